This design comes from an exercise in tuning for a short achievable clock period on the open sky130 flow, not from production work.
Where RTL was checked, it was by simulation tests only, not by an equivalence proof against the original.
Order is by start time. A run may have started before the one above it ended, and the first run may already hold edits.
The series may have gaps, and a smaller design here may also do less where the tests do not look.
For runs 1 to 5, 8 to 10, 12 to 14, 27, 29, 33 and 37, only the layout was checked, not whether the RTL still works.
The clock cells of runs 7, 9, 13, 15 to 22 and 24 to 37 come from the design's own scripts or RTL, not from TritonCTS.
No driver is modelled on the clock port, so clock power and skew are understated where the tree is cut down; a real chip needs a root buffer or a tree.
Power is estimated from default activity; no workload was simulated.

==> flow/design.v <==
module alu(OPA, OPB, CIN, INP_VALID, CLK, RST, CMD, CE, MODE, COUT, OFLOW, RES, G, E, L, ERR);
    input [7:0] OPA, OPB;
    input CLK, RST, CE, MODE, CIN;
    input [1:0] INP_VALID;
    input [3:0] CMD;
    output reg [15:0] RES;
    output reg COUT, OFLOW, G, E, L, ERR;
    wire mul_en = CE & MODE & (INP_VALID == 2'b11) & (CMD[3:2] == 2'b10) & (CMD[1] ^ CMD[0]);
    wire inc = CMD[0];
    wire [9:0] y = {1'b0, 1'b0, OPB};
    wire ym1 = inc;
    wire [9:0] x1 = inc ? {2'b00, OPA} : {1'b0, OPA, 1'b0};
    wire [9:0] x2 = inc ? {1'b0, OPA, 1'b1} : {OPA, 2'b00};
    wire b0_y0 = ym1, b0_y1 = y[0], b0_y2 = y[1];
    wire one0 = mul_en & (b0_y1 ^ b0_y0);
    wire two0 = mul_en & ((b0_y2 & ~b0_y1 & ~b0_y0) | (~b0_y2 & b0_y1 & b0_y0));
    wire neg0 = mul_en & b0_y2 & ~(b0_y1 & b0_y0);
    wire pos0 = mul_en & ~b0_y2 & (b0_y1 | b0_y0);
    wire [9:0] row0_d = (({10{one0}} & x1[9:0]) | ({10{two0}} & x2[9:0])) ^ {10{neg0}};
    wire cor0_d = inc ? pos0 : neg0;
    wire b1_y0 = y[1], b1_y1 = y[2], b1_y2 = y[3];
    wire one1 = mul_en & (b1_y1 ^ b1_y0);
    wire two1 = mul_en & ((b1_y2 & ~b1_y1 & ~b1_y0) | (~b1_y2 & b1_y1 & b1_y0));
    wire neg1 = mul_en & b1_y2 & ~(b1_y1 & b1_y0);
    wire pos1 = mul_en & ~b1_y2 & (b1_y1 | b1_y0);
    wire [9:0] row1_d = (({10{one1}} & x1[9:0]) | ({10{two1}} & x2[9:0])) ^ {10{neg1}};
    wire cor1_d = inc ? pos1 : neg1;
    wire b2_y0 = y[3], b2_y1 = y[4], b2_y2 = y[5];
    wire one2 = mul_en & (b2_y1 ^ b2_y0);
    wire two2 = mul_en & ((b2_y2 & ~b2_y1 & ~b2_y0) | (~b2_y2 & b2_y1 & b2_y0));
    wire neg2 = mul_en & b2_y2 & ~(b2_y1 & b2_y0);
    wire pos2 = mul_en & ~b2_y2 & (b2_y1 | b2_y0);
    wire [9:0] row2_d = (({10{one2}} & x1[9:0]) | ({10{two2}} & x2[9:0])) ^ {10{neg2}};
    wire cor2_d = inc ? pos2 : neg2;
    wire b3_y0 = y[5], b3_y1 = y[6], b3_y2 = y[7];
    wire one3 = mul_en & (b3_y1 ^ b3_y0);
    wire two3 = mul_en & ((b3_y2 & ~b3_y1 & ~b3_y0) | (~b3_y2 & b3_y1 & b3_y0));
    wire neg3 = mul_en & b3_y2 & ~(b3_y1 & b3_y0);
    wire pos3 = mul_en & ~b3_y2 & (b3_y1 | b3_y0);
    wire [9:0] row3_d = (({10{one3}} & x1[9:0]) | ({10{two3}} & x2[9:0])) ^ {10{neg3}};
    wire cor3_d = inc ? pos3 : neg3;
    wire b4_y0 = y[7], b4_y1 = y[8], b4_y2 = y[9];
    wire one4 = mul_en & (b4_y1 ^ b4_y0);
    wire two4 = mul_en & ((b4_y2 & ~b4_y1 & ~b4_y0) | (~b4_y2 & b4_y1 & b4_y0));
    wire neg4 = mul_en & b4_y2 & ~(b4_y1 & b4_y0);
    wire pos4 = mul_en & ~b4_y2 & (b4_y1 | b4_y0);
    wire [7:0] row4_d = (({8{one4}} & x1[7:0]) | ({8{two4}} & x2[7:0])) ^ {8{neg4}};
    wire cor4_d = inc ? pos4 : neg4;
    reg [9:0] row0_q;
    reg inv0_q, cor0_q;
    reg [9:0] row1_q;
    reg inv1_q, cor1_q;
    reg [9:0] row2_q;
    reg inv2_q, cor2_q;
    reg [9:0] row3_q;
    reg inv3_q, cor3_q;
    reg [7:0] row4_q;
    reg inv4_q, cor4_q;
    reg [7:0] a_q, b_q;
    reg cin_q, ce_q, mode_q;
    reg [1:0] iv_q;
    reg [3:0] cmd_q;
    always @(posedge CLK) begin
        row0_q <= row0_d;
        inv0_q <= neg0;
        cor0_q <= cor0_d;
        row1_q <= row1_d;
        inv1_q <= neg1;
        cor1_q <= cor1_d;
        row2_q <= row2_d;
        inv2_q <= neg2;
        cor2_q <= cor2_d;
        row3_q <= row3_d;
        inv3_q <= neg3;
        cor3_q <= cor3_d;
        row4_q <= row4_d;
        inv4_q <= neg4;
        cor4_q <= cor4_d;
        a_q <= OPA; b_q <= OPB; cin_q <= CIN; ce_q <= CE; mode_q <= MODE;
        iv_q <= INP_VALID; cmd_q <= CMD;
    end
    wire s0 = row0_q[6] ^ row1_q[4];
    wire k0 = row0_q[6] & row1_q[4];
    wire s1 = row0_q[7] ^ row1_q[5];
    wire k1 = row0_q[7] & row1_q[5];
    wire s2 = row0_q[8] ^ row1_q[6] ^ row2_q[4];
    wire k2 = (row0_q[8] & row1_q[6]) | (row0_q[8] & row2_q[4]) | (row1_q[6] & row2_q[4]);
    wire s3 = row3_q[2] ^ row4_q[0];
    wire k3 = row3_q[2] & row4_q[0];
    wire s4 = row0_q[9] ^ row1_q[7] ^ row2_q[5];
    wire k4 = (row0_q[9] & row1_q[7]) | (row0_q[9] & row2_q[5]) | (row1_q[7] & row2_q[5]);
    wire s5 = row3_q[3] ^ row4_q[1];
    wire k5 = row3_q[3] & row4_q[1];
    wire s6 = inv0_q ^ row1_q[8] ^ row2_q[6];
    wire k6 = (inv0_q & row1_q[8]) | (inv0_q & row2_q[6]) | (row1_q[8] & row2_q[6]);
    wire s7 = row3_q[4] ^ row4_q[2];
    wire k7 = row3_q[4] & row4_q[2];
    wire s8 = inv0_q ^ row1_q[9] ^ row2_q[7];
    wire k8 = (inv0_q & row1_q[9]) | (inv0_q & row2_q[7]) | (row1_q[9] & row2_q[7]);
    wire s9 = row3_q[5] ^ row4_q[3];
    wire k9 = row3_q[5] & row4_q[3];
    wire s10 = inv0_q ^ inv1_q ^ row2_q[8];
    wire k10 = (inv0_q & inv1_q) | (inv0_q & row2_q[8]) | (inv1_q & row2_q[8]);
    wire s11 = row3_q[6] ^ row4_q[4];
    wire k11 = row3_q[6] & row4_q[4];
    wire s12 = inv0_q ^ inv1_q ^ row2_q[9];
    wire k12 = (inv0_q & inv1_q) | (inv0_q & row2_q[9]) | (inv1_q & row2_q[9]);
    wire s13 = row3_q[7] ^ row4_q[5];
    wire k13 = row3_q[7] & row4_q[5];
    wire s14 = inv0_q ^ inv1_q ^ inv2_q;
    wire k14 = (inv0_q & inv1_q) | (inv0_q & inv2_q) | (inv1_q & inv2_q);
    wire s15 = row3_q[8] ^ row4_q[6];
    wire k15 = row3_q[8] & row4_q[6];
    wire s16 = inv0_q ^ inv1_q ^ inv2_q;
    wire k16 = (inv0_q & inv1_q) | (inv0_q & inv2_q) | (inv1_q & inv2_q);
    wire s17 = row3_q[9] ^ row4_q[7];
    wire k17 = row3_q[9] & row4_q[7];
    wire s18 = row0_q[4] ^ row1_q[2];
    wire k18 = row0_q[4] & row1_q[2];
    wire s19 = row0_q[5] ^ row1_q[3];
    wire k19 = row0_q[5] & row1_q[3];
    wire s20 = s0 ^ row2_q[2] ^ row3_q[0];
    wire k20 = (s0 & row2_q[2]) | (s0 & row3_q[0]) | (row2_q[2] & row3_q[0]);
    wire s21 = k0 ^ s1 ^ row2_q[3];
    wire k21 = (k0 & s1) | (k0 & row2_q[3]) | (s1 & row2_q[3]);
    wire s22 = k1 ^ s2 ^ s3;
    wire k22 = (k1 & s2) | (k1 & s3) | (s2 & s3);
    wire s23 = k2 ^ k3 ^ s4;
    wire k23 = (k2 & k3) | (k2 & s4) | (k3 & s4);
    wire s24 = k4 ^ k5 ^ s6;
    wire k24 = (k4 & k5) | (k4 & s6) | (k5 & s6);
    wire s25 = k6 ^ k7 ^ s8;
    wire k25 = (k6 & k7) | (k6 & s8) | (k7 & s8);
    wire s26 = k8 ^ k9 ^ s10;
    wire k26 = (k8 & k9) | (k8 & s10) | (k9 & s10);
    wire s27 = k10 ^ k11 ^ s12;
    wire k27 = (k10 & k11) | (k10 & s12) | (k11 & s12);
    wire s28 = k12 ^ k13 ^ s14;
    wire k28 = (k12 & k13) | (k12 & s14) | (k13 & s14);
    wire s29 = k14 ^ k15 ^ s16;
    wire k29 = (k14 & k15) | (k14 & s16) | (k15 & s16);
    wire s30 = row0_q[2] ^ row1_q[0];
    wire k30 = row0_q[2] & row1_q[0];
    wire s31 = row0_q[3] ^ row1_q[1];
    wire k31 = row0_q[3] & row1_q[1];
    wire s32 = s18 ^ row2_q[0] ^ cor2_q;
    wire k32 = (s18 & row2_q[0]) | (s18 & cor2_q) | (row2_q[0] & cor2_q);
    wire s33 = k18 ^ s19 ^ row2_q[1];
    wire k33 = (k18 & s19) | (k18 & row2_q[1]) | (s19 & row2_q[1]);
    wire s34 = k19 ^ s20 ^ cor3_q;
    wire k34 = (k19 & s20) | (k19 & cor3_q) | (s20 & cor3_q);
    wire s35 = k20 ^ s21 ^ row3_q[1];
    wire k35 = (k20 & s21) | (k20 & row3_q[1]) | (s21 & row3_q[1]);
    wire s36 = k21 ^ s22 ^ cor4_q;
    wire k36 = (k21 & s22) | (k21 & cor4_q) | (s22 & cor4_q);
    wire s37 = k22 ^ s23 ^ s5;
    wire k37 = (k22 & s23) | (k22 & s5) | (s23 & s5);
    wire s38 = k23 ^ s24 ^ s7;
    wire k38 = (k23 & s24) | (k23 & s7) | (s24 & s7);
    wire s39 = k24 ^ s25 ^ s9;
    wire k39 = (k24 & s25) | (k24 & s9) | (s25 & s9);
    wire s40 = k25 ^ s26 ^ s11;
    wire k40 = (k25 & s26) | (k25 & s11) | (s26 & s11);
    wire s41 = k26 ^ s27 ^ s13;
    wire k41 = (k26 & s27) | (k26 & s13) | (s27 & s13);
    wire s42 = k27 ^ s28 ^ s15;
    wire k42 = (k27 & s28) | (k27 & s15) | (s28 & s15);
    wire s43 = k28 ^ s29 ^ s17;
    wire k43 = (k28 & s29) | (k28 & s17) | (s29 & s17);
    wire [15:0] pa = {k42, k41, k40, k39, k38, k37, k36, k35, k34, k33, k32, k31, k30, s30, row0_q[1], row0_q[0]};
    wire [15:0] pb = {s43, s42, s41, s40, s39, s38, s37, s36, s35, s34, s33, s32, s31, cor1_q, 1'b0, cor0_q};
    wire [15:0] prod = pa + pb;
    reg [15:0] res_t;
    reg cout_t, oflow_t, g_t, e_t, l_t, err_t;
    wire ab_ok = (iv_q == 2'b11);
    wire [8:0] sadd = {a_q[7], a_q} + {b_q[7], b_q};
    wire [8:0] ssub = {a_q[7], a_q} - {b_q[7], b_q};
    always @* begin
        res_t = 16'd0;
        cout_t = 1'b0; oflow_t = 1'b0; g_t = 1'b0; e_t = 1'b0; l_t = 1'b0; err_t = 1'b0;
        if (ce_q) begin
            if (mode_q) begin
                case (cmd_q)
                    4'd0: if (ab_ok) begin
                        {cout_t, res_t[7:0]} = {1'b0, a_q} + {1'b0, b_q};
                    end
                    4'd1: if (ab_ok) begin
                        oflow_t = (a_q < b_q);
                        res_t[7:0] = a_q - b_q;
                    end
                    4'd2: if (ab_ok) begin
                        {cout_t, res_t[7:0]} = {1'b0, a_q} + {1'b0, b_q} + {8'd0, cin_q};
                    end
                    4'd3: if (ab_ok) begin
                        oflow_t = (a_q < (b_q + {7'd0, cin_q}));
                        res_t[7:0] = a_q - b_q - {7'd0, cin_q};
                    end
                    4'd4: if (iv_q[0]) res_t[7:0] = a_q + 8'd1;
                    4'd5: if (iv_q[0]) begin
                        res_t[7:0] = a_q - 8'd1;
                        oflow_t = (a_q == 8'd0);
                    end
                    4'd6: if (iv_q[1]) res_t[7:0] = b_q + 8'd1;
                    4'd7: if (iv_q[1]) begin
                        res_t[7:0] = b_q - 8'd1;
                        oflow_t = (b_q == 8'd0);
                    end
                    4'd8: if (ab_ok) begin
                        e_t = (a_q == b_q);
                        g_t = (a_q > b_q);
                        l_t = (a_q < b_q);
                    end
                    4'd11: if (ab_ok) begin
                        res_t = {{7{sadd[8]}}, sadd};
                        oflow_t = (a_q[7] == b_q[7]) && (sadd[7] != a_q[7]);
                        cout_t = sadd[8];
                        l_t = sadd[8];
                        e_t = (sadd == 9'd0);
                        g_t = ~sadd[8] & (sadd != 9'd0);
                    end
                    4'd12: if (ab_ok) begin
                        res_t = {{7{ssub[8]}}, ssub};
                        oflow_t = (a_q[7] != b_q[7]) && (ssub[7] != a_q[7]);
                        cout_t = ssub[8];
                        l_t = ssub[8];
                        e_t = (ssub == 9'd0);
                        g_t = ~ssub[8] & (ssub != 9'd0);
                    end
                    default: ;
                endcase
            end
            else begin
                case (cmd_q)
                    4'd0: if (ab_ok) res_t[7:0] = a_q & b_q;
                    4'd1: if (ab_ok) res_t[7:0] = ~(a_q & b_q);
                    4'd2: if (ab_ok) res_t[7:0] = a_q | b_q;
                    4'd3: if (ab_ok) res_t[7:0] = ~(a_q | b_q);
                    4'd4: if (ab_ok) res_t[7:0] = a_q ^ b_q;
                    4'd5: if (ab_ok) res_t[7:0] = ~(a_q ^ b_q);
                    4'd6: if (iv_q[0]) res_t[7:0] = ~a_q;
                    4'd7: if (iv_q[1]) res_t[7:0] = ~b_q;
                    4'd8: if (iv_q[0]) res_t[7:0] = {1'b0, a_q[7:1]};
                    4'd9: if (iv_q[0]) res_t[7:0] = {a_q[6:0], 1'b0};
                    4'd10: if (iv_q[1]) res_t[7:0] = {1'b0, b_q[7:1]};
                    4'd11: if (iv_q[1]) res_t[7:0] = {b_q[6:0], 1'b0};
                    4'd12: if (ab_ok) begin
                        if (b_q[7:3] == 5'd0) res_t[7:0] = ({a_q, a_q} << b_q[2:0]) >> 8;
                        else err_t = 1'b1;
                    end
                    4'd13: if (ab_ok) begin
                        if (b_q[7:3] == 5'd0) res_t[7:0] = {a_q, a_q} >> b_q[2:0];
                        else err_t = 1'b1;
                    end
                    default: ;
                endcase
            end
        end
    end
    always @(posedge CLK or posedge RST) begin
        if (RST) begin
            RES <= 16'd0;
            COUT <= 1'b0; OFLOW <= 1'b0; G <= 1'b0; E <= 1'b0; L <= 1'b0; ERR <= 1'b0;
        end
        else begin
            RES <= res_t | prod;
            COUT <= cout_t; OFLOW <= oflow_t; G <= g_t; E <= e_t; L <= l_t; ERR <= err_t;
        end
    end
endmodule
==> flow/run.sh <==
#!/bin/bash
# synth_recipe.tcl (not shown) runs the flow's synth.tcl, then flattens the netlist and writes it again
# the make line also repeats each setting of config.mk as NAME=value (left out here)
make -C /OpenROAD-flow-scripts/flow DESIGN_CONFIG=/design/flow/config.mk WORK_HOME=/design/flow/orfs CLKGATE_MAP_FILE= SYNTH_SCRIPT=/design/flow/synth_recipe.tcl finish
==> flow/config.mk <==
export PLATFORM = sky130hd
export DESIGN_NAME = alu
export DESIGN_NICKNAME = alu
export VERILOG_FILES = /design/flow/design.v
export SDC_FILE = /design/flow/constraint.sdc
export NUM_CORES = 4
export LEC_CHECK = 0
export CAP_MARGIN = 20
export CORE_MARGIN = 2
export CORE_UTILIZATION = 40
export SLEW_MARGIN = 20
==> flow/constraint.sdc <==
create_clock -name core_clock -period 8.0 [get_ports {CLK}]
set_input_delay 1.6000 -clock core_clock [delete_from_list [all_inputs] [get_ports {CLK}]]
set_output_delay 1.6000 -clock core_clock [all_outputs]
set_load 0.01 [all_outputs]
==> results of run 1 <==
==> cell families after synthesis <==
kind of cell / Yosys count
flops: 103
xor+xnor: 111
buf+inv: 156
simple gates: 330
compound gates: 293
mux: 37
fa+ha+maj: 111
==> area by class of cell <==
type	instances	area share (%)
Sequential cell	103	20.5
Multi-Input combinational cell	882	63.8
Inverter	88	3.12
Tap cell	319	3.77
Timing Repair Buffer	66	5.82
Clock inverter	6	0.663
Clock buffer	10	2.26
==> how the worst max path moves through the flow <==
stage	from	to	slack, ps
finish	CMD[0]	row2_q[6]	3940
global route	CMD[0]	row2_q[6]	3760
detailed placement	CMD[0]	row2_q[5]	3600
global placement	CMD[0]	row2_q[1]	3690
floorplan	row0_q[8]	RES[15]	4590
CTS	CMD[0]	row2_q[6]	3980
==> critical path, cell delays in order <==
cell and delay [ps]:
clkdlybuf4s50_1 450, buf_4 330, xnor2_1 150, or4_1 650, nor2_1 890, xor2_1 150
==> through the flow <==
stage,power (µW),utilization (%)
after floorplan,813,-
after global placement,929,43.7
after detailed placement,932,43.7
after CTS,1380,45.0
after global routing,1440,45.0
final,1380,45.0
==> power groups by stage <==
stage          logic [µW]  clock network [µW]  registers (µW)
6_report              387                 450             542
5_1_grt               420                 477             543
4_1_cts               380                 458             542
3_5_place_dp          378                   0             553
3_3_place_gp          376                   0             553
2_1_floorplan         261                   0             552
==> routing by layer <==
| layer | routed length (µm) | vias up | share of wire [%] | GRT usage [%] |
|---|---|---|---|---|
| li1 | - | 4092 | - | - |
| met1 | 14200 | 4189 | 47 | 36.6 |
| met2 | 12700 | 400 | 42 | 36.0 |
| met3 | 2870 | 49 | 9.5 | 5.91 |
| met4 | 598 | 0 | 2.0 | 6.22 |
| met5 | 0 | - | 0 | 0 |
==> placed cells by master (no fill, tap or decap), drive strengths merged, types with 7 or more instances in the layout <==
| cell type | n |
|---|---|
| mux2i | 29 |
| buf | 18 |
| and2 | 15 |
| a221oi | 13 |
| inv | 90 |
| dfrtp | 22 |
| and3 | 14 |
| a21oi | 67 |
| nor2 | 87 |
| or3 | 8 |
| xor2 | 55 |
| ha | 82 |
| a22oi | 9 |
| fa | 29 |
| o21a | 8 |
| mux4 | 8 |
| nor4 | 11 |
| nand4 | 8 |
| clkdlybuf4s50 | 48 |
| a31oi | 7 |
| o21ai | 48 |
| dfxtp | 81 |
| o221ai | 9 |
| nand3 | 40 |
| nand2 | 72 |
| a211oi | 8 |
| o22ai | 47 |
| nor3 | 21 |
| nand2b | 18 |
| clkbuf | 10 |
| a211o | 9 |
| nor2b | 12 |
| xnor2 | 56 |
==> sequential cells by signal (all words and copies together), names as in the netlist, 2 cells and up <==
name	flops
b_q	8
row0_q	10
row3_q	10
row2_q	10
RES	16
row4_q	8
row1_q	10
cmd_q	4
iv_q	2
a_q	8
==> impl_results.md, run 1 <==
- Final min period: around 4000 ps
- Drt wl/cell: roughly 21 µm
- Seq pwr share: 39.3%
- Sequential area share after synthesis: between 20% and 30%
- Post-CTS Setup Repair Bufs: 0
- Max Clock Skew: roughly 12 ps
- Starting density of the core: 40.7%
- Antenna cells: 0
- Crit path max fanout: 32
- Compound-cell area share of the yosys netlist: roughly a fifth
- Worst-path clk slew: ~80 ps
- First-pass GRT wire length: 47500 µm
- Async SR Flop Fraction: between 20% and 30%
- Pre-CTS setup slack: around 3600 ps
- Post-Synth XOR/XNOR Area: between 10% and 20%
- Hold Startpoint: row0_q[0]
- Fraction of layout cells with a size suffix above 1: between 5 and 6%
- Hold/Removal Path Class: reg -> reg
- Slew headroom: between 20 and 30%
- Setup TNS: 0 ps
- Worst path required time: approximately 8200 ps
- Clock Sinks: 103
- Final Setup Violations: 0
- R2r startpoint: b_q[4]
- LEAKAGE: around 0.0047 µW
- Slew Limit Fails: 0
- Via Count: roughly 8700
- Yosys cell types: 88
- Mapped cell area: around 0.0095 mm²
- Critical Path Start Type: primary input
- DR pass1 iterations: 7
- Syn. warnings: 1
- DP Wirelength: roughly 23000 µm
- Max frequency: approximately 0.25 GHz
- Largest net degree at the start of global routing: 45
- Vias in the first global route: 8152
- #FFs+latches synth: just over 100
- CP Class: in -> reg
- Dominant cell type by area after synthesis: dfxtp_1
- Final Cell Area: 0.0106 mm²
- Syn Inst Count: 1141
- DR vias/cell: a little under 6
- Remaining DRCs: 0
- Total grt overflow: 0
- Placed Instances: between 1000 and 1500
- P_int: 907 µW
- CTS tree: done
- Worst hold-check slack: around 570 ps
- Worst setup margin: 3940 ps
- Hold Path Sink: RES[0]
- Synth Area in Adders: approximately 17%
- Routed WL: ~30000 µm
- WP data arrival: about 4300 ps
- Synth Net Count: ~1300
- Synthesized area per cell: ~8.4 µm²
- Main combinational cell family by area after synthesis: compound AO/OA/AOI/OAI gates
- Worst Tran Pin Value: approximately 1100 ps
- IR drop worst, VDD: roughly 0.090 mV
- Most frequent cell after synthesis: nor2_1
- Initial DRC count: around 760
- CTS hold repair buffers: 0
- Net Sw Frac: approximately a third
- Port Buffers: 48
- Clock Tree Root: clkbuf_16
- H-tree depth: 3
- Antenna Nets Post-Route: 0
- RSZ-0062 raised after global routing: no
- # Max-Cap Violations: 0
- Reg area: about 0.0022 mm²
- Insertion delay to the later sink of the worst-skew pair: between 300 and 400 ps
- Die Wd: 158 µm
- All-Layer GR Usage: around a quarter
- CTS max path bufs: 2
- # rows: 56
- Mux share of post-synthesis cell area: a little under 5%
- Area contributors post-synth: dfxtp_1 17%, ha_1 11%, fa_1 6.1%
- Post-layout net count: about 1300
- Routability Congestion: between 0.9 and 1
- Initial antenna violation count: 0
- Period utilization: about half
- Cts repair resizes: 0
- Top cell type's share of synthesized area: 17.0%
- Ys flop type: dfxtp_1
- Chip Height: 158 µm
- Hold-critical path depth: 2
- R2R Setup Slk: 4190 ps
- FILL cells: between 2000 and 2500
- Cell Area, Placed: about 0.010 mm²
- Post-synth top cells: 85 x nor2_1, 83 x inv_1, 82 x ha_1
- Layout Cells excl Fill: 1474
- Post-Synth Simple-Gate Area: about 17%
- R2R depth: 10
- Pwr Density: between 100 and 150 mW/mm²
- Endpoints failing hold: 0
- Comb power frac: around 28%
- P&R area growth vs syn: 10.8%
- Post-synth EDFFs: 0
- Num CTS Buffers: 9
- Psw: 471 µW
- Core ar.: about 0.023 mm²
- Area of the multi-input gates: approximately 0.0067 mm²
- Critical Path Sink Type: flip-flop
- I/O pin count: 49
- Status: no timing/DRC/antenna violations
- R2r endpoint: RES[6]
- Clock share of power: about a third
- Die Area: roughly 0.025 mm²
==> run 2: changes to the inputs <==
--- a/flow/config.mk
+++ b/flow/config.mk
@@ -5,7 +5,9 @@
 export SDC_FILE = /design/flow/constraint.sdc
 export NUM_CORES = 4
 export LEC_CHECK = 0
+export ABC_CLOCK_PERIOD_IN_PS = 2500
 export CAP_MARGIN = 20
 export CORE_MARGIN = 2
 export CORE_UTILIZATION = 40
+export SETUP_SLACK_MARGIN = 5
 export SLEW_MARGIN = 20
==> run 2 against run 1 <==
  * Largest cell class unchanged
  * Clock power increased by 2%
  * Utilization increased by 7.0 points
  * Sequential share of layout area decreased by 2.5 points
  * Routed wire length increased by 11%
  * Non-clock buffer count increased by 81
  * Synthesized cell count unchanged
  * Die area unchanged
  * Hold slack improved by 7.5 ps
  * Clock skew decreased by 1.2 ps
  * Register-to-register slack improved by 290 ps
==> impl_results.md, run 2 <==
- Post-layout net count: 1369 (+6.3%)
- Vias in the first global route: 8520 (+4.5%)
- Final Setup Violations: 0 (unchanged)
- Sequential area share after synthesis: 22.8% (unchanged)
- Routability Congestion: 0.971 (-1.0%)
- WP data arrival: 3750 ps (-510 ps)
- Final Util: 52.0% (+7.0 points)
- CP Class: reg -> reg
- Most frequent cells in the layout: 78 x nor2_1, 73 x buf_4, 72 x inv_1
- Initial DRC count: 735 (-2.8%)
- Endpoints failing hold: 0 (unchanged)
- # Max-Cap Violations: 0 (unchanged)
- Biggest register: RES
- # rows: 56 (unchanged)
- DR vias/cell: 5.90 (-0.31%)
- Post-synth top cells: 85 x nor2_1, 83 x inv_1, 82 x ha_1
- Yosys cell types: 88 (unchanged)
- Syn Inst Count: 1141 (unchanged)
- P&R area growth vs syn: 28.0%
- Fraction of layout cells with a size suffix above 1: 22.2% (+16 points)
- Largest net degree at the start of global routing: 40 (-11%)
- Status: no timing/DRC/antenna violations
- Critical Path Start Type: flip-flop
- Via Count: 9181 (+5.2%)
- Period utilization: 44.0% (-6.7 points)
- Max incr delay on CP: 500 ps (-390 ps)
- Max frequency: 0.284 GHz (+15%)
- Die Area: 0.0251 mm² (unchanged)
- Synthesized area per cell: 8.36 µm² (unchanged)
- Clock share of power: 30.7% (-1.9 points)
- Hold/Removal Path Class: reg -> reg
- P_int: 970 µW (+6.9%)
- Starting density of the core: 40.7% (unchanged)
- Buffers & Inverters on Critical Path: 2 (unchanged)
- Pwr Density: 122 mW/mm² (-6.1%)
- First-pass GRT wire length: 49700 µm (+4.8%)
- Most frequent cell after synthesis: nor2_1
- I/O pin count: 49 (unchanged)
- Syn. warnings: 1 (unchanged)
- Area contributors post-synth: dfxtp_1 17%, ha_1 11%, fa_1 6.1%
- Max Clock Skew: 10.7 ps (-1.23 ps)
- Mapped cell area: 0.00954 mm² (unchanged)
- IR drop worst, VDD: 0.0973 mV (+7.8%)
- LEAKAGE: 0.00528 µW (+13%)
- Chip Height: 158 µm (unchanged)
- All-Layer GR Usage: 26.1% (+1.4 points)
- H-tree depth: 3 (unchanged)
- Commonest non-fill, non-tap cell in the layout: nor2_1
- Synth Net Count: 1279 (unchanged)
- Final min period: 3520 ps (-533 ps)
- Remaining DRCs: 0 (unchanged)
- Async SR Flop Fraction: 21.4% (unchanged)
- #FFs+latches synth: 103 (unchanged)
- Worst setup margin: 4480 ps (+533 ps)
- Net Sw Frac: 35.1% (+0.92 points)
- Die Wd: 158 µm (unchanged)
- Slew headroom: 33.0% (+5.1 points)
- Num CTS Buffers: 9 (unchanged)
- Psw: 525 µW (+11%)
- Initial antenna violation count: 0 (unchanged)
- Crit-path leading delay family: adder cells
- Worst path required time: 8230 ps (+30 ps)
- DP Wirelength: 23100 µm (+1.4%)
- Slowest cell on crit path: fa_1
- CTS tree: done
- Layout Cells excl Fill: 1555 (+5.5%)
- Drt wl/cell: 21.7 µm (+5.2%)
- Slew Limit Fails: 0 (unchanged)
- Clock Sinks: 103 (unchanged)
- Port Buffers: 48 (unchanged)
- CTS max path bufs: 2 (unchanged)
- Comb power frac: 32.8% (+4.8 points)
- Pwr Total: 1500 µW (+8.5%)
- Seq pwr share: 36.5% (-2.8 points)
- Clock Tree Root: clkbuf_16
- Worst-path clk slew: 70 ps (about the same)
- CTS hold repair buffers: 0 (unchanged)
- RSZ-0062 raised after global routing: yes
- Worst Tran Pin Value: 1000 ps (-47.7 ps)
- Post-synth EDFFs: 0 (unchanged)
- DR pass1 iterations: 5 (-2)
- Critical Path Sink Type: flip-flop
- Placed Instances: 1457 (-0.069%)
- Setup TNS: 0 ps (unchanged)
- Dominant cell type by area after synthesis: dfxtp_1
- Antenna Nets Post-Route: 0 (unchanged)
- Crit-path cells: ha_1, inv_2, fa_1, fa_1, inv_1, ha_4, a2111o_1, a31oi_4, o31ai_2, o41a_1, nand3_1, nand2_1, xnor2_1, nand2_1
- Core ar.: 0.0235 mm² (unchanged)
- Antenna cells: 0 (unchanged)
- Top cell type's share of synthesized area: 17.0% (unchanged)
- Routed WL: 33700 µm (+11%)
- Pre-CTS setup slack: 3850 ps (+254 ps)
- Insertion delay to the later sink of the worst-skew pair: 360 ps (about the same)
- Total grt overflow: 0 (unchanged)
- Crit path max fanout: 5 (-84%)
- Ys flop type: dfxtp_1
- Largest register FFs: 16 (unchanged)
==> run 2: cell counts after synthesis <==
Identical to the previous run, type by type.
==> run 2: power by group through the flow <==
stage	clock network [µW]	logic, µW	registers (µW)
after floorplan	0	267	552
after global placement	0	375	557
after detailed placement	0	377	557
after CTS	467	435	544
after global routing	492	523	547
final	459	491	546
==> run 2: final cells by class <==
| type | count | area, µm² |
|---|---|---|
| Fill cell | 2145 | 11300 |
| Multi-Input combinational cell | 882 | 7400 |
| Sequential cell | 103 | 2200 |
| Timing Repair Buffer | 147 | 1530 |
| Tap cell | 319 | 399 |
| Inverter | 88 | 362 |
| Clock buffer | 9 | 225 |
| Clock inverter | 7 | 88.8 |
==> run 2: timing repair <==
action / 4_1_cts / 5_1_grt
buffers inserted: 45 / 29
pin swaps: 40 / 45
gates resized for setup: 124 / 78
gates cloned: 5 / 3
endpoints found under the setup margin: 75 / 57
==> run 2: worst paths after layout <==
kind | depth (start not counted) | end | slack [ps] | start
max | 14 | RES[14] | 4480 | row0_q[6]
min | 2 | RES[0] | 580 | cor0_q
max reg2reg | 14 | RES[14] | 4480 | row0_q[6]
min reg2reg | 2 | RES[0] | 580 | cor0_q
max in group asynchronous | 2 | RES[0] | 5600 | RST
min in group asynchronous | 2 | RES[12] | 1780 | RST
==> run 2: worst min-delay path, delay by kind of cell, from the launching register on <==
| family | cells | cell delay, ps |
|---|---|---|
| AOI/OAI and AO/OA | 1 | 100 |
| DFF | 1 | 320 |
| adders and majority gates | 1 | 130 |
==> run 2: logic make-up after synthesis <==
family | after synthesis | share of synthesized area, %
and+or+nand+nor | 330 | 17.4
AOI/OAI and AO/OA | 293 | 21.1
buffers and inverters | 156 | 6.66
xor gates and xnor gates | 111 | 10.4
adders and majority gates | 111 | 16.8
DFF | 103 | 22.8
muxes | 37 | 4.93
==> run 2: stage by stage <==
stage / hold WS [ps] / instance area (µm²)
3_3_place_gp: 541 / 10300
6_report: 576 / 12200
4_1_cts: 578 / 11600
5_1_grt: 611 / 12200
2_1_floorplan: 512 / 9650
3_5_place_dp: 546 / 10300
==> run 2: per-layer routing <==
metal / routed length [µm] / vias to the layer above / track usage [%] / share of wire, %
li1: - / 4254 / - / -
met1: 14900 / 4431 / 36.7 / 44
met2: 14700 / 424 / 39.1 / 44
met3: 3090 / 72 / 6.70 / 9.2
met4: 1040 / 0 / 8.19 / 3.1
met5: 0 / - / 0 / 0
==> run 3: changes to the inputs <==
==> flow/flow/run.sh (new file) <==
#!/bin/bash
# Standard ORFS flow with full-adder extraction off, a tight ABC delay target and
# repair_timing aiming well below the 8 ns constraint.
bash standard.sh ADDER_MAP_FILE= ABC_CLOCK_PERIOD_IN_PS=1000 SETUP_SLACK_MARGIN=5.6 finish > flow_make.log 2>&1
==> flow/standard.sh (new file) <==
#!/bin/bash
# synth_recipe.tcl (not shown) runs the flow's synth.tcl, then flattens the netlist and writes it again
# the make line also repeats each setting of config.mk as NAME=value (left out here)
make -C /OpenROAD-flow-scripts/flow DESIGN_CONFIG=/design/flow/config.mk WORK_HOME=/design/flow/orfs CLKGATE_MAP_FILE= SYNTH_SCRIPT=/design/flow/synth_recipe.tcl "${@:-finish}"
==> flow/config.mk (replaced) <==
export PLATFORM = sky130hd
export DESIGN_NAME = alu
export DESIGN_NICKNAME = alu
export VERILOG_FILES = /design/flow/design.v
export SDC_FILE = /design/flow/constraint.sdc
export NUM_CORES = 4
export LEC_CHECK = 0
export CAP_MARGIN = 20
export CORE_MARGIN = 2
export CORE_UTILIZATION = 40
export SLEW_MARGIN = 20
removed: flow/run.sh
==> run 3 against run 2 <==
  * Synthesized area is 2.0% lower
  * Via count is 16% higher
  * First-iteration DRC count is 82% higher
  * Clock skew is 5.3 ps higher
  * Sequential cell count stayed put
  * Combinational power is 14% higher
  * Non-clock buffer count is 21 higher
  * Register-to-register slack worse by 30 ps
  * Clock power is 4% higher
  * Critical path depth stayed put
  * Die area is 2.0% lower
  * Largest power group is now combinational logic
==> impl_results.md, run 3 <==
- Status: no timing/DRC/antenna violations
- Mapped cell area: 0.00935 mm² (-2.0%)
- Endpoints failing hold: 0 (unchanged)
- Biggest register: RES
- Final Setup Violations: 0 (unchanged)
- Synth Net Count: 1325 (+3.6%)
- Core ar.: 0.0228 mm² (-3.0%)
- # Max-Cap Violations: 0 (unchanged)
- CTS max path bufs: 2 (unchanged)
- Syn Inst Count: 1298 (+14%)
- Area of the multi-input gates: 0.00829 mm² (+12%)
- IR drop worst, VDD: 0.113 mV (+16%)
- DR pass1 iterations: 6 (+1)
- Routed WL: 36500 µm (+8.1%)
- Starting density of the core: 41.1% (+0.40 points)
- Crit path max fanout: 6 (+1)
- Max Clock Skew: 16.0 ps (+5.26 ps)
- Port Buffers: 48 (unchanged)
- Slew headroom: 18.3% (-15 points)
- Worst Tran Pin Value: 1210 ps (+204 ps)
- Setup crit start: a_q[0]
- WP data arrival: 3810 ps (+60 ps)
- Most frequent cell after synthesis: nor2_1
- H-tree depth: 3 (unchanged)
- Post-synth top cells: 178 x nor2_1, 128 x nand2_1, 122 x xnor2_1
- Hold/Removal Path Class: reg -> reg
- Via Count: 10600 (+16%)
- Hold Startpoint: ce_q
- DR vias/cell: 6.24 (+5.7%)
- DP Wirelength: 21200 µm (-8.5%)
- Most frequent cells in the layout: 137 x nor2_1, 122 x nand2_1, 89 x xnor2_1
- # rows: 55 (-1.8%)
- Critical Path Start Type: flip-flop
- CTS tree: done
- Worst-path clk slew: 90 ps (+20 ps)
- Die Wd: 157 µm (-0.98%)
- Top cell type's share of synthesized area: 17.3% (+0.35 points)
- Worst path required time: 8260 ps (+30 ps)
- Period utilization: 44.4% (+0.32 points)
- Die Area: 0.0246 mm² (-2.0%)
- Synthesized area per cell: 7.21 µm² (-14%)
- Largest net degree at the start of global routing: 57 (+43%)
- Clock Sinks: 103 (unchanged)
- Syn. warnings: 1 (unchanged)
- Chip Height: 157 µm (-0.98%)
- Largest register FFs: 16 (unchanged)
- Dominant cell type by area after synthesis: dfxtp_1
- Max frequency: 0.282 GHz (-0.73%)
- Final min period: 3550 ps (+25.7 ps)
- Pwr Density: 121 mW/mm² (-1.1%)
- Async SR Flop Fraction: 21.4% (unchanged)
- Insertion delay to the later sink of the worst-skew pair: 370 ps (about the same)
- Setup TNS: 0 ps (unchanged)
- Routability Congestion: 0.912 (-6.1%)
- Pre-CTS setup slack: 3730 ps (-122 ps)
- Post-synth EDFFs: 0 (unchanged)
- Post-layout net count: 1413 (+3.2%)
- Remaining DRCs: 0 (unchanged)
- Total grt overflow: 0 (unchanged)
- P&R area growth vs syn: 40.3%
- Sequential area share after synthesis: 23.2% (+0.47 points)
- Area contributors post-synth: dfxtp_1 17%, xnor2_1 11%, nor2_1 7.1%
- Worst setup margin: 4450 ps (-25.7 ps)
- R2r startpoint: a_q[0]
- Initial DRC count: 1337 (+82%)
- #FFs+latches synth: 103 (unchanged)
- All-Layer GR Usage: 27.8% (+1.7 points)
- Vias in the first global route: 9508 (+12%)
- LEAKAGE: 0.00492 µW (-6.8%)
- Initial antenna violation count: 2 (+2)
- Num CTS Buffers: 9 (unchanged)
- Slew Limit Fails: 0 (unchanged)
- Antenna cells: 0 (unchanged)
- Ys flop type: dfxtp_1
- Antenna Nets Post-Route: 0 (unchanged)
- Reg area: 0.00220 mm² (-0.28%)
- I/O pin count: 49 (unchanged)
- Clock Tree Root: clkbuf_16
- Drt wl/cell: 21.4 µm (-1.3%)
- Commonest non-fill, non-tap cell in the layout: nor2_1
- Fraction of layout cells with a size suffix above 1: 31.0% (+8.8 points)
- Critical Path Sink Type: flip-flop
- RSZ-0062 raised after global routing: yes
- First-pass GRT wire length: 53500 µm (+7.6%)
- FILL cells: 1966 (-8.3%)
- CP Class: reg -> reg
- Yosys cell types: 71 (-19%)
- Final Util: 57.6% (+5.6 points)
## run 3: kinds of logic (layout without fill, tap and decap cells)
| kind of cell | count (synthesis) | count (layout) | synth area share, % |
|---|---|---|---|
| buffers and inverters | 136 | 220 | 5.53 |
| AO/OA/AOI/OAI | 376 | 376 | 26.0 |
| adder cells (fa/ha/maj) | 38 | 38 | 4.28 |
| multiplexers | 32 | 35 | 3.42 |
| AND/OR/NAND/NOR | 450 | 456 | 21.7 |
| flip-flops | 103 | 103 | 23.2 |
| XOR/XNOR | 163 | 163 | 15.9 |
## run 3: what timing repair did
action	4_1_cts	5_1_grt
gates cloned	13	1
hold buffers	0	0
endpoints found under the setup margin	103	121
pin swaps	77	79
setup buffers	69	34
resized for setup	376	129
## run 3: final cells by class
| class | instances | share of cell area, % |
|---|---|---|
| multi-input cells | 1068 | 63.1 |
| clock inverters | 7 | 0.601 |
| well taps | 313 | 2.98 |
| repair buffers | 168 | 13.6 |
| flip-flops and latches | 103 | 16.8 |
| clock buffers | 9 | 1.72 |
| inverters | 36 | 1.20 |
## run 3: layer usage
metal / part of all wire, % / global-route usage, % / wire (µm) / vias up
met4: 4.0 / 11.2 / 1440 / 2
met5: 0.036 / 0 / 13 / -
met3: 9.3 / 5.15 / 3390 / 127
met1: 42 / 38.5 / 15300 / 5032
li1: - / - / - / 4847
met2: 45 / 42.5 / 16300 / 627
## run 3: worst max-delay path, stage by stage (launching register included)
cell and delay, ps:
dfxtp_4 360, buf_12 130, nand2b_4 140, maj3_2 320, maj3_2 310, maj3_2 330
maj3_2 330, maj3_2 320, buf_4 140, buf_6 120, xor2_4 190, or3_4 420
xnor2_1 130, a21oi_1 140, o21ai_1 70
## run 3: path summary, 6_finish.rpt
path	endpoint	depth (start not counted)	slack, ps
min	RES[0]	2	600
max	RES[7]	14	4450
max in group asynchronous	OFLOW	2	6080
min in group asynchronous	RES[13]	2	1610
min reg2reg	RES[0]	2	600
max reg2reg	RES[7]	14	4450
## run 3: report_power, final
group	switching (µW)	leakage [µW]	internal, µW
registers	24.6	0.000966	525
logic	310	0.00380	253
clock network	249	0.000151	228
## run 3: per-stage QoR
stage          area (µm²)  hold WS [ps]  std cells  total power, µW
2_1_floorplan        9740           472       1298              819
3_5_place_dp        10100           573       1571              905
3_3_place_gp        10100           568       1571              901
4_1_cts             12200           586       1669             1490
5_1_grt             13100           617       1704             1640
6_report            13100           604       1704             1590
==> run 4: changes to the inputs <==
==> flow/design.v (replaced) <==
module alu(OPA, OPB, CIN, INP_VALID, CLK, RST, CMD, CE, MODE, COUT, OFLOW, RES, G, E, L, ERR);
    input [7:0] OPA, OPB;
    input CLK, RST, CE, MODE, CIN;
    input [1:0] INP_VALID;
    input [3:0] CMD;
    output reg [15:0] RES;
    output reg COUT, OFLOW, G, E, L, ERR;
    wire vab = INP_VALID[0] & INP_VALID[1];
    wire va = INP_VALID[0];
    wire vb = INP_VALID[1];
    wire am = CE & MODE;
    wire lm = CE & ~MODE;
    wire d_add = am & vab & (CMD == 4'd0);
    wire d_sub = am & vab & (CMD == 4'd1);
    wire d_addc = am & vab & (CMD == 4'd2);
    wire d_subc = am & vab & (CMD == 4'd3);
    wire d_inca = am & va & (CMD == 4'd4);
    wire d_deca = am & va & (CMD == 4'd5);
    wire d_incb = am & vb & (CMD == 4'd6);
    wire d_decb = am & vb & (CMD == 4'd7);
    wire d_cmp = am & vab & (CMD == 4'd8);
    wire d_sadd = am & vab & (CMD == 4'd11);
    wire d_ssub = am & vab & (CMD == 4'd12);
    wire d_and = lm & vab & (CMD == 4'd0);
    wire d_nand = lm & vab & (CMD == 4'd1);
    wire d_or = lm & vab & (CMD == 4'd2);
    wire d_nor = lm & vab & (CMD == 4'd3);
    wire d_xor = lm & vab & (CMD == 4'd4);
    wire d_xnor = lm & vab & (CMD == 4'd5);
    wire d_nota = lm & va & (CMD == 4'd6);
    wire d_notb = lm & vb & (CMD == 4'd7);
    wire d_shra = lm & va & (CMD == 4'd8);
    wire d_shla = lm & va & (CMD == 4'd9);
    wire d_shrb = lm & vb & (CMD == 4'd10);
    wire d_shlb = lm & vb & (CMD == 4'd11);
    wire d_rol = lm & vab & (CMD == 4'd12);
    wire d_ror = lm & vab & (CMD == 4'd13);
    wire mul_en = am & vab & (CMD[3:2] == 2'b10) & (CMD[1] ^ CMD[0]);
    wire inc = CMD[0];
    wire [9:0] y = {2'b00, OPB};
    wire [9:0] x1 = inc ? {2'b00, OPA} : {1'b0, OPA, 1'b0};
    wire [9:0] x2 = inc ? {1'b0, OPA, 1'b1} : {OPA, 2'b00};
    wire b0_y0 = inc, b0_y1 = y[0], b0_y2 = y[1];
    wire one0 = mul_en & (b0_y1 ^ b0_y0);
    wire two0 = mul_en & ((b0_y2 & ~b0_y1 & ~b0_y0) | (~b0_y2 & b0_y1 & b0_y0));
    wire neg0 = mul_en & b0_y2 & ~(b0_y1 & b0_y0);
    wire pos0 = mul_en & ~b0_y2 & (b0_y1 | b0_y0);
    wire [9:0] row0_d = (({10{one0}} & x1[9:0]) | ({10{two0}} & x2[9:0])) ^ {10{neg0}};
    wire cor0_d = inc ? pos0 : neg0;
    wire b1_y0 = y[1], b1_y1 = y[2], b1_y2 = y[3];
    wire one1 = mul_en & (b1_y1 ^ b1_y0);
    wire two1 = mul_en & ((b1_y2 & ~b1_y1 & ~b1_y0) | (~b1_y2 & b1_y1 & b1_y0));
    wire neg1 = mul_en & b1_y2 & ~(b1_y1 & b1_y0);
    wire pos1 = mul_en & ~b1_y2 & (b1_y1 | b1_y0);
    wire [9:0] row1_d = (({10{one1}} & x1[9:0]) | ({10{two1}} & x2[9:0])) ^ {10{neg1}};
    wire cor1_d = inc ? pos1 : neg1;
    wire b2_y0 = y[3], b2_y1 = y[4], b2_y2 = y[5];
    wire one2 = mul_en & (b2_y1 ^ b2_y0);
    wire two2 = mul_en & ((b2_y2 & ~b2_y1 & ~b2_y0) | (~b2_y2 & b2_y1 & b2_y0));
    wire neg2 = mul_en & b2_y2 & ~(b2_y1 & b2_y0);
    wire pos2 = mul_en & ~b2_y2 & (b2_y1 | b2_y0);
    wire [9:0] row2_d = (({10{one2}} & x1[9:0]) | ({10{two2}} & x2[9:0])) ^ {10{neg2}};
    wire cor2_d = inc ? pos2 : neg2;
    wire b3_y0 = y[5], b3_y1 = y[6], b3_y2 = y[7];
    wire one3 = mul_en & (b3_y1 ^ b3_y0);
    wire two3 = mul_en & ((b3_y2 & ~b3_y1 & ~b3_y0) | (~b3_y2 & b3_y1 & b3_y0));
    wire neg3 = mul_en & b3_y2 & ~(b3_y1 & b3_y0);
    wire pos3 = mul_en & ~b3_y2 & (b3_y1 | b3_y0);
    wire [9:0] row3_d = (({10{one3}} & x1[9:0]) | ({10{two3}} & x2[9:0])) ^ {10{neg3}};
    wire cor3_d = inc ? pos3 : neg3;
    wire b4_y0 = y[7], b4_y1 = y[8], b4_y2 = y[9];
    wire one4 = mul_en & (b4_y1 ^ b4_y0);
    wire two4 = mul_en & ((b4_y2 & ~b4_y1 & ~b4_y0) | (~b4_y2 & b4_y1 & b4_y0));
    wire neg4 = mul_en & b4_y2 & ~(b4_y1 & b4_y0);
    wire pos4 = mul_en & ~b4_y2 & (b4_y1 | b4_y0);
    wire [7:0] row4_d = (({8{one4}} & x1[7:0]) | ({8{two4}} & x2[7:0])) ^ {8{neg4}};
    wire cor4_d = inc ? pos4 : neg4;
    reg [9:0] row0_q;
    reg inv0_q, cor0_q;
    reg [9:0] row1_q;
    reg inv1_q, cor1_q;
    reg [9:0] row2_q;
    reg inv2_q, cor2_q;
    reg [9:0] row3_q;
    reg inv3_q, cor3_q;
    reg [7:0] row4_q;
    reg inv4_q, cor4_q;
    reg [7:0] a_q, b_q;
    reg cu_q, cv_q, bmax_cin_q;
    reg q_add;
    reg q_sub;
    reg q_addc;
    reg q_subc;
    reg q_inca;
    reg q_deca;
    reg q_incb;
    reg q_decb;
    reg q_cmp;
    reg q_sadd;
    reg q_ssub;
    reg q_and;
    reg q_nand;
    reg q_or;
    reg q_nor;
    reg q_xor;
    reg q_xnor;
    reg q_nota;
    reg q_notb;
    reg q_shra;
    reg q_shla;
    reg q_shrb;
    reg q_shlb;
    reg q_rol;
    reg q_ror;
    always @(posedge CLK) begin
        row0_q <= row0_d;
        inv0_q <= neg0;
        cor0_q <= cor0_d;
        row1_q <= row1_d;
        inv1_q <= neg1;
        cor1_q <= cor1_d;
        row2_q <= row2_d;
        inv2_q <= neg2;
        cor2_q <= cor2_d;
        row3_q <= row3_d;
        inv3_q <= neg3;
        cor3_q <= cor3_d;
        row4_q <= row4_d;
        inv4_q <= neg4;
        cor4_q <= cor4_d;
        a_q <= OPA;
        b_q <= OPB;
        cu_q <= CIN & ~CMD[3] & CMD[1] & ~CMD[0];           
        cv_q <= ~(CIN & ~CMD[3] & CMD[1] & CMD[0]);   
        bmax_cin_q <= CIN & (&OPB);
        q_add <= d_add;
        q_sub <= d_sub;
        q_addc <= d_addc;
        q_subc <= d_subc;
        q_inca <= d_inca;
        q_deca <= d_deca;
        q_incb <= d_incb;
        q_decb <= d_decb;
        q_cmp <= d_cmp;
        q_sadd <= d_sadd;
        q_ssub <= d_ssub;
        q_and <= d_and;
        q_nand <= d_nand;
        q_or <= d_or;
        q_nor <= d_nor;
        q_xor <= d_xor;
        q_xnor <= d_xnor;
        q_nota <= d_nota;
        q_notb <= d_notb;
        q_shra <= d_shra;
        q_shla <= d_shla;
        q_shrb <= d_shrb;
        q_shlb <= d_shlb;
        q_rol <= d_rol;
        q_ror <= d_ror;
    end
    wire u_g0 = a_q[0] & b_q[0];
    wire u_p0 = a_q[0] ^ b_q[0];
    wire u_g1 = a_q[1] & b_q[1];
    wire u_p1 = a_q[1] ^ b_q[1];
    wire u_g2 = a_q[2] & b_q[2];
    wire u_p2 = a_q[2] ^ b_q[2];
    wire u_g3 = a_q[3] & b_q[3];
    wire u_p3 = a_q[3] ^ b_q[3];
    wire u_g4 = a_q[4] & b_q[4];
    wire u_p4 = a_q[4] ^ b_q[4];
    wire u_g5 = a_q[5] & b_q[5];
    wire u_p5 = a_q[5] ^ b_q[5];
    wire u_g6 = a_q[6] & b_q[6];
    wire u_p6 = a_q[6] ^ b_q[6];
    wire u_g7 = a_q[7] & b_q[7];
    wire u_p7 = a_q[7] ^ b_q[7];
    wire u_G0c = u_g0 | (u_p0 & cu_q);
    wire u_G0_1 = u_g1 | (u_p1 & u_G0c);
    wire u_G0_2 = u_g2 | (u_p2 & u_g1);
    wire u_P0_2 = u_p2 & u_p1;
    wire u_G0_3 = u_g3 | (u_p3 & u_g2);
    wire u_P0_3 = u_p3 & u_p2;
    wire u_G0_4 = u_g4 | (u_p4 & u_g3);
    wire u_P0_4 = u_p4 & u_p3;
    wire u_G0_5 = u_g5 | (u_p5 & u_g4);
    wire u_P0_5 = u_p5 & u_p4;
    wire u_G0_6 = u_g6 | (u_p6 & u_g5);
    wire u_P0_6 = u_p6 & u_p5;
    wire u_G0_7 = u_g7 | (u_p7 & u_g6);
    wire u_P0_7 = u_p7 & u_p6;
    wire u_G1_2 = u_G0_2 | (u_P0_2 & u_G0c);
    wire u_G1_3 = u_G0_3 | (u_P0_3 & u_G0_1);
    wire u_G1_4 = u_G0_4 | (u_P0_4 & u_G0_2);
    wire u_P1_4 = u_P0_4 & u_P0_2;
    wire u_G1_5 = u_G0_5 | (u_P0_5 & u_G0_3);
    wire u_P1_5 = u_P0_5 & u_P0_3;
    wire u_G1_6 = u_G0_6 | (u_P0_6 & u_G0_4);
    wire u_P1_6 = u_P0_6 & u_P0_4;
    wire u_G1_7 = u_G0_7 | (u_P0_7 & u_G0_5);
    wire u_P1_7 = u_P0_7 & u_P0_5;
    wire u_G2_4 = u_G1_4 | (u_P1_4 & u_G0c);
    wire u_G2_5 = u_G1_5 | (u_P1_5 & u_G0_1);
    wire u_G2_6 = u_G1_6 | (u_P1_6 & u_G1_2);
    wire u_G2_7 = u_G1_7 | (u_P1_7 & u_G1_3);
    wire v_g0 = a_q[0] & ~b_q[0];
    wire v_p0 = a_q[0] ^ ~b_q[0];
    wire v_g1 = a_q[1] & ~b_q[1];
    wire v_p1 = a_q[1] ^ ~b_q[1];
    wire v_g2 = a_q[2] & ~b_q[2];
    wire v_p2 = a_q[2] ^ ~b_q[2];
    wire v_g3 = a_q[3] & ~b_q[3];
    wire v_p3 = a_q[3] ^ ~b_q[3];
    wire v_g4 = a_q[4] & ~b_q[4];
    wire v_p4 = a_q[4] ^ ~b_q[4];
    wire v_g5 = a_q[5] & ~b_q[5];
    wire v_p5 = a_q[5] ^ ~b_q[5];
    wire v_g6 = a_q[6] & ~b_q[6];
    wire v_p6 = a_q[6] ^ ~b_q[6];
    wire v_g7 = a_q[7] & ~b_q[7];
    wire v_p7 = a_q[7] ^ ~b_q[7];
    wire v_G0c = v_g0 | (v_p0 & cv_q);
    wire v_G0_1 = v_g1 | (v_p1 & v_G0c);
    wire v_G0_2 = v_g2 | (v_p2 & v_g1);
    wire v_P0_2 = v_p2 & v_p1;
    wire v_G0_3 = v_g3 | (v_p3 & v_g2);
    wire v_P0_3 = v_p3 & v_p2;
    wire v_G0_4 = v_g4 | (v_p4 & v_g3);
    wire v_P0_4 = v_p4 & v_p3;
    wire v_G0_5 = v_g5 | (v_p5 & v_g4);
    wire v_P0_5 = v_p5 & v_p4;
    wire v_G0_6 = v_g6 | (v_p6 & v_g5);
    wire v_P0_6 = v_p6 & v_p5;
    wire v_G0_7 = v_g7 | (v_p7 & v_g6);
    wire v_P0_7 = v_p7 & v_p6;
    wire v_G1_2 = v_G0_2 | (v_P0_2 & v_G0c);
    wire v_G1_3 = v_G0_3 | (v_P0_3 & v_G0_1);
    wire v_G1_4 = v_G0_4 | (v_P0_4 & v_G0_2);
    wire v_P1_4 = v_P0_4 & v_P0_2;
    wire v_G1_5 = v_G0_5 | (v_P0_5 & v_G0_3);
    wire v_P1_5 = v_P0_5 & v_P0_3;
    wire v_G1_6 = v_G0_6 | (v_P0_6 & v_G0_4);
    wire v_P1_6 = v_P0_6 & v_P0_4;
    wire v_G1_7 = v_G0_7 | (v_P0_7 & v_G0_5);
    wire v_P1_7 = v_P0_7 & v_P0_5;
    wire v_G2_4 = v_G1_4 | (v_P1_4 & v_G0c);
    wire v_G2_5 = v_G1_5 | (v_P1_5 & v_G0_1);
    wire v_G2_6 = v_G1_6 | (v_P1_6 & v_G1_2);
    wire v_G2_7 = v_G1_7 | (v_P1_7 & v_G1_3);
    wire [7:0] su = {(u_p7 ^ u_G2_6), (u_p6 ^ u_G2_5), (u_p5 ^ u_G2_4), (u_p4 ^ u_G1_3), (u_p3 ^ u_G1_2), (u_p2 ^ u_G0_1), (u_p1 ^ u_G0c), (u_p0 ^ cu_q)};
    wire cu8 = u_G2_7;
    wire [7:0] sv = {(v_p7 ^ v_G2_6), (v_p6 ^ v_G2_5), (v_p5 ^ v_G2_4), (v_p4 ^ v_G1_3), (v_p3 ^ v_G1_2), (v_p2 ^ v_G0_1), (v_p1 ^ v_G0c), (v_p0 ^ cv_q)};
    wire cv8 = v_G2_7;
    wire [7:0] ia = a_q + 8'd1;
    wire [7:0] da = a_q - 8'd1;
    wire [7:0] ib = b_q + 8'd1;
    wire [7:0] db = b_q - 8'd1;
    wire s8a = a_q[7] ^ b_q[7] ^ cu8;      
    wire s8s = a_q[7] ^ ~b_q[7] ^ cv8;     
    wire eq = (a_q == b_q);
    wire zsa = ~(|su) & ~s8a;
    wire zss = ~(|sv) & ~s8s;
    wire [15:0] rolv = {a_q, a_q} << b_q[2:0];
    wire [15:0] rorv = {a_q, a_q} >> b_q[2:0];
    wire berr = |b_q[7:3];
    wire [7:0] lo8 =
          ({8{q_add | q_addc | q_sadd}} & su)
        | ({8{q_sub | q_subc | q_ssub}} & sv)
        | ({8{q_inca}} & ia) | ({8{q_deca}} & da) | ({8{q_incb}} & ib) | ({8{q_decb}} & db)
        | ({8{q_and}} & (a_q & b_q)) | ({8{q_nand}} & ~(a_q & b_q))
        | ({8{q_or}} & (a_q | b_q)) | ({8{q_nor}} & ~(a_q | b_q))
        | ({8{q_xor}} & (a_q ^ b_q)) | ({8{q_xnor}} & ~(a_q ^ b_q))
        | ({8{q_nota}} & ~a_q) | ({8{q_notb}} & ~b_q)
        | ({8{q_shra}} & {1'b0, a_q[7:1]}) | ({8{q_shla}} & {a_q[6:0], 1'b0})
        | ({8{q_shrb}} & {1'b0, b_q[7:1]}) | ({8{q_shlb}} & {b_q[6:0], 1'b0})
        | ({8{q_rol & ~berr}} & rolv[15:8]) | ({8{q_ror & ~berr}} & rorv[7:0]);
    wire hi = (q_sadd & s8a) | (q_ssub & s8s);
    wire [15:0] other = {{8{hi}}, lo8};
    wire cout_d = ((q_add | q_addc) & cu8) | (q_sadd & s8a) | (q_ssub & s8s);
    wire oflow_d = (q_sub & ~cv8) | (q_subc & ~cv8 & ~bmax_cin_q)
        | (q_deca & (a_q == 8'd0)) | (q_decb & (b_q == 8'd0))
        | (q_sadd & (a_q[7] == b_q[7]) & (su[7] != a_q[7]))
        | (q_ssub & (a_q[7] != b_q[7]) & (sv[7] != a_q[7]));
    wire g_d = (q_cmp & cv8 & ~eq) | (q_sadd & ~s8a & ~zsa) | (q_ssub & ~s8s & ~zss);
    wire e_d = (q_cmp & eq) | (q_sadd & zsa) | (q_ssub & zss);
    wire l_d = (q_cmp & ~cv8) | (q_sadd & s8a) | (q_ssub & s8s);
    wire err_d = (q_rol | q_ror) & berr;
    wire t0s = row0_q[6] ^ row1_q[4];
    wire t0c = row0_q[6] & row1_q[4];
    wire t1s = row0_q[7] ^ row1_q[5];
    wire t1c = row0_q[7] & row1_q[5];
    wire t2s = row0_q[8] ^ row1_q[6] ^ row2_q[4];
    wire t2c = (row0_q[8] & row1_q[6]) | (row0_q[8] & row2_q[4]) | (row1_q[6] & row2_q[4]);
    wire t3s = row3_q[2] ^ row4_q[0];
    wire t3c = row3_q[2] & row4_q[0];
    wire t4s = row0_q[9] ^ row1_q[7] ^ row2_q[5];
    wire t4c = (row0_q[9] & row1_q[7]) | (row0_q[9] & row2_q[5]) | (row1_q[7] & row2_q[5]);
    wire t5s = row3_q[3] ^ row4_q[1];
    wire t5c = row3_q[3] & row4_q[1];
    wire t6s = inv0_q ^ row1_q[8] ^ row2_q[6];
    wire t6c = (inv0_q & row1_q[8]) | (inv0_q & row2_q[6]) | (row1_q[8] & row2_q[6]);
    wire t7s = row3_q[4] ^ row4_q[2];
    wire t7c = row3_q[4] & row4_q[2];
    wire t8s = inv0_q ^ row1_q[9] ^ row2_q[7];
    wire t8c = (inv0_q & row1_q[9]) | (inv0_q & row2_q[7]) | (row1_q[9] & row2_q[7]);
    wire t9s = row3_q[5] ^ row4_q[3];
    wire t9c = row3_q[5] & row4_q[3];
    wire t10s = inv0_q ^ inv1_q ^ row2_q[8];
    wire t10c = (inv0_q & inv1_q) | (inv0_q & row2_q[8]) | (inv1_q & row2_q[8]);
    wire t11s = row3_q[6] ^ row4_q[4];
    wire t11c = row3_q[6] & row4_q[4];
    wire t12s = inv0_q ^ inv1_q ^ row2_q[9];
    wire t12c = (inv0_q & inv1_q) | (inv0_q & row2_q[9]) | (inv1_q & row2_q[9]);
    wire t13s = row3_q[7] ^ row4_q[5];
    wire t13c = row3_q[7] & row4_q[5];
    wire t14s = inv0_q ^ inv1_q ^ inv2_q;
    wire t14c = (inv0_q & inv1_q) | (inv0_q & inv2_q) | (inv1_q & inv2_q);
    wire t15s = row3_q[8] ^ row4_q[6];
    wire t15c = row3_q[8] & row4_q[6];
    wire t16s = inv0_q ^ inv1_q ^ inv2_q;
    wire t16c = (inv0_q & inv1_q) | (inv0_q & inv2_q) | (inv1_q & inv2_q);
    wire t17s = row3_q[9] ^ row4_q[7];
    wire t17c = row3_q[9] & row4_q[7];
    wire t18s = row0_q[4] ^ row1_q[2];
    wire t18c = row0_q[4] & row1_q[2];
    wire t19s = row0_q[5] ^ row1_q[3];
    wire t19c = row0_q[5] & row1_q[3];
    wire t20s = t0s ^ row2_q[2] ^ row3_q[0];
    wire t20c = (t0s & row2_q[2]) | (t0s & row3_q[0]) | (row2_q[2] & row3_q[0]);
    wire t21s = t0c ^ t1s ^ row2_q[3];
    wire t21c = (t0c & t1s) | (t0c & row2_q[3]) | (t1s & row2_q[3]);
    wire t22s = t1c ^ t2s ^ t3s;
    wire t22c = (t1c & t2s) | (t1c & t3s) | (t2s & t3s);
    wire t23s = t2c ^ t3c ^ t4s;
    wire t23c = (t2c & t3c) | (t2c & t4s) | (t3c & t4s);
    wire t24s = t4c ^ t5c ^ t6s;
    wire t24c = (t4c & t5c) | (t4c & t6s) | (t5c & t6s);
    wire t25s = t6c ^ t7c ^ t8s;
    wire t25c = (t6c & t7c) | (t6c & t8s) | (t7c & t8s);
    wire t26s = t8c ^ t9c ^ t10s;
    wire t26c = (t8c & t9c) | (t8c & t10s) | (t9c & t10s);
    wire t27s = t10c ^ t11c ^ t12s;
    wire t27c = (t10c & t11c) | (t10c & t12s) | (t11c & t12s);
    wire t28s = t12c ^ t13c ^ t14s;
    wire t28c = (t12c & t13c) | (t12c & t14s) | (t13c & t14s);
    wire t29s = t14c ^ t15c ^ t16s;
    wire t29c = (t14c & t15c) | (t14c & t16s) | (t15c & t16s);
    wire t30s = row0_q[2] ^ row1_q[0];
    wire t30c = row0_q[2] & row1_q[0];
    wire t31s = row0_q[3] ^ row1_q[1];
    wire t31c = row0_q[3] & row1_q[1];
    wire t32s = t18s ^ row2_q[0] ^ cor2_q;
    wire t32c = (t18s & row2_q[0]) | (t18s & cor2_q) | (row2_q[0] & cor2_q);
    wire t33s = t18c ^ t19s ^ row2_q[1];
    wire t33c = (t18c & t19s) | (t18c & row2_q[1]) | (t19s & row2_q[1]);
    wire t34s = t19c ^ t20s ^ cor3_q;
    wire t34c = (t19c & t20s) | (t19c & cor3_q) | (t20s & cor3_q);
    wire t35s = t20c ^ t21s ^ row3_q[1];
    wire t35c = (t20c & t21s) | (t20c & row3_q[1]) | (t21s & row3_q[1]);
    wire t36s = t21c ^ t22s ^ cor4_q;
    wire t36c = (t21c & t22s) | (t21c & cor4_q) | (t22s & cor4_q);
    wire t37s = t22c ^ t23s ^ t5s;
    wire t37c = (t22c & t23s) | (t22c & t5s) | (t23s & t5s);
    wire t38s = t23c ^ t24s ^ t7s;
    wire t38c = (t23c & t24s) | (t23c & t7s) | (t24s & t7s);
    wire t39s = t24c ^ t25s ^ t9s;
    wire t39c = (t24c & t25s) | (t24c & t9s) | (t25s & t9s);
    wire t40s = t25c ^ t26s ^ t11s;
    wire t40c = (t25c & t26s) | (t25c & t11s) | (t26s & t11s);
    wire t41s = t26c ^ t27s ^ t13s;
    wire t41c = (t26c & t27s) | (t26c & t13s) | (t27s & t13s);
    wire t42s = t27c ^ t28s ^ t15s;
    wire t42c = (t27c & t28s) | (t27c & t15s) | (t28s & t15s);
    wire t43s = t28c ^ t29s ^ t17s;
    wire t43c = (t28c & t29s) | (t28c & t17s) | (t29s & t17s);
    wire f_g0 = row0_q[0] & cor0_q;
    wire f_p0 = row0_q[0] ^ cor0_q;
    wire f_g1 = row0_q[1] & 1'b0;
    wire f_p1 = row0_q[1] ^ 1'b0;
    wire f_g2 = t30s & cor1_q;
    wire f_p2 = t30s ^ cor1_q;
    wire f_g3 = t30c & t31s;
    wire f_p3 = t30c ^ t31s;
    wire f_g4 = t31c & t32s;
    wire f_p4 = t31c ^ t32s;
    wire f_g5 = t32c & t33s;
    wire f_p5 = t32c ^ t33s;
    wire f_g6 = t33c & t34s;
    wire f_p6 = t33c ^ t34s;
    wire f_g7 = t34c & t35s;
    wire f_p7 = t34c ^ t35s;
    wire f_g8 = t35c & t36s;
    wire f_p8 = t35c ^ t36s;
    wire f_g9 = t36c & t37s;
    wire f_p9 = t36c ^ t37s;
    wire f_g10 = t37c & t38s;
    wire f_p10 = t37c ^ t38s;
    wire f_g11 = t38c & t39s;
    wire f_p11 = t38c ^ t39s;
    wire f_g12 = t39c & t40s;
    wire f_p12 = t39c ^ t40s;
    wire f_g13 = t40c & t41s;
    wire f_p13 = t40c ^ t41s;
    wire f_g14 = t41c & t42s;
    wire f_p14 = t41c ^ t42s;
    wire f_g15 = t42c & t43s;
    wire f_p15 = t42c ^ t43s;
    wire f_G0_1 = f_g1 | (f_p1 & f_g0);
    wire f_G0_2 = f_g2 | (f_p2 & f_g1);
    wire f_P0_2 = f_p2 & f_p1;
    wire f_G0_3 = f_g3 | (f_p3 & f_g2);
    wire f_P0_3 = f_p3 & f_p2;
    wire f_G0_4 = f_g4 | (f_p4 & f_g3);
    wire f_P0_4 = f_p4 & f_p3;
    wire f_G0_5 = f_g5 | (f_p5 & f_g4);
    wire f_P0_5 = f_p5 & f_p4;
    wire f_G0_6 = f_g6 | (f_p6 & f_g5);
    wire f_P0_6 = f_p6 & f_p5;
    wire f_G0_7 = f_g7 | (f_p7 & f_g6);
    wire f_P0_7 = f_p7 & f_p6;
    wire f_G0_8 = f_g8 | (f_p8 & f_g7);
    wire f_P0_8 = f_p8 & f_p7;
    wire f_G0_9 = f_g9 | (f_p9 & f_g8);
    wire f_P0_9 = f_p9 & f_p8;
    wire f_G0_10 = f_g10 | (f_p10 & f_g9);
    wire f_P0_10 = f_p10 & f_p9;
    wire f_G0_11 = f_g11 | (f_p11 & f_g10);
    wire f_P0_11 = f_p11 & f_p10;
    wire f_G0_12 = f_g12 | (f_p12 & f_g11);
    wire f_P0_12 = f_p12 & f_p11;
    wire f_G0_13 = f_g13 | (f_p13 & f_g12);
    wire f_P0_13 = f_p13 & f_p12;
    wire f_G0_14 = f_g14 | (f_p14 & f_g13);
    wire f_P0_14 = f_p14 & f_p13;
    wire f_G0_15 = f_g15 | (f_p15 & f_g14);
    wire f_P0_15 = f_p15 & f_p14;
    wire f_G1_2 = f_G0_2 | (f_P0_2 & f_g0);
    wire f_G1_3 = f_G0_3 | (f_P0_3 & f_G0_1);
    wire f_G1_4 = f_G0_4 | (f_P0_4 & f_G0_2);
    wire f_P1_4 = f_P0_4 & f_P0_2;
    wire f_G1_5 = f_G0_5 | (f_P0_5 & f_G0_3);
    wire f_P1_5 = f_P0_5 & f_P0_3;
    wire f_G1_6 = f_G0_6 | (f_P0_6 & f_G0_4);
    wire f_P1_6 = f_P0_6 & f_P0_4;
    wire f_G1_7 = f_G0_7 | (f_P0_7 & f_G0_5);
    wire f_P1_7 = f_P0_7 & f_P0_5;
    wire f_G1_8 = f_G0_8 | (f_P0_8 & f_G0_6);
    wire f_P1_8 = f_P0_8 & f_P0_6;
    wire f_G1_9 = f_G0_9 | (f_P0_9 & f_G0_7);
    wire f_P1_9 = f_P0_9 & f_P0_7;
    wire f_G1_10 = f_G0_10 | (f_P0_10 & f_G0_8);
    wire f_P1_10 = f_P0_10 & f_P0_8;
    wire f_G1_11 = f_G0_11 | (f_P0_11 & f_G0_9);
    wire f_P1_11 = f_P0_11 & f_P0_9;
    wire f_G1_12 = f_G0_12 | (f_P0_12 & f_G0_10);
    wire f_P1_12 = f_P0_12 & f_P0_10;
    wire f_G1_13 = f_G0_13 | (f_P0_13 & f_G0_11);
    wire f_P1_13 = f_P0_13 & f_P0_11;
    wire f_G1_14 = f_G0_14 | (f_P0_14 & f_G0_12);
    wire f_P1_14 = f_P0_14 & f_P0_12;
    wire f_G1_15 = f_G0_15 | (f_P0_15 & f_G0_13);
    wire f_P1_15 = f_P0_15 & f_P0_13;
    wire f_G2_4 = f_G1_4 | (f_P1_4 & f_g0);
    wire f_G2_5 = f_G1_5 | (f_P1_5 & f_G0_1);
    wire f_G2_6 = f_G1_6 | (f_P1_6 & f_G1_2);
    wire f_G2_7 = f_G1_7 | (f_P1_7 & f_G1_3);
    wire f_G2_8 = f_G1_8 | (f_P1_8 & f_G1_4);
    wire f_P2_8 = f_P1_8 & f_P1_4;
    wire f_G2_9 = f_G1_9 | (f_P1_9 & f_G1_5);
    wire f_P2_9 = f_P1_9 & f_P1_5;
    wire f_G2_10 = f_G1_10 | (f_P1_10 & f_G1_6);
    wire f_P2_10 = f_P1_10 & f_P1_6;
    wire f_G2_11 = f_G1_11 | (f_P1_11 & f_G1_7);
    wire f_P2_11 = f_P1_11 & f_P1_7;
    wire f_G2_12 = f_G1_12 | (f_P1_12 & f_G1_8);
    wire f_P2_12 = f_P1_12 & f_P1_8;
    wire f_G2_13 = f_G1_13 | (f_P1_13 & f_G1_9);
    wire f_P2_13 = f_P1_13 & f_P1_9;
    wire f_G2_14 = f_G1_14 | (f_P1_14 & f_G1_10);
    wire f_P2_14 = f_P1_14 & f_P1_10;
    wire f_G2_15 = f_G1_15 | (f_P1_15 & f_G1_11);
    wire f_P2_15 = f_P1_15 & f_P1_11;
    wire f_G3_8 = f_G2_8 | (f_P2_8 & f_g0);
    wire f_G3_9 = f_G2_9 | (f_P2_9 & f_G0_1);
    wire f_G3_10 = f_G2_10 | (f_P2_10 & f_G1_2);
    wire f_G3_11 = f_G2_11 | (f_P2_11 & f_G1_3);
    wire f_G3_12 = f_G2_12 | (f_P2_12 & f_G2_4);
    wire f_G3_13 = f_G2_13 | (f_P2_13 & f_G2_5);
    wire f_G3_14 = f_G2_14 | (f_P2_14 & f_G2_6);
    wire f_G3_15 = f_G2_15 | (f_P2_15 & f_G2_7);
    wire [15:0] res_d = {((f_p15 | other[15]) ^ f_G3_14), ((f_p14 | other[14]) ^ f_G3_13), ((f_p13 | other[13]) ^ f_G3_12), ((f_p12 | other[12]) ^ f_G3_11), ((f_p11 | other[11]) ^ f_G3_10), ((f_p10 | other[10]) ^ f_G3_9), ((f_p9 | other[9]) ^ f_G3_8), ((f_p8 | other[8]) ^ f_G2_7), ((f_p7 | other[7]) ^ f_G2_6), ((f_p6 | other[6]) ^ f_G2_5), ((f_p5 | other[5]) ^ f_G2_4), ((f_p4 | other[4]) ^ f_G1_3), ((f_p3 | other[3]) ^ f_G1_2), ((f_p2 | other[2]) ^ f_G0_1), ((f_p1 | other[1]) ^ f_g0), ((f_p0 | other[0]) ^ 1'b0)};
    always @(posedge CLK or posedge RST) begin
        if (RST) begin
            RES <= 16'd0;
            COUT <= 1'b0; OFLOW <= 1'b0; G <= 1'b0; E <= 1'b0; L <= 1'b0; ERR <= 1'b0;
        end
        else begin
            RES <= res_d;
            COUT <= cout_d; OFLOW <= oflow_d; G <= g_d; E <= e_d; L <= l_d; ERR <= err_d;
        end
    end
endmodule
==> flow/run.sh (new file) <==
#!/bin/bash
# synth_recipe.tcl (not shown) runs the flow's synth.tcl, then flattens the netlist and writes it again
# the make line also repeats each setting of config.mk as NAME=value (left out here)
make -C /OpenROAD-flow-scripts/flow DESIGN_CONFIG=/design/flow/config.mk WORK_HOME=/design/flow/orfs CLKGATE_MAP_FILE= SYNTH_SCRIPT=/design/flow/synth_recipe.tcl finish
--- a/flow/config.mk
+++ b/flow/config.mk
@@ -5,7 +5,9 @@
 export SDC_FILE = /design/flow/constraint.sdc
 export NUM_CORES = 4
 export LEC_CHECK = 0
+export ABC_CLOCK_PERIOD_IN_PS = 2500
 export CAP_MARGIN = 20
 export CORE_MARGIN = 2
 export CORE_UTILIZATION = 40
+export SETUP_SLACK_MARGIN = 5
 export SLEW_MARGIN = 20
removed: flow/flow/run.sh
removed: flow/standard.sh
==> run 4 against run 3 <==
  * Critical path type unchanged
  * Largest cell class unchanged
  * Still clean on timing, DRC and antenna
  * Maximum frequency is 7.8% higher
  * Total power is 6.6% higher
  * Global-route usage is 3.3 points lower
==> impl_results.md, run 4 <==
- Critical Path Sink Type: flip-flop
- Critical Path Start Type: flip-flop
- H-tree depth: 4 (+1)
- Die Wd: 152 µm (-3.4%)
- Slowest cell on crit path: fa_1
- LEAKAGE: 0.00446 µW (-9.3%)
- Crit-path leading delay family: adder cells
- CTS hold repair buffers: 0 (unchanged)
- Status: no timing/DRC/antenna violations
- Pwr Total: 1690 µW (+6.6%)
- Most frequent cell after synthesis: inv_1
- Routability Congestion: 0.935 (+2.5%)
- Area of the multi-input gates: 0.00600 mm² (-28%)
- Crit-path cells: inv_1, fa_1, fa_1, fa_1, inv_1, ha_1, a21o_1, a41o_4, a31o_4, xnor2_2
- Largest net degree at the start of global routing: 33 (-42%)
- Top cell type's share of synthesized area: 23.0% (+5.6 points)
- FILL cells: 1964 (-0.10%)
- Pwr Density: 157 mW/mm² (+30%)
- Chip Height: 152 µm (-3.4%)
- Fraction of layout cells with a size suffix above 1: 18.6% (-12 points)
- Mapped cell area: 0.00871 mm² (-6.9%)
- R2R depth: 10 (-4)
- P&R area growth vs syn: 23.9%
- Ys flop type: dfxtp_1
- Vias in the first global route: 7339 (-23%)
- DR pass1 iterations: 8 (+2)
- Insertion delay to the later sink of the worst-skew pair: 430 ps (+60 ps)
- Async SR Flop Fraction: 18.0% (-3.3 points)
- Starting density of the core: 41.0% (about the same)
- # Max-Cap Violations: 0 (unchanged)
- CTS max path bufs: 2 (unchanged)
- Syn Inst Count: 978 (-25%)
- Core ar.: 0.0212 mm² (-6.8%)
- Post-synth EDFFs: 0 (unchanged)
- Drt wl/cell: 20.8 µm (-3.0%)
- Pre-CTS setup slack: 3710 ps (-27.2 ps)
- Cell Area, Placed: 0.00952 mm² (-6.1%)
- Routed WL: 27400 µm (-25%)
- Largest register FFs: 16 (unchanged)
- Sequential area share after synthesis: 29.3% (+6.1 points)
- Final min period: 3290 ps (-258 ps)
- Crit path depth: 10 (-4)
- Slew Limit Fails: 0 (unchanged)
- CTS tree: done
- Crit path max fanout: 3 (-3)
- Post-synth top cells: 110 x inv_1, 100 x dfxtp_1, 67 x nor2_1
- Setup crit end: RES[15]
- Biggest register: RES
- Post-layout net count: 1156 (-18%)
- Final Cell Area: 0.0108 mm² (-18%)
- Max frequency: 0.304 GHz (+7.8%)
- Worst path required time: 8310 ps (+50 ps)
- Hold/Removal Path Class: reg -> reg
- I/O pin count: 49 (unchanged)
- Final Util: 50.8% (-6.8 points)
- IR drop worst, VDD: 0.134 mV (+19%)
- Total grt overflow: 0 (unchanged)
- R2r endpoint: RES[15]
- Antenna Nets Post-Route: 0 (unchanged)
- All-Layer GR Usage: 24.5% (-3.3 points)
- Via Count: 7618 (-28%)
- Commonest non-fill, non-tap cell in the layout: inv_1
- RSZ-0062 raised after global routing: yes
- Initial antenna violation count: 0 (-2)
- Clock Tree Root: clkbuf_16
- First-pass GRT wire length: 42300 µm (-21%)
- Worst-path clk slew: 60 ps (-30 ps)
- Synth Net Count: 1102 (-17%)
- Area contributors post-synth: dfxtp_1 23%, ha_1 9.5%, fa_1 7.1%
- Yosys cell types: 73 (+2.8%)
- Port Buffers: 48 (unchanged)
- Most frequent cells in the layout: 97 x inv_1, 86 x dfxtp_1, 65 x nor2_1
- R2R Setup Slk: 4710 ps (+260 ps)
- #FFs+latches synth: 122 (+18%)
- DP Wirelength: 19500 µm (-7.7%)
- Worst setup margin: 4710 ps (+258 ps)
- Syn. warnings: 1 (unchanged)
- R2r startpoint: inv1_q
- Setup TNS: 0 ps (unchanged)
- Worst Tran Pin Value: 899 ps (-310 ps)
- Final Setup Violations: 0 (unchanged)
- WP data arrival: 3600 ps (-210 ps)
- Synthesized area per cell: 8.91 µm² (+24%)
- Setup crit start: inv1_q
- # rows: 53 (-3.6%)
- Dominant cell type by area after synthesis: dfxtp_1
- Max incr delay on CP: 520 ps (+100 ps)
- DR vias/cell: 5.77 (-7.5%)
- Clock Sinks: 122 (+18%)
- Remaining DRCs: 0 (unchanged)
- Die Area: 0.0230 mm² (-6.7%)
- Initial DRC count: 867 (-35%)
- Reg area: 0.00258 mm² (+17%)
- Num CTS Buffers: 17 (+8)
- Antenna cells: 0 (unchanged)
- Endpoints failing hold: 0 (unchanged)
- Top cell by count, worst path: fa_1
- Buffers & Inverters on Critical Path: 2 (-1)
- Max Clock Skew: 13.9 ps (-2.04 ps)
- CP Class: reg -> reg
- Slew headroom: 39.6% (+21 points)
- Period utilization: 41.1% (-3.2 points)
==> run 4: cell types whose count changed in the layout (fill, tap and decap cells not counted), sizes merged, moves of 53 or more <==
| cell | change |
|---|---|
| inv | +72 |
| ha | +66 |
| nor2 | -110 |
| xnor2 | -59 |
| buf | -117 |
| nand2 | -88 |
| o21ai | -64 |
| a21oi | -53 |
==> run 4: layout make-up <==
type | instances | share of cell area [%]
multi-input cells | 700 | 55.6
flip-flops and latches | 122 | 23.9
repair buffers | 80 | 7.65
clock buffers | 18 | 4.07
inverters | 111 | 4.05
well taps | 275 | 3.19
clock inverters | 14 | 1.47
==> run 4: where the power goes <==
group / switching [µW] / internal [µW]
logic: 163 / 110
clock network: 310 / 473
registers: 15.6 / 620
==> run 4: cell families (layout without fill, tap and decap cells) <==
logic type,after synthesis,count (layout),synth area share [%]
adder cells (fa/ha/maj),97,97,16.6
XOR/XNOR,84,84,8.45
buffers and inverters,159,223,7.45
flip-flops,122,122,29.3
multiplexers,48,48,6.85
AO/OA/AOI/OAI,202,204,15.9
AND/OR/NAND/NOR,266,267,15.4
==> run 4: worst min path at each step <==
stage / cells after the start / start / to
finish: 1 / q_rol / ERR
global route: 1 / q_rol / ERR
detailed placement: 1 / q_rol / ERR
global placement: 1 / q_rol / ERR
floorplan: 1 / q_rol / ERR
CTS: 1 / q_rol / ERR
==> run 4: what timing repair did <==
| action | CTS | global route |
|---|---|---|
| gates cloned | 5 | 1 |
| buffers inserted | 17 | 2 |
| resized for setup | 89 | 45 |
| endpoints found under the setup margin | 69 | 53 |
| pin swaps | 13 | 16 |
==> run 4: through the flow <==
stage                     hold WS, ps  std cells
after floorplan                   434        978
after global placement            452       1262
after detailed placement          464       1263
after CTS                         478       1317
after global routing              506       1320
final                             476       1320
==> run 4: worst register-to-register path, delay by kind of cell (launching register included) <==
kind                     cells  cell delay [ps]
AO/OA/AOI/OAI                3              670
XOR/XNOR                     1              120
adder cells (fa/ha/maj)      4             1770
buffers and inverters        2              150
flip-flops                   1              460
==> run 4: routing by layer <==
| metal | global-route usage (%) | routed length (µm) |
|---|---|---|
| met4 | 9.44 | 875 |
| met2 | 36.0 | 11900 |
| met1 | 34.1 | 12300 |
| met5 | 0 | 0 |
| met3 | 6.86 | 2300 |
==> run 5: changes to the inputs <==
==> flow/flow/run.sh (new file) <==
#!/bin/bash
# Standard ORFS flow with full-adder extraction off, a tight ABC delay target and
# repair_timing aiming well below the 8 ns constraint.
bash standard.sh ADDER_MAP_FILE= ABC_CLOCK_PERIOD_IN_PS=1000 SETUP_SLACK_MARGIN=5.6 finish > flow_make.log 2>&1
==> flow/standard.sh (new file) <==
#!/bin/bash
# synth_recipe.tcl (not shown) runs the flow's synth.tcl, then flattens the netlist and writes it again
# the make line also repeats each setting of config.mk as NAME=value (left out here)
make -C /OpenROAD-flow-scripts/flow DESIGN_CONFIG=/design/flow/config.mk WORK_HOME=/design/flow/orfs CLKGATE_MAP_FILE= SYNTH_SCRIPT=/design/flow/synth_recipe.tcl "${@:-finish}"
==> flow/config.mk (replaced) <==
export PLATFORM = sky130hd
export DESIGN_NAME = alu
export DESIGN_NICKNAME = alu
export VERILOG_FILES = /design/flow/design.v
export SDC_FILE = /design/flow/constraint.sdc
export NUM_CORES = 4
export LEC_CHECK = 0
export CAP_MARGIN = 20
export CORE_MARGIN = 2
export CORE_UTILIZATION = 40
export SLEW_MARGIN = 20
removed: flow/run.sh
==> run 5 against run 4 <==
  * First-iteration DRC count increased by 47%
  * Count of clock-buffer cells in the layout stayed put
  * Worst setup slack better by 280 ps
  * Clock power barely moved
  * Routed wire length grew 36%
  * Die area up 4.2%
  * Cell count rose by 23%
  * Synthesized cell count is 21% higher
  * Hold slack improved by 78 ps
  * Total power up 13%
  * Sequential share of layout area down 4.7 points
  * Utilization is 8.8 points higher
  * Largest cell class unchanged
==> impl_results.md, run 5 <==
- Worst-path clk slew: 70 ps (about the same)
- DR pass1 iterations: 7 (-1)
- Endpoints failing hold: 0 (unchanged)
- Pwr Density: 142 mW/mm² (-9.4%)
- Via Count: 10100 (+33%)
- Mapped cell area: 0.00909 mm² (+4.4%)
- Starting density of the core: 40.4% (-0.65 points)
- Setup TNS: 0 ps (unchanged)
- Routability Congestion: 0.930 (-0.50%)
- Initial DRC count: 1275 (+47%)
- Total grt overflow: 0 (unchanged)
- Biggest register: RES
- Vias in the first global route: 9210 (+25%)
- Antenna Nets Post-Route: 0 (unchanged)
- Hold/Removal Path Class: reg -> reg
- Critical Path Sink Type: flip-flop
- Pwr Total: 1910 µW (+13%)
- FILL cells: 1832 (-6.7%)
- Status: no timing/DRC/antenna violations
- Ys flop type: dfxtp_1
- Slew headroom: 46.8% (+7.2 points)
- Fraction of layout cells with a size suffix above 1: 36.0% (+17 points)
- CTS tree: done
- Syn Inst Count: 1184 (+21%)
- Cell Area, Placed: 0.00993 mm² (+4.3%)
- Top cell type's share of synthesized area: 22.0% (-0.96 points)
- Area contributors post-synth: dfxtp_1 22%, xnor2_1 8.7%, nor2_1 7.0%
- Dominant cell type by area after synthesis: dfxtp_1
- WP data arrival: 3310 ps (-290 ps)
- Hold-critical path depth: 2 (+1)
- Antenna cells: 0 (unchanged)
- Max Clock Skew: 11.3 ps (-2.63 ps)
- Post-synth top cells: 170 x nor2_1, 101 x nand2_1, 100 x dfxtp_1
- Async SR Flop Fraction: 18.0% (unchanged)
- Yosys cell types: 83 (+14%)
- R2R depth: 13 (+3)
- Initial antenna violation count: 0 (unchanged)
- First-pass GRT wire length: 53600 µm (+26%)
- Critical Path Start Type: flip-flop
- Syn. warnings: 1 (unchanged)
- H-tree depth: 4 (unchanged)
- CTS hold repair buffers: 0 (unchanged)
- Area of the multi-input gates: 0.00759 mm² (+26%)
- P&R area growth vs syn: 47.7%
- Drt wl/cell: 23.1 µm (+11%)
- Commonest non-fill, non-tap cell in the layout: nor2_1
- Insertion delay to the later sink of the worst-skew pair: 430 ps (about the same)
- I/O pin count: 49 (unchanged)
- RSZ-0062 raised after global routing: yes
- Routed WL: 37400 µm (+36%)
- Largest net degree at the start of global routing: 51 (+55%)
- Slew Limit Fails: 0 (unchanged)
- Clock Sinks: 122 (unchanged)
- Most frequent cells in the layout: 138 x nor2_1, 93 x nand2_1, 93 x buf_4
- Post-synth EDFFs: 0 (unchanged)
- Clock Tree Root: clkbuf_16
- CTS max path bufs: 2 (unchanged)
- # Max-Cap Violations: 0 (unchanged)
- Die Wd: 155 µm (+2.1%)
- IR drop worst, VDD: 0.124 mV (-7.4%)
- Final Setup Violations: 0 (unchanged)
- Reg area: 0.00259 mm² (+0.15%)
- All-Layer GR Usage: 28.9% (+4.4 points)
- Final min period: 3010 ps (-284 ps)
- #FFs+latches synth: 122 (unchanged)
- Remaining DRCs: 0 (unchanged)
- Chip Height: 155 µm (+2.1%)
- Synth Net Count: 1211 (+9.9%)
- Largest register FFs: 16 (unchanged)
- Crit path max fanout: 4 (+1)
- Num CTS Buffers: 17 (unchanged)
- Most frequent cell after synthesis: nor2_1
- LEAKAGE: 0.00513 µW (+15%)
- Post-layout net count: 1348 (+17%)
- Final Cell Area: 0.0134 mm² (+24%)
- Worst hold-check slack: 554 ps (+78.0 ps)
- Synthesized area per cell: 7.68 µm² (-14%)
- Port Buffers: 48 (unchanged)
- CP Class: reg -> reg
- Period utilization: 37.6% (-3.6 points)
- Worst Tran Pin Value: 790 ps (-109 ps)
- DP Wirelength: 20800 µm (+6.8%)
- Die Area: 0.0239 mm² (+4.2%)
- Worst path required time: 8300 ps (about the same)
- Core ar.: 0.0225 mm² (+6.0%)
- # rows: 55 (+3.8%)
- DR vias/cell: 6.26 (+8.4%)
- Max frequency: 0.333 GHz (+9.5%)
- Sequential area share after synthesis: 28.1% (-1.2 points)
[run 5: cells by family after synthesis]
logic type      Yosys count  share of synthesized area [%]
simple gates            419                           21.1
buf+inv                 132                           5.51
compound gates          315                           24.1
flops                   122                           28.1
xor+xnor                138                           14.3
mux                      31                           3.90
fa+ha+maj                27                           3.03
[run 5: metrics by stage]
stage               util (%)  setup slack [ps]  std cells
floorplan                  -              5080       1184
global placement        44.1              3880       1436
detailed placement      44.1              3860       1436
CTS                     55.6              4990       1586
global route            59.6              4860       1619
finish                  59.6              4990       1619
[run 5: power breakdown]
| part | switching [µW] | internal (µW) | leakage, µW |
|---|---|---|---|
| logic | 263 | 225 | 0.00376 |
| registers | 17.1 | 620 | 0.00110 |
| clock network | 341 | 442 | 0.000272 |
[run 5: worst max-delay path: stages (launching register included)]
cell     delay, ps
dfxtp_4        350
buf_12         130
maj3_2         320
maj3_2         350
o221a_4        150
o31ai_4        230
buf_4          160
nand2_2         50
maj3_2         350
nor4_2         160
a21oi_1         60
o21ai_1        190
nand2_1         70
a311o_1        290
[run 5: layout make-up]
| type | instances | area share (%) |
|---|---|---|
| multi-input cells | 936 | 56.6 |
| repair buffers | 207 | 16.0 |
| well taps | 285 | 2.66 |
| clock buffers | 18 | 3.27 |
| inverters | 37 | 1.26 |
| flip-flops and latches | 122 | 19.3 |
| clock inverters | 14 | 1.01 |
[run 5: final timing paths]
path	from	endpoint	slack (ps)
max in group asynchronous	RST	ERR	6160
max	b_q[0]	G	4990
min	q_rol	ERR	550
min reg2reg	q_rol	ERR	550
max reg2reg	b_q[0]	G	4990
min in group asynchronous	RST	RES[14]	1550
[run 5: layer usage]
| metal | track usage [%] | routed length (µm) | up-vias |
|---|---|---|---|
| met4 | 11.1 | 1640 | 0 |
| met2 | 45.1 | 16800 | 630 |
| met1 | 39.9 | 15200 | 4830 |
| li1 | - | - | 4540 |
| met5 | 0 | 0 | - |
| met3 | 5.41 | 3730 | 132 |
[run 5: what timing repair did]
item / CTS / global route
pin swaps: 79 / 71
buffers inserted: 105 / 33
endpoints found under the setup margin: 122 / 115
gates resized for setup: 382 / 123
cloned: 13 / 0
==> run 6: changes to the inputs <==
--- a/flow/design.v
+++ b/flow/design.v
@@ -41,38 +41,38 @@
     wire [9:0] x1 = inc ? {2'b00, OPA} : {1'b0, OPA, 1'b0};
     wire [9:0] x2 = inc ? {1'b0, OPA, 1'b1} : {OPA, 2'b00};
     wire b0_y0 = inc, b0_y1 = y[0], b0_y2 = y[1];
-    wire one0 = mul_en & (b0_y1 ^ b0_y0);
-    wire two0 = mul_en & ((b0_y2 & ~b0_y1 & ~b0_y0) | (~b0_y2 & b0_y1 & b0_y0));
-    wire neg0 = mul_en & b0_y2 & ~(b0_y1 & b0_y0);
-    wire pos0 = mul_en & ~b0_y2 & (b0_y1 | b0_y0);
+    wire one0 = b0_y1 ^ b0_y0;
+    wire two0 = ((b0_y2 & ~b0_y1 & ~b0_y0) | (~b0_y2 & b0_y1 & b0_y0));
+    wire neg0 = b0_y2 & ~(b0_y1 & b0_y0);
+    wire pos0 = ~b0_y2 & (b0_y1 | b0_y0);
     wire [9:0] row0_d = (({10{one0}} & x1[9:0]) | ({10{two0}} & x2[9:0])) ^ {10{neg0}};
     wire cor0_d = inc ? pos0 : neg0;
     wire b1_y0 = y[1], b1_y1 = y[2], b1_y2 = y[3];
-    wire one1 = mul_en & (b1_y1 ^ b1_y0);
-    wire two1 = mul_en & ((b1_y2 & ~b1_y1 & ~b1_y0) | (~b1_y2 & b1_y1 & b1_y0));
-    wire neg1 = mul_en & b1_y2 & ~(b1_y1 & b1_y0);
-    wire pos1 = mul_en & ~b1_y2 & (b1_y1 | b1_y0);
+    wire one1 = b1_y1 ^ b1_y0;
+    wire two1 = ((b1_y2 & ~b1_y1 & ~b1_y0) | (~b1_y2 & b1_y1 & b1_y0));
+    wire neg1 = b1_y2 & ~(b1_y1 & b1_y0);
+    wire pos1 = ~b1_y2 & (b1_y1 | b1_y0);
     wire [9:0] row1_d = (({10{one1}} & x1[9:0]) | ({10{two1}} & x2[9:0])) ^ {10{neg1}};
     wire cor1_d = inc ? pos1 : neg1;
     wire b2_y0 = y[3], b2_y1 = y[4], b2_y2 = y[5];
-    wire one2 = mul_en & (b2_y1 ^ b2_y0);
-    wire two2 = mul_en & ((b2_y2 & ~b2_y1 & ~b2_y0) | (~b2_y2 & b2_y1 & b2_y0));
-    wire neg2 = mul_en & b2_y2 & ~(b2_y1 & b2_y0);
-    wire pos2 = mul_en & ~b2_y2 & (b2_y1 | b2_y0);
+    wire one2 = b2_y1 ^ b2_y0;
+    wire two2 = ((b2_y2 & ~b2_y1 & ~b2_y0) | (~b2_y2 & b2_y1 & b2_y0));
+    wire neg2 = b2_y2 & ~(b2_y1 & b2_y0);
+    wire pos2 = ~b2_y2 & (b2_y1 | b2_y0);
     wire [9:0] row2_d = (({10{one2}} & x1[9:0]) | ({10{two2}} & x2[9:0])) ^ {10{neg2}};
     wire cor2_d = inc ? pos2 : neg2;
     wire b3_y0 = y[5], b3_y1 = y[6], b3_y2 = y[7];
-    wire one3 = mul_en & (b3_y1 ^ b3_y0);
-    wire two3 = mul_en & ((b3_y2 & ~b3_y1 & ~b3_y0) | (~b3_y2 & b3_y1 & b3_y0));
-    wire neg3 = mul_en & b3_y2 & ~(b3_y1 & b3_y0);
-    wire pos3 = mul_en & ~b3_y2 & (b3_y1 | b3_y0);
+    wire one3 = b3_y1 ^ b3_y0;
+    wire two3 = ((b3_y2 & ~b3_y1 & ~b3_y0) | (~b3_y2 & b3_y1 & b3_y0));
+    wire neg3 = b3_y2 & ~(b3_y1 & b3_y0);
+    wire pos3 = ~b3_y2 & (b3_y1 | b3_y0);
     wire [9:0] row3_d = (({10{one3}} & x1[9:0]) | ({10{two3}} & x2[9:0])) ^ {10{neg3}};
     wire cor3_d = inc ? pos3 : neg3;
     wire b4_y0 = y[7], b4_y1 = y[8], b4_y2 = y[9];
-    wire one4 = mul_en & (b4_y1 ^ b4_y0);
-    wire two4 = mul_en & ((b4_y2 & ~b4_y1 & ~b4_y0) | (~b4_y2 & b4_y1 & b4_y0));
-    wire neg4 = mul_en & b4_y2 & ~(b4_y1 & b4_y0);
-    wire pos4 = mul_en & ~b4_y2 & (b4_y1 | b4_y0);
+    wire one4 = b4_y1 ^ b4_y0;
+    wire two4 = ((b4_y2 & ~b4_y1 & ~b4_y0) | (~b4_y2 & b4_y1 & b4_y0));
+    wire neg4 = b4_y2 & ~(b4_y1 & b4_y0);
+    wire pos4 = ~b4_y2 & (b4_y1 | b4_y0);
     wire [7:0] row4_d = (({8{one4}} & x1[7:0]) | ({8{two4}} & x2[7:0])) ^ {8{neg4}};
     wire cor4_d = inc ? pos4 : neg4;
     reg [9:0] row0_q;
@@ -86,7 +86,7 @@
     reg [7:0] row4_q;
     reg inv4_q, cor4_q;
     reg [7:0] a_q, b_q;
-    reg cu_q, cv_q, bmax_cin_q;
+    reg cu_q, cv_q, bmax_cin_q, mul_q;
     reg q_add;
     reg q_sub;
     reg q_addc;
@@ -133,6 +133,7 @@
         cu_q <= CIN & ~CMD[3] & CMD[1] & ~CMD[0];           
         cv_q <= ~(CIN & ~CMD[3] & CMD[1] & CMD[0]);   
         bmax_cin_q <= CIN & (&OPB);
+        mul_q <= mul_en;
         q_add <= d_add;
         q_sub <= d_sub;
         q_addc <= d_addc;
@@ -373,38 +374,38 @@
     wire t42c = (t27c & t28s) | (t27c & t15s) | (t28s & t15s);
     wire t43s = t28c ^ t29s ^ t17s;
     wire t43c = (t28c & t29s) | (t28c & t17s) | (t29s & t17s);
-    wire f_g0 = row0_q[0] & cor0_q;
-    wire f_p0 = row0_q[0] ^ cor0_q;
-    wire f_g1 = row0_q[1] & 1'b0;
-    wire f_p1 = row0_q[1] ^ 1'b0;
-    wire f_g2 = t30s & cor1_q;
-    wire f_p2 = t30s ^ cor1_q;
-    wire f_g3 = t30c & t31s;
-    wire f_p3 = t30c ^ t31s;
-    wire f_g4 = t31c & t32s;
-    wire f_p4 = t31c ^ t32s;
-    wire f_g5 = t32c & t33s;
-    wire f_p5 = t32c ^ t33s;
-    wire f_g6 = t33c & t34s;
-    wire f_p6 = t33c ^ t34s;
-    wire f_g7 = t34c & t35s;
-    wire f_p7 = t34c ^ t35s;
-    wire f_g8 = t35c & t36s;
-    wire f_p8 = t35c ^ t36s;
-    wire f_g9 = t36c & t37s;
-    wire f_p9 = t36c ^ t37s;
-    wire f_g10 = t37c & t38s;
-    wire f_p10 = t37c ^ t38s;
-    wire f_g11 = t38c & t39s;
-    wire f_p11 = t38c ^ t39s;
-    wire f_g12 = t39c & t40s;
-    wire f_p12 = t39c ^ t40s;
-    wire f_g13 = t40c & t41s;
-    wire f_p13 = t40c ^ t41s;
-    wire f_g14 = t41c & t42s;
-    wire f_p14 = t41c ^ t42s;
-    wire f_g15 = t42c & t43s;
-    wire f_p15 = t42c ^ t43s;
+    wire f_g0 = row0_q[0] & cor0_q & mul_q;
+    wire f_p0 = (row0_q[0] ^ cor0_q) & mul_q;
+    wire f_g1 = row0_q[1] & 1'b0 & mul_q;
+    wire f_p1 = (row0_q[1] ^ 1'b0) & mul_q;
+    wire f_g2 = t30s & cor1_q & mul_q;
+    wire f_p2 = (t30s ^ cor1_q) & mul_q;
+    wire f_g3 = t30c & t31s & mul_q;
+    wire f_p3 = (t30c ^ t31s) & mul_q;
+    wire f_g4 = t31c & t32s & mul_q;
+    wire f_p4 = (t31c ^ t32s) & mul_q;
+    wire f_g5 = t32c & t33s & mul_q;
+    wire f_p5 = (t32c ^ t33s) & mul_q;
+    wire f_g6 = t33c & t34s & mul_q;
+    wire f_p6 = (t33c ^ t34s) & mul_q;
+    wire f_g7 = t34c & t35s & mul_q;
+    wire f_p7 = (t34c ^ t35s) & mul_q;
+    wire f_g8 = t35c & t36s & mul_q;
+    wire f_p8 = (t35c ^ t36s) & mul_q;
+    wire f_g9 = t36c & t37s & mul_q;
+    wire f_p9 = (t36c ^ t37s) & mul_q;
+    wire f_g10 = t37c & t38s & mul_q;
+    wire f_p10 = (t37c ^ t38s) & mul_q;
+    wire f_g11 = t38c & t39s & mul_q;
+    wire f_p11 = (t38c ^ t39s) & mul_q;
+    wire f_g12 = t39c & t40s & mul_q;
+    wire f_p12 = (t39c ^ t40s) & mul_q;
+    wire f_g13 = t40c & t41s & mul_q;
+    wire f_p13 = (t40c ^ t41s) & mul_q;
+    wire f_g14 = t41c & t42s & mul_q;
+    wire f_p14 = (t41c ^ t42s) & mul_q;
+    wire f_g15 = t42c & t43s & mul_q;
+    wire f_p15 = (t42c ^ t43s) & mul_q;
     wire f_G0_1 = f_g1 | (f_p1 & f_g0);
     wire f_G0_2 = f_g2 | (f_p2 & f_g1);
     wire f_P0_2 = f_p2 & f_p1;
==> flow/flow/run.sh (replaced) <==
#!/bin/bash
# Standard ORFS flow (standard.sh) with: the standard flow's synthesis script wrapped so that
# ABC uses flow/abc_speed.script, no full-adder cell extraction, and repair_timing aiming
# well below the 8 ns constraint.
W=$(pwd)
export MY_ABC_SCRIPT=$W/flow/abc_speed.script
export FLOW_SYNTH_TCL=$W/synth_recipe.tcl
bash standard.sh SYNTH_SCRIPT=$W/flow/my_synth.tcl ADDER_MAP_FILE= ABC_CLOCK_PERIOD_IN_PS=1000 \
  SETUP_SLACK_MARGIN=5.6 finish > flow_make.log 2>&1
==> flow/flow/abc_speed.script (new file) <==
strash
&get -n
&st
&if -g -K 6
&syn2
&if -g -K 6
&put
dch -f
map {D}
buffer
upsize {D}
dnsize {D}
stime -p
==> flow/flow/my_synth.tcl (new file) <==
# The standard flow's synthesis script (synth_recipe.tcl), with Yosys's abc pass given our own ABC
# script: SOP balancing before a delay-driven standard-cell map.
proc abc {args} {
  set i [lsearch -exact $args -script]
  if {$i >= 0} { lset args [expr {$i + 1}] $::env(MY_ABC_SCRIPT) }
  yosys abc {*}$args
}
source $::env(FLOW_SYNTH_TCL)
==> run 6 against run 5 <==
  * Still clean
  * Via count increased by 18%
  * Highest routed layer unchanged
  * Maximum frequency increased by 19%
  * Largest power group unchanged
  * Clock power increased by 5.1%
  * Count of clock-buffer cells in the layout decreased by 1
==> impl_results.md, run 6 <==
- Most frequent cells in the layout: 291 x nand2_1, 150 x nor2_1, 128 x nand3_1
- Async SR Flop Fraction: 17.9% (-0.15 points)
- Clock Tree Root: clkbuf_16
- Routed WL: 38600 µm (+3.3%)
- Sequential area share after synthesis: 25.7% (-2.3 points)
- Slowest cell on crit path: dfrtp_1
- Largest register FFs: 16 (unchanged)
- All-Layer GR Usage: 28.3% (-0.60 points)
- LEAKAGE: 0.00553 µW (+7.7%)
- Setup TNS: 0 ps (unchanged)
- Psw: 887 µW (+43%)
- DP Wirelength: 28700 µm (+38%)
- CTS hold repair buffers: 0 (unchanged)
- Vias in the first global route: 10700 (+16%)
- # rows: 57 (+3.6%)
- Worst hold-check slack: 490 ps (-64.1 ps)
- Initial antenna violation count: 0 (unchanged)
- P_int: 1440 µW (+12%)
- Synthesized area per cell: 6.36 µm² (-17%)
- CP Class: reg -> out
- Syn Inst Count: 1572 (+33%)
- Seq pwr share: 30.6% (-2.8 points)
- Most frequent cell after synthesis: nand2_1
- Slew Limit Fails: 0 (unchanged)
- Post-layout net count: 1711 (+27%)
- Antenna Nets Post-Route: 0 (unchanged)
- Final Cell Area: 0.0131 mm² (-2.7%)
- Max frequency: 0.397 GHz (+19%)
- Dominant cell type by area after synthesis: dfxtp_1
- Yosys cell types: 80 (-3.6%)
- Crit-path leading delay family: flip-flops
- Largest net degree at the start of global routing: 37 (-27%)
- Starting density of the core: 40.9% (+0.47 points)
- Top cell type's share of synthesized area: 20.2% (-1.8 points)
- Critical Path Sink Type: primary output
- Insertion delay to the later sink of the worst-skew pair: 420 ps (about the same)
- Drt wl/cell: 19.1 µm (-17%)
- Final Setup Violations: 0 (unchanged)
- #FFs+latches synth: 123 (+0.82%)
- Comb power frac: 34.1% (+8.5 points)
- Port Buffers: 48 (unchanged)
- Cell Area, Placed: 0.0109 mm² (+9.5%)
- Fraction of layout cells with a size suffix above 1: 24.7% (-11 points)
- RSZ-0062 raised after global routing: yes
- Die Area: 0.0263 mm² (+9.7%)
- Ys flop type: dfxtp_1
- Worst path required time: 6400 ps (-1900 ps)
- Pwr Density: 178 mW/mm² (+25%)
- Post-synth EDFFs: 0 (unchanged)
- Crit-path cells: buf_2
- Area contributors post-synth: dfxtp_1 20%, nand2_1 11%, nor2_1 7.5%
- Hold/Removal Path Class: reg -> reg
- Biggest register: RES
- Critical Path Start Type: flip-flop
- Buffers & Inverters on Critical Path: 1 (-1)
- Max Clock Skew: 14.2 ps (+2.91 ps)
- Total grt overflow: 0 (unchanged)
- Core ar.: 0.0245 mm² (+8.7%)
- Initial DRC count: 1252 (-1.8%)
- Clock share of power: 35.4% (-5.7 points)
- Final min period: 2520 ps (-487 ps)
- # Max-Cap Violations: 0 (unchanged)
- Antenna cells: 0 (unchanged)
- Commonest non-fill, non-tap cell in the layout: nand2_1
- Post-synth top cells: 304 x nand2_1, 199 x nor2_1, 150 x inv_1
- Crit path max fanout: 1 (-3)
- Period utilization: 31.5% (-6.1 points)
- Via Count: 11900 (+18%)
- H-tree depth: 4 (unchanged)
- CTS tree: done
- DR pass1 iterations: 7 (unchanged)
- Worst-path clk slew: 70 ps (about the same)
- Pwr Total: 2330 µW (+22%)
- Max incr delay on CP: 370 ps (+20 ps)
- Chip Height: 162 µm (+4.7%)
- Net Sw Frac: 38.1% (+5.5 points)
- P&R area growth vs syn: 30.7%
- CTS max path bufs: 2 (unchanged)
- I/O pin count: 49 (unchanged)
- Syn. warnings: 1 (unchanged)
- Routability Congestion: 0.994 (+6.9%)
- Synth Net Count: 1599 (+32%)
- Num CTS Buffers: 17 (unchanged)
- WP data arrival: 920 ps (-2390 ps)
- Die Wd: 162 µm (+4.7%)
- Slew headroom: 36.6% (-10 points)
- DR vias/cell: 5.90 (-5.8%)
- Status: no timing/DRC/antenna violations
- First-pass GRT wire length: 58700 µm (+9.5%)
- Worst Tran Pin Value: 945 ps (+155 ps)
- Endpoints failing hold: 0 (unchanged)
- Clock Sinks: 123 (+0.82%)
- Remaining DRCs: 0 (unchanged)
- Mapped cell area: 0.0100 mm² (+10%)
- IR drop worst, VDD: 0.119 mV (-4.7%)
==> run 6: cell types whose count changed in the layout (fill, tap and decap cells not counted), sizes merged, moves of 25 or more <==
cell   delta
maj3     -27
nand4    +56
nand2   +206
a21oi    +25
nor2     +36
nand3   +127
o21ai    +64
buf      -77
inv     +125
xnor2    -81
==> run 6: logic make-up (layout without fill, tap and decap cells) <==
group | Yosys count | after routing | synth area share, %
AND/OR/NAND/NOR | 791 | 791 | 35.4
multiplexers | 1 | 1 | 0.100
AO/OA/AOI/OAI | 419 | 419 | 27.5
XOR/XNOR | 33 | 33 | 2.89
buffers and inverters | 205 | 330 | 8.35
flip-flops | 123 | 123 | 25.7
==> run 6: per-stage QoR <==
| step | utilization (%) | instances | setup slack, ps |
|---|---|---|---|
| finish | 53.4 | 2021 | 5480 |
| detailed placement | 44.4 | 1906 | 4100 |
| global placement | 44.4 | 1906 | 4140 |
| global route | 53.4 | 2021 | 5420 |
| floorplan | - | 1572 | 5250 |
| CTS | 49.1 | 1966 | 5460 |
==> run 6: final timing paths <==
kind / from / to / cells after the start / slack (ps)
setup / recovery: OFLOW / OFLOW / 1 / 5480
hold / removal: q_ror / ERR / 2 / 490
setup reg to reg: b_q[0] / RES[13] / 14 / 5600
hold reg to reg: q_ror / ERR / 2 / 490
max in group asynchronous: RST / RES[6] / 2 / 5970
min in group asynchronous: RST / RES[0] / 2 / 1590
==> run 6: what timing repair did <==
item                                   4_1_cts  5_1_grt
endpoints found under the hold margin        0        0
gates cloned                                 3        3
buffers inserted                            25       52
setup endpoints to repair                  125       90
resized for setup                          254      171
pin swaps                                   23       38
==> run 6: final cells by class <==
| class | instances | area, µm² |
|---|---|---|
| Fill cell | 2463 | 11400 |
| Multi-Input combinational cell | 1244 | 7480 |
| Sequential cell | 123 | 2640 |
| Timing Repair Buffer | 134 | 1210 |
| Inverter | 162 | 693 |
| Clock buffer | 17 | 425 |
| Tap cell | 324 | 405 |
| Clock inverter | 15 | 199 |
| Timing Repair inverter | 2 | 10.0 |
==> run 6: metal layers <==
metal  vias to the layer above  share of wire [%]  global-route usage, %
li1                       5809                  -                      -
met3                        85                7.9                   4.70
met4                         0                3.4                   10.5
met2                       533                 43                   43.0
met5                         -                  0                      0
met1                      5490                 45                   40.4
==> run 6: power groups by stage <==
stage                     registers, µW  logic, µW  clock network (µW)
after detailed placement            722        658                   0
after floorplan                     697        515                   0
after global routing                717        877                 860
after CTS                           710        690                 833
after global placement              722        653                   0
final                               713        794                 824
==> run 7: changes to the inputs <==
==> flow/flow/run.sh (replaced) <==
#!/bin/bash
# Standard ORFS flow (standard.sh) with:
#  - the standard flow's synthesis script wrapped so that ABC uses flow/abc_speed.script, and no
#    full-adder cell extraction;
#  - a one-level clock tree (flow/manual_cts.tcl) in place of TritonCTS;
#  - repair_timing aiming well below the 8 ns constraint.
W=$(pwd)
export MY_FLOW_DIR=$W/flow
export MY_ABC_SCRIPT=$W/flow/abc_speed.script
export FLOW_SYNTH_TCL=$W/synth_recipe.tcl
bash standard.sh SYNTH_SCRIPT=$W/flow/my_synth.tcl ADDER_MAP_FILE= ABC_CLOCK_PERIOD_IN_PS=1000 \
  PRE_CTS_TCL=$W/flow/pre_cts.tcl SETUP_SLACK_MARGIN=${MY_MARGIN:-5.8} ${MY_EXTRA:-} finish > flow_make.log 2>&1
==> flow/flow/manual_cts.tcl (new file) <==
# One-level clock tree: the clock port drives NBUF clkbuf_16 buffers, each driving the
# flip-flops of one placement region (balanced split by x, then by y).
proc mcts_split {items key} {
  # items: list of {iterm x y}; returns two halves sorted by key index
  set s [lsort -real -index $key $items]
  set n [llength $s]
  set h [expr {$n / 2}]
  return [list [lrange $s 0 [expr {$h - 1}]] [lrange $s $h end]]
}
proc manual_cts {args} {
  set nbuf [expr {[info exists ::env(MCTS_NBUF)] ? $::env(MCTS_NBUF) : 4}]
  set bufm [expr {[info exists ::env(MCTS_BUF)] ? $::env(MCTS_BUF) : "sky130_fd_sc_hd__clkbuf_16"}]
  set block [ord::get_db_block]
  set clknet [[$block findBTerm CLK] getNet]
  set items {}
  foreach it [$clknet getITerms] {
    set b [[$it getInst] getBBox]
    lappend items [list $it [expr {([$b xMin] + [$b xMax]) / 2}] [expr {([$b yMin] + [$b yMax]) / 2}]]
  }
  puts "manual_cts: [llength $items] sinks, $nbuf buffers"
  set groups [list $items]
  # split until nbuf groups: alternate x / y
  set key 1
  while {[llength $groups] < $nbuf} {
    set ng {}
    foreach g $groups { lappend ng {*}[mcts_split $g $key] }
    set groups $ng
    set key [expr {$key == 1 ? 2 : 1}]
  }
  set master [[ord::get_db] findMaster $bufm]
  set k 0
  foreach g $groups {
    set sx 0; set sy 0
    foreach e $g { set sx [expr {$sx + [lindex $e 1]}]; set sy [expr {$sy + [lindex $e 2]}] }
    set cx [expr {int($sx / [llength $g])}]; set cy [expr {int($sy / [llength $g])}]
    set inst [odb::dbInst_create $block $master "clkbuf_m_$k"]
    set net [odb::dbNet_create $block "clknet_m_$k"]
    $net setSigType CLOCK
    [$inst findITerm A] connect $clknet
    [$inst findITerm X] connect $net
    foreach e $g { set it [lindex $e 0]; $it disconnect; $it connect $net }
    $inst setLocation $cx $cy
    $inst setPlacementStatus PLACED
    puts "manual_cts: buffer $k at ($cx, $cy) drives [llength $g] sinks"
    incr k
  }
}
==> flow/flow/pre_cts.tcl (new file) <==
# Replace TritonCTS by a one-level clock tree (see manual_cts.tcl): the rest of ORFS's
# CTS step (legalization, timing repair) runs unchanged.
source $::env(MY_FLOW_DIR)/manual_cts.tcl
rename clock_tree_synthesis tritoncts_clock_tree_synthesis
proc clock_tree_synthesis {args} { manual_cts }
==> run 7 against run 6 <==
  * Hold slack got worse by 33 ps
  * Design area grew 15%
  * First-iteration DRC count rose by 4.8%
  * Sequential share of layout area down 2.6 points
  * Maximum frequency shrank 8.2%
  * Synthesized area unchanged
  * Global-route usage up 2.6 points
  * Clock power is 69% lower
  * Critical endpoint is now row0_q[5]
  * Largest power group is now combinational logic
==> impl_results.md, run 7 <==
- Total grt overflow: 0 (unchanged)
- Ys flop type: dfxtp_1
- Biggest register: RES
- Dominant cell type by area after synthesis: dfxtp_1
- Initial antenna violation count: 1 (+1)
- Buffers & Inverters on Critical Path: 5 (+4)
- Period utilization: 34.3% (+2.8 points)
- Worst-path clk slew: 120 ps (+50 ps)
- Post-layout net count: 1830 (+7.0%)
- CTS hold repair buffers: 0 (unchanged)
- # rows: 57 (unchanged)
- Crit path max fanout: 10 (+9)
- Routed WL: 43800 µm (+14%)
- DP Wirelength: 29000 µm (+1.2%)
- Slew Limit Fails: 0 (unchanged)
- WP data arrival: 2830 ps (+1910 ps)
- Drt wl/cell: 20.6 µm (+7.9%)
- Critical Path Start Type: primary input
- Largest net degree at the start of global routing: 32 (-14%)
- Area contributors post-synth: dfxtp_1 20%, nand2_1 11%, nor2_1 7.5%
- All-Layer GR Usage: 31.0% (+2.6 points)
- Hold-critical path depth: 2 (unchanged)
- DR vias/cell: 6.07 (+3.0%)
- CP Class: in -> reg
- Placed Instances: 1906 (unchanged)
- Most frequent cell after synthesis: nand2_1
- Fraction of layout cells with a size suffix above 1: 39.4% (+15 points)
- Layout Cells excl Fill: 2126 (+5.2%)
- Top cell type's share of synthesized area: 20.2% (unchanged)
- Remaining DRCs: 0 (unchanged)
- Slew headroom: 57.7% (+21 points)
- Max incr delay on CP: 220 ps (-150 ps)
- Pwr Density: 130 mW/mm² (-27%)
- Max frequency: 0.365 GHz (-8.2%)
- Async SR Flop Fraction: 17.9% (unchanged)
- I/O pin count: 49 (unchanged)
- Antenna Nets Post-Route: 0 (unchanged)
- Yosys cell types: 80 (unchanged)
- Crit-path leading delay family: buffers and inverters
- Via Count: 12900 (+8.3%)
- Slowest cell on crit path: o21ai_4
- Port Buffers: 48 (unchanged)
- Setup TNS: 0 ps (unchanged)
- RSZ-0062 raised after global routing: yes
- Hold/Removal Path Class: reg -> reg
- Max Clock Skew: 18.3 ps (+4.15 ps)
- Chip Height: 162 µm (unchanged)
- #FFs+latches synth: 123 (unchanged)
- Final min period: 2740 ps (+224 ps)
- Most frequent cells in the layout: 256 x nand2_1, 144 x buf_4, 111 x nor2_1
- Status: no timing/DRC/antenna violations
- LEAKAGE: 0.00624 µW (+13%)
- Crit-path cells: buf_8, buf_12, buf_8, o21ai_4, clkinv_4, buf_4, nand2_1, nand3_1, o211ai_1
- Commonest non-fill, non-tap cell in the layout: nand2_1
- R2R depth: 13 (-1)
- Post-synth top cells: 304 x nand2_1, 199 x nor2_1, 150 x inv_1
- Vias in the first global route: 11500 (+7.7%)
- Core ar.: 0.0245 mm² (unchanged)
- Pre-CTS setup slack: 4220 ps (+124 ps)
- Sequential area share after synthesis: 25.7% (unchanged)
- P&R area growth vs syn: 50.8%
- Routability Congestion: 1.00 (+0.74%)
- Crit path depth: 9 (+8)
- Post-synth EDFFs: 0 (unchanged)
- Insertion delay to the later sink of the worst-skew pair: 180 ps (-240 ps)
- Synthesized area per cell: 6.36 µm² (unchanged)
- Worst path required time: 8090 ps (+1690 ps)
- Worst Tran Pin Value: 633 ps (-313 ps)
- First-pass GRT wire length: 64700 µm (+10%)
- Top cell by count, worst path: buf_8
- IR drop worst, VDD: 0.131 mV (+11%)
- Critical Path Sink Type: flip-flop
- Initial DRC count: 1312 (+4.8%)
- Starting density of the core: 40.9% (unchanged)
- Final Setup Violations: 0 (unchanged)
- DR pass1 iterations: 5 (-2)
- Largest register FFs: 16 (unchanged)
- Die Wd: 162 µm (unchanged)
- Pwr Total: 1960 µW (-16%)
- Syn. warnings: 1 (unchanged)
- Worst setup margin: 5260 ps (-224 ps)
- Die Area: 0.0263 mm² (unchanged)
- Syn Inst Count: 1572 (unchanged)
- Mapped cell area: 0.0100 mm² (unchanged)
- Synth Net Count: 1599 (unchanged)
- Endpoints failing hold: 0 (unchanged)
- # Max-Cap Violations: 0 (unchanged)
- Worst hold-check slack: 458 ps (-32.7 ps)
-- run 7: logic make-up (layout without fill, tap and decap cells) --
kind of cell | Yosys count | count (layout) | synth area share [%]
AOI/OAI and AO/OA | 419 | 419 | 27.5
xor gates and xnor gates | 33 | 33 | 2.89
buffers and inverters | 205 | 434 | 8.35
DFF | 123 | 123 | 25.7
muxes | 1 | 1 | 0.100
other | 0 | 1 | 0
and+or+nand+nor | 791 | 791 | 35.4
-- run 7: repair_timing --
action,4_1_cts,5_1_grt
buffers inserted,132,71
endpoints found under the setup margin,166,126
pin swaps,111,92
resized for setup,493,268
cloned,12,0
-- run 7: cell type report --
type | count | area (µm²)
Multi-Input combinational cell | 1244 | 8450
Inverter | 162 | 762
Tap cell | 324 | 405
Antenna cell | 1 | 2.50
Timing Repair Buffer | 264 | 2670
Sequential cell | 123 | 2660
Timing Repair inverter | 4 | 27.5
Buffer | 4 | 100
Fill cell | 2161 | 9390
-- run 7: path summary, 6_finish.rpt --
| check | start | endpoint | slack [ps] |
|---|---|---|---|
| setup reg to reg | inv0_q | RES[13] | 5550 |
| hold reg to reg | q_ror | ERR | 460 |
| hold / removal | q_ror | ERR | 460 |
| max in group asynchronous | RST | RES[3] | 6230 |
| setup / recovery | CMD[0] | row0_q[5] | 5260 |
| min in group asynchronous | RST | RES[15] | 1550 |
-- run 7: per-layer routing --
metal | global-route usage [%] | vias up | share of wire, %
met5 | 0 | - | 0
met4 | 10.3 | 0 | 4.6
met3 | 4.39 | 133 | 9.1
met2 | 47.9 | 678 | 44
met1 | 44.3 | 6081 | 43
li1 | - | 6019 | -
-- run 7: power breakdown --
part           switching, µW  internal [µW]
Sequential              58.6            655
Clock                    164           93.7
Combinational            602            389
-- run 7: metrics by stage --
stage	area, µm²	util [%]
CTS	13700	56.2
floorplan	10500	-
global route	15100	61.6
global placement	11000	45.1
finish	15100	61.6
detailed placement	11000	45.1
-- run 7: worst reg2reg max path: cells and delay by family (launching register included) --
| family | cells | cell delay, ps |
|---|---|---|
| flops | 1 | 390 |
| buf+inv | 2 | 300 |
| simple gates | 8 | 1260 |
| compound gates | 3 | 410 |
==> run 8: changes to the inputs <==
--- a/flow/design.v
+++ b/flow/design.v
@@ -41,40 +41,40 @@
     wire [9:0] x1 = inc ? {2'b00, OPA} : {1'b0, OPA, 1'b0};
     wire [9:0] x2 = inc ? {1'b0, OPA, 1'b1} : {OPA, 2'b00};
     wire b0_y0 = inc, b0_y1 = y[0], b0_y2 = y[1];
-    wire one0 = b0_y1 ^ b0_y0;
-    wire two0 = ((b0_y2 & ~b0_y1 & ~b0_y0) | (~b0_y2 & b0_y1 & b0_y0));
-    wire neg0 = b0_y2 & ~(b0_y1 & b0_y0);
+    wire one0 = b0_y1 ^ b0_y0;               
+    wire e0 = b0_y2 ^ b0_y1;                 
     wire pos0 = ~b0_y2 & (b0_y1 | b0_y0);
-    wire [9:0] row0_d = (({10{one0}} & x1[9:0]) | ({10{two0}} & x2[9:0])) ^ {10{neg0}};
-    wire cor0_d = inc ? pos0 : neg0;
+    wire zm0 = b0_y2 & b0_y1 & b0_y0;
+    wire [9:0] row0_d = {10{b0_y2}} ^ (one0 ? x1[9:0] : ({10{e0}} & x2[9:0]));
+    wire cor0_d = inc ? (pos0 | zm0) : b0_y2;
     wire b1_y0 = y[1], b1_y1 = y[2], b1_y2 = y[3];
-    wire one1 = b1_y1 ^ b1_y0;
-    wire two1 = ((b1_y2 & ~b1_y1 & ~b1_y0) | (~b1_y2 & b1_y1 & b1_y0));
-    wire neg1 = b1_y2 & ~(b1_y1 & b1_y0);
+    wire one1 = b1_y1 ^ b1_y0;               
+    wire e1 = b1_y2 ^ b1_y1;                 
     wire pos1 = ~b1_y2 & (b1_y1 | b1_y0);
-    wire [9:0] row1_d = (({10{one1}} & x1[9:0]) | ({10{two1}} & x2[9:0])) ^ {10{neg1}};
-    wire cor1_d = inc ? pos1 : neg1;
+    wire zm1 = b1_y2 & b1_y1 & b1_y0;
+    wire [9:0] row1_d = {10{b1_y2}} ^ (one1 ? x1[9:0] : ({10{e1}} & x2[9:0]));
+    wire cor1_d = inc ? (pos1 | zm1) : b1_y2;
     wire b2_y0 = y[3], b2_y1 = y[4], b2_y2 = y[5];
-    wire one2 = b2_y1 ^ b2_y0;
-    wire two2 = ((b2_y2 & ~b2_y1 & ~b2_y0) | (~b2_y2 & b2_y1 & b2_y0));
-    wire neg2 = b2_y2 & ~(b2_y1 & b2_y0);
+    wire one2 = b2_y1 ^ b2_y0;               
+    wire e2 = b2_y2 ^ b2_y1;                 
     wire pos2 = ~b2_y2 & (b2_y1 | b2_y0);
-    wire [9:0] row2_d = (({10{one2}} & x1[9:0]) | ({10{two2}} & x2[9:0])) ^ {10{neg2}};
-    wire cor2_d = inc ? pos2 : neg2;
+    wire zm2 = b2_y2 & b2_y1 & b2_y0;
+    wire [9:0] row2_d = {10{b2_y2}} ^ (one2 ? x1[9:0] : ({10{e2}} & x2[9:0]));
+    wire cor2_d = inc ? (pos2 | zm2) : b2_y2;
     wire b3_y0 = y[5], b3_y1 = y[6], b3_y2 = y[7];
-    wire one3 = b3_y1 ^ b3_y0;
-    wire two3 = ((b3_y2 & ~b3_y1 & ~b3_y0) | (~b3_y2 & b3_y1 & b3_y0));
-    wire neg3 = b3_y2 & ~(b3_y1 & b3_y0);
+    wire one3 = b3_y1 ^ b3_y0;               
+    wire e3 = b3_y2 ^ b3_y1;                 
     wire pos3 = ~b3_y2 & (b3_y1 | b3_y0);
-    wire [9:0] row3_d = (({10{one3}} & x1[9:0]) | ({10{two3}} & x2[9:0])) ^ {10{neg3}};
-    wire cor3_d = inc ? pos3 : neg3;
+    wire zm3 = b3_y2 & b3_y1 & b3_y0;
+    wire [9:0] row3_d = {10{b3_y2}} ^ (one3 ? x1[9:0] : ({10{e3}} & x2[9:0]));
+    wire cor3_d = inc ? (pos3 | zm3) : b3_y2;
     wire b4_y0 = y[7], b4_y1 = y[8], b4_y2 = y[9];
-    wire one4 = b4_y1 ^ b4_y0;
-    wire two4 = ((b4_y2 & ~b4_y1 & ~b4_y0) | (~b4_y2 & b4_y1 & b4_y0));
-    wire neg4 = b4_y2 & ~(b4_y1 & b4_y0);
+    wire one4 = b4_y1 ^ b4_y0;               
+    wire e4 = b4_y2 ^ b4_y1;                 
     wire pos4 = ~b4_y2 & (b4_y1 | b4_y0);
-    wire [7:0] row4_d = (({8{one4}} & x1[7:0]) | ({8{two4}} & x2[7:0])) ^ {8{neg4}};
-    wire cor4_d = inc ? pos4 : neg4;
+    wire zm4 = b4_y2 & b4_y1 & b4_y0;
+    wire [7:0] row4_d = {8{b4_y2}} ^ (one4 ? x1[7:0] : ({8{e4}} & x2[7:0]));
+    wire cor4_d = inc ? (pos4 | zm4) : b4_y2;
     reg [9:0] row0_q;
     reg inv0_q, cor0_q;
     reg [9:0] row1_q;
@@ -114,19 +114,19 @@
     reg q_ror;
     always @(posedge CLK) begin
         row0_q <= row0_d;
-        inv0_q <= neg0;
+        inv0_q <= b0_y2;
         cor0_q <= cor0_d;
         row1_q <= row1_d;
-        inv1_q <= neg1;
+        inv1_q <= b1_y2;
         cor1_q <= cor1_d;
         row2_q <= row2_d;
-        inv2_q <= neg2;
+        inv2_q <= b2_y2;
         cor2_q <= cor2_d;
         row3_q <= row3_d;
-        inv3_q <= neg3;
+        inv3_q <= b3_y2;
         cor3_q <= cor3_d;
         row4_q <= row4_d;
-        inv4_q <= neg4;
+        inv4_q <= b4_y2;
         cor4_q <= cor4_d;
         a_q <= OPA;
         b_q <= OPB;
--- a/flow/flow/run.sh
+++ b/flow/flow/run.sh
@@ -9,4 +9,4 @@
 export MY_ABC_SCRIPT=$W/flow/abc_speed.script
 export FLOW_SYNTH_TCL=$W/synth_recipe.tcl
 bash standard.sh SYNTH_SCRIPT=$W/flow/my_synth.tcl ADDER_MAP_FILE= ABC_CLOCK_PERIOD_IN_PS=1000 \
-  PRE_CTS_TCL=$W/flow/pre_cts.tcl SETUP_SLACK_MARGIN=${MY_MARGIN:-5.8} ${MY_EXTRA:-} finish > flow_make.log 2>&1
+  PRE_CTS_TCL=$W/flow/pre_cts.tcl SETUP_SLACK_MARGIN=5.8 CORE_UTILIZATION=65 finish > flow_make.log 2>&1
==> run 8 against run 7 <==
  * The flow now stops in global routing
  * Synthesized area is 0.68% higher
  * Synthesized cell count is 0.25% lower
==> impl_results.md, run 8 <==
- Routability Congestion: 1.13 (+13%)
- Failing step: global routing
- Yosys cell types: 76 (-5.0%)
- Post-synth top cells: 328 x nand2_1, 163 x nor2_1, 150 x nand3_1
- Syn. warnings: 1 (unchanged)
- Synth Net Count: 1595 (-0.25%)
- Main combinational cell family by area after synthesis: simple AND/OR/NAND/NOR gates
- Die Wd: 128 µm (-21%)
- Synthesized area per cell: 6.42 µm² (+0.93%)
- I/O pin count: 49 (unchanged)
- Most frequent cell after synthesis: nand2_1
- Syn Inst Count: 1568 (-0.25%)
- Post-GRT worst EP: row3_q[7]$_DFF_P_/D
- Status: stopped before the end
- #FFs+latches synth: 120 (-2.4%)
- Largest net degree at the start of global routing: 31
- Area contributors post-synth: dfxtp_1 19%, nand2_1 12%, nand3_1 7.5%
- Starting density of the core: 66.4% (+26 points)
- Post-synth EDFFs: 0 (unchanged)
- Compound-cell area share of the yosys netlist: 25.1% (-2.4 points)
- Sequential area share after synthesis: 25.0% (-0.77 points)
- Top cell type's share of synthesized area: 19.5% (-0.73 points)
- Ys flop type: dfxtp_1
- Chip Height: 128 µm (-21%)
- # rows: 45 (-21%)
- Err: [ERROR DPL-0038] Utilization greater than 100%, impossible to legalize
- Placed Instances: 1760 (-7.7%)
- DP Wirelength: 26500 µm (-8.6%)
- CTS hold repair buffers: 0 (unchanged)
- Dominant cell type by area after synthesis: dfxtp_1
- Worst EP Category: register input
- Port Buffers: 48 (unchanged)
- Post-Synth Simple-Gate Area: 38.3% (+2.8 points)
- Mapped cell area: 0.0101 mm² (+0.68%)
- Mux share of post-synthesis cell area: 0.298% (+0.20 points)
- Post-Synth XOR/XNOR Area: 2.96% (+0.068 points)
- Synth Area in Adders: 0% (unchanged)
- Async SR Flop Fraction: 18.3% (+0.45 points)
[run 8: changes by cell type after synthesis, moves of 6 or more]
cell,before,now
o211ai_1,19,13
a31oi_1,19,12
nand3_1,136,150
inv_1,150,141
o221ai_1,12,35
nor2_1,199,163
nand2_1,304,328
o21ai_0,105,99
nand3_2,6,14
a21oi_1,100,85
[run 8: logic make-up after synthesis]
kind of cell	count (synthesis)
AO/OA/AOI/OAI	383
multiplexers	3
AND/OR/NAND/NOR	825
XOR/XNOR	34
flip-flops	120
buffers and inverters	203
[run 8: worst min-delay path by stage]
stage | depth (start not counted) | end | slack [ps] | startpoint
4_1_cts | 2 | G | 490 | q_cmp
3_5_place_dp | 2 | G | 490 | q_cmp
3_3_place_gp | 2 | G | 490 | q_cmp
2_1_floorplan | 2 | ERR | 430 | q_ror
[run 8: what timing repair did]
item	CTS
endpoints found under the setup margin	162
setup buffers	120
gates resized for setup	581
cloned	14
pin swaps	123
[run 8: power by group through the flow]
stage                     logic [µW]  registers (µW)  clock network (µW)
after floorplan                  545             689                   0
after global placement           672             710                   0
after detailed placement         691             711                   0
after CTS                        878             718                 182
[run 8: metrics by stage]
step / instance area [µm²] / utilization (%) / hold WS [ps] / setup WS (ps)
4_1_cts: 13500 / 89.5 / 491 / 5170
3_5_place_dp: 10800 / 71.2 / 493 / 4230
3_3_place_gp: 10800 / 71.2 / 490 / 4360
2_1_floorplan: 10400 / - / 427 / 5440
==> run 9: changes to the inputs <==
--- a/flow/flow/run.sh
+++ b/flow/flow/run.sh
@@ -9,4 +9,4 @@
 export MY_ABC_SCRIPT=$W/flow/abc_speed.script
 export FLOW_SYNTH_TCL=$W/synth_recipe.tcl
 bash standard.sh SYNTH_SCRIPT=$W/flow/my_synth.tcl ADDER_MAP_FILE= ABC_CLOCK_PERIOD_IN_PS=1000 \
-  PRE_CTS_TCL=$W/flow/pre_cts.tcl SETUP_SLACK_MARGIN=5.8 CORE_UTILIZATION=65 finish > flow_make.log 2>&1
+  PRE_CTS_TCL=$W/flow/pre_cts.tcl SETUP_SLACK_MARGIN=${MY_MARGIN:-5.8} ${MY_EXTRA:-} finish > flow_make.log 2>&1
==> run 9 against run 8 <==
  * Now clean on timing, DRC and antenna
  * Synthesized area unchanged
  * Synthesized cell count did not move
==> impl_results.md, run 9 <==
- Slew headroom: between 60% and 70%
- Cell Area, Placed: 0.0110 mm² (+1.7%)
- Routed WL: between 40000 and 50000 µm
- Slew Limit Fails: 0
- FILL cells: approximately 2200
- Drt wl/cell: about 21 µm
- CP Class: in -> reg
- Max frequency: approximately 0.36 GHz
- Status: no timing/DRC/antenna violations
- Crit path max fanout: 7
- Worst hold-check slack: ~520 ps
- LEAKAGE: ~0.0062 µW
- Biggest register: RES
- Syn. warnings: 1 (unchanged)
- Most frequent cell after synthesis: nand2_1
- Synthesized area per cell: 6.42 µm² (unchanged)
- DP Wirelength: 28900 µm (+8.9%)
- Core ar.: 0.0250 mm²
- Setup TNS: 0 ps
- Period utilization: roughly 35%
- Dominant cell type by area after synthesis: dfxtp_1
- P&R area growth vs syn: 50.6%
- Ys flop type: dfxtp_1
- DR vias/cell: approximately 6.2
- First-pass GRT wire length: about 65000 µm
- Via Count: around 13000
- Final Setup Violations: 0
- Critical Path Start Type: primary input
- Largest register FFs: 16
- Post-synth top cells: 328 x nand2_1, 163 x nor2_1, 150 x nand3_1
- Sequential area share after synthesis: 25.0% (unchanged)
- Async SR Flop Fraction: 18.3% (unchanged)
- WP data arrival: slightly below 3000 ps
- Final Cell Area: ~0.015 mm²
- Max Clock Skew: between 20 and 25 ps
- DR pass1 iterations: 8
- Yosys cell types: 76 (unchanged)
- Area contributors post-synth: dfxtp_1 19%, nand2_1 12%, nand3_1 7.5%
- Pwr Density: 134 mW/mm²
- Mapped cell area: 0.0101 mm² (unchanged)
- Antenna Nets Post-Route: 0
- Critical Path Sink Type: flip-flop
- Largest net degree at the start of global routing: 31
- Antenna cells: 0
- RSZ-0062 raised after global routing: yes
- Commonest non-fill, non-tap cell in the layout: nand2_1
- # Max-Cap Violations: 0
- Most frequent cells in the layout: 272 x nand2_1, 127 x buf_4, 113 x nand3_1
- Pwr Total: around 2000 µW
- Syn Inst Count: 1568 (unchanged)
- Worst path required time: ~8100 ps
- Fraction of layout cells with a size suffix above 1: 41.3%
- Remaining DRCs: 0
- Initial DRC count: 1271
- Post-synth EDFFs: 0 (unchanged)
- Die Area: 0.0264 mm²
- Starting density of the core: 40.3% (-26 points)
- Top cell type's share of synthesized area: 19.5% (unchanged)
- Port Buffers: 48 (unchanged)
- Final min period: 2760 ps
- All-Layer GR Usage: between 30% and 40%
- Total grt overflow: 0
- # rows: 58 (+29%)
- I/O pin count: 49 (unchanged)
- Vias in the first global route: roughly 12000
- Post-layout net count: roughly 1800
- Die Wd: 163 µm (+27%)
- Endpoints failing hold: 0
- Worst-path clk slew: about 130 ps
- Synth Net Count: 1595 (unchanged)
- Hold/Removal Path Class: reg -> reg
- #FFs+latches synth: 120 (unchanged)
- Chip Height: 163 µm (+27%)
- IR drop worst, VDD: approximately 0.11 mV
- Worst Tran Pin Value: about 530 ps
- Initial antenna violation count: 0
- Routability Congestion: 1.04 (-8.0%)
- Insertion delay to the later sink of the worst-skew pair: 180 ps
run 9: cell counts after synthesis:
Identical to the previous run, type by type.
run 9: cell families (layout without fill, tap and decap cells):
logic type             Yosys count  count (layout)  share of synthesized area, %
AO/OA/AOI/OAI                  383             384                          25.1
XOR/XNOR                        34              34                          2.96
buffers and inverters          203             412                          8.39
flip-flops                     120             120                          25.0
multiplexers                     3               3                         0.298
AND/OR/NAND/NOR                825             825                          38.3
run 9: power by group:
group	total [µW]	internal [µW]	leakage [µW]	switching (µW)
Clock	257	93.7	0.0000493	163
Combinational	1070	418	0.00505	650
Sequential	708	643	0.00112	65.0
Total	2030	1150	0.00622	878
run 9: metal layers:
layer | share of wire (%) | up-vias | global-route usage, %
met1 | 41 | 6165 | 43.9
li1 | - | 5987 | -
met3 | 10 | 167 | 3.95
met4 | 4.3 | 0 | 10.9
met2 | 44 | 763 | 48.8
met5 | 0 | - | 0
run 9: layout make-up:
class	count	area, µm²	area share, %
Buffer	4	100	0.660
Tap cell	330	413	2.72
Inverter	153	739	4.88
Timing Repair Buffer	247	2470	16.3
Sequential cell	120	2580	17.0
Multi-Input combinational cell	1246	8780	58.0
Timing Repair inverter	8	63.8	0.421
run 9: final timing paths:
check / start / to / slack, ps / depth (start not counted)
min reg2reg: q_cmp / G / 520 / 2
min: q_cmp / G / 520 / 2
max reg2reg: b_q[1] / RES[13] / 5550 / 16
max in group asynchronous: RST / ERR / 6200 / 2
max: CMD[0] / row4_q[3] / 5240 / 8
min in group asynchronous: RST / RES[15] / 1590 / 2
run 9: stage by stage:
stage | cells | setup slack (ps) | utilization [%]
2_1_floorplan | 1568 | 5440 | -
3_3_place_gp | 1903 | 4310 | 43.9
3_5_place_dp | 1903 | 4270 | 43.9
4_1_cts | 2053 | 5220 | 55.6
5_1_grt | 2108 | 5230 | 60.7
6_report | 2108 | 5240 | 60.7
run 9: worst max-delay path: stages:
cell and delay, ps:
buf_8 80, buf_12 140, inv_8 70, o21ai_4 260, clkinvlp_4 320, buf_6 210
buf_12 110, nor2_4 90
run 9: repair_timing:
action / CTS / global route
cloned: 15 / 0
pin swaps: 113 / 123
hold buffers: 0 / 0
buffers inserted: 131 / 55
endpoints found under the hold margin: 0 / 0
setup endpoints to repair: 160 / 119
resized for setup: 588 / 266
==> run 10: changes to the inputs <==
==> flow/flow/run.sh (replaced) <==
#!/bin/bash
# Standard ORFS flow (standard.sh) with: the standard flow's synthesis script wrapped so that
# ABC uses flow/abc_speed.script, no full-adder cell extraction, and repair_timing aiming
# well below the 8 ns constraint.
W=$(pwd)
export MY_ABC_SCRIPT=$W/flow/abc_speed.script
export FLOW_SYNTH_TCL=$W/synth_recipe.tcl
bash standard.sh SYNTH_SCRIPT=$W/flow/my_synth.tcl ADDER_MAP_FILE= ABC_CLOCK_PERIOD_IN_PS=1000 \
  SETUP_SLACK_MARGIN=5.6 finish > flow_make.log 2>&1
removed: flow/flow/manual_cts.tcl
removed: flow/flow/pre_cts.tcl
==> run 10 against run 9 <==
  * Design area is 11% lower
  * Critical path depth up 2
  * Highest routed layer unchanged
  * Sequential cell count stayed put
  * Hold slack got worse by 25 ps
  * Clock power rose to 3.3 times the previous value
  * Combinational power decreased by about 20%
  * Critical path type unchanged
  * Register-to-register slack improved by 30 ps
  * Sequential power hardly changed
  * Synthesized area stayed put
  * Clock skew is 4.3 ps lower
  * Still clean on timing, DRC and antenna
==> impl_results.md, run 10 <==
- Period utilization: 32.3% (-2.3 points)
- Max Clock Skew: 16.7 ps (-4.30 ps)
- Hold-critical path depth: 2 (unchanged)
- Insertion delay to the later sink of the worst-skew pair: 430 ps (+250 ps)
- Critical Path Sink Type: flip-flop
- #FFs+latches synth: 120 (unchanged)
- Slowest cell on crit path: clkbuf_4
- Post-synth EDFFs: 0 (unchanged)
- Ys flop type: dfxtp_1
- Yosys cell types: 76 (unchanged)
- Routability Congestion: 0.986 (-5.1%)
- DR vias/cell: 6.05 (-2.4%)
- Port Buffers: 48 (unchanged)
- Crit-path cells: buf_8, buf_12, inv_16, buf_12, nor2_4, a21oi_4, clkinv_4, clkbuf_4, buf_4, o221ai_1
- Largest register FFs: 16 (unchanged)
- Max frequency: 0.387 GHz (+7.0%)
- RSZ-0062 raised after global routing: yes
- Most Crowded Layer GR: met2
- Critical Path Start Type: primary input
- DP Wirelength: 29500 µm (+2.3%)
- Fraction of layout cells with a size suffix above 1: 26.3% (-15 points)
- Hold/Removal Path Class: reg -> reg
- Syn Inst Count: 1568 (unchanged)
- Final min period: 2580 ps (-181 ps)
- Slew Limit Fails: 0 (unchanged)
- R2R depth: 14 (-2)
- Remaining DRCs: 0 (unchanged)
- Met2 Track Usage GR: 45.9% (-2.9 points)
- Worst-path clk slew: 60 ps (-70 ps)
- CTS max path bufs: 2
- Slew headroom: 58.7% (-5.6 points)
- Worst setup margin: 5420 ps (+181 ps)
- CTS tree: done
- Top cell type's share of synthesized area: 19.5% (unchanged)
- Post-layout net count: 1722 (-4.7%)
- I/O pin count: 49 (unchanged)
- H-tree depth: 4
- Pwr Density: 179 mW/mm² (+33%)
- Clock Sinks: 120
- Cell Area, Placed: 0.0109 mm² (-0.52%)
- Final Cell Area: 0.0134 mm² (-11%)
- Via Count: 12300 (-5.7%)
- Pwr Total: 2400 µW (+18%)
- R2r startpoint: b_q[1]
- Worst path required time: 8330 ps (+200 ps)
- Routed WL: 42400 µm (-5.1%)
- Mapped cell area: 0.0101 mm² (unchanged)
- GR Util met3: 7.21% (+3.3 points)
- Hold Path Sink: L
- Clock Tree Root: clkbuf_16
- GR Layer Usage met1: 42.5% (-1.4 points)
- Most frequent cell after synthesis: nand2_1
- # Max-Cap Violations: 0 (unchanged)
- Final Setup Violations: 0 (unchanged)
- Total grt overflow: 0 (unchanged)
- Die Wd: 163 µm (unchanged)
- R2R Setup Slk: 5580 ps (+30 ps)
- R2r endpoint: RES[13]
- Syn. warnings: 1 (unchanged)
- Vias in the first global route: 11100 (-6.3%)
- DR pass1 iterations: 8 (unchanged)
- WP data arrival: 2910 ps (+20 ps)
- Core ar.: 0.0250 mm² (unchanged)
- Final Util: 53.8% (-6.9 points)
- # rows: 58 (unchanged)
- LEAKAGE: 0.00566 µW (-8.9%)
- Largest net degree at the start of global routing: 35 (+13%)
- Crit path max fanout: 6 (-1)
- Hold Startpoint: q_cmp
- CP Class: in -> reg
- Dominant cell type by area after synthesis: dfxtp_1
- Endpoints failing hold: 0 (unchanged)
- Antenna cells: 0 (unchanged)
- Synth Net Count: 1595 (unchanged)
- Post-synth top cells: 328 x nand2_1, 163 x nor2_1, 150 x nand3_1
- Top cell by count, worst path: buf_12
- Initial DRC count: 1317 (+3.6%)
- Worst Tran Pin Value: 613 ps (+82.1 ps)
- Sequential area share after synthesis: 25.0% (unchanged)
- CTS hold repair buffers: 0 (unchanged)
- First-pass GRT wire length: 62400 µm (-4.5%)
- Starting density of the core: 40.3% (unchanged)
- Chip Height: 163 µm (unchanged)
- All-Layer GR Usage: 30.6% (-0.44 points)
- Most frequent cells in the layout: 309 x nand2_1, 137 x nand3_1, 118 x nor2_1
- Biggest register: RES
- Num CTS Buffers: 17
- Status: no timing/DRC/antenna violations
- Async SR Flop Fraction: 18.3% (unchanged)
- Antenna Nets Post-Route: 0 (unchanged)
- FILL cells: 2401 (+11%)
- Commonest non-fill, non-tap cell in the layout: nand2_1
- Initial antenna violation count: 0 (unchanged)
- Setup TNS: 0 ps (unchanged)
- Drt wl/cell: 20.8 µm (-1.9%)
- Synthesized area per cell: 6.42 µm² (unchanged)
- P&R area growth vs syn: 33.6%
- Area contributors post-synth: dfxtp_1 19%, nand2_1 12%, nand3_1 7.5%
- Die Area: 0.0264 mm² (unchanged)
- IR drop worst, VDD: 0.117 mV (+2.6%)
- Pre-CTS setup slack: 4360 ps (+85.3 ps)
- Max incr delay on CP: 200 ps (-120 ps)
-- run 10: cell count changes in the layout (fill, tap and decap cells not counted), sizes merged, moves of 3 or more --
cell	change
buf	-89
bufinv	+3
clkbuf	+5
clkdlybuf4s50	+6
clkinv	+6
inv	+3
-- run 10: how the worst max path moves through the flow --
stage | from | endpoint | cells after the start
3_3_place_gp | OPB[5] | row3_q[2] | 7
4_1_cts | RES[4] | RES[4] | 1
5_1_grt | CMD[0] | row2_q[5] | 10
2_1_floorplan | CMD[0] | row2_q[5] | 8
3_5_place_dp | OPB[1] | row1_q[6] | 8
6_report | CMD[0] | row2_q[5] | 10
-- run 10: routing by layer --
layer	share of wire, %	wire length, µm
met1	43	18400
met2	43	18100
met3	10	4440
met4	3.4	1450
met5	0	0
-- run 10: logic make-up (layout without fill, tap and decap cells) --
group | count (synthesis) | count (layout) | synth area share [%]
buffers and inverters | 203 | 342 | 8.39
xor gates and xnor gates | 34 | 34 | 2.96
and+or+nand+nor | 825 | 825 | 38.3
muxes | 3 | 3 | 0.298
AOI/OAI and AO/OA | 383 | 384 | 25.1
DFF | 120 | 120 | 25.0
-- run 10: per-stage QoR --
stage	hold WS, ps	std cells
floorplan	427	1568
global placement	496	1906
detailed placement	493	1906
CTS	501	1995
global route	526	2038
finish	492	2038
-- run 10: what timing repair did --
action                                  4_1_cts  5_1_grt
endpoints found under the hold margin         0        0
pin swaps                                    20       42
setup buffers                                49       38
endpoints found under the setup margin      145       97
gates cloned                                  8        5
gates resized for setup                     282      190
-- run 10: cell type report --
class	instances	area, µm²	area share, %
clock buffer	20	457	3.40
clock inverter	12	163	1.21
inverter	153	691	5.14
multi-input combinational	1246	7640	56.9
sequential	120	2570	19.1
tap	330	413	3.07
timing repair buffer	151	1460	10.9
timing repair inverter	6	47.5	0.354
-- run 10: critical path, delay by kind of cell --
kind	cells	cell delay [ps]
buf+inv	7	890
compound gates	2	360
simple gates	1	50
-- run 10: where the power goes --
group          total, µW  leakage [µW]  switching [µW]  internal, µW
Combinational        857       0.00424             548           309
Sequential           707       0.00112            63.9           643
Clock                840      0.000306             328           512
==> run 11: changes to the inputs <==
==> flow/design.v: back to that of run 6 <==
--- a/flow/flow/run.sh
+++ b/flow/flow/run.sh
@@ -6,4 +6,4 @@
 export MY_ABC_SCRIPT=$W/flow/abc_speed.script
 export FLOW_SYNTH_TCL=$W/synth_recipe.tcl
 bash standard.sh SYNTH_SCRIPT=$W/flow/my_synth.tcl ADDER_MAP_FILE= ABC_CLOCK_PERIOD_IN_PS=1000 \
-  SETUP_SLACK_MARGIN=5.6 finish > flow_make.log 2>&1
+  SETUP_SLACK_MARGIN=5.6 GPL_TIMING_DRIVEN=1 finish > flow_make.log 2>&1
==> run 11 against run 10 <==
  * Still clean
  * First-iteration DRC count fell by 4.9%
  * Synthesized cell count rose by 0.26%
  * Global-route usage fell by 2.3 points
  * Die area fell by 0.66%
  * Largest power group is now clock
  * Utilization fell by 0.45 points
  * Clock skew fell by 2.5 ps
  * Synthesized area fell by 0.67%
  * Total power fell by 3.1%
==> impl_results.md, run 11 <==
- Slowest cell on crit path: dfrtp_1
- Post-Synth Simple-Gate Area: 35.4% (-2.8 points)
- DP Wirelength: 28700 µm (-2.9%)
- Mux share of post-synthesis cell area: 0.100% (-0.20 points)
- Vias in the first global route: 10700 (-3.5%)
- Cell Area, Placed: 0.0109 mm² (-0.31%)
- Crit-path leading delay family: flip-flops
- Remaining DRCs: 0 (unchanged)
- Initial antenna violation count: 0 (unchanged)
- Status: no timing/DRC/antenna violations
- Syn. warnings: 1 (unchanged)
- Die Area: 0.0263 mm² (-0.66%)
- Worst setup margin: 5480 ps (+61.8 ps)
- R2R depth: 14 (unchanged)
- Synth Area in Adders: 0% (unchanged)
- Pwr Density: 178 mW/mm² (-0.26%)
- Async SR Flop Fraction: 17.9% (-0.45 points)
- Commonest non-fill, non-tap cell in the layout: nand2_1
- IR drop worst, VDD: 0.119 mV (+0.94%)
- LEAKAGE: 0.00553 µW (-2.3%)
- Largest register FFs: 16 (unchanged)
- Syn Inst Count: 1572 (+0.26%)
- Crit path max fanout: 1 (-5)
- CP Class: reg -> out
- Antenna cells: 0 (unchanged)
- Post-Synth XOR/XNOR Area: 2.89% (-0.068 points)
- Worst path required time: 6400 ps (-1930 ps)
- Slew Limit Fails: 0 (unchanged)
- I/O pin count: 49 (unchanged)
- RSZ-0062 raised after global routing: yes
- Most frequent cells in the layout: 291 x nand2_1, 150 x nor2_1, 128 x nand3_1
- Ys flop type: dfxtp_1
- Critical Path Sink Type: primary output
- Total grt overflow: 0 (unchanged)
- Chip Height: 162 µm (-0.33%)
- Pre-CTS setup slack: 4100 ps (-263 ps)
- Crit-path cells: buf_2
- P&R area growth vs syn: 30.7%
- Hold Path Sink: ERR
- Worst hold-check slack: 490 ps (-1.96 ps)
- Core ar.: 0.0245 mm² (-2.0%)
- #FFs+latches synth: 123 (+2.5%)
- Starting density of the core: 40.9% (+0.55 points)
- All-Layer GR Usage: 28.3% (-2.3 points)
- Final Cell Area: 0.0131 mm² (-2.8%)
- Synth Net Count: 1599 (+0.25%)
- Worst Tran Pin Value: 945 ps (+332 ps)
- R2r endpoint: RES[13]
- Mapped cell area: 0.0100 mm² (-0.67%)
- Die Wd: 162 µm (-0.33%)
- R2r startpoint: b_q[0]
- Post-layout net count: 1711 (-0.64%)
- Area contributors post-synth: dfxtp_1 20%, nand2_1 11%, nor2_1 7.5%
- Via Count: 11900 (-3.4%)
- DR vias/cell: 5.90 (-2.6%)
- H-tree depth: 4 (unchanged)
- Dominant cell type by area after synthesis: dfxtp_1
- Hold-critical path depth: 2 (unchanged)
- Drt wl/cell: 19.1 µm (-8.2%)
- Slew headroom: 36.6% (-22 points)
- Sequential area share after synthesis: 25.7% (+0.77 points)
- Fraction of layout cells with a size suffix above 1: 24.7% (-1.6 points)
- # Max-Cap Violations: 0 (unchanged)
- First-pass GRT wire length: 58700 µm (-6.0%)
- Clock Sinks: 123 (+2.5%)
- Biggest register: RES
- Final Setup Violations: 0 (unchanged)
- # rows: 57 (-1.7%)
- Top cell type's share of synthesized area: 20.2% (+0.73 points)
- WP data arrival: 920 ps (-1990 ps)
- Num CTS Buffers: 17 (unchanged)
- Setup TNS: 0 ps (unchanged)
- Hold/Removal Path Class: reg -> reg
- Hold Startpoint: q_ror
- Synthesized area per cell: 6.36 µm² (-0.92%)
- Post-synth EDFFs: 0 (unchanged)
- Routability Congestion: 0.994 (+0.82%)
- Clock Tree Root: clkbuf_16
- R2R Setup Slk: 5600 ps (+20 ps)
- Worst-path clk slew: 70 ps (about the same)
- CTS max path bufs: 2 (unchanged)
- Final min period: 2520 ps (-61.8 ps)
- Post-synth top cells: 304 x nand2_1, 199 x nor2_1, 150 x inv_1
- Most frequent cell after synthesis: nand2_1
- Max incr delay on CP: 370 ps (+170 ps)
- Insertion delay to the later sink of the worst-skew pair: 420 ps (about the same)
- Largest net degree at the start of global routing: 37 (+5.7%)
- Compound-cell area share of the yosys netlist: 27.5% (+2.4 points)
- CTS tree: done
- Main combinational cell family by area after synthesis: simple AND/OR/NAND/NOR gates
- Buffers & Inverters on Critical Path: 1 (-6)
- Port Buffers: 48 (unchanged)
- Routed WL: 38600 µm (-9.0%)
- Critical Path Start Type: flip-flop
- Antenna Nets Post-Route: 0 (unchanged)
- Period utilization: 31.5% (-0.77 points)
- Endpoints failing hold: 0 (unchanged)
- DR pass1 iterations: 7 (-1)
- Initial DRC count: 1252 (-4.9%)
- Max Clock Skew: 14.2 ps (-2.49 ps)
- Max frequency: 0.397 GHz (+2.5%)
- Yosys cell types: 80 (+5.3%)
[run 11: final cells by class]
class                      count  area, µm²
fill                        2463      11400
multi-input combinational   1244       7480
sequential                   123       2640
timing repair buffer         134       1210
inverter                     162        693
clock buffer                  17        425
tap                          324        405
clock inverter                15        199
timing repair inverter         2       10.0
[run 11: timing repair]
action,4_1_cts,5_1_grt
gates resized for setup,254,171
endpoints found under the setup margin,125,90
endpoints found under the hold margin,0,0
hold buffers,0,0
cloned,3,3
pin swaps,23,38
setup buffers,25,52
[run 11: logic make-up (layout without fill, tap and decap cells)]
| family | Yosys count | after routing |
|---|---|---|
| and+or+nand+nor | 791 | 791 |
| AOI/OAI and AO/OA | 419 | 419 |
| buffers and inverters | 205 | 330 |
| DFF | 123 | 123 |
| xor gates and xnor gates | 33 | 33 |
| muxes | 1 | 1 |
[run 11: stage by stage]
| stage | cells | util (%) | total power, µW |
|---|---|---|---|
| final | 2021 | 53.4 | 2330 |
| after global routing | 2021 | 53.4 | 2450 |
| after CTS | 1966 | 49.1 | 2230 |
| after detailed placement | 1906 | 44.4 | 1380 |
| after global placement | 1906 | 44.4 | 1380 |
| after floorplan | 1572 | - | 1210 |
[run 11: worst max path at each step]
stage,endpoint,cells after the start,from,slack [ps]
6_report,OFLOW,1,OFLOW,5480
3_3_place_gp,row3_q[2],9,CMD[0],4140
3_5_place_dp,row3_q[2],9,CMD[0],4100
2_1_floorplan,row3_q[2],10,OPB[5],5250
5_1_grt,RES[14],11,row1_q[9],5420
4_1_cts,row3_q[2],9,CMD[0],5460
[run 11: per-layer routing]
metal	track usage (%)	share of wire, %	wire length, µm
met2	43.0	43	16700
met5	0	0	0
met1	40.4	45	17600
met4	10.5	3.4	1300
met3	4.70	7.9	3050
[run 11: where the power goes]
group	leakage (µW)	internal, µW	switching (µW)
sequential	0.00114	656	57.0
clock	0.000304	502	322
combinational	0.00408	286	508
==> run 12: changes to the inputs <==
==> flow/design.v (replaced) <==
module alu(OPA, OPB, CIN, INP_VALID, CLK, RST, CMD, CE, MODE, COUT, OFLOW, RES, G, E, L, ERR);
    input [7:0] OPA, OPB;
    input CLK, RST, CE, MODE, CIN;
    input [1:0] INP_VALID;
    input [3:0] CMD;
    output reg [15:0] RES;
    output reg COUT, OFLOW, G, E, L, ERR;
    wire vab = INP_VALID[0] & INP_VALID[1];
    wire va = INP_VALID[0];
    wire vb = INP_VALID[1];
    wire am = CE & MODE;
    wire lm = CE & ~MODE;
    wire d_add = am & vab & (CMD == 4'd0);
    wire d_sub = am & vab & (CMD == 4'd1);
    wire d_addc = am & vab & (CMD == 4'd2);
    wire d_subc = am & vab & (CMD == 4'd3);
    wire d_inca = am & va & (CMD == 4'd4);
    wire d_deca = am & va & (CMD == 4'd5);
    wire d_incb = am & vb & (CMD == 4'd6);
    wire d_decb = am & vb & (CMD == 4'd7);
    wire d_cmp = am & vab & (CMD == 4'd8);
    wire d_sadd = am & vab & (CMD == 4'd11);
    wire d_ssub = am & vab & (CMD == 4'd12);
    wire d_and = lm & vab & (CMD == 4'd0);
    wire d_nand = lm & vab & (CMD == 4'd1);
    wire d_or = lm & vab & (CMD == 4'd2);
    wire d_nor = lm & vab & (CMD == 4'd3);
    wire d_xor = lm & vab & (CMD == 4'd4);
    wire d_xnor = lm & vab & (CMD == 4'd5);
    wire d_nota = lm & va & (CMD == 4'd6);
    wire d_notb = lm & vb & (CMD == 4'd7);
    wire d_shra = lm & va & (CMD == 4'd8);
    wire d_shla = lm & va & (CMD == 4'd9);
    wire d_shrb = lm & vb & (CMD == 4'd10);
    wire d_shlb = lm & vb & (CMD == 4'd11);
    wire d_rol = lm & vab & (CMD == 4'd12);
    wire d_ror = lm & vab & (CMD == 4'd13);
    wire mul_en = am & vab & (CMD[3:2] == 2'b10) & (CMD[1] ^ CMD[0]);
    wire inc = CMD[0];
    wire [9:0] y = {2'b00, OPB};
    wire [9:0] x1 = inc ? {2'b00, OPA} : {1'b0, OPA, 1'b0};
    wire [9:0] x2 = inc ? {1'b0, OPA, 1'b1} : {OPA, 2'b00};
    wire b0_y0 = inc, b0_y1 = y[0], b0_y2 = y[1];
    wire one0 = b0_y1 ^ b0_y0;               
    wire e0 = b0_y2 ^ b0_y1;                 
    wire pos0 = ~b0_y2 & (b0_y1 | b0_y0);
    wire zm0 = b0_y2 & b0_y1 & b0_y0;
    wire [9:0] row0_d = {10{b0_y2}} ^ (one0 ? x1[9:0] : ({10{e0}} & x2[9:0]));
    wire cor0_d = inc ? (pos0 | zm0) : b0_y2;
    wire b1_y0 = y[1], b1_y1 = y[2], b1_y2 = y[3];
    wire one1 = b1_y1 ^ b1_y0;               
    wire e1 = b1_y2 ^ b1_y1;                 
    wire pos1 = ~b1_y2 & (b1_y1 | b1_y0);
    wire zm1 = b1_y2 & b1_y1 & b1_y0;
    wire [9:0] row1_d = {10{b1_y2}} ^ (one1 ? x1[9:0] : ({10{e1}} & x2[9:0]));
    wire cor1_d = inc ? (pos1 | zm1) : b1_y2;
    wire b2_y0 = y[3], b2_y1 = y[4], b2_y2 = y[5];
    wire one2 = b2_y1 ^ b2_y0;               
    wire e2 = b2_y2 ^ b2_y1;                 
    wire pos2 = ~b2_y2 & (b2_y1 | b2_y0);
    wire zm2 = b2_y2 & b2_y1 & b2_y0;
    wire [9:0] row2_d = {10{b2_y2}} ^ (one2 ? x1[9:0] : ({10{e2}} & x2[9:0]));
    wire cor2_d = inc ? (pos2 | zm2) : b2_y2;
    wire b3_y0 = y[5], b3_y1 = y[6], b3_y2 = y[7];
    wire one3 = b3_y1 ^ b3_y0;               
    wire e3 = b3_y2 ^ b3_y1;                 
    wire pos3 = ~b3_y2 & (b3_y1 | b3_y0);
    wire zm3 = b3_y2 & b3_y1 & b3_y0;
    wire [9:0] row3_d = {10{b3_y2}} ^ (one3 ? x1[9:0] : ({10{e3}} & x2[9:0]));
    wire cor3_d = inc ? (pos3 | zm3) : b3_y2;
    wire b4_y0 = y[7], b4_y1 = y[8], b4_y2 = y[9];
    wire one4 = b4_y1 ^ b4_y0;               
    wire e4 = b4_y2 ^ b4_y1;                 
    wire pos4 = ~b4_y2 & (b4_y1 | b4_y0);
    wire zm4 = b4_y2 & b4_y1 & b4_y0;
    wire [7:0] row4_d = {8{b4_y2}} ^ (one4 ? x1[7:0] : ({8{e4}} & x2[7:0]));
    wire cor4_d = inc ? (pos4 | zm4) : b4_y2;
    wire cu_d = CIN & ~CMD[3] & CMD[1] & ~CMD[0];       
    wire cv_d = ~(CIN & ~CMD[3] & CMD[1] & CMD[0]);    
    reg [9:0] row0_q;
    reg inv0_q, cor0_q;
    reg [9:0] row1_q;
    reg inv1_q, cor1_q;
    reg [9:0] row2_q;
    reg inv2_q, cor2_q;
    reg [9:0] row3_q;
    reg inv3_q, cor3_q;
    reg [7:0] row4_q;
    reg inv4_q, cor4_q;
    reg [7:0] a_q, b_q;
    reg [7:0] ug_q, up_q, vg_q, vp_q;
    reg ug0c_q, vg0c_q;
    reg cu_q, cv_q, bmax_cin_q, mul_q;
    reg q_add;
    reg q_sub;
    reg q_addc;
    reg q_subc;
    reg q_inca;
    reg q_deca;
    reg q_incb;
    reg q_decb;
    reg q_cmp;
    reg q_sadd;
    reg q_ssub;
    reg q_and;
    reg q_nand;
    reg q_or;
    reg q_nor;
    reg q_xor;
    reg q_xnor;
    reg q_nota;
    reg q_notb;
    reg q_shra;
    reg q_shla;
    reg q_shrb;
    reg q_shlb;
    reg q_rol;
    reg q_ror;
    always @(posedge CLK) begin
        row0_q <= row0_d;
        inv0_q <= b0_y2;
        cor0_q <= cor0_d;
        row1_q <= row1_d;
        inv1_q <= b1_y2;
        cor1_q <= cor1_d;
        row2_q <= row2_d;
        inv2_q <= b2_y2;
        cor2_q <= cor2_d;
        row3_q <= row3_d;
        inv3_q <= b3_y2;
        cor3_q <= cor3_d;
        row4_q <= row4_d;
        inv4_q <= b4_y2;
        cor4_q <= cor4_d;
        a_q <= OPA;
        ug_q <= OPA & OPB;
        up_q <= OPA ^ OPB;
        vg_q <= OPA & ~OPB;
        vp_q <= ~(OPA ^ OPB);
        ug0c_q <= (OPA[0] & OPB[0]) | ((OPA[0] ^ OPB[0]) & cu_d);
        vg0c_q <= (OPA[0] & ~OPB[0]) | (~(OPA[0] ^ OPB[0]) & cv_d);
        b_q <= OPB;
        cu_q <= cu_d;
        cv_q <= cv_d;
        bmax_cin_q <= CIN & (&OPB);
        mul_q <= mul_en;
        q_add <= d_add;
        q_sub <= d_sub;
        q_addc <= d_addc;
        q_subc <= d_subc;
        q_inca <= d_inca;
        q_deca <= d_deca;
        q_incb <= d_incb;
        q_decb <= d_decb;
        q_cmp <= d_cmp;
        q_sadd <= d_sadd;
        q_ssub <= d_ssub;
        q_and <= d_and;
        q_nand <= d_nand;
        q_or <= d_or;
        q_nor <= d_nor;
        q_xor <= d_xor;
        q_xnor <= d_xnor;
        q_nota <= d_nota;
        q_notb <= d_notb;
        q_shra <= d_shra;
        q_shla <= d_shla;
        q_shrb <= d_shrb;
        q_shlb <= d_shlb;
        q_rol <= d_rol;
        q_ror <= d_ror;
    end
    wire u_G0_1 = ug_q[1] | (up_q[1] & ug0c_q);
    wire u_G0_2 = ug_q[2] | (up_q[2] & ug_q[1]);
    wire u_P0_2 = up_q[2] & up_q[1];
    wire u_G0_3 = ug_q[3] | (up_q[3] & ug_q[2]);
    wire u_P0_3 = up_q[3] & up_q[2];
    wire u_G0_4 = ug_q[4] | (up_q[4] & ug_q[3]);
    wire u_P0_4 = up_q[4] & up_q[3];
    wire u_G0_5 = ug_q[5] | (up_q[5] & ug_q[4]);
    wire u_P0_5 = up_q[5] & up_q[4];
    wire u_G0_6 = ug_q[6] | (up_q[6] & ug_q[5]);
    wire u_P0_6 = up_q[6] & up_q[5];
    wire u_G0_7 = ug_q[7] | (up_q[7] & ug_q[6]);
    wire u_P0_7 = up_q[7] & up_q[6];
    wire u_G1_2 = u_G0_2 | (u_P0_2 & ug0c_q);
    wire u_G1_3 = u_G0_3 | (u_P0_3 & u_G0_1);
    wire u_G1_4 = u_G0_4 | (u_P0_4 & u_G0_2);
    wire u_P1_4 = u_P0_4 & u_P0_2;
    wire u_G1_5 = u_G0_5 | (u_P0_5 & u_G0_3);
    wire u_P1_5 = u_P0_5 & u_P0_3;
    wire u_G1_6 = u_G0_6 | (u_P0_6 & u_G0_4);
    wire u_P1_6 = u_P0_6 & u_P0_4;
    wire u_G1_7 = u_G0_7 | (u_P0_7 & u_G0_5);
    wire u_P1_7 = u_P0_7 & u_P0_5;
    wire u_G2_4 = u_G1_4 | (u_P1_4 & ug0c_q);
    wire u_G2_5 = u_G1_5 | (u_P1_5 & u_G0_1);
    wire u_G2_6 = u_G1_6 | (u_P1_6 & u_G1_2);
    wire u_G2_7 = u_G1_7 | (u_P1_7 & u_G1_3);
    wire v_G0_1 = vg_q[1] | (vp_q[1] & vg0c_q);
    wire v_G0_2 = vg_q[2] | (vp_q[2] & vg_q[1]);
    wire v_P0_2 = vp_q[2] & vp_q[1];
    wire v_G0_3 = vg_q[3] | (vp_q[3] & vg_q[2]);
    wire v_P0_3 = vp_q[3] & vp_q[2];
    wire v_G0_4 = vg_q[4] | (vp_q[4] & vg_q[3]);
    wire v_P0_4 = vp_q[4] & vp_q[3];
    wire v_G0_5 = vg_q[5] | (vp_q[5] & vg_q[4]);
    wire v_P0_5 = vp_q[5] & vp_q[4];
    wire v_G0_6 = vg_q[6] | (vp_q[6] & vg_q[5]);
    wire v_P0_6 = vp_q[6] & vp_q[5];
    wire v_G0_7 = vg_q[7] | (vp_q[7] & vg_q[6]);
    wire v_P0_7 = vp_q[7] & vp_q[6];
    wire v_G1_2 = v_G0_2 | (v_P0_2 & vg0c_q);
    wire v_G1_3 = v_G0_3 | (v_P0_3 & v_G0_1);
    wire v_G1_4 = v_G0_4 | (v_P0_4 & v_G0_2);
    wire v_P1_4 = v_P0_4 & v_P0_2;
    wire v_G1_5 = v_G0_5 | (v_P0_5 & v_G0_3);
    wire v_P1_5 = v_P0_5 & v_P0_3;
    wire v_G1_6 = v_G0_6 | (v_P0_6 & v_G0_4);
    wire v_P1_6 = v_P0_6 & v_P0_4;
    wire v_G1_7 = v_G0_7 | (v_P0_7 & v_G0_5);
    wire v_P1_7 = v_P0_7 & v_P0_5;
    wire v_G2_4 = v_G1_4 | (v_P1_4 & vg0c_q);
    wire v_G2_5 = v_G1_5 | (v_P1_5 & v_G0_1);
    wire v_G2_6 = v_G1_6 | (v_P1_6 & v_G1_2);
    wire v_G2_7 = v_G1_7 | (v_P1_7 & v_G1_3);
    wire [7:0] su = {(up_q[7] ^ u_G2_6), (up_q[6] ^ u_G2_5), (up_q[5] ^ u_G2_4), (up_q[4] ^ u_G1_3), (up_q[3] ^ u_G1_2), (up_q[2] ^ u_G0_1), (up_q[1] ^ ug0c_q), (up_q[0] ^ cu_q)};
    wire cu8 = u_G2_7;
    wire [7:0] sv = {(vp_q[7] ^ v_G2_6), (vp_q[6] ^ v_G2_5), (vp_q[5] ^ v_G2_4), (vp_q[4] ^ v_G1_3), (vp_q[3] ^ v_G1_2), (vp_q[2] ^ v_G0_1), (vp_q[1] ^ vg0c_q), (vp_q[0] ^ cv_q)};
    wire cv8 = v_G2_7;
    wire [7:0] ia = a_q + 8'd1;
    wire [7:0] da = a_q - 8'd1;
    wire [7:0] ib = b_q + 8'd1;
    wire [7:0] db = b_q - 8'd1;
    wire s8a = a_q[7] ^ b_q[7] ^ cu8;      
    wire s8s = a_q[7] ^ ~b_q[7] ^ cv8;     
    wire eq = &vp_q;
    wire zsa = ~(|su) & ~s8a;
    wire zss = ~(|sv) & ~s8s;
    wire [15:0] rolv = {a_q, a_q} << b_q[2:0];
    wire [15:0] rorv = {a_q, a_q} >> b_q[2:0];
    wire berr = |b_q[7:3];
    wire [7:0] lo8 =
          ({8{q_add | q_addc | q_sadd}} & su)
        | ({8{q_sub | q_subc | q_ssub}} & sv)
        | ({8{q_inca}} & ia) | ({8{q_deca}} & da) | ({8{q_incb}} & ib) | ({8{q_decb}} & db)
        | ({8{q_and}} & (a_q & b_q)) | ({8{q_nand}} & ~(a_q & b_q))
        | ({8{q_or}} & (a_q | b_q)) | ({8{q_nor}} & ~(a_q | b_q))
        | ({8{q_xor}} & (a_q ^ b_q)) | ({8{q_xnor}} & ~(a_q ^ b_q))
        | ({8{q_nota}} & ~a_q) | ({8{q_notb}} & ~b_q)
        | ({8{q_shra}} & {1'b0, a_q[7:1]}) | ({8{q_shla}} & {a_q[6:0], 1'b0})
        | ({8{q_shrb}} & {1'b0, b_q[7:1]}) | ({8{q_shlb}} & {b_q[6:0], 1'b0})
        | ({8{q_rol & ~berr}} & rolv[15:8]) | ({8{q_ror & ~berr}} & rorv[7:0]);
    wire hi = (q_sadd & s8a) | (q_ssub & s8s);
    wire [15:0] other = {{8{hi}}, lo8};
    wire cout_d = ((q_add | q_addc) & cu8) | (q_sadd & s8a) | (q_ssub & s8s);
    wire oflow_d = (q_sub & ~cv8) | (q_subc & ~cv8 & ~bmax_cin_q)
        | (q_deca & (a_q == 8'd0)) | (q_decb & (b_q == 8'd0))
        | (q_sadd & (a_q[7] == b_q[7]) & (su[7] != a_q[7]))
        | (q_ssub & (a_q[7] != b_q[7]) & (sv[7] != a_q[7]));
    wire g_d = (q_cmp & cv8 & ~eq) | (q_sadd & ~s8a & ~zsa) | (q_ssub & ~s8s & ~zss);
    wire e_d = (q_cmp & eq) | (q_sadd & zsa) | (q_ssub & zss);
    wire l_d = (q_cmp & ~cv8) | (q_sadd & s8a) | (q_ssub & s8s);
    wire err_d = (q_rol | q_ror) & berr;
    wire t0s = row0_q[6] ^ row1_q[4];
    wire t0c = row0_q[6] & row1_q[4];
    wire t1s = row0_q[7] ^ row1_q[5];
    wire t1c = row0_q[7] & row1_q[5];
    wire t2s = row0_q[8] ^ row1_q[6] ^ row2_q[4];
    wire t2c = (row0_q[8] & row1_q[6]) | (row0_q[8] & row2_q[4]) | (row1_q[6] & row2_q[4]);
    wire t3s = row3_q[2] ^ row4_q[0];
    wire t3c = row3_q[2] & row4_q[0];
    wire t4s = row0_q[9] ^ row1_q[7] ^ row2_q[5];
    wire t4c = (row0_q[9] & row1_q[7]) | (row0_q[9] & row2_q[5]) | (row1_q[7] & row2_q[5]);
    wire t5s = row3_q[3] ^ row4_q[1];
    wire t5c = row3_q[3] & row4_q[1];
    wire t6s = row1_q[8] ^ row2_q[6] ^ row3_q[4];
    wire t6c = (row1_q[8] & row2_q[6]) | (row1_q[8] & row3_q[4]) | (row2_q[6] & row3_q[4]);
    wire t7s = row4_q[2] ^ inv0_q;
    wire t7c = row4_q[2] & inv0_q;
    wire t8s = row1_q[9] ^ row2_q[7] ^ row3_q[5];
    wire t8c = (row1_q[9] & row2_q[7]) | (row1_q[9] & row3_q[5]) | (row2_q[7] & row3_q[5]);
    wire t9s = row4_q[3] ^ inv0_q;
    wire t9c = row4_q[3] & inv0_q;
    wire t10s = row2_q[8] ^ row3_q[6] ^ row4_q[4];
    wire t10c = (row2_q[8] & row3_q[6]) | (row2_q[8] & row4_q[4]) | (row3_q[6] & row4_q[4]);
    wire t11s = ~inv0_q ^ ~inv1_q;
    wire t11c = ~inv0_q & ~inv1_q;
    wire t12s = row2_q[9] ^ row3_q[7] ^ row4_q[5];
    wire t12c = (row2_q[9] & row3_q[7]) | (row2_q[9] & row4_q[5]) | (row3_q[7] & row4_q[5]);
    wire t13s = row0_q[4] ^ row1_q[2];
    wire t13c = row0_q[4] & row1_q[2];
    wire t14s = row0_q[5] ^ row1_q[3];
    wire t14c = row0_q[5] & row1_q[3];
    wire t15s = t0s ^ row2_q[2] ^ row3_q[0];
    wire t15c = (t0s & row2_q[2]) | (t0s & row3_q[0]) | (row2_q[2] & row3_q[0]);
    wire t16s = t0c ^ t1s ^ row2_q[3];
    wire t16c = (t0c & t1s) | (t0c & row2_q[3]) | (t1s & row2_q[3]);
    wire t17s = t1c ^ t2s ^ t3s;
    wire t17c = (t1c & t2s) | (t1c & t3s) | (t2s & t3s);
    wire t18s = t2c ^ t3c ^ t4s;
    wire t18c = (t2c & t3c) | (t2c & t4s) | (t3c & t4s);
    wire t19s = t4c ^ t5c ^ t6s;
    wire t19c = (t4c & t5c) | (t4c & t6s) | (t5c & t6s);
    wire t20s = t6c ^ t7c ^ t8s;
    wire t20c = (t6c & t7c) | (t6c & t8s) | (t7c & t8s);
    wire t21s = t8c ^ t9c ^ t10s;
    wire t21c = (t8c & t9c) | (t8c & t10s) | (t9c & t10s);
    wire t22s = t10c ^ t11c ^ t12s;
    wire t22c = (t10c & t11c) | (t10c & t12s) | (t11c & t12s);
    wire t23s = t12c ^ row3_q[8] ^ row4_q[6];
    wire t23c = (t12c & row3_q[8]) | (t12c & row4_q[6]) | (row3_q[8] & row4_q[6]);
    wire t24s = row3_q[9] ^ row4_q[7];
    wire t24c = row3_q[9] & row4_q[7];
    wire t25s = row0_q[2] ^ row1_q[0];
    wire t25c = row0_q[2] & row1_q[0];
    wire t26s = row0_q[3] ^ row1_q[1];
    wire t26c = row0_q[3] & row1_q[1];
    wire t27s = t13s ^ row2_q[0] ^ cor2_q;
    wire t27c = (t13s & row2_q[0]) | (t13s & cor2_q) | (row2_q[0] & cor2_q);
    wire t28s = t13c ^ t14s ^ row2_q[1];
    wire t28c = (t13c & t14s) | (t13c & row2_q[1]) | (t14s & row2_q[1]);
    wire t29s = t14c ^ t15s ^ cor3_q;
    wire t29c = (t14c & t15s) | (t14c & cor3_q) | (t15s & cor3_q);
    wire t30s = t15c ^ t16s ^ row3_q[1];
    wire t30c = (t15c & t16s) | (t15c & row3_q[1]) | (t16s & row3_q[1]);
    wire t31s = t16c ^ t17s ^ cor4_q;
    wire t31c = (t16c & t17s) | (t16c & cor4_q) | (t17s & cor4_q);
    wire t32s = t17c ^ t18s ^ t5s;
    wire t32c = (t17c & t18s) | (t17c & t5s) | (t18s & t5s);
    wire t33s = t18c ^ t19s ^ t7s;
    wire t33c = (t18c & t19s) | (t18c & t7s) | (t19s & t7s);
    wire t34s = t19c ^ t20s ^ t9s;
    wire t34c = (t19c & t20s) | (t19c & t9s) | (t20s & t9s);
    wire t35s = t20c ^ t21s ^ t11s;
    wire t35c = (t20c & t21s) | (t20c & t11s) | (t21s & t11s);
    wire t36s = t21c ^ t22s ^ 1'b1;
    wire t36c = (t21c & t22s) | (t21c & 1'b1) | (t22s & 1'b1);
    wire t37s = t22c ^ t23s ^ ~inv2_q;
    wire t37c = (t22c & t23s) | (t22c & ~inv2_q) | (t23s & ~inv2_q);
    wire t38s = t23c ^ t24s ^ 1'b1;
    wire t38c = (t23c & t24s) | (t23c & 1'b1) | (t24s & 1'b1);
    wire f_g0 = row0_q[0] & cor0_q & mul_q;
    wire f_p0 = (row0_q[0] ^ cor0_q) & mul_q;
    wire f_g1 = row0_q[1] & 1'b0 & mul_q;
    wire f_p1 = (row0_q[1] ^ 1'b0) & mul_q;
    wire f_g2 = t25s & cor1_q & mul_q;
    wire f_p2 = (t25s ^ cor1_q) & mul_q;
    wire f_g3 = t25c & t26s & mul_q;
    wire f_p3 = (t25c ^ t26s) & mul_q;
    wire f_g4 = t26c & t27s & mul_q;
    wire f_p4 = (t26c ^ t27s) & mul_q;
    wire f_g5 = t27c & t28s & mul_q;
    wire f_p5 = (t27c ^ t28s) & mul_q;
    wire f_g6 = t28c & t29s & mul_q;
    wire f_p6 = (t28c ^ t29s) & mul_q;
    wire f_g7 = t29c & t30s & mul_q;
    wire f_p7 = (t29c ^ t30s) & mul_q;
    wire f_g8 = t30c & t31s & mul_q;
    wire f_p8 = (t30c ^ t31s) & mul_q;
    wire f_g9 = t31c & t32s & mul_q;
    wire f_p9 = (t31c ^ t32s) & mul_q;
    wire f_g10 = t32c & t33s & mul_q;
    wire f_p10 = (t32c ^ t33s) & mul_q;
    wire f_g11 = t33c & t34s & mul_q;
    wire f_p11 = (t33c ^ t34s) & mul_q;
    wire f_g12 = t34c & t35s & mul_q;
    wire f_p12 = (t34c ^ t35s) & mul_q;
    wire f_g13 = t35c & t36s & mul_q;
    wire f_p13 = (t35c ^ t36s) & mul_q;
    wire f_g14 = t36c & t37s & mul_q;
    wire f_p14 = (t36c ^ t37s) & mul_q;
    wire f_g15 = t37c & t38s & mul_q;
    wire f_p15 = (t37c ^ t38s) & mul_q;
    wire f_G0_1 = f_g1 | (f_p1 & f_g0);
    wire f_G0_2 = f_g2 | (f_p2 & f_g1);
    wire f_P0_2 = f_p2 & f_p1;
    wire f_G0_3 = f_g3 | (f_p3 & f_g2);
    wire f_P0_3 = f_p3 & f_p2;
    wire f_G0_4 = f_g4 | (f_p4 & f_g3);
    wire f_P0_4 = f_p4 & f_p3;
    wire f_G0_5 = f_g5 | (f_p5 & f_g4);
    wire f_P0_5 = f_p5 & f_p4;
    wire f_G0_6 = f_g6 | (f_p6 & f_g5);
    wire f_P0_6 = f_p6 & f_p5;
    wire f_G0_7 = f_g7 | (f_p7 & f_g6);
    wire f_P0_7 = f_p7 & f_p6;
    wire f_G0_8 = f_g8 | (f_p8 & f_g7);
    wire f_P0_8 = f_p8 & f_p7;
    wire f_G0_9 = f_g9 | (f_p9 & f_g8);
    wire f_P0_9 = f_p9 & f_p8;
    wire f_G0_10 = f_g10 | (f_p10 & f_g9);
    wire f_P0_10 = f_p10 & f_p9;
    wire f_G0_11 = f_g11 | (f_p11 & f_g10);
    wire f_P0_11 = f_p11 & f_p10;
    wire f_G0_12 = f_g12 | (f_p12 & f_g11);
    wire f_P0_12 = f_p12 & f_p11;
    wire f_G0_13 = f_g13 | (f_p13 & f_g12);
    wire f_P0_13 = f_p13 & f_p12;
    wire f_G0_14 = f_g14 | (f_p14 & f_g13);
    wire f_P0_14 = f_p14 & f_p13;
    wire f_G0_15 = f_g15 | (f_p15 & f_g14);
    wire f_P0_15 = f_p15 & f_p14;
    wire f_G1_2 = f_G0_2 | (f_P0_2 & f_g0);
    wire f_G1_3 = f_G0_3 | (f_P0_3 & f_G0_1);
    wire f_G1_4 = f_G0_4 | (f_P0_4 & f_G0_2);
    wire f_P1_4 = f_P0_4 & f_P0_2;
    wire f_G1_5 = f_G0_5 | (f_P0_5 & f_G0_3);
    wire f_P1_5 = f_P0_5 & f_P0_3;
    wire f_G1_6 = f_G0_6 | (f_P0_6 & f_G0_4);
    wire f_P1_6 = f_P0_6 & f_P0_4;
    wire f_G1_7 = f_G0_7 | (f_P0_7 & f_G0_5);
    wire f_P1_7 = f_P0_7 & f_P0_5;
    wire f_G1_8 = f_G0_8 | (f_P0_8 & f_G0_6);
    wire f_P1_8 = f_P0_8 & f_P0_6;
    wire f_G1_9 = f_G0_9 | (f_P0_9 & f_G0_7);
    wire f_P1_9 = f_P0_9 & f_P0_7;
    wire f_G1_10 = f_G0_10 | (f_P0_10 & f_G0_8);
    wire f_P1_10 = f_P0_10 & f_P0_8;
    wire f_G1_11 = f_G0_11 | (f_P0_11 & f_G0_9);
    wire f_P1_11 = f_P0_11 & f_P0_9;
    wire f_G1_12 = f_G0_12 | (f_P0_12 & f_G0_10);
    wire f_P1_12 = f_P0_12 & f_P0_10;
    wire f_G1_13 = f_G0_13 | (f_P0_13 & f_G0_11);
    wire f_P1_13 = f_P0_13 & f_P0_11;
    wire f_G1_14 = f_G0_14 | (f_P0_14 & f_G0_12);
    wire f_P1_14 = f_P0_14 & f_P0_12;
    wire f_G1_15 = f_G0_15 | (f_P0_15 & f_G0_13);
    wire f_P1_15 = f_P0_15 & f_P0_13;
    wire f_G2_4 = f_G1_4 | (f_P1_4 & f_g0);
    wire f_G2_5 = f_G1_5 | (f_P1_5 & f_G0_1);
    wire f_G2_6 = f_G1_6 | (f_P1_6 & f_G1_2);
    wire f_G2_7 = f_G1_7 | (f_P1_7 & f_G1_3);
    wire f_G2_8 = f_G1_8 | (f_P1_8 & f_G1_4);
    wire f_P2_8 = f_P1_8 & f_P1_4;
    wire f_G2_9 = f_G1_9 | (f_P1_9 & f_G1_5);
    wire f_P2_9 = f_P1_9 & f_P1_5;
    wire f_G2_10 = f_G1_10 | (f_P1_10 & f_G1_6);
    wire f_P2_10 = f_P1_10 & f_P1_6;
    wire f_G2_11 = f_G1_11 | (f_P1_11 & f_G1_7);
    wire f_P2_11 = f_P1_11 & f_P1_7;
    wire f_G2_12 = f_G1_12 | (f_P1_12 & f_G1_8);
    wire f_P2_12 = f_P1_12 & f_P1_8;
    wire f_G2_13 = f_G1_13 | (f_P1_13 & f_G1_9);
    wire f_P2_13 = f_P1_13 & f_P1_9;
    wire f_G2_14 = f_G1_14 | (f_P1_14 & f_G1_10);
    wire f_P2_14 = f_P1_14 & f_P1_10;
    wire f_G2_15 = f_G1_15 | (f_P1_15 & f_G1_11);
    wire f_P2_15 = f_P1_15 & f_P1_11;
    wire f_G3_8 = f_G2_8 | (f_P2_8 & f_g0);
    wire f_G3_9 = f_G2_9 | (f_P2_9 & f_G0_1);
    wire f_G3_10 = f_G2_10 | (f_P2_10 & f_G1_2);
    wire f_G3_11 = f_G2_11 | (f_P2_11 & f_G1_3);
    wire f_G3_12 = f_G2_12 | (f_P2_12 & f_G2_4);
    wire f_G3_13 = f_G2_13 | (f_P2_13 & f_G2_5);
    wire f_G3_14 = f_G2_14 | (f_P2_14 & f_G2_6);
    wire f_G3_15 = f_G2_15 | (f_P2_15 & f_G2_7);
    wire [15:0] res_d = {((f_p15 | other[15]) ^ f_G3_14), ((f_p14 | other[14]) ^ f_G3_13), ((f_p13 | other[13]) ^ f_G3_12), ((f_p12 | other[12]) ^ f_G3_11), ((f_p11 | other[11]) ^ f_G3_10), ((f_p10 | other[10]) ^ f_G3_9), ((f_p9 | other[9]) ^ f_G3_8), ((f_p8 | other[8]) ^ f_G2_7), ((f_p7 | other[7]) ^ f_G2_6), ((f_p6 | other[6]) ^ f_G2_5), ((f_p5 | other[5]) ^ f_G2_4), ((f_p4 | other[4]) ^ f_G1_3), ((f_p3 | other[3]) ^ f_G1_2), ((f_p2 | other[2]) ^ f_G0_1), ((f_p1 | other[1]) ^ f_g0), ((f_p0 | other[0]) ^ 1'b0)};
    always @(posedge CLK or posedge RST) begin
        if (RST) begin
            RES <= 16'd0;
            COUT <= 1'b0; OFLOW <= 1'b0; G <= 1'b0; E <= 1'b0; L <= 1'b0; ERR <= 1'b0;
        end
        else begin
            RES <= res_d;
            COUT <= cout_d; OFLOW <= oflow_d; G <= g_d; E <= e_d; L <= l_d; ERR <= err_d;
        end
    end
endmodule
--- a/flow/flow/run.sh
+++ b/flow/flow/run.sh
@@ -6,4 +6,4 @@
 export MY_ABC_SCRIPT=$W/flow/abc_speed.script
 export FLOW_SYNTH_TCL=$W/synth_recipe.tcl
 bash standard.sh SYNTH_SCRIPT=$W/flow/my_synth.tcl ADDER_MAP_FILE= ABC_CLOCK_PERIOD_IN_PS=1000 \
-  SETUP_SLACK_MARGIN=5.6 GPL_TIMING_DRIVEN=1 finish > flow_make.log 2>&1
+  SETUP_SLACK_MARGIN=5.6 finish > flow_make.log 2>&1
==> run 12 against run 11 <==
  * Still clean
  * Register-to-register slack got worse by 50 ps
  * Cell count increased by 2.2%
  * Global-route usage increased by 0.96 points
  * Sequential cell count increased by 29
  * Non-clock buffer count increased by 6
  * Sequential power increased by 25%
==> impl_results.md, run 12 <==
- Ys flop type: dfxtp_1
- Endpoints failing hold: 0 (unchanged)
- Post-synth EDFFs: 0 (unchanged)
- Dominant cell type by area after synthesis: dfxtp_1
- Period utilization: 31.8% (+0.28 points)
- Setup TNS: 0 ps (unchanged)
- Clock Tree Root: clkbuf_16
- Met2 Track Usage GR: 44.1% (+1.1 points)
- R2r startpoint: b_q[1]
- Die Area: 0.0274 mm² (+4.3%)
- Crit-path leading delay family: flip-flops
- Critical Path Sink Type: primary output
- WP data arrival: 940 ps (+20 ps)
- Slew Limit Fails: 0 (unchanged)
- First-pass GRT wire length: 61000 µm (+4.0%)
- Largest register FFs: 16 (unchanged)
- Post-synth top cells: 298 x nand2_1, 187 x nor2_1, 175 x inv_1
- Area contributors post-synth: dfxtp_1 25%, nand2_1 11%, nand3_1 7.3%
- Pwr Density: 185 mW/mm² (+3.8%)
- Biggest register: RES
- P&R area growth vs syn: 32.1%
- Setup crit end: RES[4]
- GR Layer Usage met1: 41.4% (+0.95 points)
- #FFs+latches synth: 152 (+24%)
- Commonest non-fill, non-tap cell in the layout: nand2_1
- Sequential area share after synthesis: 30.2% (+4.5 points)
- Most frequent cells in the layout: 286 x nand2_1, 157 x nor2_1, 138 x nand3_1
- Setup crit start: RES[4]
- Antenna cells: 0 (unchanged)
- R2R depth: 13 (-1)
- Max Clock Skew: 11.7 ps (-2.49 ps)
- CP Class: reg -> out
- Final Setup Violations: 0 (unchanged)
- Starting density of the core: 40.4% (-0.46 points)
- Syn Inst Count: 1595 (+1.5%)
- Crit path depth: 1 (unchanged)
- Worst-path clk slew: 70 ps (about the same)
- Initial antenna violation count: 0 (unchanged)
- Final Cell Area: 0.0138 mm² (+5.5%)
- RSZ-0062 raised after global routing: yes
- Yosys cell types: 62 (-23%)
- Slowest cell on crit path: dfrtp_1
- Async SR Flop Fraction: 14.5% (-3.4 points)
- FILL cells: 2513 (+2.0%)
- Crit path max fanout: 1 (unchanged)
- Hold-critical path depth: 2 (unchanged)
- Post-layout net count: 1745 (+2.0%)
- Vias in the first global route: 10800 (+1.6%)
- Max incr delay on CP: 390 ps (+20 ps)
- Die Wd: 166 µm (+2.1%)
- Remaining DRCs: 0 (unchanged)
- Core ar.: 0.0258 mm² (+5.6%)
- Status: no timing/DRC/antenna violations
- Syn. warnings: 1 (unchanged)
- Top cell type's share of synthesized area: 24.9% (+4.7 points)
- Crit-path cells: buf_6
- Most frequent cell after synthesis: nand2_1
- GR Util met3: 6.77% (+2.1 points)
- R2R Setup Slk: 5550 ps (-50 ps)
- Num CTS Buffers: 17 (unchanged)
- Max frequency: 0.393 GHz (-0.89%)
- Critical Path Start Type: flip-flop
- Largest net degree at the start of global routing: 34 (-8.1%)
- LEAKAGE: 0.00595 µW (+7.6%)
- DP Wirelength: 30100 µm (+5.0%)
- Synth Net Count: 1622 (+1.4%)
- Synthesized area per cell: 6.54 µm² (+2.9%)
- Chip Height: 166 µm (+2.1%)
- # rows: 59 (+3.5%)
- Slew headroom: 59.4% (+23 points)
- Port Buffers: 48 (unchanged)
- Cell Area, Placed: 0.0114 mm² (+4.9%)
- Fraction of layout cells with a size suffix above 1: 24.9% (+0.15 points)
- DR pass1 iterations: 5 (-2)
- Clock Sinks: 152 (+24%)
- Routability Congestion: 1.02 (+3.0%)
- Worst path required time: 6400 ps (about the same)
- Hold/Removal Path Class: reg -> reg
- Drt wl/cell: 20.3 µm (+6.3%)
- I/O pin count: 49 (unchanged)
- Most Crowded Layer GR: met2
- Worst Tran Pin Value: 608 ps (-337 ps)
- DR vias/cell: 6.05 (+2.6%)
- R2r endpoint: RES[7]
- Routed WL: 42000 µm (+8.7%)
- H-tree depth: 4 (unchanged)
- Mapped cell area: 0.0104 mm² (+4.4%)
- Insertion delay to the later sink of the worst-skew pair: 440 ps (+20 ps)
- IR drop worst, VDD: 0.137 mV (+15%)
- Final min period: 2540 ps (+22.6 ps)
- Via Count: 12500 (+4.9%)
- Total grt overflow: 0 (unchanged)
- CTS tree: done
- All-Layer GR Usage: 29.3% (+0.96 points)
- Initial DRC count: 1552 (+24%)
- CTS hold repair buffers: 0 (unchanged)
- Buffers & Inverters on Critical Path: 1 (unchanged)
- # Max-Cap Violations: 0 (unchanged)
- Antenna Nets Post-Route: 0 (unchanged)
- CTS max path bufs: 2 (unchanged)
## run 12: changes by cell type after synthesis, moves of 15 or more
| cell | delta |
|---|---|
| dfxtp_1 | +29 |
| inv_1 | +25 |
| o2bb2ai_1 | +15 |
| nand3_1 | +16 |
| o221ai_1 | +25 |
| o22ai_1 | -18 |
## run 12: logic make-up (layout without fill, tap and decap cells)
| family | count (synthesis) | in the layout | synth area share, % |
|---|---|---|---|
| compound gates | 394 | 394 | 24.3 |
| flops | 152 | 152 | 30.2 |
| buf+inv | 221 | 357 | 8.09 |
| mux | 1 | 1 | 0.0959 |
| simple gates | 796 | 796 | 34.7 |
| xor+xnor | 31 | 31 | 2.60 |
## run 12: cell type report
type,instances,area [µm²],share of cell area [%]
multi-input cells,1222,7340,53.3
flip-flops and latches,152,3230,23.4
repair buffers,140,1360,9.89
inverters,178,752,5.46
clock buffers,17,425,3.09
well taps,335,419,3.04
clock inverters,15,204,1.48
repair inverters,7,52.6,0.381
## run 12: stage by stage
stage / hold WS, ps / total power (µW) / setup WS [ps] / util, % / instances
final: 454 / 2550 / 5460 / 53.4 / 2066
after global routing: 506 / 2680 / 5430 / 53.4 / 2066
after CTS: 452 / 2450 / 5450 / 49.3 / 2016
after detailed placement: 442 / 1560 / 4220 / 44.2 / 1939
after global placement: 435 / 1550 / 4280 / 44.2 / 1939
after floorplan: 420 / 1380 / 5450 / - / 1595
## run 12: how the worst min path moves through the flow
| stage | from | to | slack (ps) |
|---|---|---|---|
| 5_1_grt | q_ror | ERR | 510 |
| 3_3_place_gp | q_ror | ERR | 430 |
| 2_1_floorplan | q_ror | ERR | 420 |
| 6_report | q_ror | ERR | 450 |
| 3_5_place_dp | q_ror | ERR | 440 |
| 4_1_cts | q_ror | ERR | 450 |
## run 12: power breakdown
part,switching [µW],internal (µW)
clock,423,436
sequential,75.1,813
combinational,519,288
total,1020,1540
## run 12: metal layers
metal / vias to the layer above / share of wire (%)
li1: 5893 / -
met1: 5813 / 44
met2: 686 / 43
met3: 110 / 9.9
met4: 0 / 3.7
met5: - / 0
## run 12: repair_timing
| action | CTS | global route |
|---|---|---|
| hold endpoints to repair | 0 | 0 |
| buffers inserted | 35 | 47 |
| endpoints found under the setup margin | 164 | 94 |
| gates resized for setup | 272 | 177 |
| gates cloned | 10 | 3 |
| pin swaps | 9 | 54 |
==> run 13: changes to the inputs <==
--- a/flow/design.v
+++ b/flow/design.v
@@ -75,6 +75,8 @@
     wire zm4 = b4_y2 & b4_y1 & b4_y0;
     wire [7:0] row4_d = {8{b4_y2}} ^ (one4 ? x1[7:0] : ({8{e4}} & x2[7:0]));
     wire cor4_d = inc ? (pos4 | zm4) : b4_y2;
+    wire [15:0] rol_d = {OPA, OPA} << OPB[2:0];
+    wire [15:0] ror_d = {OPA, OPA} >> OPB[2:0];
     wire cu_d = CIN & ~CMD[3] & CMD[1] & ~CMD[0];       
     wire cv_d = ~(CIN & ~CMD[3] & CMD[1] & CMD[0]);    
     reg [9:0] row0_q;
@@ -88,6 +90,8 @@
     reg [7:0] row4_q;
     reg inv4_q, cor4_q;
     reg [7:0] a_q, b_q;
+    reg [7:0] rol_q, ror_q;    
+    reg err1_q;                
     reg [7:0] ug_q, up_q, vg_q, vp_q;
     reg ug0c_q, vg0c_q;
     reg cu_q, cv_q, bmax_cin_q, mul_q;
@@ -133,6 +137,9 @@
         inv4_q <= b4_y2;
         cor4_q <= cor4_d;
         a_q <= OPA;
+        rol_q <= rol_d[15:8];
+        ror_q <= ror_d[7:0];
+        err1_q <= (d_rol | d_ror) & (|OPB[7:3]);
         ug_q <= OPA & OPB;
         up_q <= OPA ^ OPB;
         vg_q <= OPA & ~OPB;
@@ -237,8 +244,6 @@
     wire eq = &vp_q;
     wire zsa = ~(|su) & ~s8a;
     wire zss = ~(|sv) & ~s8s;
-    wire [15:0] rolv = {a_q, a_q} << b_q[2:0];
-    wire [15:0] rorv = {a_q, a_q} >> b_q[2:0];
     wire berr = |b_q[7:3];
     wire [7:0] lo8 =
           ({8{q_add | q_addc | q_sadd}} & su)
@@ -250,7 +255,7 @@
         | ({8{q_nota}} & ~a_q) | ({8{q_notb}} & ~b_q)
         | ({8{q_shra}} & {1'b0, a_q[7:1]}) | ({8{q_shla}} & {a_q[6:0], 1'b0})
         | ({8{q_shrb}} & {1'b0, b_q[7:1]}) | ({8{q_shlb}} & {b_q[6:0], 1'b0})
-        | ({8{q_rol & ~berr}} & rolv[15:8]) | ({8{q_ror & ~berr}} & rorv[7:0]);
+        | ({8{q_rol & ~berr}} & rol_q) | ({8{q_ror & ~berr}} & ror_q);
     wire hi = (q_sadd & s8a) | (q_ssub & s8s);
     wire [15:0] other = {{8{hi}}, lo8};
     wire cout_d = ((q_add | q_addc) & cu8) | (q_sadd & s8a) | (q_ssub & s8s);
@@ -261,7 +266,7 @@
     wire g_d = (q_cmp & cv8 & ~eq) | (q_sadd & ~s8a & ~zsa) | (q_ssub & ~s8s & ~zss);
     wire e_d = (q_cmp & eq) | (q_sadd & zsa) | (q_ssub & zss);
     wire l_d = (q_cmp & ~cv8) | (q_sadd & s8a) | (q_ssub & s8s);
-    wire err_d = (q_rol | q_ror) & berr;
+    wire err_d = err1_q;
     wire t0s = row0_q[6] ^ row1_q[4];
     wire t0c = row0_q[6] & row1_q[4];
     wire t1s = row0_q[7] ^ row1_q[5];
==> flow/flow/run.sh (replaced) <==
#!/bin/bash
# Standard ORFS flow (standard.sh) with:
#  - the standard flow's synthesis script wrapped so that ABC uses flow/abc_speed.script, and no
#    full-adder cell extraction;
#  - input port buffers resized and a hand-built two-level clock tree
#    (flow/pre_cts.tcl, flow/manual_cts.tcl) in place of TritonCTS;
#  - repair_timing aiming well below the 8 ns constraint.
W=$(pwd)
export MY_FLOW_DIR=$W/flow
export MY_ABC_SCRIPT=$W/flow/abc_speed.script
export FLOW_SYNTH_TCL=$W/synth_recipe.tcl
export MCTS_NROOT=4
export MCTS_NLEAF=2
bash standard.sh SYNTH_SCRIPT=$W/flow/my_synth.tcl ADDER_MAP_FILE= ABC_CLOCK_PERIOD_IN_PS=1000 \
  PRE_CTS_TCL=$W/flow/pre_cts.tcl SETUP_SLACK_MARGIN=5.7 finish > flow_make.log 2>&1
==> flow/flow/manual_cts.tcl (new file) <==
proc mcts_split {items key} {
  set s [lsort -real -index $key $items]
  set h [expr {[llength $s] / 2}]
  return [list [lrange $s 0 [expr {$h - 1}]] [lrange $s $h end]]
}
proc mcts_groups {items n} {
  set groups [list $items]
  set key 1
  while {[llength $groups] < $n} {
    set ng {}
    foreach g $groups { lappend ng {*}[mcts_split $g $key] }
    set groups $ng
    set key [expr {$key == 1 ? 2 : 1}]
  }
  return $groups
}
proc mcts_center {g} {
  set sx 0; set sy 0
  foreach e $g { set sx [expr {$sx + [lindex $e 1]}]; set sy [expr {$sy + [lindex $e 2]}] }
  return [list [expr {int($sx / [llength $g])}] [expr {int($sy / [llength $g])}]]
}
proc mcts_buffer {block master name innet g} {
  lassign [mcts_center $g] cx cy
  set inst [odb::dbInst_create $block $master $name]
  set net [odb::dbNet_create $block "${name}_net"]
  $net setSigType CLOCK
  [$inst findITerm A] connect $innet
  [$inst findITerm X] connect $net
  foreach e $g { set it [lindex $e 0]; $it disconnect; $it connect $net }
  $inst setLocation $cx $cy
  $inst setPlacementStatus PLACED
  return [list [$inst findITerm A] $cx $cy]
}
proc manual_cts {args} {
  set nroot [expr {[info exists ::env(MCTS_NROOT)] ? $::env(MCTS_NROOT) : 4}]
  set nleaf [expr {[info exists ::env(MCTS_NLEAF)] ? $::env(MCTS_NLEAF) : 1}]
  set block [ord::get_db_block]
  set master [[ord::get_db] findMaster sky130_fd_sc_hd__clkbuf_16]
  set clknet [[$block findBTerm CLK] getNet]
  set items {}
  foreach it [$clknet getITerms] {
    set b [[$it getInst] getBBox]
    lappend items [list $it [expr {([$b xMin] + [$b xMax]) / 2}] [expr {([$b yMin] + [$b yMax]) / 2}]]
  }
  puts "manual_cts: [llength $items] sinks, $nroot root buffers, $nleaf leaf buffers each"
  set r 0
  foreach g [mcts_groups $items $nroot] {
    if {$nleaf > 1} {
      # leaf buffers first, on the clock port's net; then the root buffer takes them over
      set leaves {}
      set l 0
      foreach lg [mcts_groups $g $nleaf] {
        lappend leaves [mcts_buffer $block $master "clkbuf_m_${r}_$l" $clknet $lg]
        puts "manual_cts: leaf $r.$l drives [llength $lg] sinks"
        incr l
      }
      mcts_buffer $block $master "clkbuf_m_$r" $clknet $leaves
    } else {
      mcts_buffer $block $master "clkbuf_m_$r" $clknet $g
      puts "manual_cts: root $r drives [llength $g] sinks"
    }
    incr r
  }
}
==> flow/flow/pre_cts.tcl (new file) <==
foreach inst [get_cells input*] {
  set m [get_property $inst ref_name]
  if {[string match "sky130_fd_sc_hd__*buf*" $m]} {
    replace_cell $inst sky130_fd_sc_hd__buf_8
  }
}
# 2. Replace TritonCTS by the clock tree of manual_cts.tcl; the rest of the step
#    (legalization, timing repair) runs unchanged.
source $::env(MY_FLOW_DIR)/manual_cts.tcl
rename clock_tree_synthesis tritoncts_clock_tree_synthesis
proc clock_tree_synthesis {args} { manual_cts }
==> run 13 against run 12 <==
  * First-iteration DRC count fell by 2.4%
  * Sequential share of layout area grew 0.14 points
  * Critical path type is now in -> reg
  * Synthesized cell count fell by 1.9%
  * Combinational power increased by about 10%
  * Die area rose by 0.98%
  * Cell count increased by 0.92%
  * Maximum frequency down 4.0%
  * Worst setup slack worse by 110 ps
  * Critical endpoint is now row2_q[1]
  * Hold slack lost 59 ps
  * Sequential cell count is 17 higher
==> impl_results.md, run 13 <==
- Antenna Nets Post-Route: 0 (unchanged)
- DR vias/cell: 6.18 (+2.1%)
- Slew Limit Fails: 0 (unchanged)
- Total grt overflow: 0 (unchanged)
- Worst Tran Pin Value: 744 ps (+135 ps)
- Starting density of the core: 40.6% (+0.17 points)
- Post-layout net count: 1779 (+1.9%)
- Dominant cell type by area after synthesis: dfxtp_1
- #FFs+latches synth: 169 (+11%)
- RSZ-0062 raised after global routing: yes
- Pwr Density: 159 mW/mm² (-14%)
- Largest net degree at the start of global routing: 36 (+5.9%)
- Max frequency: 0.377 GHz (-4.0%)
- Most frequent cell after synthesis: nand2_1
- Critical Path Start Type: primary input
- Most frequent cells in the layout: 265 x nand2_1, 131 x nand3_1, 121 x inv_1
- Post-synth top cells: 291 x nand2_1, 174 x nor2_1, 170 x inv_1
- Worst path required time: 8160 ps (+1760 ps)
- Endpoints failing hold: 0 (unchanged)
- Fraction of layout cells with a size suffix above 1: 32.9% (+8.0 points)
- Crit path max fanout: 7 (+6)
- Die Wd: 166 µm (+0.49%)
- Seq pwr share: 40.6% (+5.8 points)
- Biggest register: RES
- Post-synth EDFFs: 0 (unchanged)
- Top sig layer: met4
- Status: no timing/DRC/antenna violations
- # rows: 59 (unchanged)
- Final min period: 2650 ps (+107 ps)
- Largest register FFs: 16 (unchanged)
- P&R area growth vs syn: 44.0%
- Vias in the first global route: 11100 (+2.2%)
- DP Wirelength: 28800 µm (-4.2%)
- Commonest non-fill, non-tap cell in the layout: nand2_1
- WP data arrival: 2810 ps (+1870 ps)
- I/O pin count: 49 (unchanged)
- Routability Congestion: 0.946 (-7.7%)
- Syn. warnings: 1 (unchanged)
- Pwr Total: 2410 µW (-5.6%)
- Top cell type's share of synthesized area: 27.9% (+3.0 points)
- Slew headroom: 49.1% (-10 points)
- CTS hold repair buffers: 0 (unchanged)
- Yosys cell types: 62 (unchanged)
- Pre-CTS setup slack: 3750 ps (-474 ps)
- Core ar.: 0.0260 mm² (+0.57%)
- Routed WL: 45600 µm (+8.6%)
- Initial antenna violation count: 1 (+1)
- DR pass1 iterations: 6 (+1)
- First-pass GRT wire length: 63100 µm (+3.5%)
- All-Layer GR Usage: 28.3% (-1.0 points)
- Final Setup Violations: 0 (unchanged)
- Max Clock Skew: 18.8 ps (+7.14 ps)
- Ys flop type: dfxtp_1
- # Max-Cap Violations: 0 (unchanged)
- Async SR Flop Fraction: 13.0% (-1.5 points)
- Metal2 WL: 19900 µm (+10%)
- Sequential area share after synthesis: 33.1% (+2.9 points)
- Chip Height: 166 µm (+0.49%)
- Remaining DRCs: 0 (unchanged)
- Psw: 901 µW (-11%)
- Drt wl/cell: 21.9 µm (+7.6%)
- Comb power frac: 36.9% (+5.3 points)
- LEAKAGE: 0.00640 µW (+7.6%)
- Mapped cell area: 0.0105 mm² (+1.0%)
- Met1 wire length: 18700 µm (+2.1%)
- Initial DRC count: 1514 (-2.4%)
- Antenna cells: 0 (unchanged)
- Critical Path Sink Type: flip-flop
- Area contributors post-synth: dfxtp_1 28%, nand2_1 10%, nand3_1 7.1%
- Clock share of power: 22.5% (-11 points)
- Syn Inst Count: 1564 (-1.9%)
- Insertion delay to the later sink of the worst-skew pair: 290 ps (-150 ps)
- Period utilization: 33.1% (+1.3 points)
- Net Sw Frac: 37.4% (-2.4 points)
- Worst setup margin: 5350 ps (-107 ps)
- Synth Net Count: 1591 (-1.9%)
- P_int: 1510 µW (-1.8%)
- Met3 wire len: 4630 µm (+12%)
- Hold/Removal Path Class: reg -> reg
- IR drop worst, VDD: 0.121 mV (-12%)
- Setup TNS: 0 ps (unchanged)
- Port Buffers: 48 (unchanged)
- Die Area: 0.0277 mm² (+0.98%)
- Worst-path clk slew: 100 ps (+30 ps)
- Via Count: 12900 (+3.1%)
- Synthesized area per cell: 6.74 µm² (+3.0%)
- CP Class: in -> reg
run 13: changes by cell type after synthesis, moves of 5 or more:
| cell | change |
|---|---|
| nor2_1 | -13 |
| o21ai_0 | +10 |
| buf_2 | -6 |
| nor3_1 | +7 |
| o2bb2ai_1 | -12 |
| dfxtp_1 | +17 |
| inv_1 | -5 |
| a21oi_1 | -21 |
| nand2_2 | -5 |
| nand2_1 | -7 |
| and3_1 | +5 |
| nor4_1 | -5 |
| a22oi_1 | +6 |
run 13: per-stage QoR:
step | instance area, µm² | util [%] | cells | hold slack (ps)
final | 15200 | 58.4 | 2085 | 395
after global routing | 15200 | 58.4 | 2085 | 385
after CTS | 14100 | 54.2 | 2027 | 372
after detailed placement | 11500 | 44.3 | 1914 | 372
after global placement | 11500 | 44.3 | 1914 | 372
after floorplan | 10900 | - | 1564 | 316
run 13: path summary, 6_finish.rpt:
| kind | start | to | slack [ps] | depth (start not counted) |
|---|---|---|---|---|
| min | err1_q | ERR | 390 | 0 |
| min in group asynchronous | RST | COUT | 1320 | 2 |
| min reg2reg | err1_q | ERR | 390 | 0 |
| max | CMD[0] | row2_q[1] | 5350 | 8 |
| max reg2reg | mul_q | RES[1] | 5640 | 8 |
| max in group asynchronous | RST | RES[3] | 6360 | 2 |
run 13: cells by family (layout without fill, tap and decap cells):
| group | Yosys count | count (layout) | synth area share [%] |
|---|---|---|---|
| simple gates | 770 | 770 | 33.0 |
| compound gates | 378 | 379 | 23.2 |
| buf+inv | 211 | 396 | 7.62 |
| flops | 169 | 169 | 33.1 |
| xor+xnor | 35 | 35 | 2.91 |
| mux | 1 | 1 | 0.0949 |
run 13: layout make-up:
class                           instances  area (µm²)
Timing Repair Buffer                  209        2300
Timing Repair inverter                  1        8.76
Inverter                              174         812
Buffer                                 12         300
Sequential cell                       169        3580
Multi-Input combinational cell       1185        7770
Tap cell                              335         419
Fill cell                            2238       10800
run 13: layer usage:
layer  GRT usage [%]  vias up
li1                -     5918
met1            40.2     6041
met2            43.9      737
met3            5.00      189
met4            8.58        0
met5               0        -
run 13: critical path: stages:
cell        delay [ps]
buf_12              90
buf_16             140
clkinvlp_4         100
buf_6              140
nor2_4             210
a22oi_2            120
o21ai_1            230
o221ai_1           170
run 13: power groups by stage:
stage                     clock network (µW)  logic [µW]  registers (µW)
after detailed placement                   0         616             987
after CTS                                419         754             988
final                                    543         890             978
after global placement                     0         608             986
after floorplan                            0         472             961
after global routing                     571         954             983
run 13: timing repair:
| item | 4_1_cts | 5_1_grt |
|---|---|---|
| resized for setup | 328 | 231 |
| gates cloned | 9 | 2 |
| setup buffers | 92 | 56 |
| setup endpoints to repair | 176 | 110 |
| pin swaps | 72 | 68 |
==> run 14: changes to the inputs <==
--- a/flow/flow/run.sh
+++ b/flow/flow/run.sh
@@ -9,7 +9,5 @@
 export MY_FLOW_DIR=$W/flow
 export MY_ABC_SCRIPT=$W/flow/abc_speed.script
 export FLOW_SYNTH_TCL=$W/synth_recipe.tcl
-export MCTS_NROOT=4
-export MCTS_NLEAF=2
 bash standard.sh SYNTH_SCRIPT=$W/flow/my_synth.tcl ADDER_MAP_FILE= ABC_CLOCK_PERIOD_IN_PS=1000 \
   PRE_CTS_TCL=$W/flow/pre_cts.tcl SETUP_SLACK_MARGIN=5.7 finish > flow_make.log 2>&1
==> flow/flow/pre_cts.tcl (replaced) <==
foreach inst [get_cells input*] {
  set m [get_property $inst ref_name]
  if {[string match "sky130_fd_sc_hd__*buf*" $m]} {
    replace_cell $inst sky130_fd_sc_hd__buf_8
  }
}
removed: flow/flow/manual_cts.tcl
==> run 14 against run 13 <==
  * Combinational power decreased by 9.1%
  * Die area did not move
  * Design area decreased by 5.0%
  * Via count is 4.8% lower
  * First-iteration DRC count is 7.5% lower
  * Global-route usage decreased by 1.7 points
  * Total power increased by 12%
  * Clock power grew 68%
  * Largest cell class unchanged
  * Highest routed layer is now met5
==> impl_results.md, run 14 <==
- Status: no timing/DRC/antenna violations
- Main combinational cell family by area after synthesis: simple AND/OR/NAND/NOR gates
- #FFs+latches synth: 169 (unchanged)
- Die Area: 0.0277 mm² (unchanged)
- CP Class: reg -> out
- Sequential area share after synthesis: 33.1% (unchanged)
- Initial antenna violation count: 1 (unchanged)
- DP Wirelength: 28800 µm (unchanged)
- DR pass1 iterations: 5 (-1)
- R2R depth: 12 (+4)
- Buffers & Inverters on Critical Path: 1 (-3)
- Post-Synth Simple-Gate Area: 33.0% (unchanged)
- DR vias/cell: 5.99 (-3.1%)
- Hold/Removal Path Class: reg -> reg
- Compound-cell area share of the yosys netlist: 23.2% (unchanged)
- Async SR Flop Fraction: 13.0% (unchanged)
- Routed WL: 40900 µm (-10%)
- Syn Inst Count: 1564 (unchanged)
- Die Wd: 166 µm (unchanged)
- Hold-critical path depth: 0 (unchanged)
- Worst Tran Pin Value: 592 ps (-152 ps)
- Slew headroom: 60.3% (+11 points)
- Core ar.: 0.0260 mm² (unchanged)
- Dominant cell type by area after synthesis: dfxtp_1
- Reg area: 0.00358 mm² (about the same)
- First-pass GRT wire length: 58200 µm (-7.8%)
- Area contributors post-synth: dfxtp_1 28%, nand2_1 10%, nand3_1 7.1%
- Endpoints failing hold: 0 (unchanged)
- Fraction of layout cells with a size suffix above 1: 27.7% (-5.2 points)
- Mapped cell area: 0.0105 mm² (unchanged)
- Crit path max fanout: 1 (-6)
- Max Clock Skew: 15.5 ps (-3.35 ps)
- Met2 Track Usage GR: 39.0% (-4.8 points)
- Hold Startpoint: err1_q
- Post-Synth XOR/XNOR Area: 2.91% (unchanged)
- Synth Net Count: 1591 (unchanged)
- R2R Setup Slk: 5670 ps (+30 ps)
- Via Count: 12300 (-4.8%)
- Yosys cell types: 62 (unchanged)
- CTS tree: done
- Vias in the first global route: 10300 (-7.4%)
- Critical Path Start Type: flip-flop
- Clock Sinks: 169
- WP data arrival: 950 ps (-1860 ps)
- Starting density of the core: 40.6% (unchanged)
- Mux share of post-synthesis cell area: 0.0949% (unchanged)
- Largest register FFs: 16 (unchanged)
- CTS hold repair buffers: 0 (unchanged)
- Initial DRC count: 1401 (-7.5%)
- Max incr delay on CP: 370 ps (+140 ps)
- Most frequent cell after synthesis: nand2_1
- Num CTS Buffers: 17
- Worst path required time: 6400 ps (-1760 ps)
- Post-synth top cells: 291 x nand2_1, 174 x nor2_1, 170 x inv_1
- Pwr Density: 187 mW/mm² (+18%)
- P&R area growth vs syn: 36.8%
- Setup TNS: 0 ps (unchanged)
- Syn. warnings: 1 (unchanged)
- Period utilization: 31.9% (-1.2 points)
- All-Layer GR Usage: 26.6% (-1.7 points)
- Biggest register: RES
- Post-synth EDFFs: 0 (unchanged)
- Insertion delay to the later sink of the worst-skew pair: 440 ps (+150 ps)
- GR Layer Usage met1: 38.7% (-1.4 points)
- Pre-CTS setup slack: 3750 ps (unchanged)
- Hold Path Sink: ERR
- LEAKAGE: 0.00615 µW (-3.8%)
- Cell Area, Placed: 0.0115 mm² (unchanged)
- Critical Path Sink Type: primary output
- Top cell type's share of synthesized area: 27.9% (unchanged)
- Post-layout net count: 1727 (-2.9%)
- # rows: 59 (unchanged)
- Area of the multi-input gates: 0.00751 mm² (-3.4%)
- Commonest non-fill, non-tap cell in the layout: nand2_1
- Final Setup Violations: 0 (unchanged)
- Final Cell Area: 0.0144 mm² (-5.0%)
- Max frequency: 0.392 GHz (+3.8%)
- Worst-path clk slew: 80 ps (-20 ps)
- Routability Congestion: 0.946 (unchanged)
- Most Crowded Layer GR: met2
- IR drop worst, VDD: 0.112 mV (-7.2%)
- Largest net degree at the start of global routing: 36 (unchanged)
- Crit-path leading delay family: flip-flops
- Synthesized area per cell: 6.74 µm² (unchanged)
- Crit-path cells: buf_2
- RSZ-0062 raised after global routing: yes
- Ys flop type: dfxtp_1
- Final min period: 2550 ps (-98.1 ps)
- Most frequent cells in the layout: 268 x nand2_1, 136 x inv_1, 131 x nor2_1
- GR Util met3: 5.00% (unchanged)
- I/O pin count: 49 (unchanged)
- Port Buffers: 48 (unchanged)
- Drt wl/cell: 20.0 µm (-8.7%)
- R2r endpoint: RES[15]
- Synth Area in Adders: 0% (unchanged)
- Antenna Nets Post-Route: 0 (unchanged)
- # Max-Cap Violations: 0 (unchanged)
- Worst setup margin: 5450 ps (+98.1 ps)
- Antenna cells: 0 (unchanged)
- Slew Limit Fails: 0 (unchanged)
- R2r startpoint: row2_q[4]
- Slowest cell on crit path: dfrtp_1
- FILL cells: 2412 (+7.8%)
- Crit path depth: 1 (-7)
- Total grt overflow: 0 (unchanged)
- Remaining DRCs: 0 (unchanged)
- Chip Height: 166 µm (unchanged)
## run 14: layout make-up
cell class	count	area share, %
sequential	169	24.8
clock inverter	15	1.58
clock buffer	17	2.95
inverter	174	5.12
multi-input combinational	1189	52.0
timing repair buffer	149	10.6
tap	335	2.90
## run 14: metrics by stage
stage / std cells / hold slack, ps / total power (µW) / utilization, %
global route: 2048 / 365 / 2820 / 55.5
detailed placement: 1914 / 372 / 1600 / 44.3
CTS: 1975 / 369 / 2560 / 49.6
floorplan: 1564 / 316 / 1430 / -
finish: 2048 / 365 / 2700 / 55.5
global placement: 1914 / 372 / 1590 / 44.3
## run 14: repair_timing
item                                    CTS  global route
pin swaps                                14            93
endpoints found under the setup margin  120            89
cloned                                    4             6
buffers inserted                         25            66
resized for setup                       193           227
## run 14: worst max path at each step
stage               startpoint         to  slack, ps
floorplan               CMD[0]  row3_q[8]       5490
global placement        OPB[1]  row1_q[3]       3820
detailed placement      OPB[1]  row1_q[3]       3750
CTS                     RES[1]     RES[1]       5440
global route            RES[1]     RES[1]       5420
finish                  RES[1]     RES[1]       5450
## run 14: layer usage
metal	vias to the layer above	share of wire (%)
met5	-	0.029
met4	2	3.6
met3	101	8.9
met2	570	43
met1	5748	44
li1	5844	-
## run 14: kinds of logic (layout without fill, tap and decap cells)
kind of cell / Yosys count / after routing
simple gates: 770 / 770
compound gates: 378 / 383
buf+inv: 211 / 355
flops: 169 / 169
xor+xnor: 35 / 35
mux: 1 / 1
## run 14: report_power, final
part | switching (µW) | total, µW | internal (µW)
logic | 516 | 809 | 293
clock network | 425 | 914 | 488
registers | 71.4 | 977 | 906
==> run 15: too many edits to list; what changed since run 14 <==
flow/design.v: 474 -> 661 lines; modules unchanged: 0
  alu: edited, 474 -> 661 lines, not shown
--- a/flow/flow/run.sh
+++ b/flow/flow/run.sh
@@ -9,5 +9,7 @@
 export MY_FLOW_DIR=$W/flow
 export MY_ABC_SCRIPT=$W/flow/abc_speed.script
 export FLOW_SYNTH_TCL=$W/synth_recipe.tcl
+export MCTS_NROOT=4
+export MCTS_NLEAF=2
 bash standard.sh SYNTH_SCRIPT=$W/flow/my_synth.tcl ADDER_MAP_FILE= ABC_CLOCK_PERIOD_IN_PS=1000 \
-  PRE_CTS_TCL=$W/flow/pre_cts.tcl SETUP_SLACK_MARGIN=5.7 finish > flow_make.log 2>&1
+  PRE_CTS_TCL=$W/flow/pre_cts.tcl SETUP_SLACK_MARGIN=5.7 CORE_UTILIZATION=50 finish > flow_make.log 2>&1
==> flow/flow/manual_cts.tcl (new file) <==
proc mcts_split {items key} {
  set s [lsort -real -index $key $items]
  set h [expr {[llength $s] / 2}]
  return [list [lrange $s 0 [expr {$h - 1}]] [lrange $s $h end]]
}
proc mcts_groups {items n} {
  set groups [list $items]
  set key 1
  while {[llength $groups] < $n} {
    set ng {}
    foreach g $groups { lappend ng {*}[mcts_split $g $key] }
    set groups $ng
    set key [expr {$key == 1 ? 2 : 1}]
  }
  return $groups
}
proc mcts_center {g} {
  set sx 0; set sy 0
  foreach e $g { set sx [expr {$sx + [lindex $e 1]}]; set sy [expr {$sy + [lindex $e 2]}] }
  return [list [expr {int($sx / [llength $g])}] [expr {int($sy / [llength $g])}]]
}
proc mcts_buffer {block master name innet g} {
  lassign [mcts_center $g] cx cy
  set inst [odb::dbInst_create $block $master $name]
  set net [odb::dbNet_create $block "${name}_net"]
  $net setSigType CLOCK
  [$inst findITerm A] connect $innet
  [$inst findITerm X] connect $net
  foreach e $g { set it [lindex $e 0]; $it disconnect; $it connect $net }
  $inst setLocation $cx $cy
  $inst setPlacementStatus PLACED
  return [list [$inst findITerm A] $cx $cy]
}
proc manual_cts {args} {
  set nroot [expr {[info exists ::env(MCTS_NROOT)] ? $::env(MCTS_NROOT) : 4}]
  set nleaf [expr {[info exists ::env(MCTS_NLEAF)] ? $::env(MCTS_NLEAF) : 1}]
  set block [ord::get_db_block]
  set master [[ord::get_db] findMaster sky130_fd_sc_hd__clkbuf_16]
  set clknet [[$block findBTerm CLK] getNet]
  set items {}
  foreach it [$clknet getITerms] {
    set b [[$it getInst] getBBox]
    lappend items [list $it [expr {([$b xMin] + [$b xMax]) / 2}] [expr {([$b yMin] + [$b yMax]) / 2}]]
  }
  puts "manual_cts: [llength $items] sinks, $nroot root buffers, $nleaf leaf buffers each"
  set r 0
  foreach g [mcts_groups $items $nroot] {
    if {$nleaf > 1} {
      # leaf buffers first, on the clock port's net; then the root buffer takes them over
      set leaves {}
      set l 0
      foreach lg [mcts_groups $g $nleaf] {
        lappend leaves [mcts_buffer $block $master "clkbuf_m_${r}_$l" $clknet $lg]
        puts "manual_cts: leaf $r.$l drives [llength $lg] sinks"
        incr l
      }
      mcts_buffer $block $master "clkbuf_m_$r" $clknet $leaves
    } else {
      mcts_buffer $block $master "clkbuf_m_$r" $clknet $g
      puts "manual_cts: root $r drives [llength $g] sinks"
    }
    incr r
  }
}
--- a/flow/flow/pre_cts.tcl
+++ b/flow/flow/pre_cts.tcl
@@ -4,3 +4,8 @@
     replace_cell $inst sky130_fd_sc_hd__buf_8
   }
 }
+# 2. Replace TritonCTS by the clock tree of manual_cts.tcl; the rest of the step
+#    (legalization, timing repair) runs unchanged.
+source $::env(MY_FLOW_DIR)/manual_cts.tcl
+rename clock_tree_synthesis tritoncts_clock_tree_synthesis
+proc clock_tree_synthesis {args} { manual_cts }
==> run 15 against run 14 <==
  * Routed wire length rose by 71%
  * Largest cell class unchanged
  * Combinational power up 67%
  * Worst setup slack lost 160 ps
  * Maximum frequency decreased by 5.9%
==> impl_results.md, run 15 <==
- Status: no timing/DRC/antenna violations
- Top cell type's share of synthesized area: 25.3% (-2.6 points)
- Setup TNS: 0 ps (unchanged)
- Critical Path Sink Type: flip-flop
- Period utilization: 33.9% (+2.0 points)
- Routed WL: 69700 µm (+71%)
- Hold Startpoint: err1_q
- Fraction of layout cells with a size suffix above 1: 39.6% (+12 points)
- Yosys cell types: 77 (+24%)
- # rows: 57 (-3.4%)
- Slowest cell on crit path: clkinvlp_4
- Final Cell Area: 0.0189 mm² (+31%)
- Vias in the first global route: 14800 (+44%)
- Final Util: 78.0% (+22 points)
- Post-synth top cells: 365 x nand2_1, 240 x nand3_1, 208 x nor2_1
- Dominant cell type by area after synthesis: dfxtp_1
- Endpoints failing hold: 0 (unchanged)
- I/O pin count: 49 (unchanged)
- Critical Path Start Type: primary input
- Most frequent cells in the layout: 299 x nand2_1, 188 x buf_4, 165 x nand3_1
- IR drop worst, VDD: 0.244 mV (+120%)
- Worst-path clk slew: 100 ps (+20 ps)
- LEAKAGE: 0.00786 µW (+28%)
- DP Wirelength: 36400 µm (+26%)
- Crit-path cells: buf_12, clkinvlp_4, nor2_4, a21oi_4, o21ai_2, nand2_1, o21ai_1
- Buffers & Inverters on Critical Path: 2 (+1)
- Max frequency: 0.369 GHz (-5.9%)
- Die Wd: 161 µm (-3.1%)
- Top Registers: RES (16), row0i_q (9), row0s_q (9)
- Port Buffers: 48 (unchanged)
- Worst path required time: 8190 ps (+1790 ps)
- DR pass1 iterations: 10 (+5)
- All-Layer GR Usage: 42.4% (+16 points)
- Commonest non-fill, non-tap cell in the layout: nand2_1
- Drt wl/cell: 28.1 µm (+41%)
- Slew headroom: 44.6% (-16 points)
- Chip Height: 161 µm (-3.1%)
- Initial antenna violation count: 4 (+3)
- Pwr Density: 158 mW/mm² (-15%)
- Synthesized area per cell: 6.55 µm² (-2.9%)
- # Max-Cap Violations: 0 (unchanged)
- Async SR Flop Fraction: 12.4% (-0.66 points)
- Cell Area, Placed: 0.0132 mm² (+15%)
- Starting density of the core: 50.9% (+10 points)
- CP Class: in -> reg
- Crit-path leading delay family: compound AO/OA/AOI/OAI gates
- Largest net degree at the start of global routing: 24 (-33%)
- Syn Inst Count: 1885 (+21%)
- CTS hold repair buffers: 0 (unchanged)
- Pwr Total: 2990 µW (+11%)
- Area contributors post-synth: dfxtp_1 25%, nand2_1 11%, nand3_1 9.7%
- Slew Limit Fails: 0 (unchanged)
- Max Clock Skew: 50.0 ps (+34.5 ps)
- Routability Congestion: 1.00 (+6.0%)
- WP data arrival: 2900 ps (+1950 ps)
- R2r startpoint: row2_q[8]
- Sequential area share after synthesis: 29.8% (-3.4 points)
- Post-synth EDFFs: 0 (unchanged)
- Largest register FFs: 16 (unchanged)
- Synth Net Count: 1912 (+20%)
- Biggest register: RES
- Mapped cell area: 0.0123 mm² (+17%)
- Most frequent cell after synthesis: nand2_1
- Final min period: 2710 ps (+160 ps)
- Post-layout net count: 2183 (+26%)
- Die Area: 0.0260 mm² (-6.2%)
- Initial DRC count: 2904 (+110%)
- Worst Tran Pin Value: 826 ps (+234 ps)
- Worst setup margin: 5290 ps (-160 ps)
- Hold/Removal Path Class: reg -> reg
- First-pass GRT wire length: 86400 µm (+48%)
- P&R area growth vs syn: 53.1%
- Remaining DRCs: 0 (unchanged)
- Ys flop type: dfxtp_1
- Core ar.: 0.0242 mm² (-6.7%)
- Final Setup Violations: 0 (unchanged)
- RSZ-0062 raised after global routing: yes
- Insertion delay to the later sink of the worst-skew pair: 340 ps (-100 ps)
- Syn. warnings: 1 (unchanged)
- Setup crit start: OPA[1]
- Via Count: 17800 (+45%)
- Crit path max fanout: 4 (+3)
- DR vias/cell: 7.19 (+20%)
- Max incr delay on CP: 330 ps (-40 ps)
- Pre-CTS setup slack: 3870 ps (+123 ps)
- #FFs+latches synth: 178 (+5.3%)
- Total grt overflow: 0 (unchanged)
- Antenna Nets Post-Route: 0 (unchanged)
-- run 15: worst paths after layout --
kind | endpoint | slack (ps) | depth (start not counted)
worst max-delay path | ror_q[0] | 5290 | 7
worst min-delay path | ERR | 340 | 0
worst max register to register | RES[15] | 5400 | 13
worst min register to register | ERR | 340 | 0
max in group asynchronous | OFLOW | 6370 | 2
min in group asynchronous | RES[0] | 1310 | 2
-- run 15: per-stage QoR --
| stage | hold WS [ps] | cells |
|---|---|---|
| final | 335 | 2482 |
| after CTS | 322 | 2379 |
| after floorplan | 316 | 1885 |
| after global routing | 351 | 2479 |
| after global placement | 322 | 2206 |
| after detailed placement | 322 | 2206 |
-- run 15: kinds of logic after synthesis --
group                     share of synthesized area [%]
AOI/OAI and AO/OA                                  22.3
buffers and inverters                              7.15
muxes                                            0.0811
DFF                                                29.8
and+or+nand+nor                                    39.1
xor gates and xnor gates                           1.63
-- run 15: layout make-up --
class / instances / area, µm²
Sequential cell: 178 / 3780
Tap cell: 324 / 405
Timing Repair Buffer: 305 / 3080
Timing Repair inverter: 6 / 55.1
Fill cell: 1522 / 5350
Multi-Input combinational cell: 1483 / 10400
Antenna cell: 4 / 10.0
Inverter: 170 / 846
Buffer: 12 / 300
-- run 15: per-layer routing --
layer	share of wire, %	GRT usage, %	vias up	routed length [µm]
met5	0.020	0	-	14
met4	8.6	16.8	2	5980
met3	16	9.55	603	11300
met2	40	64.0	1776	28100
met1	35	58.9	8138	24300
li1	-	-	7319	-
-- run 15: power by group --
part / total (µW) / switching (µW) / internal, µW
registers: 1050 / 100 / 953
logic: 1350 / 859 / 494
clock network: 587 / 316 / 271
total: 2990 / 1280 / 1720
-- run 15: repair_timing --
item                       CTS  global route
gates cloned                14             5
resized for setup          461           374
setup endpoints to repair  194            78
buffers inserted           147            94
pin swaps                  114           161
==> run 16: changes to the inputs <==
--- a/flow/design.v
+++ b/flow/design.v
@@ -101,7 +101,7 @@
     reg err1_q;                
     reg [7:0] ug_q, up_q, vg_q, vp_q;
     reg ug0c_q, vg0c_q;
-    reg cu_q, cv_q, bmax_cin_q;
+    reg cu_q, cv_q, bmax_cin_q, za_q, zb_q;
     reg q_add;
     reg q_sub;
     reg q_addc;
@@ -159,6 +159,8 @@
         cu_q <= cu_d;
         cv_q <= cv_d;
         bmax_cin_q <= CIN & (&OPB);
+        za_q <= (OPA == 8'd0);
+        zb_q <= (OPB == 8'd0);
         q_add <= d_add;
         q_sub <= d_sub;
         q_addc <= d_addc;
@@ -247,8 +249,8 @@
     wire [7:0] da = a_q - 8'd1;
     wire [7:0] ib = b_q + 8'd1;
     wire [7:0] db = b_q - 8'd1;
-    wire s8a = a_q[7] ^ b_q[7] ^ cu8;      
-    wire s8s = a_q[7] ^ ~b_q[7] ^ cv8;     
+    wire s8a = up_q[7] ^ cu8;      
+    wire s8s = vp_q[7] ^ cv8;      
     wire eq = &vp_q;
     wire zsa = ~(|su) & ~s8a;
     wire zss = ~(|sv) & ~s8s;
@@ -268,9 +270,9 @@
     wire [15:0] other = {{8{hi}}, lo8};
     wire cout_d = ((q_add | q_addc) & cu8) | (q_sadd & s8a) | (q_ssub & s8s);
     wire oflow_d = (q_sub & ~cv8) | (q_subc & ~cv8 & ~bmax_cin_q)
-        | (q_deca & (a_q == 8'd0)) | (q_decb & (b_q == 8'd0))
-        | (q_sadd & (a_q[7] == b_q[7]) & (su[7] != a_q[7]))
-        | (q_ssub & (a_q[7] != b_q[7]) & (sv[7] != a_q[7]));
+        | (q_deca & za_q) | (q_decb & zb_q)
+        | (q_sadd & ~up_q[7] & (su[7] ^ ug_q[7]))      
+        | (q_ssub & ~vp_q[7] & (sv[7] ^ vg_q[7]));     
     wire g_d = (q_cmp & cv8 & ~eq) | (q_sadd & ~s8a & ~zsa) | (q_ssub & ~s8s & ~zss);
     wire e_d = (q_cmp & eq) | (q_sadd & zsa) | (q_ssub & zss);
     wire l_d = (q_cmp & ~cv8) | (q_sadd & s8a) | (q_ssub & s8s);
--- a/flow/flow/run.sh
+++ b/flow/flow/run.sh
@@ -12,4 +12,4 @@
 export MCTS_NROOT=4
 export MCTS_NLEAF=2
 bash standard.sh SYNTH_SCRIPT=$W/flow/my_synth.tcl ADDER_MAP_FILE= ABC_CLOCK_PERIOD_IN_PS=1000 \
-  PRE_CTS_TCL=$W/flow/pre_cts.tcl SETUP_SLACK_MARGIN=5.7 CORE_UTILIZATION=50 finish > flow_make.log 2>&1
+  PRE_CTS_TCL=$W/flow/pre_cts.tcl SETUP_SLACK_MARGIN=5.7 finish > flow_make.log 2>&1
==> run 16 against run 15 <==
  * Still clean on timing, DRC and antenna
  * Critical path depth up 1
  * Worst setup slack gained 27 ps
  * Sequential share of layout area is 1.1 points higher
  * Maximum frequency up 1.0%
  * Cell count shrank 0.32%
  * Routed wire length is 19% lower
  * Via count fell by 12%
  * Global-route usage is 10 points lower
  * Total power decreased by 7.8%
  * Clock skew decreased by 14 ps
==> impl_results.md, run 16 <==
- Insertion delay to the later sink of the worst-skew pair: 310 ps (-30 ps)
- Mapped cell area: 0.0122 mm² (-1.0%)
- CP Class: in -> reg
- Final Setup Violations: 0 (unchanged)
- Antenna cells: 0 (-4)
- Buffers & Inverters on Critical Path: 5 (+3)
- Crit-path cells: buf_8, buf_16, buf_4, buf_12, clkinvlp_4, nand3_1, o21ai_1, o21ai_0
- P&R area growth vs syn: 47.4%
- Final Util: 60.3% (-18 points)
- Max incr delay on CP: 280 ps (-50 ps)
- # Max-Cap Violations: 0 (unchanged)
- Syn. warnings: 1 (unchanged)
- Total grt overflow: 0 (unchanged)
- Status: no timing/DRC/antenna violations
- IR drop worst, VDD: 0.123 mV (-50%)
- Routability Congestion: 0.959 (-4.4%)
- Hold/Removal Path Class: reg -> reg
- Pwr Total: 2760 µW (-7.8%)
- # rows: 63 (+11%)
- Initial antenna violation count: 1 (-3)
- Most frequent cells in the layout: 324 x nand2_1, 192 x nand3_1, 137 x buf_4
- R2r endpoint: RES[13]
- Top cell type's share of synthesized area: 25.9% (+0.59 points)
- Comb power frac: 41.4% (-3.8 points)
- Reg area: 0.00381 mm² (+0.69%)
- Clock share of power: 20.1% (+0.5 points)
- Post-synth top cells: 368 x nand2_1, 230 x nand3_1, 207 x nor2_1
- DR pass1 iterations: 7 (-3)
- Psw: 1090 µW (-14%)
- #FFs+latches synth: 180 (+1.1%)
- Hold-critical path depth: 0 (unchanged)
- Initial DRC count: 1863 (-36%)
- Endpoints failing hold: 0 (unchanged)
- Commonest non-fill, non-tap cell in the layout: nand2_1
- Max frequency: 0.373 GHz (+1.0%)
- R2R Setup Slk: 5590 ps (+190 ps)
- All-Layer GR Usage: 32.4% (-10 points)
- CTS hold repair buffers: 0 (unchanged)
- Routed WL: 56400 µm (-19%)
- Async SR Flop Fraction: 12.2% (-0.14 points)
- Port Buffers: 48 (unchanged)
- Sequential area share after synthesis: 30.4% (+0.64 points)
- Worst Tran Pin Value: 570 ps (-256 ps)
- Slew headroom: 61.9% (+17 points)
- Worst-path clk slew: 90 ps (about the same)
- Top Registers: RES (16), row0i_q (9), row0s_q (9)
- Crit path depth: 8 (+1)
- Crit-path leading delay family: buffers and inverters
- Synth Net Count: 1877 (-1.8%)
- Chip Height: 179 µm (+11%)
- Biggest register: RES
- Fraction of layout cells with a size suffix above 1: 36.0% (-3.7 points)
- Die Wd: 179 µm (+11%)
- Largest net degree at the start of global routing: 24 (unchanged)
- Final min period: 2680 ps (-27.0 ps)
- Seq pwr share: 38.4% (+3.2 points)
- Critical Path Start Type: primary input
- First-pass GRT wire length: 79900 µm (-7.5%)
- P_int: 1670 µW (-2.9%)
- RSZ-0062 raised after global routing: yes
- Die Area: 0.0320 mm² (+23%)
- Ys flop type: dfxtp_1
- Antenna Nets Post-Route: 0 (unchanged)
- Net Sw Frac: 39.5% (-3.1 points)
- Crit path max fanout: 7 (+3)
- Hold Path Sink: ERR
- Dominant cell type by area after synthesis: dfxtp_1
- Worst path required time: 8180 ps (about the same)
- Area contributors post-synth: dfxtp_1 26%, nand2_1 11%, nand3_1 9.4%
- Hold Startpoint: err1_q
- DP Wirelength: 36500 µm (+0.22%)
- R2R depth: 12 (-1)
- Drt wl/cell: 22.8 µm (-19%)
- Syn Inst Count: 1850 (-1.9%)
- Post-synth EDFFs: 0 (unchanged)
- Period utilization: 33.6% (-0.34 points)
- R2r startpoint: m_inc_q
- Pwr Density: 153 mW/mm² (-3.2%)
- Synthesized area per cell: 6.60 µm² (+0.84%)
- Via Count: 15600 (-12%)
- Largest register FFs: 16 (unchanged)
- Critical Path Sink Type: flip-flop
- Slew Limit Fails: 0 (unchanged)
- Starting density of the core: 40.9% (-10 points)
- Worst hold-check slack: 345 ps (+10.2 ps)
- FILL cells: 2564 (+68%)
- Max Clock Skew: 36.0 ps (-14.0 ps)
- Post-layout net count: 2113 (-3.2%)
- Most frequent cell after synthesis: nand2_1
- Area of the multi-input gates: 0.00970 mm² (-6.9%)
- DR vias/cell: 6.32 (-12%)
- Yosys cell types: 68 (-12%)
- Slowest cell on crit path: o21ai_0
- Vias in the first global route: 13500 (-8.2%)
- WP data arrival: 2860 ps (-40 ps)
- Core ar.: 0.0299 mm² (+23%)
- Setup TNS: 0 ps (unchanged)
- LEAKAGE: 0.00764 µW (-2.8%)
- Remaining DRCs: 0 (unchanged)
- I/O pin count: 49 (unchanged)
run 16: changes by cell type in the layout (fill, tap and decap cells not counted), sizes merged, moves of 7 or more:
cell,before,now
inv,146,154
a21oi,73,82
o21bai,2,9
o21ai,123,110
buf,278,237
o211ai,20,13
nor3,43,34
run 16: how the worst max path moves through the flow:
stage | from | endpoint | slack, ps
floorplan | OPB[3] | row2_q[2] | 5550
global placement | OPB[2] | row1_q[7] | 3960
detailed placement | OPB[2] | row1_q[7] | 3910
CTS | OPB[1] | row1_q[3] | 5270
global route | OPB[1] | ror_q[3] | 5330
finish | OPB[1] | ror_q[3] | 5320
run 16: power groups by stage:
stage	Clock, µW	Sequential (µW)	Combinational, µW
after global placement	0	1060	776
after CTS	428	1070	964
final	556	1060	1140
after floorplan	0	1030	579
after global routing	595	1070	1220
after detailed placement	0	1060	784
run 16: layout make-up:
| cell class | instances | share of cell area, % |
|---|---|---|
| repair buffers | 263 | 15.9 |
| inverters | 175 | 4.45 |
| well taps | 390 | 2.71 |
| flip-flops and latches | 180 | 21.2 |
| repair inverters | 5 | 0.208 |
| multi-input cells | 1449 | 53.9 |
| plain buffers | 12 | 1.67 |
run 16: kinds of logic (layout without fill, tap and decap cells):
| logic type | after synthesis | after routing | synth area share, % |
|---|---|---|---|
| AND/OR/NAND/NOR | 1033 | 1034 | 39.4 |
| AO/OA/AOI/OAI | 385 | 385 | 21.1 |
| buffers and inverters | 222 | 455 | 7.00 |
| flip-flops | 180 | 180 | 30.4 |
| XOR/XNOR | 29 | 29 | 2.08 |
| multiplexers | 1 | 1 | 0.0819 |
run 16: layer usage:
layer	vias up	global-route usage (%)	routed length, µm
met1	7325	47.2	23200
met3	207	3.80	5930
li1	7057	-	-
met5	-	0	0
met2	1042	49.0	24400
met4	0	11.7	2900
run 16: through the flow:
step / std cells / setup slack (ps) / cell area (µm²)
after global placement: 2247 / 3960 / 13200
after CTS: 2406 / 5270 / 16600
after detailed placement: 2247 / 3910 / 13200
final: 2474 / 5320 / 18000
after global routing: 2474 / 5330 / 18000
after floorplan: 1850 / 5550 / 12500
run 16: what timing repair did:
action | in CTS | in global routing
gates cloned | 15 | 2
endpoints found under the hold margin | 0 | 0
resized for setup | 461 | 286
setup endpoints to repair | 196 | 82
pin swaps | 100 | 100
setup buffers | 132 | 66
==> run 17: changes to the inputs <==
--- a/flow/design.v
+++ b/flow/design.v
@@ -101,7 +101,7 @@
     reg err1_q;                
     reg [7:0] ug_q, up_q, vg_q, vp_q;
     reg ug0c_q, vg0c_q;
-    reg cu_q, cv_q, bmax_cin_q, za_q, zb_q;
+    reg cu_q, cv_q, bmax_cin_q;
     reg q_add;
     reg q_sub;
     reg q_addc;
@@ -159,8 +159,6 @@
         cu_q <= cu_d;
         cv_q <= cv_d;
         bmax_cin_q <= CIN & (&OPB);
-        za_q <= (OPA == 8'd0);
-        zb_q <= (OPB == 8'd0);
         q_add <= d_add;
         q_sub <= d_sub;
         q_addc <= d_addc;
@@ -249,8 +247,8 @@
     wire [7:0] da = a_q - 8'd1;
     wire [7:0] ib = b_q + 8'd1;
     wire [7:0] db = b_q - 8'd1;
-    wire s8a = up_q[7] ^ cu8;      
-    wire s8s = vp_q[7] ^ cv8;      
+    wire s8a = a_q[7] ^ b_q[7] ^ cu8;      
+    wire s8s = a_q[7] ^ ~b_q[7] ^ cv8;     
     wire eq = &vp_q;
     wire zsa = ~(|su) & ~s8a;
     wire zss = ~(|sv) & ~s8s;
@@ -270,9 +268,9 @@
     wire [15:0] other = {{8{hi}}, lo8};
     wire cout_d = ((q_add | q_addc) & cu8) | (q_sadd & s8a) | (q_ssub & s8s);
     wire oflow_d = (q_sub & ~cv8) | (q_subc & ~cv8 & ~bmax_cin_q)
-        | (q_deca & za_q) | (q_decb & zb_q)
-        | (q_sadd & ~up_q[7] & (su[7] ^ ug_q[7]))      
-        | (q_ssub & ~vp_q[7] & (sv[7] ^ vg_q[7]));     
+        | (q_deca & (a_q == 8'd0)) | (q_decb & (b_q == 8'd0))
+        | (q_sadd & (a_q[7] == b_q[7]) & (su[7] != a_q[7]))
+        | (q_ssub & (a_q[7] != b_q[7]) & (sv[7] != a_q[7]));
     wire g_d = (q_cmp & cv8 & ~eq) | (q_sadd & ~s8a & ~zsa) | (q_ssub & ~s8s & ~zss);
     wire e_d = (q_cmp & eq) | (q_sadd & zsa) | (q_ssub & zss);
     wire l_d = (q_cmp & ~cv8) | (q_sadd & s8a) | (q_ssub & s8s);
==> run 17 against run 16 <==
  * Still clean
  * Clock skew down 8.0 ps
  * Sequential cell count fell by 2
  * Utilization is 0.072 points lower
  * Sequential share of layout area decreased by 0.60 points
  * Synthesized cell count is 1.9% higher
  * Hold slack worse by 4.7 ps
  * Synthesized area up 1.0%
  * Critical endpoint is now RES[3]
  * Largest cell class unchanged
==> impl_results.md, run 17 <==
- R2r startpoint: b_q[1]
- Hold/Removal Path Class: reg -> reg
- Largest net degree at the start of global routing: 24 (unchanged)
- Most frequent cells in the layout: 305 x nand2_1, 177 x nand3_1, 146 x buf_4
- DP Wirelength: 37900 µm (+3.7%)
- DR vias/cell: 6.35 (+0.53%)
- Final Util: 60.2% (-0.072 points)
- Crit-path leading delay family: flip-flops
- Port Buffers: 48 (unchanged)
- IR drop worst, VDD: 0.107 mV (-13%)
- I/O pin count: 49 (unchanged)
- Routability Congestion: 1.00 (+4.7%)
- Antenna Nets Post-Route: 0 (unchanged)
- Async SR Flop Fraction: 12.4% (+0.14 points)
- Crit path max fanout: 1 (-6)
- Fraction of layout cells with a size suffix above 1: 37.1% (+1.1 points)
- Vias in the first global route: 14400 (+6.0%)
- Post-synth top cells: 365 x nand2_1, 240 x nand3_1, 208 x nor2_1
- Endpoints failing hold: 0 (unchanged)
- Chip Height: 180 µm (+0.51%)
- Insertion delay to the later sink of the worst-skew pair: 300 ps (about the same)
- Post-synth EDFFs: 0 (unchanged)
- Setup TNS: 0 ps (unchanged)
- P&R area growth vs syn: 48.8%
- RSZ-0062 raised after global routing: yes
- Largest register FFs: 16 (unchanged)
- Worst hold-check slack: 341 ps (-4.70 ps)
- All-Layer GR Usage: 32.5% (+0.12 points)
- #FFs+latches synth: 178 (-1.1%)
- Period utilization: 30.3% (-3.2 points)
- Critical Path Sink Type: primary output
- Crit-path cells: clkbuf_2
- Hold Startpoint: err1_q
- CP Class: reg -> out
- Initial antenna violation count: 1 (unchanged)
- Post-layout net count: 2146 (+1.6%)
- FILL cells: 2614 (+2.0%)
- Starting density of the core: 40.5% (-0.43 points)
- Remaining DRCs: 0 (unchanged)
- Final Setup Violations: 0 (unchanged)
- Syn. warnings: 1 (unchanged)
- Pwr Density: 151 mW/mm² (-1.6%)
- Slowest cell on crit path: dfrtp_1
- Max incr delay on CP: 400 ps (+120 ps)
- Drt wl/cell: 22.8 µm (+0.16%)
- First-pass GRT wire length: 84000 µm (+5.2%)
- Core ar.: 0.0305 mm² (+2.1%)
- Mapped cell area: 0.0123 mm² (+1.0%)
- Area contributors post-synth: dfxtp_1 25%, nand2_1 11%, nand3_1 9.7%
- Buffers & Inverters on Critical Path: 1 (-4)
- Commonest non-fill, non-tap cell in the layout: nand2_1
- Slew headroom: 62.7% (+0.78 points)
- CTS hold repair buffers: 0 (unchanged)
- Top cell type's share of synthesized area: 25.3% (-0.59 points)
- Syn Inst Count: 1885 (+1.9%)
- Antenna cells: 0 (unchanged)
- LEAKAGE: 0.00762 µW (-0.21%)
- Total grt overflow: 0 (unchanged)
- Via Count: 16000 (+2.1%)
- Die Wd: 180 µm (+0.51%)
- DR pass1 iterations: 6 (-1)
- Setup crit start: RES[3]
- Yosys cell types: 77 (+13%)
- Most frequent cell after synthesis: nand2_1
- Worst-path clk slew: 100 ps (about the same)
- Synthesized area per cell: 6.55 µm² (-0.83%)
- Max Clock Skew: 27.9 ps (-8.04 ps)
- Routed WL: 57400 µm (+1.7%)
- Top Registers: RES (16), row0i_q (9), row0s_q (9)
- Die Area: 0.0323 mm² (+1.0%)
- Critical Path Start Type: flip-flop
- Max frequency: 0.412 GHz (+11%)
- Ys flop type: dfxtp_1
- Slew Limit Fails: 0 (unchanged)
- Status: no timing/DRC/antenna violations
- Dominant cell type by area after synthesis: dfxtp_1
- # Max-Cap Violations: 0 (unchanged)
- Initial DRC count: 1766 (-5.2%)
- WP data arrival: 830 ps (-2030 ps)
- Synth Net Count: 1912 (+1.9%)
- # rows: 64 (+1.6%)
- Sequential area share after synthesis: 29.8% (-0.64 points)
- Biggest register: RES
- Worst path required time: 6400 ps (-1780 ps)
- Final min period: 2430 ps (-257 ps)
- Worst Tran Pin Value: 558 ps (-11.6 ps)
[run 17: cell count changes after synthesis, sizes merged, moves of 6 or more]
cell    before  now
nand4      117  123
nand2      373  367
o211ai      13   20
a21oi       82   73
clkbuf      34   42
nor3        34   43
o21bai       9    2
a31oi       16   22
o31ai        2    8
o21ai      110  123
[run 17: kinds of logic after synthesis]
logic type / Yosys count / share of synthesized area, %
AND/OR/NAND/NOR: 1047 / 39.1
AO/OA/AOI/OAI: 408 / 22.3
buffers and inverters: 228 / 7.15
flip-flops: 178 / 29.8
XOR/XNOR: 23 / 1.63
multiplexers: 1 / 0.0811
[run 17: layout make-up]
cell class | instances | area, µm² | share of cell area (%)
buffer | 12 | 300 | 1.63
inverter | 170 | 823 | 4.48
multi-input combinational | 1479 | 10100 | 54.9
sequential | 178 | 3780 | 20.6
tap | 396 | 495 | 2.70
timing repair buffer | 271 | 2850 | 15.5
timing repair inverter | 7 | 48.8 | 0.266
[run 17: metal layers]
layer / GRT usage (%) / routed length [µm] / vias up
li1: - / - / 7236
met1: 46.7 / 24400 / 7606
met2: 48.9 / 24700 / 940
met3: 6.16 / 6050 / 177
met4: 10.5 / 2240 / 2
met5: 0 / 19 / -
[run 17: report_power, final]
part	leakage [µW]	total, µW	switching, µW	internal (µW)
clock network	0.000148	553	284	270
registers	0.00161	1050	94.4	954
logic	0.00587	1170	725	446
total	0.00762	2770	1100	1670
[run 17: worst paths after layout]
kind | endpoint | slack, ps | cells after the start
max | RES[3] | 5570 | 1
min | ERR | 340 | 0
max reg2reg | RES[15] | 5580 | 13
min reg2reg | ERR | 340 | 0
max in group asynchronous | OFLOW | 6350 | 2
min in group asynchronous | E | 1320 | 2
[run 17: repair_timing]
item,in CTS,in global routing
setup endpoints to repair,194,74
resized for setup,542,232
setup buffers,154,51
pin swaps,151,114
cloned,16,0
[run 17: per-stage QoR]
step / power [µW] / cells / setup slack (ps) / cell area [µm²]
floorplan: 1590 / 1885 / 5540 / 12700
global placement: 1810 / 2280 / 3920 / 13300
detailed placement: 1820 / 2280 / 3830 / 13300
CTS: 2500 / 2462 / 5310 / 17200
global route: 2890 / 2513 / 5450 / 18400
finish: 2770 / 2513 / 5570 / 18400
==> run 18: changes to the inputs <==
--- a/flow/design.v
+++ b/flow/design.v
@@ -101,7 +101,7 @@
     reg err1_q;                
     reg [7:0] ug_q, up_q, vg_q, vp_q;
     reg ug0c_q, vg0c_q;
-    reg cu_q, cv_q, bmax_cin_q;
+    reg cu_q, cv_q, bmax_cin_q, za_q, zb_q;
     reg q_add;
     reg q_sub;
     reg q_addc;
@@ -159,6 +159,8 @@
         cu_q <= cu_d;
         cv_q <= cv_d;
         bmax_cin_q <= CIN & (&OPB);
+        za_q <= (OPA == 8'd0);
+        zb_q <= (OPB == 8'd0);
         q_add <= d_add;
         q_sub <= d_sub;
         q_addc <= d_addc;
@@ -247,8 +249,8 @@
     wire [7:0] da = a_q - 8'd1;
     wire [7:0] ib = b_q + 8'd1;
     wire [7:0] db = b_q - 8'd1;
-    wire s8a = a_q[7] ^ b_q[7] ^ cu8;      
-    wire s8s = a_q[7] ^ ~b_q[7] ^ cv8;     
+    wire s8a = up_q[7] ^ cu8;      
+    wire s8s = vp_q[7] ^ cv8;      
     wire eq = &vp_q;
     wire zsa = ~(|su) & ~s8a;
     wire zss = ~(|sv) & ~s8s;
@@ -268,9 +270,9 @@
     wire [15:0] other = {{8{hi}}, lo8};
     wire cout_d = ((q_add | q_addc) & cu8) | (q_sadd & s8a) | (q_ssub & s8s);
     wire oflow_d = (q_sub & ~cv8) | (q_subc & ~cv8 & ~bmax_cin_q)
-        | (q_deca & (a_q == 8'd0)) | (q_decb & (b_q == 8'd0))
-        | (q_sadd & (a_q[7] == b_q[7]) & (su[7] != a_q[7]))
-        | (q_ssub & (a_q[7] != b_q[7]) & (sv[7] != a_q[7]));
+        | (q_deca & za_q) | (q_decb & zb_q)
+        | (q_sadd & ~up_q[7] & (su[7] ^ ug_q[7]))      
+        | (q_ssub & ~vp_q[7] & (sv[7] ^ vg_q[7]));     
     wire g_d = (q_cmp & cv8 & ~eq) | (q_sadd & ~s8a & ~zsa) | (q_ssub & ~s8s & ~zss);
     wire e_d = (q_cmp & eq) | (q_sadd & zsa) | (q_ssub & zss);
     wire l_d = (q_cmp & ~cv8) | (q_sadd & s8a) | (q_ssub & s8s);
--- a/flow/flow/run.sh
+++ b/flow/flow/run.sh
@@ -12,4 +12,4 @@
 export MCTS_NROOT=4
 export MCTS_NLEAF=2
 bash standard.sh SYNTH_SCRIPT=$W/flow/my_synth.tcl ADDER_MAP_FILE= ABC_CLOCK_PERIOD_IN_PS=1000 \
-  PRE_CTS_TCL=$W/flow/pre_cts.tcl SETUP_SLACK_MARGIN=5.7 finish > flow_make.log 2>&1
+  PRE_CTS_TCL=$W/flow/pre_cts.tcl SETUP_SLACK_MARGIN=5.7 TNS_END_PERCENT=20 finish > flow_make.log 2>&1
==> run 18 against run 17 <==
  * Clock skew is 26 ps higher
  * Critical path type is now in -> reg
  * Clock power is 0.9% higher
  * Total power is 6.9% lower
  * Routed wire length is 12% lower
  * Largest power group is now registers
  * First-iteration DRC count is 9.3% higher
  * Maximum frequency is 2.1% lower
  * Sequential power hardly changed
==> impl_results.md, run 18 <==
- #FFs+latches synth: 180 (+1.1%)
- Synthesized area per cell: 6.60 µm² (+0.84%)
- R2r startpoint: b_q[1]
- Largest register FFs: 16 (unchanged)
- Port Buffers: 48 (unchanged)
- Compound-cell area share of the yosys netlist: 21.1% (-1.2 points)
- Vias in the first global route: 13100 (-8.5%)
- Starting density of the core: 40.9% (+0.43 points)
- # rows: 63 (-1.6%)
- Biggest register: RES
- Pwr Density: 164 mW/mm² (+8.4%)
- Cell Area, Placed: 0.0131 mm² (-1.7%)
- Post-synth EDFFs: 0 (unchanged)
- R2R Setup Slk: 5550 ps (-30 ps)
- Largest net degree at the start of global routing: 24 (unchanged)
- Max Clock Skew: 53.9 ps (+26.0 ps)
- Seq pwr share: 41.1% (+3.3 points)
- Setup crit start: OPB[0]
- First-pass GRT wire length: 75800 µm (-9.8%)
- Post-Synth Simple-Gate Area: 39.4% (+0.27 points)
- Slew Limit Fails: 0 (unchanged)
- Initial DRC count: 1930 (+9.3%)
- Crit path max fanout: 6 (+5)
- IR drop worst, VDD: 0.116 mV (+8.1%)
- Fraction of layout cells with a size suffix above 1: 23.5% (-14 points)
- Remaining DRCs: 0 (unchanged)
- I/O pin count: 49 (unchanged)
- Syn. warnings: 1 (unchanged)
- Most frequent cells in the layout: 337 x nand2_1, 211 x nand3_1, 166 x nor2_1
- Clock share of power: 21.6% (+1.6 points)
- P&R area growth vs syn: 29.2%
- Sequential area share after synthesis: 30.4% (+0.64 points)
- Final min period: 2480 ps (+51.1 ps)
- Die Wd: 179 µm (-0.51%)
- Top Registers: RES (16), row0i_q (9), row0s_q (9)
- Max frequency: 0.404 GHz (-2.1%)
- Comb power frac: 37.2% (-5.0 points)
- Commonest non-fill, non-tap cell in the layout: nand2_1
- RSZ-0062 raised after global routing: yes
- Net Sw Frac: 38.8% (-0.99 points)
- Antenna Nets Post-Route: 0 (unchanged)
- CP Class: in -> reg
- Worst Tran Pin Value: 827 ps (+269 ps)
- Core ar.: 0.0299 mm² (-2.1%)
- Critical Path Sink Type: flip-flop
- Layout Cells excl Fill: 2377 (-5.4%)
- Drt wl/cell: 21.2 µm (-7.1%)
- Chip Height: 179 µm (-0.51%)
- DP Wirelength: 36600 µm (-3.4%)
- Post-synth top cells: 368 x nand2_1, 230 x nand3_1, 207 x nor2_1
- Syn Inst Count: 1850 (-1.9%)
- Slew headroom: 44.4% (-18 points)
- Synth Area in Adders: 0% (unchanged)
- Routability Congestion: 0.967 (-3.7%)
- Hold-critical path depth: 0 (unchanged)
- Most frequent cell after synthesis: nand2_1
- Top cell type's share of synthesized area: 25.9% (+0.59 points)
- Area contributors post-synth: dfxtp_1 26%, nand2_1 11%, nand3_1 9.4%
- Antenna cells: 0 (unchanged)
- Post-layout net count: 2016 (-6.1%)
- Worst-path clk slew: 100 ps (about the same)
- Hold/Removal Path Class: reg -> reg
- Mux share of post-synthesis cell area: 0.0819% (+0.00085 points)
- R2R depth: 14 (+1)
- DR pass1 iterations: 6 (unchanged)
- All-Layer GR Usage: 30.5% (-2.0 points)
- Insertion delay to the later sink of the worst-skew pair: 320 ps (+20 ps)
- Final Setup Violations: 0 (unchanged)
- Placed Instances: 2245 (-1.5%)
- Via Count: 14800 (-7.4%)
- Status: no timing/DRC/antenna violations
- Psw: 1000 µW (-9.3%)
- Critical Path Start Type: primary input
- Ys flop type: dfxtp_1
- Post-Synth XOR/XNOR Area: 2.08% (+0.45 points)
- Routed WL: 50500 µm (-12%)
- DR vias/cell: 6.21 (-2.2%)
- Async SR Flop Fraction: 12.2% (-0.14 points)
- CTS hold repair buffers: 0 (unchanged)
- Die Area: 0.0320 mm² (-1.0%)
- Initial antenna violation count: 2 (+1)
- WP data arrival: 2650 ps (+1820 ps)
- Period utilization: 31.0% (+0.64 points)
- FILL cells: 2882 (+10%)
- Mapped cell area: 0.0122 mm² (-1.0%)
- P_int: 1580 µW (-5.4%)
- Yosys cell types: 68 (-12%)
- Setup TNS: 0 ps (unchanged)
- LEAKAGE: 0.00694 µW (-8.9%)
- Synth Net Count: 1877 (-1.8%)
- # Max-Cap Violations: 0 (unchanged)
- R2r endpoint: RES[14]
- Main combinational cell family by area after synthesis: simple AND/OR/NAND/NOR gates
- Dominant cell type by area after synthesis: dfxtp_1
- Worst path required time: 8170 ps (+1770 ps)
- Endpoints failing hold: 0 (unchanged)
- Final Cell Area: 0.0158 mm² (-14%)
- Setup crit end: ror_q[7]
- Total grt overflow: 0 (unchanged)
run 18: cell types whose count changed after synthesis, moves of 8 or more:
cell / change
nand4_1: -8
nor3_1: -10
clkbuf_1: -8
nand3_1: -10
o21ai_0: -12
run 18: how the worst min path moves through the flow:
| stage | endpoint | startpoint |
|---|---|---|
| 4_1_cts | ERR | err1_q |
| 2_1_floorplan | ERR | err1_q |
| 5_1_grt | ERR | err1_q |
| 3_5_place_dp | ERR | err1_q |
| 3_3_place_gp | ERR | err1_q |
| 6_report | ERR | err1_q |
run 18: layout make-up:
cell class              instances  area [µm²]  area share [%]
inverters                     175         737            4.67
repair inverters                4        30.0           0.190
multi-input cells            1449        8660            54.9
plain buffers                  12         300            1.90
well taps                     390         488            3.09
repair buffers                167        1760            11.2
flip-flops and latches        180        3800            24.1
run 18: power by group through the flow:
| stage | combinational (µW) | clock [µW] | sequential (µW) |
|---|---|---|---|
| floorplan | 573 | 0 | 1030 |
| global placement | 765 | 0 | 1070 |
| detailed placement | 774 | 0 | 1070 |
| CTS | 894 | 428 | 1070 |
| global route | 1040 | 597 | 1070 |
| finish | 960 | 558 | 1060 |
run 18: critical path: stages:
cell and delay [ps]:
buf_16 100, clkinvlp_4 240, a21oi_2 250, nor2_1 80, or2_4 230, nand2_1 50, o21ai_1 90
run 18: timing repair:
action	4_1_cts	5_1_grt
pin swaps	60	27
cloned	9	0
buffers inserted	92	19
gates resized for setup	268	134
endpoints found under the setup margin	194	89
run 18: metal layers:
| metal | wire length (µm) | GRT usage (%) | share of wire [%] | up-vias |
|---|---|---|---|---|
| li1 | - | - | - | 6843 |
| met1 | 22000 | 44.9 | 44 | 6933 |
| met2 | 21500 | 47.3 | 43 | 852 |
| met3 | 5220 | 3.71 | 10 | 142 |
| met4 | 1640 | 7.59 | 3.3 | 2 |
| met5 | 13 | 0 | 0.026 | - |
run 18: kinds of logic after synthesis:
logic type      Yosys count
compound gates          385
simple gates           1033
flops                   180
xor+xnor                 29
buf+inv                 222
mux                       1
run 18: stage by stage:
stage	setup WS, ps	utilization (%)	power (µW)	hold WS, ps
2_1_floorplan	5550	-	1600	316
3_3_place_gp	3870	43.9	1830	480
3_5_place_dp	3820	43.9	1840	475
4_1_cts	5300	51.4	2400	475
5_1_grt	5450	52.8	2710	493
6_report	5520	52.8	2580	493
==> run 19: changes to the inputs <==
--- a/flow/flow/run.sh
+++ b/flow/flow/run.sh
@@ -12,4 +12,4 @@
 export MCTS_NROOT=4
 export MCTS_NLEAF=2
 bash standard.sh SYNTH_SCRIPT=$W/flow/my_synth.tcl ADDER_MAP_FILE= ABC_CLOCK_PERIOD_IN_PS=1000 \
-  PRE_CTS_TCL=$W/flow/pre_cts.tcl SETUP_SLACK_MARGIN=5.7 TNS_END_PERCENT=20 finish > flow_make.log 2>&1
+  PRE_CTS_TCL=$W/flow/pre_cts.tcl POST_CTS_TCL=$W/flow/post_cts.tcl SETUP_SLACK_MARGIN=5.6 finish > flow_make.log 2>&1
==> flow/flow/post_cts.tcl (new file) <==
# End of ORFS's CTS step: size up the weakest logic cells (drive 0, low-power inverters)
# left by repair_timing, run one more round of timing repair, and legalize again.
foreach inst [get_cells *] {
  set m [get_property $inst ref_name]
  if {[regexp {^sky130_fd_sc_hd__([a-z0-9]+)_0$} $m -> base]} {
    catch { replace_cell $inst sky130_fd_sc_hd__${base}_1 }
  } elseif {[regexp {^sky130_fd_sc_hd__clkinvlp_([0-9]+)$} $m -> n]} {
    catch { replace_cell $inst sky130_fd_sc_hd__inv_$n }
  }
}
estimate_parasitics -placement
repair_timing_helper
detailed_placement
check_placement -verbose
==> run 19 against run 18 <==
  * Worst setup slack better by 45 ps
  * Die area unchanged
  * Routed wire length up 3.6%
  * Synthesized area unchanged
  * Clock skew down 3.3 ps
  * Largest cell class unchanged
  * Highest routed layer unchanged
==> impl_results.md, run 19 <==
- P_int: 1610 µW (+2.1%)
- Max frequency: 0.411 GHz (+1.8%)
- LEAKAGE: 0.00718 µW (+3.4%)
- Commonest non-fill, non-tap cell in the layout: nand2_1
- R2R depth: 11 (-3)
- Reg area: 0.00379 mm² (-0.39%)
- Most frequent cell after synthesis: nand2_1
- Port Buffers: 48 (unchanged)
- # Max-Cap Violations: 0 (unchanged)
- Most frequent cells in the layout: 341 x nand2_1, 207 x nand3_1, 143 x nor2_1
- RSZ-0062 raised after global routing: yes
- Period utilization: 30.4% (-0.56 points)
- DR vias/cell: 6.20 (-0.18%)
- Antenna cells: 0 (unchanged)
- Insertion delay to the later sink of the worst-skew pair: 320 ps (about the same)
- Mapped cell area: 0.0122 mm² (unchanged)
- Initial antenna violation count: 2 (unchanged)
- Final Setup Violations: 0 (unchanged)
- Max Clock Skew: 50.6 ps (-3.33 ps)
- Top sig layer: met5
- Starting density of the core: 40.9% (unchanged)
- Post-synth top cells: 368 x nand2_1, 230 x nand3_1, 207 x nor2_1
- Area contributors post-synth: dfxtp_1 26%, nand2_1 11%, nand3_1 9.4%
- Worst hold-check slack: 406 ps (-86.9 ps)
- Pre-CTS setup slack: 3390 ps (-425 ps)
- Slowest cell on crit path: dfrtp_1
- Routability Congestion: 0.946 (-2.2%)
- Max incr delay on CP: 390 ps (+140 ps)
- Met1 wire length: 23200 µm (+5.3%)
- Biggest register: RES
- Largest net degree at the start of global routing: 30 (+25%)
- Seq pwr share: 40.1% (-1.0 points)
- Setup TNS: 0 ps (unchanged)
- All-Layer GR Usage: 32.1% (+1.5 points)
- Largest register FFs: 16 (unchanged)
- Dominant cell type by area after synthesis: dfxtp_1
- I/O pin count: 49 (unchanged)
- Syn Inst Count: 1850 (unchanged)
- Final Util: 55.0% (+2.2 points)
- Die Area: 0.0320 mm² (unchanged)
- Remaining DRCs: 0 (unchanged)
- IR drop worst, VDD: 0.151 mV (+30%)
- Chip Height: 179 µm (unchanged)
- Via Count: 14900 (+1.2%)
- Yosys cell types: 68 (unchanged)
- Initial DRC count: 1933 (+0.16%)
- Hold-critical path depth: 0 (unchanged)
- CP Class: reg -> out
- # rows: 63 (unchanged)
- Critical Path Sink Type: primary output
- Final min period: 2430 ps (-45.0 ps)
- Sequential area share after synthesis: 30.4% (unchanged)
- Psw: 1020 µW (+1.9%)
- Critical Path Start Type: flip-flop
- Clock share of power: 20.9% (-0.7 points)
- Met3 wire len: 5080 µm (-2.6%)
- Status: no timing/DRC/antenna violations
- Synthesized area per cell: 6.60 µm² (unchanged)
- Vias in the first global route: 13500 (+2.9%)
- Slew headroom: 63.3% (+19 points)
- Buffers & Inverters on Critical Path: 1 (-1)
- Top Registers: RES (16), row0i_q (9), row0s_q (9)
- FILL cells: 2787 (-3.3%)
- Metal2 WL: 21800 µm (+1.4%)
- Top cell type's share of synthesized area: 25.9% (unchanged)
- Comb power frac: 39.0% (+1.8 points)
- Hold/Removal Path Class: reg -> reg
- Crit-path leading delay family: flip-flops
- Endpoints failing hold: 0 (unchanged)
- Total grt overflow: 0 (unchanged)
- Worst setup margin: 5570 ps (+45.0 ps)
- Post-synth EDFFs: 0 (unchanged)
- Core ar.: 0.0299 mm² (unchanged)
- WP data arrival: 830 ps (-1820 ps)
- First-pass GRT wire length: 79300 µm (+4.6%)
- Die Wd: 179 µm (unchanged)
- Worst Tran Pin Value: 549 ps (-278 ps)
- Net Sw Frac: 38.7% (-0.058 points)
- DP Wirelength: 37200 µm (+1.8%)
- Routed WL: 52300 µm (+3.6%)
- Async SR Flop Fraction: 12.2% (unchanged)
- Drt wl/cell: 21.7 µm (+2.2%)
- #FFs+latches synth: 180 (unchanged)
- Ys flop type: dfxtp_1
- Slew Limit Fails: 0 (unchanged)
- Crit path max fanout: 1 (-5)
- Crit path depth: 1 (-6)
- Worst path required time: 6400 ps (-1770 ps)
- Pwr Density: 160 mW/mm² (-2.0%)
- Post-layout net count: 2048 (+1.6%)
- Antenna Nets Post-Route: 0 (unchanged)
- Worst-path clk slew: 120 ps (+20 ps)
- P&R area growth vs syn: 34.5%
- Crit-path cells: buf_6
- DR pass1 iterations: 6 (unchanged)
- Synth Net Count: 1877 (unchanged)
- Syn. warnings: 1 (unchanged)
- Fraction of layout cells with a size suffix above 1: 27.7% (+4.3 points)
- Area of the multi-input gates: 0.00889 mm² (+2.7%)
run 19: cells by family (layout without fill, tap and decap cells):
kind of cell / count (synthesis) / count (layout) / synth area share [%]
compound gates: 385 / 385 / 21.1
buf+inv: 222 / 391 / 7.00
mux: 1 / 1 / 0.0819
simple gates: 1033 / 1033 / 39.4
xor+xnor: 29 / 29 / 2.08
flops: 180 / 180 / 30.4
run 19: metal layers:
metal	vias to the layer above	track usage, %
met3	153	4.07
met2	852	48.2
met4	2	10.3
met5	-	0
li1	6933	-
met1	7004	47.2
run 19: layout make-up:
type                            instances  area share (%)
Timing Repair inverter                  3          0.0990
Multi-Input combinational cell       1448            54.1
Inverter                              175            4.88
Tap cell                              390            2.97
Timing Repair Buffer                  201            13.0
Buffer                                 12            1.83
Sequential cell                       180            23.1
run 19: power by group through the flow:
stage / Clock [µW] / Combinational [µW] / Sequential [µW]
detailed placement: 0 / 781 / 1060
global placement: 0 / 776 / 1060
floorplan: 0 / 573 / 1030
global route: 594 / 1110 / 1060
finish: 550 / 1030 / 1060
run 19: worst paths after layout:
kind                               from       to  slack (ps)
worst max register to register   b_q[1]  RES[15]        5570
worst min register to register   err1_q      ERR         410
max in group asynchronous           RST   RES[3]        6490
worst max-delay path            RES[13]  RES[13]        5570
worst min-delay path             err1_q      ERR         410
min in group asynchronous           RST   RES[2]        1220
run 19: metrics by stage:
| stage | instances | total power (µW) | cell area (µm²) |
|---|---|---|---|
| finish | 2409 | 2630 | 16400 |
| global route | 2409 | 2770 | 16400 |
| detailed placement | 2246 | 1840 | 13100 |
| global placement | 2246 | 1840 | 13100 |
| floorplan | 1850 | 1600 | 12400 |
==> run 20: changes to the inputs <==
--- a/flow/flow/run.sh
+++ b/flow/flow/run.sh
@@ -12,4 +12,4 @@
 export MCTS_NROOT=4
 export MCTS_NLEAF=2
 bash standard.sh SYNTH_SCRIPT=$W/flow/my_synth.tcl ADDER_MAP_FILE= ABC_CLOCK_PERIOD_IN_PS=1000 \
-  PRE_CTS_TCL=$W/flow/pre_cts.tcl POST_CTS_TCL=$W/flow/post_cts.tcl SETUP_SLACK_MARGIN=5.6 finish > flow_make.log 2>&1
+  PRE_CTS_TCL=$W/flow/pre_cts.tcl POST_CTS_TCL=$W/flow/post_cts.tcl SETUP_SLACK_MARGIN=5.8 finish > flow_make.log 2>&1
==> run 20 against run 19 <==
  * Total power is 9.6% higher
  * Clock skew is 17 ps lower
  * Sequential power hardly changed
  * Global-route usage is 4.5 points higher
  * Critical path depth is 7 higher
  * Critical path type is now in -> reg
  * Largest cell class unchanged
==> impl_results.md, run 20 <==
- Worst hold-check slack: 334 ps (-72.8 ps)
- Syn. warnings: 1 (unchanged)
- Commonest non-fill, non-tap cell in the layout: nand2_1
- Most frequent cells in the layout: 300 x nand2_1, 183 x nand3_1, 156 x buf_4
- Insertion delay to the later sink of the worst-skew pair: 310 ps (about the same)
- Critical Path Start Type: primary input
- Final Cell Area: 0.0195 mm² (+19%)
- Chip Height: 179 µm (unchanged)
- Async SR Flop Fraction: 12.2% (unchanged)
- Seq pwr share: 37.0% (-3.1 points)
- WP data arrival: 2720 ps (+1890 ps)
- Starting density of the core: 40.9% (unchanged)
- Yosys cell types: 68 (unchanged)
- Via Count: 16200 (+8.3%)
- I/O pin count: 49 (unchanged)
- Max incr delay on CP: 230 ps (-160 ps)
- Synthesized area per cell: 6.60 µm² (unchanged)
- Top Registers: RES (16), row0i_q (9), row0s_q (9)
- Worst path required time: 8180 ps (+1780 ps)
- Core ar.: 0.0299 mm² (unchanged)
- Crit-path leading delay family: buffers and inverters
- Hold Path Sink: ERR
- # Max-Cap Violations: 0 (unchanged)
- P&R area growth vs syn: 59.7%
- RSZ-0062 raised after global routing: yes
- DR vias/cell: 6.35 (+2.3%)
- Status: no timing/DRC/antenna violations
- Mapped cell area: 0.0122 mm² (unchanged)
- LEAKAGE: 0.00836 µW (+16%)
- All-Layer GR Usage: 36.6% (+4.5 points)
- Period utilization: 31.9% (+1.4 points)
- Setup TNS: 0 ps (unchanged)
- #FFs+latches synth: 180 (unchanged)
- Final Setup Violations: 0 (unchanged)
- Die Area: 0.0320 mm² (unchanged)
- Top cell type's share of synthesized area: 25.9% (unchanged)
- Slowest cell on crit path: nor2_4
- R2R Setup Slk: 5580 ps (about the same)
- DP Wirelength: 37400 µm (+0.38%)
- IR drop worst, VDD: 0.214 mV (+42%)
- Largest net degree at the start of global routing: 24 (-20%)
- Clock share of power: 19.7% (-1.2 points)
- CP Class: in -> reg
- Worst setup margin: 5450 ps (-115 ps)
- Psw: 1170 µW (+14%)
- Synth Net Count: 1877 (unchanged)
- Total grt overflow: 0 (unchanged)
- P_int: 1720 µW (+6.6%)
- Remaining DRCs: 0 (unchanged)
- R2r startpoint: b_q[1]
- Biggest register: RES
- Sequential area share after synthesis: 30.4% (unchanged)
- Slew headroom: 68.5% (+5.3 points)
- Post-layout net count: 2188 (+6.8%)
- Pwr Total: 2890 µW (+9.6%)
- Worst Tran Pin Value: 470 ps (-78.9 ps)
- Buffers & Inverters on Critical Path: 5 (+4)
- Syn Inst Count: 1850 (unchanged)
- Crit path max fanout: 5 (+4)
- R2r endpoint: RES[7]
- FILL cells: 2341 (-16%)
- Antenna cells: 0 (unchanged)
- Area contributors post-synth: dfxtp_1 26%, nand2_1 11%, nand3_1 9.4%
- Routability Congestion: 0.955 (+0.99%)
- Max Clock Skew: 33.9 ps (-16.7 ps)
- Dominant cell type by area after synthesis: dfxtp_1
- Endpoints failing hold: 0 (unchanged)
- Drt wl/cell: 24.5 µm (+13%)
- Cell Area, Placed: 0.0133 mm² (+1.2%)
- Crit-path cells: buf_8, buf_16, clkinv_8, buf_6, nor2_4, buf_6, o21ai_1, o211ai_1
- Die Wd: 179 µm (unchanged)
- Hold/Removal Path Class: reg -> reg
- Vias in the first global route: 14900 (+11%)
- Post-synth EDFFs: 0 (unchanged)
- Fraction of layout cells with a size suffix above 1: 42.3% (+15 points)
- Net Sw Frac: 40.4% (+1.7 points)
- Pwr Density: 148 mW/mm² (-7.7%)
- Worst-path clk slew: 90 ps (-30 ps)
- Hold Startpoint: err1_q
- Ys flop type: dfxtp_1
- Most frequent cell after synthesis: nand2_1
- Comb power frac: 43.3% (+4.3 points)
- Slew Limit Fails: 0 (unchanged)
- First-pass GRT wire length: 89000 µm (+12%)
- Port Buffers: 48 (unchanged)
- DR pass1 iterations: 8 (+2)
- Largest register FFs: 16 (unchanged)
- Routed WL: 62500 µm (+20%)
- Top cell by count, worst path: buf_6
- R2R depth: 12 (+1)
- Initial antenna violation count: 0 (-2)
- Hold-critical path depth: 0 (unchanged)
- Final min period: 2550 ps (+115 ps)
- Pre-CTS setup slack: 3640 ps (+247 ps)
- Max frequency: 0.392 GHz (-4.5%)
- Post-synth top cells: 368 x nand2_1, 230 x nand3_1, 207 x nor2_1
- # rows: 63 (unchanged)
- Critical Path Sink Type: flip-flop
- Initial DRC count: 2143 (+11%)
- Antenna Nets Post-Route: 0 (unchanged)
-- run 20: cell count changes in the layout (fill, tap and decap cells not counted), moves of 14 or more --
cell	delta
buf_6	+56
buf_4	+53
nand2_1	-41
nor2_1	-38
nor2_4	+33
nand3_1	-24
nand2_2	+23
o21ai_1	-23
inv_1	-20
nand3_2	+19
nand2_4	+17
buf_12	+16
dfxtp_4	+16
o21ai_4	+14
-- run 20: per-stage QoR --
step	utilization (%)	std cells
after floorplan	-	1850
after global placement	44.4	2245
after detailed placement	44.4	2245
after global routing	65.3	2549
final	65.3	2549
-- run 20: worst register-to-register path, stage by stage (launching register included) --
cell       delay, ps
dfxtp_4          390
buf_6            120
buf_6            100
buf_6            120
nor3_4           200
nand4_1          230
nor2_2           200
a21oi_2           80
a21oi_2          110
nand4_1          110
a211oi_2         260
o2111ai_2        180
xor2_1           260
-- run 20: cell type report --
class	instances	area (µm²)	area share, %
buffer	12	300	1.54
tap	390	488	2.50
timing repair buffer	338	3710	19.0
inverter	175	923	4.73
sequential	180	3840	19.7
multi-input combinational	1448	10200	52.3
timing repair inverter	6	45.0	0.231
-- run 20: power groups by stage --
stage	registers, µW	clock network [µW]	logic (µW)
6_report	1070	567	1250
5_1_grt	1070	596	1330
3_5_place_dp	1070	0	791
3_3_place_gp	1070	0	781
2_1_floorplan	1030	0	588
-- run 20: cell families (layout without fill, tap and decap cells) --
logic type,Yosys count,after routing,synth area share (%)
compound gates,385,385,21.1
xor+xnor,29,29,2.08
buf+inv,222,531,7.00
flops,180,180,30.4
mux,1,1,0.0819
simple gates,1033,1033,39.4
-- run 20: worst max-delay path by stage --
stage,from,to,slack [ps],depth (start not counted)
final,OPB[1],row1_q[3],5450,8
after global routing,row2_q[4],RES[15],5470,14
after global placement,OPB[2],row1_q[7],3690,7
after detailed placement,OPB[2],row1_q[7],3640,7
after floorplan,OPB[3],row2_q[1],5550,8
-- run 20: per-layer routing --
layer | wire, µm | part of all wire, % | global-route usage (%) | vias up
li1 | - | - | - | 7222
met1 | 24800 | 40 | 49.9 | 7574
met5 | 0 | 0 | 0 | -
met3 | 6700 | 11 | 5.43 | 276
met2 | 27100 | 43 | 57.8 | 1112
met4 | 3950 | 6.3 | 15.3 | 0
==> run 21: changes to the inputs <==
--- a/flow/flow/run.sh
+++ b/flow/flow/run.sh
@@ -12,4 +12,4 @@
 export MCTS_NROOT=4
 export MCTS_NLEAF=2
 bash standard.sh SYNTH_SCRIPT=$W/flow/my_synth.tcl ADDER_MAP_FILE= ABC_CLOCK_PERIOD_IN_PS=1000 \
-  PRE_CTS_TCL=$W/flow/pre_cts.tcl POST_CTS_TCL=$W/flow/post_cts.tcl SETUP_SLACK_MARGIN=5.8 finish > flow_make.log 2>&1
+  PRE_CTS_TCL=$W/flow/pre_cts.tcl POST_CTS_TCL=$W/flow/post_cts.tcl SETUP_SLACK_MARGIN=5.7 finish > flow_make.log 2>&1
==> flow/flow/abc_speed.script (replaced) <==
strash
&get -n
&st
&if -g -K 6
&syn2
&if -g -K 6
&syn2
&if -g -K 6
&put
dch -f
map {D}
buffer
upsize {D}
dnsize {D}
stime -p
==> run 21 against run 20 <==
  * Design area decreased by 4.6%
  * Sequential power about the same
  * Largest cell class unchanged
  * Largest power group unchanged
  * Utilization decreased by 2.8 points
  * Combinational power decreased by 5%
  * Synthesized area decreased by 0.64%
  * Highest routed layer unchanged
==> impl_results.md, run 21 <==
- Status: no timing/DRC/antenna violations
- Clock share of power: 20.1% (+0.4 points)
- Yosys cell types: 71 (+4.4%)
- Drt wl/cell: 23.1 µm (-6.0%)
- Crit path max fanout: 6 (+1)
- Endpoints failing hold: 0 (unchanged)
- FILL cells: 2529 (+8.0%)
- Crit-path cells: buf_8, buf_12, inv_8, buf_12, nor2_4, inv_2, nand2_4, buf_6, buf_6, nor2_2, xor2_1
- Dominant cell type by area after synthesis: dfxtp_1
- Top cell type's share of synthesized area: 26.1% (+0.17 points)
- Net Sw Frac: 40.2% (-0.21 points)
- Setup TNS: 0 ps (unchanged)
- Buffers & Inverters on Critical Path: 7 (+2)
- Die Area: 0.0318 mm² (-0.63%)
- Layout Cells excl Fill: 2500 (-1.9%)
- LEAKAGE: 0.00797 µW (-4.6%)
- First-pass GRT wire length: 85400 µm (-4.1%)
- Final min period: 2500 ps (-45.0 ps)
- Max Clock Skew: 31.7 ps (-2.22 ps)
- Hold/Removal Path Class: reg -> reg
- Pwr Total: 2810 µW (-2.6%)
- Largest register FFs: 16 (unchanged)
- Syn Inst Count: 1860 (+0.54%)
- Chip Height: 178 µm (-0.31%)
- Max frequency: 0.400 GHz (+1.8%)
- Max incr delay on CP: 180 ps (-50 ps)
- Final Setup Violations: 0 (unchanged)
- IR drop worst, VDD: 0.151 mV (-30%)
- Biggest register: RES
- DR vias/cell: 6.22 (-2.0%)
- P_int: 1680 µW (-2.3%)
- Critical Path Start Type: primary input
- I/O pin count: 49 (unchanged)
- Commonest non-fill, non-tap cell in the layout: nand2_1
- Largest net degree at the start of global routing: 24 (unchanged)
- Area contributors post-synth: dfxtp_1 26%, nand2_1 12%, nand3_1 8.5%
- Sequential area share after synthesis: 30.6% (+0.19 points)
- Post-synth EDFFs: 0 (unchanged)
- Critical Path Sink Type: flip-flop
- Port Buffers: 48 (unchanged)
- WP data arrival: 2700 ps (-20 ps)
- Seq pwr share: 37.4% (+0.4 points)
- Slew Limit Fails: 0 (unchanged)
- Synth Net Count: 1887 (+0.53%)
- CP Class: in -> reg
- R2r startpoint: b_q[1]
- Remaining DRCs: 0 (unchanged)
- Mapped cell area: 0.0121 mm² (-0.64%)
- Crit-path leading delay family: buffers and inverters
- Most frequent cells in the layout: 315 x nand2_1, 161 x nand3_1, 140 x buf_4
- Slew headroom: 63.1% (-5.5 points)
- Comb power frac: 42.5% (-0.8 points)
- #FFs+latches synth: 180 (unchanged)
- Via Count: 15600 (-3.8%)
- P&R area growth vs syn: 53.3%
- Synthesized area per cell: 6.53 µm² (-1.2%)
- Psw: 1130 µW (-3.1%)
- Async SR Flop Fraction: 12.2% (unchanged)
- Period utilization: 31.3% (-0.56 points)
- Routed WL: 57600 µm (-7.8%)
- Setup crit start: OPB[2]
- # rows: 63 (unchanged)
- Worst path required time: 8200 ps (+20 ps)
- Die Wd: 178 µm (-0.31%)
- DP Wirelength: 37700 µm (+0.90%)
- Met2 Track Usage GR: 54.6% (-3.2 points)
- Insertion delay to the later sink of the worst-skew pair: 310 ps (about the same)
- Placed Instances: 2260 (+0.67%)
- Fraction of layout cells with a size suffix above 1: 38.8% (-3.5 points)
- Slowest cell on crit path: nor2_4
- Post-synth top cells: 394 x nand2_1, 207 x nand3_1, 193 x nor2_1
- All-Layer GR Usage: 35.0% (-1.6 points)
- Pwr Density: 151 mW/mm² (+2.1%)
- Ys flop type: dfxtp_1
- Worst Tran Pin Value: 553 ps (+83.0 ps)
- Initial antenna violation count: 2 (+2)
- DR pass1 iterations: 5 (-3)
- Hold Startpoint: err1_q
- R2R Setup Slk: 5590 ps (about the same)
- Post-layout net count: 2137 (-2.3%)
- Worst-path clk slew: 100 ps (about the same)
- Vias in the first global route: 14600 (-2.4%)
- RSZ-0062 raised after global routing: yes
- Total grt overflow: 0 (unchanged)
- Worst hold-check slack: 355 ps (+21.5 ps)
- Syn. warnings: 1 (unchanged)
- GR Util met3: 6.42% (+0.99 points)
- Top Registers: RES (16), row0i_q (9), row0s_q (9)
- Starting density of the core: 40.7% (-0.15 points)
- Initial DRC count: 1678 (-22%)
- Most frequent cell after synthesis: nand2_1
- # Max-Cap Violations: 0 (unchanged)
- Routability Congestion: 0.971 (+1.6%)
- Most Crowded Layer GR: met2
- Antenna Nets Post-Route: 0 (unchanged)
- Core ar.: 0.0298 mm² (-0.26%)
- GR Layer Usage met1: 47.8% (-2.1 points)
## run 21: routing by layer
layer  part of all wire, %  vias to the layer above
met1                    42                     7395
met2                    43                      868
met4                   5.2                        0
met5                     0                        -
li1                      -                     7120
met3                    10                      179
## run 21: kinds of logic after synthesis
logic type	count (synthesis)	share of synthesized area (%)
flops	180	30.6
buf+inv	233	7.58
compound gates	398	21.3
xor+xnor	25	1.80
simple gates	1024	38.8
## run 21: final timing paths
kind,end,depth (start not counted)
max,row1s0_q,11
min,ERR,0
max reg2reg,RES[4],10
min reg2reg,ERR,0
max in group asynchronous,COUT,3
min in group asynchronous,RES[2],3
## run 21: stage by stage
step	setup WS [ps]	util (%)	area (µm²)
after floorplan	5520	-	12500
after global placement	3800	44.2	13200
after detailed placement	3700	44.2	13200
after global routing	5480	62.4	18600
final	5500	62.4	18600
## run 21: cell type report
cell class	count	area [µm²]	share of cell area (%)
Timing Repair Buffer	281	3150	17.0
Antenna cell	2	5.00	0.0269
Inverter	184	901	4.84
Tap cell	390	488	2.62
Sequential cell	180	3830	20.6
Buffer	12	300	1.61
Multi-Input combinational cell	1448	9870	53.1
Timing Repair inverter	3	52.6	0.282
## run 21: power by group through the flow
| stage | clock (µW) | sequential (µW) | combinational (µW) |
|---|---|---|---|
| after floorplan | 0 | 1030 | 600 |
| after global placement | 0 | 1060 | 791 |
| after detailed placement | 0 | 1060 | 803 |
| after global routing | 596 | 1050 | 1280 |
| final | 566 | 1050 | 1190 |
==> run 22: changes to the inputs <==
==> flow/flow/abc_speed.script (replaced) <==
strash
&get -n
&st
&if -g -K 6
&syn2
&if -g -K 6
&put
dch -f
map {D}
buffer
upsize {D}
dnsize {D}
stime -p
==> run 22 against run 21 <==
  * Still clean on timing, DRC and antenna
  * Maximum frequency increased by 2.5%
  * Sequential cell count unchanged
  * Cell count decreased by 0.44%
  * Design area decreased by 0.60%
  * Hold slack got worse by 6.7 ps
  * Sequential share of layout area about the same
  * First-iteration DRC count increased by 9.9%
  * Utilization decreased by 0.54 points
  * Synthesized cell count decreased by 0.54%
  * Sequential power about the same
  * Combinational power about the same
  * Clock power about the same
  * Critical path type is now reg -> out
  * Critical endpoint is now RES[14]
==> impl_results.md, run 22 <==
- Status: no timing/DRC/antenna violations
- Slew headroom: 67.6% (+4.6 points)
- Largest register FFs: 16 (unchanged)
- Async SR Flop Fraction: 12.2% (unchanged)
- #FFs+latches synth: 180 (unchanged)
- Slowest cell on crit path: dfrtp_1
- Ys flop type: dfxtp_1
- Largest net degree at the start of global routing: 24 (unchanged)
- Remaining DRCs: 0 (unchanged)
- DR pass1 iterations: 7 (+2)
- Crit path max fanout: 1 (-5)
- Cell Area, Placed: 0.0132 mm² (+0.15%)
- Routed WL: 60000 µm (+4.0%)
- WP data arrival: 840 ps (-1860 ps)
- Synth Net Count: 1877 (-0.53%)
- Final Setup Violations: 0 (unchanged)
- Buffers & Inverters on Critical Path: 1 (-6)
- Worst Tran Pin Value: 486 ps (-67.5 ps)
- Period utilization: 30.5% (-0.75 points)
- Critical Path Sink Type: primary output
- Core ar.: 0.0299 mm² (+0.26%)
- Crit-path cells: buf_6
- Most frequent cell after synthesis: nand2_1
- Critical Path Start Type: flip-flop
- Syn. warnings: 1 (unchanged)
- Post-synth top cells: 368 x nand2_1, 230 x nand3_1, 207 x nor2_1
- # Max-Cap Violations: 0 (unchanged)
- Top cell type's share of synthesized area: 25.9% (-0.17 points)
- Routability Congestion: 0.959 (-1.2%)
- CP Class: reg -> out
- Port Buffers: 48 (unchanged)
- Vias in the first global route: 14200 (-2.3%)
- I/O pin count: 49 (unchanged)
- Die Wd: 179 µm (+0.31%)
- DR vias/cell: 6.36 (+2.2%)
- Drt wl/cell: 24.1 µm (+4.5%)
- Mapped cell area: 0.0122 mm² (+0.64%)
- Final min period: 2440 ps (-59.9 ps)
- Area contributors post-synth: dfxtp_1 26%, nand2_1 11%, nand3_1 9.4%
- Via Count: 15800 (+1.7%)
- Yosys cell types: 68 (-4.2%)
- Most frequent cells in the layout: 316 x nand2_1, 195 x nand3_1, 132 x buf_4
- FILL cells: 2461 (-2.7%)
- Endpoints failing hold: 0 (unchanged)
- Hold/Removal Path Class: reg -> reg
- Final Cell Area: 0.0185 mm² (-0.60%)
- IR drop worst, VDD: 0.106 mV (-30%)
- Worst-path clk slew: 120 ps (+20 ps)
- Commonest non-fill, non-tap cell in the layout: nand2_1
- Final Util: 61.9% (-0.54 points)
- P&R area growth vs syn: 51.4%
- Fraction of layout cells with a size suffix above 1: 37.4% (-1.3 points)
- Initial DRC count: 1844 (+9.9%)
- Worst path required time: 6400 ps (-1800 ps)
- Max Clock Skew: 39.0 ps (+7.35 ps)
- Setup TNS: 0 ps (unchanged)
- Crit-path leading delay family: flip-flops
- DP Wirelength: 36500 µm (-3.2%)
- Syn Inst Count: 1850 (-0.54%)
- Synthesized area per cell: 6.60 µm² (+1.2%)
- Pwr Total: 2810 µW (about the same)
- Dominant cell type by area after synthesis: dfxtp_1
- Post-layout net count: 2127 (-0.47%)
- All-Layer GR Usage: 35.1% (+0.081 points)
- Total grt overflow: 0 (unchanged)
- Insertion delay to the later sink of the worst-skew pair: 320 ps (about the same)
- RSZ-0062 raised after global routing: yes
- Biggest register: RES
- Chip Height: 179 µm (+0.31%)
- First-pass GRT wire length: 85700 µm (+0.40%)
- Top Registers: RES (16), row0i_q (9), row0s_q (9)
- Die Area: 0.0320 mm² (+0.63%)
- Max incr delay on CP: 400 ps (+220 ps)
- Post-synth EDFFs: 0 (unchanged)
- Sequential area share after synthesis: 30.4% (-0.19 points)
- Max frequency: 0.409 GHz (+2.5%)
- Starting density of the core: 40.9% (+0.15 points)
- Pwr Density: 152 mW/mm² (+0.61%)
- LEAKAGE: 0.00786 µW (-1.5%)
- Slew Limit Fails: 0 (unchanged)
- Initial antenna violation count: 2 (unchanged)
- Antenna Nets Post-Route: 0 (unchanged)
- # rows: 63 (unchanged)
-- run 22: cell types whose count changed after synthesis, sizes merged, moves of 6 or more --
| cell | delta |
|---|---|
| and2 | +8 |
| o22ai | -7 |
| nand3 | +23 |
| a21oi | -22 |
| inv | -7 |
| nand4 | -11 |
| a22oi | +6 |
| nand2 | -27 |
| a221oi | -16 |
| o221ai | +28 |
| nor2 | +12 |
| o2111ai | +7 |
-- run 22: layout make-up --
type                       count  area, µm²  share of cell area, %
sequential                   180       3810                   20.6
multi-input combinational   1448       9910                   53.6
tap                          390        488                   2.64
antenna                        1       2.50                 0.0135
inverter                     175        848                   4.59
timing repair buffer         278       3090                   16.7
timing repair inverter         5       41.3                  0.223
buffer                        12        300                   1.62
-- run 22: stage by stage --
| step | setup slack [ps] | std cells | hold WS [ps] |
|---|---|---|---|
| after floorplan | 5550 | 1850 | 316 |
| after global placement | 3960 | 2247 | 319 |
| after detailed placement | 3910 | 2247 | 340 |
| after global routing | 5440 | 2488 | 365 |
| final | 5560 | 2489 | 348 |
-- run 22: logic make-up (layout without fill, tap and decap cells) --
family | after synthesis | count (layout) | synth area share [%]
compound gates | 385 | 385 | 21.1
flops | 180 | 180 | 30.4
buf+inv | 222 | 470 | 7.00
other cells | 0 | 1 | 0
simple gates | 1033 | 1033 | 39.4
xor+xnor | 29 | 29 | 2.08
mux | 1 | 1 | 0.0819
-- run 22: worst register-to-register path, stage by stage (launching register included) --
cell      delay, ps
dfxtp_4         390
buf_12          140
inv_4           100
o22a_1          260
nor2_4          160
nand3_2         150
nand3_2         140
nand4_4         140
nand2_4         140
nand3_1          80
o211ai_1        350
nand2_1         110
nand4_1          90
nand2_1          80
-- run 22: metal layers --
layer	up-vias	wire, µm	global-route usage (%)
li1	7078	-	-
met1	7474	24000	48.4
met2	1031	26000	53.7
met3	244	6520	5.79
met4	0	3380	15.4
met5	-	0	0
-- run 22: power breakdown --
group | total [µW] | internal (µW) | switching, µW
clock | 563 | 270 | 293
sequential | 1060 | 966 | 96.7
combinational | 1180 | 446 | 738
total | 2810 | 1680 | 1130
-- run 22: path summary, 6_finish.rpt --
| kind | from | endpoint | slack [ps] | cells past startpoint |
|---|---|---|---|---|
| max in group asynchronous | RST | RES[1] | 6510 | 2 |
| min reg2reg | err1_q | ERR | 350 | 0 |
| max | RES[14] | RES[14] | 5560 | 1 |
| min | err1_q | ERR | 350 | 0 |
| max reg2reg | b_q[1] | RES[13] | 5580 | 13 |
| min in group asynchronous | RST | RES[2] | 1210 | 2 |
==> run 23: changes to the inputs <==
--- a/flow/design.v
+++ b/flow/design.v
@@ -80,8 +80,8 @@
     wire row4s0_d = b4_y2 ^ (one4 & xa[0]);
     wire cor4i_d = (~b4_y2 & (b4_y1 | b4_y0)) | (b4_y2 & b4_y1 & b4_y0);
     wire cor4s_d = b4_y2;
-    wire [15:0] rol_d = {OPA, OPA} << OPB[2:0];
-    wire [15:0] ror_d = {OPA, OPA} >> OPB[2:0];
+    wire [15:0] rol_d = {OPA, OPA} << OPB[1:0];    
+    wire [15:0] ror_d = {OPA, OPA} >> OPB[1:0];
     wire cu_d = CIN & ~CMD[3] & CMD[1] & ~CMD[0];       
     wire cv_d = ~(CIN & ~CMD[3] & CMD[1] & CMD[0]);    
     reg [8:0] row0i_q, row0s_q;
@@ -94,7 +94,7 @@
     reg row3i0_q, row3s0_q, cor3i_q, cor3s_q;
     reg [7:1] row4_q;
     reg row4i0_q, row4s0_q, cor4i_q, cor4s_q;
-    reg [3:0] sgn_q;         
+    reg [3:0] nsgn_q;        
     reg m_inc_q, m_sft_q;
     reg [7:0] a_q, b_q;
     reg [7:0] rol_q, ror_q;    
@@ -142,7 +142,7 @@
         row4_q <= row4_d;
         row4i0_q <= row4i0_d; row4s0_q <= row4s0_d;
         cor4i_q <= cor4i_d; cor4s_q <= cor4s_d;
-        sgn_q <= {OPB[7], OPB[5], OPB[3], OPB[1]};
+        nsgn_q <= ~{OPB[7], OPB[5], OPB[3], OPB[1]};
         m_inc_q <= mul_en & CMD[0];
         m_sft_q <= mul_en & ~CMD[0];
         a_q <= OPA;
@@ -255,6 +255,8 @@
     wire zsa = ~(|su) & ~s8a;
     wire zss = ~(|sv) & ~s8s;
     wire berr = |b_q[7:3];
+    wire [7:0] rol8 = b_q[2] ? {rol_q[3:0], rol_q[7:4]} : rol_q;
+    wire [7:0] ror8 = b_q[2] ? {ror_q[3:0], ror_q[7:4]} : ror_q;
     wire [7:0] lo8 =
           ({8{q_add | q_addc | q_sadd}} & su)
         | ({8{q_sub | q_subc | q_ssub}} & sv)
@@ -265,7 +267,7 @@
         | ({8{q_nota}} & ~a_q) | ({8{q_notb}} & ~b_q)
         | ({8{q_shra}} & {1'b0, a_q[7:1]}) | ({8{q_shla}} & {a_q[6:0], 1'b0})
         | ({8{q_shrb}} & {1'b0, b_q[7:1]}) | ({8{q_shlb}} & {b_q[6:0], 1'b0})
-        | ({8{q_rol & ~berr}} & rol_q) | ({8{q_ror & ~berr}} & ror_q);
+        | ({8{q_rol & ~berr}} & rol8) | ({8{q_ror & ~berr}} & ror8);
     wire hi = (q_sadd & s8a) | (q_ssub & s8s);
     wire [15:0] other = {{8{hi}}, lo8};
     wire cout_d = ((q_add | q_addc) & cu8) | (q_sadd & s8a) | (q_ssub & s8s);
@@ -287,16 +289,16 @@
     wire t3c = row3_q[2] & row4i0_q;
     wire t4s = row1_q[7] ^ row2_q[5] ^ row3_q[3];
     wire t4c = (row1_q[7] & row2_q[5]) | (row1_q[7] & row3_q[3]) | (row2_q[5] & row3_q[3]);
-    wire t5s = row4_q[1] ^ sgn_q[0];
-    wire t5c = row4_q[1] & sgn_q[0];
+    wire t5s = row4_q[1] ^ ~nsgn_q[0];
+    wire t5c = row4_q[1] & ~nsgn_q[0];
     wire t6s = row1_q[8] ^ row2_q[6] ^ row3_q[4];
     wire t6c = (row1_q[8] & row2_q[6]) | (row1_q[8] & row3_q[4]) | (row2_q[6] & row3_q[4]);
-    wire t7s = row4_q[2] ^ sgn_q[0];
-    wire t7c = row4_q[2] & sgn_q[0];
+    wire t7s = row4_q[2] ^ ~nsgn_q[0];
+    wire t7c = row4_q[2] & ~nsgn_q[0];
     wire t8s = row2_q[7] ^ row3_q[5] ^ row4_q[3];
     wire t8c = (row2_q[7] & row3_q[5]) | (row2_q[7] & row4_q[3]) | (row3_q[5] & row4_q[3]);
-    wire t9s = ~sgn_q[1] ^ ~sgn_q[0];
-    wire t9c = ~sgn_q[1] & ~sgn_q[0];
+    wire t9s = nsgn_q[1] ^ nsgn_q[0];
+    wire t9c = nsgn_q[1] & nsgn_q[0];
     wire t10s = row2_q[8] ^ row3_q[6] ^ row4_q[4];
     wire t10c = (row2_q[8] & row3_q[6]) | (row2_q[8] & row4_q[4]) | (row3_q[6] & row4_q[4]);
     wire t11s = row0i_q[4] ^ row1_q[2];
@@ -343,12 +345,12 @@
     wire t31c = (t17c & t18s) | (t17c & t9s) | (t18s & t9s);
     wire t32s = t18c ^ t19s ^ 1'b1;
     wire t32c = (t18c & t19s) | (t18c & 1'b1) | (t19s & 1'b1);
-    wire t33s = t19c ^ t20s ^ ~sgn_q[2];
-    wire t33c = (t19c & t20s) | (t19c & ~sgn_q[2]) | (t20s & ~sgn_q[2]);
+    wire t33s = t19c ^ t20s ^ nsgn_q[2];
+    wire t33c = (t19c & t20s) | (t19c & nsgn_q[2]) | (t20s & nsgn_q[2]);
     wire t34s = t20c ^ t21s ^ 1'b1;
     wire t34c = (t20c & t21s) | (t20c & 1'b1) | (t21s & 1'b1);
-    wire t35s = t21c ^ row4_q[7] ^ ~sgn_q[3];
-    wire t35c = (t21c & row4_q[7]) | (t21c & ~sgn_q[3]) | (row4_q[7] & ~sgn_q[3]);
+    wire t35s = t21c ^ row4_q[7] ^ nsgn_q[3];
+    wire t35c = (t21c & row4_q[7]) | (t21c & nsgn_q[3]) | (row4_q[7] & nsgn_q[3]);
     wire fi_g0 = row0i_q[0] & cor0i_q & m_inc_q;
     wire fi_p0 = (row0i_q[0] ^ cor0i_q) & m_inc_q;
     wire fi_g1 = row0i_q[1] & 1'b0 & m_inc_q;
@@ -474,16 +476,16 @@
     wire t39c = row3_q[2] & row4s0_q;
     wire t40s = row1_q[7] ^ row2_q[5] ^ row3_q[3];
     wire t40c = (row1_q[7] & row2_q[5]) | (row1_q[7] & row3_q[3]) | (row2_q[5] & row3_q[3]);
-    wire t41s = row4_q[1] ^ sgn_q[0];
-    wire t41c = row4_q[1] & sgn_q[0];
+    wire t41s = row4_q[1] ^ ~nsgn_q[0];
+    wire t41c = row4_q[1] & ~nsgn_q[0];
     wire t42s = row1_q[8] ^ row2_q[6] ^ row3_q[4];
     wire t42c = (row1_q[8] & row2_q[6]) | (row1_q[8] & row3_q[4]) | (row2_q[6] & row3_q[4]);
-    wire t43s = row4_q[2] ^ sgn_q[0];
-    wire t43c = row4_q[2] & sgn_q[0];
+    wire t43s = row4_q[2] ^ ~nsgn_q[0];
+    wire t43c = row4_q[2] & ~nsgn_q[0];
     wire t44s = row2_q[7] ^ row3_q[5] ^ row4_q[3];
     wire t44c = (row2_q[7] & row3_q[5]) | (row2_q[7] & row4_q[3]) | (row3_q[5] & row4_q[3]);
-    wire t45s = ~sgn_q[1] ^ ~sgn_q[0];
-    wire t45c = ~sgn_q[1] & ~sgn_q[0];
+    wire t45s = nsgn_q[1] ^ nsgn_q[0];
+    wire t45c = nsgn_q[1] & nsgn_q[0];
     wire t46s = row2_q[8] ^ row3_q[6] ^ row4_q[4];
     wire t46c = (row2_q[8] & row3_q[6]) | (row2_q[8] & row4_q[4]) | (row3_q[6] & row4_q[4]);
     wire t47s = row0s_q[4] ^ row1_q[2];
@@ -530,8 +532,8 @@
     wire t67c = (t53c & t54s) | (t53c & t45s) | (t54s & t45s);
     wire t68s = t54c ^ t55s ^ 1'b1;
     wire t68c = (t54c & t55s) | (t54c & 1'b1) | (t55s & 1'b1);
-    wire t69s = t55c ^ t56s ^ ~sgn_q[2];
-    wire t69c = (t55c & t56s) | (t55c & ~sgn_q[2]) | (t56s & ~sgn_q[2]);
+    wire t69s = t55c ^ t56s ^ nsgn_q[2];
+    wire t69c = (t55c & t56s) | (t55c & nsgn_q[2]) | (t56s & nsgn_q[2]);
     wire t70s = t56c ^ t57s ^ 1'b1;
     wire t70c = (t56c & t57s) | (t56c & 1'b1) | (t57s & 1'b1);
     wire fs_g0 = 1'b0 & 1'b0 & m_sft_q;
==> run 23 against run 22 <==
  * The run now fails in synthesis
==> impl_results.md, run 23 <==
- Err: ERROR: ABC script did not complete successfully
- Failing step: synthesis
- Syn. warnings: 1 (unchanged)
- Status: stopped before the end
==> run 24: changes to the inputs <==
==> flow/flow/abc_speed.script (replaced) <==
strash
&get -n
&st
&if -g -K 6
&syn2
&if -g -K 6
&put
dch
map {D}
buffer
upsize {D}
dnsize {D}
stime -p
==> run 24 against run 23 <==
  * The run now finishes clean
==> impl_results.md, run 24 <==
- Synthesized area per cell: approximately 6.5 µm²
- Pwr Density: 151 mW/mm²
- Largest register FFs: 16
- Max frequency: 0.402 GHz
- Routed WL: around 53000 µm
- Drt wl/cell: around 21 µm
- Placed Instances: between 2000 and 2500
- DP Wirelength: around 36000 µm
- Post-Synth XOR/XNOR Area: 2.10%
- Remaining DRCs: 0
- Port Buffers: 48
- Area contributors post-synth: dfxtp_1 27%, nand2_1 11%, nand3_1 8.1%
- Initial antenna violation count: 1
- First-pass GRT wire length: between 70000 and 80000 µm
- Worst path required time: slightly above 8000 ps
- Final Util: between 60% and 70%
- Async SR Flop Fraction: about an eighth
- Syn Inst Count: approximately 1900
- Total grt overflow: 0
- #FFs+latches synth: roughly 180
- Hold Startpoint: err1_q
- Worst Tran Pin Value: roughly 530 ps
- Setup TNS: 0 ps
- Mux share of post-synthesis cell area: less than 1%
- Cell Area, Placed: about 0.013 mm²
- Ys flop type: dfxtp_1
- Mapped cell area: about 0.012 mm²
- # Max-Cap Violations: 0
- Compound-cell area share of the yosys netlist: 21.9%
- Fraction of layout cells with a size suffix above 1: roughly a third
- Sequential area share after synthesis: ~31%
- Antenna cells: 0
- Crit path max fanout: 7
- IR drop worst, VDD: between 0.1 and 0.15 mV
- Core ar.: 0.0297 mm²
- Period utilization: a little under a third
- DR pass1 iterations: 6
- Most frequent cells in the layout: 314 x nand2_1, 161 x nand3_1, 154 x nor2_1
- # rows: between 60 and 70
- Vias in the first global route: 13900
- Synth Area in Adders: 0%
- Biggest register: RES
- Synth Net Count: between 1500 and 2000
- Final Cell Area: roughly 0.018 mm²
- Post-synth top cells: 366 x nand2_1, 227 x nor2_1, 196 x nand3_1
- Post-Synth Simple-Gate Area: between 30% and 40%
- Critical Path Sink Type: flip-flop
- I/O pin count: 49
- Insertion delay to the later sink of the worst-skew pair: roughly 310 ps
- Status: no timing/DRC/antenna violations
- Main combinational cell family by area after synthesis: simple AND/OR/NAND/NOR gates
- Critical Path Start Type: flip-flop
- Via Count: roughly 15000
- Die Area: ~0.032 mm²
- Top Registers: RES (16), row0i_q (9), row0s_q (9)
- Slew headroom: 64.4%
- P&R area growth vs syn: 47.1%
- Chip Height: between 150 and 200 µm
- Die Wd: 178 µm
- Final min period: about 2500 ps
- WP data arrival: approximately 2700 ps
- R2r startpoint: row1_q[5]
- Routability Congestion: about 0.95
- Yosys cell types: 69
- Top cell type's share of synthesized area: a little over a quarter
- Largest net degree at the start of global routing: 28
- Most frequent cell after synthesis: nand2_1
- DR vias/cell: roughly 6.1
- Commonest non-fill, non-tap cell in the layout: nand2_1
- Starting density of the core: around 41%
- Setup crit start: row1_q[5]
- Worst-path clk slew: 110 ps
- Dominant cell type by area after synthesis: dfxtp_1
- CP Class: reg -> reg
- Final Setup Violations: 0
- Pre-CTS setup slack: slightly above 4000 ps
- Worst setup margin: roughly 5500 ps
- Initial DRC count: between 1500 and 2000
- Syn. warnings: 1 (unchanged)
- Post-synth EDFFs: 0
- Antenna Nets Post-Route: 0
- R2R Setup Slk: 5510 ps
- Layout Cells excl Fill: about 2500
- RSZ-0062 raised after global routing: yes
- LEAKAGE: between 0.007 and 0.008 µW
- Endpoints failing hold: 0
- All-Layer GR Usage: roughly 32%
- Post-layout net count: about 2100
- Max Clock Skew: ~33 ps
- Slew Limit Fails: 0
- Hold/Removal Path Class: reg -> reg
-- run 24: where the power goes --
group	total, µW	switching (µW)	internal, µW	leakage [µW]
clock network	560	289	270	0.000148
logic	1070	656	413	0.00581
registers	1070	89.0	983	0.00166
total	2700	1030	1670	0.00762
-- run 24: logic make-up (layout without fill, tap and decap cells) --
family,count (synthesis),count (layout)
AO/OA/AOI/OAI,417,417
AND/OR/NAND/NOR,1001,1001
flip-flops,184,184
XOR/XNOR,29,29
multiplexers,1,1
buffers and inverters,223,452
-- run 24: path summary, 6_finish.rpt --
| check | depth (start not counted) | to |
|---|---|---|
| min | 0 | ERR |
| min in group asynchronous | 2 | COUT |
| min reg2reg | 0 | ERR |
| max in group asynchronous | 2 | E |
| max | 12 | RES[15] |
| max reg2reg | 12 | RES[15] |
-- run 24: final cells by class --
cell class                      instances  area [µm²]
Timing Repair inverter                  1        11.3
Buffer                                 12         300
Sequential cell                       184        3910
Multi-Input combinational cell       1448        9460
Inverter                              179         856
Fill cell                            2546       11900
Tap cell                              390         488
Timing Repair Buffer                  260        2810
-- run 24: critical path: stages (launching register included) --
cell and delay, ps:
dfxtp_4 400, buf_4 190, buf_4 150, xnor2_2 160, a21boi_1 220, nand3_2 220, o2111ai_1 300, nand2_2 160
o2bb2ai_2 190, nand4_1 130, nand3_1 100, o21bai_1 130, nand2_1 60
-- run 24: stage by stage --
| stage | hold slack [ps] | power [µW] |
|---|---|---|
| floorplan | 316 | 1590 |
| global placement | 340 | 1790 |
| detailed placement | 344 | 1800 |
| global route | 357 | 2830 |
| finish | 349 | 2700 |
-- run 24: metal layers --
layer,routed length (µm),share of wire [%],track usage [%],up-vias
met4,1940,3.7,9.53,2
met1,23000,44,46.0,7145
met5,9,0.017,0,-
met3,4470,8.5,3.45,139
met2,23300,44,50.6,741
li1,-,-,-,7019
==> run 25: changes to the inputs <==
--- a/flow/flow/run.sh
+++ b/flow/flow/run.sh
@@ -12,4 +12,4 @@
 export MCTS_NROOT=4
 export MCTS_NLEAF=2
 bash standard.sh SYNTH_SCRIPT=$W/flow/my_synth.tcl ADDER_MAP_FILE= ABC_CLOCK_PERIOD_IN_PS=1000 \
-  PRE_CTS_TCL=$W/flow/pre_cts.tcl POST_CTS_TCL=$W/flow/post_cts.tcl SETUP_SLACK_MARGIN=5.7 finish > flow_make.log 2>&1
+  PRE_CTS_TCL=$W/flow/pre_cts.tcl POST_CTS_TCL=$W/flow/post_cts.tcl SETUP_SLACK_MARGIN=5.75 finish > flow_make.log 2>&1
==> run 25 against run 24 <==
  * Still clean on timing, DRC and antenna
  * Cell count grew 1.9%
  * Synthesized area is the same
  * Sequential cell count is the same
==> impl_results.md, run 25 <==
- Critical Path Start Type: flip-flop
- # rows: 63 (unchanged)
- Via Count: 15600 (+4.0%)
- Async SR Flop Fraction: 12.0% (unchanged)
- Largest register FFs: 16 (unchanged)
- Post-synth top cells: 366 x nand2_1, 227 x nor2_1, 196 x nand3_1
- Top cell type's share of synthesized area: 26.8% (unchanged)
- IR drop worst, VDD: 0.169 mV (+26%)
- Max Clock Skew: 24.5 ps (-8.69 ps)
- Initial DRC count: 1732 (-3.3%)
- P_int: 1710 µW (+2.6%)
- Seq pwr share: 38.3% (-1.4 points)
- Slew headroom: 58.7% (-5.7 points)
- Total grt overflow: 0 (unchanged)
- Post-synth EDFFs: 0 (unchanged)
- Crit path max fanout: 7 (unchanged)
- Final min period: 2410 ps (-77.2 ps)
- First-pass GRT wire length: 83800 µm (+5.4%)
- Crit-path leading delay family: simple AND/OR/NAND/NOR gates
- Most frequent cell after synthesis: nand2_1
- Syn Inst Count: 1855 (unchanged)
- Routed WL: 57000 µm (+8.2%)
- Mapped cell area: 0.0121 mm² (unchanged)
- Slowest cell on crit path: dfxtp_4
- RSZ-0062 raised after global routing: yes
- Comb power frac: 41.3% (+1.7 points)
- Clock share of power: 20.4% (-0.3 points)
- Crit-path cells: or2_4, nand3_4, nand2_4, nand4_1, nand4_1, nand2_1, nand2_1, o21ai_4, nand4_4, nand3_4, nand2_1, o2111ai_1, nand2_1
- Status: no timing/DRC/antenna violations
- Drt wl/cell: 22.6 µm (+6.2%)
- Final Util: 63.1% (+3.1 points)
- Ys flop type: dfxtp_1
- All-Layer GR Usage: 34.1% (+2.0 points)
- CP Class: reg -> reg
- Psw: 1100 µW (+6.3%)
- LEAKAGE: 0.00798 µW (+4.7%)
- Area contributors post-synth: dfxtp_1 27%, nand2_1 11%, nand3_1 8.1%
- Fraction of layout cells with a size suffix above 1: 39.5% (+4.6 points)
- Critical Path Sink Type: flip-flop
- Pwr Density: 150 mW/mm² (-1.1%)
- Max frequency: 0.415 GHz (+3.2%)
- Dominant cell type by area after synthesis: dfxtp_1
- Setup TNS: 0 ps (unchanged)
- Final Setup Violations: 0 (unchanged)
- Most frequent cells in the layout: 297 x nand2_1, 156 x buf_4, 149 x nand3_1
- Largest net degree at the start of global routing: 25 (-11%)
- Top Registers: RES (16), row0i_q (9), row0s_q (9)
- Biggest register: RES
- Syn. warnings: 1 (unchanged)
- Antenna Nets Post-Route: 0 (unchanged)
- WP data arrival: 2620 ps (-80 ps)
- Buffers & Inverters on Critical Path: 0 (-2)
- DR vias/cell: 6.21 (+2.0%)
- Synth Net Count: 1882 (unchanged)
- Vias in the first global route: 14400 (+3.8%)
- Die Wd: 178 µm (unchanged)
- DP Wirelength: 35500 µm (-0.37%)
- Core ar.: 0.0297 mm² (unchanged)
- Worst-path clk slew: 110 ps (about the same)
- Routability Congestion: 0.941 (-0.65%)
- DR pass1 iterations: 5 (-1)
- #FFs+latches synth: 184 (unchanged)
- Worst Tran Pin Value: 616 ps (+83.1 ps)
- Commonest non-fill, non-tap cell in the layout: nand2_1
- Sequential area share after synthesis: 31.3% (unchanged)
- Remaining DRCs: 0 (unchanged)
- # Max-Cap Violations: 0 (unchanged)
- Period utilization: 30.1% (-0.96 points)
- Endpoints failing hold: 0 (unchanged)
- Slew Limit Fails: 0 (unchanged)
- Die Area: 0.0317 mm² (unchanged)
- Top cell by count, worst path: nand2_1
- Post-layout net count: 2159 (+2.2%)
- Chip Height: 178 µm (unchanged)
- Yosys cell types: 69 (unchanged)
- I/O pin count: 49 (unchanged)
- Starting density of the core: 40.8% (unchanged)
- Synthesized area per cell: 6.53 µm² (unchanged)
- Hold/Removal Path Class: reg -> reg
- Port Buffers: 48 (unchanged)
- Max incr delay on CP: 390 ps (about the same)
- P&R area growth vs syn: 54.7%
- Insertion delay to the later sink of the worst-skew pair: 310 ps (about the same)
- Initial antenna violation count: 4 (+3)
- Net Sw Frac: 39.2% (+0.85 points)
- Worst path required time: 8210 ps (about the same)
-- run 25: power groups by stage --
| stage | Sequential, µW | Clock (µW) | Combinational (µW) |
|---|---|---|---|
| final | 1070 | 574 | 1160 |
| after global placement | 1080 | 0 | 722 |
| after global routing | 1080 | 600 | 1240 |
| after floorplan | 1040 | 0 | 555 |
| after detailed placement | 1080 | 0 | 730 |
-- run 25: kinds of logic (layout without fill, tap and decap cells) --
group                     after synthesis  count (layout)  share of synthesized area, %
muxes                                   1               1                        0.0826
other                                   0               1                             0
DFF                                   184             184                          31.3
xor gates and xnor gates               29              29                          2.10
AOI/OAI and AO/OA                     417             417                          21.9
buffers and inverters                 223             498                          6.95
and+or+nand+nor                      1001            1001                          37.7
-- run 25: per-layer routing --
layer  share of wire, %  track usage [%]
met1                 41             47.2
met2                 44             53.4
met3                9.6             5.09
met4                5.0             12.9
met5              0.053                0
-- run 25: path summary, 6_finish.rpt --
path | cells after the start | startpoint | slack [ps] | endpoint
worst min register to register | 0 | err1_q | 340 | ERR
max in group asynchronous | 2 | RST | 6490 | G
worst min-delay path | 0 | err1_q | 340 | ERR
worst max register to register | 13 | row3_q[3] | 5590 | RES[13]
min in group asynchronous | 2 | RST | 1240 | RES[1]
worst max-delay path | 13 | row3_q[3] | 5590 | RES[13]
-- run 25: worst reg2reg max path, stage by stage (launching register included) --
cell and delay, ps:
dfxtp_4 390, or2_4 270, nand3_4 100, nand2_4 90, nand4_1 140, nand4_1 210
nand2_1 160, nand2_1 110, o21ai_4 330, nand4_4 190, nand3_4 140, nand2_1 60
o2111ai_1 70, nand2_1 70
-- run 25: final cells by class --
class | instances | area, µm²
Buffer | 12 | 300
Multi-Input combinational cell | 1448 | 9870
Inverter | 179 | 872
Antenna cell | 1 | 2.50
Tap cell | 390 | 488
Timing Repair inverter | 1 | 11.3
Sequential cell | 184 | 3940
Fill cell | 2408 | 11000
Timing Repair Buffer | 306 | 3270
-- run 25: stage by stage --
step                hold slack, ps  power [µW]  cells  cell area [µm²]  setup WS [ps]
finish                         336        2810   2521            18800           5590
global route                   351        2920   2520            18800           5440
detailed placement             328        1800   2258            13200           4110
global placement               325        1800   2258            13200           4130
floorplan                      316        1600   1855            12700           5570
==> run 26: changes to the inputs <==
--- a/flow/flow/run.sh
+++ b/flow/flow/run.sh
@@ -12,4 +12,4 @@
 export MCTS_NROOT=4
 export MCTS_NLEAF=2
 bash standard.sh SYNTH_SCRIPT=$W/flow/my_synth.tcl ADDER_MAP_FILE= ABC_CLOCK_PERIOD_IN_PS=1000 \
-  PRE_CTS_TCL=$W/flow/pre_cts.tcl POST_CTS_TCL=$W/flow/post_cts.tcl SETUP_SLACK_MARGIN=5.75 finish > flow_make.log 2>&1
+  PRE_CTS_TCL=$W/flow/pre_cts.tcl POST_CTS_TCL=$W/flow/post_cts.tcl SETUP_SLACK_MARGIN=5.65 finish > flow_make.log 2>&1
==> run 26 against run 25 <==
  * Synthesized area stayed put
  * Register-to-register slack gained 30 ps
  * Routed wire length down 9.0%
  * Hold slack improved by 160 ps
  * Worst setup slack gained 4.2 ps
==> impl_results.md, run 26 <==
- Status: no timing/DRC/antenna violations
- Hold Startpoint: err1_q
- Max Clock Skew: 18.6 ps (-5.85 ps)
- Crit-path leading delay family: flip-flops
- Reg area: 0.00389 mm² (-1.3%)
- R2r startpoint: row1_q[6]
- Synthesized area per cell: 6.53 µm² (unchanged)
- P&R area growth vs syn: 38.7%
- FILL cells: 2665 (+11%)
- First-pass GRT wire length: 77100 µm (-8.0%)
- Setup TNS: 0 ps (unchanged)
- I/O pin count: 49 (unchanged)
- Async SR Flop Fraction: 12.0% (unchanged)
- Sequential area share after synthesis: 31.3% (unchanged)
- Worst-path clk slew: 100 ps (about the same)
- Met2 Track Usage GR: 48.0% (-5.3 points)
- Commonest non-fill, non-tap cell in the layout: nand2_1
- Initial DRC count: 1693 (-2.3%)
- Hold Path Sink: ERR
- Hold/Removal Path Class: reg -> reg
- Worst Tran Pin Value: 479 ps (-136 ps)
- Biggest register: RES
- Layout Cells excl Fill: 2426 (-3.8%)
- Yosys cell types: 69 (unchanged)
- R2R depth: 13 (unchanged)
- Port Buffers: 48 (unchanged)
- # Max-Cap Violations: 0 (unchanged)
- CP Class: reg -> out
- Buffers & Inverters on Critical Path: 1 (+1)
- LEAKAGE: 0.00719 µW (-9.9%)
- Routed WL: 51900 µm (-9.0%)
- IR drop worst, VDD: 0.161 mV (-4.3%)
- Period utilization: 30.1% (-0.052 points)
- Pwr Density: 156 mW/mm² (+4.0%)
- DR vias/cell: 6.11 (-1.6%)
- All-Layer GR Usage: 31.4% (-2.7 points)
- RSZ-0062 raised after global routing: yes
- Insertion delay to the later sink of the worst-skew pair: 300 ps (about the same)
- Die Area: 0.0317 mm² (unchanged)
- Routability Congestion: 0.973 (+3.5%)
- Slew Limit Fails: 0 (unchanged)
- GR Layer Usage met1: 44.6% (-2.5 points)
- Via Count: 14800 (-5.3%)
- Top cell type's share of synthesized area: 26.8% (unchanged)
- #FFs+latches synth: 184 (unchanged)
- Slew headroom: 68.0% (+9.4 points)
- Area contributors post-synth: dfxtp_1 27%, nand2_1 11%, nand3_1 8.1%
- Critical Path Start Type: flip-flop
- GR Util met3: 5.84% (+0.75 points)
- Critical Path Sink Type: primary output
- Setup crit start: RES[12]
- Antenna Nets Post-Route: 0 (unchanged)
- Post-synth top cells: 366 x nand2_1, 227 x nor2_1, 196 x nand3_1
- Top Registers: RES (16), row0i_q (9), row0s_q (9)
- Fraction of layout cells with a size suffix above 1: 29.6% (-9.9 points)
- Core ar.: 0.0297 mm² (unchanged)
- Hold-critical path depth: 0 (unchanged)
- Crit-path cells: clkbuf_2
- WP data arrival: 810 ps (-1810 ps)
- Slowest cell on crit path: dfrtp_1
- R2R Setup Slk: 5620 ps (+30 ps)
- Most frequent cells in the layout: 323 x nand2_1, 175 x nand3_1, 167 x nor2_1
- Most frequent cell after synthesis: nand2_1
- # rows: 63 (unchanged)
- Largest net degree at the start of global routing: 28 (+12%)
- Post-synth EDFFs: 0 (unchanged)
- Max frequency: 0.416 GHz (+0.17%)
- Placed Instances: 2257 (-0.044%)
- Remaining DRCs: 0 (unchanged)
- Worst path required time: 6400 ps (-1810 ps)
- Most Crowded Layer GR: met2
- Chip Height: 178 µm (unchanged)
- Ys flop type: dfxtp_1
- Mapped cell area: 0.0121 mm² (unchanged)
- Synth Net Count: 1882 (unchanged)
- Die Wd: 178 µm (unchanged)
- Final min period: 2410 ps (-4.17 ps)
- Endpoints failing hold: 0 (unchanged)
- Syn. warnings: 1 (unchanged)
- R2r endpoint: RES[12]
- DR pass1 iterations: 6 (+1)
- Dominant cell type by area after synthesis: dfxtp_1
- Starting density of the core: 40.8% (unchanged)
- Final Setup Violations: 0 (unchanged)
- Post-layout net count: 2064 (-4.4%)
- DP Wirelength: 35700 µm (+0.63%)
- Largest register FFs: 16 (unchanged)
- Syn Inst Count: 1855 (unchanged)
- Worst hold-check slack: 501 ps (+165 ps)
- Crit path max fanout: 1 (-6)
- Total grt overflow: 0 (unchanged)
- Max incr delay on CP: 380 ps (about the same)
- Initial antenna violation count: 5 (+1)
- Vias in the first global route: 13400 (-7.2%)
- Pwr Total: 2620 µW (-6.8%)
- Area of the multi-input gates: 0.00906 mm² (-8.2%)
- Drt wl/cell: 21.4 µm (-5.4%)
[run 26: layout make-up]
class	instances	area share (%)
well taps	390	2.90
plain buffers	12	1.79
repair buffers	210	13.4
inverters	179	4.73
repair inverters	2	0.0893
flip-flops and latches	184	23.1
diodes	1	0.0149
multi-input cells	1448	53.9
[run 26: routing by layer]
metal,vias to the layer above,wire [µm]
met5,-,12
met4,2,1990
met3,144,5470
met2,810,22100
met1,6971,22300
li1,6895,-
[run 26: kinds of logic (layout without fill, tap and decap cells)]
family	after synthesis	in the layout	synth area share (%)
AO/OA/AOI/OAI	417	417	21.9
multiplexers	1	1	0.0826
AND/OR/NAND/NOR	1001	1001	37.7
flip-flops	184	184	31.3
buffers and inverters	223	403	6.95
XOR/XNOR	29	29	2.10
other	0	1	0
[run 26: through the flow]
step	setup WS (ps)	cell area (µm²)	utilization [%]
floorplan	5570	12300	-
detailed placement	4130	13100	44.0
global placement	4190	13100	44.0
finish	5590	16800	56.6
global route	5470	16800	56.6
[run 26: worst max path at each step]
stage | cells past startpoint | slack [ps] | endpoint
after global routing | 12 | 5470 | RES[13]
final | 1 | 5590 | RES[12]
after global placement | 8 | 4190 | row3_q[7]
after detailed placement | 8 | 4130 | row3_q[7]
after floorplan | 7 | 5570 | row2_q[7]
[run 26: power breakdown]
group | total (µW) | switching, µW | internal, µW | leakage (µW)
sequential | 1070 | 91.1 | 983 | 0.00166
clock | 552 | 282 | 270 | 0.000148
combinational | 991 | 621 | 371 | 0.00538
total | 2620 | 994 | 1620 | 0.00719
==> run 27: changes to the inputs <==
--- a/flow/design.v
+++ b/flow/design.v
@@ -86,13 +86,13 @@
     wire cv_d = ~(CIN & ~CMD[3] & CMD[1] & CMD[0]);    
     reg [8:0] row0i_q, row0s_q;
     reg cor0i_q, cor0s_q;
-    reg [8:1] row1_q;
+    reg [8:1] row1_q, row1n_q;    
     reg row1i0_q, row1s0_q, cor1i_q, cor1s_q;
-    reg [8:1] row2_q;
+    reg [8:1] row2_q, row2n_q;    
     reg row2i0_q, row2s0_q, cor2i_q, cor2s_q;
-    reg [8:1] row3_q;
+    reg [8:1] row3_q, row3n_q;    
     reg row3i0_q, row3s0_q, cor3i_q, cor3s_q;
-    reg [7:1] row4_q;
+    reg [7:1] row4_q, row4n_q;    
     reg row4i0_q, row4s0_q, cor4i_q, cor4s_q;
     reg [3:0] nsgn_q;        
     reg m_inc_q, m_sft_q;
@@ -131,15 +131,19 @@
         row0i_q <= row0i_d; row0s_q <= row0s_d;
         cor0i_q <= cor0i_d; cor0s_q <= cor0s_d;
         row1_q <= row1_d;
+        row1n_q <= ~row1_d;
         row1i0_q <= row1i0_d; row1s0_q <= row1s0_d;
         cor1i_q <= cor1i_d; cor1s_q <= cor1s_d;
         row2_q <= row2_d;
+        row2n_q <= ~row2_d;
         row2i0_q <= row2i0_d; row2s0_q <= row2s0_d;
         cor2i_q <= cor2i_d; cor2s_q <= cor2s_d;
         row3_q <= row3_d;
+        row3n_q <= ~row3_d;
         row3i0_q <= row3i0_d; row3s0_q <= row3s0_d;
         cor3i_q <= cor3i_d; cor3s_q <= cor3s_d;
         row4_q <= row4_d;
+        row4n_q <= ~row4_d;
         row4i0_q <= row4i0_d; row4s0_q <= row4s0_d;
         cor4i_q <= cor4i_d; cor4s_q <= cor4s_d;
         nsgn_q <= ~{OPB[7], OPB[5], OPB[3], OPB[1]};
@@ -466,36 +470,36 @@
     wire fi_G3_13 = fi_G2_13 | (fi_P2_13 & fi_G2_5);
     wire fi_G3_14 = fi_G2_14 | (fi_P2_14 & fi_G2_6);
     wire fi_G3_15 = fi_G2_15 | (fi_P2_15 & fi_G2_7);
-    wire t36s = row0s_q[6] ^ row1_q[4];
-    wire t36c = row0s_q[6] & row1_q[4];
-    wire t37s = row0s_q[7] ^ row1_q[5];
-    wire t37c = row0s_q[7] & row1_q[5];
-    wire t38s = row0s_q[8] ^ row1_q[6] ^ row2_q[4];
-    wire t38c = (row0s_q[8] & row1_q[6]) | (row0s_q[8] & row2_q[4]) | (row1_q[6] & row2_q[4]);
-    wire t39s = row3_q[2] ^ row4s0_q;
-    wire t39c = row3_q[2] & row4s0_q;
-    wire t40s = row1_q[7] ^ row2_q[5] ^ row3_q[3];
-    wire t40c = (row1_q[7] & row2_q[5]) | (row1_q[7] & row3_q[3]) | (row2_q[5] & row3_q[3]);
-    wire t41s = row4_q[1] ^ ~nsgn_q[0];
-    wire t41c = row4_q[1] & ~nsgn_q[0];
-    wire t42s = row1_q[8] ^ row2_q[6] ^ row3_q[4];
-    wire t42c = (row1_q[8] & row2_q[6]) | (row1_q[8] & row3_q[4]) | (row2_q[6] & row3_q[4]);
-    wire t43s = row4_q[2] ^ ~nsgn_q[0];
-    wire t43c = row4_q[2] & ~nsgn_q[0];
-    wire t44s = row2_q[7] ^ row3_q[5] ^ row4_q[3];
-    wire t44c = (row2_q[7] & row3_q[5]) | (row2_q[7] & row4_q[3]) | (row3_q[5] & row4_q[3]);
+    wire t36s = row0s_q[6] ^ ~row1n_q[4];
+    wire t36c = row0s_q[6] & ~row1n_q[4];
+    wire t37s = row0s_q[7] ^ ~row1n_q[5];
+    wire t37c = row0s_q[7] & ~row1n_q[5];
+    wire t38s = row0s_q[8] ^ ~row1n_q[6] ^ ~row2n_q[4];
+    wire t38c = (row0s_q[8] & ~row1n_q[6]) | (row0s_q[8] & ~row2n_q[4]) | (~row1n_q[6] & ~row2n_q[4]);
+    wire t39s = ~row3n_q[2] ^ row4s0_q;
+    wire t39c = ~row3n_q[2] & row4s0_q;
+    wire t40s = ~row1n_q[7] ^ ~row2n_q[5] ^ ~row3n_q[3];
+    wire t40c = (~row1n_q[7] & ~row2n_q[5]) | (~row1n_q[7] & ~row3n_q[3]) | (~row2n_q[5] & ~row3n_q[3]);
+    wire t41s = ~row4n_q[1] ^ ~nsgn_q[0];
+    wire t41c = ~row4n_q[1] & ~nsgn_q[0];
+    wire t42s = ~row1n_q[8] ^ ~row2n_q[6] ^ ~row3n_q[4];
+    wire t42c = (~row1n_q[8] & ~row2n_q[6]) | (~row1n_q[8] & ~row3n_q[4]) | (~row2n_q[6] & ~row3n_q[4]);
+    wire t43s = ~row4n_q[2] ^ ~nsgn_q[0];
+    wire t43c = ~row4n_q[2] & ~nsgn_q[0];
+    wire t44s = ~row2n_q[7] ^ ~row3n_q[5] ^ ~row4n_q[3];
+    wire t44c = (~row2n_q[7] & ~row3n_q[5]) | (~row2n_q[7] & ~row4n_q[3]) | (~row3n_q[5] & ~row4n_q[3]);
     wire t45s = nsgn_q[1] ^ nsgn_q[0];
     wire t45c = nsgn_q[1] & nsgn_q[0];
-    wire t46s = row2_q[8] ^ row3_q[6] ^ row4_q[4];
-    wire t46c = (row2_q[8] & row3_q[6]) | (row2_q[8] & row4_q[4]) | (row3_q[6] & row4_q[4]);
-    wire t47s = row0s_q[4] ^ row1_q[2];
-    wire t47c = row0s_q[4] & row1_q[2];
-    wire t48s = row0s_q[5] ^ row1_q[3];
-    wire t48c = row0s_q[5] & row1_q[3];
-    wire t49s = t36s ^ row2_q[2] ^ row3s0_q;
-    wire t49c = (t36s & row2_q[2]) | (t36s & row3s0_q) | (row2_q[2] & row3s0_q);
-    wire t50s = t36c ^ t37s ^ row2_q[3];
-    wire t50c = (t36c & t37s) | (t36c & row2_q[3]) | (t37s & row2_q[3]);
+    wire t46s = ~row2n_q[8] ^ ~row3n_q[6] ^ ~row4n_q[4];
+    wire t46c = (~row2n_q[8] & ~row3n_q[6]) | (~row2n_q[8] & ~row4n_q[4]) | (~row3n_q[6] & ~row4n_q[4]);
+    wire t47s = row0s_q[4] ^ ~row1n_q[2];
+    wire t47c = row0s_q[4] & ~row1n_q[2];
+    wire t48s = row0s_q[5] ^ ~row1n_q[3];
+    wire t48c = row0s_q[5] & ~row1n_q[3];
+    wire t49s = t36s ^ ~row2n_q[2] ^ row3s0_q;
+    wire t49c = (t36s & ~row2n_q[2]) | (t36s & row3s0_q) | (~row2n_q[2] & row3s0_q);
+    wire t50s = t36c ^ t37s ^ ~row2n_q[3];
+    wire t50c = (t36c & t37s) | (t36c & ~row2n_q[3]) | (t37s & ~row2n_q[3]);
     wire t51s = t37c ^ t38s ^ t39s;
     wire t51c = (t37c & t38s) | (t37c & t39s) | (t38s & t39s);
     wire t52s = t38c ^ t39c ^ t40s;
@@ -506,22 +510,22 @@
     wire t54c = (t42c & t43c) | (t42c & t44s) | (t43c & t44s);
     wire t55s = t44c ^ t45c ^ t46s;
     wire t55c = (t44c & t45c) | (t44c & t46s) | (t45c & t46s);
-    wire t56s = t46c ^ row3_q[7] ^ row4_q[5];
-    wire t56c = (t46c & row3_q[7]) | (t46c & row4_q[5]) | (row3_q[7] & row4_q[5]);
-    wire t57s = row3_q[8] ^ row4_q[6];
-    wire t57c = row3_q[8] & row4_q[6];
+    wire t56s = t46c ^ ~row3n_q[7] ^ ~row4n_q[5];
+    wire t56c = (t46c & ~row3n_q[7]) | (t46c & ~row4n_q[5]) | (~row3n_q[7] & ~row4n_q[5]);
+    wire t57s = ~row3n_q[8] ^ ~row4n_q[6];
+    wire t57c = ~row3n_q[8] & ~row4n_q[6];
     wire t58s = row0s_q[2] ^ row1s0_q;
     wire t58c = row0s_q[2] & row1s0_q;
-    wire t59s = row0s_q[3] ^ row1_q[1];
-    wire t59c = row0s_q[3] & row1_q[1];
+    wire t59s = row0s_q[3] ^ ~row1n_q[1];
+    wire t59c = row0s_q[3] & ~row1n_q[1];
     wire t60s = t47s ^ row2s0_q ^ cor2s_q;
     wire t60c = (t47s & row2s0_q) | (t47s & cor2s_q) | (row2s0_q & cor2s_q);
-    wire t61s = t47c ^ t48s ^ row2_q[1];
-    wire t61c = (t47c & t48s) | (t47c & row2_q[1]) | (t48s & row2_q[1]);
+    wire t61s = t47c ^ t48s ^ ~row2n_q[1];
+    wire t61c = (t47c & t48s) | (t47c & ~row2n_q[1]) | (t48s & ~row2n_q[1]);
     wire t62s = t48c ^ t49s ^ cor3s_q;
     wire t62c = (t48c & t49s) | (t48c & cor3s_q) | (t49s & cor3s_q);
-    wire t63s = t49c ^ t50s ^ row3_q[1];
-    wire t63c = (t49c & t50s) | (t49c & row3_q[1]) | (t50s & row3_q[1]);
+    wire t63s = t49c ^ t50s ^ ~row3n_q[1];
+    wire t63c = (t49c & t50s) | (t49c & ~row3n_q[1]) | (t50s & ~row3n_q[1]);
     wire t64s = t50c ^ t51s ^ cor4s_q;
     wire t64c = (t50c & t51s) | (t50c & cor4s_q) | (t51s & cor4s_q);
     wire t65s = t51c ^ t52s ^ t41s;
--- a/flow/flow/run.sh
+++ b/flow/flow/run.sh
@@ -12,4 +12,4 @@
 export MCTS_NROOT=4
 export MCTS_NLEAF=2
 bash standard.sh SYNTH_SCRIPT=$W/flow/my_synth.tcl ADDER_MAP_FILE= ABC_CLOCK_PERIOD_IN_PS=1000 \
-  PRE_CTS_TCL=$W/flow/pre_cts.tcl POST_CTS_TCL=$W/flow/post_cts.tcl SETUP_SLACK_MARGIN=5.65 finish > flow_make.log 2>&1
+  PRE_CTS_TCL=$W/flow/pre_cts.tcl POST_CTS_TCL=$W/flow/post_cts.tcl SETUP_SLACK_MARGIN=5.7 finish > flow_make.log 2>&1
==> run 27 against run 26 <==
  * Synthesized area increased by 14%
  * Utilization increased by 3.9 points
  * Still clean on timing, DRC and antenna
  * Critical path type unchanged
  * Clock skew increased by 11 ps
  * Sequential cell count increased by 30
  * Sequential power increased by 16%
  * Hold slack got worse by 160 ps
  * Maximum frequency decreased by 1.3%
  * Routed wire length increased by 14%
  * Cell count increased by 15%
  * Global-route usage decreased by 0.26 points
==> impl_results.md, run 27 <==
- Die Area: 0.0359 mm² (+13%)
- Worst path required time: 6400 ps (about the same)
- Die Wd: 190 µm (+6.5%)
- Chip Height: 190 µm (+6.5%)
- DP Wirelength: 39300 µm (+9.9%)
- Final Cell Area: 0.0204 mm² (+21%)
- Hold Startpoint: err1_q
- Starting density of the core: 40.9% (+0.085 points)
- First-pass GRT wire length: 87700 µm (+14%)
- Largest net degree at the start of global routing: 30 (+7.1%)
- Crit path max fanout: 1 (unchanged)
- Post-Synth XOR/XNOR Area: 1.91% (-0.19 points)
- IR drop worst, VDD: 0.133 mV (-18%)
- Buffers & Inverters on Critical Path: 1 (unchanged)
- Port Buffers: 48 (unchanged)
- R2R depth: 14 (+1)
- All-Layer GR Usage: 31.1% (-0.26 points)
- Routed WL: 59300 µm (+14%)
- Most frequent cells in the layout: 374 x nand2_1, 186 x inv_1, 164 x nand3_1
- #FFs+latches synth: 214 (+16%)
- Insertion delay to the later sink of the worst-skew pair: 320 ps (+20 ps)
- Syn. warnings: 1 (unchanged)
- Dominant cell type by area after synthesis: dfxtp_1
- Core ar.: 0.0337 mm² (+13%)
- Top Registers: RES (16), row0i_q (9), row0s_q (9)
- Yosys cell types: 76 (+10%)
- # rows: 67 (+6.3%)
- Syn Inst Count: 2084 (+12%)
- LEAKAGE: 0.00877 µW (+22%)
- CP Class: reg -> out
- FILL cells: 2867 (+7.6%)
- Worst Tran Pin Value: 503 ps (+24.0 ps)
- Async SR Flop Fraction: 10.3% (-1.7 points)
- Initial DRC count: 1897 (+12%)
- Placed Instances: 2544 (+13%)
- GR Layer Usage met1: 43.4% (-1.2 points)
- I/O pin count: 49 (unchanged)
- Ys flop type: dfxtp_1
- Setup TNS: 0 ps (unchanged)
- Max frequency: 0.410 GHz (-1.3%)
- Endpoints failing hold: 0 (unchanged)
- Initial antenna violation count: 2 (-3)
- Max incr delay on CP: 400 ps (+20 ps)
- Synthesized area per cell: 6.61 µm² (+1.1%)
- R2r endpoint: RES[14]
- Antenna Nets Post-Route: 0 (unchanged)
- DR pass1 iterations: 6 (unchanged)
- Via Count: 16800 (+13%)
- Compound-cell area share of the yosys netlist: 22.2% (+0.36 points)
- Max Clock Skew: 30.1 ps (+11.5 ps)
- Critical Path Start Type: flip-flop
- # Max-Cap Violations: 0 (unchanged)
- Drt wl/cell: 21.2 µm (-0.88%)
- Post-synth EDFFs: 0 (unchanged)
- Total grt overflow: 0 (unchanged)
- DR vias/cell: 5.99 (-2.0%)
- Final min period: 2440 ps (+31.1 ps)
- Fraction of layout cells with a size suffix above 1: 36.1% (+6.5 points)
- P&R area growth vs syn: 47.9%
- GR Util met3: 7.14% (+1.3 points)
- Remaining DRCs: 0 (unchanged)
- Critical Path Sink Type: primary output
- Main combinational cell family by area after synthesis: simple AND/OR/NAND/NOR gates
- Cell Area, Placed: 0.0150 mm² (+14%)
- Met2 Track Usage GR: 48.4% (+0.33 points)
- Routability Congestion: 0.970 (-0.33%)
- Period utilization: 30.5% (+0.39 points)
- Area contributors post-synth: dfxtp_1 28%, nand2_1 12%, nand3_1 7.8%
- Post-synth top cells: 425 x nand2_1, 234 x inv_1, 222 x nor2_1
- Crit-path leading delay family: flip-flops
- Slew headroom: 66.1% (-1.9 points)
- Slew Limit Fails: 0 (unchanged)
- Post-Synth Simple-Gate Area: 36.1% (-1.6 points)
- Top cell type's share of synthesized area: 27.9% (+1.1 points)
- Commonest non-fill, non-tap cell in the layout: nand2_1
- Most Crowded Layer GR: met2
- Layout Cells excl Fill: 2800 (+15%)
- Mux share of post-synthesis cell area: 0% (-0.083 points)
- Synth Area in Adders: 0% (unchanged)
- Crit-path cells: clkbuf_2
- Biggest register: RES
- R2r startpoint: nsgn_q[0]
- Final Setup Violations: 0 (unchanged)
- R2R Setup Slk: 5560 ps (-60 ps)
- WP data arrival: 840 ps (+30 ps)
- Most frequent cell after synthesis: nand2_1
- Slowest cell on crit path: dfrtp_1
- Largest register FFs: 16 (unchanged)
- Pwr Total: 3090 µW (+18%)
- Hold Path Sink: ERR
- Sequential area share after synthesis: 31.9% (+0.60 points)
- Mapped cell area: 0.0138 mm² (+14%)
- Vias in the first global route: 15400 (+15%)
- Pwr Density: 152 mW/mm² (-2.5%)
- Hold/Removal Path Class: reg -> reg
- Synth Net Count: 2111 (+12%)
- Post-layout net count: 2380 (+15%)
- Status: no timing/DRC/antenna violations
- Hold-critical path depth: 0 (unchanged)
- RSZ-0062 raised after global routing: yes
- Worst-path clk slew: 120 ps (+20 ps)
-- run 27: cell count changes after synthesis, moves of 11 or more --
cell,delta
inv_1,+57
nand3_1,+18
nand4_1,+18
nand2_1,+59
o21ai_1,+11
o221ai_1,-18
a22oi_1,+13
dfxtp_1,+30
-- run 27: power by group --
group          total [µW]  leakage [µW]  internal [µW]  switching, µW
registers            1240       0.00191           1150           97.4
logic                1240       0.00671            474            769
clock network         606      0.000148            272            334
total                3090       0.00877           1890           1200
-- run 27: worst max path at each step --
stage / start / end / slack (ps) / cells past startpoint
global route: row3_q[6] / RES[13] / 5470 / 13
global placement: OPB[5] / row3n_q[6] / 3970 / 6
detailed placement: OPB[5] / row3n_q[1] / 3860 / 6
floorplan: OPB[5] / row3_q[6] / 5540 / 6
finish: RES[0] / RES[0] / 5560 / 1
-- run 27: final cells by class --
class	instances	area (µm²)	area share (%)
Multi-Input combinational cell	1587	10700	52.6
Antenna cell	1	2.50	0.0123
Inverter	240	1120	5.51
Timing Repair inverter	4	47.5	0.233
Timing Repair Buffer	294	3110	15.3
Buffer	12	300	1.47
Tap cell	448	561	2.75
Sequential cell	214	4510	22.1
-- run 27: cell families after synthesis --
logic type | after synthesis
AND/OR/NAND/NOR | 1083
AO/OA/AOI/OAI | 473
buffers and inverters | 284
flip-flops | 214
XOR/XNOR | 30
-- run 27: layer usage --
layer,vias up,wire length [µm]
li1,7839,-
met1,7932,25500
met2,831,26000
met3,157,5830
met4,2,1940
met5,-,11
-- run 27: stage by stage --
step / hold WS [ps] / util, % / worst slack [ps]
finish: 338 / 60.5 / 5560
global route: 347 / 60.5 / 5470
detailed placement: 327 / 44.4 / 3860
global placement: 322 / 44.4 / 3970
floorplan: 316 / - / 5540
==> run 28: changes to the inputs <==
==> flow/design.v: back to that of run 23 <==
--- a/flow/flow/run.sh
+++ b/flow/flow/run.sh
@@ -4,6 +4,8 @@
 #    full-adder cell extraction;
 #  - input port buffers resized and a hand-built two-level clock tree
 #    (flow/pre_cts.tcl, flow/manual_cts.tcl) in place of TritonCTS;
+#  - after CTS, drive-0 and low-power cells sized up and one more timing repair
+#    (flow/post_cts.tcl);
 #  - repair_timing aiming well below the 8 ns constraint.
 W=$(pwd)
 export MY_FLOW_DIR=$W/flow
@@ -12,4 +14,4 @@
 export MCTS_NROOT=4
 export MCTS_NLEAF=2
 bash standard.sh SYNTH_SCRIPT=$W/flow/my_synth.tcl ADDER_MAP_FILE= ABC_CLOCK_PERIOD_IN_PS=1000 \
-  PRE_CTS_TCL=$W/flow/pre_cts.tcl POST_CTS_TCL=$W/flow/post_cts.tcl SETUP_SLACK_MARGIN=5.7 finish > flow_make.log 2>&1
+  PRE_CTS_TCL=$W/flow/pre_cts.tcl POST_CTS_TCL=$W/flow/post_cts.tcl SETUP_SLACK_MARGIN=5.65 finish > flow_make.log 2>&1
==> run 28 against run 27 <==
  * Largest cell class unchanged
  * Synthesized cell count is 11% lower
  * Cell count is 13% lower
  * Critical endpoint is now RES[12]
  * Highest routed layer unchanged
  * Routed wire length is 13% lower
==> impl_results.md, run 28 <==
- Status: no timing/DRC/antenna violations
- Yosys cell types: 69 (-9.2%)
- First-pass GRT wire length: 77100 µm (-12%)
- Top cell type's share of synthesized area: 26.8% (-1.1 points)
- Fraction of layout cells with a size suffix above 1: 29.6% (-6.5 points)
- FILL cells: 2665 (-7.0%)
- Commonest non-fill, non-tap cell in the layout: nand2_1
- Chip Height: 178 µm (-6.1%)
- Max frequency: 0.416 GHz (+1.3%)
- Dominant cell type by area after synthesis: dfxtp_1
- CP Class: reg -> out
- Slowest cell on crit path: dfrtp_1
- DP Wirelength: 35700 µm (-9.0%)
- P&R area growth vs syn: 38.7%
- IR drop worst, VDD: 0.161 mV (+21%)
- Post-synth top cells: 366 x nand2_1, 227 x nor2_1, 196 x nand3_1
- I/O pin count: 49 (unchanged)
- Largest register FFs: 16 (unchanged)
- Seq pwr share: 41.0% (+0.8 points)
- Initial DRC count: 1693 (-11%)
- Hold/Removal Path Class: reg -> reg
- Port Buffers: 48 (unchanged)
- R2R Setup Slk: 5620 ps (+60 ps)
- Via Count: 14800 (-12%)
- RSZ-0062 raised after global routing: yes
- Top Registers: RES (16), row0i_q (9), row0s_q (9)
- Crit-path leading delay family: flip-flops
- Period utilization: 30.1% (-0.39 points)
- All-Layer GR Usage: 31.4% (+0.26 points)
- Crit path max fanout: 1 (unchanged)
- Worst-path clk slew: 100 ps (-20 ps)
- Ys flop type: dfxtp_1
- Vias in the first global route: 13400 (-13%)
- Remaining DRCs: 0 (unchanged)
- Final Setup Violations: 0 (unchanged)
- Crit-path cells: clkbuf_2
- Pwr Density: 156 mW/mm² (+2.6%)
- Final min period: 2410 ps (-31.1 ps)
- #FFs+latches synth: 184 (-14%)
- Setup crit start: RES[12]
- Worst path required time: 6400 ps (about the same)
- Hold Startpoint: err1_q
- Most frequent cell after synthesis: nand2_1
- Critical Path Start Type: flip-flop
- Starting density of the core: 40.8% (-0.085 points)
- Buffers & Inverters on Critical Path: 1 (unchanged)
- Comb power frac: 37.9% (-2.3 points)
- Setup TNS: 0 ps (unchanged)
- Post-synth EDFFs: 0 (unchanged)
- P_int: 1620 µW (-14%)
- R2r startpoint: row1_q[6]
- LEAKAGE: 0.00719 µW (-18%)
- Routed WL: 51900 µm (-13%)
- Biggest register: RES
- Largest net degree at the start of global routing: 28 (-6.7%)
- Sequential area share after synthesis: 31.3% (-0.60 points)
- Worst hold-check slack: 501 ps (+163 ps)
- Psw: 994 µW (-17%)
- Post-layout net count: 2064 (-13%)
- Drt wl/cell: 21.4 µm (+0.89%)
- Routability Congestion: 0.973 (+0.33%)
- Endpoints failing hold: 0 (unchanged)
- Hold Path Sink: ERR
- # rows: 63 (-6.0%)
- Most frequent cells in the layout: 323 x nand2_1, 175 x nand3_1, 167 x nor2_1
- R2R depth: 13 (-1)
- # Max-Cap Violations: 0 (unchanged)
- Slew headroom: 68.0% (+1.9 points)
- Synth Net Count: 1882 (-11%)
- Area contributors post-synth: dfxtp_1 27%, nand2_1 11%, nand3_1 8.1%
- R2r endpoint: RES[12]
- Hold-critical path depth: 0 (unchanged)
- Total grt overflow: 0 (unchanged)
- Max Clock Skew: 18.6 ps (-11.5 ps)
- Die Wd: 178 µm (-6.1%)
- Syn. warnings: 1 (unchanged)
- Net Sw Frac: 38.0% (-0.82 points)
- WP data arrival: 810 ps (-30 ps)
- Antenna Nets Post-Route: 0 (unchanged)
- Async SR Flop Fraction: 12.0% (+1.7 points)
- Worst Tran Pin Value: 479 ps (-24.0 ps)
- Synthesized area per cell: 6.53 µm² (-1.1%)
- Max incr delay on CP: 380 ps (-20 ps)
- Area of the multi-input gates: 0.00906 mm² (-15%)
- Slew Limit Fails: 0 (unchanged)
- DR vias/cell: 6.11 (+2.1%)
- Die Area: 0.0317 mm² (-12%)
- Mapped cell area: 0.0121 mm² (-12%)
- Reg area: 0.00389 mm² (-14%)
- Core ar.: 0.0297 mm² (-12%)
- Syn Inst Count: 1855 (-11%)
- Critical Path Sink Type: primary output
- Initial antenna violation count: 5 (+3)
- Insertion delay to the later sink of the worst-skew pair: 300 ps (-20 ps)
- Clock share of power: 21.1% (+1.5 points)
- DR pass1 iterations: 6 (unchanged)
run 28: layout make-up:
| cell class | instances | share of cell area [%] |
|---|---|---|
| Multi-Input combinational cell | 1448 | 53.9 |
| Sequential cell | 184 | 23.1 |
| Timing Repair Buffer | 210 | 13.4 |
| Inverter | 179 | 4.73 |
| Tap cell | 390 | 2.90 |
| Buffer | 12 | 1.79 |
| Timing Repair inverter | 2 | 0.0893 |
| Antenna cell | 1 | 0.0149 |
run 28: kinds of logic (layout without fill, tap and decap cells):
family / after synthesis / count (layout) / share of synthesized area, %
and+or+nand+nor: 1001 / 1001 / 37.7
other: 0 / 1 / 0
AOI/OAI and AO/OA: 417 / 417 / 21.9
DFF: 184 / 184 / 31.3
xor gates and xnor gates: 29 / 29 / 2.10
muxes: 1 / 1 / 0.0826
buffers and inverters: 223 / 403 / 6.95
run 28: worst max path at each step:
stage,endpoint,cells after the start
2_1_floorplan,row2_q[7],7
3_3_place_gp,row3_q[7],8
3_5_place_dp,row3_q[7],8
5_1_grt,RES[13],12
6_report,RES[12],1
run 28: metal layers:
layer,global-route usage (%),share of wire (%)
met3,5.84,11
met5,0,0.023
met1,44.6,43
met4,9.22,3.8
met2,48.0,43
run 28: power groups by stage:
stage / sequential, µW / clock, µW / combinational [µW]
floorplan: 1040 / 0 / 538
global placement: 1080 / 0 / 702
detailed placement: 1080 / 0 / 714
global route: 1080 / 588 / 1080
finish: 1070 / 552 / 991
run 28: metrics by stage:
step	cells	utilization (%)	worst slack, ps	instance area [µm²]	power, µW
2_1_floorplan	1855	-	5570	12300	1580
3_3_place_gp	2257	44.0	4190	13100	1780
3_5_place_dp	2257	44.0	4130	13100	1790
5_1_grt	2426	56.6	5470	16800	2740
6_report	2426	56.6	5590	16800	2620
==> run 29: changes to the inputs <==
==> flow/design.v: back to that of run 27 <==
==> run 29 against run 28 <==
  * Design area is 19% higher
  * Global-route usage is 0.68 points higher
  * Utilization is 2.8 points higher
  * Via count is 15% higher
  * Hold slack worse by 170 ps
  * Worst setup slack worse by 43 ps
  * Still clean
  * Routed wire length is 18% higher
  * Largest power group unchanged
  * Synthesized cell count is 12% higher
==> impl_results.md, run 29 <==
- Status: no timing/DRC/antenna violations
- RSZ-0062 raised after global routing: yes
- R2r endpoint: RES[13]
- Remaining DRCs: 0 (unchanged)
- Setup TNS: 0 ps (unchanged)
- Antenna Nets Post-Route: 0 (unchanged)
- DR vias/cell: 6.12 (+0.13%)
- Pre-CTS setup slack: 3850 ps (-283 ps)
- I/O pin count: 49 (unchanged)
- Die Area: 0.0359 mm² (+13%)
- Pwr Density: 152 mW/mm² (-2.4%)
- Pwr Total: 3040 µW (+16%)
- Psw: 1170 µW (+18%)
- Yosys cell types: 76 (+10%)
- Worst path required time: 8210 ps (+1810 ps)
- Most frequent cells in the layout: 388 x nand2_1, 193 x inv_1, 186 x nand3_1
- Vias in the first global route: 15800 (+18%)
- Hold Startpoint: err1_q
- Post-synth top cells: 425 x nand2_1, 234 x inv_1, 222 x nor2_1
- Critical Path Sink Type: flip-flop
- Syn Inst Count: 2084 (+12%)
- Endpoints failing hold: 0 (unchanged)
- Ys flop type: dfxtp_1
- Slowest cell on crit path: nor2_4
- R2R Setup Slk: 5590 ps (-30 ps)
- All-Layer GR Usage: 32.0% (+0.68 points)
- Period utilization: 30.6% (+0.54 points)
- Sequential area share after synthesis: 31.9% (+0.60 points)
- Mapped cell area: 0.0138 mm² (+14%)
- R2r startpoint: row1n_q[7]
- Routability Congestion: 0.971 (-0.20%)
- Fraction of layout cells with a size suffix above 1: 32.8% (+3.2 points)
- Async SR Flop Fraction: 10.3% (-1.7 points)
- WP data arrival: 2660 ps (+1850 ps)
- Via Count: 17100 (+15%)
- IR drop worst, VDD: 0.161 mV (-0.28%)
- P_int: 1870 µW (+15%)
- Seq pwr share: 40.7% (-0.3 points)
- P&R area growth vs syn: 45.2%
- Final Setup Violations: 0 (unchanged)
- Die Wd: 190 µm (+6.5%)
- Core ar.: 0.0337 mm² (+13%)
- Syn. warnings: 1 (unchanged)
- R2R depth: 13 (unchanged)
- Largest register FFs: 16 (unchanged)
- LEAKAGE: 0.00872 µW (+21%)
- Max Clock Skew: 28.8 ps (+10.2 ps)
- Top cell by count, worst path: nor2_4
- Crit path max fanout: 4 (+3)
- Top Registers: RES (16), row0i_q (9), row0s_q (9)
- Crit-path cells: buf_12, inv_12, nor2_4, nor2_4, inv_4, nor2_4, inv_4, o221ai_4, inv_1
- Synth Net Count: 2111 (+12%)
- Hold-critical path depth: 0 (unchanged)
- Net Sw Frac: 38.5% (+0.49 points)
- Most frequent cell after synthesis: nand2_1
- Synthesized area per cell: 6.61 µm² (+1.1%)
- Hold/Removal Path Class: reg -> reg
- Post-synth EDFFs: 0 (unchanged)
- FILL cells: 2913 (+9.3%)
- Comb power frac: 39.5% (+1.6 points)
- # Max-Cap Violations: 0 (unchanged)
- Hold Path Sink: ERR
- Slew headroom: 61.0% (-7.0 points)
- Slew Limit Fails: 0 (unchanged)
- Initial DRC count: 2004 (+18%)
- Dominant cell type by area after synthesis: dfxtp_1
- Starting density of the core: 40.9% (+0.085 points)
- Worst-path clk slew: 110 ps (about the same)
- Max incr delay on CP: 210 ps (-170 ps)
- #FFs+latches synth: 214 (+16%)
- Commonest non-fill, non-tap cell in the layout: nand2_1
- First-pass GRT wire length: 90100 µm (+17%)
- DP Wirelength: 38900 µm (+8.8%)
- Critical Path Start Type: primary input
- Initial antenna violation count: 1 (-4)
- Antenna cells: 0 (-1)
- Area contributors post-synth: dfxtp_1 28%, nand2_1 12%, nand3_1 7.8%
- Biggest register: RES
- DR pass1 iterations: 6 (unchanged)
- Worst Tran Pin Value: 583 ps (+104 ps)
- Drt wl/cell: 21.9 µm (+2.6%)
- Total grt overflow: 0 (unchanged)
- Area of the multi-input gates: 0.0103 mm² (+14%)
- Port Buffers: 48 (unchanged)
- Worst setup margin: 5550 ps (-43.3 ps)
- Largest net degree at the start of global routing: 30 (+7.1%)
- Post-layout net count: 2373 (+15%)
- # rows: 67 (+6.3%)
- CP Class: in -> reg
- Routed WL: 61200 µm (+18%)
- Chip Height: 190 µm (+6.5%)
- Top cell type's share of synthesized area: 27.9% (+1.1 points)
- Insertion delay to the later sink of the worst-skew pair: 320 ps (+20 ps)
- Final min period: 2450 ps (+43.3 ps)
- Clock share of power: 19.7% (-1.4 points)
- Reg area: 0.00448 mm² (+15%)
- Max frequency: 0.408 GHz (-1.8%)
-- run 29: logic make-up (layout without fill, tap and decap cells) --
group                  count (synthesis)  count (layout)  share of synthesized area (%)
AND/OR/NAND/NOR                     1083            1083                           36.1
flip-flops                           214             214                           31.9
XOR/XNOR                              30              30                           1.91
AO/OA/AOI/OAI                        473             473                           22.2
buffers and inverters                284             544                           7.83
-- run 29: final cells by class --
class	count	area share, %
Buffer	12	1.50
Inverter	240	5.41
Multi-Input combinational cell	1586	51.7
Sequential cell	214	22.4
Tap cell	448	2.80
Timing Repair Buffer	286	15.9
Timing Repair inverter	6	0.288
-- run 29: through the flow --
stage / cells / cell area [µm²] / util (%) / hold WS (ps)
global route: 2792 / 20000 / 59.4 / 340
floorplan: 2084 / 14100 / - / 316
detailed placement: 2545 / 14900 / 44.3 / 322
finish: 2792 / 20000 / 59.4 / 335
global placement: 2544 / 14900 / 44.2 / 321
-- run 29: worst max-delay path by stage --
stage               cells after the start          to  startpoint  slack, ps
detailed placement                      6  row3n_q[6]      OPB[5]       3850
global route                           13     RES[13]  row0s_q[8]       5450
finish                                  9  row2n_q[1]      OPB[3]       5550
global placement                        6  row3n_q[6]      OPB[5]       3950
floorplan                               6   row3_q[6]      OPB[5]       5540
-- run 29: critical path: cells and delay by family --
kind,cells,cell delay [ps]
AO/OA/AOI/OAI,1,170
AND/OR/NAND/NOR,3,440
buffers and inverters,5,440
-- run 29: power by group through the flow --
stage	Combinational (µW)	Sequential [µW]	Clock [µW]
global route	1300	1250	638
global placement	808	1250	0
floorplan	624	1220	0
finish	1200	1240	601
detailed placement	824	1250	0
-- run 29: per-layer routing --
layer | wire length [µm] | vias to the layer above | global-route usage [%]
li1 | - | 7832 | -
met1 | 25300 | 8053 | 43.8
met2 | 26300 | 953 | 49.1
met3 | 6630 | 241 | 7.73
met4 | 3010 | 2 | 11.5
met5 | 9 | - | 0
==> run 30: too many edits to list; what changed since run 29 <==
flow/design.v: 669 -> 550 lines; modules unchanged: 0
  alu: edited, 669 -> 550 lines, shown in part
==> module alu, changes in run 30, first 45 of 490 lines <==
@@ -86,13 +86,13 @@
     wire cv_d = ~(CIN & ~CMD[3] & CMD[1] & CMD[0]);    
     reg [8:0] row0i_q, row0s_q;
     reg cor0i_q, cor0s_q;
-    reg [8:1] row1_q, row1n_q;    
+    reg [8:1] row1_q;
     reg row1i0_q, row1s0_q, cor1i_q, cor1s_q;
-    reg [8:1] row2_q, row2n_q;    
+    reg [8:1] row2_q;
     reg row2i0_q, row2s0_q, cor2i_q, cor2s_q;
-    reg [8:1] row3_q, row3n_q;    
+    reg [8:1] row3_q;
     reg row3i0_q, row3s0_q, cor3i_q, cor3s_q;
-    reg [7:1] row4_q, row4n_q;    
+    reg [7:1] row4_q;
     reg row4i0_q, row4s0_q, cor4i_q, cor4s_q;
     reg [3:0] nsgn_q;        
     reg m_inc_q, m_sft_q;
@@ -131,19 +131,15 @@
         row0i_q <= row0i_d; row0s_q <= row0s_d;
         cor0i_q <= cor0i_d; cor0s_q <= cor0s_d;
         row1_q <= row1_d;
-        row1n_q <= ~row1_d;
         row1i0_q <= row1i0_d; row1s0_q <= row1s0_d;
         cor1i_q <= cor1i_d; cor1s_q <= cor1s_d;
         row2_q <= row2_d;
-        row2n_q <= ~row2_d;
         row2i0_q <= row2i0_d; row2s0_q <= row2s0_d;
         cor2i_q <= cor2i_d; cor2s_q <= cor2s_d;
         row3_q <= row3_d;
-        row3n_q <= ~row3_d;
         row3i0_q <= row3i0_d; row3s0_q <= row3s0_d;
         cor3i_q <= cor3i_d; cor3s_q <= cor3s_d;
         row4_q <= row4_d;
-        row4n_q <= ~row4_d;
         row4i0_q <= row4i0_d; row4s0_q <= row4s0_d;
         cor4i_q <= cor4i_d; cor4s_q <= cor4s_d;
         nsgn_q <= ~{OPB[7], OPB[5], OPB[3], OPB[1]};
@@ -355,151 +351,36 @@
     wire t34c = (t20c & t21s) | (t20c & 1'b1) | (t21s & 1'b1);
     wire t35s = t21c ^ row4_q[7] ^ nsgn_q[3];
     wire t35c = (t21c & row4_q[7]) | (t21c & nsgn_q[3]) | (row4_q[7] & nsgn_q[3]);
-    wire fi_g0 = row0i_q[0] & cor0i_q & m_inc_q;
-    wire fi_p0 = (row0i_q[0] ^ cor0i_q) & m_inc_q;
-    wire fi_g1 = row0i_q[1] & 1'b0 & m_inc_q;
==> run 30 against run 29 <==
  * Via count is 17% lower
  * Largest cell class unchanged
  * Sequential share of layout area is 1.0 points higher
  * Still clean on timing, DRC and antenna
  * Hold slack better by 3.2 ps
  * Sequential cell count is 30 lower
  * Combinational power is 32% lower
==> impl_results.md, run 30 <==
- Remaining DRCs: 0 (unchanged)
- Commonest non-fill, non-tap cell in the layout: nand2_1
- Final Setup Violations: 0 (unchanged)
- Period utilization: 30.3% (-0.31 points)
- Core ar.: 0.0296 mm² (-12%)
- Initial antenna violation count: 0 (-1)
- CP Class: reg -> out
- Worst Tran Pin Value: 583 ps (-0.620 ps)
- Setup crit start: RES[13]
- Routability Congestion: 0.962 (-0.96%)
- Fraction of layout cells with a size suffix above 1: 31.2% (-1.6 points)
- Top cell type's share of synthesized area: 27.1% (-0.82 points)
- Total grt overflow: 0 (unchanged)
- Die Wd: 177 µm (-6.6%)
- Synth Net Count: 1835 (-13%)
- Crit path max fanout: 1 (-3)
- Critical Path Start Type: flip-flop
- Worst hold-check slack: 338 ps (+3.22 ps)
- Worst-path clk slew: 100 ps (about the same)
- Largest net degree at the start of global routing: 28 (-6.7%)
- RSZ-0062 raised after global routing: yes
- R2R depth: 13 (unchanged)
- Initial DRC count: 1507 (-25%)
- DR vias/cell: 5.98 (-2.2%)
- Slew Limit Fails: 0 (unchanged)
- Ys flop type: dfxtp_1
- IR drop worst, VDD: 0.141 mV (-12%)
- Drt wl/cell: 20.3 µm (-7.5%)
- Endpoints failing hold: 0 (unchanged)
- Post-synth EDFFs: 0 (unchanged)
- Syn. warnings: 1 (unchanged)
- P&R area growth vs syn: 39.4%
- Status: no timing/DRC/antenna violations
- Hold-critical path depth: 0 (unchanged)
- Synthesized area per cell: 6.62 µm² (+0.19%)
- Max incr delay on CP: 400 ps (+190 ps)
- Biggest register: RES
- Crit-path cells: clkbuf_2
- WP data arrival: 830 ps (-1830 ps)
- Max frequency: 0.412 GHz (+1.0%)
- # rows: 63 (-6.0%)
- Starting density of the core: 40.5% (-0.37 points)
- FILL cells: 2668 (-8.4%)
- Async SR Flop Fraction: 12.0% (+1.7 points)
- DP Wirelength: 32700 µm (-16%)
- #FFs+latches synth: 184 (-14%)
- Largest register FFs: 16 (unchanged)
- Buffers & Inverters on Critical Path: 1 (-4)
- Hold/Removal Path Class: reg -> reg
- Pwr Density: 146 mW/mm² (-4.1%)
- Setup TNS: 0 ps (unchanged)
- Slowest cell on crit path: dfrtp_1
- Chip Height: 177 µm (-6.6%)
- Worst path required time: 6400 ps (-1810 ps)
- Most frequent cells in the layout: 334 x nand2_1, 149 x nand3_1, 148 x nor2_1
- Mapped cell area: 0.0120 mm² (-13%)
- Syn Inst Count: 1808 (-13%)
- Area contributors post-synth: dfxtp_1 27%, nand2_1 12%, nand3_1 7.4%
- Dominant cell type by area after synthesis: dfxtp_1
- Insertion delay to the later sink of the worst-skew pair: 300 ps (-20 ps)
- All-Layer GR Usage: 29.8% (-2.3 points)
- Antenna Nets Post-Route: 0 (unchanged)
- Yosys cell types: 77 (+1.3%)
- # Max-Cap Violations: 0 (unchanged)
- Hold Startpoint: err1_q
- Post-layout net count: 2019 (-15%)
- I/O pin count: 49 (unchanged)
- Via Count: 14200 (-17%)
- DR pass1 iterations: 6 (unchanged)
- R2r startpoint: row2_q[2]
- Final Util: 56.5% (-2.9 points)
- LEAKAGE: 0.00719 µW (-18%)
- Crit-path leading delay family: flip-flops
- Sequential area share after synthesis: 31.7% (-0.22 points)
- Routed WL: 48300 µm (-21%)
- Slew headroom: 61.1% (about the same)
- Most frequent cell after synthesis: nand2_1
- Antenna cells: 0 (unchanged)
- Max Clock Skew: 22.7 ps (-6.12 ps)
- Pwr Total: 2430 µW (-20%)
- Port Buffers: 48 (unchanged)
- Vias in the first global route: 13300 (-16%)
- Die Area: 0.0313 mm² (-13%)
- Final min period: 2430 ps (-24.6 ps)
- Critical Path Sink Type: primary output
- Top Registers: RES (16), row0i_q (9), row0s_q (9)
- Crit path depth: 1 (-8)
- First-pass GRT wire length: 73700 µm (-18%)
- Post-synth top cells: 384 x nand2_1, 207 x nor2_1, 176 x nand3_1
[run 30: cell types whose count changed in the layout (fill, tap and decap cells not counted), sizes merged, moves of 17 or more]
cell    delta
a21oi     -23
buf       -70
dfxtp     -30
inv       -62
nand2     -44
nand3     -41
nand4     -28
nor2      -17
o21ai     -20
o221ai    +17
[run 30: logic make-up after synthesis]
| family | share of synthesized area [%] |
|---|---|
| and+or+nand+nor | 36.4 |
| AOI/OAI and AO/OA | 22.1 |
| buffers and inverters | 7.70 |
| DFF | 31.7 |
| xor gates and xnor gates | 2.11 |
| muxes | 0.0836 |
[run 30: per-layer routing]
layer / up-vias / global-route usage, % / share of wire [%]
li1: 6727 / - / -
met1: 6690 / 40.7 / 42
met2: 707 / 47.8 / 45
met3: 120 / 5.24 / 9.6
met4: 0 / 9.06 / 3.6
met5: - / 0 / 0
[run 30: area by class of cell]
class	count	area [µm²]	share of cell area, %
Multi-Input combinational cell	1392	8790	52.7
Sequential cell	184	3910	23.4
Inverter	180	817	4.90
Tap cell	390	488	2.92
Buffer	12	300	1.80
Timing Repair Buffer	219	2370	14.2
Timing Repair inverter	3	13.8	0.0825
[run 30: path summary, 6_finish.rpt]
kind / endpoint / slack (ps)
max: RES[13] / 5570
min: ERR / 340
max reg2reg: RES[14] / 5630
min reg2reg: ERR / 340
max in group asynchronous: OFLOW / 6340
min in group asynchronous: RES[9] / 1350
[run 30: through the flow]
stage | cells | worst slack, ps | area (µm²)
finish | 2380 | 5570 | 16700
floorplan | 1808 | 5570 | 12200
global route | 2380 | 5530 | 16700
detailed placement | 2201 | 4130 | 12900
global placement | 2201 | 4210 | 12900
[run 30: power by group]
| part | switching (µW) | total [µW] | internal (µW) | leakage [µW] |
|---|---|---|---|---|
| clock network | 289 | 560 | 270 | 0.000148 |
| logic | 499 | 810 | 311 | 0.00538 |
| registers | 81.3 | 1060 | 981 | 0.00166 |
==> run 31: changes to the inputs <==
==> flow/flow/run.sh (replaced) <==
#!/bin/bash
# Standard ORFS flow (standard.sh) with:
#  - the standard flow's synthesis script wrapped so that ABC uses flow/abc_speed.script, and no
#    full-adder cell extraction;
#  - input port buffers resized and a hand-built clock tree of buf_16/buf_12 buffers
#    (flow/pre_cts.tcl, flow/manual_cts.tcl) in place of TritonCTS;
#  - after CTS, drive-0 and low-power cells sized up and one more timing repair
#    (flow/post_cts.tcl);
#  - repair_timing aiming well below the 8 ns constraint.
W=$(pwd)
export MY_FLOW_DIR=$W/flow
export MY_ABC_SCRIPT=$W/flow/abc_speed.script
export FLOW_SYNTH_TCL=$W/synth_recipe.tcl
export MCTS_NROOT=4
export MCTS_NLEAF=2
export MCTS_ROOT_CELL=sky130_fd_sc_hd__buf_16
export MCTS_LEAF_CELL=sky130_fd_sc_hd__buf_12
bash standard.sh SYNTH_SCRIPT=$W/flow/my_synth.tcl ADDER_MAP_FILE= ABC_CLOCK_PERIOD_IN_PS=1000 \
  PRE_CTS_TCL=$W/flow/pre_cts.tcl POST_CTS_TCL=$W/flow/post_cts.tcl SETUP_SLACK_MARGIN=5.65 finish > flow_make.log 2>&1
--- a/flow/flow/manual_cts.tcl
+++ b/flow/flow/manual_cts.tcl
@@ -35,7 +35,10 @@
   set nroot [expr {[info exists ::env(MCTS_NROOT)] ? $::env(MCTS_NROOT) : 4}]
   set nleaf [expr {[info exists ::env(MCTS_NLEAF)] ? $::env(MCTS_NLEAF) : 1}]
   set block [ord::get_db_block]
-  set master [[ord::get_db] findMaster sky130_fd_sc_hd__clkbuf_16]
+  set rcell [expr {[info exists ::env(MCTS_ROOT_CELL)] ? $::env(MCTS_ROOT_CELL) : "sky130_fd_sc_hd__clkbuf_16"}]
+  set lcell [expr {[info exists ::env(MCTS_LEAF_CELL)] ? $::env(MCTS_LEAF_CELL) : "sky130_fd_sc_hd__clkbuf_16"}]
+  set master [[ord::get_db] findMaster $rcell]
+  set lmaster [[ord::get_db] findMaster $lcell]
   set clknet [[$block findBTerm CLK] getNet]
   set items {}
   foreach it [$clknet getITerms] {
@@ -50,7 +53,7 @@
       set leaves {}
       set l 0
       foreach lg [mcts_groups $g $nleaf] {
-        lappend leaves [mcts_buffer $block $master "clkbuf_m_${r}_$l" $clknet $lg]
+        lappend leaves [mcts_buffer $block $lmaster "clkbuf_m_${r}_$l" $clknet $lg]
         puts "manual_cts: leaf $r.$l drives [llength $lg] sinks"
         incr l
       }
==> run 31 against run 30 <==
  * Via count rose by 0.50%
  * First-iteration DRC count is 8.1% higher
  * Synthesized area is the same
  * Sequential share of layout area grew 0.21 points
  * Utilization fell by 0.50 points
  * Sequential power barely moved
  * Global-route usage decreased by 0.11 points
  * Total power about the same
==> impl_results.md, run 31 <==
- Worst-path clk slew: 110 ps (about the same)
- Port Buffers: 48 (unchanged)
- Max frequency: 0.418 GHz (+1.3%)
- Fraction of layout cells with a size suffix above 1: 31.4% (+0.20 points)
- Die Area: 0.0313 mm² (unchanged)
- Pwr Density: 147 mW/mm² (+0.85%)
- R2R depth: 11 (-2)
- IR drop worst, VDD: 0.145 mV (+2.8%)
- Slew headroom: 61.2% (+0.18 points)
- Biggest register: RES
- Endpoints failing hold: 0 (unchanged)
- R2r endpoint: RES[13]
- Setup TNS: 0 ps (unchanged)
- Area of the multi-input gates: 0.00878 mm² (-0.16%)
- Initial DRC count: 1629 (+8.1%)
- Initial antenna violation count: 0 (unchanged)
- Hold-critical path depth: 0 (unchanged)
- DR pass1 iterations: 6 (unchanged)
- Slowest cell on crit path: dfrtp_1
- Routed WL: 48100 µm (-0.33%)
- Buffers & Inverters on Critical Path: 1 (unchanged)
- Synthesized area per cell: 6.62 µm² (unchanged)
- # Max-Cap Violations: 0 (unchanged)
- Sequential area share after synthesis: 31.7% (unchanged)
- R2r startpoint: row3_q[2]
- DR vias/cell: 6.02 (+0.63%)
- Post-synth EDFFs: 0 (unchanged)
- Antenna Nets Post-Route: 0 (unchanged)
- # rows: 63 (unchanged)
- Core ar.: 0.0296 mm² (unchanged)
- Reg area: 0.00391 mm² (about the same)
- Worst Tran Pin Value: 580 ps (-2.66 ps)
- Post-synth top cells: 384 x nand2_1, 207 x nor2_1, 176 x nand3_1
- Insertion delay to the later sink of the worst-skew pair: 250 ps (-50 ps)
- Post-layout net count: 2016 (-0.15%)
- Net Sw Frac: 35.9% (+0.073 points)
- Top Registers: RES (16), row0i_q (9), row0s_q (9)
- Largest net degree at the start of global routing: 28 (unchanged)
- Most frequent cell after synthesis: nand2_1
- P&R area growth vs syn: 38.2%
- Drt wl/cell: 20.2 µm (-0.20%)
- Final min period: 2390 ps (-31.7 ps)
- Final Setup Violations: 0 (unchanged)
- Hold Startpoint: err1_q
- Mapped cell area: 0.0120 mm² (unchanged)
- Top cell type's share of synthesized area: 27.1% (unchanged)
- Starting density of the core: 40.5% (unchanged)
- Ys flop type: dfxtp_1
- Crit path max fanout: 1 (unchanged)
- Most frequent cells in the layout: 331 x nand2_1, 153 x nor2_1, 147 x nand3_1
- Period utilization: 29.9% (-0.40 points)
- #FFs+latches synth: 184 (unchanged)
- Hold/Removal Path Class: reg -> reg
- Seq pwr share: 43.6% (about the same)
- Worst path required time: 6400 ps (about the same)
- Clock share of power: 23.2% (+0.2 points)
- Syn Inst Count: 1808 (unchanged)
- Max incr delay on CP: 410 ps (about the same)
- CP Class: reg -> out
- Routability Congestion: 0.962 (unchanged)
- Remaining DRCs: 0 (unchanged)
- First-pass GRT wire length: 73500 µm (-0.34%)
- Yosys cell types: 77 (unchanged)
- DP Wirelength: 32700 µm (unchanged)
- Pwr Total: 2430 µW (about the same)
- Total grt overflow: 0 (unchanged)
- Max Clock Skew: 23.1 ps (+0.403 ps)
- WP data arrival: 790 ps (-40 ps)
- Slew Limit Fails: 0 (unchanged)
- I/O pin count: 49 (unchanged)
- Vias in the first global route: 13300 (-0.27%)
- Status: no timing/DRC/antenna violations
- Hold Path Sink: ERR
- Dominant cell type by area after synthesis: dfxtp_1
- Crit-path leading delay family: flip-flops
- Syn. warnings: 1 (unchanged)
- Crit-path cells: clkbuf_2
- Largest register FFs: 16 (unchanged)
- Area contributors post-synth: dfxtp_1 27%, nand2_1 12%, nand3_1 7.4%
- Comb power frac: 33.2% (about the same)
- Critical Path Sink Type: primary output
- R2R Setup Slk: 5640 ps (about the same)
- All-Layer GR Usage: 29.7% (-0.11 points)
- Synth Net Count: 1835 (unchanged)
- P_int: 1560 µW (-0.15%)
- LEAKAGE: 0.00715 µW (-0.50%)
- Async SR Flop Fraction: 12.0% (unchanged)
- Via Count: 14300 (+0.50%)
- Die Wd: 177 µm (unchanged)
- Psw: 872 µW (+0.17%)
- Critical Path Start Type: flip-flop
- Antenna cells: 0 (unchanged)
- Commonest non-fill, non-tap cell in the layout: nand2_1
- RSZ-0062 raised after global routing: yes
- Chip Height: 177 µm (unchanged)
- FILL cells: 2708 (+1.5%)
==> run 31: layer usage <==
metal	up-vias	GRT usage [%]	part of all wire (%)
met1	6783	41.7	42
met2	707	46.7	44
met5	-	0	0
li1	6706	-	-
met3	119	3.20	9.2
met4	0	11.0	4.3
==> run 31: how the worst max path moves through the flow <==
| stage | from | endpoint | slack [ps] | cells past startpoint |
|---|---|---|---|---|
| after floorplan | OPB[3] | row2_q[7] | 5570 | 7 |
| after global placement | OPB[1] | row1s0_q | 4210 | 7 |
| after detailed placement | OPB[5] | row3_q[1] | 4130 | 8 |
| after global routing | row2_q[2] | RES[14] | 5540 | 13 |
| final | RES[13] | RES[13] | 5610 | 1 |
==> run 31: power groups by stage <==
stage	Combinational, µW	Clock (µW)	Sequential, µW
final	807	564	1060
after global routing	873	606	1070
after detailed placement	584	0	1070
after global placement	575	0	1070
after floorplan	445	0	1040
==> run 31: layout make-up <==
type / count / share of cell area, %
well taps: 390 / 2.95
plain buffers: 12 / 1.63
flip-flops and latches: 184 / 23.6
repair buffers: 216 / 13.8
multi-input cells: 1392 / 53.1
inverters: 180 / 4.82
repair inverters: 3 / 0.0832
==> run 31: cell families (layout without fill, tap and decap cells) <==
logic type	count (synthesis)	in the layout	share of synthesized area, %
AND/OR/NAND/NOR	959	960	36.4
flip-flops	184	184	31.7
XOR/XNOR	28	28	2.11
multiplexers	1	1	0.0836
buffers and inverters	233	411	7.70
AO/OA/AOI/OAI	403	403	22.1
==> run 31: worst register-to-register path, cell delays in order, from the launching register on <==
cell and delay (ps):
dfxtp_4 390, and2_2 240, o21ai_4 230, nand4_1 230, nand4_1 200, nand3_2 130
nand3_2 120, nand2_4 90, o211ai_1 210, nand4_1 210, o2111ai_1 130, nand2_1 90
==> run 31: through the flow <==
stage	std cells	setup slack [ps]	util, %	area (µm²)	hold WS (ps)
finish	2377	5610	56.0	16500	343
global route	2377	5540	56.0	16500	355
detailed placement	2201	4130	43.5	12900	330
global placement	2201	4210	43.5	12900	321
floorplan	1808	5570	-	12200	316
==> run 32: changes to the inputs <==
--- a/flow/flow/run.sh
+++ b/flow/flow/run.sh
@@ -16,4 +16,4 @@
 export MCTS_ROOT_CELL=sky130_fd_sc_hd__buf_16
 export MCTS_LEAF_CELL=sky130_fd_sc_hd__buf_12
 bash standard.sh SYNTH_SCRIPT=$W/flow/my_synth.tcl ADDER_MAP_FILE= ABC_CLOCK_PERIOD_IN_PS=1000 \
-  PRE_CTS_TCL=$W/flow/pre_cts.tcl POST_CTS_TCL=$W/flow/post_cts.tcl SETUP_SLACK_MARGIN=5.65 finish > flow_make.log 2>&1
+  PRE_CTS_TCL=$W/flow/pre_cts.tcl POST_CTS_TCL=$W/flow/post_cts.tcl SETUP_SLACK_MARGIN=5.6 finish > flow_make.log 2>&1
==> run 32 against run 31 <==
  * Still clean on timing, DRC and antenna
  * Design area grew 0.45%
  * Critical path depth grew 11
  * Cell count grew 0.42%
  * Utilization grew 0.25 points
  * Clock skew shrank 1.6 ps
  * Worst setup slack lost 16 ps
  * Global-route usage shrank 0.22 points
  * Sequential power is essentially flat
  * Sequential share of layout area shrank 0.20 points
  * Register-to-register slack lost 50 ps
  * Synthesized area is the same
  * Critical endpoint is now RES[13]
  * Largest power group unchanged
==> impl_results.md, run 32 <==
- Antenna cells: 0 (unchanged)
- Largest net degree at the start of global routing: 28 (unchanged)
- Die Wd: 177 µm (unchanged)
- All-Layer GR Usage: 29.4% (-0.22 points)
- P&R area growth vs syn: 38.8%
- Biggest register: RES
- IR drop worst, VDD: 0.157 mV (+8.0%)
- Starting density of the core: 40.5% (unchanged)
- Post-synth EDFFs: 0 (unchanged)
- Max Clock Skew: 21.4 ps (-1.63 ps)
- Final Util: 56.2% (+0.25 points)
- Worst path required time: 8190 ps (+1790 ps)
- Vias in the first global route: 13000 (-1.6%)
- # rows: 63 (unchanged)
- First-pass GRT wire length: 72600 µm (-1.2%)
- Remaining DRCs: 0 (unchanged)
- Final Setup Violations: 0 (unchanged)
- Via Count: 14300 (+0.22%)
- #FFs+latches synth: 184 (unchanged)
- FILL cells: 2702 (-0.22%)
- Area contributors post-synth: dfxtp_1 27%, nand2_1 12%, nand3_1 7.4%
- Synth Net Count: 1835 (unchanged)
- Routed WL: 48400 µm (+0.56%)
- Routability Congestion: 0.956 (-0.59%)
- Critical Path Sink Type: flip-flop
- Worst-path clk slew: 90 ps (-20 ps)
- Ys flop type: dfxtp_1
- DP Wirelength: 32400 µm (-1.0%)
- Final min period: 2410 ps (+15.5 ps)
- I/O pin count: 49 (unchanged)
- Slew Limit Fails: 0 (unchanged)
- DR pass1 iterations: 6 (unchanged)
- Core ar.: 0.0296 mm² (unchanged)
- Final Cell Area: 0.0166 mm² (+0.45%)
- RSZ-0062 raised after global routing: yes
- Sequential area share after synthesis: 31.7% (unchanged)
- Reg area: 0.00389 mm² (-0.38%)
- Initial antenna violation count: 0 (unchanged)
- Commonest non-fill, non-tap cell in the layout: nand2_1
- Initial DRC count: 1606 (-1.4%)
- Slew headroom: 61.8% (+0.62 points)
- Max frequency: 0.415 GHz (-0.64%)
- LEAKAGE: 0.00718 µW (+0.39%)
- Post-synth top cells: 384 x nand2_1, 207 x nor2_1, 176 x nand3_1
- Syn. warnings: 1 (unchanged)
- Hold/Removal Path Class: reg -> reg
- DR vias/cell: 6.01 (-0.20%)
- Worst hold-check slack: 341 ps (-1.07 ps)
- Synthesized area per cell: 6.62 µm² (unchanged)
- Cell Area, Placed: 0.0128 mm² (-0.52%)
- Pwr Density: 148 mW/mm² (+0.69%)
- Chip Height: 177 µm (unchanged)
- Syn Inst Count: 1808 (unchanged)
- Crit path max fanout: 9 (+8)
- Dominant cell type by area after synthesis: dfxtp_1
- Die Area: 0.0313 mm² (unchanged)
- Top cell type's share of synthesized area: 27.1% (unchanged)
- Top Registers: RES (16), row0i_q (9), row0s_q (9)
- Pwr Total: 2460 µW (+1.1%)
- Insertion delay to the later sink of the worst-skew pair: 260 ps (about the same)
- Worst Tran Pin Value: 571 ps (-9.21 ps)
- Most frequent cell after synthesis: nand2_1
- Post-layout net count: 2026 (+0.50%)
- Largest register FFs: 16 (unchanged)
- Critical Path Start Type: flip-flop
- Drt wl/cell: 20.3 µm (+0.14%)
- Antenna Nets Post-Route: 0 (unchanged)
- Period utilization: 30.1% (+0.19 points)
- Setup TNS: 0 ps (unchanged)
- Area of the multi-input gates: 0.00874 mm² (-0.48%)
- Port Buffers: 48 (unchanged)
- # Max-Cap Violations: 0 (unchanged)
- Status: no timing/DRC/antenna violations
- WP data arrival: 2600 ps (+1810 ps)
- Async SR Flop Fraction: 12.0% (unchanged)
- Mapped cell area: 0.0120 mm² (unchanged)
- Endpoints failing hold: 0 (unchanged)
- Fraction of layout cells with a size suffix above 1: 31.2% (-0.16 points)
- Most frequent cells in the layout: 334 x nand2_1, 151 x nor2_1, 143 x inv_1
- CP Class: reg -> reg
- Total grt overflow: 0 (unchanged)
- Yosys cell types: 77 (unchanged)
[run 32: worst max-delay path: stages (launching register included)]
cell and delay (ps):
dfxtp_4 370, buf_12 120, buf_4 160, buf_6 180
nand3_2 100, nand4_1 170, buf_4 150, nand4_1 170
o211ai_1 400, nand4_1 250, nand3_1 140, nand2_1 60
nand2_1 60
[run 32: report_power, final]
group | switching, µW | internal, µW | leakage [µW]
Clock | 298 | 270 | 0.000126
Sequential | 76.6 | 982 | 0.00166
Combinational | 505 | 328 | 0.00540
Total | 880 | 1580 | 0.00718
[run 32: cell type report]
class                      instances  area share (%)
tap                              390            2.94
sequential                       184            23.4
timing repair buffer             226            14.6
buffer                            12            1.63
inverter                         180            4.66
multi-input combinational       1391            52.6
timing repair inverter             4           0.136
[run 32: routing by layer]
| metal | vias up | share of wire (%) | routed length, µm | global-route usage [%] |
|---|---|---|---|---|
| met1 | 6724 | 43 | 20700 | 41.5 |
| met5 | - | 0 | 0 | 0 |
| met4 | 0 | 3.7 | 1790 | 9.09 |
| met3 | 119 | 10 | 4970 | 5.65 |
| met2 | 758 | 43 | 21000 | 45.3 |
| li1 | 6746 | - | - | - |
[run 32: cells by family (layout without fill, tap and decap cells)]
| kind of cell | Yosys count | after routing | synth area share (%) |
|---|---|---|---|
| compound gates | 403 | 403 | 22.1 |
| simple gates | 959 | 959 | 36.4 |
| buf+inv | 233 | 422 | 7.70 |
| xor+xnor | 28 | 28 | 2.11 |
| mux | 1 | 1 | 0.0836 |
| flops | 184 | 184 | 31.7 |
[run 32: path summary, 6_finish.rpt]
path                       slack [ps]     from  depth (start not counted)       to
setup / recovery                 5590  m_sft_q                         12  RES[13]
setup reg to reg                 5590  m_sft_q                         12  RES[13]
max in group asynchronous        6300      RST                          3      ERR
hold / removal                    340   err1_q                          0      ERR
min in group asynchronous        1400      RST                          3   RES[7]
hold reg to reg                   340   err1_q                          0      ERR
[run 32: per-stage QoR]
step | std cells | setup slack, ps
final | 2387 | 5590
after floorplan | 1808 | 5560
after global placement | 2200 | 4020
after global routing | 2387 | 5450
after detailed placement | 2200 | 4040
==> run 33: changes to the inputs <==
--- a/flow/design.v
+++ b/flow/design.v
@@ -279,14 +279,14 @@
     wire e_d = (q_cmp & eq) | (q_sadd & zsa) | (q_ssub & zss);
     wire l_d = (q_cmp & ~cv8) | (q_sadd & s8a) | (q_ssub & s8s);
     wire err_d = err1_q;
-    wire t0s = row0i_q[6] ^ row1_q[4];
-    wire t0c = row0i_q[6] & row1_q[4];
-    wire t1s = row0i_q[7] ^ row1_q[5];
-    wire t1c = row0i_q[7] & row1_q[5];
-    wire t2s = row0i_q[8] ^ row1_q[6] ^ row2_q[4];
-    wire t2c = (row0i_q[8] & row1_q[6]) | (row0i_q[8] & row2_q[4]) | (row1_q[6] & row2_q[4]);
-    wire t3s = row3_q[2] ^ row4i0_q;
-    wire t3c = row3_q[2] & row4i0_q;
+    wire t0s = row1_q[4] ^ row2_q[2];
+    wire t0c = row1_q[4] & row2_q[2];
+    wire t1s = row1_q[5] ^ row2_q[3];
+    wire t1c = row1_q[5] & row2_q[3];
+    wire t2s = row1_q[6] ^ row2_q[4] ^ row3_q[2];
+    wire t2c = (row1_q[6] & row2_q[4]) | (row1_q[6] & row3_q[2]) | (row2_q[4] & row3_q[2]);
+    wire t3s = row0i_q[8] ^ row4i0_q;
+    wire t3c = row0i_q[8] & row4i0_q;
     wire t4s = row1_q[7] ^ row2_q[5] ^ row3_q[3];
     wire t4c = (row1_q[7] & row2_q[5]) | (row1_q[7] & row3_q[3]) | (row2_q[5] & row3_q[3]);
     wire t5s = row4_q[1] ^ ~nsgn_q[0];
@@ -301,14 +301,14 @@
     wire t9c = nsgn_q[1] & nsgn_q[0];
     wire t10s = row2_q[8] ^ row3_q[6] ^ row4_q[4];
     wire t10c = (row2_q[8] & row3_q[6]) | (row2_q[8] & row4_q[4]) | (row3_q[6] & row4_q[4]);
-    wire t11s = row0i_q[4] ^ row1_q[2];
-    wire t11c = row0i_q[4] & row1_q[2];
-    wire t12s = row0i_q[5] ^ row1_q[3];
-    wire t12c = row0i_q[5] & row1_q[3];
-    wire t13s = t0s ^ row2_q[2] ^ row3i0_q;
-    wire t13c = (t0s & row2_q[2]) | (t0s & row3i0_q) | (row2_q[2] & row3i0_q);
-    wire t14s = t0c ^ t1s ^ row2_q[3];
-    wire t14c = (t0c & t1s) | (t0c & row2_q[3]) | (t1s & row2_q[3]);
+    wire t11s = row1_q[2] ^ row0i_q[4];
+    wire t11c = row1_q[2] & row0i_q[4];
+    wire t12s = row1_q[3] ^ row2_q[1];
+    wire t12c = row1_q[3] & row2_q[1];
+    wire t13s = t0s ^ row0i_q[6] ^ row3i0_q;
+    wire t13c = (t0s & row0i_q[6]) | (t0s & row3i0_q) | (row0i_q[6] & row3i0_q);
+    wire t14s = t0c ^ t1s ^ row3_q[1];
+    wire t14c = (t0c & t1s) | (t0c & row3_q[1]) | (t1s & row3_q[1]);
     wire t15s = t1c ^ t2s ^ t3s;
     wire t15c = (t1c & t2s) | (t1c & t3s) | (t2s & t3s);
     wire t16s = t2c ^ t3c ^ t4s;
@@ -325,16 +325,16 @@
     wire t21c = row3_q[8] & row4_q[6];
     wire t22s = row0i_q[2] ^ row1i0_q;
     wire t22c = row0i_q[2] & row1i0_q;
-    wire t23s = row0i_q[3] ^ row1_q[1];
-    wire t23c = row0i_q[3] & row1_q[1];
+    wire t23s = row1_q[1] ^ row0i_q[3];
+    wire t23c = row1_q[1] & row0i_q[3];
     wire t24s = t11s ^ row2i0_q ^ cor2i_q;
     wire t24c = (t11s & row2i0_q) | (t11s & cor2i_q) | (row2i0_q & cor2i_q);
-    wire t25s = t11c ^ t12s ^ row2_q[1];
-    wire t25c = (t11c & t12s) | (t11c & row2_q[1]) | (t12s & row2_q[1]);
+    wire t25s = t11c ^ t12s ^ row0i_q[5];
+    wire t25c = (t11c & t12s) | (t11c & row0i_q[5]) | (t12s & row0i_q[5]);
     wire t26s = t12c ^ t13s ^ cor3i_q;
     wire t26c = (t12c & t13s) | (t12c & cor3i_q) | (t13s & cor3i_q);
-    wire t27s = t13c ^ t14s ^ row3_q[1];
-    wire t27c = (t13c & t14s) | (t13c & row3_q[1]) | (t14s & row3_q[1]);
+    wire t27s = t13c ^ t14s ^ row0i_q[7];
+    wire t27c = (t13c & t14s) | (t13c & row0i_q[7]) | (t14s & row0i_q[7]);
     wire t28s = t14c ^ t15s ^ cor4i_q;
     wire t28c = (t14c & t15s) | (t14c & cor4i_q) | (t15s & cor4i_q);
     wire t29s = t15c ^ t16s ^ t5s;
@@ -351,108 +351,96 @@
     wire t34c = (t20c & t21s) | (t20c & 1'b1) | (t21s & 1'b1);
     wire t35s = t21c ^ row4_q[7] ^ nsgn_q[3];
     wire t35c = (t21c & row4_q[7]) | (t21c & nsgn_q[3]) | (row4_q[7] & nsgn_q[3]);
-    wire t36s = row0s_q[6] ^ row1_q[4];
-    wire t36c = row0s_q[6] & row1_q[4];
-    wire t37s = row0s_q[7] ^ row1_q[5];
-    wire t37c = row0s_q[7] & row1_q[5];
-    wire t38s = row0s_q[8] ^ row1_q[6] ^ row2_q[4];
-    wire t38c = (row0s_q[8] & row1_q[6]) | (row0s_q[8] & row2_q[4]) | (row1_q[6] & row2_q[4]);
-    wire t39s = row3_q[2] ^ row4s0_q;
-    wire t39c = row3_q[2] & row4s0_q;
-    wire t40s = row1_q[7] ^ row2_q[5] ^ row3_q[3];
-    wire t40c = (row1_q[7] & row2_q[5]) | (row1_q[7] & row3_q[3]) | (row2_q[5] & row3_q[3]);
-    wire t41s = row4_q[1] ^ ~nsgn_q[0];
-    wire t41c = row4_q[1] & ~nsgn_q[0];
-    wire t42s = row1_q[8] ^ row2_q[6] ^ row3_q[4];
-    wire t42c = (row1_q[8] & row2_q[6]) | (row1_q[8] & row3_q[4]) | (row2_q[6] & row3_q[4]);
-    wire t43s = row4_q[2] ^ ~nsgn_q[0];
-    wire t43c = row4_q[2] & ~nsgn_q[0];
-    wire t44s = row2_q[7] ^ row3_q[5] ^ row4_q[3];
-    wire t44c = (row2_q[7] & row3_q[5]) | (row2_q[7] & row4_q[3]) | (row3_q[5] & row4_q[3]);
-    wire t45s = nsgn_q[1] ^ nsgn_q[0];
-    wire t45c = nsgn_q[1] & nsgn_q[0];
-    wire t46s = row2_q[8] ^ row3_q[6] ^ row4_q[4];
-    wire t46c = (row2_q[8] & row3_q[6]) | (row2_q[8] & row4_q[4]) | (row3_q[6] & row4_q[4]);
-    wire t47s = row0s_q[4] ^ row1_q[2];
-    wire t47c = row0s_q[4] & row1_q[2];
-    wire t48s = row0s_q[5] ^ row1_q[3];
-    wire t48c = row0s_q[5] & row1_q[3];
-    wire t49s = t36s ^ row2_q[2] ^ row3s0_q;
-    wire t49c = (t36s & row2_q[2]) | (t36s & row3s0_q) | (row2_q[2] & row3s0_q);
-    wire t50s = t36c ^ t37s ^ row2_q[3];
-    wire t50c = (t36c & t37s) | (t36c & row2_q[3]) | (t37s & row2_q[3]);
-    wire t51s = t37c ^ t38s ^ t39s;
-    wire t51c = (t37c & t38s) | (t37c & t39s) | (t38s & t39s);
-    wire t52s = t38c ^ t39c ^ t40s;
-    wire t52c = (t38c & t39c) | (t38c & t40s) | (t39c & t40s);
-    wire t53s = t40c ^ t41c ^ t42s;
-    wire t53c = (t40c & t41c) | (t40c & t42s) | (t41c & t42s);
-    wire t54s = t42c ^ t43c ^ t44s;
-    wire t54c = (t42c & t43c) | (t42c & t44s) | (t43c & t44s);
-    wire t55s = t44c ^ t45c ^ t46s;
-    wire t55c = (t44c & t45c) | (t44c & t46s) | (t45c & t46s);
-    wire t56s = t46c ^ row3_q[7] ^ row4_q[5];
-    wire t56c = (t46c & row3_q[7]) | (t46c & row4_q[5]) | (row3_q[7] & row4_q[5]);
-    wire t57s = row3_q[8] ^ row4_q[6];
-    wire t57c = row3_q[8] & row4_q[6];
-    wire t58s = row0s_q[2] ^ row1s0_q;
-    wire t58c = row0s_q[2] & row1s0_q;
-    wire t59s = row0s_q[3] ^ row1_q[1];
-    wire t59c = row0s_q[3] & row1_q[1];
-    wire t60s = t47s ^ row2s0_q ^ cor2s_q;
-    wire t60c = (t47s & row2s0_q) | (t47s & cor2s_q) | (row2s0_q & cor2s_q);
-    wire t61s = t47c ^ t48s ^ row2_q[1];
-    wire t61c = (t47c & t48s) | (t47c & row2_q[1]) | (t48s & row2_q[1]);
-    wire t62s = t48c ^ t49s ^ cor3s_q;
-    wire t62c = (t48c & t49s) | (t48c & cor3s_q) | (t49s & cor3s_q);
-    wire t63s = t49c ^ t50s ^ row3_q[1];
-    wire t63c = (t49c & t50s) | (t49c & row3_q[1]) | (t50s & row3_q[1]);
-    wire t64s = t50c ^ t51s ^ cor4s_q;
-    wire t64c = (t50c & t51s) | (t50c & cor4s_q) | (t51s & cor4s_q);
-    wire t65s = t51c ^ t52s ^ t41s;
-    wire t65c = (t51c & t52s) | (t51c & t41s) | (t52s & t41s);
-    wire t66s = t52c ^ t53s ^ t43s;
-    wire t66c = (t52c & t53s) | (t52c & t43s) | (t53s & t43s);
-    wire t67s = t53c ^ t54s ^ t45s;
-    wire t67c = (t53c & t54s) | (t53c & t45s) | (t54s & t45s);
-    wire t68s = t54c ^ t55s ^ 1'b1;
-    wire t68c = (t54c & t55s) | (t54c & 1'b1) | (t55s & 1'b1);
-    wire t69s = t55c ^ t56s ^ nsgn_q[2];
-    wire t69c = (t55c & t56s) | (t55c & nsgn_q[2]) | (t56s & nsgn_q[2]);
-    wire t70s = t56c ^ t57s ^ 1'b1;
-    wire t70c = (t56c & t57s) | (t56c & 1'b1) | (t57s & 1'b1);
+    wire t36s = row1_q[4] ^ row2_q[2];
+    wire t36c = row1_q[4] & row2_q[2];
+    wire t37s = row1_q[5] ^ row2_q[3];
+    wire t37c = row1_q[5] & row2_q[3];
+    wire t38s = row0s_q[8] ^ row4s0_q;
+    wire t38c = row0s_q[8] & row4s0_q;
+    wire t39s = row4_q[1] ^ ~nsgn_q[0];
+    wire t39c = row4_q[1] & ~nsgn_q[0];
+    wire t40s = row4_q[2] ^ ~nsgn_q[0];
+    wire t40c = row4_q[2] & ~nsgn_q[0];
+    wire t41s = nsgn_q[1] ^ nsgn_q[0];
+    wire t41c = nsgn_q[1] & nsgn_q[0];
+    wire t42s = row1_q[2] ^ row0s_q[4];
+    wire t42c = row1_q[2] & row0s_q[4];
+    wire t43s = row1_q[3] ^ row2_q[1];
+    wire t43c = row1_q[3] & row2_q[1];
+    wire t44s = t36s ^ row0s_q[6] ^ row3s0_q;
+    wire t44c = (t36s & row0s_q[6]) | (t36s & row3s0_q) | (row0s_q[6] & row3s0_q);
+    wire t45s = t36c ^ t37s ^ row3_q[1];
+    wire t45c = (t36c & t37s) | (t36c & row3_q[1]) | (t37s & row3_q[1]);
+    wire t46s = t37c ^ t2s ^ t38s;
+    wire t46c = (t37c & t2s) | (t37c & t38s) | (t2s & t38s);
+    wire t47s = t2c ^ t38c ^ t4s;
+    wire t47c = (t2c & t38c) | (t2c & t4s) | (t38c & t4s);
+    wire t48s = t4c ^ t39c ^ t6s;
+    wire t48c = (t4c & t39c) | (t4c & t6s) | (t39c & t6s);
+    wire t49s = t6c ^ t40c ^ t8s;
+    wire t49c = (t6c & t40c) | (t6c & t8s) | (t40c & t8s);
+    wire t50s = t8c ^ t41c ^ t10s;
+    wire t50c = (t8c & t41c) | (t8c & t10s) | (t41c & t10s);
+    wire t51s = row3_q[8] ^ row4_q[6];
+    wire t51c = row3_q[8] & row4_q[6];
+    wire t52s = row0s_q[2] ^ row1s0_q;
+    wire t52c = row0s_q[2] & row1s0_q;
+    wire t53s = row1_q[1] ^ row0s_q[3];
+    wire t53c = row1_q[1] & row0s_q[3];
+    wire t54s = t42s ^ row2s0_q ^ cor2s_q;
+    wire t54c = (t42s & row2s0_q) | (t42s & cor2s_q) | (row2s0_q & cor2s_q);
+    wire t55s = t42c ^ t43s ^ row0s_q[5];
+    wire t55c = (t42c & t43s) | (t42c & row0s_q[5]) | (t43s & row0s_q[5]);
+    wire t56s = t43c ^ t44s ^ cor3s_q;
+    wire t56c = (t43c & t44s) | (t43c & cor3s_q) | (t44s & cor3s_q);
+    wire t57s = t44c ^ t45s ^ row0s_q[7];
+    wire t57c = (t44c & t45s) | (t44c & row0s_q[7]) | (t45s & row0s_q[7]);
+    wire t58s = t45c ^ t46s ^ cor4s_q;
+    wire t58c = (t45c & t46s) | (t45c & cor4s_q) | (t46s & cor4s_q);
+    wire t59s = t46c ^ t47s ^ t39s;
+    wire t59c = (t46c & t47s) | (t46c & t39s) | (t47s & t39s);
+    wire t60s = t47c ^ t48s ^ t40s;
+    wire t60c = (t47c & t48s) | (t47c & t40s) | (t48s & t40s);
+    wire t61s = t48c ^ t49s ^ t41s;
+    wire t61c = (t48c & t49s) | (t48c & t41s) | (t49s & t41s);
+    wire t62s = t49c ^ t50s ^ 1'b1;
+    wire t62c = (t49c & t50s) | (t49c & 1'b1) | (t50s & 1'b1);
+    wire t63s = t50c ^ t20s ^ nsgn_q[2];
+    wire t63c = (t50c & t20s) | (t50c & nsgn_q[2]) | (t20s & nsgn_q[2]);
+    wire t64s = t20c ^ t51s ^ 1'b1;
+    wire t64c = (t20c & t51s) | (t20c & 1'b1) | (t51s & 1'b1);
     wire f_g0 = ((row0i_q[0] & m_inc_q) | (1'b0 & m_sft_q)) & ((cor0i_q & m_inc_q) | (1'b0 & m_sft_q));
     wire f_p0 = ((row0i_q[0] & m_inc_q) | (1'b0 & m_sft_q)) ^ ((cor0i_q & m_inc_q) | (1'b0 & m_sft_q));
     wire f_g1 = ((row0i_q[1] & m_inc_q) | (row0s_q[0] & m_sft_q)) & ((1'b0 & m_inc_q) | (cor0s_q & m_sft_q));
     wire f_p1 = ((row0i_q[1] & m_inc_q) | (row0s_q[0] & m_sft_q)) ^ ((1'b0 & m_inc_q) | (cor0s_q & m_sft_q));
     wire f_g2 = ((t22s & m_inc_q) | (row0s_q[1] & m_sft_q)) & ((cor1i_q & m_inc_q) | (1'b0 & m_sft_q));
     wire f_p2 = ((t22s & m_inc_q) | (row0s_q[1] & m_sft_q)) ^ ((cor1i_q & m_inc_q) | (1'b0 & m_sft_q));
-    wire f_g3 = ((t22c & m_inc_q) | (t58s & m_sft_q)) & ((t23s & m_inc_q) | (cor1s_q & m_sft_q));
-    wire f_p3 = ((t22c & m_inc_q) | (t58s & m_sft_q)) ^ ((t23s & m_inc_q) | (cor1s_q & m_sft_q));
-    wire f_g4 = ((t23c & m_inc_q) | (t58c & m_sft_q)) & ((t24s & m_inc_q) | (t59s & m_sft_q));
-    wire f_p4 = ((t23c & m_inc_q) | (t58c & m_sft_q)) ^ ((t24s & m_inc_q) | (t59s & m_sft_q));
-    wire f_g5 = ((t24c & m_inc_q) | (t59c & m_sft_q)) & ((t25s & m_inc_q) | (t60s & m_sft_q));
-    wire f_p5 = ((t24c & m_inc_q) | (t59c & m_sft_q)) ^ ((t25s & m_inc_q) | (t60s & m_sft_q));
-    wire f_g6 = ((t25c & m_inc_q) | (t60c & m_sft_q)) & ((t26s & m_inc_q) | (t61s & m_sft_q));
-    wire f_p6 = ((t25c & m_inc_q) | (t60c & m_sft_q)) ^ ((t26s & m_inc_q) | (t61s & m_sft_q));
-    wire f_g7 = ((t26c & m_inc_q) | (t61c & m_sft_q)) & ((t27s & m_inc_q) | (t62s & m_sft_q));
-    wire f_p7 = ((t26c & m_inc_q) | (t61c & m_sft_q)) ^ ((t27s & m_inc_q) | (t62s & m_sft_q));
-    wire f_g8 = ((t27c & m_inc_q) | (t62c & m_sft_q)) & ((t28s & m_inc_q) | (t63s & m_sft_q));
-    wire f_p8 = ((t27c & m_inc_q) | (t62c & m_sft_q)) ^ ((t28s & m_inc_q) | (t63s & m_sft_q));
-    wire f_g9 = ((t28c & m_inc_q) | (t63c & m_sft_q)) & ((t29s & m_inc_q) | (t64s & m_sft_q));
-    wire f_p9 = ((t28c & m_inc_q) | (t63c & m_sft_q)) ^ ((t29s & m_inc_q) | (t64s & m_sft_q));
-    wire f_g10 = ((t29c & m_inc_q) | (t64c & m_sft_q)) & ((t30s & m_inc_q) | (t65s & m_sft_q));
-    wire f_p10 = ((t29c & m_inc_q) | (t64c & m_sft_q)) ^ ((t30s & m_inc_q) | (t65s & m_sft_q));
-    wire f_g11 = ((t30c & m_inc_q) | (t65c & m_sft_q)) & ((t31s & m_inc_q) | (t66s & m_sft_q));
-    wire f_p11 = ((t30c & m_inc_q) | (t65c & m_sft_q)) ^ ((t31s & m_inc_q) | (t66s & m_sft_q));
-    wire f_g12 = ((t31c & m_inc_q) | (t66c & m_sft_q)) & ((t32s & m_inc_q) | (t67s & m_sft_q));
-    wire f_p12 = ((t31c & m_inc_q) | (t66c & m_sft_q)) ^ ((t32s & m_inc_q) | (t67s & m_sft_q));
-    wire f_g13 = ((t32c & m_inc_q) | (t67c & m_sft_q)) & ((t33s & m_inc_q) | (t68s & m_sft_q));
-    wire f_p13 = ((t32c & m_inc_q) | (t67c & m_sft_q)) ^ ((t33s & m_inc_q) | (t68s & m_sft_q));
-    wire f_g14 = ((t33c & m_inc_q) | (t68c & m_sft_q)) & ((t34s & m_inc_q) | (t69s & m_sft_q));
-    wire f_p14 = ((t33c & m_inc_q) | (t68c & m_sft_q)) ^ ((t34s & m_inc_q) | (t69s & m_sft_q));
-    wire f_g15 = ((t34c & m_inc_q) | (t69c & m_sft_q)) & ((t35s & m_inc_q) | (t70s & m_sft_q));
-    wire f_p15 = ((t34c & m_inc_q) | (t69c & m_sft_q)) ^ ((t35s & m_inc_q) | (t70s & m_sft_q));
+    wire f_g3 = ((t22c & m_inc_q) | (t52s & m_sft_q)) & ((t23s & m_inc_q) | (cor1s_q & m_sft_q));
+    wire f_p3 = ((t22c & m_inc_q) | (t52s & m_sft_q)) ^ ((t23s & m_inc_q) | (cor1s_q & m_sft_q));
+    wire f_g4 = ((t23c & m_inc_q) | (t52c & m_sft_q)) & ((t24s & m_inc_q) | (t53s & m_sft_q));
+    wire f_p4 = ((t23c & m_inc_q) | (t52c & m_sft_q)) ^ ((t24s & m_inc_q) | (t53s & m_sft_q));
+    wire f_g5 = ((t24c & m_inc_q) | (t53c & m_sft_q)) & ((t25s & m_inc_q) | (t54s & m_sft_q));
+    wire f_p5 = ((t24c & m_inc_q) | (t53c & m_sft_q)) ^ ((t25s & m_inc_q) | (t54s & m_sft_q));
+    wire f_g6 = ((t25c & m_inc_q) | (t54c & m_sft_q)) & ((t26s & m_inc_q) | (t55s & m_sft_q));
+    wire f_p6 = ((t25c & m_inc_q) | (t54c & m_sft_q)) ^ ((t26s & m_inc_q) | (t55s & m_sft_q));
+    wire f_g7 = ((t26c & m_inc_q) | (t55c & m_sft_q)) & ((t27s & m_inc_q) | (t56s & m_sft_q));
+    wire f_p7 = ((t26c & m_inc_q) | (t55c & m_sft_q)) ^ ((t27s & m_inc_q) | (t56s & m_sft_q));
+    wire f_g8 = ((t27c & m_inc_q) | (t56c & m_sft_q)) & ((t28s & m_inc_q) | (t57s & m_sft_q));
+    wire f_p8 = ((t27c & m_inc_q) | (t56c & m_sft_q)) ^ ((t28s & m_inc_q) | (t57s & m_sft_q));
+    wire f_g9 = ((t28c & m_inc_q) | (t57c & m_sft_q)) & ((t29s & m_inc_q) | (t58s & m_sft_q));
+    wire f_p9 = ((t28c & m_inc_q) | (t57c & m_sft_q)) ^ ((t29s & m_inc_q) | (t58s & m_sft_q));
+    wire f_g10 = ((t29c & m_inc_q) | (t58c & m_sft_q)) & ((t30s & m_inc_q) | (t59s & m_sft_q));
+    wire f_p10 = ((t29c & m_inc_q) | (t58c & m_sft_q)) ^ ((t30s & m_inc_q) | (t59s & m_sft_q));
+    wire f_g11 = ((t30c & m_inc_q) | (t59c & m_sft_q)) & ((t31s & m_inc_q) | (t60s & m_sft_q));
+    wire f_p11 = ((t30c & m_inc_q) | (t59c & m_sft_q)) ^ ((t31s & m_inc_q) | (t60s & m_sft_q));
+    wire f_g12 = ((t31c & m_inc_q) | (t60c & m_sft_q)) & ((t32s & m_inc_q) | (t61s & m_sft_q));
+    wire f_p12 = ((t31c & m_inc_q) | (t60c & m_sft_q)) ^ ((t32s & m_inc_q) | (t61s & m_sft_q));
+    wire f_g13 = ((t32c & m_inc_q) | (t61c & m_sft_q)) & ((t33s & m_inc_q) | (t62s & m_sft_q));
+    wire f_p13 = ((t32c & m_inc_q) | (t61c & m_sft_q)) ^ ((t33s & m_inc_q) | (t62s & m_sft_q));
+    wire f_g14 = ((t33c & m_inc_q) | (t62c & m_sft_q)) & ((t34s & m_inc_q) | (t63s & m_sft_q));
+    wire f_p14 = ((t33c & m_inc_q) | (t62c & m_sft_q)) ^ ((t34s & m_inc_q) | (t63s & m_sft_q));
+    wire f_g15 = ((t34c & m_inc_q) | (t63c & m_sft_q)) & ((t35s & m_inc_q) | (t64s & m_sft_q));
+    wire f_p15 = ((t34c & m_inc_q) | (t63c & m_sft_q)) ^ ((t35s & m_inc_q) | (t64s & m_sft_q));
     wire f_G0_1 = f_g1 | (f_p1 & f_g0);
     wire f_G0_2 = f_g2 | (f_p2 & f_g1);
     wire f_P0_2 = f_p2 & f_p1;
--- a/flow/flow/run.sh
+++ b/flow/flow/run.sh
@@ -16,4 +16,4 @@
 export MCTS_ROOT_CELL=sky130_fd_sc_hd__buf_16
 export MCTS_LEAF_CELL=sky130_fd_sc_hd__buf_12
 bash standard.sh SYNTH_SCRIPT=$W/flow/my_synth.tcl ADDER_MAP_FILE= ABC_CLOCK_PERIOD_IN_PS=1000 \
-  PRE_CTS_TCL=$W/flow/pre_cts.tcl POST_CTS_TCL=$W/flow/post_cts.tcl SETUP_SLACK_MARGIN=5.6 finish > flow_make.log 2>&1
+  PRE_CTS_TCL=$W/flow/pre_cts.tcl POST_CTS_TCL=$W/flow/post_cts.tcl SETUP_SLACK_MARGIN=5.65 finish > flow_make.log 2>&1
==> run 33 against run 32 <==
  * Still clean on timing, DRC and antenna
  * Sequential power barely moved
  * Combinational power decreased by 4.0%
  * Synthesized area fell by 2.3%
  * Cell count decreased by 1.8%
  * Routed wire length is 1.7% higher
  * Critical path depth decreased by 1
  * Clock skew grew 5.7 ps
  * Total power decreased by 1.3%
  * Critical path type unchanged
  * Highest routed layer unchanged
==> impl_results.md, run 33 <==
- Critical Path Sink Type: flip-flop
- Most frequent cell after synthesis: nand2_1
- #FFs+latches synth: 184 (unchanged)
- Pre-CTS setup slack: 4130 ps (+85.0 ps)
- Port Buffers: 48 (unchanged)
- Core ar.: 0.0288 mm² (-2.6%)
- # Max-Cap Violations: 0 (unchanged)
- Crit path max fanout: 8 (-1)
- LEAKAGE: 0.00708 µW (-1.4%)
- Max Clock Skew: 27.1 ps (+5.70 ps)
- Routability Congestion: 0.948 (-0.85%)
- RSZ-0062 raised after global routing: yes
- Worst-path clk slew: 110 ps (+20 ps)
- Ys flop type: dfxtp_1
- Crit-path cells: nand2_4, nand4_1, buf_4, a21boi_4, a22oi_2, nand4_1, a22oi_2, nand4_1, o21bai_4, nand2_1, nand2_1
- Slew headroom: 57.7% (-4.2 points)
- Cell Area, Placed: 0.0126 mm² (-1.3%)
- Die Wd: 175 µm (-1.1%)
- DR vias/cell: 6.09 (+1.3%)
- Vias in the first global route: 13100 (+0.31%)
- Hold/Removal Path Class: reg -> reg
- Synthesized area per cell: 6.63 µm² (about the same)
- Critical Path Start Type: flip-flop
- IR drop worst, VDD: 0.162 mV (+3.5%)
- Period utilization: 30.3% (+0.14 points)
- Antenna Nets Post-Route: 0 (unchanged)
- Async SR Flop Fraction: 12.0% (unchanged)
- Biggest register: RES
- First-pass GRT wire length: 73900 µm (+1.8%)
- Syn Inst Count: 1766 (-2.3%)
- Pwr Density: 146 mW/mm² (-1.2%)
- Worst setup margin: 5580 ps (-11.3 ps)
- P&R area growth vs syn: 41.8%
- Max frequency: 0.413 GHz (-0.47%)
- Mapped cell area: 0.0117 mm² (-2.3%)
- Insertion delay to the later sink of the worst-skew pair: 260 ps (about the same)
- Routed WL: 49200 µm (+1.7%)
- Top cell by count, worst path: nand4_1
- Total grt overflow: 0 (unchanged)
- DP Wirelength: 33600 µm (+3.8%)
- Area contributors post-synth: dfxtp_1 28%, nand2_1 11%, nand3_1 7.0%
- Dominant cell type by area after synthesis: dfxtp_1
- Endpoints failing hold: 0 (unchanged)
- Worst path required time: 8150 ps (-40 ps)
- Drt wl/cell: 21.0 µm (+3.6%)
- Syn. warnings: 1 (unchanged)
- Fraction of layout cells with a size suffix above 1: 32.4% (+1.2 points)
- All-Layer GR Usage: 30.6% (+1.1 points)
- Die Area: 0.0306 mm² (-2.2%)
- Final Setup Violations: 0 (unchanged)
- WP data arrival: 2570 ps (-30 ps)
- Synth Net Count: 1793 (-2.3%)
- Slowest cell on crit path: dfxtp_4
- I/O pin count: 49 (unchanged)
- CP Class: reg -> reg
- Top cell type's share of synthesized area: 27.7% (+0.63 points)
- Setup TNS: 0 ps (unchanged)
- Max incr delay on CP: 410 ps (about the same)
- DR pass1 iterations: 6 (unchanged)
- Sequential area share after synthesis: 32.4% (+0.74 points)
- # rows: 62 (-1.6%)
- Slew Limit Fails: 0 (unchanged)
- Post-synth EDFFs: 0 (unchanged)
- Remaining DRCs: 0 (unchanged)
- Chip Height: 175 µm (-1.1%)
- Status: no timing/DRC/antenna violations
- Post-synth top cells: 341 x nand2_1, 206 x nor2_1, 181 x inv_1
- Final Cell Area: 0.0166 mm² (-0.17%)
- Initial antenna violation count: 2 (+2)
- Starting density of the core: 40.7% (+0.15 points)
- Final min period: 2420 ps (+11.3 ps)
- Top Registers: RES (16), row0i_q (9), row0s_q (9)
- Largest register FFs: 16 (unchanged)
- Post-layout net count: 1986 (-2.0%)
- Initial DRC count: 1760 (+9.6%)
- Most frequent cells in the layout: 284 x nand2_1, 141 x nor2_1, 141 x inv_1
- Via Count: 14300 (-0.61%)
- Commonest non-fill, non-tap cell in the layout: nand2_1
- Worst Tran Pin Value: 630 ps (+59.4 ps)
- Yosys cell types: 72 (-6.5%)
- Largest net degree at the start of global routing: 26 (-7.1%)
[run 33: worst max-delay path: cells and delay by family (launching register included)]
family	cells	cell delay (ps)
buffers and inverters	1	230
DFF	1	410
and+or+nand+nor	6	860
AOI/OAI and AO/OA	4	810
[run 33: cell type report]
cell class                 instances  area [µm²]
timing repair inverter             2        20.0
sequential                       184        3870
inverter                         185         871
antenna                            2        5.00
fill                            2602       12200
tap                              384         480
buffer                            12         270
multi-input combinational       1348        8710
timing repair buffer             226        2360
[run 33: power breakdown]
group	internal (µW)	total [µW]	switching [µW]
clock	270	566	296
sequential	984	1060	76.2
combinational	312	800	489
[run 33: logic make-up after synthesis]
| kind of cell | share of synthesized area [%] |
|---|---|
| AOI/OAI and AO/OA | 22.5 |
| xor gates and xnor gates | 1.95 |
| buffers and inverters | 7.65 |
| DFF | 32.4 |
| muxes | 0.171 |
| and+or+nand+nor | 35.3 |
[run 33: routing by layer]
metal / vias to the layer above / global-route usage (%) / part of all wire (%)
li1: 6620 / - / -
met1: 6736 / 43.2 / 43
met2: 781 / 47.7 / 44
met3: 123 / 5.81 / 10
met4: 0 / 8.13 / 3.3
met5: - / 0 / 0
[run 33: worst paths after layout]
path	slack (ps)	start	endpoint	cells past startpoint
max in group asynchronous	6250	RST	RES[6]	3
min in group asynchronous	1410	RST	RES[8]	3
setup reg to reg	5580	row1_q[6]	RES[15]	11
hold / removal	330	err1_q	ERR	0
hold reg to reg	330	err1_q	ERR	0
setup / recovery	5580	row1_q[6]	RES[15]	11
[run 33: per-stage QoR]
step | utilization (%) | power, µW | hold slack, ps | cells
global placement | 43.9 | 1610 | 320 | 2157
detailed placement | 43.9 | 1620 | 325 | 2157
floorplan | - | 1450 | 316 | 1766
global route | 57.6 | 2530 | 353 | 2341
finish | 57.6 | 2430 | 335 | 2343
==> run 34: changes to the inputs <==
==> flow/design.v: back to that of run 30 <==
==> flow/flow/abc_speed.script (replaced) <==
strash
&get -n
&st
&if -g -K 6
&syn2
&if -g -K 6
&put
dch -f
map {D}
buffer
upsize {D}
dnsize {D}
stime -p
==> run 34 against run 33 <==
  * Clock skew rose by 1.4 ps
  * Worst setup slack got worse by 17 ps
  * Synthesized cell count is 4.3% higher
  * Sequential power about the same
  * Die area up 3.8%
  * Clock power increased by 2%
  * Design area is 5.0% higher
  * Sequential share of layout area shrank 0.98 points
  * First-iteration DRC count decreased by 1.1%
  * Maximum frequency decreased by 0.70%
  * Via count up 7.2%
  * Utilization increased by 0.81 points
  * Critical path type is now reg -> out
  * Critical endpoint is now OFLOW
  * Largest power group unchanged
  * Highest routed layer unchanged
==> impl_results.md, run 34 <==
- Status: no timing/DRC/antenna violations
- Commonest non-fill, non-tap cell in the layout: nand2_1
- Final Util: 58.4% (+0.81 points)
- Crit path max fanout: 1 (-7)
- Starting density of the core: 40.8% (+0.15 points)
- Syn. warnings: 1 (unchanged)
- Largest net degree at the start of global routing: 24 (-7.7%)
- Max incr delay on CP: 430 ps (+20 ps)
- Pre-CTS setup slack: 4280 ps (+153 ps)
- Setup crit start: OFLOW
- Drt wl/cell: 22.5 µm (+7.2%)
- Sequential area share after synthesis: 31.2% (-1.2 points)
- Post-synth EDFFs: 0 (unchanged)
- IR drop worst, VDD: 0.131 mV (-20%)
- Initial DRC count: 1741 (-1.1%)
- Clock share of power: 23.0% (-0.3 points)
- P&R area growth vs syn: 43.2%
- Buffers & Inverters on Critical Path: 1 (unchanged)
- Die Area: 0.0318 mm² (+3.8%)
- Slew Limit Fails: 0 (unchanged)
- Die Wd: 178 µm (+1.9%)
- Worst path required time: 6400 ps (-1750 ps)
- CP Class: reg -> out
- Biggest register: RES
- Antenna Nets Post-Route: 0 (unchanged)
- Psw: 930 µW (+8.0%)
- DP Wirelength: 36400 µm (+8.5%)
- Synth Net Count: 1869 (+4.2%)
- Most frequent cell after synthesis: nand2_1
- Endpoints failing hold: 0 (unchanged)
- Final Setup Violations: 0 (unchanged)
- Comb power frac: 34.2% (+1.2 points)
- Most frequent cells in the layout: 334 x nand2_1, 174 x nand3_1, 138 x inv_1, 138 x buf_4, 127 x nor2_1
- Setup crit end: OFLOW
- First-pass GRT wire length: 82100 µm (+11%)
- Seq pwr share: 42.9% (-0.8 points)
- Critical Path Sink Type: primary output
- # Max-Cap Violations: 0 (unchanged)
- Chip Height: 178 µm (+1.9%)
- Crit-path cells: clkbuf_2
- Net Sw Frac: 37.1% (+1.6 points)
- Routed WL: 55400 µm (+13%)
- Routability Congestion: 0.963 (+1.6%)
- Critical Path Start Type: flip-flop
- Syn Inst Count: 1842 (+4.3%)
- Antenna cells: 0 (-2)
- Worst Tran Pin Value: 631 ps (+0.284 ps)
- Area of the multi-input gates: 0.00914 mm² (+5.0%)
- Post-layout net count: 2102 (+5.8%)
- Worst setup margin: 5560 ps (-17.1 ps)
- Dominant cell type by area after synthesis: dfxtp_1
- R2r endpoint: RES[15]
- FILL cells: 2605 (+0.12%)
- LEAKAGE: 0.00749 µW (+5.7%)
- Hold/Removal Path Class: reg -> reg
- I/O pin count: 49 (unchanged)
- Reg area: 0.00390 mm² (+0.58%)
- Remaining DRCs: 0 (unchanged)
- R2r startpoint: row1_q[4]
- Post-synth top cells: 373 x nand2_1, 207 x nand3_1, 191 x nor2_1
- R2R Setup Slk: 5620 ps (+40 ps)
- Initial antenna violation count: 1 (-1)
- WP data arrival: 840 ps (-1730 ps)
- Mapped cell area: 0.0122 mm² (+3.9%)
- DR pass1 iterations: 5 (-1)
- Insertion delay to the later sink of the worst-skew pair: 260 ps (about the same)
- Yosys cell types: 68 (-5.6%)
- P_int: 1580 µW (+0.91%)
- Period utilization: 30.5% (+0.21 points)
- Ys flop type: dfxtp_1
- Placed Instances: 2239 (+3.8%)
- Slowest cell on crit path: dfrtp_1
- Synthesized area per cell: 6.60 µm² (-0.36%)
- #FFs+latches synth: 184 (unchanged)
- Crit-path leading delay family: flip-flops
- Top Registers: RES (16), row0i_q (9), row0s_q (9)
- Worst-path clk slew: 120 ps (about the same)
- Crit path depth: 1 (-10)
- Area contributors post-synth: dfxtp_1 27%, nand2_1 12%, nand3_1 8.5%
- Via Count: 15300 (+7.2%)
- R2R depth: 13 (+2)
- Pwr Density: 144 mW/mm² (-1.5%)
- Slew headroom: 57.8% (+0.16 points)
- Max frequency: 0.410 GHz (-0.70%)
- Fraction of layout cells with a size suffix above 1: 33.3% (+0.89 points)
- Core ar.: 0.0298 mm² (+3.5%)
- Top cell type's share of synthesized area: 26.7% (-1.0 points)
- RSZ-0062 raised after global routing: yes
- Total grt overflow: 0 (unchanged)
- Port Buffers: 48 (unchanged)
- Final min period: 2440 ps (+17.1 ps)
- # rows: 63 (+1.6%)
- Largest register FFs: 16 (unchanged)
- Setup TNS: 0 ps (unchanged)
- DR vias/cell: 6.21 (+2.0%)
- Max Clock Skew: 28.5 ps (+1.39 ps)
- Vias in the first global route: 14000 (+6.6%)
- Layout Cells excl Fill: 2463 (+5.1%)
- Async SR Flop Fraction: 12.0% (unchanged)
- All-Layer GR Usage: 33.4% (+2.9 points)
## run 34: layer usage
layer / vias to the layer above / GRT usage (%) / wire length [µm]
met4: 0 / 13.3 / 2710
met1: 7226 / 47.5 / 23600
met2: 868 / 51.8 / 24000
met5: - / 0 / 0
met3: 188 / 3.47 / 5070
li1: 7001 / - / -
## run 34: final cells by class
class                      count  share of cell area [%]
timing repair inverter         8                   0.345
timing repair buffer         257                    15.6
inverter                     182                    4.85
tap                          390                    2.80
buffer                        12                    1.55
multi-input combinational   1430                    52.5
sequential                   184                    22.4
## run 34: through the flow
step	hold slack, ps	power [µW]	area (µm²)
floorplan	316	1470	12200
finish	441	2510	17400
global route	437	2610	17400
global placement	448	1650	13000
detailed placement	424	1660	13000
## run 34: how the worst min path moves through the flow
stage / slack [ps] / cells after the start / startpoint / end
after floorplan: 320 / 0 / err1_q / ERR
after global placement: 450 / 0 / err1_q / ERR
after detailed placement: 420 / 0 / err1_q / ERR
after global routing: 440 / 0 / err1_q / ERR
final: 440 / 0 / err1_q / ERR
## run 34: power by group through the flow
stage	clock, µW	combinational (µW)	sequential, µW
2_1_floorplan	0	436	1030
3_3_place_gp	0	567	1080
3_5_place_dp	0	575	1080
5_1_grt	607	919	1080
6_report	577	857	1080
## run 34: logic make-up (layout without fill, tap and decap cells)
| group | count (synthesis) | count (layout) | share of synthesized area (%) |
|---|---|---|---|
| AND/OR/NAND/NOR | 972 | 973 | 36.6 |
| buffers and inverters | 229 | 459 | 7.38 |
| XOR/XNOR | 26 | 26 | 1.87 |
| flip-flops | 184 | 184 | 31.2 |
| AO/OA/AOI/OAI | 431 | 431 | 23.0 |
==> run 35: changes to the inputs <==
--- a/flow/flow/run.sh
+++ b/flow/flow/run.sh
@@ -16,4 +16,4 @@
 export MCTS_ROOT_CELL=sky130_fd_sc_hd__buf_16
 export MCTS_LEAF_CELL=sky130_fd_sc_hd__buf_12
 bash standard.sh SYNTH_SCRIPT=$W/flow/my_synth.tcl ADDER_MAP_FILE= ABC_CLOCK_PERIOD_IN_PS=1000 \
-  PRE_CTS_TCL=$W/flow/pre_cts.tcl POST_CTS_TCL=$W/flow/post_cts.tcl SETUP_SLACK_MARGIN=5.65 finish > flow_make.log 2>&1
+  PRE_CTS_TCL=$W/flow/pre_cts.tcl POST_CTS_TCL=$W/flow/post_cts.tcl SETUP_SLACK_MARGIN=5.65 CORE_UTILIZATION=45 finish > flow_make.log 2>&1
==> flow/flow/abc_speed.script (replaced) <==
strash
&get -n
&st
&if -g -K 6
&syn2
&if -g -K 6
&put
dch
map {D}
buffer
upsize {D}
dnsize {D}
stime -p
==> run 35 against run 34 <==
  * Hold slack got worse by 81 ps
  * First-iteration DRC count barely moved
  * Register-to-register slack got worse by 20 ps
  * Sequential share of layout area rose by 0.85 points
  * Design area fell by 3.5%
  * Combinational power barely moved
  * Die area fell by 12%
  * Highest routed layer unchanged
==> impl_results.md, run 35 <==
- RSZ-0062 raised after global routing: yes
- Initial DRC count: 1740 (-0.057%)
- Routability Congestion: 0.966 (+0.23%)
- Final Setup Violations: 0 (unchanged)
- Syn. warnings: 1 (unchanged)
- Post-synth EDFFs: 0 (unchanged)
- Setup TNS: 0 ps (unchanged)
- Cell Area, Placed: 0.0128 mm² (-1.6%)
- Comb power frac: 34.5% (+0.3 points)
- Synthesized area per cell: 6.62 µm² (+0.31%)
- P_int: 1590 µW (+0.72%)
- DP Wirelength: 32700 µm (-10%)
- Endpoints failing hold: 0 (unchanged)
- Drt wl/cell: 21.1 µm (-6.1%)
- Dominant cell type by area after synthesis: dfxtp_1
- Hold/Removal Path Class: reg -> reg
- Period utilization: 29.9% (-0.53 points)
- Fraction of layout cells with a size suffix above 1: 31.5% (-1.8 points)
- LEAKAGE: 0.00726 µW (-3.0%)
- Remaining DRCs: 0 (unchanged)
- Worst-path clk slew: 100 ps (-20 ps)
- Max Clock Skew: 22.3 ps (-6.24 ps)
- Die Area: 0.0279 mm² (-12%)
- # rows: 59 (-6.3%)
- Psw: 900 µW (-3.3%)
- Starting density of the core: 45.9% (+5.1 points)
- DR pass1 iterations: 8 (+3)
- All-Layer GR Usage: 33.5% (+0.087 points)
- Placed Instances: 2147 (-4.1%)
- Area contributors post-synth: dfxtp_1 27%, nand2_1 12%, nand3_1 7.4%
- I/O pin count: 49 (unchanged)
- Sequential area share after synthesis: 31.7% (+0.49 points)
- Critical Path Start Type: flip-flop
- # Max-Cap Violations: 0 (unchanged)
- First-pass GRT wire length: 74900 µm (-8.8%)
- Core ar.: 0.0261 mm² (-13%)
- Seq pwr share: 42.7% (-0.2 points)
- IR drop worst, VDD: 0.180 mV (+38%)
- Final Cell Area: 0.0168 mm² (-3.5%)
- DR vias/cell: 6.17 (-0.64%)
- Routed WL: 49400 µm (-11%)
- Commonest non-fill, non-tap cell in the layout: nand2_1
- Mapped cell area: 0.0120 mm² (-1.5%)
- Critical Path Sink Type: flip-flop
- Vias in the first global route: 13300 (-4.5%)
- Pwr Density: 148 mW/mm² (+2.8%)
- Worst path required time: 8140 ps (+1740 ps)
- Most frequent cell after synthesis: nand2_1
- Biggest register: RES
- Syn Inst Count: 1808 (-1.8%)
- Slew Limit Fails: 0 (unchanged)
- Via Count: 14400 (-5.7%)
- Port Buffers: 48 (unchanged)
- Antenna Nets Post-Route: 0 (unchanged)
- #FFs+latches synth: 184 (unchanged)
- Ys flop type: dfxtp_1
- Worst hold-check slack: 360 ps (-81.1 ps)
- Top Registers: RES (16), row0i_q (9), row0s_q (9)
- Top cell type's share of synthesized area: 27.1% (+0.42 points)
- CP Class: reg -> reg
- Post-layout net count: 2032 (-3.3%)
- Status: no timing/DRC/antenna violations
- WP data arrival: 2530 ps (+1690 ps)
- Layout Cells excl Fill: 2338 (-5.1%)
- Post-synth top cells: 384 x nand2_1, 207 x nor2_1, 176 x nand3_1
- Total grt overflow: 0 (unchanged)
- Synth Net Count: 1835 (-1.8%)
- Crit path max fanout: 6 (+5)
- Antenna cells: 0 (unchanged)
- FILL cells: 2231 (-14%)
- Worst Tran Pin Value: 560 ps (-71.0 ps)
- P&R area growth vs syn: 40.4%
- Largest register FFs: 16 (unchanged)
- Max frequency: 0.417 GHz (+1.8%)
- Insertion delay to the later sink of the worst-skew pair: 250 ps (about the same)
- Slew headroom: 62.6% (+4.8 points)
- Chip Height: 167 µm (-6.3%)
- Most frequent cells in the layout: 335 x nand2_1, 153 x nor2_1, 149 x nand3_1
- Die Wd: 167 µm (-6.3%)
- Net Sw Frac: 36.1% (-0.94 points)
- Clock share of power: 22.7% (-0.3 points)
- Initial antenna violation count: 0 (-1)
- Largest net degree at the start of global routing: 28 (+17%)
- Final min period: 2400 ps (-42.1 ps)
- Async SR Flop Fraction: 12.0% (unchanged)
- Yosys cell types: 77 (+13%)
## run 35: power by group through the flow
stage          clock, µW  combinational (µW)  sequential, µW
6_report             566                 860            1060
5_1_grt              601                 929            1070
3_5_place_dp           0                 584            1070
3_3_place_gp           0                 578            1070
2_1_floorplan          0                 445            1040
## run 35: metal layers
metal	up-vias	wire length, µm	global-route usage (%)
met1	6749	20900	48.4
met2	768	21200	51.1
li1	6757	-	-
met3	140	5110	5.03
met4	0	2090	11.4
met5	-	0	0
## run 35: final timing paths
kind	from	end	slack, ps	cells past startpoint
max	row3_q[3]	RES[14]	5600	15
min	err1_q	ERR	360	0
max reg2reg	row3_q[3]	RES[14]	5600	15
min reg2reg	err1_q	ERR	360	0
max in group asynchronous	RST	COUT	6320	3
min in group asynchronous	RST	RES[8]	1390	3
## run 35: kinds of logic (layout without fill, tap and decap cells)
group / count (synthesis) / count (layout) / synth area share, %
multiplexers: 1 / 1 / 0.0836
XOR/XNOR: 28 / 28 / 2.11
buffers and inverters: 233 / 426 / 7.70
AND/OR/NAND/NOR: 959 / 961 / 36.4
flip-flops: 184 / 184 / 31.7
AO/OA/AOI/OAI: 403 / 403 / 22.1
## run 35: per-stage QoR
stage          setup WS [ps]  utilization (%)  power (µW)
5_1_grt                 5500             64.5        2600
6_report                5600             64.5        2490
3_3_place_gp            4180             49.1        1650
2_1_floorplan           5570                -        1490
3_5_place_dp            4110             49.1        1660
## run 35: layout make-up
class	instances	area, µm²	area share, %
sequential	184	3900	23.2
inverter	180	832	4.95
timing repair inverter	2	15.0	0.0893
buffer	12	270	1.61
timing repair buffer	232	2530	15.1
tap	335	419	2.49
multi-input combinational	1393	8840	52.6
## run 35: critical path: stages, from the launching register on
cell	delay (ps)
dfxtp_4	430
inv_2	80
nand2_4	90
nand3_4	150
buf_6	160
a21oi_4	160
o21bai_2	90
nand3_1	80
nand4_1	230
nand2_2	220
buf_6	140
nand2_4	50
a41oi_4	190
o21ai_1	90
nand2_1	60
nand2_1	50
==> run 36: changes to the inputs <==
--- a/flow/flow/run.sh
+++ b/flow/flow/run.sh
@@ -16,4 +16,4 @@
 export MCTS_ROOT_CELL=sky130_fd_sc_hd__buf_16
 export MCTS_LEAF_CELL=sky130_fd_sc_hd__buf_12
 bash standard.sh SYNTH_SCRIPT=$W/flow/my_synth.tcl ADDER_MAP_FILE= ABC_CLOCK_PERIOD_IN_PS=1000 \
-  PRE_CTS_TCL=$W/flow/pre_cts.tcl POST_CTS_TCL=$W/flow/post_cts.tcl SETUP_SLACK_MARGIN=5.65 CORE_UTILIZATION=45 finish > flow_make.log 2>&1
+  PRE_CTS_TCL=$W/flow/pre_cts.tcl POST_CTS_TCL=$W/flow/post_cts.tcl SETUP_SLACK_MARGIN=5.65 CORE_UTILIZATION=35 finish > flow_make.log 2>&1
==> run 36 against run 35 <==
  * Still clean
  * Sequential cell count is the same
  * Register-to-register slack is essentially flat
  * Clock skew grew 11 ps
  * Sequential power is essentially flat
  * Utilization shrank 15 points
  * Total power shrank 1.6%
  * Sequential share of layout area shrank 0.063 points
  * Routed wire length shrank 0.40%
  * Critical path depth shrank 2
  * Synthesized area is the same
  * Die area grew 28%
  * Critical endpoint is now RES[15]
  * Largest cell class unchanged
  * Highest routed layer unchanged
==> impl_results.md, run 36 <==
- Status: no timing/DRC/antenna violations
- Max frequency: 0.419 GHz (+0.29%)
- Final Setup Violations: 0 (unchanged)
- Initial DRC count: 1413 (-19%)
- Synth Net Count: 1835 (unchanged)
- Top cell type's share of synthesized area: 27.1% (unchanged)
- P&R area growth vs syn: 40.0%
- Critical Path Sink Type: flip-flop
- Max Clock Skew: 32.9 ps (+10.7 ps)
- Critical Path Start Type: flip-flop
- Final Cell Area: 0.0168 mm² (-0.31%)
- Port Buffers: 48 (unchanged)
- Fraction of layout cells with a size suffix above 1: 31.3% (-0.24 points)
- Antenna cells: 0 (unchanged)
- Largest register FFs: 16 (unchanged)
- Remaining DRCs: 0 (unchanged)
- IR drop worst, VDD: 0.152 mV (-16%)
- Area contributors post-synth: dfxtp_1 27%, nand2_1 12%, nand3_1 7.4%
- Sequential area share after synthesis: 31.7% (unchanged)
- Total grt overflow: 0 (unchanged)
- Vias in the first global route: 13600 (+1.8%)
- Die Area: 0.0357 mm² (+28%)
- Most frequent cell after synthesis: nand2_1
- First-pass GRT wire length: 76200 µm (+1.8%)
- Initial antenna violation count: 0 (unchanged)
- Ys flop type: dfxtp_1
- Worst path required time: 8140 ps (about the same)
- Final min period: 2390 ps (-6.97 ps)
- Chip Height: 189 µm (+13%)
- DR vias/cell: 5.84 (-5.3%)
- Via Count: 14200 (-1.6%)
- Dominant cell type by area after synthesis: dfxtp_1
- Largest net degree at the start of global routing: 28 (unchanged)
- # Max-Cap Violations: 0 (unchanged)
- WP data arrival: 2530 ps (about the same)
- Syn Inst Count: 1808 (unchanged)
- Slew Limit Fails: 0 (unchanged)
- Most frequent cells in the layout: 340 x nand2_1, 151 x nor2_1, 149 x nand3_1
- Biggest register: RES
- Die Wd: 189 µm (+13%)
- Insertion delay to the later sink of the worst-skew pair: 260 ps (about the same)
- Most Crowded Layer GR: met2
- Routed WL: 49200 µm (-0.40%)
- CP Class: reg -> reg
- Crit path max fanout: 6 (unchanged)
- Worst-path clk slew: 100 ps (about the same)
- Synthesized area per cell: 6.62 µm² (unchanged)
- Cell Area, Placed: 0.0129 mm² (+1.0%)
- # rows: 67 (+14%)
- Post-synth EDFFs: 0 (unchanged)
- Commonest non-fill, non-tap cell in the layout: nand2_1
- Hold/Removal Path Class: reg -> reg
- RSZ-0062 raised after global routing: yes
- All-Layer GR Usage: 26.7% (-6.8 points)
- Met2 Track Usage GR: 43.7% (-7.5 points)
- Slew headroom: 60.2% (-2.3 points)
- Post-synth top cells: 384 x nand2_1, 207 x nor2_1, 176 x nand3_1
- Setup TNS: 0 ps (unchanged)
- DR pass1 iterations: 5 (-3)
- DP Wirelength: 33200 µm (+1.6%)
- Routability Congestion: 0.933 (-3.4%)
- Starting density of the core: 35.6% (-10 points)
- I/O pin count: 49 (unchanged)
- Endpoints failing hold: 0 (unchanged)
- Async SR Flop Fraction: 12.0% (unchanged)
- Worst Tran Pin Value: 595 ps (+35.3 ps)
- Yosys cell types: 77 (unchanged)
- Antenna Nets Post-Route: 0 (unchanged)
- Top Registers: RES (16), row0i_q (9), row0s_q (9)
- #FFs+latches synth: 184 (unchanged)
- LEAKAGE: 0.00716 µW (-1.4%)
- Mapped cell area: 0.0120 mm² (unchanged)
- Syn. warnings: 1 (unchanged)
- GR Util met3: 3.84% (-1.2 points)
- Pwr Density: 146 mW/mm² (-1.3%)
- Core ar.: 0.0336 mm² (+29%)
- Period utilization: 29.9% (-0.087 points)
- Drt wl/cell: 20.3 µm (-4.1%)
- GR Layer Usage met1: 36.4% (-12 points)
- Post-layout net count: 2009 (-1.1%)
[run 36: cell families (layout without fill, tap and decap cells)]
logic type / after synthesis / after routing / synth area share [%]
DFF: 184 / 184 / 31.7
and+or+nand+nor: 959 / 960 / 36.4
xor gates and xnor gates: 28 / 28 / 2.11
muxes: 1 / 1 / 0.0836
AOI/OAI and AO/OA: 403 / 403 / 22.1
buffers and inverters: 233 / 404 / 7.70
[run 36: worst max-delay path: stages (launching register included)]
cell and delay, ps:
dfxtp_2 410, nand2_4 120, nand2_1 130, nand3_2 150
nand2_2 120, nand4_1 150, nand4_4 190, nand2_1 60
nand4_1 170, nand3_2 120, a22oi_2 250, nand3_1 140
a21oi_2 180, o21ai_1 90
[run 36: layout make-up]
class                   instances  area [µm²]
flip-flops and latches        184        3880
plain buffers                  12         270
inverters                     180         803
repair buffers                211        2390
well taps                     448         561
fillers                      3214       16900
multi-input cells            1392        8850
repair inverters                1        6.26
[run 36: worst paths after layout]
kind,slack (ps),endpoint,start,cells after the start
setup / recovery,5610,RES[15],row3_q[3],13
hold / removal,330,ERR,err1_q,0
setup reg to reg,5610,RES[15],row3_q[3],13
hold reg to reg,330,ERR,err1_q,0
max in group asynchronous,6150,RES[3],RST,3
min in group asynchronous,1280,L,RST,2
[run 36: metal layers]
| metal | part of all wire (%) | vias to the layer above | routed length (µm) |
|---|---|---|---|
| met3 | 8.7 | 125 | 4280 |
| met5 | 0 | - | 0 |
| met2 | 45 | 656 | 22100 |
| met1 | 43 | 6684 | 21000 |
| li1 | - | 6714 | - |
| met4 | 3.7 | 0 | 1830 |
[run 36: metrics by stage]
step | hold slack [ps] | total power (µW) | utilization, % | instances | worst slack (ps)
after floorplan | 316 | 1490 | - | 1808 | 5570
after global placement | 337 | 1650 | 38.5 | 2259 | 4190
after detailed placement | 329 | 1650 | 38.5 | 2259 | 4130
after global routing | 344 | 2570 | 49.8 | 2428 | 5470
final | 334 | 2450 | 49.8 | 2428 | 5610
[run 36: report_power, final]
group	switching, µW	internal [µW]
clock	299	270
combinational	506	319
sequential	76.0	981
total	881	1570
--- run 37: outline of the changes from run 36 ---
flow/design.v: 550 -> 550 lines; modules unchanged: 0
  alu: edited, 550 -> 550 lines, shown in part
==> module alu as of run 37, first 43 of 550 lines <==
module alu(OPA, OPB, CIN, INP_VALID, CLK, RST, CMD, CE, MODE, COUT, OFLOW, RES, G, E, L, ERR);
    input [7:0] OPA, OPB;
    input CLK, RST, CE, MODE, CIN;
    input [1:0] INP_VALID;
    input [3:0] CMD;
    output reg [15:0] RES;
    output reg COUT, OFLOW, G, E, L, ERR;
    wire vab = INP_VALID[0] & INP_VALID[1];
    wire va = INP_VALID[0];
    wire vb = INP_VALID[1];
    wire am = CE & MODE;
    wire lm = CE & ~MODE;
    wire d_add = am & vab & (CMD == 4'd0);
    wire d_sub = am & vab & (CMD == 4'd1);
    wire d_addc = am & vab & (CMD == 4'd2);
    wire d_subc = am & vab & (CMD == 4'd3);
    wire d_inca = am & va & (CMD == 4'd4);
    wire d_deca = am & va & (CMD == 4'd5);
    wire d_incb = am & vb & (CMD == 4'd6);
    wire d_decb = am & vb & (CMD == 4'd7);
    wire d_cmp = am & vab & (CMD == 4'd8);
    wire d_sadd = am & vab & (CMD == 4'd11);
    wire d_ssub = am & vab & (CMD == 4'd12);
    wire d_and = lm & vab & (CMD == 4'd0);
    wire d_nand = lm & vab & (CMD == 4'd1);
    wire d_or = lm & vab & (CMD == 4'd2);
    wire d_nor = lm & vab & (CMD == 4'd3);
    wire d_xor = lm & vab & (CMD == 4'd4);
    wire d_xnor = lm & vab & (CMD == 4'd5);
    wire d_nota = lm & va & (CMD == 4'd6);
    wire d_notb = lm & vb & (CMD == 4'd7);
    wire d_shra = lm & va & (CMD == 4'd8);
    wire d_shla = lm & va & (CMD == 4'd9);
    wire d_shrb = lm & vb & (CMD == 4'd10);
    wire d_shlb = lm & vb & (CMD == 4'd11);
    wire d_rol = lm & vab & (CMD == 4'd12);
    wire d_ror = lm & vab & (CMD == 4'd13);
    wire mul_en = am & vab & (CMD[3:2] == 2'b10) & (CMD[1] ^ CMD[0]);
    wire [9:0] y = {2'b00, OPB};
    wire [9:0] xa = {2'b00, OPA};
    wire b0i_y0 = 1'b1, b0i_y1 = y[0], b0i_y2 = y[1];
    wire one0i = b0i_y1 ^ b0i_y0;
    wire e0i = b0i_y2 ^ b0i_y1;
--- a/flow/flow/run.sh
+++ b/flow/flow/run.sh
@@ -16,4 +16,4 @@
 export MCTS_ROOT_CELL=sky130_fd_sc_hd__buf_16
 export MCTS_LEAF_CELL=sky130_fd_sc_hd__buf_12
 bash standard.sh SYNTH_SCRIPT=$W/flow/my_synth.tcl ADDER_MAP_FILE= ABC_CLOCK_PERIOD_IN_PS=1000 \
-  PRE_CTS_TCL=$W/flow/pre_cts.tcl POST_CTS_TCL=$W/flow/post_cts.tcl SETUP_SLACK_MARGIN=5.65 CORE_UTILIZATION=35 finish > flow_make.log 2>&1
+  PRE_CTS_TCL=$W/flow/pre_cts.tcl POST_CTS_TCL=$W/flow/post_cts.tcl SETUP_SLACK_MARGIN=5.65 finish > flow_make.log 2>&1
==> run 37 against run 36 <==
  * First-iteration DRC count grew 0.64%
  * Sequential cell count is the same
  * Synthesized cell count down 2.2%
  * Total power up 18%
  * Critical path depth grew 1
  * Clock skew fell by 15 ps
  * Largest power group is now combinational logic
  * Die area is 12% lower
  * Sequential power barely moved
  * Largest cell class unchanged
  * Cell count fell by 1.3%
  * Synthesized area decreased by 0.19%
  * Critical path type unchanged
  * Design area is 5.6% higher
==> impl_results.md, run 37 <==
- All-Layer GR Usage: 32.1% (+5.4 points)
- DR pass1 iterations: 5 (unchanged)
- Vias in the first global route: 14200 (+4.8%)
- Sequential area share after synthesis: 31.7% (+0.060 points)
- Insertion delay to the later sink of the worst-skew pair: 250 ps (about the same)
- Drt wl/cell: 21.4 µm (+5.8%)
- Ys flop type: dfxtp_1
- Commonest non-fill, non-tap cell in the layout: nand2_1
- RSZ-0062 raised after global routing: yes
- Top cell type's share of synthesized area: 27.1% (+0.051 points)
- Post-synth EDFFs: 0 (unchanged)
- Crit path max fanout: 7 (+1)
- Core ar.: 0.0296 mm² (-12%)
- Post-layout net count: 2035 (+1.3%)
- DP Wirelength: 33000 µm (-0.84%)
- Worst setup margin: 5230 ps (-377 ps)
- Antenna Nets Post-Route: 0 (unchanged)
- Largest net degree at the start of global routing: 33 (+18%)
- Comb power frac: 43.8% (+10 points)
- P&R area growth vs syn: 48.1%
- Most frequent cell after synthesis: nand2_1
- Top cell by count, worst path: nand4_1
- Critical Path Start Type: flip-flop
- # rows: 63 (-6.0%)
- Most frequent cells in the layout: 283 x nand2_1, 139 x nor2_1, 129 x inv_1
- Final Cell Area: 0.0177 mm² (+5.6%)
- Starting density of the core: 40.4% (+4.8 points)
- Fraction of layout cells with a size suffix above 1: 38.1% (+6.9 points)
- Setup TNS: 0 ps (unchanged)
- Pre-CTS setup slack: 4250 ps (+123 ps)
- Via Count: 14500 (+2.0%)
- Chip Height: 177 µm (-6.4%)
- Cell Area, Placed: 0.0129 mm² (-0.63%)
- Clock share of power: 19.6% (-3.6 points)
- Routability Congestion: 0.940 (+0.78%)
- Seq pwr share: 36.6% (-6.5 points)
- Endpoints failing hold: 0 (unchanged)
- Initial DRC count: 1422 (+0.64%)
- Max frequency: 0.362 GHz (-14%)
- Crit-path cells: o21ai_4, nand4_1, nand4_1, o21a_1, o21ai_2, a21boi_2, o21bai_1, nand3_1, nand4_1, buf_4, nand2_2, o211ai_1, nand3_1, nor2_1
- FILL cells: 2499 (-22%)
- Max incr delay on CP: 400 ps (about the same)
- I/O pin count: 49 (unchanged)
- Hold/Removal Path Class: reg -> reg
- Final Setup Violations: 0 (unchanged)
- Port Buffers: 48 (unchanged)
- Final Util: 59.9% (+10 points)
- Die Wd: 177 µm (-6.4%)
- Critical Path Sink Type: flip-flop
- Post-synth top cells: 326 x nand2_1, 228 x nor2_1, 178 x inv_1
- Worst-path clk slew: 110 ps (about the same)
- Dominant cell type by area after synthesis: dfxtp_1
- Slowest cell on crit path: dfxtp_4
- Pwr Density: 164 mW/mm² (+12%)
- Worst hold-check slack: 403 ps (+69.6 ps)
- Synth Net Count: 1796 (-2.1%)
- Biggest register: RES
- Routed WL: 51300 µm (+4.4%)
- Slew Limit Fails: 0 (unchanged)
- Period utilization: 34.6% (+4.7 points)
- LEAKAGE: 0.00749 µW (+4.6%)
- Final min period: 2770 ps (+377 ps)
- Worst Tran Pin Value: 581 ps (-14.0 ps)
- CP Class: reg -> reg
- DR vias/cell: 6.04 (+3.4%)
- Total grt overflow: 0 (unchanged)
- WP data arrival: 2900 ps (+370 ps)
- Die Area: 0.0313 mm² (-12%)
- Initial antenna violation count: 0 (unchanged)
- Area contributors post-synth: dfxtp_1 27%, nand2_1 10%, nor2_1 7.2%
- P_int: 1750 µW (+11%)
- Antenna cells: 0 (unchanged)
- Largest register FFs: 16 (unchanged)
- First-pass GRT wire length: 78800 µm (+3.4%)
- Status: no timing/DRC/antenna violations
- Syn. warnings: 1 (unchanged)
- Top Registers: RES (16), row0i_q (9), row0s_q (9)
- Synthesized area per cell: 6.75 µm² (+2.0%)
- Yosys cell types: 80 (+3.9%)
- Psw: 1150 µW (+31%)
- Worst path required time: 8140 ps (about the same)
- Max Clock Skew: 17.6 ps (-15.3 ps)
- Slew headroom: 61.0% (+0.77 points)
- Net Sw Frac: 39.7% (+3.8 points)
- IR drop worst, VDD: 0.107 mV (-30%)
- # Max-Cap Violations: 0 (unchanged)
- #FFs+latches synth: 184 (unchanged)
- Remaining DRCs: 0 (unchanged)
- Syn Inst Count: 1769 (-2.2%)
- Async SR Flop Fraction: 12.0% (unchanged)
- Mapped cell area: 0.0119 mm² (-0.19%)
## run 37: cell types whose count changed after synthesis, sizes merged, moves of 7 or more
cell     change
nand2       -52
nor2        +22
nand4       -14
nand3       -13
o2111ai     -12
a21oi       +10
a22oi        +9
buf          -8
inv          +7
## run 37: cells by family (layout without fill, tap and decap cells)
| logic type | count (synthesis) | count (layout) | share of synthesized area [%] |
|---|---|---|---|
| buffers and inverters | 230 | 465 | 7.56 |
| xor gates and xnor gates | 35 | 35 | 2.57 |
| and+or+nand+nor | 893 | 895 | 34.1 |
| AOI/OAI and AO/OA | 426 | 426 | 23.9 |
| muxes | 1 | 1 | 0.0838 |
| DFF | 184 | 184 | 31.7 |
## run 37: critical path, delay by kind of cell (launching register included)
kind                   cells  cell delay [ps]
AND/OR/NAND/NOR            7              970
AO/OA/AOI/OAI              6             1010
buffers and inverters      1              250
flip-flops                 1              400
## run 37: path summary, 6_finish.rpt
path / startpoint / endpoint / slack [ps] / cells past startpoint
hold / removal: err1_q / ERR / 400 / 0
setup / recovery: row2_q[1] / RES[13] / 5230 / 14
max in group asynchronous: RST / RES[5] / 6460 / 2
setup reg to reg: row2_q[1] / RES[13] / 5230 / 14
hold reg to reg: err1_q / ERR / 400 / 0
min in group asynchronous: RST / RES[1] / 1290 / 2
## run 37: per-stage QoR
stage | total power, µW | cells
2_1_floorplan | 1680 | 1769
3_3_place_gp | 1890 | 2171
3_5_place_dp | 1900 | 2171
5_1_grt | 3020 | 2396
6_report | 2900 | 2396
## run 37: power by group through the flow
stage | Sequential, µW | Clock [µW] | Combinational [µW]
floorplan | 1040 | 0 | 640
global placement | 1070 | 0 | 819
detailed placement | 1070 | 0 | 831
global route | 1070 | 601 | 1360
finish | 1060 | 568 | 1270
## run 37: area by class of cell
class	count	area [µm²]	share of cell area [%]
inverter	186	841	4.75
tap	390	488	2.76
timing repair buffer	262	2860	16.2
sequential	184	3900	22.0
buffer	12	270	1.53
timing repair inverter	5	33.8	0.191
multi-input combinational	1357	9310	52.6
## run 37: metal layers
metal | wire, µm | track usage [%] | share of wire, % | vias up
li1 | - | - | - | 6692
met5 | 0 | 0 | 0 | -
met4 | 3260 | 16.4 | 6.4 | 0
met2 | 24100 | 54.6 | 47 | 683
met3 | 3480 | 3.35 | 6.8 | 190
met1 | 20500 | 40.2 | 40 | 6899

## separate check: timing with driven ports
The results above use ideal ports. As a check the final layouts listed here were re-extracted and re-timed, cells and wires unchanged. Step 1, drivers: a clkbuf_16 drives CLK and a buf_2 each remaining input, both assumed. Step 2 adds t to the input delays and takes it off the output delays; t is the mean of the earliest and latest rising clock arrival at the registers after step 1. Input paths then give back, and output paths get back, about the clock's delay inside the block. Slacks: ideal ports / drivers / drivers and shift; pairs: ideal ports / drivers.
run | t, ns | setup slack, ns | worst data-port slew with drivers (ns)
run 1 | 0.394 | 3.943 / 3.959 / 3.565 | 0.03
run 2 | 0.397 | 4.477 / 4.477 / 4.477 | 0.05
run 3 | 0.414 | 4.451 / 4.451 / 4.451 | 0.05
run 4 | 0.473 | 4.709 / 4.709 / 4.588 | 0.04
run 5 | 0.476 | 4.993 / 4.993 / 4.725 | 0.06
run 6 | 0.460 | 5.480 / 5.432 / 5.141 | 0.12
run 7 | 0.272 | 5.257 / 5.305 / 5.032 | 0.06
run 9 | 0.273 | 5.238 / 5.287 / 5.014 | 0.06
run 10 | 0.478 | 5.419 / 5.369 / 4.955 | 0.05
run 11 | 0.460 | 5.480 / 5.432 / 5.141 | 0.12
run 12 | 0.485 | 5.458 / 5.408 / 5.077 | 0.06
run 13 | 0.387 | 5.351 / 5.389 / 5.002 | 0.14
run 14 | 0.483 | 5.449 / 5.401 / 5.084 | 0.06
run 15 | 0.427 | 5.289 / 5.343 / 4.916 | 0.22
run 16 | 0.392 | 5.316 / 5.360 / 4.968 | 0.15
run 17 | 0.402 | 5.573 / 5.461 / 5.221 | 0.21
run 18 | 0.400 | 5.522 / 5.461 / 5.136 | 0.09
run 19 | 0.400 | 5.567 / 5.463 / 5.240 | 0.16
run 20 | 0.394 | 5.452 / 5.474 / 5.103 | 0.18
run 21 | 0.395 | 5.497 / 5.484 / 5.154 | 0.09
run 22 | 0.410 | 5.557 / 5.448 / 5.180 | 0.14
run 24 | 0.390 | 5.512 / 5.480 / 5.364 | 0.07
run 25 | 0.396 | 5.589 / 5.494 / 5.369 | 0.10
run 26 | 0.392 | 5.593 / 5.490 / 5.386 | 0.12
run 27 | 0.413 | 5.562 / 5.453 / 5.248 | 0.09
run 28 | 0.392 | 5.593 / 5.490 / 5.386 | 0.12
run 29 | 0.412 | 5.550 / 5.455 / 5.202 | 0.09
run 30 | 0.391 | 5.575 / 5.470 / 5.339 | 0.23
run 31 | 0.361 | 5.606 / 5.487 / 5.410 | 0.16
run 32 | 0.367 | 5.591 / 5.516 / 5.348 | 0.19
run 33 | 0.364 | 5.580 / 5.490 / 5.357 | 0.30
run 34 | 0.372 | 5.563 / 5.437 / 5.356 | 0.08
run 35 | 0.365 | 5.605 / 5.497 / 5.387 | 0.25
run 36 | 0.363 | 5.612 / 5.497 / 5.360 | 0.11
run 37 | 0.377 | 5.235 / 5.235 / 5.235 | 0.13
After both steps setup and hold are still met in every run listed. The setup slack of run 10, which loses most, moves by -0.050 ns with the drivers and by -0.464 ns with both steps.
